Source: an optimization exercise on an open RTL-to-GDS flow (aim: small area). Production flows keep margins and buffers that such runs may drop. Only simulation tests tie the RTL to the original design; equivalence was not proved. The runs stand in the order in which they began. Some may have run side by side, so a run need not build on the results above it, and the first need not be the original design. Not every run is shown, and edits may drop behaviour that the tests do not exercise. Power is estimated from default activity; no workload was simulated.

==> design.v <==
`timescale 1ns / 1ps
module StartCastle(clk_vga, CurrentX, CurrentY, mapData, wall);
	input clk_vga;
	input [9:0]CurrentX;
	input [8:0]CurrentY;
	input [7:0]wall;
	output [7:0]mapData;
	reg [7:0]mColor;
	always @(posedge clk_vga) begin
		if(CurrentY < 40) begin
			mColor[7:0] <= wall;
		end
		else if(CurrentX < 40) begin
			mColor[7:0] <= wall;
		end
		else if(~(CurrentX < 600)) begin
			mColor[7:0] <= wall;
		end
		else if((~(CurrentY < 440) && (CurrentX < 260)) || (~(CurrentY < 440) && ~(CurrentX < 380))) begin
			mColor[7:0] <= wall;
		end else
			mColor[7:0] <= 8'b10110110;	
	end
	assign mapData = mColor;
endmodule
`timescale 1ns / 1ps
module HallwayTop(clk_vga, CurrentX, CurrentY, mapData, wall);
	input clk_vga;
	input [9:0]CurrentX;
	input [8:0]CurrentY;
	input [7:0]wall;
	output [7:0]mapData;
	reg [7:0]mColor;
	always @(posedge clk_vga) begin
		if(~(CurrentY < 440)) begin
			mColor[7:0] <= wall;
		end
		else if(CurrentX > 600)begin
			mColor[7:0] <= wall;
		end
		else if(((CurrentY < 40) && (CurrentX < 260)) || ((CurrentY < 40) && ~(CurrentX < 380))) begin
			mColor[7:0] <= wall;
		end else
			mColor[7:0] <= 8'b10110110;
	end
	assign mapData = mColor;
endmodule
`timescale 1ns / 1ps
module HallwayLeft(clk_vga, CurrentX, CurrentY, mapData, wall);
	input clk_vga;
	input [9:0]CurrentX;
	input [8:0]CurrentY;
	input [7:0]wall;
	output [7:0]mapData;
	reg [7:0]mColor;
	always @(posedge clk_vga) begin
		if(((CurrentY < 40) && (CurrentX < 260)) || ((CurrentY < 40) && ~(CurrentX < 380))) begin
			mColor[7:0] <= wall;
		end
		else if(CurrentX < 40)
			mColor[7:0] <= wall;
		else if(~(CurrentY < 440)) begin
			mColor[7:0] <= wall;
		end else
			mColor[7:0] <= 8'b10110110;	
		end
	assign mapData = mColor;
endmodule
module Castle(clk_vga, CurrentX, CurrentY, mapData, wall);
	input clk_vga;
	input [9:0]CurrentX;
	input [8:0]CurrentY;
	input [7:0]wall;
	output [7:0]mapData;
	reg [7:0]mColor;
	always @(posedge clk_vga) begin
		if(CurrentX >= 0 && CurrentX <= 31)
			mColor[7:0] <= wall;
		else if(CurrentX >= 608)
			mColor[7:0] <= wall;
		else if(CurrentY >=441 && ( (CurrentX <= 256) || (CurrentX >= 384) ) )
			mColor[7:0] <= wall;
		else if(CurrentY <= 39 && ( (CurrentX <= 159) || (CurrentX >= 480) ) )
			mColor[7:0] <= wall;
		else if( (CurrentX >= 160 && CurrentX <= 175) && (
			(CurrentY <= 199) ) )
			mColor[7:0] <= wall;
		else if( (CurrentX >= 176 && CurrentX <= 191) && (
			(CurrentY >= 40 && CurrentY <= 199) ) )
			mColor[7:0] <= wall;
		else if( (CurrentX >= 192 && CurrentX <= 207) && (
			(CurrentY <= 359) ) )
			mColor[7:0] <= wall;
		else if( (CurrentX >= 208 && CurrentX <= 223) && (
			(CurrentY >= 40 && CurrentY <= 359) ) )
			mColor[7:0] <= wall;
		else if( (CurrentX >= 224 && CurrentX <= 239) && (
			(CurrentY <= 359) ) )
			mColor[7:0] <= wall;
		else if( (CurrentX >= 240 && CurrentX <= 255) && (
			(CurrentY >= 40 && CurrentY <= 359) ) )
			mColor[7:0] <= wall;
		else if( (CurrentX >= 256 && CurrentX <= 271) && (
			(CurrentY <= 359) ) )
			mColor[7:0] <= wall;
		else if( (CurrentX >= 272 && CurrentX <= 287) && (
			(CurrentY >= 120 && CurrentY <= 359) ) )
			mColor[7:0] <= wall;
		else if( (CurrentX >= 288 && CurrentX <= 351) && (
			(CurrentY >= 120 && CurrentY <= 279) ) )
			mColor[7:0] <= wall;
		else if( (CurrentX >= 352 && CurrentX <= 367) && (
			(CurrentY >= 120 && CurrentY <= 359) ) )
			mColor[7:0] <= wall;
		else if( (CurrentX >= 368 && CurrentX <= 383) && (
			(CurrentY <= 359) ) )
			mColor[7:0] <= wall;
		else if( (CurrentX >= 384 && CurrentX <= 399) && (
			(CurrentY >= 40 && CurrentY <= 359) ) )
			mColor[7:0] <= wall;
		else if( (CurrentX >= 400 && CurrentX <= 415) && (
			(CurrentY <= 359) ) )
			mColor[7:0] <= wall;
		else if( (CurrentX >= 416 && CurrentX <= 431) && (
			(CurrentY >= 40 && CurrentY <= 359) ) )
			mColor[7:0] <= wall;
		else if( (CurrentX >= 432 && CurrentX <= 447) && (
			(CurrentY <= 359) ) )
			mColor[7:0] <= wall;
		else if( (CurrentX >= 448 && CurrentX <= 463) && (
			(CurrentY >= 40 && CurrentY <= 199) ) )
			mColor[7:0] <= wall;
		else if( (CurrentX >= 464 && CurrentX <= 479) && (
			(CurrentY <= 199) ) )
			mColor[7:0] <= wall;
		else
			mColor[7:0] <= 8'b10110110;
	end
	assign mapData = mColor;
endmodule
 module CenterMaze(clk_vga, CurrentX, CurrentY, mapData, wall);
	input clk_vga;
	input [9:0]CurrentX;
	input [8:0]CurrentY;
	input [7:0]wall;
	output [7:0]mapData;
	reg [7:0]mColor;
	always @(posedge clk_vga) begin
		if((CurrentX >= 0 && CurrentX <=63) && ( 
			(CurrentY <= 39) ||
			(CurrentY >= 120 && CurrentY <= 199) || 
			(CurrentY >= 280 && CurrentY <= 359) ||
			(CurrentY >= 441) ) )
			mColor[7:0] <= wall;
		else if( (CurrentX >= 64 && CurrentX <= 95) && ( 
			(CurrentY >= 120 && CurrentY <= 199) || 
			(CurrentY >= 441) ) )
			mColor[7:0] <= wall;
		else if( (CurrentX >= 96 && CurrentX <= 127) && ( 
			(CurrentY <= 199) || 
			(CurrentY >= 441) ) ) 
			mColor[7:0] <= wall;
		else if( (CurrentX >= 128 && CurrentX <= 159) && ( 
			(CurrentY >= 120 && CurrentY <= 199) ) )
			mColor[7:0] <= wall;
		else if( (CurrentX >= 160 && CurrentX <= 191) && (
			(CurrentY <= 39) ||
			(CurrentY >= 120) ) )
			mColor[7:0] <= wall;
		else if( (CurrentX >= 192 && CurrentX <= 223) && (
			(CurrentY <= 39) ) )
			mColor[7:0] <= wall;
		else if( (CurrentX >= 224 && CurrentX <= 255) ) 
			mColor[7:0] <= wall;
		else if( (CurrentX >= 256 && CurrentX <= 287) && (
			(CurrentY <= 359) ) )
			mColor[7:0] <= wall;
		else if( (CurrentX >= 352 && CurrentX <= 383) && (
			(CurrentY <= 359) ) )
			mColor[7:0] <= wall;
		else if( (CurrentX >= 384 && CurrentX <= 415) ) 
			mColor[7:0] <= wall;
		else if( (CurrentX >= 416 && CurrentX <= 447) && (
			(CurrentY <= 39) ) )
			mColor[7:0] <= wall;
		else if( (CurrentX >= 448 && CurrentX <= 479) && (
			(CurrentY <= 39) ||
			(CurrentY >= 120) ) )
			mColor[7:0] <= wall;
		else if( (CurrentX >= 480 && CurrentX <= 511) && (
			(CurrentY >= 120 && CurrentY <= 199) ) )
			mColor[7:0] <= wall;
		else if( (CurrentX >= 512 && CurrentX <= 543) && (
			(CurrentY <= 199) || 
			(CurrentY >= 441) ) ) 
			mColor[7:0] <= wall;
		else if( (CurrentX >= 544 && CurrentX <= 575) && ( 
			(CurrentY >= 120 && CurrentY <= 199) || 
			(CurrentY >= 441) ) )
			mColor[7:0] <= wall;
		else if((CurrentX >= 576 && CurrentX <= 640) && ( 
			(CurrentY <= 39) ||
			(CurrentY >= 120 && CurrentY <= 199) || 
			(CurrentY >= 280 && CurrentY <= 359) ||
			(CurrentY >= 441) ) )
			mColor[7:0] <= wall;
		else
			mColor[7:0] <= 8'b10110110;
	end
	assign mapData = mColor;
endmodule
module ECenter(clk_vga, CurrentX, CurrentY, mapData, wall);
	input clk_vga;
	input [9:0]CurrentX;
	input [8:0]CurrentY;
	input [7:0]wall;
	output [7:0]mapData;
	reg [7:0]mColor;
	always @(posedge clk_vga) begin
		if((CurrentX >= 0 && CurrentX <=63) && ( 
			(CurrentY <= 39) || 
			(CurrentY >= 120 && CurrentY <=199) ||
			(CurrentY >= 280 && CurrentY <= 359) ||
			(CurrentY >= 441) ) )
			mColor[7:0] <= wall;
		else if( (CurrentX >= 64 && CurrentX <= 95) && ( 
			(CurrentY <= 39) ||
			(CurrentY >= 280 && CurrentY <= 359) ||
			(CurrentY >= 441) ) )
			mColor[7:0] <= wall;
		else if( (CurrentX >= 96 && CurrentX <= 127) && ( 
			(CurrentY <= 359) || 
			(CurrentY >= 441) ) ) 
			mColor[7:0] <= wall;
		else if( (CurrentX >= 128 && CurrentX <= 159) && ( 
			(CurrentY >= 441) ) ) 
			mColor[7:0] <= wall;
		else if( (CurrentX >= 160 && CurrentX <= 191) && (
			(CurrentY <= 359) || 
			(CurrentY >= 441) ) ) 
			mColor[7:0] <= wall;
		else if( (CurrentX >= 192 && CurrentX <= 223) && (
			(CurrentY >= 280 && CurrentY <= 360) || 
			(CurrentY >= 441) ) )
			mColor[7:0] <= wall;
		else if( (CurrentX >= 224 && CurrentX <= 255) && (
			(CurrentY <= 199) || 
			(CurrentY >= 280 && CurrentY <= 359))) 
			mColor[7:0] <= wall;
		else if( (CurrentX >= 256 && CurrentX <= 287) && (
			(CurrentY >= 120 && CurrentY <= 199) ||
			(CurrentY >= 280 && CurrentY <= 359) ) )
			mColor[7:0] <= wall;
		else if( (CurrentX >= 288 && CurrentX <= 351) && (
			(CurrentY <= 39) ||
			(CurrentY >= 120 && CurrentY <= 199) ||
			(CurrentY >= 280 && CurrentY <= 359) ) )
			mColor[7:0] <= wall;
		else if( (CurrentX >= 352 && CurrentX <= 383) && (
			(CurrentY >= 120 && CurrentY <= 199) ||
			(CurrentY >= 280 && CurrentY <= 359) ) )
			mColor[7:0] <= wall;
		else if( (CurrentX >= 384 && CurrentX <= 415) && (
			(CurrentY <= 199) || 
			(CurrentY >= 280 && CurrentY <= 359))) 
			mColor[7:0] <= wall;
		else if( (CurrentX >= 416 && CurrentX <= 447) && (
			(CurrentY >= 280 && CurrentY <= 360) || 
			(CurrentY >= 441) ) )
			mColor[7:0] <= wall;
		else if( (CurrentX >= 448 && CurrentX <= 479) && (
			(CurrentY <= 359) || 
			(CurrentY >= 441) ) ) 
			mColor[7:0] <= wall;
		else if( (CurrentX >= 480 && CurrentX <= 511) && (
			(CurrentY >= 441) ) ) 
			mColor[7:0] <= wall;
		else if( (CurrentX >= 512 && CurrentX <= 543) && (
			(CurrentY <= 359) || 
			(CurrentY >= 441) ) ) 
			mColor[7:0] <= wall;
		else if( (CurrentX >= 544 && CurrentX <= 575) && ( 
			(CurrentY <= 39) ||
			(CurrentY >= 280 && CurrentY <= 359) ||
			(CurrentY >= 441) ) )
			mColor[7:0] <= wall;
		else if((CurrentX >= 576 && CurrentX <= 640) && ( 
			(CurrentY <= 39) || 
			(CurrentY >= 120 && CurrentY <=199) ||
			(CurrentY >= 280 && CurrentY <= 359) ||
			(CurrentY >= 441) ) )
			mColor[7:0] <= wall;
		else
			mColor[7:0] <= 8'b10110110;
	end
	assign mapData = mColor;
endmodule
module NCenterMaze(clk_vga, CurrentX, CurrentY, mapData, wall);
	input clk_vga;
	input [9:0] CurrentX;
	input [8:0] CurrentY;
	input [7:0] wall;
	output [7:0] mapData;
	reg [7:0] mColor;
	always @(posedge clk_vga) begin
		if((CurrentX >= 0 && CurrentX <=63) && (
			(CurrentY <= 39) ||
			(CurrentY >= 120 && CurrentY <= 359) || 
			(CurrentY >= 441) ) )
			mColor[7:0] <= wall;
		else if( (CurrentX >= 64 && CurrentX <= 95) && ( 
			(CurrentY <= 39) || 
			(CurrentY >= 280 && CurrentY <= 359) ) )
			mColor[7:0] <= wall;
		else if( (CurrentX >= 96 && CurrentX <= 127) && ( 
			(CurrentY <= 39) || 
			(CurrentY >= 280) ) )
			mColor[7:0] <= wall;
		else if( (CurrentX >= 128 && CurrentX <= 159) && ( 
			(CurrentY <= 359) ) )
			mColor[7:0] <= wall;
		else if( (CurrentX >= 160 && CurrentX <= 224) && (
			(CurrentY <= 39) ||
			(CurrentY >= 280 && CurrentY <= 359) ||
			(CurrentY >= 441) ) )
			mColor[7:0] <= wall;
		else if( (CurrentX >= 224 && CurrentX <= 255) && (
			(CurrentY <= 199) || 
			(CurrentY >= 280 && CurrentY <= 359) ||
			(CurrentY >= 441) ) )
			mColor[7:0] <= wall;
		else if( (CurrentX >= 256 && CurrentX <= 287) && (
			(CurrentY >= 120 && CurrentY <= 199) ||
			(CurrentY >= 280) ) )
			mColor[7:0] <= wall;
		else if( (CurrentX >= 352 && CurrentX <= 383) && (
			(CurrentY >= 120 && CurrentY <= 199) ||
			(CurrentY >= 280) ) )
			mColor[7:0] <= wall;
		else if( (CurrentX >= 384 && CurrentX <= 415) && (
			(CurrentY <= 199) || 
			(CurrentY >= 280 && CurrentY <= 359) ||
			(CurrentY >= 441) ) )
			mColor[7:0] <= wall;
		else if( (CurrentX >= 416 && CurrentX <= 479) && (
			(CurrentY <= 39) ||
			(CurrentY >= 280 && CurrentY <= 359) ||
			(CurrentY >= 441) ) )
			mColor[7:0] <= wall;
		else if( (CurrentX >= 480 && CurrentX <= 511) && (
			(CurrentY <= 359) ) )
			mColor[7:0] <= wall;
		else if( (CurrentX >= 512 && CurrentX <= 543) && (
			(CurrentY <= 39) || 
			(CurrentY >= 280) ) )
			mColor[7:0] <= wall;
		else if( (CurrentX >= 544 && CurrentX <= 575) && ( 
			(CurrentY <= 39) || 
			(CurrentY >= 280 && CurrentY <= 359) ) )
			mColor[7:0] <= wall;
		else if((CurrentX >= 576 && CurrentX <= 640) && ( 
			(CurrentY <= 39) ||
			(CurrentY >= 120 && CurrentY <= 359) || 
			(CurrentY >= 441) ) )
			mColor[7:0] <= wall;
		else
			mColor[7:0] <= 8'b10110110;
	end
	assign mapData = mColor;
endmodule
module SCenterMaze(clk_vga, CurrentX, CurrentY, mapData, wall);
	input clk_vga;
	input [9:0]CurrentX;
	input [8:0]CurrentY;
	input [7:0]wall;
	output [7:0]mapData;
	reg [7:0]mColor;
	always @(posedge clk_vga) begin
		if((CurrentX >= 0 && CurrentX <=63) && ( 
			(CurrentY <= 39) ||
			(CurrentY >= 120 && CurrentY <= 359) || 
			(CurrentY >= 441) ) )
			mColor[7:0] <= wall;
		else if( (CurrentX >= 64 && CurrentX <= 95) && ( 
			(CurrentY <= 39) ||
			(CurrentY >= 280 && CurrentY <= 359) || 
			(CurrentY >= 441) ) )
			mColor[7:0] <= wall;
		else if( (CurrentX >= 96 && CurrentX <= 127) && ( 
			(CurrentY <= 199) || 
			(CurrentY >= 281) ) ) 
			mColor[7:0] <= wall;
		else if( (CurrentX >= 128 && CurrentX <= 159) && ( 
			(CurrentY >= 120 && CurrentY <= 199) || 
			(CurrentY >= 441) ) )
			mColor[7:0] <= wall;
		else if( (CurrentX >= 160 && CurrentX <= 191) && (
			(CurrentY <= 39) ||
			(CurrentY >= 120 && CurrentY <= 199) ||
			(CurrentY >= 441) ) )
			mColor[7:0] <= wall;
		else if( (CurrentX >= 192 && CurrentX <= 223) && (
			(CurrentY >= 120 && CurrentY <= 199) || 
			(CurrentY >= 441) ) )
			mColor[7:0] <= wall;
		else if( (CurrentX >= 224 && CurrentX <= 255) && (
			(CurrentY <= 199) || 
			(CurrentY >= 441) ) ) 
			mColor[7:0] <= wall;
		else if( (CurrentX >= 256 && CurrentX <= 383) && (
			(CurrentY >= 441) ) )
			mColor[7:0] <= wall;
		else if( (CurrentX >= 384 && CurrentX <= 415) && (
			(CurrentY <= 199) || 
			(CurrentY >= 441) ) ) 
			mColor[7:0] <= wall;
		else if( (CurrentX >= 416 && CurrentX <= 447) && (
			(CurrentY >= 120 && CurrentY <= 199) || 
			(CurrentY >= 441) ) )
			mColor[7:0] <= wall;
		else if( (CurrentX >= 448 && CurrentX <= 479) && (
			(CurrentY <= 39) ||
			(CurrentY >= 120 && CurrentY <= 199) ||
			(CurrentY >= 441) ) )
			mColor[7:0] <= wall;
		else if( (CurrentX >= 480 && CurrentX <= 511) && (
			(CurrentY >= 120 && CurrentY <= 199) || 
			(CurrentY >= 441) ) )
			mColor[7:0] <= wall;
		else if( (CurrentX >= 512 && CurrentX <= 543) && (
			(CurrentY <= 199) || 
			(CurrentY >= 281) ) ) 
			mColor[7:0] <= wall;
		else if( (CurrentX >= 544 && CurrentX <= 575) && ( 
			(CurrentY <= 39) ||
			(CurrentY >= 280 && CurrentY <= 359) || 
			(CurrentY >= 441) ) )
			mColor[7:0] <= wall;
		else if((CurrentX >= 576 && CurrentX <= 640) && ( 
			(CurrentY <= 39) ||
			(CurrentY >= 120 && CurrentY <= 359) || 
			(CurrentY >= 441) ) )
			mColor[7:0] <= wall;
		else
			mColor[7:0] <= 8'b10110110;
	end
	assign mapData = mColor;
endmodule
module SWMaze(clk_vga, CurrentX, CurrentY, mapData, wall);
	input clk_vga;
	input [9:0]CurrentX;
	input [8:0]CurrentY;
	input [7:0]wall;
	output [7:0]mapData;
	reg [7:0]mColor;
	always @(posedge clk_vga) begin
		if((CurrentY < 40) && (CurrentX >= 0))
			mColor[7:0] <= wall;
		else if((CurrentX >= 0 && CurrentX <=63) && ( 
			(CurrentY >= 120 && CurrentY <= 359) || 
			(CurrentY >= 441) ) )
			mColor[7:0] <= wall;
		else if( (CurrentX >= 64 && CurrentX <= 95) && ( 
			(CurrentY >= 120 && CurrentY <= 199) || 
			(CurrentY >= 441) ) )
			mColor[7:0] <= wall;
		else if( (CurrentX >= 96 && CurrentX <= 127) && ( 
			(CurrentY >= 120 && CurrentY <= 199) || 
			(CurrentY >= 280) ) ) 
			mColor[7:0] <= wall;
		else if( (CurrentX >= 128 && CurrentX <= 159) && ( 
			(CurrentY >= 120 && CurrentY <= 199) || 
			(CurrentY >= 280 && CurrentY <= 359) ) )
			mColor[7:0] <= wall;
		else if( (CurrentX >= 160 && CurrentX <= 191) && (
			(CurrentY >= 280 && CurrentY <= 359) ||
			(CurrentY >= 400) ) )
			mColor[7:0] <= wall;
		else if( (CurrentX >= 192 && CurrentX <= 223) && (
			(CurrentY >= 120 && CurrentY <= 199) || 
			(CurrentY >= 280 && CurrentY <= 359) ) )
			mColor[7:0] <= wall;
		else if( (CurrentX >= 224 && CurrentX <= 255) && (
			(CurrentY >= 120 && CurrentY <= 199) || 
			(CurrentY >= 280) ) ) 
			mColor[7:0] <= wall;
		else if( (CurrentX >= 256 && CurrentX <= 287) && (
			(CurrentY >= 120 && CurrentY <= 199) ) )
			mColor[7:0] <= wall;
		else if( (CurrentX >= 288 && CurrentX <= 351) && (
			(CurrentY >= 120) ) )
			mColor[7:0] <= wall;
		else if( (CurrentX >= 352 && CurrentX <= 383) && (
			(CurrentY >= 120 && CurrentY <= 199) ) )
			mColor[7:0] <= wall;
		else if( (CurrentX >= 384 && CurrentX <= 415) && (
			(CurrentY >= 120 && CurrentY <= 199) || 
			(CurrentY >= 280) ) ) 
			mColor[7:0] <= wall;
		else if( (CurrentX >= 416 && CurrentX <= 447) && (
			(CurrentY >= 120 && CurrentY <= 199) || 
			(CurrentY >= 280 && CurrentY <= 359) ) )
			mColor[7:0] <= wall;
		else if( (CurrentX >= 448 && CurrentX <= 479) && (
			(CurrentY >= 280 && CurrentY <= 359) ||
			(CurrentY >= 400) ) )
			mColor[7:0] <= wall;
		else if( (CurrentX >= 480 && CurrentX <= 511) && (
			(CurrentY >= 120 && CurrentY <= 199) || 
			(CurrentY >= 280 && CurrentY <= 359) ) )
			mColor[7:0] <= wall;
		else if( (CurrentX >= 512 && CurrentX <= 543) && (
			(CurrentY >= 120 && CurrentY <= 199) || 
			(CurrentY >= 280) ) ) 
			mColor[7:0] <= wall;
		else if( (CurrentX >= 544 && CurrentX <= 575) && ( 
			(CurrentY >= 120 && CurrentY <= 199) || 
			(CurrentY >= 441) ) )
			mColor[7:0] <= wall;
		else if((CurrentX >= 576 && CurrentX <= 640) && ( 
			(CurrentY >= 120 && CurrentY <= 359) || 
			(CurrentY >= 441) ) )
			mColor[7:0] <= wall;
		else
			mColor[7:0] <= 8'b10110110;
	end
	assign mapData = mColor;
endmodule
`timescale 1ns / 1ps
module map_generator(clk_vga, reset, CurrentX, CurrentY, playerColor, mapData,
							mapX, mapY
    );
	input [9:0]CurrentX;
	input [8:0]CurrentY;
	input [7:0]playerColor;
	input [3:0]mapX;
	input [3:0]mapY;
	input clk_vga;
	input reset;
	output [7:0]mapData;
	reg [7:0]mColor;
	wire [7:0] startCastle;
	wire [7:0] hallwayTop;
	wire [7:0] hallwayRight = 8'b00000000;
	wire [7:0] blackKeyRoom = 8'b00000000;
	wire [7:0] hallwayLeft;
	wire [7:0] centerMaze;
	wire [7:0] eCenterMaze;
	wire [7:0] nCenterMaze;
	wire [7:0] sCenterMaze;
	wire [7:0] swMaze;
	wire [7:0] castle;
	StartCastle StartCastle(
		.clk_vga(clk_vga),
		.CurrentX(CurrentX),
		.CurrentY(CurrentY),
		.mapData(startCastle),
		.wall(playerColor)
	);
	HallwayTop HallwayTop(
		.clk_vga(clk_vga),
		.CurrentX(CurrentX),
		.CurrentY(CurrentY),
		.mapData(hallwayTop),
		.wall(playerColor)
	);
	HallwayLeft HallwayLeft(
		.clk_vga(clk_vga),
		.CurrentX(CurrentX),
		.CurrentY(CurrentY),
		.mapData(hallwayLeft),
		.wall(playerColor)
	);
	Castle Castle(
		.clk_vga(clk_vga),
		.CurrentX(CurrentX),
		.CurrentY(CurrentY),
		.mapData(castle),
		.wall(playerColor)
	);
	CenterMaze CenterMaze(
		.clk_vga(clk_vga),
		.CurrentX(CurrentX),
		.CurrentY(CurrentY),
		.mapData(centerMaze),
		.wall(playerColor)
	);
	ECenter ECenterMaze(
		.clk_vga(clk_vga),
		.CurrentX(CurrentX),
		.CurrentY(CurrentY),
		.mapData(eCenterMaze),
		.wall(playerColor)
	);
	NCenterMaze NCenterMaze(
		.clk_vga(clk_vga),
		.CurrentX(CurrentX),
		.CurrentY(CurrentY),
		.mapData(nCenterMaze),
		.wall(playerColor)
	);
	SCenterMaze SCenterMaze(
		.clk_vga(clk_vga),
		.CurrentX(CurrentX),
		.CurrentY(CurrentY),
		.mapData(sCenterMaze),
		.wall(playerColor)
	);
	SWMaze SWMaze(
		.clk_vga(clk_vga),
		.CurrentX(CurrentX),
		.CurrentY(CurrentY),
		.mapData(swMaze),
		.wall(playerColor)
	);
	always @(posedge clk_vga) begin
			if(mapX == 3 && mapY == 5)
				mColor[7:0] <= startCastle[7:0]; 
			else if(mapX == 3 && mapY == 6)
				mColor[7:0] <= hallwayTop[7:0]; 
			else if(mapX == 4 && mapY == 6)
				mColor[7:0] <= hallwayRight[7:0];
			else if(mapX == 4 && mapY == 7)
				mColor[7:0] <= blackKeyRoom[7:0];
			else if(mapX == 2 && mapY == 6)
				mColor[7:0] <= hallwayLeft;
			else if(mapX == 1 && mapY == 6) 
				mColor[7:0] <= sCenterMaze;
			else if(mapX == 2 && mapY == 4)
				mColor[7:0] <= swMaze;
			else if(mapX == 2 && mapY == 5)
				mColor[7:0] <= eCenterMaze;
			else if(mapX == 1 && mapY == 5)
				mColor[7:0] <= centerMaze;
			else if(mapX == 1 && mapY == 4)
				mColor[7:0] <= nCenterMaze;
			else if(mapX == 1 && mapY == 3)
				mColor[7:0] <= castle;
			else if(mapX == 1 && mapY == 2)
				mColor[7:0] <= startCastle;
			else begin
				mColor[7:0] <= 8'b00000000;
			end
		end
	assign mapData[7:0] = mColor[7:0];
endmodule
`timescale 1ns / 1ps
module vga_driver(clk, vs_vga, hs_vga, RED, GREEN, BLUE, CURX, CURY, COLOR, RESET);
	input clk;
	output vs_vga;
	output hs_vga;
	output [2:0] RED;
	output [2:0] GREEN;
	output [1:0] BLUE;
	reg VS;
	reg HS;
	input RESET;
	input [7:0] COLOR;
	output [9:0] CURX;
	output [8:0] CURY;
	parameter HDisplayArea = 640;   
	parameter HLimit = 800;         
	parameter HFrontPorch = 16; 	  
	parameter HBackPorch = 48;		  
	parameter HSyncWidth = 96;		  
	parameter VDisplayArea = 480;   
	parameter VLimit = 525; 		  
	parameter VFrontPorch = 10;	  
	parameter VBackPorch = 33;		  
	parameter VSyncWidth = 2;		  
	reg [9:0] CurHPos;  
	reg [9:0] CurVPos;  
	reg HBlank_reg, VBlank_reg, Blank;
	reg [9:0] CurrentX;     
	reg [8:0] CurrentY;     
	always @(posedge clk) begin
		if(CurHPos < HLimit-1) begin
			CurHPos <= CurHPos + 1;
		end
		else begin
			CurHPos <= 0;
			if(CurVPos < VLimit-1)
				CurVPos <= CurVPos + 1;
			else
				CurVPos <= 0;
		end
		if(RESET) begin
			CurHPos <= 0;
			CurVPos <= 0;
		end
	end
	always @(posedge clk)
		if((CurHPos < HSyncWidth) && ~RESET)
			HS <= 1;
		else
			HS <= 0;
	always @(posedge clk)
		if((CurVPos < VSyncWidth) && ~RESET)
			VS <= 1;
		else
			VS <= 0;
	always @(posedge clk) 
		if((CurHPos >= HSyncWidth + HFrontPorch) && (CurHPos < HSyncWidth + HFrontPorch + HDisplayArea) || RESET)
			HBlank_reg <= 0;
		else
			HBlank_reg <= 1;
	always @(posedge clk)
		if((CurVPos >= VSyncWidth + VFrontPorch) && (CurVPos < VSyncWidth + VFrontPorch + VDisplayArea) || RESET)
			VBlank_reg <= 0;
		else
			VBlank_reg <= 1;
	always @(posedge clk)
		if((HBlank_reg || VBlank_reg) && ~RESET)
			Blank <= 1;
		else
			Blank <= 0;
	always @(posedge clk)
		if(HBlank_reg && ~RESET)
			CurrentX <= 0;
		else
			CurrentX <= CurHPos - HSyncWidth - HFrontPorch;
	always @(posedge clk) 
		if(VBlank_reg && ~RESET)
			CurrentY <= 0;
		else
			CurrentY <= CurVPos - VSyncWidth - VFrontPorch;
	assign CURX = CurrentX;
	assign CURY = CurrentY;
	assign hs_vga = HS;
	assign vs_vga = VS;
	assign RED = (Blank) ? 3'b000 : COLOR[7:5];
	assign GREEN = (Blank) ? 3'b000 : COLOR[4:2];
	assign BLUE = (Blank) ? 2'b00 : COLOR[1:0];
endmodule
`timescale 1ns / 1ps
module main(clk, vs_vga, hs_vga, RED, GREEN, BLUE, SWITCH, BUTTON);
	input [3:0] SWITCH;
	input [3:0] BUTTON;
	input clk;
	output [2:0] RED;
	output [2:0] GREEN;
	output [1:0] BLUE;
	output vs_vga;
	output hs_vga;
	parameter TICK_BITS = 9;
	wire [9:0] CurrentX;
	wire [8:0] CurrentY;
	wire [7:0] mapData;
	wire reset = SWITCH[3];
	reg [TICK_BITS-1:0] counter;
	reg turn;
	wire tick = (counter == {TICK_BITS{1'b1}}) && ~turn;
	reg [9:0] playerPosX;
	reg [8:0] playerPosY;
	reg [7:0] playerColor;
	reg [3:0] mapX;
	reg [3:0] mapY;
	reg [1:0] dragState;
	reg [9:0] grundleX;
	reg [8:0] grundleY;
	localparam [3:0] grundleMapX = 3;
	localparam [3:0] grundleMapY = 5;
	reg itemGet;
	reg [9:0] swordX;
	reg [8:0] swordY;
	parameter swordMapX = 3;
	parameter swordMapY = 5;
	reg [7:0] color;
	reg collision;
	vga_driver vga(.clk(clk),
	               .vs_vga(vs_vga),
						.hs_vga(hs_vga),
						.RED(RED),
						.GREEN(GREEN),
						.BLUE(BLUE),
						.CURX(CurrentX), 
						.CURY(CurrentY), 
						.COLOR(color),
						.RESET(SWITCH[3])
	);
	map_generator map(.clk_vga(clk),
						.CurrentX(CurrentX),
						.CurrentY(CurrentY),
						.reset(SWITCH[3]),
						.mapData(mapData),
						.playerColor(playerColor),
						.mapX(mapX),
						.mapY(mapY)
	);
	always @(posedge clk)begin
		if(reset) begin
			counter <= 0;
			turn <= 0;
		end
		else if(counter < {TICK_BITS{1'b1}})
			counter <= counter +1;
		else begin
			counter <= 0;
			turn <= ~turn;
		end
	end
	always @(posedge clk) begin
		if(reset) begin
			playerPosX <= 320;
			playerPosY <= 380;
			mapX <= 3;
			mapY <= 5;
			playerColor <= 8'b11111100;
		end
		else if(tick) begin
		if(~(dragState == 1))begin
			if(BUTTON[0] && (playerPosX < 624)) begin
				if(collision)begin
					playerPosX <= playerPosX - 7;
				end
				else begin
					playerPosX <= playerPosX + 1;
				end
			end
			if (BUTTON[1] && (playerPosY < 470)) begin
				if(collision) begin
					playerPosY <= playerPosY - 7;
					end
				else begin
					playerPosY <= playerPosY + 1;
				end
			end
			if(BUTTON[2] && ~(playerPosY <= 10)) begin
				if(collision) begin
					playerPosY <= playerPosY + 7;
					end
				else begin
					playerPosY <= playerPosY - 1;
				end
			end
			if(BUTTON[3] && ~(playerPosX <= 16)) begin
				if(collision) begin
					playerPosX <= playerPosX + 7;
					end
				else begin
					playerPosX <= playerPosX - 1;
				end
			end
		end
		if(~(playerPosX < 624) && ~(mapX == 8)) begin
			if(mapX == 1 && mapY == 6) begin
				mapX <= 1;
				mapY <= 4;
			end
			else if(mapX == 2 && mapY == 5) begin
				mapX <= 1;
				mapY <= 5;
			end
			else if(mapX == 2 && mapY == 4) begin
				mapX <= 1;
				mapY <= 6;
			end
			else begin
				mapX <= mapX + 1;
			end
			playerPosX <= 20;
		end
		else if(~(playerPosY < 470) && ~(mapY == 8)) begin
			playerPosY <= 14;
			mapY <= mapY + 1;
		end
		else if(playerPosY <= 10 && ~(mapY == 0)) begin
			playerPosY <= 466;
			mapY <= mapY - 1;
		end
		else if(playerPosX <= 16 && ~(mapX == 0)) begin
			if(mapX == 1 && mapY == 6) begin
				mapX <= 2;
				mapY <= 4;
			end
			else if(mapX == 1 && mapY == 5) begin
				mapX <= 2;
				mapY <= 5;
			end
			else if(mapX == 1 && mapY == 4) begin
				mapX <= 1;
				mapY <= 6;
			end
			else begin
				mapX <= mapX - 1;
			end
			playerPosX <= 619;
		end
		if(mapX == 3 && mapY <= 5) begin
			if(itemGet == 1 && dragState == 2)begin
				playerColor[3:0] <= playerPosX[3:0];
				playerColor[7:4] <= playerPosY[7:4];
			end
			else
				playerColor[7:0] <= 8'b11111100;		
		end
		else if(mapX == 1) begin
			if(mapY == 2)
				playerColor[7:0] <= 8'b10000111;
			else if(mapY == 3)
				playerColor[7:0] <= 8'b00000000;
			else
				playerColor[7:0] <= 8'b00100111;
		end
		else if(mapX == 2	&& mapY < 6)
			playerColor[7:0] <= 8'b00100111;
		else if(mapX == 2 && mapY == 6)
			playerColor[7:0] <= 8'b01111000;
		else if(mapX == 3 && mapY == 6)
			playerColor[7:0] <= 8'b00011100;
		else
			playerColor[7:0] <= 8'b11111111;
		end
	end
	always @(posedge clk) begin
		if(reset) begin
			dragState <= 0;
			grundleX <= 160;
			grundleY <= 240;
		end
		else if(tick) begin
		if(mapX == grundleMapX && mapY == grundleMapY && dragState == 0) begin
			if(playerPosX > grundleX)
				grundleX <= grundleX + 1;
			if(playerPosY > grundleY)
				grundleY <= grundleY + 1;
			if(playerPosX < grundleX)
				grundleX <= grundleX - 1;
			if(playerPosY < grundleY)
				grundleY <= grundleY - 1;	
			if(playerPosX == grundleX && playerPosY == grundleY)
				if(itemGet == 1)
					dragState <= 2;
				else
					dragState <= 1;
			else 
				dragState <= 0;
		end
		end
	end
	always @(posedge clk)begin
		if(reset) begin
			itemGet <= 0;
			swordX <= 560;
			swordY <= 240;
		end
		else if(tick) begin
		if(mapX == swordMapX && mapY == swordMapY) begin
			if((playerPosX > swordX -28 && playerPosX < swordX -24) &&  (playerPosY > swordY -4 && playerPosY < swordY +8))begin
				itemGet <= 1;
			end
		end
		if(itemGet == 1) begin
			swordX <= playerPosX +32;
			swordY <= playerPosY;
		end
		end
	end
	always @(posedge clk) begin
			if((mapX == grundleMapX && mapY == grundleMapY && dragState == 0) 
				&& (
						(((CurrentX >= grundleX -12) && (CurrentX < grundleX -8)) && (
								((CurrentY >= grundleY) && (CurrentY <= grundleY+8)) || 
								((CurrentY >= grundleY + 32) && (CurrentY <= grundleY + 52)) ||
								((CurrentY >= grundleY + 60) && (CurrentY <= grundleY + 68))
							))
						||	(((CurrentX >= grundleX -8) && (CurrentX < grundleX -4)) && (
								((CurrentY >= grundleY) && (CurrentY <= grundleY+8)) ||
								((CurrentY >= grundleY +28) && (CurrentY <= grundleY +52)) ||
								((CurrentY >= grundleY +64) && (CurrentY <= grundleY +68))
							))
						|| (((CurrentX >= grundleX -4) && (CurrentX < grundleX)) && (
								((CurrentY >= grundleY) && (CurrentY <= grundleY+8)) ||
								((CurrentY >= grundleY +24) && (CurrentY <= grundleY +36)) ||
								((CurrentY >= grundleY +48) && (CurrentY <= grundleY +56)) ||
								((CurrentY >= grundleY +64) && (CurrentY <= grundleY +72))
							))
						|| (((CurrentX >= grundleX) && (CurrentX < grundleX +4)) && (
								((CurrentY >= grundleY) && (CurrentY <= grundleY+8)) ||
								((CurrentY >= grundleY +20) && (CurrentY <= grundleY +32)) ||
								((CurrentY >= grundleY +48) && (CurrentY <= grundleY +56)) ||
								((CurrentY >= grundleY +68) && (CurrentY <= grundleY +72))
							))
						|| (((CurrentX >= grundleX +4) && (CurrentX < grundleX +8)) && (
								((CurrentY >= grundleY -4) && (CurrentY <= grundleY)) ||
								((CurrentY >= grundleY +4) && (CurrentY <= grundleY +12)) ||
								((CurrentY >= grundleY +20) && (CurrentY <= grundleY +32)) ||
								((CurrentY >= grundleY +48) && (CurrentY <= grundleY +64)) ||
								((CurrentY >= grundleY +68) && (CurrentY <= grundleY +72))
							))
						|| (((CurrentX >= grundleX +8) && (CurrentX < grundleX +12)) && (
								((CurrentY >= grundleY -8) && (CurrentY <= grundleY)) ||
								((CurrentY >= grundleY +4) && (CurrentY <= grundleY +32)) ||
								((CurrentY >= grundleY +44) && (CurrentY <= grundleY +56)) ||
								((CurrentY >= grundleY +60) && (CurrentY <= grundleY +64)) ||
								((CurrentY >= grundleY +68) && (CurrentY <= grundleY +72))
							))
						|| (((CurrentX >= grundleX +12) && (CurrentX < grundleX +16)) && (
								((CurrentY >= grundleY -8) && (CurrentY <= grundleY +12)) ||
								((CurrentY >= grundleY +20) && (CurrentY <= grundleY +52)) ||
								((CurrentY >= grundleY +60) && (CurrentY <= grundleY +72))
							))
						|| (((CurrentX >= grundleX +16) && (CurrentX < grundleX +20)) && (
								((CurrentY >= grundleY -4) && (CurrentY <= grundleY +4)) ||
								((CurrentY >= grundleY +24) && (CurrentY <= grundleY +52))
							))
						)
			) begin
						color[7:0] <= 8'b00011100;
			end
			else if((mapX == grundleMapX && mapY == grundleMapY && dragState == 1) 
				&& (
						(((CurrentX >= grundleX -12) && (CurrentX < grundleX -8)) && (
								((CurrentY >= grundleY -16) && (CurrentY <= grundleY -12)) || 
								((CurrentY >= grundleY +20) && (CurrentY <= grundleY +24)) ||
								((CurrentY >= grundleY +60) && (CurrentY <= grundleY +72))
							))
						||	(((CurrentX >= grundleX -8) && (CurrentX < grundleX -4)) && (
								((CurrentY >= grundleY -12) && (CurrentY <= grundleY -8)) ||
								((CurrentY >= grundleY +16) && (CurrentY <= grundleY +20)) ||
								((CurrentY >= grundleY +32) && (CurrentY <= grundleY +48)) ||
								((CurrentY >= grundleY +60) && (CurrentY <= grundleY +64)) ||
								((CurrentY >= grundleY +68) && (CurrentY <= grundleY +72))
							))
						|| (((CurrentX >= grundleX -4) && (CurrentX < grundleX)) && (
								((CurrentY >= grundleY -8) && (CurrentY <= grundleY -4)) ||
								((CurrentY >= grundleY +12) && (CurrentY <= grundleY +16)) ||
								((CurrentY >= grundleY +28) && (CurrentY <= grundleY +52)) ||
								((CurrentY >= grundleY +60) && (CurrentY <= grundleY +64)) ||
								((CurrentY >= grundleY +68) && (CurrentY <= grundleY +72))
							))
						|| (((CurrentX >= grundleX) && (CurrentX < grundleX +4)) && (
								((CurrentY >= grundleY -4) && (CurrentY <= grundleY)) ||
								((CurrentY >= grundleY +8) && (CurrentY <= grundleY +12)) ||
								((CurrentY >= grundleY +24) && (CurrentY <= grundleY +56)) ||
								((CurrentY >= grundleY +60) && (CurrentY <= grundleY +64))
							))
						|| (((CurrentX >= grundleX +4) && (CurrentX < grundleX +8)) && (
								((CurrentY >= grundleY -4) && (CurrentY <= grundleY +12)) ||
								((CurrentY >= grundleY +20) && (CurrentY <= grundleY +64))
							))
						|| (((CurrentX >= grundleX +8) && (CurrentX < grundleX +12)) && (
								((CurrentY >= grundleY -8) && (CurrentY <= grundleY)) ||
								((CurrentY >= grundleY +4) && (CurrentY <= grundleY +56))
							))
						|| (((CurrentX >= grundleX +12) && (CurrentX < grundleX +16)) && (
								((CurrentY >= grundleY -8) && (CurrentY <= grundleY +12)) ||
								((CurrentY >= grundleY +20) && (CurrentY <= grundleY +52))
							))
						|| (((CurrentX >= grundleX +16) && (CurrentX < grundleX +20)) && (
								((CurrentY >= grundleY -4) && (CurrentY <= grundleY +4)) ||
								((CurrentY >= grundleY +28) && (CurrentY <= grundleY +48))
						))
					)
			) begin
						color[7:0] <= 8'b00011100;
			end
			else if((mapX == grundleMapX && mapY == grundleMapY && dragState == 2) 
				&& (
						(((CurrentX >= grundleX -12) && (CurrentX < grundleX -8)) && (
								((CurrentY >= grundleY +16) && (CurrentY <= grundleY +36))
							))
						||	(((CurrentX >= grundleX -8) && (CurrentX < grundleX -4)) && (
								((CurrentY >= grundleY +12) && (CurrentY <= grundleY +20)) ||
								((CurrentY >= grundleY +24) && (CurrentY <= grundleY +44)) ||
								((CurrentY >= grundleY +48) && (CurrentY <= grundleY +60))
							))
						|| (((CurrentX >= grundleX -4) && (CurrentX < grundleX)) && (
								((CurrentY >= grundleY +12) && (CurrentY <= grundleY +16)) ||
								((CurrentY >= grundleY +24) && (CurrentY <= grundleY +52)) ||
								((CurrentY >= grundleY +56) && (CurrentY <= grundleY +60))
							))
						|| (((CurrentX >= grundleX) && (CurrentX < grundleX +4)) && (
								((CurrentY >= grundleY +8) && (CurrentY <= grundleY +16)) ||
								((CurrentY >= grundleY +24) && (CurrentY <= grundleY +44)) ||
								((CurrentY >= grundleY +56) && (CurrentY <= grundleY +60))
							))
						|| (((CurrentX >= grundleX +4) && (CurrentX < grundleX +8)) && (
								((CurrentY >= grundleY -8) && (CurrentY <= grundleY +20)) ||
								((CurrentY >= grundleY +24) && (CurrentY <= grundleY +44)) ||
								((CurrentY >= grundleY +48) && (CurrentY <= grundleY +52)) ||
								((CurrentY >= grundleY +56) && (CurrentY <= grundleY +60))
							))
						|| (((CurrentX >= grundleX +8) && (CurrentX < grundleX +12)) && (
								((CurrentY >= grundleY -8) && (CurrentY <= grundleY +8)) ||
								((CurrentY >= grundleY +12) && (CurrentY <= grundleY +20)) ||
								((CurrentY >= grundleY +24) && (CurrentY <= grundleY +40)) ||
								((CurrentY >= grundleY +48) && (CurrentY <= grundleY +52)) ||
								((CurrentY >= grundleY +56) && (CurrentY <= grundleY +60)) 
							))
						|| (((CurrentX >= grundleX +12) && (CurrentX < grundleX +16)) && (
								((CurrentY >= grundleY +4) && (CurrentY <= grundleY +20)) ||
								((CurrentY >= grundleY +28) && (CurrentY <= grundleY +40)) ||
								((CurrentY >= grundleY +48) && (CurrentY <= grundleY +60)) 
							))
						|| (((CurrentX >= grundleX +16) && (CurrentX < grundleX +20)) && (
								((CurrentY >= grundleY +8) && (CurrentY <= grundleY +16))
						))
					)
			) begin
				color[7:0] <= 8'b00011100;
			end
			else if((dragState == 2) && (
					(((CurrentX >= swordX) && (CurrentX < swordX +4)) && (
								((CurrentY >= swordY) && (CurrentY <= swordY +12))
					))
				|| (((CurrentX >= swordX +4) && (CurrentX < swordX +8)) && (
								((CurrentY >= swordY +8) && (CurrentY <= swordY +20)) ||
								((CurrentY >= swordY +32) && (CurrentY <= swordY +36))
					))
				|| (((CurrentX >= swordX +8) && (CurrentX < swordX +12)) && (
								((CurrentY >= swordY +12) && (CurrentY <= swordY +24)) ||
								((CurrentY >= swordY +32) && (CurrentY <= swordY +36))
					))
				|| (((CurrentX >= swordX +12) && (CurrentX < swordX +16)) && (
								((CurrentY >= swordY +12) && (CurrentY <= swordY +36))
					))
				|| (((CurrentX >= swordX +16) && (CurrentX < swordX +20)) && (
								((CurrentY >= swordY +12) && (CurrentY <= swordY +36))
					))
				|| (((CurrentX >= swordX +20) && (CurrentX < swordX +24)) && (
								((CurrentY >= swordY +12) && (CurrentY <= swordY +24)) ||
								((CurrentY >= swordY +32) && (CurrentY <= swordY +36))
					))
				|| (((CurrentX >= swordX +24) && (CurrentX < swordX +28)) && (
								((CurrentY >= swordY +8) && (CurrentY <= swordY +20)) ||
								((CurrentY >= swordY +32) && (CurrentY <= swordY +36))
					))
				|| (((CurrentX >= swordX +28) && (CurrentX < swordX +32)) && (
								((CurrentY >= swordY) && (CurrentY <= swordY +12))
					))
				) 
			) begin
				color[3:0] <= playerPosX[3:0];
				color[7:4] <= playerPosY[7:4];
			end
			else if((((mapX == swordMapX && mapY == swordMapY) || (itemGet == 1)) && ~(dragState == 2)) && (
					(((CurrentY >= swordY -8) && (CurrentY < swordY -4)) && (
								((CurrentX >= swordX -20) && (CurrentX <= swordX -16))
					))
				|| (((CurrentY >= swordY -4) && (CurrentY < swordY)) && (
								((CurrentX >= swordX -24) && (CurrentX <= swordX -20))
					))
				|| (((CurrentY >= swordY) && (CurrentY < swordY +4)) && (
								((CurrentX >= swordX -28) && (CurrentX <= swordX))
					))
				|| (((CurrentY >= swordY +4) && (CurrentY < swordY +8)) && (
								((CurrentX >= swordX -24) && (CurrentX <= swordX -20))
					))
				|| (((CurrentY >= swordY +8) && (CurrentY < swordY +12)) && (
								((CurrentX >= swordX -20) && (CurrentX <= swordX -16))
					))
				)	
			)
				color[7:0] <= 8'b11111100;
			else if((CurrentY < playerPosY+9) && (CurrentX < playerPosX+9) && ~(CurrentY < playerPosY-9) && ~(CurrentX < playerPosX-9))begin
					color[7:0] <= playerColor[7:0];
					if(mapData[7:0] == playerColor[7:0] && ~(mapX == 1 && mapY == 3 && CurrentX > 256 && CurrentX < 384)) begin
						collision <= 1;
					end
					else begin
						collision <= 0;
					end
			end
			else
				color[7:0] <= mapData;
			if(reset)
				collision <= 0;
		end
endmodule
==> run.sh <==
#!/bin/bash
# synth_recipe.tcl (not shown) runs the flow's synth.tcl, then flattens the netlist and writes it again
# the make line also repeats each setting of config.mk as NAME=value (left out here)
make -C /OpenROAD-flow-scripts/flow DESIGN_CONFIG=/design/flow/config.mk WORK_HOME=/design/flow/orfs CLKGATE_MAP_FILE= SYNTH_SCRIPT=/design/flow/synth_recipe.tcl finish
==> config.mk <==
export PLATFORM = sky130hd
export DESIGN_NAME = main
export DESIGN_NICKNAME = main
export VERILOG_FILES = /design/flow/design.v
export SDC_FILE = /design/flow/constraint.sdc
export NUM_CORES = 4
export LEC_CHECK = 0
export CAP_MARGIN = 20
export CORE_MARGIN = 2
export CORE_UTILIZATION = 40
export SLEW_MARGIN = 20
==> constraint.sdc <==
create_clock -name core_clock -period 20.0 [get_ports {clk}]
set_input_delay 4.0000 -clock core_clock [delete_from_list [all_inputs] [get_ports {clk}]]
set_output_delay 4.0000 -clock core_clock [all_outputs]
set_load 0.01 [all_outputs]
==> results of run 1 <==
## worst paths after layout
path / end / slack (ns) / cells after the start
worst min register to register: swordX[1] / 0.46 / 2
worst max register to register: color[7] / 14.04 / 16
worst min-delay path: swordX[1] / 0.46 / 2
worst max-delay path: playerPosX[4] / 13.92 / 7
## cell type report
class	count	area, um2	area share
clock buffer	33	728	0.0254
clock inverter	17	200	0.00699
inverter	181	679	0.0237
multi-input combinational	2912	21100	0.736
sequential	219	4400	0.153
tap	864	1080	0.0377
timing repair buffer	57	463	0.0162
## stage by stage
stage,setup slack [ns],area [um2]
final,13.92,28600
after global routing,13.92,28600
after CTS,14.07,28600
after detailed placement,13.48,27700
after global placement,13.43,27700
after floorplan,14.61,26700
## worst max-delay path, delay by kind of cell
kind,cells,cell delay [ns]
and+or+nand+nor,4,1.24
AOI/OAI and AO/OA,2,0.68
buffers and inverters,1,0.62
## power breakdown
| part | switching [mW] | total, mW | internal, mW | leakage, nW |
|---|---|---|---|---|
| Clock | 0.214 | 0.515 | 0.301 | 0.447 |
| Combinational | 0.119 | 0.189 | 0.0705 | 9.58 |
| Sequential | 0.00923 | 0.456 | 0.447 | 1.78 |
## logic make-up after synthesis
kind of cell / after synthesis
AND/OR/NAND/NOR: 1080
AO/OA/AOI/OAI: 1020
adder cells (fa/ha/maj): 504
buffers and inverters: 329
XOR/XNOR: 282
flip-flops: 219
multiplexers: 26
## Yosys cell counts, drive strengths merged, types with 37 or more instances
library cell / count / area [um2]
a211oi: 42 / 328
a21o: 58 / 435
a21oi: 290 / 1460
a31oi: 44 / 275
clkbuf: 126 / 473
dfxtp: 219 / 4380
ha: 502 / 6280
inv: 177 / 664
nand2: 239 / 897
nand2b: 69 / 432
nand3: 112 / 561
nand4: 50 / 313
nor2: 305 / 1140
nor2b: 87 / 552
nor3: 61 / 305
o21a: 57 / 428
o21ai: 203 / 1020
o22ai: 38 / 244
or2: 39 / 244
xnor2: 245 / 2150
xor2: 37 / 324
## per-layer routing
metal,up-vias,GRT usage,wire (um)
met1,11900,0.335,40400
met2,813,0.392,37700
met3,139,0.0219,4860
met4,2,0.0708,2450
li1,12500,-,-
met5,-,0,16
==> summary.txt, run 1 <==
- Die area: 0.0689 mm2
- Vias in the first global route: between 20,000 and 25,000
- Initial DRC count: roughly 2,000
- Cts hold-fix bufs: 0
- Simple-Gate Fraction of Synth Area: 0.199
- Final WL: 85,400 um
- FF-to-FF Start: grundleY[4]
- Tcrit/Tclk final: 0.304
- Setup bufs post-CTS: 0
- DP HPWL: slightly above 60,000 um
- Post-Synth Adder-Cell Area: 0.237
- GRT Util Overall: 0.240
- Mapped Area: 0.0267 mm2
- RSZ-0062 raised after global routing: false
- First-pass DRT Iterations: 5
- CTS buffer count: 27
- Final global-route overflow total: 0
- Syn_nets: 3,973
- CP required: 20.47 ns
- CP peak stage delay: 0.75 ns
- Post-route insts no fill: 4,283
- Most frequent cells in the layout: ha_1, nor2_1, a21oi_1, xnor2_1, nand2_1
- Die width: 262 um
- Io pins: 19
- TritonCTS clock tree: built
- Skew final: 0.0117 ns
- Startpoint types: input port
- Setup violators final: 0
- Final hold violations: 0
- Flops & latches, synth: 219
- Mapped Cells: 3,460
- Post-CTS sizing: 0
- Post-synthesis mux area share: 0.00993
- Maximum VDD drop: 0.0720 mV
- Crit end category: flop
- Layout area overhead: 7.19%
- Setup_tns: 0 ns
- Die H: 262 um
- Via density: between 5 and 6
- Antenna cells: 0
- Placed Cells: roughly 4,200
- Clk Latency, worst-skew pair: 0.57 ns
- Status: complete, no violations
- PortBufs: 15
- Cell breakdown of the critical path: clkdlybuf4s50_1 > nor2b_1 > nor2_1 > a221o_1 > nand3_1 > nand2_1 > a221oi_1
- Post-synthesis sequential area ratio: 0.164
- Tmin final: just over 6 ns
- Global-route wire length before repair: 136,000 um
- Clock sink total: 219
- Clk slew on worst S/H paths: 0.06 ns
- Drt wl/cell: 19.9 um
- Largest net degree at the start of global routing: 79
- Initial antenna violation count: 1
- Filler instances: ~6,700
- Post-synth ARST share: 0
- CTS max path bufs: 3
- Synth warnings: 12
- MaxCap Viol Count: 0
- Distinct cells, synth: 92
- Crit path DAT: ~6.5 ns
- Ys flop type: dfxtp_1
- Core Area: approximately 0.066 mm2
- Avg Cell Area, Syn: 7.72 um2
- CTS Root Cell: clkbuf_16
- Compound-Gate Fraction of Synth Area: 0.252
- Placer Congestion: 0.938
- Setup crit start: BUTTON[3]
- Hold crit path type: reg -> reg
- Routed Antenna Nets: 0
- Most common cell after layout, fill and taps aside: ha_1
- # rows: between 90 and 100
- PD cells: 40.5 mW/mm2
- Final Core Density: 0.434
- Total power: 1.16 mW
- Slew @ Worst Pin: 0.994 ns
- Largest family of logic cells by synthesized area: compound AO/OA/AOI/OAI gates
- Post-Synth XOR/XNOR Area: 0.0924
- Share of layout cells above drive strength 1: 0.0529
- Remaining DRCs: 0
- Worst path slowest cell: nor2b_1
- Pins Over Slew Limit: 0
- Slew margin rel.: 0.321
- H-tree lvl count: 1
- Initial Utilization: 0.405
- Max frequency: 165 MHz
- Top fanout value on the critical path: 10
- Min Hold Slack: 0.463 ns
- Crit Path Class: in -> reg
- # nets final: just under 4,000
- Detailed-route via count: 25,400
- Post-synth EDFFs: 0
- Leak pwr: between 10 and 15 nW
- Worst hold start: swordX[1]
==> run 2, diff against run 1 <==
==> design.v (replaced) <==
`timescale 1ns / 1ps
module main(clk, vs_vga, hs_vga, RED, GREEN, BLUE, SWITCH, BUTTON);
	input [3:0] SWITCH;
	input [3:0] BUTTON;
	input clk;
	output [2:0] RED;
	output [2:0] GREEN;
	output [1:0] BLUE;
	output vs_vga;
	output hs_vga;
	wire reset = SWITCH[3];
	reg [9:0] xc;
	reg [9:0] yc;
	reg hs, vs, rst_d;
	wire xc_wrap = (xc == 10'd799);
	wire xc_687 = (xc == 10'd687);
	wire [9:0] xc_inc = inc10(xc);
	wire [9:0] yc_inc = (yc == 10'd524) ? 10'd0 : inc10(yc);
	wire [9:0] yc_next = xc_687 ? yc_inc : yc;
	always @(posedge clk) begin
		rst_d <= reset;
		if (reset) begin
			xc <= 10'd687;
			yc <= 10'd512;
		end else begin
			xc <= xc_wrap ? 10'd0 : xc_inc;
			yc <= yc_next;
		end
		hs <= ~reset && GE(xc, 687) && LE(xc, 782);
		vs <= ~reset && (yc_next == 10'd513 || yc_next == 10'd514);
	end
	assign hs_vga = hs;
	assign vs_vga = vs;
	wire x_in = GE(xc, 1) && LE(xc, 640);
	wire y_lt480 = LT(yc, 480);
	wire y_in = y_lt480 || (xc == 10'd688 && yc == 10'd480);
	wire [9:0] CurrentX = x_in ? xc : 10'd0;
	wire [8:0] CurrentY = y_in ? yc[8:0] : 9'd0;
	wire blank_next = ~rst_d && (GE(xc, 640) || ~y_lt480);
	reg [9:0] counter;
	wire tick = (counter == 10'd511);
	always @(posedge clk)
		if (reset) counter <= 10'd0;
		else counter <= inc10(counter);
	reg [9:0] playerPosX;
	reg [8:0] playerPosY;
	reg [2:0] pcClass;       
	reg [3:0] mapX;
	reg [3:0] mapY;
	reg [1:0] dragState;
	reg [9:0] grundleX;
	reg [8:0] grundleY;
	reg itemGet;
	reg [9:0] swordX;
	reg [8:0] swordY;
	reg collision;
	function [7:0] pc_decode; input [2:0] c; input [9:0] sx; input [8:0] sy;
		case (c)
			3'd0: pc_decode = 8'b11111100;
			3'd1: pc_decode = 8'b10000111;
			3'd2: pc_decode = 8'b00000000;
			3'd3: pc_decode = 8'b00100111;
			3'd4: pc_decode = 8'b01111000;
			3'd5: pc_decode = 8'b00011100;
			3'd6: pc_decode = 8'b11111111;
			default: pc_decode = {sy[7:4], sx[3:0]};
		endcase
	endfunction
	wire [7:0] playerColor = pc_decode(pcClass, swordX, swordY);
	wire [9:0] pX_n;
	wire [8:0] pY_n;
	wire [3:0] mX_n;
	wire [3:0] mY_n;
	wire [2:0] pc_n;
	wire [9:0] gX_n;
	wire [8:0] gY_n;
	wire [1:0] dS_n;
	wire iG_n;
	wire [9:0] sX_n;
	wire [8:0] sY_n;
	step step_i(.BUTTON(BUTTON), .collision(collision),
		.playerPosX(playerPosX), .playerPosY(playerPosY), .mapX(mapX), .mapY(mapY),
		.dragState(dragState), .grundleX(grundleX), .grundleY(grundleY), .itemGet(itemGet),
		.swordX(swordX), .swordY(swordY),
		.pX_n(pX_n), .pY_n(pY_n), .mX_n(mX_n), .mY_n(mY_n), .pc_n(pc_n),
		.gX_n(gX_n), .gY_n(gY_n), .dS_n(dS_n), .iG_n(iG_n), .sX_n(sX_n), .sY_n(sY_n));
	wire [3:0] mapX_d = reset ? 4'd3 : (tick ? mX_n : mapX);
	wire [3:0] mapY_d = reset ? 4'd5 : (tick ? mY_n : mapY);
	always @(posedge clk) begin
		mapX <= mapX_d;
		mapY <= mapY_d;
		if (reset) begin
			playerPosX <= 10'd320;
			playerPosY <= 9'd380;
			pcClass <= 3'd0;
			dragState <= 2'd0;
			grundleX <= 10'd160;
			grundleY <= 9'd240;
			itemGet <= 1'b0;
			swordX <= 10'd560;
			swordY <= 9'd240;
		end else if (tick) begin
			playerPosX <= pX_n;
			playerPosY <= pY_n;
			pcClass <= pc_n;
			dragState <= dS_n;
			grundleX <= gX_n;
			grundleY <= gY_n;
			itemGet <= iG_n;
			swordX <= sX_n;
			swordY <= sY_n;
		end
	end
	wire [7:0] roomColor;
	rooms rooms_i(.mapX(mapX_d), .mapY(mapY_d), .CurrentX(CurrentX), .CurrentY(CurrentY),
		.playerColor(playerColor), .color(roomColor));
	reg [7:0] mapStage;
	reg [7:0] mapData;
	always @(posedge clk) begin
		mapStage <= roomColor;
		mapData <= mapStage;
	end
	wire [7:0] color_n;
	wire collision_n;
	render render_i(.CurrentX(CurrentX), .CurrentY(CurrentY), .mapX(mapX), .mapY(mapY),
		.dragState(dragState), .grundleX(grundleX), .grundleY(grundleY), .itemGet(itemGet),
		.swordX(swordX), .swordY(swordY), .playerPosX(playerPosX), .playerPosY(playerPosY),
		.playerColor(playerColor), .mapData(mapData), .collision_in(collision),
		.color(color_n), .collision(collision_n));
	reg [7:0] color;
	always @(posedge clk) begin
		color <= blank_next ? 8'd0 : color_n;
		collision <= ~reset & collision_n;
	end
	assign RED = color[7:5];
	assign GREEN = color[4:2];
	assign BLUE = color[1:0];
	function [11:0] add12; input [11:0] a; input [11:0] b; input cin;
		integer i; reg c;
		begin
			c = cin;
			for (i = 0; i < 12; i = i + 1) begin
				add12[i] = a[i] ^ b[i] ^ c;
				c = (a[i] & b[i]) | (c & (a[i] ^ b[i]));
			end
		end
	endfunction
	function [9:0] add10; input [9:0] a; input [9:0] b;
		reg [11:0] t; begin t = add12({2'b0, a}, {2'b0, b}, 1'b0); add10 = t[9:0]; end
	endfunction
	function [8:0] add9; input [8:0] a; input [8:0] b;
		reg [11:0] t; begin t = add12({3'b0, a}, {3'b0, b}, 1'b0); add9 = t[8:0]; end
	endfunction
	function [3:0] add4; input [3:0] a; input [3:0] b;
		reg [11:0] t; begin t = add12({8'b0, a}, {8'b0, b}, 1'b0); add4 = t[3:0]; end
	endfunction
	function [9:0] inc10; input [9:0] a;
		reg [11:0] t; begin t = add12({2'b0, a}, 12'd0, 1'b1); inc10 = t[9:0]; end
	endfunction
	function [10:0] sub11; input [10:0] a; input [10:0] b;
		reg [11:0] t; begin t = add12({1'b0, a}, ~{1'b0, b}, 1'b1); sub11 = t[10:0]; end
	endfunction
	function [9:0] sub10; input [9:0] a; input [9:0] b;
		reg [11:0] t; begin t = add12({2'b0, a}, ~{2'b0, b}, 1'b1); sub10 = t[9:0]; end
	endfunction
	function LT; input [11:0] a; input [11:0] b;
		integer i; reg c;
		begin
			c = 1'b1;
			for (i = 0; i < 12; i = i + 1)
				c = (a[i] & ~b[i]) | (c & ~(a[i] ^ b[i]));
			LT = ~c;
		end
	endfunction
	function GE; input [11:0] a; input [11:0] b; GE = ~LT(a, b); endfunction
	function GT; input [11:0] a; input [11:0] b; GT = LT(b, a); endfunction
	function LE; input [11:0] a; input [11:0] b; LE = ~LT(b, a); endfunction
endmodule
module step(BUTTON, collision, playerPosX, playerPosY, mapX, mapY, dragState,
		grundleX, grundleY, itemGet, swordX, swordY,
		pX_n, pY_n, mX_n, mY_n, pc_n, gX_n, gY_n, dS_n, iG_n, sX_n, sY_n);
	input [3:0] BUTTON;
	input collision;
	input [9:0] playerPosX;
	input [8:0] playerPosY;
	input [3:0] mapX, mapY;
	input [1:0] dragState;
	input [9:0] grundleX;
	input [8:0] grundleY;
	input itemGet;
	input [9:0] swordX;
	input [8:0] swordY;
	output reg [9:0] pX_n;
	output reg [8:0] pY_n;
	output reg [3:0] mX_n, mY_n;
	output reg [2:0] pc_n;
	output [9:0] gX_n;
	output [8:0] gY_n;
	output [1:0] dS_n;
	output iG_n;
	output [9:0] sX_n;
	output [8:0] sY_n;
	wire startRoom = (mapX == 4'd3) && (mapY == 4'd5);
	wire xr = ~LT(playerPosX, 624);       
	wire xl = LE(playerPosX, 16);         
	wire yd = ~LT(playerPosY, 470);
	wire yu = LE(playerPosY, 10);
	wire mvL = BUTTON[3] & ~xl;
	wire mvR = BUTTON[0] & ~xr;
	wire mvU = BUTTON[2] & ~yu;
	wire mvD = BUTTON[1] & ~yd;
	wire canMove = (dragState != 2'd1);
	wire xmove = canMove & (mvL | mvR);
	wire xneg = mvL ^ collision;          
	wire ymove = canMove & (mvU | mvD);
	wire yneg = mvU ^ collision;
	wire [9:0] xdelta = xmove ? (xneg ? (collision ? 10'h3F9 : 10'h3FF) : (collision ? 10'd7 : 10'd1)) : 10'd0;
	wire [8:0] ydelta = ymove ? (yneg ? (collision ? 9'h1F9 : 9'h1FF) : (collision ? 9'd7 : 9'd1)) : 9'd0;
	wire [9:0] pX_mv = add10(playerPosX, xdelta);
	wire [8:0] pY_mv = add9(playerPosY, ydelta);
	wire trR = xr & (mapX != 4'd8);
	wire trD = yd & (mapY != 4'd8);
	wire trU = yu & (mapY != 4'd0);
	wire trL = xl & (mapX != 4'd0);
	always @(*) begin
		pX_n = pX_mv;
		pY_n = pY_mv;
		mX_n = mapX;
		mY_n = mapY;
		if (trR) begin
			if (mapX == 4'd1 && mapY == 4'd6) begin
				mX_n = 4'd1; mY_n = 4'd4;
			end else if (mapX == 4'd2 && mapY == 4'd5) begin
				mX_n = 4'd1; mY_n = 4'd5;
			end else if (mapX == 4'd2 && mapY == 4'd4) begin
				mX_n = 4'd1; mY_n = 4'd6;
			end else
				mX_n = add4(mapX, 4'd1);
			pX_n = 10'd20;
		end else if (trD) begin
			pY_n = 9'd14;
			mY_n = add4(mapY, 4'd1);
		end else if (trU) begin
			pY_n = 9'd466;
			mY_n = add4(mapY, 4'hF);
		end else if (trL) begin
			if (mapX == 4'd1 && mapY == 4'd6) begin
				mX_n = 4'd2; mY_n = 4'd4;
			end else if (mapX == 4'd1 && mapY == 4'd5) begin
				mX_n = 4'd2; mY_n = 4'd5;
			end else if (mapX == 4'd1 && mapY == 4'd4) begin
				mX_n = 4'd1; mY_n = 4'd6;
			end else
				mX_n = add4(mapX, 4'hF);
			pX_n = 10'd619;
		end
		if (mapX == 4'd3 && LE(mapY, 5))
			pc_n = (itemGet && dragState == 2'd2) ? 3'd7 : 3'd0;
		else if (mapX == 4'd1)
			pc_n = (mapY == 4'd2) ? 3'd1 : (mapY == 4'd3) ? 3'd2 : 3'd3;
		else if (mapX == 4'd2 && LT(mapY, 6))
			pc_n = 3'd3;
		else if (mapX == 4'd2 && mapY == 4'd6)
			pc_n = 3'd4;
		else if (mapX == 4'd3 && mapY == 4'd6)
			pc_n = 3'd5;
		else
			pc_n = 3'd6;
	end
	wire chase = startRoom && (dragState == 2'd0);
	wire [10:0] dgx = sub11({1'b0, playerPosX}, {1'b0, grundleX});
	wire [9:0] dgy = sub10({1'b0, playerPosY}, {1'b0, grundleY});
	wire gx_eq = (dgx == 11'd0);
	wire gy_eq = (dgy == 10'd0);
	assign gX_n = (chase & ~gx_eq) ? add10(grundleX, dgx[10] ? 10'h3FF : 10'd1) : grundleX;
	assign gY_n = (chase & ~gy_eq) ? add9(grundleY, dgy[9] ? 9'h1FF : 9'd1) : grundleY;
	assign dS_n = (chase & gx_eq & gy_eq) ? (itemGet ? 2'd2 : 2'd1) : dragState;
	wire pick = startRoom && GE(playerPosX, 533) && LE(playerPosX, 535) &&
	            GE(playerPosY, 237) && LE(playerPosY, 247);
	assign iG_n = itemGet | pick;
	assign sX_n = itemGet ? add10(playerPosX, 10'd32) : swordX;
	assign sY_n = itemGet ? playerPosY : swordY;
	function [11:0] add12; input [11:0] a; input [11:0] b; input cin;
		integer i; reg c;
		begin
			c = cin;
			for (i = 0; i < 12; i = i + 1) begin
				add12[i] = a[i] ^ b[i] ^ c;
				c = (a[i] & b[i]) | (c & (a[i] ^ b[i]));
			end
		end
	endfunction
	function [9:0] add10; input [9:0] a; input [9:0] b;
		reg [11:0] t; begin t = add12({2'b0, a}, {2'b0, b}, 1'b0); add10 = t[9:0]; end
	endfunction
	function [8:0] add9; input [8:0] a; input [8:0] b;
		reg [11:0] t; begin t = add12({3'b0, a}, {3'b0, b}, 1'b0); add9 = t[8:0]; end
	endfunction
	function [3:0] add4; input [3:0] a; input [3:0] b;
		reg [11:0] t; begin t = add12({8'b0, a}, {8'b0, b}, 1'b0); add4 = t[3:0]; end
	endfunction
	function [9:0] inc10; input [9:0] a;
		reg [11:0] t; begin t = add12({2'b0, a}, 12'd0, 1'b1); inc10 = t[9:0]; end
	endfunction
	function [10:0] sub11; input [10:0] a; input [10:0] b;
		reg [11:0] t; begin t = add12({1'b0, a}, ~{1'b0, b}, 1'b1); sub11 = t[10:0]; end
	endfunction
	function [9:0] sub10; input [9:0] a; input [9:0] b;
		reg [11:0] t; begin t = add12({2'b0, a}, ~{2'b0, b}, 1'b1); sub10 = t[9:0]; end
	endfunction
	function LT; input [11:0] a; input [11:0] b;
		integer i; reg c;
		begin
			c = 1'b1;
			for (i = 0; i < 12; i = i + 1)
				c = (a[i] & ~b[i]) | (c & ~(a[i] ^ b[i]));
			LT = ~c;
		end
	endfunction
	function GE; input [11:0] a; input [11:0] b; GE = ~LT(a, b); endfunction
	function GT; input [11:0] a; input [11:0] b; GT = LT(b, a); endfunction
	function LE; input [11:0] a; input [11:0] b; LE = ~LT(b, a); endfunction
endmodule
module rooms(mapX, mapY, CurrentX, CurrentY, playerColor, color);
	input [3:0] mapX, mapY;
	input [9:0] CurrentX;
	input [8:0] CurrentY;
	input [7:0] playerColor;
	output [7:0] color;
	localparam [7:0] GREY = 8'b10110110;
	function wall_start; input [9:0] X; input [8:0] Y;
		wall_start = (LT(Y, 40)) || (LT(X, 40)) || ~(LT(X, 600)) || (~(LT(Y, 440)) && ((LT(X, 260)) || ~(LT(X, 380))));
	endfunction
	function wall_htop; input [9:0] X; input [8:0] Y;
		wall_htop = ~(LT(Y, 440)) || (GT(X, 600)) || ((LT(Y, 40)) && ((LT(X, 260)) || ~(LT(X, 380))));
	endfunction
	function wall_hleft; input [9:0] X; input [8:0] Y;
		wall_hleft = ((LT(Y, 40)) && ((LT(X, 260)) || ~(LT(X, 380)))) || (LT(X, 40)) || ~(LT(Y, 440));
	endfunction
	function wall_castle; input [9:0] X; input [8:0] Y;
		wall_castle = (LE(X, 31)) || (GE(X, 608)) ||
			(GE(Y, 441) && (LE(X, 256) || GE(X, 384))) ||
			(LE(Y, 39) && (LE(X, 159) || GE(X, 480))) ||
			(GE(X, 160) && LE(X, 175) && LE(Y, 199)) ||
			(GE(X, 176) && LE(X, 191) && GE(Y, 40) && LE(Y, 199)) ||
			(GE(X, 192) && LE(X, 207) && LE(Y, 359)) ||
			(GE(X, 208) && LE(X, 223) && GE(Y, 40) && LE(Y, 359)) ||
			(GE(X, 224) && LE(X, 239) && LE(Y, 359)) ||
			(GE(X, 240) && LE(X, 255) && GE(Y, 40) && LE(Y, 359)) ||
			(GE(X, 256) && LE(X, 271) && LE(Y, 359)) ||
			(GE(X, 272) && LE(X, 287) && GE(Y, 120) && LE(Y, 359)) ||
			(GE(X, 288) && LE(X, 351) && GE(Y, 120) && LE(Y, 279)) ||
			(GE(X, 352) && LE(X, 367) && GE(Y, 120) && LE(Y, 359)) ||
			(GE(X, 368) && LE(X, 383) && LE(Y, 359)) ||
			(GE(X, 384) && LE(X, 399) && GE(Y, 40) && LE(Y, 359)) ||
			(GE(X, 400) && LE(X, 415) && LE(Y, 359)) ||
			(GE(X, 416) && LE(X, 431) && GE(Y, 40) && LE(Y, 359)) ||
			(GE(X, 432) && LE(X, 447) && LE(Y, 359)) ||
			(GE(X, 448) && LE(X, 463) && GE(Y, 40) && LE(Y, 199)) ||
			(GE(X, 464) && LE(X, 479) && LE(Y, 199));
	endfunction
	function wall_center; input [9:0] X; input [8:0] Y;
		wall_center =
			(LE(X, 63) && (LE(Y, 39) || (GE(Y, 120) && LE(Y, 199)) || (GE(Y, 280) && LE(Y, 359)) || GE(Y, 441))) ||
			(GE(X, 64) && LE(X, 95) && ((GE(Y, 120) && LE(Y, 199)) || GE(Y, 441))) ||
			(GE(X, 96) && LE(X, 127) && (LE(Y, 199) || GE(Y, 441))) ||
			(GE(X, 128) && LE(X, 159) && (GE(Y, 120) && LE(Y, 199))) ||
			(GE(X, 160) && LE(X, 191) && (LE(Y, 39) || GE(Y, 120))) ||
			(GE(X, 192) && LE(X, 223) && (LE(Y, 39))) ||
			(GE(X, 224) && LE(X, 255)) ||
			(GE(X, 256) && LE(X, 287) && (LE(Y, 359))) ||
			(GE(X, 352) && LE(X, 383) && (LE(Y, 359))) ||
			(GE(X, 384) && LE(X, 415)) ||
			(GE(X, 416) && LE(X, 447) && (LE(Y, 39))) ||
			(GE(X, 448) && LE(X, 479) && (LE(Y, 39) || GE(Y, 120))) ||
			(GE(X, 480) && LE(X, 511) && (GE(Y, 120) && LE(Y, 199))) ||
			(GE(X, 512) && LE(X, 543) && (LE(Y, 199) || GE(Y, 441))) ||
			(GE(X, 544) && LE(X, 575) && ((GE(Y, 120) && LE(Y, 199)) || GE(Y, 441))) ||
			(GE(X, 576) && LE(X, 640) && (LE(Y, 39) || (GE(Y, 120) && LE(Y, 199)) || (GE(Y, 280) && LE(Y, 359)) || GE(Y, 441)));
	endfunction
	function wall_ecenter; input [9:0] X; input [8:0] Y;
		wall_ecenter =
			(LE(X, 63) && (LE(Y, 39) || (GE(Y, 120) && LE(Y, 199)) || (GE(Y, 280) && LE(Y, 359)) || GE(Y, 441))) ||
			(GE(X, 64) && LE(X, 95) && (LE(Y, 39) || (GE(Y, 280) && LE(Y, 359)) || GE(Y, 441))) ||
			(GE(X, 96) && LE(X, 127) && (LE(Y, 359) || GE(Y, 441))) ||
			(GE(X, 128) && LE(X, 159) && (GE(Y, 441))) ||
			(GE(X, 160) && LE(X, 191) && (LE(Y, 359) || GE(Y, 441))) ||
			(GE(X, 192) && LE(X, 223) && ((GE(Y, 280) && LE(Y, 360)) || GE(Y, 441))) ||
			(GE(X, 224) && LE(X, 255) && (LE(Y, 199) || (GE(Y, 280) && LE(Y, 359)))) ||
			(GE(X, 256) && LE(X, 287) && ((GE(Y, 120) && LE(Y, 199)) || (GE(Y, 280) && LE(Y, 359)))) ||
			(GE(X, 288) && LE(X, 351) && (LE(Y, 39) || (GE(Y, 120) && LE(Y, 199)) || (GE(Y, 280) && LE(Y, 359)))) ||
			(GE(X, 352) && LE(X, 383) && ((GE(Y, 120) && LE(Y, 199)) || (GE(Y, 280) && LE(Y, 359)))) ||
			(GE(X, 384) && LE(X, 415) && (LE(Y, 199) || (GE(Y, 280) && LE(Y, 359)))) ||
			(GE(X, 416) && LE(X, 447) && ((GE(Y, 280) && LE(Y, 360)) || GE(Y, 441))) ||
			(GE(X, 448) && LE(X, 479) && (LE(Y, 359) || GE(Y, 441))) ||
			(GE(X, 480) && LE(X, 511) && (GE(Y, 441))) ||
			(GE(X, 512) && LE(X, 543) && (LE(Y, 359) || GE(Y, 441))) ||
			(GE(X, 544) && LE(X, 575) && (LE(Y, 39) || (GE(Y, 280) && LE(Y, 359)) || GE(Y, 441))) ||
			(GE(X, 576) && LE(X, 640) && (LE(Y, 39) || (GE(Y, 120) && LE(Y, 199)) || (GE(Y, 280) && LE(Y, 359)) || GE(Y, 441)));
	endfunction
	function wall_ncenter; input [9:0] X; input [8:0] Y;
		wall_ncenter =
			(LE(X, 63) && (LE(Y, 39) || (GE(Y, 120) && LE(Y, 359)) || GE(Y, 441))) ||
			(GE(X, 64) && LE(X, 95) && (LE(Y, 39) || (GE(Y, 280) && LE(Y, 359)))) ||
			(GE(X, 96) && LE(X, 127) && (LE(Y, 39) || GE(Y, 280))) ||
			(GE(X, 128) && LE(X, 159) && (LE(Y, 359))) ||
			(GE(X, 160) && LE(X, 224) && (LE(Y, 39) || (GE(Y, 280) && LE(Y, 359)) || GE(Y, 441))) ||
			(GE(X, 224) && LE(X, 255) && (LE(Y, 199) || (GE(Y, 280) && LE(Y, 359)) || GE(Y, 441))) ||
			(GE(X, 256) && LE(X, 287) && ((GE(Y, 120) && LE(Y, 199)) || GE(Y, 280))) ||
			(GE(X, 352) && LE(X, 383) && ((GE(Y, 120) && LE(Y, 199)) || GE(Y, 280))) ||
			(GE(X, 384) && LE(X, 415) && (LE(Y, 199) || (GE(Y, 280) && LE(Y, 359)) || GE(Y, 441))) ||
			(GE(X, 416) && LE(X, 479) && (LE(Y, 39) || (GE(Y, 280) && LE(Y, 359)) || GE(Y, 441))) ||
			(GE(X, 480) && LE(X, 511) && (LE(Y, 359))) ||
			(GE(X, 512) && LE(X, 543) && (LE(Y, 39) || GE(Y, 280))) ||
			(GE(X, 544) && LE(X, 575) && (LE(Y, 39) || (GE(Y, 280) && LE(Y, 359)))) ||
			(GE(X, 576) && LE(X, 640) && (LE(Y, 39) || (GE(Y, 120) && LE(Y, 359)) || GE(Y, 441)));
	endfunction
	function wall_scenter; input [9:0] X; input [8:0] Y;
		wall_scenter =
			(LE(X, 63) && (LE(Y, 39) || (GE(Y, 120) && LE(Y, 359)) || GE(Y, 441))) ||
			(GE(X, 64) && LE(X, 95) && (LE(Y, 39) || (GE(Y, 280) && LE(Y, 359)) || GE(Y, 441))) ||
			(GE(X, 96) && LE(X, 127) && (LE(Y, 199) || GE(Y, 281))) ||
			(GE(X, 128) && LE(X, 159) && ((GE(Y, 120) && LE(Y, 199)) || GE(Y, 441))) ||
			(GE(X, 160) && LE(X, 191) && (LE(Y, 39) || (GE(Y, 120) && LE(Y, 199)) || GE(Y, 441))) ||
			(GE(X, 192) && LE(X, 223) && ((GE(Y, 120) && LE(Y, 199)) || GE(Y, 441))) ||
			(GE(X, 224) && LE(X, 255) && (LE(Y, 199) || GE(Y, 441))) ||
			(GE(X, 256) && LE(X, 383) && (GE(Y, 441))) ||
			(GE(X, 384) && LE(X, 415) && (LE(Y, 199) || GE(Y, 441))) ||
			(GE(X, 416) && LE(X, 447) && ((GE(Y, 120) && LE(Y, 199)) || GE(Y, 441))) ||
			(GE(X, 448) && LE(X, 479) && (LE(Y, 39) || (GE(Y, 120) && LE(Y, 199)) || GE(Y, 441))) ||
			(GE(X, 480) && LE(X, 511) && ((GE(Y, 120) && LE(Y, 199)) || GE(Y, 441))) ||
			(GE(X, 512) && LE(X, 543) && (LE(Y, 199) || GE(Y, 281))) ||
			(GE(X, 544) && LE(X, 575) && (LE(Y, 39) || (GE(Y, 280) && LE(Y, 359)) || GE(Y, 441))) ||
			(GE(X, 576) && LE(X, 640) && (LE(Y, 39) || (GE(Y, 120) && LE(Y, 359)) || GE(Y, 441)));
	endfunction
	function wall_swmaze; input [9:0] X; input [8:0] Y;
		wall_swmaze = (LT(Y, 40)) ||
			(LE(X, 63) && ((GE(Y, 120) && LE(Y, 359)) || GE(Y, 441))) ||
			(GE(X, 64) && LE(X, 95) && ((GE(Y, 120) && LE(Y, 199)) || GE(Y, 441))) ||
			(GE(X, 96) && LE(X, 127) && ((GE(Y, 120) && LE(Y, 199)) || GE(Y, 280))) ||
			(GE(X, 128) && LE(X, 159) && ((GE(Y, 120) && LE(Y, 199)) || (GE(Y, 280) && LE(Y, 359)))) ||
			(GE(X, 160) && LE(X, 191) && ((GE(Y, 280) && LE(Y, 359)) || GE(Y, 400))) ||
			(GE(X, 192) && LE(X, 223) && ((GE(Y, 120) && LE(Y, 199)) || (GE(Y, 280) && LE(Y, 359)))) ||
			(GE(X, 224) && LE(X, 255) && ((GE(Y, 120) && LE(Y, 199)) || GE(Y, 280))) ||
			(GE(X, 256) && LE(X, 287) && (GE(Y, 120) && LE(Y, 199))) ||
			(GE(X, 288) && LE(X, 351) && (GE(Y, 120))) ||
			(GE(X, 352) && LE(X, 383) && (GE(Y, 120) && LE(Y, 199))) ||
			(GE(X, 384) && LE(X, 415) && ((GE(Y, 120) && LE(Y, 199)) || GE(Y, 280))) ||
			(GE(X, 416) && LE(X, 447) && ((GE(Y, 120) && LE(Y, 199)) || (GE(Y, 280) && LE(Y, 359)))) ||
			(GE(X, 448) && LE(X, 479) && ((GE(Y, 280) && LE(Y, 359)) || GE(Y, 400))) ||
			(GE(X, 480) && LE(X, 511) && ((GE(Y, 120) && LE(Y, 199)) || (GE(Y, 280) && LE(Y, 359)))) ||
			(GE(X, 512) && LE(X, 543) && ((GE(Y, 120) && LE(Y, 199)) || GE(Y, 280))) ||
			(GE(X, 544) && LE(X, 575) && ((GE(Y, 120) && LE(Y, 199)) || GE(Y, 441))) ||
			(GE(X, 576) && LE(X, 640) && ((GE(Y, 120) && LE(Y, 359)) || GE(Y, 441)));
	endfunction
	reg room_ok, room_wall;
	always @(*) begin
		room_ok = 1'b1;
		case ({mapX, mapY})
			8'h35, 8'h12: room_wall = wall_start(CurrentX, CurrentY);
			8'h36: room_wall = wall_htop(CurrentX, CurrentY);
			8'h26: room_wall = wall_hleft(CurrentX, CurrentY);
			8'h16: room_wall = wall_scenter(CurrentX, CurrentY);
			8'h24: room_wall = wall_swmaze(CurrentX, CurrentY);
			8'h25: room_wall = wall_ecenter(CurrentX, CurrentY);
			8'h15: room_wall = wall_center(CurrentX, CurrentY);
			8'h14: room_wall = wall_ncenter(CurrentX, CurrentY);
			8'h13: room_wall = wall_castle(CurrentX, CurrentY);
			default: begin room_wall = 1'b0; room_ok = 1'b0; end
		endcase
	end
	assign color = room_ok ? (room_wall ? playerColor : GREY) : 8'd0;
	function [11:0] add12; input [11:0] a; input [11:0] b; input cin;
		integer i; reg c;
		begin
			c = cin;
			for (i = 0; i < 12; i = i + 1) begin
				add12[i] = a[i] ^ b[i] ^ c;
				c = (a[i] & b[i]) | (c & (a[i] ^ b[i]));
			end
		end
	endfunction
	function [9:0] add10; input [9:0] a; input [9:0] b;
		reg [11:0] t; begin t = add12({2'b0, a}, {2'b0, b}, 1'b0); add10 = t[9:0]; end
	endfunction
	function [8:0] add9; input [8:0] a; input [8:0] b;
		reg [11:0] t; begin t = add12({3'b0, a}, {3'b0, b}, 1'b0); add9 = t[8:0]; end
	endfunction
	function [3:0] add4; input [3:0] a; input [3:0] b;
		reg [11:0] t; begin t = add12({8'b0, a}, {8'b0, b}, 1'b0); add4 = t[3:0]; end
	endfunction
	function [9:0] inc10; input [9:0] a;
		reg [11:0] t; begin t = add12({2'b0, a}, 12'd0, 1'b1); inc10 = t[9:0]; end
	endfunction
	function [10:0] sub11; input [10:0] a; input [10:0] b;
		reg [11:0] t; begin t = add12({1'b0, a}, ~{1'b0, b}, 1'b1); sub11 = t[10:0]; end
	endfunction
	function [9:0] sub10; input [9:0] a; input [9:0] b;
		reg [11:0] t; begin t = add12({2'b0, a}, ~{2'b0, b}, 1'b1); sub10 = t[9:0]; end
	endfunction
	function LT; input [11:0] a; input [11:0] b;
		integer i; reg c;
		begin
			c = 1'b1;
			for (i = 0; i < 12; i = i + 1)
				c = (a[i] & ~b[i]) | (c & ~(a[i] ^ b[i]));
			LT = ~c;
		end
	endfunction
	function GE; input [11:0] a; input [11:0] b; GE = ~LT(a, b); endfunction
	function GT; input [11:0] a; input [11:0] b; GT = LT(b, a); endfunction
	function LE; input [11:0] a; input [11:0] b; LE = ~LT(b, a); endfunction
endmodule
module render(CurrentX, CurrentY, mapX, mapY, dragState, grundleX, grundleY, itemGet,
		swordX, swordY, playerPosX, playerPosY, playerColor, mapData, collision_in,
		color, collision);
	input [9:0] CurrentX;
	input [8:0] CurrentY;
	input [3:0] mapX, mapY;
	input [1:0] dragState;
	input [9:0] grundleX;
	input [8:0] grundleY;
	input itemGet;
	input [9:0] swordX;
	input [8:0] swordY;
	input [9:0] playerPosX;
	input [8:0] playerPosY;
	input [7:0] playerColor;
	input [7:0] mapData;
	input collision_in;
	output reg [7:0] color;
	output reg collision;
function [23:0] g_main; input [4:0] i; begin case (i)
  5'd0: g_main = 24'h19f030;
  5'd1: g_main = 24'h11f830;
  5'd2: g_main = 24'h331c30;
  5'd3: g_main = 24'h230e30;
  5'd4: g_main = 24'h2f0e60;
  5'd5: g_main = 24'h2b8fe0;
  5'd6: g_main = 24'h39fe00;
  5'd7: g_main = 24'h01fc00;
  5'd8: g_main = 24'h380200;
  5'd9: g_main = 24'h28f100;
  5'd10: g_main = 24'h29f880;
  5'd11: g_main = 24'h0bfc40;
  5'd12: g_main = 24'h0ffe00;
  5'd13: g_main = 24'h03ffe0;
  5'd14: g_main = 24'h01fe00;
  5'd15: g_main = 24'h00f800;
  5'd16: g_main = 24'h001f00;
  5'd17: g_main = 24'h077d80;
  5'd18: g_main = 24'h05fc80;
  5'd19: g_main = 24'h047cc0;
  5'd20: g_main = 24'h057c00;
  5'd21: g_main = 24'h053d80;
  5'd22: g_main = 24'h0739e0;
  5'd23: g_main = 24'h0000c0;
  default: g_main = 24'h0; endcase end endfunction
function [23:0] g_neg; input [4:0] i; begin case (i)
  5'd4: g_neg = 24'h000008;
  5'd5: g_neg = 24'h00000c;
  5'd6: g_neg = 24'h00007c;
  5'd7: g_neg = 24'h000018;
  5'd8: g_neg = 24'h000001;
  5'd9: g_neg = 24'h000002;
  5'd10: g_neg = 24'h000004;
  5'd11: g_neg = 24'h000008;
  5'd12: g_neg = 24'h000078;
  5'd13: g_neg = 24'h00000c;
  5'd14: g_neg = 24'h00007c;
  5'd15: g_neg = 24'h000018;
  5'd20: g_neg = 24'h0001fc;
  5'd21: g_neg = 24'h00003c;
  default: g_neg = 24'h0; endcase end endfunction
function [1:0] g_thr; input [4:0] i; begin case (i)
  5'd4: g_thr = 2'd0;
  5'd5: g_thr = 2'd1;
  5'd6: g_thr = 2'd1;
  5'd7: g_thr = 2'd0;
  5'd8: g_thr = 2'd3;
  5'd9: g_thr = 2'd2;
  5'd10: g_thr = 2'd1;
  5'd11: g_thr = 2'd0;
  5'd12: g_thr = 2'd0;
  5'd13: g_thr = 2'd1;
  5'd14: g_thr = 2'd1;
  5'd15: g_thr = 2'd0;
  5'd20: g_thr = 2'd1;
  5'd21: g_thr = 2'd1;
  default: g_thr = 2'd0; endcase end endfunction
function [15:0] c_mask; input [2:0] i; begin case (i)
  3'd0: c_mask = 16'h001c;
  3'd1: c_mask = 16'h0470;
  3'd2: c_mask = 16'h04e0;
  3'd3: c_mask = 16'h07e0;
  3'd4: c_mask = 16'h07e0;
  3'd5: c_mask = 16'h04e0;
  3'd6: c_mask = 16'h0470;
  3'd7: c_mask = 16'h001c;
  default: c_mask = 16'h0; endcase end endfunction
	wire startRoom = (mapX == 4'd3) && (mapY == 4'd5);
	wire [11:0] gdx = add12(add12({2'b0, CurrentX}, 12'd12, 1'b0), ~{2'b0, grundleX}, 1'b1);
	wire [11:0] gdy = add12(add12({3'b0, CurrentY}, 12'd16, 1'b0), ~{3'b0, grundleY}, 1'b1);
	wire [4:0] gidx = {dragState, gdx[4:2]};
	wire [31:0] gm = {8'd0, g_main(gidx)};
	wire [31:0] gn = {8'd0, g_neg(gidx)};
	wire [1:0] gt = g_thr(gidx);
	wire [4:0] gq = gdy[6:2];
	wire [4:0] gq1 = gq - 5'd1;
	wire gr0 = (gdy[1:0] == 2'd0);
	wire gm_on = gm[gq] | (gr0 & (gq != 5'd0) & gm[gq1]);
	wire gn_on = gn[gq] | (gr0 & (gq != 5'd0) & gn[gq1]);
	wire gy_ok = (gt == 2'd0) ? GE(grundleY, 4) :
	             (gt == 2'd1) ? GE(grundleY, 8) :
	             (gt == 2'd2) ? GE(grundleY, 12) : GE(grundleY, 16);
	wire gx_ok = (gdx[4:2] == 3'd0) ? GE(grundleX, 12) :
	             (gdx[4:2] == 3'd1) ? GE(grundleX, 8) :
	             (gdx[4:2] == 3'd2) ? GE(grundleX, 4) : 1'b1;
	wire grundle_on = startRoom && (dragState != 2'd3) &&
	                  (gdx[11:5] == 7'd0) && (gdy[11:7] == 5'd0) && gx_ok &&
	                  (gm_on | (gy_ok & gn_on));
	wire [11:0] sdx = add12(add12({2'b0, CurrentX}, 12'd28, 1'b0), ~{2'b0, swordX}, 1'b1);
	wire [11:0] sdy = add12(add12({3'b0, CurrentY}, 12'd8, 1'b0), ~{3'b0, swordY}, 1'b1);
	wire s_win = (sdx[11:6] == 6'd0) && (sdy[11:6] == 6'd0);
	wire [15:0] cm = c_mask(sdx[4:2] + 3'd1);
	wire [3:0] cq = sdy[5:2];
	wire [3:0] cq1 = cq - 4'd1;
	wire c_on = s_win && GE(sdx[5:2], 7) && LE(sdx[5:2], 14) &&
	            (cm[cq] | ((sdy[1:0] == 2'd0) & (cq != 4'd0) & cm[cq1]));
	wire challice_on = (dragState == 2'd2) && c_on;
	wire [5:0] sx6 = sdx[5:0];
	wire sw_r0 = GE(swordY, 8) && GE(swordX, 20) && GE(sx6, 8) && LE(sx6, 12);
	wire sw_r1 = GE(swordY, 4) && GE(swordX, 24) && GE(sx6, 4) && LE(sx6, 8);
	wire sw_r2 = GE(swordX, 28) && LE(sx6, 28);
	wire sw_r3 = GE(swordX, 24) && GE(sx6, 4) && LE(sx6, 8);
	wire sw_r4 = GE(swordX, 20) && GE(sx6, 8) && LE(sx6, 12);
	wire [2:0] sk = sdy[4:2];
	wire sw_on = s_win && (sdy[5] == 1'b0) &&
	             ((sk == 3'd0 && sw_r0) || (sk == 3'd1 && sw_r1) || (sk == 3'd2 && sw_r2) ||
	              (sk == 3'd3 && sw_r3) || (sk == 3'd4 && sw_r4));
	wire sword_on = (startRoom || itemGet) && (dragState != 2'd2) && sw_on;
	wire [11:0] pxd = add12(add12({2'b0, CurrentX}, 12'd9, 1'b0), ~{2'b0, playerPosX}, 1'b1);
	wire [11:0] pyd = add12(add12({3'b0, CurrentY}, 12'd9, 1'b0), ~{3'b0, playerPosY}, 1'b1);
	wire player_on = GE(playerPosX, 9) && GE(playerPosY, 9) &&
	                 LT(pxd, 18) && LT(pyd, 18);
	wire noCollideZone = (mapX == 4'd1) && (mapY == 4'd3) && GT(CurrentX, 256) && LT(CurrentX, 384);
	always @(*) begin
		collision = collision_in;
		if (grundle_on)
			color = 8'b00011100;
		else if (challice_on)
			color = {playerPosY[7:4], playerPosX[3:0]};
		else if (sword_on)
			color = 8'b11111100;
		else if (player_on) begin
			color = playerColor;
			collision = (mapData == playerColor) && ~noCollideZone;
		end else
			color = mapData;
	end
	function [11:0] add12; input [11:0] a; input [11:0] b; input cin;
		integer i; reg c;
		begin
			c = cin;
			for (i = 0; i < 12; i = i + 1) begin
				add12[i] = a[i] ^ b[i] ^ c;
				c = (a[i] & b[i]) | (c & (a[i] ^ b[i]));
			end
		end
	endfunction
	function [9:0] add10; input [9:0] a; input [9:0] b;
		reg [11:0] t; begin t = add12({2'b0, a}, {2'b0, b}, 1'b0); add10 = t[9:0]; end
	endfunction
	function [8:0] add9; input [8:0] a; input [8:0] b;
		reg [11:0] t; begin t = add12({3'b0, a}, {3'b0, b}, 1'b0); add9 = t[8:0]; end
	endfunction
	function [3:0] add4; input [3:0] a; input [3:0] b;
		reg [11:0] t; begin t = add12({8'b0, a}, {8'b0, b}, 1'b0); add4 = t[3:0]; end
	endfunction
	function [9:0] inc10; input [9:0] a;
		reg [11:0] t; begin t = add12({2'b0, a}, 12'd0, 1'b1); inc10 = t[9:0]; end
	endfunction
	function [10:0] sub11; input [10:0] a; input [10:0] b;
		reg [11:0] t; begin t = add12({1'b0, a}, ~{1'b0, b}, 1'b1); sub11 = t[10:0]; end
	endfunction
	function [9:0] sub10; input [9:0] a; input [9:0] b;
		reg [11:0] t; begin t = add12({2'b0, a}, ~{2'b0, b}, 1'b1); sub10 = t[9:0]; end
	endfunction
	function LT; input [11:0] a; input [11:0] b;
		integer i; reg c;
		begin
			c = 1'b1;
			for (i = 0; i < 12; i = i + 1)
				c = (a[i] & ~b[i]) | (c & ~(a[i] ^ b[i]));
			LT = ~c;
		end
	endfunction
	function GE; input [11:0] a; input [11:0] b; GE = ~LT(a, b); endfunction
	function GT; input [11:0] a; input [11:0] b; GT = LT(b, a); endfunction
	function LE; input [11:0] a; input [11:0] b; LE = ~LT(b, a); endfunction
endmodule
==> summary.txt, run 2 <==
- Pins Over Slew Limit: 0 (unchanged)
- Setup_tns: 0 ns (unchanged)
- Hold depth: 0 (-2)
- Final global-route overflow total: 0 (unchanged)
- Final hold violations: 0 (unchanged)
- Global-route wire length before repair: 61,600 um (-55%)
- Tcrit/Tclk final: 0.417 (+0.113)
- Clk Latency, worst-skew pair: 0.45 ns (-0.12 ns)
- Max frequency: 120 MHz (-27%)
- Leak pwr: 6.06 nW (-49%)
- Cell Area, Placed: 0.0136 mm2 (-51%)
- CTS buffer count: 17 (-37%)
- Post-route insts no fill: 2,015 (-53%)
- PD cells: 51.0 mW/mm2 (+26%)
- Syn_nets: 1,825 (-54%)
- CP required: 20.33 ns (-0.14 ns)
- Distinct cells, synth: 95 (+3.3%)
- Synth warnings: 4 (-8)
- Tmin final: 8.34 ns (+2.27 ns)
- Skew final: 0.0217 ns (+0.00999 ns)
- Slew margin rel.: 0.307 (-0.0135)
- H-tree lvl count: 4 (+3)
- Post-CTS sizing: 0 (unchanged)
- Finished Cell Area: 0.0142 mm2 (-50%)
- Reg2reg path depth: 26 (+10)
- Initial DRC count: 1,022 (-50%)
- Initial antenna violation count: 0 (-1)
- First-pass DRT Iterations: 5 (unchanged)
- Routed Antenna Nets: 0 (unchanged)
- FF-to-FF Start: xc[0]
- Worst hold start: mapStage[6]
- Die width: 185 um (-30%)
- Clock Power Share: 0.459 (+0.015)
- Post-synth ARST share: 0 (unchanged)
- Placer Congestion: 0.943 (+0.51%)
- Post-synthesis sequential area ratio: 0.198 (+0.0336)
- Cell family with most CP delay: adder cells
- Setup bufs post-CTS: 0 (unchanged)
- Clock sink total: 129 (-41%)
- Vias in the first global route: 11,400 (-53%)
- Hold endpoint: mapData[6]
- Flops & latches, synth: 129 (-41%)
- Maximum VDD drop: 0.0623 mV (-13%)
- CP peak stage delay: 0.81 ns (+0.06 ns)
- Startpoint types: flop
- Initial Utilization: 0.404 (-0.00135)
- Crit Path Class: reg -> reg
- Status: complete, no violations
- Clk slew on worst S/H paths: 0.08 ns (+0.02 ns)
- Switching part of the total: 0.313 (+0.0188)
- Synth area leaders: dfxtp_1, fa_1, ha_1
- Cts hold-fix bufs: 0 (unchanged)
- Worst path slowest cell: nor4_2
- Die H: 185 um (-30%)
- Drt wl/cell: 18.9 um (-5.3%)
- Cell taking the most area after synthesis: dfxtp_1
- Die area: 0.0341 mm2 (-50%)
- Mapped Area: 0.0131 mm2 (-51%)
- Pre-CTS WS: 11.82 ns (-1.66 ns)
- Io pins: 19 (unchanged)
- Via density: 5.73 (-3.2%)
- Synth top cells by count: nand2_1, inv_1, nor2_1
- RSZ-0062 raised after global routing: false
- DP HPWL: 29,100 um (-53%)
- Ys flop type: dfxtp_1
- Count leader, synth: nand2_1
- Largest net degree at the start of global routing: 76 (-3.8%)
- Total power: 0.724 mW (-38%)
- P_int: 0.497 mW (-39%)
- # rows: 66 (-30%)
- Remaining DRCs: 0 (unchanged)
- Share of the synthesized area in the top cell type: 0.198 (-0.0374)
- Avg Cell Area, Syn: 8.20 um2 (+6.2%)
- CTS max path bufs: 2 (-1)
- Post-route setup slack: 11.66 ns (-2.27 ns)
- Crit end category: flop
- Share of layout cells above drive strength 1: 0.0585 (+0.00555)
- Post-synth EDFFs: 0 (unchanged)
- Flop pwr share: 0.393 (about the same)
- Antenna cells: 0 (unchanged)
- R2R Setup Slk: 11.66 ns (-2.38 ns)
- Crit path DAT: 8.67 ns (+2.13 ns)
- Setup violators final: 0 (unchanged)
- Logic gate share of total power: 0.148 (-0.015)
- PortBufs: 15 (unchanged)
- Most common cell after layout, fill and taps aside: nand2_1
- CTS Root Cell: clkbuf_16
- R2R Path End: color[0]
- Sw Pwr: 0.227 mW (-34%)
- Core Area: 0.0324 mm2 (-51%)
- Crit path buf inv count: 4 (+3)
- MaxCap Viol Count: 0 (unchanged)
- TritonCTS clock tree: built
- GRT Util Overall: 0.231 (-0.00911)
- Most frequent cells in the layout: nand2_1, inv_1, nor2_1, dfxtp_1, ha_1
- Final WL: 38,000 um (-55%)
- Mapped Cells: 1,593 (-54%)
- Placed Cells: 1,983 (-53%)
- # nets final: 1,792 (-54%)
- Hold crit path type: reg -> reg
- Layout area overhead: 8.51%
- CP dominant cell by count: fa_1
- Detailed-route via count: 11,600 (-54%)
- Top fanout value on the critical path: 7 (-3)
- Slew @ Worst Pin: 1.04 ns (+0.0420 ns)
[run 2: changes by cell type after synthesis, moves of 50 or more]
cell | previous run | this run
a21oi_1 | 288 | 107
xnor2_1 | 245 | 16
nand2_1 | 239 | 174
nand3_1 | 112 | 34
nand2b_1 | 69 | 19
nor2b_1 | 86 | 25
ha_1 | 502 | 128
nor2_1 | 305 | 134
dfxtp_1 | 219 | 129
o21ai_0 | 180 | 79
o21a_1 | 57 | 4
clkbuf_1 | 126 | 67
fa_1 | 2 | 95
[run 2: worst register-to-register path: stages (launching register included)]
cell and delay, ns:
dfxtp_1 0.34, inv_1 0.08, ha_1 0.16, nor3b_1 0.34, a31oi_1 0.29, a31oi_1 0.54
and2_1 0.35, inv_1 0.12, ha_1 0.32, fa_1 0.42, fa_1 0.37, inv_1 0.07
fa_1 0.16, inv_1 0.05, fa_1 0.39, fa_1 0.40, fa_1 0.39, fa_1 0.40
fa_1 0.39, fa_1 0.43, or4_1 0.44, nor3_1 0.15, nand4_1 0.22, nor4_2 0.81
mux2_2 0.42, nand3b_1 0.09, a21oi_1 0.08
[run 2: layout make-up]
cell class / instances / area [um2]
Tap cell: 442 / 553
Multi-Input combinational cell: 1224 / 9580
Clock inverter: 15 / 193
Sequential cell: 129 / 2580
Clock buffer: 17 / 425
Timing Repair Buffer: 28 / 243
Inverter: 160 / 601
Fill cell: 3266 / 18200
[run 2: cells by family (layout without fill, tap and decap cells)]
group,count (synthesis),count (layout),share of synthesized area
AO/OA/AOI/OAI,391,391,0.200
adder cells (fa/ha/maj),224,224,0.269
buffers and inverters,240,220,0.0705
flip-flops,129,129,0.198
multiplexers,36,36,0.0373
AND/OR/NAND/NOR,544,544,0.206
XOR/XNOR,29,29,0.0194
[run 2: metal layers]
layer  share of wire  wire length, um  global-route usage  up-vias
li1                -                -                   -     5540
met1            0.46            17300               0.316     5601
met2            0.46            17600               0.377      349
met3           0.055             2110              0.0287       66
met4           0.026              979              0.0768        0
met5               0                0                   0        -
[run 2: worst max path at each step]
stage | startpoint | endpoint | slack [ns] | depth (start not counted)
after floorplan | playerPosX[0] | grundleX[9] | 12.48 | 27
after global placement | xc[0] | color[0] | 11.82 | 26
after detailed placement | xc[0] | color[0] | 11.82 | 26
after CTS | xc[0] | color[0] | 11.76 | 26
after global routing | xc[0] | color[0] | 11.36 | 26
final | xc[0] | color[0] | 11.66 | 26
[run 2: metrics by stage]
step                 util  hold WS (ns)
floorplan               -         0.310
global placement    0.419         0.310
detailed placement  0.419         0.315
CTS                 0.438         0.328
global route        0.438         0.332
finish              0.438         0.328
[run 2: power groups by stage]
stage          logic (mW)  clock network (mW)  registers [mW]
5_1_grt             0.119               0.349           0.286
3_3_place_gp        0.105                   0           0.289
3_5_place_dp        0.106                   0           0.290
4_1_cts             0.107               0.337           0.284
2_1_floorplan      0.0737                   0           0.288
6_report            0.107               0.332           0.284
==> run 3, diff against run 2 <==
--- a/design.v
+++ b/design.v
@@ -330,143 +330,4 @@
 	localparam [7:0] GREY = 8'b10110110;
-	function wall_start; input [9:0] X; input [8:0] Y;
-		wall_start = (LT(Y, 40)) || (LT(X, 40)) || ~(LT(X, 600)) || (~(LT(Y, 440)) && ((LT(X, 260)) || ~(LT(X, 380))));
-	endfunction
-	function wall_htop; input [9:0] X; input [8:0] Y;
-		wall_htop = ~(LT(Y, 440)) || (GT(X, 600)) || ((LT(Y, 40)) && ((LT(X, 260)) || ~(LT(X, 380))));
-	endfunction
-	function wall_hleft; input [9:0] X; input [8:0] Y;
-		wall_hleft = ((LT(Y, 40)) && ((LT(X, 260)) || ~(LT(X, 380)))) || (LT(X, 40)) || ~(LT(Y, 440));
-	endfunction
-	function wall_castle; input [9:0] X; input [8:0] Y;
-		wall_castle = (LE(X, 31)) || (GE(X, 608)) ||
-			(GE(Y, 441) && (LE(X, 256) || GE(X, 384))) ||
-			(LE(Y, 39) && (LE(X, 159) || GE(X, 480))) ||
-			(GE(X, 160) && LE(X, 175) && LE(Y, 199)) ||
-			(GE(X, 176) && LE(X, 191) && GE(Y, 40) && LE(Y, 199)) ||
-			(GE(X, 192) && LE(X, 207) && LE(Y, 359)) ||
-			(GE(X, 208) && LE(X, 223) && GE(Y, 40) && LE(Y, 359)) ||
-			(GE(X, 224) && LE(X, 239) && LE(Y, 359)) ||
-			(GE(X, 240) && LE(X, 255) && GE(Y, 40) && LE(Y, 359)) ||
-			(GE(X, 256) && LE(X, 271) && LE(Y, 359)) ||
-			(GE(X, 272) && LE(X, 287) && GE(Y, 120) && LE(Y, 359)) ||
-			(GE(X, 288) && LE(X, 351) && GE(Y, 120) && LE(Y, 279)) ||
-			(GE(X, 352) && LE(X, 367) && GE(Y, 120) && LE(Y, 359)) ||
-			(GE(X, 368) && LE(X, 383) && LE(Y, 359)) ||
-			(GE(X, 384) && LE(X, 399) && GE(Y, 40) && LE(Y, 359)) ||
-			(GE(X, 400) && LE(X, 415) && LE(Y, 359)) ||
-			(GE(X, 416) && LE(X, 431) && GE(Y, 40) && LE(Y, 359)) ||
-			(GE(X, 432) && LE(X, 447) && LE(Y, 359)) ||
-			(GE(X, 448) && LE(X, 463) && GE(Y, 40) && LE(Y, 199)) ||
-			(GE(X, 464) && LE(X, 479) && LE(Y, 199));
-	endfunction
-	function wall_center; input [9:0] X; input [8:0] Y;
-		wall_center =
-			(LE(X, 63) && (LE(Y, 39) || (GE(Y, 120) && LE(Y, 199)) || (GE(Y, 280) && LE(Y, 359)) || GE(Y, 441))) ||
-			(GE(X, 64) && LE(X, 95) && ((GE(Y, 120) && LE(Y, 199)) || GE(Y, 441))) ||
-			(GE(X, 96) && LE(X, 127) && (LE(Y, 199) || GE(Y, 441))) ||
-			(GE(X, 128) && LE(X, 159) && (GE(Y, 120) && LE(Y, 199))) ||
-			(GE(X, 160) && LE(X, 191) && (LE(Y, 39) || GE(Y, 120))) ||
-			(GE(X, 192) && LE(X, 223) && (LE(Y, 39))) ||
-			(GE(X, 224) && LE(X, 255)) ||
-			(GE(X, 256) && LE(X, 287) && (LE(Y, 359))) ||
-			(GE(X, 352) && LE(X, 383) && (LE(Y, 359))) ||
-			(GE(X, 384) && LE(X, 415)) ||
-			(GE(X, 416) && LE(X, 447) && (LE(Y, 39))) ||
-			(GE(X, 448) && LE(X, 479) && (LE(Y, 39) || GE(Y, 120))) ||
-			(GE(X, 480) && LE(X, 511) && (GE(Y, 120) && LE(Y, 199))) ||
-			(GE(X, 512) && LE(X, 543) && (LE(Y, 199) || GE(Y, 441))) ||
-			(GE(X, 544) && LE(X, 575) && ((GE(Y, 120) && LE(Y, 199)) || GE(Y, 441))) ||
-			(GE(X, 576) && LE(X, 640) && (LE(Y, 39) || (GE(Y, 120) && LE(Y, 199)) || (GE(Y, 280) && LE(Y, 359)) || GE(Y, 441)));
-	endfunction
-	function wall_ecenter; input [9:0] X; input [8:0] Y;
-		wall_ecenter =
-			(LE(X, 63) && (LE(Y, 39) || (GE(Y, 120) && LE(Y, 199)) || (GE(Y, 280) && LE(Y, 359)) || GE(Y, 441))) ||
-			(GE(X, 64) && LE(X, 95) && (LE(Y, 39) || (GE(Y, 280) && LE(Y, 359)) || GE(Y, 441))) ||
-			(GE(X, 96) && LE(X, 127) && (LE(Y, 359) || GE(Y, 441))) ||
-			(GE(X, 128) && LE(X, 159) && (GE(Y, 441))) ||
-			(GE(X, 160) && LE(X, 191) && (LE(Y, 359) || GE(Y, 441))) ||
-			(GE(X, 192) && LE(X, 223) && ((GE(Y, 280) && LE(Y, 360)) || GE(Y, 441))) ||
-			(GE(X, 224) && LE(X, 255) && (LE(Y, 199) || (GE(Y, 280) && LE(Y, 359)))) ||
-			(GE(X, 256) && LE(X, 287) && ((GE(Y, 120) && LE(Y, 199)) || (GE(Y, 280) && LE(Y, 359)))) ||
-			(GE(X, 288) && LE(X, 351) && (LE(Y, 39) || (GE(Y, 120) && LE(Y, 199)) || (GE(Y, 280) && LE(Y, 359)))) ||
-			(GE(X, 352) && LE(X, 383) && ((GE(Y, 120) && LE(Y, 199)) || (GE(Y, 280) && LE(Y, 359)))) ||
-			(GE(X, 384) && LE(X, 415) && (LE(Y, 199) || (GE(Y, 280) && LE(Y, 359)))) ||
-			(GE(X, 416) && LE(X, 447) && ((GE(Y, 280) && LE(Y, 360)) || GE(Y, 441))) ||
-			(GE(X, 448) && LE(X, 479) && (LE(Y, 359) || GE(Y, 441))) ||
-			(GE(X, 480) && LE(X, 511) && (GE(Y, 441))) ||
-			(GE(X, 512) && LE(X, 543) && (LE(Y, 359) || GE(Y, 441))) ||
-			(GE(X, 544) && LE(X, 575) && (LE(Y, 39) || (GE(Y, 280) && LE(Y, 359)) || GE(Y, 441))) ||
-			(GE(X, 576) && LE(X, 640) && (LE(Y, 39) || (GE(Y, 120) && LE(Y, 199)) || (GE(Y, 280) && LE(Y, 359)) || GE(Y, 441)));
-	endfunction
-	function wall_ncenter; input [9:0] X; input [8:0] Y;
-		wall_ncenter =
-			(LE(X, 63) && (LE(Y, 39) || (GE(Y, 120) && LE(Y, 359)) || GE(Y, 441))) ||
-			(GE(X, 64) && LE(X, 95) && (LE(Y, 39) || (GE(Y, 280) && LE(Y, 359)))) ||
-			(GE(X, 96) && LE(X, 127) && (LE(Y, 39) || GE(Y, 280))) ||
-			(GE(X, 128) && LE(X, 159) && (LE(Y, 359))) ||
-			(GE(X, 160) && LE(X, 224) && (LE(Y, 39) || (GE(Y, 280) && LE(Y, 359)) || GE(Y, 441))) ||
-			(GE(X, 224) && LE(X, 255) && (LE(Y, 199) || (GE(Y, 280) && LE(Y, 359)) || GE(Y, 441))) ||
-			(GE(X, 256) && LE(X, 287) && ((GE(Y, 120) && LE(Y, 199)) || GE(Y, 280))) ||
-			(GE(X, 352) && LE(X, 383) && ((GE(Y, 120) && LE(Y, 199)) || GE(Y, 280))) ||
-			(GE(X, 384) && LE(X, 415) && (LE(Y, 199) || (GE(Y, 280) && LE(Y, 359)) || GE(Y, 441))) ||
-			(GE(X, 416) && LE(X, 479) && (LE(Y, 39) || (GE(Y, 280) && LE(Y, 359)) || GE(Y, 441))) ||
-			(GE(X, 480) && LE(X, 511) && (LE(Y, 359))) ||
-			(GE(X, 512) && LE(X, 543) && (LE(Y, 39) || GE(Y, 280))) ||
-			(GE(X, 544) && LE(X, 575) && (LE(Y, 39) || (GE(Y, 280) && LE(Y, 359)))) ||
-			(GE(X, 576) && LE(X, 640) && (LE(Y, 39) || (GE(Y, 120) && LE(Y, 359)) || GE(Y, 441)));
-	endfunction
-	function wall_scenter; input [9:0] X; input [8:0] Y;
-		wall_scenter =
-			(LE(X, 63) && (LE(Y, 39) || (GE(Y, 120) && LE(Y, 359)) || GE(Y, 441))) ||
-			(GE(X, 64) && LE(X, 95) && (LE(Y, 39) || (GE(Y, 280) && LE(Y, 359)) || GE(Y, 441))) ||
-			(GE(X, 96) && LE(X, 127) && (LE(Y, 199) || GE(Y, 281))) ||
-			(GE(X, 128) && LE(X, 159) && ((GE(Y, 120) && LE(Y, 199)) || GE(Y, 441))) ||
-			(GE(X, 160) && LE(X, 191) && (LE(Y, 39) || (GE(Y, 120) && LE(Y, 199)) || GE(Y, 441))) ||
-			(GE(X, 192) && LE(X, 223) && ((GE(Y, 120) && LE(Y, 199)) || GE(Y, 441))) ||
-			(GE(X, 224) && LE(X, 255) && (LE(Y, 199) || GE(Y, 441))) ||
-			(GE(X, 256) && LE(X, 383) && (GE(Y, 441))) ||
-			(GE(X, 384) && LE(X, 415) && (LE(Y, 199) || GE(Y, 441))) ||
-			(GE(X, 416) && LE(X, 447) && ((GE(Y, 120) && LE(Y, 199)) || GE(Y, 441))) ||
-			(GE(X, 448) && LE(X, 479) && (LE(Y, 39) || (GE(Y, 120) && LE(Y, 199)) || GE(Y, 441))) ||
-			(GE(X, 480) && LE(X, 511) && ((GE(Y, 120) && LE(Y, 199)) || GE(Y, 441))) ||
-			(GE(X, 512) && LE(X, 543) && (LE(Y, 199) || GE(Y, 281))) ||
-			(GE(X, 544) && LE(X, 575) && (LE(Y, 39) || (GE(Y, 280) && LE(Y, 359)) || GE(Y, 441))) ||
-			(GE(X, 576) && LE(X, 640) && (LE(Y, 39) || (GE(Y, 120) && LE(Y, 359)) || GE(Y, 441)));
-	endfunction
-	function wall_swmaze; input [9:0] X; input [8:0] Y;
-		wall_swmaze = (LT(Y, 40)) ||
-			(LE(X, 63) && ((GE(Y, 120) && LE(Y, 359)) || GE(Y, 441))) ||
-			(GE(X, 64) && LE(X, 95) && ((GE(Y, 120) && LE(Y, 199)) || GE(Y, 441))) ||
-			(GE(X, 96) && LE(X, 127) && ((GE(Y, 120) && LE(Y, 199)) || GE(Y, 280))) ||
-			(GE(X, 128) && LE(X, 159) && ((GE(Y, 120) && LE(Y, 199)) || (GE(Y, 280) && LE(Y, 359)))) ||
-			(GE(X, 160) && LE(X, 191) && ((GE(Y, 280) && LE(Y, 359)) || GE(Y, 400))) ||
-			(GE(X, 192) && LE(X, 223) && ((GE(Y, 120) && LE(Y, 199)) || (GE(Y, 280) && LE(Y, 359)))) ||
-			(GE(X, 224) && LE(X, 255) && ((GE(Y, 120) && LE(Y, 199)) || GE(Y, 280))) ||
-			(GE(X, 256) && LE(X, 287) && (GE(Y, 120) && LE(Y, 199))) ||
-			(GE(X, 288) && LE(X, 351) && (GE(Y, 120))) ||
-			(GE(X, 352) && LE(X, 383) && (GE(Y, 120) && LE(Y, 199))) ||
-			(GE(X, 384) && LE(X, 415) && ((GE(Y, 120) && LE(Y, 199)) || GE(Y, 280))) ||
-			(GE(X, 416) && LE(X, 447) && ((GE(Y, 120) && LE(Y, 199)) || (GE(Y, 280) && LE(Y, 359)))) ||
-			(GE(X, 448) && LE(X, 479) && ((GE(Y, 280) && LE(Y, 359)) || GE(Y, 400))) ||
-			(GE(X, 480) && LE(X, 511) && ((GE(Y, 120) && LE(Y, 199)) || (GE(Y, 280) && LE(Y, 359)))) ||
-			(GE(X, 512) && LE(X, 543) && ((GE(Y, 120) && LE(Y, 199)) || GE(Y, 280))) ||
-			(GE(X, 544) && LE(X, 575) && ((GE(Y, 120) && LE(Y, 199)) || GE(Y, 441))) ||
-			(GE(X, 576) && LE(X, 640) && ((GE(Y, 120) && LE(Y, 359)) || GE(Y, 441)));
-	endfunction
-	reg room_ok, room_wall;
-	always @(*) begin
-		room_ok = 1'b1;
-		case ({mapX, mapY})
-			8'h35, 8'h12: room_wall = wall_start(CurrentX, CurrentY);
-			8'h36: room_wall = wall_htop(CurrentX, CurrentY);
-			8'h26: room_wall = wall_hleft(CurrentX, CurrentY);
-			8'h16: room_wall = wall_scenter(CurrentX, CurrentY);
-			8'h24: room_wall = wall_swmaze(CurrentX, CurrentY);
-			8'h25: room_wall = wall_ecenter(CurrentX, CurrentY);
-			8'h15: room_wall = wall_center(CurrentX, CurrentY);
-			8'h14: room_wall = wall_ncenter(CurrentX, CurrentY);
-			8'h13: room_wall = wall_castle(CurrentX, CurrentY);
-			default: begin room_wall = 1'b0; room_ok = 1'b0; end
-		endcase
-	end
+	wire room_ok, room_wall;
+	rooms_core core(.mapX(mapX), .mapY(mapY), .CurrentX(CurrentX), .CurrentY(CurrentY), .ok(room_ok), .wall(room_wall));
 	assign color = room_ok ? (room_wall ? playerColor : GREY) : 8'd0;
@@ -532,115 +393,18 @@
 	output reg collision;
-function [23:0] g_main; input [4:0] i; begin case (i)
-  5'd0: g_main = 24'h19f030;
-  5'd1: g_main = 24'h11f830;
-  5'd2: g_main = 24'h331c30;
-  5'd3: g_main = 24'h230e30;
-  5'd4: g_main = 24'h2f0e60;
-  5'd5: g_main = 24'h2b8fe0;
-  5'd6: g_main = 24'h39fe00;
-  5'd7: g_main = 24'h01fc00;
-  5'd8: g_main = 24'h380200;
-  5'd9: g_main = 24'h28f100;
-  5'd10: g_main = 24'h29f880;
-  5'd11: g_main = 24'h0bfc40;
-  5'd12: g_main = 24'h0ffe00;
-  5'd13: g_main = 24'h03ffe0;
-  5'd14: g_main = 24'h01fe00;
-  5'd15: g_main = 24'h00f800;
-  5'd16: g_main = 24'h001f00;
-  5'd17: g_main = 24'h077d80;
-  5'd18: g_main = 24'h05fc80;
-  5'd19: g_main = 24'h047cc0;
-  5'd20: g_main = 24'h057c00;
-  5'd21: g_main = 24'h053d80;
-  5'd22: g_main = 24'h0739e0;
-  5'd23: g_main = 24'h0000c0;
-  default: g_main = 24'h0; endcase end endfunction
-function [23:0] g_neg; input [4:0] i; begin case (i)
-  5'd4: g_neg = 24'h000008;
-  5'd5: g_neg = 24'h00000c;
-  5'd6: g_neg = 24'h00007c;
-  5'd7: g_neg = 24'h000018;
-  5'd8: g_neg = 24'h000001;
-  5'd9: g_neg = 24'h000002;
-  5'd10: g_neg = 24'h000004;
-  5'd11: g_neg = 24'h000008;
-  5'd12: g_neg = 24'h000078;
-  5'd13: g_neg = 24'h00000c;
-  5'd14: g_neg = 24'h00007c;
-  5'd15: g_neg = 24'h000018;
-  5'd20: g_neg = 24'h0001fc;
-  5'd21: g_neg = 24'h00003c;
-  default: g_neg = 24'h0; endcase end endfunction
-function [1:0] g_thr; input [4:0] i; begin case (i)
-  5'd4: g_thr = 2'd0;
-  5'd5: g_thr = 2'd1;
-  5'd6: g_thr = 2'd1;
-  5'd7: g_thr = 2'd0;
-  5'd8: g_thr = 2'd3;
-  5'd9: g_thr = 2'd2;
-  5'd10: g_thr = 2'd1;
-  5'd11: g_thr = 2'd0;
-  5'd12: g_thr = 2'd0;
-  5'd13: g_thr = 2'd1;
-  5'd14: g_thr = 2'd1;
-  5'd15: g_thr = 2'd0;
-  5'd20: g_thr = 2'd1;
-  5'd21: g_thr = 2'd1;
-  default: g_thr = 2'd0; endcase end endfunction
-function [15:0] c_mask; input [2:0] i; begin case (i)
-  3'd0: c_mask = 16'h001c;
-  3'd1: c_mask = 16'h0470;
-  3'd2: c_mask = 16'h04e0;
-  3'd3: c_mask = 16'h07e0;
-  3'd4: c_mask = 16'h07e0;
-  3'd5: c_mask = 16'h04e0;
-  3'd6: c_mask = 16'h0470;
-  3'd7: c_mask = 16'h001c;
-  default: c_mask = 16'h0; endcase end endfunction
 	wire startRoom = (mapX == 4'd3) && (mapY == 4'd5);
-	wire [11:0] gdx = add12(add12({2'b0, CurrentX}, 12'd12, 1'b0), ~{2'b0, grundleX}, 1'b1);
-	wire [11:0] gdy = add12(add12({3'b0, CurrentY}, 12'd16, 1'b0), ~{3'b0, grundleY}, 1'b1);
-	wire [4:0] gidx = {dragState, gdx[4:2]};
-	wire [31:0] gm = {8'd0, g_main(gidx)};
-	wire [31:0] gn = {8'd0, g_neg(gidx)};
-	wire [1:0] gt = g_thr(gidx);
-	wire [4:0] gq = gdy[6:2];
-	wire [4:0] gq1 = gq - 5'd1;
-	wire gr0 = (gdy[1:0] == 2'd0);
-	wire gm_on = gm[gq] | (gr0 & (gq != 5'd0) & gm[gq1]);
-	wire gn_on = gn[gq] | (gr0 & (gq != 5'd0) & gn[gq1]);
-	wire gy_ok = (gt == 2'd0) ? GE(grundleY, 4) :
-	             (gt == 2'd1) ? GE(grundleY, 8) :
-	             (gt == 2'd2) ? GE(grundleY, 12) : GE(grundleY, 16);
-	wire gx_ok = (gdx[4:2] == 3'd0) ? GE(grundleX, 12) :
-	             (gdx[4:2] == 3'd1) ? GE(grundleX, 8) :
-	             (gdx[4:2] == 3'd2) ? GE(grundleX, 4) : 1'b1;
-	wire grundle_on = startRoom && (dragState != 2'd3) &&
-	                  (gdx[11:5] == 7'd0) && (gdy[11:7] == 5'd0) && gx_ok &&
-	                  (gm_on | (gy_ok & gn_on));
-	wire [11:0] sdx = add12(add12({2'b0, CurrentX}, 12'd28, 1'b0), ~{2'b0, swordX}, 1'b1);
-	wire [11:0] sdy = add12(add12({3'b0, CurrentY}, 12'd8, 1'b0), ~{3'b0, swordY}, 1'b1);
-	wire s_win = (sdx[11:6] == 6'd0) && (sdy[11:6] == 6'd0);
-	wire [15:0] cm = c_mask(sdx[4:2] + 3'd1);
-	wire [3:0] cq = sdy[5:2];
-	wire [3:0] cq1 = cq - 4'd1;
-	wire c_on = s_win && GE(sdx[5:2], 7) && LE(sdx[5:2], 14) &&
-	            (cm[cq] | ((sdy[1:0] == 2'd0) & (cq != 4'd0) & cm[cq1]));
-	wire challice_on = (dragState == 2'd2) && c_on;
-	wire [5:0] sx6 = sdx[5:0];
-	wire sw_r0 = GE(swordY, 8) && GE(swordX, 20) && GE(sx6, 8) && LE(sx6, 12);
-	wire sw_r1 = GE(swordY, 4) && GE(swordX, 24) && GE(sx6, 4) && LE(sx6, 8);
-	wire sw_r2 = GE(swordX, 28) && LE(sx6, 28);
-	wire sw_r3 = GE(swordX, 24) && GE(sx6, 4) && LE(sx6, 8);
-	wire sw_r4 = GE(swordX, 20) && GE(sx6, 8) && LE(sx6, 12);
-	wire [2:0] sk = sdy[4:2];
-	wire sw_on = s_win && (sdy[5] == 1'b0) &&
-	             ((sk == 3'd0 && sw_r0) || (sk == 3'd1 && sw_r1) || (sk == 3'd2 && sw_r2) ||
-	              (sk == 3'd3 && sw_r3) || (sk == 3'd4 && sw_r4));
-	wire sword_on = (startRoom || itemGet) && (dragState != 2'd2) && sw_on;
-	wire [11:0] pxd = add12(add12({2'b0, CurrentX}, 12'd9, 1'b0), ~{2'b0, playerPosX}, 1'b1);
-	wire [11:0] pyd = add12(add12({3'b0, CurrentY}, 12'd9, 1'b0), ~{3'b0, playerPosY}, 1'b1);
-	wire player_on = GE(playerPosX, 9) && GE(playerPosY, 9) &&
-	                 LT(pxd, 18) && LT(pyd, 18);
+	wire [10:0] ge = sub11({1'b0, CurrentX}, {1'b0, grundleX});
+	wire [9:0] gf = sub10({1'b0, CurrentY}, {1'b0, grundleY});
+	wire grundle_on;
+	grundle_core gcore(.dragState(dragState), .startRoom(startRoom), .ge(ge), .gf(gf),
+		.grundleX(grundleX), .grundleY(grundleY), .on(grundle_on));
+	wire [10:0] se = sub11({1'b0, CurrentX}, {1'b0, swordX});
+	wire [9:0] sf = sub10({1'b0, CurrentY}, {1'b0, swordY});
+	wire challice_on, sword_on;
+	sword_core score(.dragState(dragState), .itemGet(itemGet), .startRoom(startRoom), .se(se), .sf(sf),
+		.swordX(swordX), .swordY(swordY), .challice_on(challice_on), .sword_on(sword_on));
+	wire [10:0] pe = sub11({1'b0, CurrentX}, {1'b0, playerPosX});
+	wire [9:0] pf = sub10({1'b0, CurrentY}, {1'b0, playerPosY});
+	wire p_xin = (pe[10:4] == 7'd0) ? LE(pe[3:0], 8) : ((pe[10:4] == 7'h7F) && GE(pe[3:0], 7));
+	wire p_yin = (pf[9:4] == 6'd0) ? LE(pf[3:0], 8) : ((pf[9:4] == 6'h3F) && GE(pf[3:0], 7));
+	wire player_on = GE(playerPosX, 9) && GE(playerPosY, 9) && p_xin && p_yin;
 	wire noCollideZone = (mapX == 4'd1) && (mapY == 4'd3) && GT(CurrentX, 256) && LT(CurrentX, 384);
@@ -701 +465,1262 @@
 endmodule
+module rooms_core(mapX, mapY, CurrentX, CurrentY, ok, wall);
+  input [3:0] mapX;
+  wire [3:0] mapX;
+  input [3:0] mapY;
+  wire [3:0] mapY;
+  input [9:0] CurrentX;
+  wire [9:0] CurrentX;
+  input [8:0] CurrentY;
+  wire [8:0] CurrentY;
+  output ok;
+  wire ok;
+  output wall;
+  wire wall;
+  wire _000_;
+  wire _001_;
+  wire _002_;
+  wire _003_;
+  wire _004_;
+  wire _005_;
+  wire _006_;
+  wire _007_;
+  wire _008_;
+  wire _009_;
+  wire _010_;
+  wire _011_;
+  wire _012_;
+  wire _013_;
+  wire _014_;
+  wire _015_;
+  wire _016_;
+  wire _017_;
+  wire _018_;
+  wire _019_;
+  wire _020_;
+  wire _021_;
+  wire _022_;
+  wire _023_;
+  wire _024_;
+  wire _025_;
+  wire _026_;
+  wire _027_;
+  wire _028_;
+  wire _029_;
+  wire _030_;
+  wire _031_;
+  wire _032_;
+  wire _033_;
+  wire _034_;
+  wire _035_;
+  wire _036_;
+  wire _037_;
+  wire _038_;
+  wire _039_;
+  wire _040_;
+  wire _041_;
+  wire _042_;
+  wire _043_;
+  wire _044_;
+  wire _045_;
+  wire _046_;
+  wire _047_;
+  wire _048_;
+  wire _049_;
+  wire _050_;
+  wire _051_;
+  wire _052_;
+  wire _053_;
+  wire _054_;
+  wire _055_;
+  wire _056_;
+  wire _057_;
+  wire _058_;
+  wire _059_;
+  wire _060_;
+  wire _061_;
+  wire _062_;
+  wire _063_;
+  wire _064_;
+  wire _065_;
+  wire _066_;
+  wire _067_;
+  wire _068_;
+  wire _069_;
+  wire _070_;
+  wire _071_;
+  wire _072_;
+  wire _073_;
+  wire _074_;
+  wire _075_;
+  wire _076_;
+  wire _077_;
+  wire _078_;
+  wire _079_;
+  wire _080_;
+  wire _081_;
+  wire _082_;
+  wire _083_;
+  wire _084_;
+  wire _085_;
+  wire _086_;
+  wire _087_;
+  wire _088_;
+  wire _089_;
+  wire _090_;
+  wire _091_;
+  wire _092_;
+  wire _093_;
+  wire _094_;
+  wire _095_;
+  wire _096_;
+  wire _097_;
+  wire _098_;
+  wire _099_;
+  wire _100_;
+  wire _101_;
+  wire _102_;
+  wire _103_;
+  wire _104_;
+  wire _105_;
+  wire _106_;
+  wire _107_;
+  wire _108_;
+  wire _109_;
+  wire _110_;
+  wire _111_;
+  wire _112_;
+  wire _113_;
+  wire _114_;
+  wire _115_;
+  wire _116_;
+  wire _117_;
+  wire _118_;
+  wire _119_;
+  wire _120_;
+  wire _121_;
+  wire _122_;
+  wire _123_;
+  wire _124_;
+  wire _125_;
+  wire _126_;
+  wire _127_;
+  wire _128_;
+  wire _129_;
+  wire _130_;
+  wire _131_;
+  wire _132_;
+  wire _133_;
+  wire _134_;
+  wire _135_;
+  wire _136_;
+  wire _137_;
+  wire _138_;
+  wire _139_;
+  wire _140_;
+  wire _141_;
+  wire _142_;
+  wire _143_;
+  wire _144_;
+  wire _145_;
+  wire _146_;
+  wire _147_;
+  wire _148_;
+  wire _149_;
+  wire _150_;
+  wire _151_;
+  wire _152_;
+  wire _153_;
+  wire _154_;
+  wire _155_;
+  wire _156_;
+  wire _157_;
+  wire _158_;
+  wire _159_;
+  wire _160_;
+  wire _161_;
+  wire _162_;
+  wire _163_;
+  wire _164_;
+  wire _165_;
+  wire _166_;
+  wire _167_;
+  wire _168_;
+  wire _169_;
+  wire _170_;
+  wire _171_;
+  wire _172_;
+  wire _173_;
+  wire _174_;
+  wire _175_;
+  wire _176_;
+  wire _177_;
+  wire _178_;
+  wire _179_;
+  wire _180_;
+  wire _181_;
+  wire _182_;
+  wire _183_;
+  wire _184_;
+  wire _185_;
+  wire _186_;
+  wire _187_;
+  wire _188_;
+  wire _189_;
+  wire _190_;
+  wire _191_;
+  wire _192_;
+  wire _193_;
+  wire _194_;
+  wire _195_;
+  wire _196_;
+  wire _197_;
+  wire _198_;
+  wire _199_;
+  wire _200_;
+  wire _201_;
+  wire _202_;
+  wire _203_;
+  wire _204_;
+  wire _205_;
+  wire _206_;
+  wire _207_;
+  wire _208_;
+  wire _209_;
+  wire _210_;
+  wire _211_;
+  wire _212_;
+  wire _213_;
+  wire _214_;
+  wire _215_;
+  wire _216_;
+  wire _217_;
+  wire _218_;
+  wire _219_;
+  wire _220_;
+  wire _221_;
+  wire _222_;
+  wire _223_;
+  wire _224_;
+  wire _225_;
+  wire _226_;
+  wire _227_;
+  wire _228_;
+  wire _229_;
+  wire _230_;
+  assign _161_ = 4'h1 >> { CurrentX[6], CurrentX[8] };
+  assign _162_ = 4'h8 >> { CurrentX[6], CurrentX[8] };
+  assign _163_ = 4'h1 >> { _162_, _161_ };
+  assign _164_ = 4'h4 >> { CurrentX[7], CurrentX[9] };
+  assign _165_ = 4'h1 >> { CurrentX[5], CurrentX[8] };
+  assign _166_ = 4'h8 >> { CurrentX[5], CurrentX[8] };
+  assign _167_ = 4'h1 >> { _166_, _165_ };
+  assign _168_ = 4'h8 >> { _167_, _164_ };
+  assign _169_ = 4'h8 >> { _168_, _163_ };
+  assign _170_ = 4'h1 >> { CurrentY[7], CurrentY[8] };
+  assign _171_ = 4'h8 >> { CurrentY[3], CurrentY[4] };
+  assign _172_ = 4'h8 >> { _171_, CurrentY[5] };
+  assign _173_ = 4'h8 >> { _172_, CurrentY[6] };
+  assign _174_ = 4'h2 >> { _173_, _170_ };
+  assign _175_ = 4'h8 >> { CurrentY[7], CurrentY[8] };
+  assign _176_ = 4'h1 >> { _172_, CurrentY[6] };
+  assign _177_ = 4'h2 >> { _176_, _175_ };
+  assign _178_ = 4'h1 >> { CurrentY[0], CurrentY[1] };
+  assign _179_ = 4'h4 >> { _178_, CurrentY[2] };
+  assign _180_ = 4'h4 >> { _179_, CurrentY[6] };
+  assign _181_ = 4'h2 >> { _180_, _177_ };
+  assign _182_ = 4'h1 >> { _181_, _174_ };
+  assign _183_ = 4'h2 >> { _182_, _169_ };
+  assign _184_ = 4'h1 >> { CurrentX[5], CurrentX[6] };
+  assign _185_ = 4'h8 >> { CurrentX[5], CurrentX[6] };
+  assign _186_ = 4'h1 >> { _185_, _184_ };
+  assign _187_ = 4'h1 >> { _165_, CurrentX[9] };
+  assign _188_ = 4'h8 >> { _165_, CurrentX[9] };
+  assign _189_ = 4'h1 >> { _188_, _187_ };
+  assign _190_ = 4'h1 >> { _189_, CurrentX[7] };
+  assign _191_ = 4'h1 >> { CurrentY[3], CurrentY[4] };
+  assign _192_ = 4'h2 >> { _191_, CurrentY[5] };
+  assign _193_ = 4'h8 >> { _192_, CurrentY[6] };
+  assign _194_ = 4'h1 >> { _193_, CurrentY[7] };
+  assign _195_ = 4'h2 >> { _194_, CurrentY[8] };
+  assign _196_ = 4'h1 >> CurrentY[6:5];
+  assign _197_ = 4'h4 >> { _196_, _171_ };
+  assign _198_ = 4'h2 >> { _197_, CurrentY[8] };
+  assign _199_ = 4'h1 >> { _198_, _195_ };
+  assign _200_ = 4'h2 >> { _199_, _190_ };
+  assign _201_ = 4'h4 >> { _191_, CurrentY[5] };
+  assign _202_ = 4'h8 >> { CurrentY[6], CurrentY[7] };
+  assign _203_ = 4'h4 >> { _202_, _201_ };
+  assign _204_ = 4'h1 >> { _203_, CurrentY[8] };
+  assign _205_ = 4'h8 >> { _198_, _194_ };
+  assign _206_ = 4'h1 >> { _205_, _204_ };
+  assign _207_ = 4'h2 >> { CurrentX[7], CurrentX[8] };
+  assign _208_ = 4'h4 >> { _207_, CurrentX[9] };
+  assign _209_ = 4'h4 >> { _208_, _174_ };
+  assign _210_ = 4'h1 >> { _209_, _168_ };
+  assign _211_ = 4'h1 >> { _210_, _206_ };
+  assign _212_ = 4'h2 >> { _167_, _164_ };
+  assign _213_ = 4'h8 >> { _212_, _199_ };
+  assign _214_ = 4'h1 >> { _213_, _211_ };
+  assign _215_ = 4'h4 >> { _214_, _200_ };
+  assign _216_ = 4'h1 >> { _215_, _186_ };
+  assign _217_ = 4'h1 >> { _192_, CurrentY[6] };
+  assign _218_ = 4'h8 >> { _217_, _170_ };
+  assign _219_ = 4'h1 >> { _218_, _205_ };
+  assign _220_ = 4'h1 >> { CurrentX[7], CurrentX[8] };
+  assign _221_ = 4'h1 >> { _220_, _164_ };
+  assign _222_ = 4'h1 >> { _221_, _219_ };
+  assign _223_ = 4'h8 >> { _186_, _164_ };
+  assign _224_ = 4'h8 >> { _223_, _181_ };
+  assign _225_ = 4'h1 >> { _224_, _222_ };
+  assign _226_ = 4'h4 >> { _225_, _216_ };
+  assign _227_ = 4'h1 >> { _226_, mapY[1] };
+  assign _228_ = 4'h1 >> { _227_, _183_ };
+  assign _229_ = 4'h1 >> { _228_, mapX[1] };
+  assign _230_ = 4'h1 >> { CurrentX[6], CurrentX[9] };
+  assign _000_ = 4'h8 >> { CurrentX[6], CurrentX[9] };
+  assign _001_ = 4'h1 >> { _000_, _230_ };
+  assign _002_ = 4'h2 >> { _001_, _220_ };
+  assign _003_ = 4'h1 >> CurrentX[1:0];
+  assign _004_ = 4'h1 >> { CurrentX[3], CurrentX[4] };
+  assign _005_ = 4'h4 >> { _184_, CurrentX[2] };
+  assign _006_ = 4'h8 >> { _005_, _004_ };
+  assign _007_ = 4'h8 >> { _006_, _003_ };
+  assign _008_ = 4'h4 >> { _221_, CurrentX[8] };
+  assign _009_ = 4'h8 >> { _008_, _007_ };
+  assign _010_ = 4'h1 >> { _009_, _002_ };
+  assign _011_ = 4'h4 >> { _010_, mapX[1] };
+  assign _012_ = 4'h1 >> { _186_, CurrentX[8] };
+  assign _013_ = 4'h8 >> { _012_, _190_ };
+  assign _014_ = 4'h4 >> { _204_, _174_ };
+  assign _015_ = 4'h1 >> { _014_, _181_ };
+  assign _016_ = 4'h2 >> { _015_, _220_ };
+  assign _017_ = 4'h1 >> { _016_, _169_ };
+  assign _018_ = 4'h4 >> { _017_, _013_ };
+  assign _019_ = 4'h2 >> { _014_, _199_ };
+  assign _020_ = 4'h1 >> { _019_, _018_ };
+  assign _021_ = 4'h8 >> { _208_, _186_ };
+  assign _022_ = 4'h4 >> { _195_, _181_ };
+  assign _023_ = 4'h1 >> { _022_, _010_ };
+  assign _024_ = 4'h1 >> { _023_, _021_ };
+  assign _025_ = 4'h1 >> { _024_, _174_ };
+  assign _026_ = 4'h4 >> { _196_, CurrentY[4] };
+  assign _027_ = 4'h8 >> { _175_, _167_ };
+  assign _028_ = 4'h4 >> { _027_, _026_ };
+  assign _029_ = 4'h1 >> { _028_, _205_ };
+  assign _030_ = 4'h2 >> { _029_, _164_ };
+  assign _031_ = 4'h4 >> { _014_, CurrentX[9] };
+  assign _032_ = 4'h4 >> { _031_, _168_ };
+  assign _033_ = 4'h1 >> { _032_, _218_ };
+  assign _034_ = 4'h4 >> { _033_, _030_ };
+  assign _035_ = 4'h4 >> { _034_, _025_ };
+  assign _036_ = 4'h4 >> { _035_, _020_ };
+  assign _037_ = 4'h1 >> { _036_, _011_ };
+  assign _038_ = 4'h4 >> { _179_, CurrentY[7] };
+  assign _039_ = 4'h8 >> { _038_, _196_ };
+  assign _040_ = 4'h1 >> { _039_, _199_ };
+  assign _041_ = 4'h1 >> { _040_, _204_ };
+  assign _042_ = 4'h4 >> { _181_, CurrentX[9] };
+  assign _043_ = 4'h1 >> { _042_, _013_ };
+  assign _044_ = 4'h1 >> { _043_, _041_ };
+  assign _045_ = 4'h8 >> { _220_, _186_ };
+  assign _046_ = 4'h4 >> { _219_, _181_ };
+  assign _047_ = 4'h2 >> { _046_, _045_ };
+  assign _048_ = 4'h8 >> { _218_, _167_ };
+  assign _049_ = 4'h1 >> { _048_, _014_ };
+  assign _050_ = 4'h2 >> { _049_, _164_ };
+  assign _051_ = 4'h1 >> { _050_, mapX[1] };
+  assign _052_ = 4'h4 >> { _051_, _047_ };
+  assign _053_ = 4'h4 >> { _052_, _044_ };
+  assign _054_ = 4'h2 >> { _053_, mapY[1] };
+  assign _055_ = 4'h1 >> { _054_, _037_ };
+  assign _056_ = 4'h4 >> { _055_, _229_ };
+  assign _057_ = 4'h4 >> { mapY[2], mapY[0] };
+  assign _058_ = 4'h8 >> { _230_, _220_ };
+  assign _059_ = 4'h2 >> { _004_, CurrentX[5] };
+  assign _060_ = 4'h2 >> { _059_, _058_ };
+  assign _061_ = 4'h2 >> { _060_, mapY[1] };
+  assign _062_ = 4'h4 >> { _061_, mapX[0] };
+  assign _063_ = 4'h8 >> mapX[1:0];
+  assign _064_ = 4'h1 >> { _045_, _164_ };
+  assign _065_ = 4'h4 >> { _064_, _190_ };
+  assign _066_ = 4'h8 >> { CurrentX[3], CurrentX[4] };
+  assign _067_ = 4'h8 >> { _066_, _000_ };
+  assign _068_ = 4'h4 >> { _003_, CurrentX[2] };
+  assign _069_ = 4'h2 >> { _068_, _067_ };
+  assign _070_ = 4'h1 >> { _069_, _065_ };
+  assign _071_ = 4'h2 >> { _070_, _061_ };
+  assign _072_ = 4'h2 >> { _071_, _063_ };
+  assign _073_ = 4'h1 >> { _072_, _062_ };
+  assign _074_ = 4'h8 >> { _185_, CurrentX[4] };
+  assign _075_ = 4'h8 >> CurrentX[3:2];
+  assign _076_ = 4'h8 >> { _075_, _074_ };
+  assign _077_ = 4'h2 >> { _006_, _208_ };
+  assign _078_ = 4'h4 >> { _077_, _076_ };
+  assign _079_ = 4'h2 >> { _078_, _218_ };
+  assign _080_ = 4'h1 >> { _079_, _177_ };
+  assign _081_ = 4'h4 >> { _080_, _073_ };
+  assign _082_ = 4'h2 >> { _081_, _057_ };
+  assign _083_ = 4'h4 >> { _082_, _056_ };
+  assign _084_ = 4'h4 >> { _208_, _195_ };
+  assign _085_ = 4'h1 >> { _084_, _031_ };
+  assign _086_ = 4'h1 >> { _085_, _186_ };
+  assign _087_ = 4'h8 >> { _223_, _217_ };
+  assign _088_ = 4'h1 >> { _087_, _013_ };
+  assign _089_ = 4'h2 >> { _088_, _174_ };
+  assign _090_ = 4'h2 >> { _174_, _168_ };
+  assign _091_ = 4'h1 >> { _090_, mapX[1] };
+  assign _092_ = 4'h4 >> { _091_, _089_ };
+  assign _093_ = 4'h4 >> { _092_, _086_ };
+  assign _094_ = 4'h8 >> { _093_, _017_ };
+  assign _095_ = 4'h4 >> { _168_, _163_ };
+  assign _096_ = 4'h1 >> { _095_, _013_ };
+  assign _097_ = 4'h1 >> { _096_, _022_ };
+  assign _098_ = 4'h8 >> { _021_, _218_ };
+  assign _099_ = 4'h1 >> { _098_, mapX[0] };
+  assign _100_ = 4'h4 >> { _099_, _211_ };
+  assign _101_ = 4'h4 >> { _100_, _097_ };
+  assign _102_ = 4'h8 >> { _198_, _186_ };
+  assign _103_ = 4'h4 >> { _038_, CurrentY[4] };
+  assign _104_ = 4'h1 >> { _103_, _194_ };
+  assign _105_ = 4'h2 >> { _104_, _102_ };
+  assign _106_ = 4'h1 >> { _105_, _181_ };
+  assign _107_ = 4'h2 >> { _106_, _212_ };
+  assign _108_ = 4'h1 >> { _107_, _047_ };
+  assign _109_ = 4'h8 >> { _108_, _101_ };
+  assign _110_ = 4'h1 >> { _109_, _094_ };
+  assign _111_ = 4'h8 >> { _015_, _219_ };
+  assign _112_ = 4'h1 >> { _111_, _010_ };
+  assign _113_ = 4'h1 >> { _112_, _110_ };
+  assign _114_ = 4'h2 >> { _113_, mapY[0] };
+  assign _115_ = 4'h2 >> { _114_, mapY[2] };
+  assign _116_ = 4'h8 >> { _204_, _186_ };
+  assign _117_ = 4'h1 >> { _116_, _163_ };
+  assign _118_ = 4'h2 >> { _117_, CurrentX[7] };
+  assign _119_ = 4'h2 >> { _118_, _079_ };
+  assign _120_ = 4'h2 >> { mapY[2], mapY[0] };
+  assign _121_ = 4'h2 >> { _007_, _208_ };
+  assign _122_ = 4'h2 >> { _121_, _181_ };
+  assign _123_ = 4'h2 >> { _122_, _120_ };
+  assign _124_ = 4'h2 >> { _078_, _177_ };
+  assign _125_ = 4'h8 >> { _058_, _004_ };
+  assign _126_ = 4'h1 >> { _125_, _067_ };
+  assign _127_ = 4'h4 >> { _126_, _218_ };
+  assign _128_ = 4'h4 >> { _127_, _124_ };
+  assign _129_ = 4'h1 >> { _128_, _123_ };
+  assign _130_ = 4'h2 >> { _063_, mapY[2] };
+  assign _131_ = 4'h1 >> { _130_, _065_ };
+  assign _132_ = 4'h4 >> { _131_, _129_ };
+  assign _133_ = 4'h4 >> { _132_, _119_ };
+  assign _134_ = 4'h1 >> { _133_, _115_ };
+  assign _135_ = 4'h1 >> { CurrentX[4], CurrentX[8] };
+  assign _136_ = 4'h8 >> { CurrentX[4], CurrentX[8] };
+  assign _137_ = 4'h1 >> { _136_, _135_ };
+  assign _138_ = 4'h8 >> { _137_, _218_ };
+  assign _139_ = 4'h2 >> { _138_, _118_ };
+  assign _140_ = 4'h2 >> { _102_, _209_ };
+  assign _141_ = 4'h4 >> { _184_, CurrentX[4] };
+  assign _142_ = 4'h1 >> { _141_, _074_ };
+  assign _143_ = 4'h2 >> { _142_, _207_ };
+  assign _144_ = 4'h1 >> { _143_, _140_ };
+  assign _145_ = 4'h4 >> { _144_, _139_ };
+  assign _146_ = 4'h4 >> { _120_, _195_ };
+  assign _147_ = 4'h4 >> { _146_, _145_ };
+  assign _148_ = 4'h1 >> { _147_, _134_ };
+  assign _149_ = 4'h4 >> { _148_, _083_ };
+  assign _150_ = 4'h1 >> { mapX[1], mapY[2] };
+  assign _151_ = 4'h2 >> { _057_, mapY[1] };
+  assign _152_ = 4'h4 >> { _151_, _150_ };
+  assign _153_ = 4'h8 >> { mapY[2], mapY[0] };
+  assign _154_ = 4'h1 >> { _153_, mapY[1] };
+  assign _155_ = 4'h4 >> { _154_, _130_ };
+  assign _156_ = 4'h1 >> mapX[1:0];
+  assign _157_ = 4'h1 >> { mapX[3], mapY[3] };
+  assign _158_ = 4'h4 >> { _157_, mapX[2] };
+  assign _159_ = 4'h4 >> { _158_, _156_ };
+  assign _160_ = 4'h4 >> { _159_, _155_ };
+  assign ok = 4'h4 >> { _160_, _152_ };
+  assign wall = 4'h4 >> { ok, _149_ };
+endmodule
+module grundle_core(dragState, startRoom, ge, gf, grundleX, grundleY, on);
+  input [1:0] dragState;
+  wire [1:0] dragState;
+  input startRoom;
+  wire startRoom;
+  input [10:0] ge;
+  wire [10:0] ge;
+  input [9:0] gf;
+  wire [9:0] gf;
+  input [9:0] grundleX;
+  wire [9:0] grundleX;
+  input [8:0] grundleY;
+  wire [8:0] grundleY;
+  output on;
+  wire on;
+  wire _000_;
+  wire _001_;
+  wire _002_;
+  wire _003_;
+  wire _004_;
+  wire _005_;
+  wire _006_;
+  wire _007_;
+  wire _008_;
+  wire _009_;
+  wire _010_;
+  wire _011_;
+  wire _012_;
+  wire _013_;
+  wire _014_;
+  wire _015_;
+  wire _016_;
+  wire _017_;
+  wire _018_;
+  wire _019_;
+  wire _020_;
+  wire _021_;
+  wire _022_;
+  wire _023_;
+  wire _024_;
+  wire _025_;
+  wire _026_;
+  wire _027_;
+  wire _028_;
+  wire _029_;
+  wire _030_;
+  wire _031_;
+  wire _032_;
+  wire _033_;
+  wire _034_;
+  wire _035_;
+  wire _036_;
+  wire _037_;
+  wire _038_;
+  wire _039_;
+  wire _040_;
+  wire _041_;
+  wire _042_;
+  wire _043_;
+  wire _044_;
+  wire _045_;
+  wire _046_;
+  wire _047_;
+  wire _048_;
+  wire _049_;
+  wire _050_;
+  wire _051_;
+  wire _052_;
+  wire _053_;
+  wire _054_;
+  wire _055_;
+  wire _056_;
+  wire _057_;
+  wire _058_;
+  wire _059_;
+  wire _060_;
+  wire _061_;
+  wire _062_;
+  wire _063_;
+  wire _064_;
+  wire _065_;
+  wire _066_;
+  wire _067_;
+  wire _068_;
+  wire _069_;
+  wire _070_;
+  wire _071_;
+  wire _072_;
+  wire _073_;
+  wire _074_;
+  wire _075_;
+  wire _076_;
+  wire _077_;
+  wire _078_;
+  wire _079_;
+  wire _080_;
+  wire _081_;
+  wire _082_;
+  wire _083_;
+  wire _084_;
+  wire _085_;
+  wire _086_;
+  wire _087_;
+  wire _088_;
+  wire _089_;
+  wire _090_;
+  wire _091_;
+  wire _092_;
+  wire _093_;
+  wire _094_;
+  wire _095_;
+  wire _096_;
+  wire _097_;
+  wire _098_;
+  wire _099_;
+  wire _100_;
+  wire _101_;
+  wire _102_;
+  wire _103_;
+  wire _104_;
+  wire _105_;
+  wire _106_;
+  wire _107_;
+  wire _108_;
+  wire _109_;
+  wire _110_;
+  wire _111_;
+  wire _112_;
+  wire _113_;
+  wire _114_;
+  wire _115_;
+  wire _116_;
+  wire _117_;
+  wire _118_;
+  wire _119_;
+  wire _120_;
+  wire _121_;
+  wire _122_;
+  wire _123_;
+  wire _124_;
+  wire _125_;
+  wire _126_;
+  wire _127_;
+  wire _128_;
+  wire _129_;
+  wire _130_;
+  wire _131_;
+  wire _132_;
+  wire _133_;
+  wire _134_;
+  wire _135_;
+  wire _136_;
+  wire _137_;
+  wire _138_;
+  wire _139_;
+  wire _140_;
+  wire _141_;
+  wire _142_;
+  wire _143_;
+  wire _144_;
+  wire _145_;
+  wire _146_;
+  wire _147_;
+  wire _148_;
+  wire _149_;
+  wire _150_;
+  wire _151_;
+  wire _152_;
+  wire _153_;
+  wire _154_;
+  wire _155_;
+  wire _156_;
+  wire _157_;
+  wire _158_;
+  wire _159_;
+  wire _160_;
+  wire _161_;
+  wire _162_;
+  wire _163_;
+  wire _164_;
+  wire _165_;
+  wire _166_;
+  wire _167_;
+  wire _168_;
+  wire _169_;
+  wire _170_;
+  wire _171_;
+  wire _172_;
+  wire _173_;
+  wire _174_;
+  wire _175_;
+  wire _176_;
+  wire _177_;
+  wire _178_;
+  wire _179_;
+  wire _180_;
+  wire _181_;
+  wire _182_;
+  wire _183_;
+  wire _184_;
+  wire _185_;
+  wire _186_;
+  wire _187_;
+  wire _188_;
+  wire _189_;
+  wire _190_;
+  wire _191_;
+  wire _192_;
+  wire _193_;
+  wire _194_;
+  wire _195_;
+  wire _196_;
+  wire _197_;
+  wire _198_;
+  wire _199_;
+  wire _200_;
+  wire _201_;
+  wire _202_;
+  wire _203_;
+  wire _204_;
+  wire _205_;
+  wire _206_;
+  wire _207_;
+  wire _208_;
+  wire _209_;
+  wire _210_;
+  wire _211_;
+  wire _212_;
+  wire _213_;
+  wire _214_;
+  wire _215_;
+  wire _216_;
+  wire _217_;
+  wire _218_;
+  wire _219_;
+  wire _220_;
+  wire _221_;
+  wire _222_;
+  wire _223_;
+  wire _224_;
+  wire _225_;
+  wire _226_;
+  wire _227_;
+  wire _228_;
+  wire _229_;
+  wire _230_;
+  wire _231_;
+  wire _232_;
+  wire _233_;
+  wire _234_;
+  wire _235_;
+  wire _236_;
+  wire _237_;
+  wire _238_;
+  wire _239_;
+  wire _240_;
+  wire _241_;
+  wire _242_;
+  wire _243_;
+  wire _244_;
+  wire _245_;
+  wire _246_;
+  wire _247_;
+  wire _248_;
+  wire _249_;
+  wire _250_;
+  wire _251_;
+  wire _252_;
+  wire _253_;
+  wire _254_;
+  wire _255_;
+  wire _256_;
+  wire _257_;
+  wire _258_;
+  wire _259_;
+  wire _260_;
+  wire _261_;
+  wire _262_;
+  wire _263_;
+  wire _264_;
+  wire _265_;
+  wire _266_;
+  wire _267_;
+  wire _268_;
+  wire _269_;
+  wire _270_;
+  wire _271_;
+  assign _211_ = 4'h8 >> { ge[2], ge[3] };
+  assign _212_ = 4'h1 >> { dragState[1], ge[4] };
+  assign _213_ = 4'h4 >> { _212_, _211_ };
+  assign _214_ = 4'h4 >> { _213_, dragState[0] };
+  assign _215_ = 4'h8 >> { _214_, ge[2] };
+  assign _216_ = 4'h1 >> dragState;
+  assign _217_ = 4'h4 >> { ge[3], ge[4] };
+  assign _218_ = 4'h2 >> { _217_, _216_ };
+  assign _219_ = 4'h1 >> { dragState[1], ge[2] };
+  assign _220_ = 4'h4 >> { _219_, ge[4] };
+  assign _221_ = 4'h4 >> { _220_, _218_ };
+  assign _222_ = 4'h1 >> { _221_, _215_ };
+  assign _223_ = 4'h2 >> { _222_, gf[2] };
+  assign _224_ = 4'h4 >> { gf[3], dragState[1] };
+  assign _225_ = 4'h2 >> { _224_, gf[5] };
+  assign _226_ = 4'h4 >> { gf[2], ge[4] };
+  assign _227_ = 4'h8 >> { ge[3], ge[4] };
+  assign _228_ = 4'h4 >> { _227_, ge[2] };
+  assign _229_ = 4'h2 >> { gf[2], ge[4] };
+  assign _230_ = 4'h1 >> { _229_, _228_ };
+  assign _231_ = 4'h4 >> { _230_, _226_ };
+  assign _232_ = 4'h1 >> { ge[2], ge[3] };
+  assign _233_ = 4'h4 >> { _232_, _216_ };
+  assign _234_ = 4'h8 >> { _216_, ge[4] };
+  assign _235_ = 4'h4 >> { gf[4], gf[5] };
+  assign _236_ = 4'h4 >> { _235_, _234_ };
+  assign _237_ = 4'h4 >> { _236_, _233_ };
+  assign _238_ = 4'h4 >> { _237_, _231_ };
+  assign _239_ = 4'h1 >> { _238_, _225_ };
+  assign _240_ = 4'h8 >> { _217_, gf[2] };
+  assign _241_ = 4'h1 >> { dragState[1], ge[3] };
+  assign _242_ = 4'h2 >> { ge[3], ge[4] };
+  assign _243_ = 4'h2 >> { _242_, dragState[1] };
+  assign _244_ = 4'h1 >> { _243_, _241_ };
+  assign _245_ = 4'h1 >> { _244_, _240_ };
+  assign _246_ = 4'h2 >> { _245_, gf[3] };
+  assign _247_ = 4'h1 >> { _246_, _239_ };
+  assign _248_ = 4'h1 >> { _247_, _223_ };
+  assign _249_ = 4'h2 >> { dragState[1], gf[2] };
+  assign _250_ = 4'h4 >> { _249_, _227_ };
+  assign _251_ = 4'h2 >> { _232_, ge[4] };
+  assign _252_ = 4'h2 >> { _251_, gf[2] };
+  assign _253_ = 4'h1 >> { _252_, _211_ };
+  assign _254_ = 4'h1 >> { _251_, _241_ };
+  assign _255_ = 4'h2 >> { _254_, _253_ };
+  assign _256_ = 4'h8 >> { _242_, ge[2] };
+  assign _257_ = 4'h2 >> { gf[2], ge[3] };
+  assign _258_ = 4'h4 >> { _257_, ge[2] };
+  assign _259_ = 4'h1 >> { _258_, _256_ };
+  assign _260_ = 4'h1 >> { _259_, dragState[1] };
+  assign _261_ = 4'h2 >> { _260_, _255_ };
+  assign _262_ = 4'h1 >> { _261_, ge[3] };
+  assign _263_ = 4'h1 >> { _262_, _250_ };
+  assign _264_ = 4'h1 >> { _263_, gf[3] };
+  assign _265_ = 4'h1 >> { _264_, _248_ };
+  assign _266_ = 4'h1 >> gf[3:2];
+  assign _267_ = 4'h8 >> { gf[4], gf[5] };
+  assign _268_ = 4'h4 >> { _267_, _266_ };
+  assign _269_ = 4'h8 >> { dragState[1], ge[2] };
+  assign _270_ = 4'h1 >> { _219_, ge[4] };
+  assign _271_ = 4'h4 >> { _270_, _269_ };
+  assign _000_ = 4'h2 >> { _271_, ge[3] };
+  assign _001_ = 4'h1 >> { _232_, ge[4] };
+  assign _002_ = 4'h8 >> { _232_, ge[4] };
+  assign _003_ = 4'h1 >> { _002_, dragState[0] };
+  assign _004_ = 4'h4 >> { _003_, _001_ };
+  assign _005_ = 4'h2 >> { _004_, _000_ };
+  assign _006_ = 4'h1 >> { _232_, _211_ };
+  assign _007_ = 4'h2 >> { _006_, dragState[1] };
+  assign _008_ = 4'h8 >> { dragState[1], ge[3] };
+  assign _009_ = 4'h1 >> { _008_, _007_ };
+  assign _010_ = 4'h1 >> { _009_, _257_ };
+  assign _011_ = 4'h1 >> { _010_, _005_ };
+  assign _012_ = 4'h8 >> { _266_, _235_ };
+  assign _013_ = 4'h4 >> { _012_, _011_ };
+  assign _014_ = 4'h1 >> { _013_, _268_ };
+  assign _015_ = 4'h4 >> { _014_, _265_ };
+  assign _016_ = 4'h4 >> { _271_, _223_ };
+  assign _017_ = 4'h1 >> { _240_, _218_ };
+  assign _018_ = 4'h1 >> { gf[4], gf[5] };
+  assign _019_ = 4'h4 >> { _018_, _002_ };
+  assign _020_ = 4'h4 >> { _019_, _017_ };
+  assign _021_ = 4'h4 >> { _020_, _016_ };
+  assign _022_ = 4'h4 >> { _021_, gf[2] };
+  assign _023_ = 4'h4 >> { _251_, gf[2] };
+  assign _024_ = 4'h2 >> { _023_, _253_ };
+  assign _025_ = 4'h2 >> { _257_, ge[2] };
+  assign _026_ = 4'h4 >> { _025_, _024_ };
+  assign _027_ = 4'h8 >> { gf[3], ge[4] };
+  assign _028_ = 4'h1 >> { _027_, gf[4] };
+  assign _029_ = 4'h4 >> { _028_, _226_ };
+  assign _030_ = 4'h1 >> { _029_, _026_ };
+  assign _031_ = 4'h8 >> gf[3:2];
+  assign _032_ = 4'h1 >> { _251_, gf[5] };
+  assign _033_ = 4'h1 >> { _032_, _031_ };
+  assign _034_ = 4'h4 >> { _033_, _030_ };
+  assign _035_ = 4'h8 >> { _241_, grundleY[2] };
+  assign _036_ = 4'h1 >> { _035_, grundleY[3] };
+  assign _037_ = 4'h4 >> { _228_, grundleY[2] };
+  assign _038_ = 4'h1 >> { _037_, _256_ };
+  assign _039_ = 4'h4 >> { _038_, _036_ };
+  assign _040_ = 4'h1 >> grundleY[5:4];
+  assign _041_ = 4'h1 >> grundleY[7:6];
+  assign _042_ = 4'h4 >> { _041_, grundleY[8] };
+  assign _043_ = 4'h8 >> { _042_, _040_ };
+  assign _044_ = 4'h4 >> { _043_, _039_ };
+  assign _045_ = 4'h1 >> { _007_, _004_ };
+  assign _046_ = 4'h4 >> { _045_, _044_ };
+  assign _047_ = 4'h2 >> { _031_, gf[5] };
+  assign _048_ = 4'h8 >> { _047_, _251_ };
+  assign _049_ = 4'h2 >> { _048_, _030_ };
+  assign _050_ = 4'h2 >> { _049_, _046_ };
+  assign _051_ = 4'h4 >> { _050_, _034_ };
+  assign _052_ = 4'h1 >> { _051_, _022_ };
+  assign _053_ = 4'h4 >> { _052_, _015_ };
+  assign _054_ = 4'h1 >> { _031_, dragState[1] };
+  assign _055_ = 4'h8 >> { _054_, _019_ };
+  assign _056_ = 4'h2 >> { _055_, _014_ };
+  assign _057_ = 4'h8 >> { _021_, _266_ };
+  assign _058_ = 4'h1 >> { _211_, dragState[0] };
+  assign _059_ = 4'h2 >> { _058_, ge[4] };
+  assign _060_ = 4'h1 >> { _027_, dragState[0] };
+  assign _061_ = 4'h4 >> { _266_, ge[3] };
+  assign _062_ = 4'h1 >> { _061_, _060_ };
+  assign _063_ = 4'h4 >> { _062_, _059_ };
+  assign _064_ = 4'h1 >> { gf[3], ge[2] };
+  assign _065_ = 4'h2 >> { _064_, _242_ };
+  assign _066_ = 4'h1 >> { _031_, _217_ };
+  assign _067_ = 4'h4 >> { gf[2], ge[2] };
+  assign _068_ = 4'h8 >> { _067_, _066_ };
+  assign _069_ = 4'h1 >> { _068_, _065_ };
+  assign _070_ = 4'h1 >> { _069_, _216_ };
+  assign _071_ = 4'h1 >> { _070_, _224_ };
+  assign _072_ = 4'h4 >> { gf[5], gf[6] };
+  assign _073_ = 4'h8 >> { _234_, _211_ };
+  assign _074_ = 4'h2 >> { _213_, gf[4] };
+  assign _075_ = 4'h4 >> { _074_, _073_ };
+  assign _076_ = 4'h1 >> { _075_, _031_ };
+  assign _077_ = 4'h2 >> { _076_, _072_ };
+  assign _078_ = 4'h4 >> { _077_, _071_ };
+  assign _079_ = 4'h1 >> { gf[0], gf[1] };
+  assign _080_ = 4'h4 >> { _079_, _078_ };
+  assign _081_ = 4'h4 >> { _080_, _063_ };
+  assign _082_ = 4'h4 >> { _081_, _057_ };
+  assign _083_ = 4'h4 >> { _082_, _056_ };
+  assign _084_ = 4'h4 >> { _083_, _053_ };
+  assign _085_ = 4'h2 >> { _229_, ge[2] };
+  assign _086_ = 4'h8 >> { _085_, ge[4] };
+  assign _087_ = 4'h2 >> { _086_, _267_ };
+  assign _088_ = 4'h8 >> { _087_, _046_ };
+  assign _089_ = 4'h8 >> { _088_, _255_ };
+  assign _090_ = 4'h1 >> { _089_, _019_ };
+  assign _091_ = 4'h2 >> { _024_, _216_ };
+  assign _092_ = 4'h8 >> { _256_, dragState[0] };
+  assign _093_ = 4'h8 >> { dragState[0], gf[2] };
+  assign _094_ = 4'h8 >> { _093_, _227_ };
+  assign _095_ = 4'h1 >> { _094_, _092_ };
+  assign _096_ = 4'h4 >> { _095_, _091_ };
+  assign _097_ = 4'h1 >> { _096_, gf[3] };
+  assign _098_ = 4'h4 >> { _097_, _090_ };
+  assign _099_ = 4'h2 >> { _255_, gf[3] };
+  assign _100_ = 4'h8 >> { _099_, _088_ };
+  assign _101_ = 4'h2 >> { _100_, gf[6] };
+  assign _102_ = 4'h4 >> { _101_, _098_ };
+  assign _103_ = 4'h4 >> { _102_, _084_ };
+  assign _104_ = 4'h1 >> { _085_, _223_ };
+  assign _105_ = 4'h1 >> { _104_, ge[3] };
+  assign _106_ = 4'h4 >> { _240_, dragState[0] };
+  assign _107_ = 4'h1 >> { _106_, _094_ };
+  assign _108_ = 4'h4 >> { _107_, _105_ };
+  assign _109_ = 4'h1 >> { _108_, dragState[1] };
+  assign _110_ = 4'h4 >> { dragState[1], gf[2] };
+  assign _111_ = 4'h4 >> { _110_, _242_ };
+  assign _112_ = 4'h1 >> { _111_, _109_ };
+  assign _113_ = 4'h2 >> { _112_, _267_ };
+  assign _114_ = 4'h1 >> { _222_, gf[2] };
+  assign _115_ = 4'h2 >> { _260_, gf[4] };
+  assign _116_ = 4'h2 >> { _115_, _011_ };
+  assign _117_ = 4'h4 >> { _116_, _114_ };
+  assign _118_ = 4'h4 >> { _257_, ge[4] };
+  assign _119_ = 4'h1 >> { _118_, _242_ };
+  assign _120_ = 4'h8 >> { _007_, gf[4] };
+  assign _121_ = 4'h4 >> { _120_, _119_ };
+  assign _122_ = 4'h2 >> { _230_, dragState[0] };
+  assign _123_ = 4'h1 >> { _122_, gf[5] };
+  assign _124_ = 4'h4 >> { _123_, _121_ };
+  assign _125_ = 4'h4 >> { _124_, _117_ };
+  assign _126_ = 4'h2 >> { _125_, gf[3] };
+  assign _127_ = 4'h4 >> { _126_, _113_ };
+  assign _128_ = 4'h8 >> { _227_, ge[2] };
+  assign _129_ = 4'h2 >> { _128_, dragState[1] };
+  assign _130_ = 4'h8 >> { _129_, _000_ };
+  assign _131_ = 4'h1 >> { _216_, _211_ };
+  assign _132_ = 4'h4 >> { _131_, _001_ };
+  assign _133_ = 4'h1 >> { _132_, gf[2] };
+  assign _134_ = 4'h2 >> { _133_, _075_ };
+  assign _135_ = 4'h4 >> { _134_, _130_ };
+  assign _136_ = 4'h2 >> { gf[2], ge[2] };
+  assign _137_ = 4'h4 >> { _136_, _241_ };
+  assign _138_ = 4'h1 >> { _008_, gf[4] };
+  assign _139_ = 4'h4 >> { _138_, _137_ };
+  assign _140_ = 4'h2 >> { _139_, gf[5] };
+  assign _141_ = 4'h4 >> { _140_, _135_ };
+  assign _142_ = 4'h2 >> { _119_, dragState[1] };
+  assign _143_ = 4'h1 >> { _258_, _250_ };
+  assign _144_ = 4'h4 >> { _143_, _142_ };
+  assign _145_ = 4'h2 >> { _144_, _237_ };
+  assign _146_ = 4'h1 >> { _145_, gf[3] };
+  assign _147_ = 4'h4 >> { _146_, _141_ };
+  assign _148_ = 4'h4 >> { _147_, _021_ };
+  assign _149_ = 4'h1 >> { _148_, _127_ };
+  assign _150_ = 4'h8 >> { _052_, _015_ };
+  assign _151_ = 4'h2 >> { _150_, _080_ };
+  assign _152_ = 4'h2 >> { _249_, ge[2] };
+  assign _153_ = 4'h2 >> { _152_, gf[3] };
+  assign _154_ = 4'h4 >> { _067_, dragState[1] };
+  assign _155_ = 4'h2 >> { _110_, gf[4] };
+  assign _156_ = 4'h1 >> { _155_, _154_ };
+  assign _157_ = 4'h8 >> { _156_, _032_ };
+  assign _158_ = 4'h4 >> { _157_, _153_ };
+  assign _159_ = 4'h8 >> { _158_, _222_ };
+  assign _160_ = 4'h8 >> { _159_, _046_ };
+  assign _161_ = 4'h1 >> { _160_, gf[6] };
+  assign _162_ = 4'h4 >> { _161_, _151_ };
+  assign _163_ = 4'h4 >> { _162_, _149_ };
+  assign _164_ = 4'h1 >> { _163_, _103_ };
+  assign _165_ = 4'h4 >> { _072_, gf[4] };
+  assign _166_ = 4'h4 >> { _165_, _073_ };
+  assign _167_ = 4'h4 >> { _166_, _092_ };
+  assign _168_ = 4'h4 >> { _066_, _242_ };
+  assign _169_ = 4'h2 >> { _168_, _129_ };
+  assign _170_ = 4'h8 >> { _240_, gf[3] };
+  assign _171_ = 4'h2 >> { _170_, _214_ };
+  assign _172_ = 4'h1 >> { _171_, _169_ };
+  assign _173_ = 4'h8 >> { _172_, _167_ };
+  assign _174_ = 4'h1 >> { _173_, _164_ };
+  assign _175_ = 4'h1 >> { _211_, grundleX[3] };
+  assign _176_ = 4'h2 >> { _175_, grundleX[2] };
+  assign _177_ = 4'h1 >> grundleX[6:5];
+  assign _178_ = 4'h1 >> grundleX[8:7];
+  assign _179_ = 4'h8 >> { _178_, _177_ };
+  assign _180_ = 4'h8 >> { ge[3], grundleX[3] };
+  assign _181_ = 4'h1 >> { grundleX[4], grundleX[9] };
+  assign _182_ = 4'h4 >> { _181_, _180_ };
+  assign _183_ = 4'h8 >> { _182_, _179_ };
+  assign _184_ = 4'h4 >> { _183_, _176_ };
+  assign _185_ = 4'h8 >> { ge[9], ge[10] };
+  assign _186_ = 4'h8 >> ge[6:5];
+  assign _187_ = 4'h8 >> ge[8:7];
+  assign _188_ = 4'h8 >> { _187_, _186_ };
+  assign _189_ = 4'h8 >> { _188_, _185_ };
+  assign _190_ = 4'h8 >> { _189_, _251_ };
+  assign _191_ = 4'h4 >> { _190_, _184_ };
+  assign _192_ = 4'h1 >> { ge[9], ge[10] };
+  assign _193_ = 4'h1 >> ge[6:5];
+  assign _194_ = 4'h1 >> ge[8:7];
+  assign _195_ = 4'h8 >> { _194_, _193_ };
+  assign _196_ = 4'h8 >> { _195_, _192_ };
+  assign _197_ = 4'h4 >> { _196_, _251_ };
+  assign _198_ = 4'h1 >> { _197_, _191_ };
+  assign _199_ = 4'h8 >> { gf[4], gf[6] };
+  assign _200_ = 4'h1 >> gf[8:7];
+  assign _201_ = 4'h4 >> { _200_, gf[9] };
+  assign _202_ = 4'h4 >> { _201_, _199_ };
+  assign _203_ = 4'h8 >> gf[8:7];
+  assign _204_ = 4'h8 >> { _203_, gf[9] };
+  assign _205_ = 4'h8 >> { _204_, _199_ };
+  assign _206_ = 4'h1 >> { _205_, _202_ };
+  assign _207_ = 4'h8 >> dragState;
+  assign _208_ = 4'h2 >> { _207_, startRoom };
+  assign _209_ = 4'h4 >> { _208_, _206_ };
+  assign _210_ = 4'h4 >> { _209_, _198_ };
+  assign on = 4'h4 >> { _210_, _174_ };
+endmodule
+module sword_core(dragState, itemGet, startRoom, se, sf, swordX, swordY, challice_on, sword_on);
+  input [1:0] dragState;
+  wire [1:0] dragState;
+  input itemGet;
+  wire itemGet;
+  input startRoom;
+  wire startRoom;
+  input [10:0] se;
+  wire [10:0] se;
+  input [9:0] sf;
+  wire [9:0] sf;
+  input [9:0] swordX;
+  wire [9:0] swordX;
+  input [8:0] swordY;
+  wire [8:0] swordY;
+  output challice_on;
+  wire challice_on;
+  output sword_on;
+  wire sword_on;
+  wire _000_;
+  wire _001_;
+  wire _002_;
+  wire _003_;
+  wire _004_;
+  wire _005_;
+  wire _006_;
+  wire _007_;
+  wire _008_;
+  wire _009_;
+  wire _010_;
+  wire _011_;
+  wire _012_;
+  wire _013_;
+  wire _014_;
+  wire _015_;
+  wire _016_;
+  wire _017_;
+  wire _018_;
+  wire _019_;
+  wire _020_;
+  wire _021_;
+  wire _022_;
+  wire _023_;
+  wire _024_;
+  wire _025_;
+  wire _026_;
+  wire _027_;
+  wire _028_;
+  wire _029_;
+  wire _030_;
+  wire _031_;
+  wire _032_;
+  wire _033_;
+  wire _034_;
+  wire _035_;
+  wire _036_;
+  wire _037_;
+  wire _038_;
+  wire _039_;
+  wire _040_;
+  wire _041_;
+  wire _042_;
+  wire _043_;
+  wire _044_;
+  wire _045_;
+  wire _046_;
+  wire _047_;
+  wire _048_;
+  wire _049_;
+  wire _050_;
+  wire _051_;
+  wire _052_;
+  wire _053_;
+  wire _054_;
+  wire _055_;
+  wire _056_;
+  wire _057_;
+  wire _058_;
+  wire _059_;
+  wire _060_;
+  wire _061_;
+  wire _062_;
+  wire _063_;
+  wire _064_;
+  wire _065_;
+  wire _066_;
+  wire _067_;
+  wire _068_;
+  wire _069_;
+  wire _070_;
+  wire _071_;
+  wire _072_;
+  wire _073_;
+  wire _074_;
+  wire _075_;
+  wire _076_;
+  wire _077_;
+  wire _078_;
+  wire _079_;
+  wire _080_;
+  wire _081_;
+  wire _082_;
+  wire _083_;
+  wire _084_;
+  wire _085_;
+  wire _086_;
+  wire _087_;
+  wire _088_;
+  wire _089_;
+  wire _090_;
+  wire _091_;
+  wire _092_;
+  wire _093_;
+  wire _094_;
+  wire _095_;
+  wire _096_;
+  wire _097_;
+  wire _098_;
+  wire _099_;
+  assign _043_ = 4'h1 >> { swordX[5], swordX[9] };
+  assign _044_ = 4'h1 >> swordX[7:6];
+  assign _045_ = 4'h4 >> { _044_, swordX[8] };
+  assign _046_ = 4'h8 >> { _045_, _043_ };
+  assign _047_ = 4'h4 >> { _046_, swordX[2] };
+  assign _048_ = 4'h1 >> { se[0], se[1] };
+  assign _049_ = 4'h1 >> { _048_, se[5] };
+  assign _050_ = 4'h1 >> { sf[3], sf[4] };
+  assign _051_ = 4'h4 >> { _050_, _049_ };
+  assign _052_ = 4'h4 >> { _051_, _047_ };
+  assign _053_ = 4'h4 >> se[4:3];
+  assign _054_ = 4'h2 >> se[4:3];
+  assign _055_ = 4'h1 >> { _054_, _053_ };
+  assign _056_ = 4'h1 >> { se[4], se[2] };
+  assign _057_ = 4'h8 >> { se[4], se[2] };
+  assign _058_ = 4'h1 >> { _057_, _056_ };
+  assign _059_ = 4'h4 >> { _058_, _055_ };
+  assign _060_ = 4'h1 >> swordY[6:5];
+  assign _061_ = 4'h4 >> { _060_, swordY[7] };
+  assign _062_ = 4'h2 >> { swordY[8], sf[4] };
+  assign _063_ = 4'h1 >> swordY[4:3];
+  assign _064_ = 4'h8 >> { _063_, _062_ };
+  assign _065_ = 4'h8 >> { _064_, _061_ };
+  assign _066_ = 4'h2 >> { _048_, se[4] };
+  assign _067_ = 4'h2 >> { _066_, sf[3] };
+  assign _068_ = 4'h4 >> { _067_, _065_ };
+  assign _069_ = 4'h8 >> { _068_, _059_ };
+  assign _070_ = 4'h1 >> { _069_, _052_ };
+  assign _071_ = 4'h1 >> { _070_, sf[2] };
+  assign _072_ = 4'h2 >> { _048_, se[2] };
+  assign _073_ = 4'h8 >> { sf[3], sf[4] };
+  assign _074_ = 4'h1 >> { _073_, _050_ };
+  assign _075_ = 4'h8 >> { _054_, sf[2] };
+  assign _076_ = 4'h4 >> { _075_, _074_ };
+  assign _077_ = 4'h4 >> { _076_, _072_ };
+  assign _078_ = 4'h1 >> { _077_, _071_ };
+  assign _079_ = 4'h4 >> { _065_, swordY[2] };
+  assign _080_ = 4'h2 >> { sf[4], sf[5] };
+  assign _081_ = 4'h1 >> { startRoom, itemGet };
+  assign _082_ = 4'h2 >> { dragState[0], dragState[1] };
+  assign _083_ = 4'h1 >> { _082_, _081_ };
+  assign _084_ = 4'h4 >> { _083_, _080_ };
+  assign _085_ = 4'h4 >> { _084_, _079_ };
+  assign _086_ = 4'h4 >> { sf[4], sf[5] };
+  assign _087_ = 4'h2 >> { _086_, se[5] };
+  assign _088_ = 4'h8 >> { _056_, _055_ };
+  assign _089_ = 4'h1 >> { _088_, _087_ };
+  assign _090_ = 4'h8 >> { sf[3], sf[5] };
+  assign _091_ = 4'h8 >> sf[7:6];
+  assign _092_ = 4'h8 >> { sf[8], sf[9] };
+  assign _093_ = 4'h8 >> { _092_, _091_ };
+  assign _094_ = 4'h8 >> { _093_, _090_ };
+  assign _095_ = 4'h1 >> sf[7:6];
+  assign _096_ = 4'h1 >> { sf[8], sf[9] };
+  assign _097_ = 4'h8 >> { _096_, _095_ };
+  assign _098_ = 4'h4 >> { _097_, _090_ };
+  assign _099_ = 4'h1 >> { _098_, _094_ };
+  assign _000_ = 4'h1 >> { _099_, _089_ };
+  assign _001_ = 4'h8 >> { _000_, _085_ };
+  assign _002_ = 4'h1 >> { se[9], se[10] };
+  assign _003_ = 4'h1 >> { se[5], se[6] };
+  assign _004_ = 4'h1 >> { se[7], se[8] };
+  assign _005_ = 4'h8 >> { _004_, _003_ };
+  assign _006_ = 4'h8 >> { _005_, _002_ };
+  assign _007_ = 4'h8 >> { se[9], se[10] };
+  assign _008_ = 4'h8 >> { se[8], se[6] };
+  assign _009_ = 4'h8 >> { _008_, se[7] };
+  assign _010_ = 4'h8 >> { _009_, _007_ };
+  assign _011_ = 4'h4 >> { _010_, _088_ };
+  assign _012_ = 4'h1 >> { _011_, _006_ };
+  assign _013_ = 4'h2 >> { sf[2], sf[3] };
+  assign _014_ = 4'h8 >> { _013_, swordX[2] };
+  assign _015_ = 4'h1 >> { _014_, swordX[3] };
+  assign _016_ = 4'h2 >> { _015_, swordX[4] };
+  assign _017_ = 4'h2 >> { _016_, _046_ };
+  assign _018_ = 4'h1 >> { _017_, _012_ };
+  assign _019_ = 4'h8 >> { _018_, _001_ };
+  assign sword_on = 4'h4 >> { _019_, _078_ };
+  assign _020_ = 4'h2 >> { _058_, _055_ };
+  assign _021_ = 4'h2 >> { _020_, _074_ };
+  assign _022_ = 4'h1 >> { sf[0], sf[1] };
+  assign _023_ = 4'h2 >> { _022_, sf[2] };
+  assign _024_ = 4'h8 >> { _023_, sf[3] };
+  assign _025_ = 4'h4 >> { _020_, sf[4] };
+  assign _026_ = 4'h4 >> { _025_, _024_ };
+  assign _027_ = 4'h1 >> { _026_, _021_ };
+  assign _028_ = 4'h4 >> { _013_, _055_ };
+  assign _029_ = 4'h4 >> { sf[2], sf[3] };
+  assign _030_ = 4'h8 >> { _029_, _058_ };
+  assign _031_ = 4'h1 >> { _030_, _028_ };
+  assign _032_ = 4'h4 >> { _031_, sf[5] };
+  assign _033_ = 4'h4 >> { _032_, _027_ };
+  assign _034_ = 4'h2 >> { _031_, _022_ };
+  assign _035_ = 4'h1 >> { _034_, _059_ };
+  assign _036_ = 4'h2 >> { _035_, _086_ };
+  assign _037_ = 4'h2 >> { _023_, _080_ };
+  assign _038_ = 4'h8 >> { _037_, _027_ };
+  assign _039_ = 4'h1 >> { _038_, _036_ };
+  assign _040_ = 4'h4 >> { _039_, _033_ };
+  assign _041_ = 4'h8 >> { _006_, _082_ };
+  assign _042_ = 4'h4 >> { _041_, _099_ };
+  assign challice_on = 4'h4 >> { _042_, _040_ };
+endmodule
==> summary.txt, run 3 <==
- # nets final: 1,552 (-13%)
- Post-synth EDFFs: 0 (unchanged)
- Placed Cells: 1,748 (-12%)
- Layout area overhead: 8.74%
- Leak pwr: 5.13 nW (-15%)
- Initial DRC count: 922 (-9.8%)
- R2R Setup Slk: 11.79 ns (+0.14 ns)
- MaxCap Viol Count: 0 (unchanged)
- Post-synth ARST share: 0 (unchanged)
- PD cells: 53.2 mW/mm2 (+4.3%)
- Crit path depth: 26 (unchanged)
- Clock sink total: 129 (unchanged)
- Count leader, synth: nand2_1
- Post-Synth XOR/XNOR Area: 0.0211 (+0.00166)
- Detailed-route via count: 10,600 (-8.6%)
- Tmin final: 8.21 ns (-0.135 ns)
- TritonCTS clock tree: built
- Largest family of logic cells by synthesized area: adder cells
- Setup crit start: playerPosX[0]
- Setup bufs post-CTS: 0 (unchanged)
- Final WL: 35,000 um (-8.1%)
- Worst hold start: mapStage[6]
- Mapped Cells: 1,420 (-11%)
- Post-CTS sizing: 0 (unchanged)
- M1 GR Usage: 0.324 (+0.00752)
- GR Util met3: 0.0385 (+0.00984)
- Hold crit path type: reg -> reg
- Cell taking the most area after synthesis: dfxtp_1
- Synth warnings: 3 (-1)
- Die H: 174 um (-5.6%)
- DP HPWL: 26,000 um (-11%)
- Compound-Gate Fraction of Synth Area: 0.223 (+0.0226)
- Most frequent cells in the layout: nand2_1, inv_1, dfxtp_1, nor2_1, a21oi_1
- Drt wl/cell: 19.6 um (+4.0%)
- Distinct cells, synth: 96 (+1.1%)
- Via density: 5.94 (+3.5%)
- RSZ-0062 raised after global routing: false
- Worst path slowest cell: dfxtp_1
- Skew final: 0.0133 ns (-0.00842 ns)
- Crit Path Class: reg -> reg
- Status: complete, no violations
- Max frequency: 122 MHz (+1.6%)
- Share of layout cells above drive strength 1: 0.0566 (-0.00190)
- Maximum VDD drop: 0.0483 mV (-22%)
- Final global-route overflow total: 0 (unchanged)
- Synth area leaders: dfxtp_1, fa_1, ha_1
- Setup_tns: 0 ns (unchanged)
- Slew @ Worst Pin: 1.17 ns (+0.134 ns)
- Largest net degree at the start of global routing: 49 (-36%)
- CTS buffer count: 17 (unchanged)
- # rows: 62 (-6.1%)
- Initial Utilization: 0.406 (+0.00234)
- Ys flop type: dfxtp_1
- Reg2reg path depth: 26 (unchanged)
- Vias in the first global route: 10,100 (-11%)
- Io pins: 19 (unchanged)
- Avg Cell Area, Syn: 8.18 um2 (-0.22%)
- Tcrit/Tclk final: 0.410 (-0.00676)
- Antenna cells: 0 (unchanged)
- Crit path buf inv count: 4 (unchanged)
- CTS max path bufs: 2 (unchanged)
- Crit end category: flop
- Post-Synth Adder-Cell Area: 0.234 (-0.0344)
- Startpoint types: flop
- Cell Area, Placed: 0.0120 mm2 (-11%)
- GR Util met2: 0.376 (-0.00130)
- Synth top cells by count: nand2_1, inv_1, dfxtp_1
- Slew margin rel.: 0.219 (-0.0885)
- Post-synthesis mux area share: 0.0157 (-0.0216)
- Top fanout value on the critical path: 9 (+2)
- Final Core Density: 0.441 (+0.00347)
- PortBufs: 15 (unchanged)
- Initial antenna violation count: 0 (unchanged)
- Cell family with most CP delay: adder cells
- Min Hold Slack: 0.326 ns (-0.00225 ns)
- Routed Antenna Nets: 0 (unchanged)
- Mapped Area: 0.0116 mm2 (-11%)
- Syn_nets: 1,589 (-13%)
- Post-route insts no fill: 1,780 (-12%)
- CP peak stage delay: 0.68 ns (-0.13 ns)
- Critical Path End: grundleX[9]
- CP required: 20.33 ns (about the same)
- CTS Root Cell: clkbuf_16
- Global-route wire length before repair: 56,600 um (-8.2%)
- H-tree lvl count: 4 (unchanged)
- Setup violators final: 0 (unchanged)
- GRT Util Overall: 0.234 (+0.00282)
- Simple-Gate Fraction of Synth Area: 0.214 (+0.00809)
- Remaining DRCs: 0 (unchanged)
- Core Area: 0.0286 mm2 (-12%)
- Share of the synthesized area in the top cell type: 0.222 (+0.0246)
- Cts hold-fix bufs: 0 (unchanged)
- Clk Latency, worst-skew pair: 0.44 ns (about the same)
- CP dominant cell by count: fa_1
- Most common cell after layout, fill and taps aside: nand2_1
- Final hold violations: 0 (unchanged)
- Pins Over Slew Limit: 0 (unchanged)
- Flops & latches, synth: 129 (unchanged)
- Die area: 0.0304 mm2 (-11%)
- Most Used Layer, Global Route: met2
- Post-synthesis sequential area ratio: 0.222 (+0.0246)
- Crit path DAT: 8.53 ns (-0.14 ns)
- Placer Congestion: 0.959 (+1.6%)
- Clk slew on worst S/H paths: 0.07 ns (about the same)
- First-pass DRT Iterations: 7 (+2)
- Die width: 174 um (-5.6%)
- Finished Cell Area: 0.0126 mm2 (-11%)
- FF-to-FF Start: playerPosX[0]
- R2R Path End: grundleX[9]
[run 3: how the worst min path moves through the flow]
stage	end	slack, ns	depth (start not counted)
after floorplan	mapData[0]	0.31	0
after detailed placement	mapData[4]	0.32	0
final	mapData[6]	0.33	0
after global placement	mapData[3]	0.31	0
after CTS	mapData[6]	0.33	0
after global routing	mapData[5]	0.33	0
[run 3: kinds of logic after synthesis]
group	count (synthesis)
xor+xnor	28
flops	129
mux	18
fa+ha+maj	161
compound gates	382
buf+inv	212
simple gates	490
[run 3: cell type report]
cell class / count / area (um2)
clock inverters: 15 / 199
clock buffers: 17 / 425
inverters: 132 / 495
fillers: 2879 / 16000
multi-input cells: 1079 / 8240
repair buffers: 24 / 213
well taps: 384 / 480
flip-flops and latches: 129 / 2580
[run 3: power breakdown]
group | switching (mW) | total (mW) | internal [mW]
Sequential | 0.0112 | 0.274 | 0.263
Clock | 0.141 | 0.341 | 0.200
Combinational | 0.0354 | 0.0573 | 0.0219
Total | 0.188 | 0.673 | 0.485
[run 3: per-stage QoR]
step / setup slack, ns / total power, mW
floorplan: 12.41 / 0.317
global placement: 11.87 / 0.335
detailed placement: 11.80 / 0.336
CTS: 11.79 / 0.677
global route: 11.47 / 0.697
finish: 11.79 / 0.673
[run 3: routing by layer]
metal / part of all wire / up-vias / wire, um
met5: 0 / - / 0
met4: 0.024 / 0 / 848
li1: - / 4965 / -
met3: 0.058 / 64 / 2040
met2: 0.46 / 399 / 16200
met1: 0.45 / 5139 / 15800
==> run 4, diff against run 3 <==
--- a/design.v
+++ b/design.v
@@ -40,6 +40,7 @@
 	reg [9:0] counter;
-	wire tick = (counter == 10'd511);
+	wire tick = (counter == 10'd132);
+	wire cnt_fb = counter[9] ^ counter[6] ^ (counter[8:0] == 9'd0);
 	always @(posedge clk)
 		if (reset) counter <= 10'd0;
-		else counter <= inc10(counter);
+		else counter <= {counter[8:0], cnt_fb};
 	reg [9:0] playerPosX;
@@ -80,4 +81,4 @@
 	wire [8:0] sY_n;
-	step step_i(.BUTTON(BUTTON), .collision(collision),
-		.playerPosX(playerPosX), .playerPosY(playerPosY), .mapX(mapX), .mapY(mapY),
+	step step_i(.tick(tick), .BUTTON(BUTTON), .collision(collision),
+		.playerPosX(playerPosX), .playerPosY(playerPosY), .mapX(mapX), .mapY(mapY), .pcClass(pcClass),
 		.dragState(dragState), .grundleX(grundleX), .grundleY(grundleY), .itemGet(itemGet),
@@ -86,4 +87,4 @@
 		.gX_n(gX_n), .gY_n(gY_n), .dS_n(dS_n), .iG_n(iG_n), .sX_n(sX_n), .sY_n(sY_n));
-	wire [3:0] mapX_d = reset ? 4'd3 : (tick ? mX_n : mapX);
-	wire [3:0] mapY_d = reset ? 4'd5 : (tick ? mY_n : mapY);
+	wire [3:0] mapX_d = reset ? 4'd3 : mX_n;
+	wire [3:0] mapY_d = reset ? 4'd5 : mY_n;
 	always @(posedge clk) begin
@@ -101,3 +102,3 @@
 			swordY <= 9'd240;
-		end else if (tick) begin
+		end else begin
 			playerPosX <= pX_n;
@@ -178,5 +179,6 @@
 endmodule
-module step(BUTTON, collision, playerPosX, playerPosY, mapX, mapY, dragState,
+module step(tick, BUTTON, collision, playerPosX, playerPosY, mapX, mapY, pcClass, dragState,
 		grundleX, grundleY, itemGet, swordX, swordY,
 		pX_n, pY_n, mX_n, mY_n, pc_n, gX_n, gY_n, dS_n, iG_n, sX_n, sY_n);
+	input tick;
 	input [3:0] BUTTON;
@@ -186,2 +188,3 @@
 	input [3:0] mapX, mapY;
+	input [2:0] pcClass;
 	input [1:0] dragState;
@@ -192,6 +195,6 @@
 	input [8:0] swordY;
-	output reg [9:0] pX_n;
-	output reg [8:0] pY_n;
+	output [9:0] pX_n;
+	output [8:0] pY_n;
 	output reg [3:0] mX_n, mY_n;
-	output reg [2:0] pc_n;
+	output [2:0] pc_n;
 	output [9:0] gX_n;
@@ -211,3 +214,3 @@
 	wire mvD = BUTTON[1] & ~yd;
-	wire canMove = (dragState != 2'd1);
+	wire canMove = tick & (dragState != 2'd1);
 	wire xmove = canMove & (mvL | mvR);
@@ -216,13 +219,13 @@
 	wire yneg = mvU ^ collision;
-	wire [9:0] xdelta = xmove ? (xneg ? (collision ? 10'h3F9 : 10'h3FF) : (collision ? 10'd7 : 10'd1)) : 10'd0;
-	wire [8:0] ydelta = ymove ? (yneg ? (collision ? 9'h1F9 : 9'h1FF) : (collision ? 9'd7 : 9'd1)) : 9'd0;
+	wire [9:0] xdelta = {{7{xmove & xneg}}, xmove & (xneg ^ collision), xmove & (xneg ^ collision), xmove};
+	wire [8:0] ydelta = {{6{ymove & yneg}}, ymove & (yneg ^ collision), ymove & (yneg ^ collision), ymove};
 	wire [9:0] pX_mv = add10(playerPosX, xdelta);
 	wire [8:0] pY_mv = add9(playerPosY, ydelta);
-	wire trR = xr & (mapX != 4'd8);
-	wire trD = yd & (mapY != 4'd8);
-	wire trU = yu & (mapY != 4'd0);
-	wire trL = xl & (mapX != 4'd0);
+	wire trR = tick & xr & (mapX != 4'd8);
+	wire trD = tick & ~trR & yd & (mapY != 4'd8);
+	wire trU = tick & ~trR & ~trD & yu & (mapY != 4'd0);
+	wire trL = tick & ~trR & ~trD & ~trU & xl & (mapX != 4'd0);
+	assign pX_n = trR ? 10'd20 : trL ? 10'd619 : pX_mv;
+	assign pY_n = trD ? 9'd14 : trU ? 9'd466 : pY_mv;
 	always @(*) begin
-		pX_n = pX_mv;
-		pY_n = pY_mv;
 		mX_n = mapX;
@@ -238,8 +241,5 @@
 				mX_n = add4(mapX, 4'd1);
-			pX_n = 10'd20;
 		end else if (trD) begin
-			pY_n = 9'd14;
 			mY_n = add4(mapY, 4'd1);
 		end else if (trU) begin
-			pY_n = 9'd466;
 			mY_n = add4(mapY, 4'hF);
@@ -254,18 +254,21 @@
 				mX_n = add4(mapX, 4'hF);
-			pX_n = 10'd619;
 		end
+	end
+	reg [2:0] pc_s;
+	always @(*) begin
 		if (mapX == 4'd3 && LE(mapY, 5))
-			pc_n = (itemGet && dragState == 2'd2) ? 3'd7 : 3'd0;
+			pc_s = (itemGet && dragState == 2'd2) ? 3'd7 : 3'd0;
 		else if (mapX == 4'd1)
-			pc_n = (mapY == 4'd2) ? 3'd1 : (mapY == 4'd3) ? 3'd2 : 3'd3;
+			pc_s = (mapY == 4'd2) ? 3'd1 : (mapY == 4'd3) ? 3'd2 : 3'd3;
 		else if (mapX == 4'd2 && LT(mapY, 6))
-			pc_n = 3'd3;
+			pc_s = 3'd3;
 		else if (mapX == 4'd2 && mapY == 4'd6)
-			pc_n = 3'd4;
+			pc_s = 3'd4;
 		else if (mapX == 4'd3 && mapY == 4'd6)
-			pc_n = 3'd5;
+			pc_s = 3'd5;
 		else
-			pc_n = 3'd6;
+			pc_s = 3'd6;
 	end
-	wire chase = startRoom && (dragState == 2'd0);
+	assign pc_n = tick ? pc_s : pcClass;
+	wire chase = tick && startRoom && (dragState == 2'd0);
 	wire [10:0] dgx = sub11({1'b0, playerPosX}, {1'b0, grundleX});
@@ -274,4 +277,10 @@
 	wire gy_eq = (dgy == 10'd0);
-	assign gX_n = (chase & ~gx_eq) ? add10(grundleX, dgx[10] ? 10'h3FF : 10'd1) : grundleX;
-	assign gY_n = (chase & ~gy_eq) ? add9(grundleY, dgy[9] ? 9'h1FF : 9'd1) : grundleY;
+	wire gx_dec = chase & ~gx_eq & dgx[10];
+	wire gx_inc = chase & ~gx_eq & ~dgx[10];
+	wire gy_dec = chase & ~gy_eq & dgy[9];
+	wire gy_inc = chase & ~gy_eq & ~dgy[9];
+	wire [11:0] gX_s = add12({2'b0, grundleX}, {12{gx_dec}}, gx_inc);
+	wire [11:0] gY_s = add12({3'b0, grundleY}, {12{gy_dec}}, gy_inc);
+	assign gX_n = gX_s[9:0];
+	assign gY_n = gY_s[8:0];
 	assign dS_n = (chase & gx_eq & gy_eq) ? (itemGet ? 2'd2 : 2'd1) : dragState;
@@ -279,5 +288,6 @@
 	            GE(playerPosY, 237) && LE(playerPosY, 247);
-	assign iG_n = itemGet | pick;
-	assign sX_n = itemGet ? add10(playerPosX, 10'd32) : swordX;
-	assign sY_n = itemGet ? playerPosY : swordY;
+	assign iG_n = itemGet | (tick & pick);
+	wire carry = tick & itemGet;
+	assign sX_n = carry ? add10(playerPosX, 10'd32) : swordX;
+	assign sY_n = carry ? playerPosY : swordY;
 	function [11:0] add12; input [11:0] a; input [11:0] b; input cin;
==> summary.txt, run 4 <==
- Slew @ Worst Pin: 1.01 ns (-0.157 ns)
- Antenna cells: 0 (unchanged)
- Post-synth EDFFs: 0 (unchanged)
- Synth warnings: 3 (unchanged)
- Routed met1 length: 14,400 um (-9.2%)
- Max frequency: 107 MHz (-13%)
- CP required: 20.28 ns (-0.05 ns)
- Syn_nets: 1,504 (-5.3%)
- Flops & latches, synth: 129 (unchanged)
- Die H: 172 um (-1.4%)
- Ys flop type: dfxtp_1
- Mapped Cells: 1,341 (-5.6%)
- Post-CTS sizing: 0 (unchanged)
- # rows: 61 (-1.6%)
- Initial antenna violation count: 0 (unchanged)
- Met3 wire length: 1970 um (-3.5%)
- RSZ-0062 raised after global routing: false
- Global-route wire length before repair: 52,200 um (-7.7%)
- Slew margin rel.: 0.324 (+0.105)
- Final Core Density: 0.444 (+0.00264)
- PD cells: 51.0 mW/mm2 (-4.2%)
- Filler instances: 2,808 (-2.5%)
- Cell taking the most area after synthesis: dfxtp_1
- Placer Congestion: 0.963 (+0.51%)
- R2R Setup Slk: 10.62 ns (-1.18 ns)
- Min Hold Slack: 0.328 ns (+0.00225 ns)
- CP dominant cell by count: fa_1
- Routed Antenna Nets: 0 (unchanged)
- Clock sink total: 129 (unchanged)
- Top sig layer: met4
- Via density: 5.82 (-1.9%)
- Largest net degree at the start of global routing: 57 (+16%)
- TritonCTS clock tree: built
- Skew final: 0.0129 ns (-0.000385 ns)
- CTS buffer count: 17 (unchanged)
- Hold crit path type: reg -> reg
- Crit Path Class: reg -> reg
- Startpoint types: flop
- First-pass DRT Iterations: 5 (-2)
- MaxCap Viol Count: 0 (unchanged)
- Post-synth ARST share: 0 (unchanged)
- Maximum VDD drop: 0.0522 mV (+8.1%)
- Pins Over Slew Limit: 0 (unchanged)
- Distinct cells, synth: 94 (-2.1%)
- Leak pwr: 4.98 nW (-2.9%)
- Final hold violations: 0 (unchanged)
- DP HPWL: 25,000 um (-4.1%)
- Reg area: 0.00258 mm2 (unchanged)
- Metal2 WL: 15,100 um (-6.9%)
- Final global-route overflow total: 0 (unchanged)
- CTS Root Cell: clkbuf_16
- Drt wl/cell: 18.9 um (-3.9%)
- Io pins: 19 (unchanged)
- Die area: 0.0296 mm2 (-2.7%)
- Avg Cell Area, Syn: 8.43 um2 (+3.0%)
- Cts hold-fix bufs: 0 (unchanged)
- Post-synthesis sequential area ratio: 0.229 (+0.00632)
- Detailed-route via count: 9,968 (-5.7%)
- Worst path slowest cell: nor3_1
- Total power: 0.629 mW (-6.5%)
- # nets final: 1,484 (-4.4%)
- Most frequent cells in the layout: nand2_1, dfxtp_1, inv_1, fa_1, a21oi_1
- Tmin final: 9.38 ns (+1.18 ns)
- Multi-input logic area: 0.00803 mm2 (-2.5%)
- Synth area leaders: dfxtp_1, fa_1, ha_1
- Setup bufs post-CTS: 0 (unchanged)
- Initial Utilization: 0.407 (+0.000749)
- Tcrit/Tclk final: 0.469 (+0.0588)
- Layout area overhead: 9.19%
- Final WL: 32,300 um (-7.6%)
- Synth top cells by count: dfxtp_1, nand2_1, inv_1
- Clk Latency, worst-skew pair: 0.43 ns (about the same)
- GRT Util Overall: 0.227 (-0.00622)
- CTS max path bufs: 2 (unchanged)
- H-tree lvl count: 4 (unchanged)
- Die width: 172 um (-1.4%)
- Crit end category: flop
- Remaining DRCs: 0 (unchanged)
- Initial DRC count: 854 (-7.4%)
- Top fanout value on the critical path: 10 (+1)
- Share of layout cells above drive strength 1: 0.0720 (+0.0154)
- Clk slew on worst S/H paths: 0.07 ns (about the same)
- Status: complete, no violations
- PortBufs: 15 (unchanged)
- CP peak stage delay: 0.52 ns (-0.16 ns)
- Setup violators final: 0 (unchanged)
- Mapped Area: 0.0113 mm2 (-2.8%)
- Crit path DAT: 9.66 ns (+1.13 ns)
- Core Area: 0.0278 mm2 (-2.9%)
- Setup_tns: 0 ns (unchanged)
- Vias in the first global route: 9,667 (-4.2%)
- Share of the synthesized area in the top cell type: 0.229 (+0.00632)
[run 4: changes by cell type after synthesis, moves of 12 or more]
cell,previous run,this run
a21o_1,4,16
nor2_1,114,88
a31oi_1,17,30
o211ai_1,30,14
inv_1,132,120
nand2_1,146,129
clkbuf_1,69,55
a21oi_1,108,89
[run 4: metrics by stage]
stage | worst slack [ns] | cells | instance area [um2]
after floorplan | 11.46 | 1341 | 11300
final | 10.62 | 1712 | 12300
after CTS | 10.61 | 1712 | 12300
after detailed placement | 10.75 | 1680 | 11700
after global placement | 10.81 | 1680 | 11700
after global routing | 10.23 | 1712 | 12300
[run 4: area by class of cell]
class,instances,share of cell area
flip-flops and latches,129,0.209
repair buffers,23,0.0168
clock buffers,17,0.0345
clock inverters,15,0.0131
multi-input cells,1029,0.651
well taps,378,0.0383
inverters,121,0.0368
[run 4: final timing paths]
kind	start	endpoint	cells after the start
setup / recovery	playerPosX[0]	grundleX[9]	28
hold / removal	mapStage[5]	mapData[5]	0
setup reg to reg	playerPosX[0]	grundleX[9]	28
hold reg to reg	mapStage[5]	mapData[5]	0
[run 4: kinds of logic (layout without fill, tap and decap cells)]
group / after synthesis / after routing / synth area share
AO/OA/AOI/OAI: 354 / 354 / 0.216
buffers and inverters: 183 / 176 / 0.0613
adder cells (fa/ha/maj): 154 / 154 / 0.235
XOR/XNOR: 29 / 29 / 0.0225
flip-flops: 129 / 129 / 0.229
multiplexers: 14 / 14 / 0.0131
AND/OR/NAND/NOR: 478 / 478 / 0.224
[run 4: layer usage]
metal	track usage	up-vias
met3	0.0421	54
li1	-	4733
met2	0.371	330
met1	0.306	4851
met5	0	-
met4	0.0716	0
[run 4: worst max-delay path, delay by kind of cell (launching register included)]
family | cells | cell delay, ns
compound gates | 1 | 0.07
buf+inv | 3 | 0.45
flops | 1 | 0.48
fa+ha+maj | 18 | 7.00
simple gates | 4 | 0.86
xor+xnor | 2 | 0.35
[run 4: where the power goes]
part	internal [mW]	leakage, nW	switching [mW]
Sequential	0.263	1.05	0.00882
Clock	0.167	0.281	0.145
Combinational	0.0188	3.65	0.0267
Total	0.448	4.98	0.181
==> run 5, diff against run 4 <==
--- a/design.v
+++ b/design.v
@@ -51,7 +51,7 @@
 	reg [1:0] dragState;
-	reg [9:0] grundleX;
-	reg [8:0] grundleY;
+	reg [9:0] ngX;           
+	reg [8:0] ngY;
 	reg itemGet;
-	reg [9:0] swordX;
-	reg [8:0] swordY;
+	reg [9:0] nsX;           
+	reg [8:0] nsY;
 	reg collision;
@@ -69,3 +69,3 @@
 	endfunction
-	wire [7:0] playerColor = pc_decode(pcClass, swordX, swordY);
+	wire [7:0] playerColor = pc_decode(pcClass, ~nsX, ~nsY);
 	wire [9:0] pX_n;
@@ -83,4 +83,4 @@
 		.playerPosX(playerPosX), .playerPosY(playerPosY), .mapX(mapX), .mapY(mapY), .pcClass(pcClass),
-		.dragState(dragState), .grundleX(grundleX), .grundleY(grundleY), .itemGet(itemGet),
-		.swordX(swordX), .swordY(swordY),
+		.dragState(dragState), .ngX(ngX), .ngY(ngY), .itemGet(itemGet),
+		.nsX(nsX), .nsY(nsY),
 		.pX_n(pX_n), .pY_n(pY_n), .mX_n(mX_n), .mY_n(mY_n), .pc_n(pc_n),
@@ -97,7 +97,7 @@
 			dragState <= 2'd0;
-			grundleX <= 10'd160;
-			grundleY <= 9'd240;
+			ngX <= ~10'd160;
+			ngY <= ~9'd240;
 			itemGet <= 1'b0;
-			swordX <= 10'd560;
-			swordY <= 9'd240;
+			nsX <= ~10'd560;
+			nsY <= ~9'd240;
 		end else begin
@@ -107,7 +107,7 @@
 			dragState <= dS_n;
-			grundleX <= gX_n;
-			grundleY <= gY_n;
+			ngX <= gX_n;
+			ngY <= gY_n;
 			itemGet <= iG_n;
-			swordX <= sX_n;
-			swordY <= sY_n;
+			nsX <= sX_n;
+			nsY <= sY_n;
 		end
@@ -126,4 +126,4 @@
 	render render_i(.CurrentX(CurrentX), .CurrentY(CurrentY), .mapX(mapX), .mapY(mapY),
-		.dragState(dragState), .grundleX(grundleX), .grundleY(grundleY), .itemGet(itemGet),
-		.swordX(swordX), .swordY(swordY), .playerPosX(playerPosX), .playerPosY(playerPosY),
+		.dragState(dragState), .ngX(ngX), .ngY(ngY), .itemGet(itemGet),
+		.nsX(nsX), .nsY(nsY), .playerPosX(playerPosX), .playerPosY(playerPosY),
 		.playerColor(playerColor), .mapData(mapData), .collision_in(collision),
@@ -180,3 +180,3 @@
 module step(tick, BUTTON, collision, playerPosX, playerPosY, mapX, mapY, pcClass, dragState,
-		grundleX, grundleY, itemGet, swordX, swordY,
+		ngX, ngY, itemGet, nsX, nsY,
 		pX_n, pY_n, mX_n, mY_n, pc_n, gX_n, gY_n, dS_n, iG_n, sX_n, sY_n);
@@ -190,7 +190,7 @@
 	input [1:0] dragState;
-	input [9:0] grundleX;
-	input [8:0] grundleY;
+	input [9:0] ngX;          
+	input [8:0] ngY;
 	input itemGet;
-	input [9:0] swordX;
-	input [8:0] swordY;
+	input [9:0] nsX;          
+	input [8:0] nsY;
 	output [9:0] pX_n;
@@ -273,4 +273,6 @@
 	wire chase = tick && startRoom && (dragState == 2'd0);
-	wire [10:0] dgx = sub11({1'b0, playerPosX}, {1'b0, grundleX});
-	wire [9:0] dgy = sub10({1'b0, playerPosY}, {1'b0, grundleY});
+	wire [11:0] dgx12 = add12({2'b0, playerPosX}, {2'b11, ngX}, 1'b1);
+	wire [10:0] dgx = dgx12[10:0];
+	wire [11:0] dgy12 = add12({3'b0, playerPosY}, {3'b111, ngY}, 1'b1);
+	wire [9:0] dgy = dgy12[9:0];
 	wire gx_eq = (dgx == 11'd0);
@@ -281,4 +283,4 @@
 	wire gy_inc = chase & ~gy_eq & ~dgy[9];
-	wire [11:0] gX_s = add12({2'b0, grundleX}, {12{gx_dec}}, gx_inc);
-	wire [11:0] gY_s = add12({3'b0, grundleY}, {12{gy_dec}}, gy_inc);
+	wire [11:0] gX_s = add12({2'b0, ngX}, {12{gx_inc}}, gx_dec);
+	wire [11:0] gY_s = add12({3'b0, ngY}, {12{gy_inc}}, gy_dec);
 	assign gX_n = gX_s[9:0];
@@ -290,4 +292,4 @@
 	wire carry = tick & itemGet;
-	assign sX_n = carry ? add10(playerPosX, 10'd32) : swordX;
-	assign sY_n = carry ? playerPosY : swordY;
+	assign sX_n = carry ? ~add10(playerPosX, 10'd32) : nsX;
+	assign sY_n = carry ? ~playerPosY : nsY;
 	function [11:0] add12; input [11:0] a; input [11:0] b; input cin;
@@ -384,4 +386,4 @@
 endmodule
-module render(CurrentX, CurrentY, mapX, mapY, dragState, grundleX, grundleY, itemGet,
-		swordX, swordY, playerPosX, playerPosY, playerColor, mapData, collision_in,
+module render(CurrentX, CurrentY, mapX, mapY, dragState, ngX, ngY, itemGet,
+		nsX, nsY, playerPosX, playerPosY, playerColor, mapData, collision_in,
 		color, collision);
@@ -391,7 +393,7 @@
 	input [1:0] dragState;
-	input [9:0] grundleX;
-	input [8:0] grundleY;
+	input [9:0] ngX;          
+	input [8:0] ngY;
 	input itemGet;
-	input [9:0] swordX;
-	input [8:0] swordY;
+	input [9:0] nsX;          
+	input [8:0] nsY;
 	input [9:0] playerPosX;
@@ -404,12 +406,16 @@
 	wire startRoom = (mapX == 4'd3) && (mapY == 4'd5);
-	wire [10:0] ge = sub11({1'b0, CurrentX}, {1'b0, grundleX});
-	wire [9:0] gf = sub10({1'b0, CurrentY}, {1'b0, grundleY});
+	wire [11:0] ge12 = add12({2'b0, CurrentX}, {2'b11, ngX}, 1'b1);
+	wire [10:0] ge = ge12[10:0];
+	wire [11:0] gf12 = add12({3'b0, CurrentY}, {3'b111, ngY}, 1'b1);
+	wire [9:0] gf = gf12[9:0];
 	wire grundle_on;
 	grundle_core gcore(.dragState(dragState), .startRoom(startRoom), .ge(ge), .gf(gf),
-		.grundleX(grundleX), .grundleY(grundleY), .on(grundle_on));
-	wire [10:0] se = sub11({1'b0, CurrentX}, {1'b0, swordX});
-	wire [9:0] sf = sub10({1'b0, CurrentY}, {1'b0, swordY});
+		.ngX(ngX), .ngY(ngY), .on(grundle_on));
+	wire [11:0] se12 = add12({2'b0, CurrentX}, {2'b11, nsX}, 1'b1);
+	wire [10:0] se = se12[10:0];
+	wire [11:0] sf12 = add12({3'b0, CurrentY}, {3'b111, nsY}, 1'b1);
+	wire [9:0] sf = sf12[9:0];
 	wire challice_on, sword_on;
 	sword_core score(.dragState(dragState), .itemGet(itemGet), .startRoom(startRoom), .se(se), .sf(sf),
-		.swordX(swordX), .swordY(swordY), .challice_on(challice_on), .sword_on(sword_on));
+		.nsX(nsX), .nsY(nsY), .challice_on(challice_on), .sword_on(sword_on));
 	wire [10:0] pe = sub11({1'b0, CurrentX}, {1'b0, playerPosX});
@@ -953,3 +959,3 @@
 endmodule
-module grundle_core(dragState, startRoom, ge, gf, grundleX, grundleY, on);
+module grundle_core(dragState, startRoom, ge, gf, ngX, ngY, on);
   input [1:0] dragState;
@@ -962,6 +968,6 @@
   wire [9:0] gf;
-  input [9:0] grundleX;
-  wire [9:0] grundleX;
-  input [8:0] grundleY;
-  wire [8:0] grundleY;
+  input [9:0] ngX;
+  wire [9:0] ngX;
+  input [8:0] ngY;
+  wire [8:0] ngY;
   output on;
@@ -1240,277 +1246,287 @@
   wire _271_;
-  assign _211_ = 4'h8 >> { ge[2], ge[3] };
-  assign _212_ = 4'h1 >> { dragState[1], ge[4] };
-  assign _213_ = 4'h4 >> { _212_, _211_ };
-  assign _214_ = 4'h4 >> { _213_, dragState[0] };
-  assign _215_ = 4'h8 >> { _214_, ge[2] };
-  assign _216_ = 4'h1 >> dragState;
-  assign _217_ = 4'h4 >> { ge[3], ge[4] };
-  assign _218_ = 4'h2 >> { _217_, _216_ };
-  assign _219_ = 4'h1 >> { dragState[1], ge[2] };
-  assign _220_ = 4'h4 >> { _219_, ge[4] };
-  assign _221_ = 4'h4 >> { _220_, _218_ };
-  assign _222_ = 4'h1 >> { _221_, _215_ };
-  assign _223_ = 4'h2 >> { _222_, gf[2] };
-  assign _224_ = 4'h4 >> { gf[3], dragState[1] };
-  assign _225_ = 4'h2 >> { _224_, gf[5] };
-  assign _226_ = 4'h4 >> { gf[2], ge[4] };
-  assign _227_ = 4'h8 >> { ge[3], ge[4] };
-  assign _228_ = 4'h4 >> { _227_, ge[2] };
-  assign _229_ = 4'h2 >> { gf[2], ge[4] };
-  assign _230_ = 4'h1 >> { _229_, _228_ };
-  assign _231_ = 4'h4 >> { _230_, _226_ };
-  assign _232_ = 4'h1 >> { ge[2], ge[3] };
-  assign _233_ = 4'h4 >> { _232_, _216_ };
-  assign _234_ = 4'h8 >> { _216_, ge[4] };
-  assign _235_ = 4'h4 >> { gf[4], gf[5] };
-  assign _236_ = 4'h4 >> { _235_, _234_ };
-  assign _237_ = 4'h4 >> { _236_, _233_ };
-  assign _238_ = 4'h4 >> { _237_, _231_ };
-  assign _239_ = 4'h1 >> { _238_, _225_ };
-  assign _240_ = 4'h8 >> { _217_, gf[2] };
-  assign _241_ = 4'h1 >> { dragState[1], ge[3] };
-  assign _242_ = 4'h2 >> { ge[3], ge[4] };
-  assign _243_ = 4'h2 >> { _242_, dragState[1] };
-  assign _244_ = 4'h1 >> { _243_, _241_ };
+  wire _272_;
+  wire _273_;
+  wire _274_;
+  wire _275_;
+  wire _276_;
+  assign _216_ = 4'h1 >> { dragState[1], ge[3] };
+  assign _217_ = 4'h4 >> { _216_, ngY[2] };
+  assign _218_ = 4'h2 >> { _217_, ngY[3] };
+  assign _219_ = 4'h1 >> { ge[2], ge[3] };
+  assign _220_ = 4'h8 >> { ge[2], ge[3] };
+  assign _221_ = 4'h1 >> { _220_, _219_ };
+  assign _222_ = 4'h1 >> { ngY[2], ge[2] };
+  assign _223_ = 4'h2 >> { _222_, ge[4] };
+  assign _224_ = 4'h8 >> { _223_, _221_ };
+  assign _225_ = 4'h1 >> { _224_, _218_ };
+  assign _226_ = 4'h8 >> ngY[5:4];
+  assign _227_ = 4'h8 >> ngY[7:6];
+  assign _228_ = 4'h8 >> { _227_, ngY[8] };
+  assign _229_ = 4'h8 >> { _228_, _226_ };
+  assign _230_ = 4'h4 >> { _229_, _225_ };
+  assign _231_ = 4'h8 >> gf[3:2];
+  assign _232_ = 4'h1 >> { _231_, ge[2] };
+  assign _233_ = 4'h2 >> { _232_, ge[3] };
+  assign _234_ = 4'h1 >> { dragState[0], ge[4] };
+  assign _235_ = 4'h4 >> { _234_, _233_ };
+  assign _236_ = 4'h4 >> { ge[2], ge[3] };
+  assign _237_ = 4'h1 >> { _236_, dragState[1] };
+  assign _238_ = 4'h8 >> { dragState[0], ge[4] };
+  assign _239_ = 4'h1 >> { _238_, dragState[1] };
+  assign _240_ = 4'h1 >> { _239_, _237_ };
+  assign _241_ = 4'h8 >> { ge[2], ge[4] };
+  assign _242_ = 4'h1 >> dragState;
+  assign _243_ = 4'h8 >> { _242_, ge[3] };
+  assign _244_ = 4'h8 >> { _243_, _241_ };
   assign _245_ = 4'h1 >> { _244_, _240_ };
-  assign _246_ = 4'h2 >> { _245_, gf[3] };
-  assign _247_ = 4'h1 >> { _246_, _239_ };
-  assign _248_ = 4'h1 >> { _247_, _223_ };
-  assign _249_ = 4'h2 >> { dragState[1], gf[2] };
-  assign _250_ = 4'h4 >> { _249_, _227_ };
-  assign _251_ = 4'h2 >> { _232_, ge[4] };
-  assign _252_ = 4'h2 >> { _251_, gf[2] };
-  assign _253_ = 4'h1 >> { _252_, _211_ };
-  assign _254_ = 4'h1 >> { _251_, _241_ };
-  assign _255_ = 4'h2 >> { _254_, _253_ };
-  assign _256_ = 4'h8 >> { _242_, ge[2] };
-  assign _257_ = 4'h2 >> { gf[2], ge[3] };
-  assign _258_ = 4'h4 >> { _257_, ge[2] };
-  assign _259_ = 4'h1 >> { _258_, _256_ };
-  assign _260_ = 4'h1 >> { _259_, dragState[1] };
-  assign _261_ = 4'h2 >> { _260_, _255_ };
-  assign _262_ = 4'h1 >> { _261_, ge[3] };
-  assign _263_ = 4'h1 >> { _262_, _250_ };
-  assign _264_ = 4'h1 >> { _263_, gf[3] };
-  assign _265_ = 4'h1 >> { _264_, _248_ };
-  assign _266_ = 4'h1 >> gf[3:2];
-  assign _267_ = 4'h8 >> { gf[4], gf[5] };
-  assign _268_ = 4'h4 >> { _267_, _266_ };
-  assign _269_ = 4'h8 >> { dragState[1], ge[2] };
-  assign _270_ = 4'h1 >> { _219_, ge[4] };
-  assign _271_ = 4'h4 >> { _270_, _269_ };
-  assign _000_ = 4'h2 >> { _271_, ge[3] };
-  assign _001_ = 4'h1 >> { _232_, ge[4] };
-  assign _002_ = 4'h8 >> { _232_, ge[4] };
-  assign _003_ = 4'h1 >> { _002_, dragState[0] };
-  assign _004_ = 4'h4 >> { _003_, _001_ };
-  assign _005_ = 4'h2 >> { _004_, _000_ };
-  assign _006_ = 4'h1 >> { _232_, _211_ };
-  assign _007_ = 4'h2 >> { _006_, dragState[1] };
-  assign _008_ = 4'h8 >> { dragState[1], ge[3] };
-  assign _009_ = 4'h1 >> { _008_, _007_ };
-  assign _010_ = 4'h1 >> { _009_, _257_ };
-  assign _011_ = 4'h1 >> { _010_, _005_ };
-  assign _012_ = 4'h8 >> { _266_, _235_ };
-  assign _013_ = 4'h4 >> { _012_, _011_ };
-  assign _014_ = 4'h1 >> { _013_, _268_ };
-  assign _015_ = 4'h4 >> { _014_, _265_ };
-  assign _016_ = 4'h4 >> { _271_, _223_ };
-  assign _017_ = 4'h1 >> { _240_, _218_ };
-  assign _018_ = 4'h1 >> { gf[4], gf[5] };
-  assign _019_ = 4'h4 >> { _018_, _002_ };
-  assign _020_ = 4'h4 >> { _019_, _017_ };
-  assign _021_ = 4'h4 >> { _020_, _016_ };
-  assign _022_ = 4'h4 >> { _021_, gf[2] };
-  assign _023_ = 4'h4 >> { _251_, gf[2] };
-  assign _024_ = 4'h2 >> { _023_, _253_ };
-  assign _025_ = 4'h2 >> { _257_, ge[2] };
-  assign _026_ = 4'h4 >> { _025_, _024_ };
-  assign _027_ = 4'h8 >> { gf[3], ge[4] };
-  assign _028_ = 4'h1 >> { _027_, gf[4] };
-  assign _029_ = 4'h4 >> { _028_, _226_ };
-  assign _030_ = 4'h1 >> { _029_, _026_ };
-  assign _031_ = 4'h8 >> gf[3:2];
-  assign _032_ = 4'h1 >> { _251_, gf[5] };
-  assign _033_ = 4'h1 >> { _032_, _031_ };
-  assign _034_ = 4'h4 >> { _033_, _030_ };
-  assign _035_ = 4'h8 >> { _241_, grundleY[2] };
-  assign _036_ = 4'h1 >> { _035_, grundleY[3] };
-  assign _037_ = 4'h4 >> { _228_, grundleY[2] };
-  assign _038_ = 4'h1 >> { _037_, _256_ };
-  assign _039_ = 4'h4 >> { _038_, _036_ };
-  assign _040_ = 4'h1 >> grundleY[5:4];
-  assign _041_ = 4'h1 >> grundleY[7:6];
-  assign _042_ = 4'h4 >> { _041_, grundleY[8] };
-  assign _043_ = 4'h8 >> { _042_, _040_ };
-  assign _044_ = 4'h4 >> { _043_, _039_ };
-  assign _045_ = 4'h1 >> { _007_, _004_ };
-  assign _046_ = 4'h4 >> { _045_, _044_ };
-  assign _047_ = 4'h2 >> { _031_, gf[5] };
-  assign _048_ = 4'h8 >> { _047_, _251_ };
-  assign _049_ = 4'h2 >> { _048_, _030_ };
-  assign _050_ = 4'h2 >> { _049_, _046_ };
-  assign _051_ = 4'h4 >> { _050_, _034_ };
-  assign _052_ = 4'h1 >> { _051_, _022_ };
-  assign _053_ = 4'h4 >> { _052_, _015_ };
-  assign _054_ = 4'h1 >> { _031_, dragState[1] };
-  assign _055_ = 4'h8 >> { _054_, _019_ };
-  assign _056_ = 4'h2 >> { _055_, _014_ };
-  assign _057_ = 4'h8 >> { _021_, _266_ };
-  assign _058_ = 4'h1 >> { _211_, dragState[0] };
-  assign _059_ = 4'h2 >> { _058_, ge[4] };
-  assign _060_ = 4'h1 >> { _027_, dragState[0] };
-  assign _061_ = 4'h4 >> { _266_, ge[3] };
-  assign _062_ = 4'h1 >> { _061_, _060_ };
-  assign _063_ = 4'h4 >> { _062_, _059_ };
-  assign _064_ = 4'h1 >> { gf[3], ge[2] };
-  assign _065_ = 4'h2 >> { _064_, _242_ };
-  assign _066_ = 4'h1 >> { _031_, _217_ };
-  assign _067_ = 4'h4 >> { gf[2], ge[2] };
-  assign _068_ = 4'h8 >> { _067_, _066_ };
-  assign _069_ = 4'h1 >> { _068_, _065_ };
-  assign _070_ = 4'h1 >> { _069_, _216_ };
-  assign _071_ = 4'h1 >> { _070_, _224_ };
-  assign _072_ = 4'h4 >> { gf[5], gf[6] };
-  assign _073_ = 4'h8 >> { _234_, _211_ };
-  assign _074_ = 4'h2 >> { _213_, gf[4] };
-  assign _075_ = 4'h4 >> { _074_, _073_ };
-  assign _076_ = 4'h1 >> { _075_, _031_ };
-  assign _077_ = 4'h2 >> { _076_, _072_ };
-  assign _078_ = 4'h4 >> { _077_, _071_ };
-  assign _079_ = 4'h1 >> { gf[0], gf[1] };
-  assign _080_ = 4'h4 >> { _079_, _078_ };
-  assign _081_ = 4'h4 >> { _080_, _063_ };
-  assign _082_ = 4'h4 >> { _081_, _057_ };
-  assign _083_ = 4'h4 >> { _082_, _056_ };
-  assign _084_ = 4'h4 >> { _083_, _053_ };
-  assign _085_ = 4'h2 >> { _229_, ge[2] };
-  assign _086_ = 4'h8 >> { _085_, ge[4] };
-  assign _087_ = 4'h2 >> { _086_, _267_ };
-  assign _088_ = 4'h8 >> { _087_, _046_ };
-  assign _089_ = 4'h8 >> { _088_, _255_ };
-  assign _090_ = 4'h1 >> { _089_, _019_ };
-  assign _091_ = 4'h2 >> { _024_, _216_ };
-  assign _092_ = 4'h8 >> { _256_, dragState[0] };
-  assign _093_ = 4'h8 >> { dragState[0], gf[2] };
-  assign _094_ = 4'h8 >> { _093_, _227_ };
-  assign _095_ = 4'h1 >> { _094_, _092_ };
-  assign _096_ = 4'h4 >> { _095_, _091_ };
-  assign _097_ = 4'h1 >> { _096_, gf[3] };
-  assign _098_ = 4'h4 >> { _097_, _090_ };
-  assign _099_ = 4'h2 >> { _255_, gf[3] };
-  assign _100_ = 4'h8 >> { _099_, _088_ };
-  assign _101_ = 4'h2 >> { _100_, gf[6] };
-  assign _102_ = 4'h4 >> { _101_, _098_ };
-  assign _103_ = 4'h4 >> { _102_, _084_ };
-  assign _104_ = 4'h1 >> { _085_, _223_ };
-  assign _105_ = 4'h1 >> { _104_, ge[3] };
-  assign _106_ = 4'h4 >> { _240_, dragState[0] };
-  assign _107_ = 4'h1 >> { _106_, _094_ };
-  assign _108_ = 4'h4 >> { _107_, _105_ };
-  assign _109_ = 4'h1 >> { _108_, dragState[1] };
-  assign _110_ = 4'h4 >> { dragState[1], gf[2] };
-  assign _111_ = 4'h4 >> { _110_, _242_ };
-  assign _112_ = 4'h1 >> { _111_, _109_ };
-  assign _113_ = 4'h2 >> { _112_, _267_ };
-  assign _114_ = 4'h1 >> { _222_, gf[2] };
-  assign _115_ = 4'h2 >> { _260_, gf[4] };
-  assign _116_ = 4'h2 >> { _115_, _011_ };
-  assign _117_ = 4'h4 >> { _116_, _114_ };
-  assign _118_ = 4'h4 >> { _257_, ge[4] };
-  assign _119_ = 4'h1 >> { _118_, _242_ };
-  assign _120_ = 4'h8 >> { _007_, gf[4] };
+  assign _246_ = 4'h4 >> { _245_, _235_ };
+  assign _247_ = 4'h1 >> { gf[2], gf[4] };
+  assign _248_ = 4'h2 >> { _247_, gf[3] };
+  assign _249_ = 4'h8 >> { _248_, _246_ };
+  assign _250_ = 4'h2 >> { ge[3], ge[4] };
+  assign _251_ = 4'h1 >> { _250_, _219_ };
+  assign _252_ = 4'h1 >> { _251_, _237_ };
+  assign _253_ = 4'h1 >> { _252_, _249_ };
+  assign _254_ = 4'h8 >> { gf[2], gf[4] };
+  assign _255_ = 4'h1 >> { _254_, _253_ };
+  assign _256_ = 4'h1 >> { gf[2], ge[2] };
+  assign _257_ = 4'h8 >> { gf[2], ge[2] };
+  assign _258_ = 4'h1 >> { _257_, _256_ };
+  assign _259_ = 4'h4 >> { _258_, _243_ };
+  assign _260_ = 4'h2 >> { _259_, ge[4] };
+  assign _261_ = 4'h4 >> { _216_, gf[2] };
+  assign _262_ = 4'h4 >> { _261_, _238_ };
+  assign _263_ = 4'h1 >> { _262_, _260_ };
+  assign _264_ = 4'h4 >> { dragState[0], ge[3] };
+  assign _265_ = 4'h4 >> { _264_, gf[3] };
+  assign _266_ = 4'h4 >> { _265_, _263_ };
+  assign _267_ = 4'h4 >> { _266_, _255_ };
+  assign _268_ = 4'h1 >> { dragState[1], ge[2] };
+  assign _269_ = 4'h4 >> { _268_, ge[4] };
+  assign _270_ = 4'h4 >> { dragState[0], ge[2] };
+  assign _271_ = 4'h1 >> { _270_, dragState[1] };
+  assign _272_ = 4'h1 >> { _241_, gf[2] };
+  assign _273_ = 4'h4 >> { _272_, _271_ };
+  assign _274_ = 4'h1 >> { _273_, _269_ };
+  assign _275_ = 4'h2 >> { _274_, ge[3] };
+  assign _276_ = 4'h1 >> { _275_, _220_ };
+  assign _000_ = 4'h2 >> { _276_, _249_ };
+  assign _001_ = 4'h2 >> { dragState[1], ge[4] };
+  assign _002_ = 4'h4 >> { _001_, gf[3] };
+  assign _003_ = 4'h1 >> { _002_, _221_ };
+  assign _004_ = 4'h2 >> { _219_, ge[4] };
+  assign _005_ = 4'h1 >> { _004_, gf[5] };
+  assign _006_ = 4'h4 >> { _005_, _003_ };
+  assign _007_ = 4'h1 >> { _006_, _000_ };
+  assign _008_ = 4'h4 >> { _007_, _267_ };
+  assign _009_ = 4'h8 >> { gf[4], gf[6] };
+  assign _010_ = 4'h8 >> { _009_, gf[5] };
+  assign _011_ = 4'h1 >> gf[3:2];
+  assign _012_ = 4'h2 >> { _011_, _010_ };
+  assign _013_ = 4'h2 >> { dragState[1], gf[4] };
+  assign _014_ = 4'h1 >> { _013_, gf[6] };
+  assign _015_ = 4'h1 >> { _014_, _012_ };
+  assign _016_ = 4'h1 >> { gf[0], gf[1] };
+  assign _017_ = 4'h8 >> { _011_, dragState[1] };
+  assign _018_ = 4'h1 >> { _017_, _016_ };
+  assign _019_ = 4'h1 >> { _018_, _015_ };
+  assign _020_ = 4'h4 >> { _019_, _008_ };
+  assign _021_ = 4'h1 >> { _249_, _221_ };
+  assign _022_ = 4'h4 >> { gf[3], ge[4] };
+  assign _023_ = 4'h2 >> { _022_, _221_ };
+  assign _024_ = 4'h4 >> { _023_, _002_ };
+  assign _025_ = 4'h2 >> { _024_, _010_ };
+  assign _026_ = 4'h8 >> { _025_, _263_ };
+  assign _027_ = 4'h4 >> { _026_, _021_ };
+  assign _028_ = 4'h8 >> { dragState[1], ge[2] };
+  assign _029_ = 4'h1 >> { _028_, _268_ };
+  assign _030_ = 4'h1 >> { dragState[0], ge[3] };
+  assign _031_ = 4'h1 >> { _030_, ge[4] };
+  assign _032_ = 4'h4 >> { _031_, _029_ };
+  assign _033_ = 4'h4 >> { _030_, _001_ };
+  assign _034_ = 4'h8 >> { _033_, _029_ };
+  assign _035_ = 4'h1 >> { _034_, _032_ };
+  assign _036_ = 4'h4 >> { gf[3], ge[2] };
+  assign _037_ = 4'h1 >> { _036_, _004_ };
+  assign _038_ = 4'h2 >> { gf[3], ge[2] };
+  assign _039_ = 4'h2 >> { dragState[1], gf[2] };
+  assign _040_ = 4'h4 >> { _039_, _038_ };
+  assign _041_ = 4'h1 >> { gf[4], gf[5] };
+  assign _042_ = 4'h4 >> { _041_, gf[6] };
+  assign _043_ = 4'h4 >> { _042_, _040_ };
+  assign _044_ = 4'h8 >> { _043_, _037_ };
+  assign _045_ = 4'h8 >> { _044_, _035_ };
+  assign _046_ = 4'h1 >> { _045_, _027_ };
+  assign _047_ = 4'h4 >> { _046_, _020_ };
+  assign _048_ = 4'h1 >> { _047_, _230_ };
+  assign _049_ = 4'h8 >> { _236_, gf[3] };
+  assign _050_ = 4'h2 >> { _241_, ge[3] };
+  assign _051_ = 4'h2 >> { _050_, gf[2] };
+  assign _052_ = 4'h1 >> { dragState[1], ge[4] };
+  assign _053_ = 4'h1 >> { _052_, _264_ };
+  assign _054_ = 4'h1 >> { _236_, gf[3] };
+  assign _055_ = 4'h8 >> { _054_, _053_ };
+  assign _056_ = 4'h4 >> { _055_, _051_ };
+  assign _057_ = 4'h1 >> { _056_, _049_ };
+  assign _058_ = 4'h1 >> { _057_, _242_ };
+  assign _059_ = 4'h2 >> { _058_, gf[4] };
+  assign _060_ = 4'h8 >> { _022_, ge[3] };
+  assign _061_ = 4'h2 >> { _060_, dragState[1] };
+  assign _062_ = 4'h2 >> { _250_, gf[3] };
+  assign _063_ = 4'h8 >> { _062_, _061_ };
+  assign _064_ = 4'h8 >> { _038_, dragState[1] };
+  assign _065_ = 4'h2 >> { _064_, gf[5] };
+  assign _066_ = 4'h4 >> { _065_, _063_ };
+  assign _067_ = 4'h1 >> { _066_, _059_ };
+  assign _068_ = 4'h2 >> { _269_, _255_ };
+  assign _069_ = 4'h4 >> { gf[3], dragState[1] };
+  assign _070_ = 4'h4 >> { gf[2], ge[4] };
+  assign _071_ = 4'h1 >> { _070_, _069_ };
+  assign _072_ = 4'h1 >> { _071_, gf[4] };
+  assign _073_ = 4'h2 >> { _072_, gf[5] };
+  assign _074_ = 4'h4 >> { _073_, _068_ };
+  assign _075_ = 4'h1 >> { _074_, _067_ };
+  assign _076_ = 4'h4 >> { _069_, _042_ };
+  assign _077_ = 4'h4 >> { gf[3], gf[5] };
+  assign _078_ = 4'h8 >> { _241_, _216_ };
+  assign _079_ = 4'h2 >> { _078_, _041_ };
+  assign _080_ = 4'h8 >> { gf[4], gf[5] };
+  assign _081_ = 4'h4 >> { _080_, _239_ };
+  assign _082_ = 4'h1 >> { _081_, _079_ };
+  assign _083_ = 4'h2 >> { _269_, _243_ };
+  assign _084_ = 4'h1 >> { _041_, _268_ };
+  assign _085_ = 4'h8 >> { _084_, _251_ };
+  assign _086_ = 4'h1 >> { _085_, _083_ };
+  assign _087_ = 4'h4 >> { _086_, _082_ };
+  assign _088_ = 4'h1 >> { _087_, _077_ };
+  assign _089_ = 4'h2 >> { _035_, _022_ };
+  assign _090_ = 4'h1 >> { _089_, _088_ };
+  assign _091_ = 4'h1 >> { _090_, _076_ };
+  assign _092_ = 4'h2 >> { _091_, gf[2] };
+  assign _093_ = 4'h2 >> { _004_, dragState[0] };
+  assign _094_ = 4'h1 >> { _093_, _219_ };
+  assign _095_ = 4'h1 >> { _094_, _264_ };
+  assign _096_ = 4'h4 >> { _095_, gf[3] };
+  assign _097_ = 4'h1 >> { _052_, dragState[0] };
+  assign _098_ = 4'h1 >> { _097_, gf[4] };
+  assign _099_ = 4'h4 >> { _098_, _093_ };
+  assign _100_ = 4'h1 >> { _099_, _244_ };
+  assign _101_ = 4'h4 >> { _239_, gf[3] };
+  assign _102_ = 4'h2 >> { _101_, _100_ };
+  assign _103_ = 4'h1 >> { _102_, _096_ };
+  assign _104_ = 4'h2 >> { _103_, gf[6] };
+  assign _105_ = 4'h8 >> { _219_, ge[4] };
+  assign _106_ = 4'h2 >> { _105_, _242_ };
+  assign _107_ = 4'h1 >> { _219_, ge[4] };
+  assign _108_ = 4'h2 >> { _107_, _106_ };
+  assign _109_ = 4'h4 >> { _042_, _231_ };
+  assign _110_ = 4'h4 >> { _109_, _108_ };
+  assign _111_ = 4'h2 >> { _041_, gf[6] };
+  assign _112_ = 4'h2 >> { _111_, _016_ };
+  assign _113_ = 4'h4 >> { _112_, _110_ };
+  assign _114_ = 4'h4 >> { _113_, _104_ };
+  assign _115_ = 4'h4 >> { _114_, _092_ };
+  assign _116_ = 4'h4 >> { _115_, _075_ };
+  assign _117_ = 4'h8 >> { dragState[1], ge[4] };
+  assign _118_ = 4'h1 >> { _117_, _052_ };
+  assign _119_ = 4'h1 >> { _118_, ge[2] };
+  assign _120_ = 4'h4 >> { _050_, _029_ };
   assign _121_ = 4'h4 >> { _120_, _119_ };
-  assign _122_ = 4'h2 >> { _230_, dragState[0] };
-  assign _123_ = 4'h1 >> { _122_, gf[5] };
-  assign _124_ = 4'h4 >> { _123_, _121_ };
-  assign _125_ = 4'h4 >> { _124_, _117_ };
-  assign _126_ = 4'h2 >> { _125_, gf[3] };
-  assign _127_ = 4'h4 >> { _126_, _113_ };
-  assign _128_ = 4'h8 >> { _227_, ge[2] };
-  assign _129_ = 4'h2 >> { _128_, dragState[1] };
-  assign _130_ = 4'h8 >> { _129_, _000_ };
-  assign _131_ = 4'h1 >> { _216_, _211_ };
-  assign _132_ = 4'h4 >> { _131_, _001_ };
-  assign _133_ = 4'h1 >> { _132_, gf[2] };
-  assign _134_ = 4'h2 >> { _133_, _075_ };
-  assign _135_ = 4'h4 >> { _134_, _130_ };
-  assign _136_ = 4'h2 >> { gf[2], ge[2] };
-  assign _137_ = 4'h4 >> { _136_, _241_ };
-  assign _138_ = 4'h1 >> { _008_, gf[4] };
+  assign _122_ = 4'h2 >> { _268_, _250_ };
+  assign _123_ = 4'h4 >> { _238_, gf[2] };
+  assign _124_ = 4'h1 >> { _123_, _122_ };
+  assign _125_ = 4'h4 >> { _124_, _121_ };
+  assign _126_ = 4'h8 >> { gf[2], ge[3] };
+  assign _127_ = 4'h4 >> { _126_, dragState[0] };
+  assign _128_ = 4'h2 >> { _127_, _077_ };
+  assign _129_ = 4'h4 >> { _128_, _125_ };
+  assign _130_ = 4'h2 >> { _270_, gf[2] };
+  assign _131_ = 4'h4 >> { _130_, _053_ };
+  assign _132_ = 4'h1 >> { _131_, gf[3] };
+  assign _133_ = 4'h4 >> { _132_, _275_ };
+  assign _134_ = 4'h1 >> { _133_, _129_ };
+  assign _135_ = 4'h8 >> { _028_, _250_ };
+  assign _136_ = 4'h1 >> { _135_, _134_ };
+  assign _137_ = 4'h4 >> { _097_, _216_ };
+  assign _138_ = 4'h2 >> { _105_, _231_ };
   assign _139_ = 4'h4 >> { _138_, _137_ };
-  assign _140_ = 4'h2 >> { _139_, gf[5] };
-  assign _141_ = 4'h4 >> { _140_, _135_ };
-  assign _142_ = 4'h2 >> { _119_, dragState[1] };
-  assign _143_ = 4'h1 >> { _258_, _250_ };
-  assign _144_ = 4'h4 >> { _143_, _142_ };
-  assign _145_ = 4'h2 >> { _144_, _237_ };
-  assign _146_ = 4'h1 >> { _145_, gf[3] };
-  assign _147_ = 4'h4 >> { _146_, _141_ };
-  assign _148_ = 4'h4 >> { _147_, _021_ };
-  assign _149_ = 4'h1 >> { _148_, _127_ };
-  assign _150_ = 4'h8 >> { _052_, _015_ };
-  assign _151_ = 4'h2 >> { _150_, _080_ };
-  assign _152_ = 4'h2 >> { _249_, ge[2] };
-  assign _153_ = 4'h2 >> { _152_, gf[3] };
-  assign _154_ = 4'h4 >> { _067_, dragState[1] };
-  assign _155_ = 4'h2 >> { _110_, gf[4] };
-  assign _156_ = 4'h1 >> { _155_, _154_ };
-  assign _157_ = 4'h8 >> { _156_, _032_ };
-  assign _158_ = 4'h4 >> { _157_, _153_ };
-  assign _159_ = 4'h8 >> { _158_, _222_ };
-  assign _160_ = 4'h8 >> { _159_, _046_ };
-  assign _161_ = 4'h1 >> { _160_, gf[6] };
-  assign _162_ = 4'h4 >> { _161_, _151_ };
-  assign _163_ = 4'h4 >> { _162_, _149_ };
-  assign _164_ = 4'h1 >> { _163_, _103_ };
-  assign _165_ = 4'h4 >> { _072_, gf[4] };
-  assign _166_ = 4'h4 >> { _165_, _073_ };
-  assign _167_ = 4'h4 >> { _166_, _092_ };
-  assign _168_ = 4'h4 >> { _066_, _242_ };
-  assign _169_ = 4'h2 >> { _168_, _129_ };
-  assign _170_ = 4'h8 >> { _240_, gf[3] };
-  assign _171_ = 4'h2 >> { _170_, _214_ };
-  assign _172_ = 4'h1 >> { _171_, _169_ };
-  assign _173_ = 4'h8 >> { _172_, _167_ };
-  assign _174_ = 4'h1 >> { _173_, _164_ };
-  assign _175_ = 4'h1 >> { _211_, grundleX[3] };
-  assign _176_ = 4'h2 >> { _175_, grundleX[2] };
-  assign _177_ = 4'h1 >> grundleX[6:5];
-  assign _178_ = 4'h1 >> grundleX[8:7];
-  assign _179_ = 4'h8 >> { _178_, _177_ };
-  assign _180_ = 4'h8 >> { ge[3], grundleX[3] };
-  assign _181_ = 4'h1 >> { grundleX[4], grundleX[9] };
-  assign _182_ = 4'h4 >> { _181_, _180_ };
-  assign _183_ = 4'h8 >> { _182_, _179_ };
-  assign _184_ = 4'h4 >> { _183_, _176_ };
-  assign _185_ = 4'h8 >> { ge[9], ge[10] };
-  assign _186_ = 4'h8 >> ge[6:5];
-  assign _187_ = 4'h8 >> ge[8:7];
+  assign _140_ = 4'h4 >> { _139_, _095_ };
+  assign _141_ = 4'h1 >> { _250_, _231_ };
+  assign _142_ = 4'h4 >> { _141_, _237_ };
+  assign _143_ = 4'h2 >> { _142_, gf[5] };
+  assign _144_ = 4'h4 >> { _143_, _140_ };
+  assign _145_ = 4'h1 >> { _144_, _136_ };
+  assign _146_ = 4'h2 >> { _145_, gf[4] };
+  assign _147_ = 4'h1 >> { _051_, _011_ };
+  assign _148_ = 4'h4 >> { _147_, _035_ };
+  assign _149_ = 4'h4 >> { _107_, _051_ };
+  assign _150_ = 4'h4 >> { _106_, gf[3] };
+  assign _151_ = 4'h4 >> { _150_, _149_ };
+  assign _152_ = 4'h2 >> { _268_, _231_ };
+  assign _153_ = 4'h4 >> { _152_, _236_ };
+  assign _154_ = 4'h4 >> { _153_, _239_ };
+  assign _155_ = 4'h2 >> { _154_, _041_ };
+  assign _156_ = 4'h4 >> { _155_, _151_ };
+  assign _157_ = 4'h4 >> { _156_, _148_ };
+  assign _158_ = 4'h1 >> { _142_, _220_ };
+  assign _159_ = 4'h2 >> { _158_, _061_ };
+  assign _160_ = 4'h2 >> { _216_, ge[2] };
+  assign _161_ = 4'h8 >> { _160_, _011_ };
+  assign _162_ = 4'h2 >> { gf[4], gf[5] };
+  assign _163_ = 4'h4 >> { _162_, _161_ };
+  assign _164_ = 4'h4 >> { _163_, _246_ };
+  assign _165_ = 4'h4 >> { _164_, _159_ };
+  assign _166_ = 4'h1 >> { _165_, gf[6] };
+  assign _167_ = 4'h4 >> { _166_, _157_ };
+  assign _168_ = 4'h4 >> { _167_, _146_ };
+  assign _169_ = 4'h2 >> { _100_, gf[2] };
+  assign _170_ = 4'h2 >> { _119_, gf[2] };
+  assign _171_ = 4'h8 >> { _170_, _035_ };
+  assign _172_ = 4'h1 >> { _171_, _087_ };
+  assign _173_ = 4'h1 >> { _172_, _169_ };
+  assign _174_ = 4'h1 >> { _080_, gf[6] };
+  assign _175_ = 4'h1 >> { _174_, gf[3] };
+  assign _176_ = 4'h4 >> { _175_, _111_ };
+  assign _177_ = 4'h4 >> { _176_, _173_ };
+  assign _178_ = 4'h1 >> { _177_, _168_ };
+  assign _179_ = 4'h4 >> { _178_, _116_ };
+  assign _180_ = 4'h4 >> { _179_, _048_ };
+  assign _181_ = 4'h4 >> { _220_, ngX[2] };
+  assign _182_ = 4'h2 >> { _181_, ngX[3] };
+  assign _183_ = 4'h2 >> { ge[3], ngX[2] };
+  assign _184_ = 4'h1 >> { _183_, _182_ };
+  assign _185_ = 4'h8 >> { ngX[7], ngX[8] };
+  assign _186_ = 4'h8 >> { ngX[5], ngX[6] };
+  assign _187_ = 4'h8 >> { ngX[9], ngX[4] };
   assign _188_ = 4'h8 >> { _187_, _186_ };
   assign _189_ = 4'h8 >> { _188_, _185_ };
-  assign _190_ = 4'h8 >> { _189_, _251_ };
-  assign _191_ = 4'h4 >> { _190_, _184_ };
-  assign _192_ = 4'h1 >> { ge[9], ge[10] };
-  assign _193_ = 4'h1 >> ge[6:5];
-  assign _194_ = 4'h1 >> ge[8:7];
-  assign _195_ = 4'h8 >> { _194_, _193_ };
-  assign _196_ = 4'h8 >> { _195_, _192_ };
-  assign _197_ = 4'h4 >> { _196_, _251_ };
-  assign _198_ = 4'h1 >> { _197_, _191_ };
-  assign _199_ = 4'h8 >> { gf[4], gf[6] };
-  assign _200_ = 4'h1 >> gf[8:7];
-  assign _201_ = 4'h4 >> { _200_, gf[9] };
-  assign _202_ = 4'h4 >> { _201_, _199_ };
-  assign _203_ = 4'h8 >> gf[8:7];
-  assign _204_ = 4'h8 >> { _203_, gf[9] };
-  assign _205_ = 4'h8 >> { _204_, _199_ };
-  assign _206_ = 4'h1 >> { _205_, _202_ };
-  assign _207_ = 4'h8 >> dragState;
-  assign _208_ = 4'h2 >> { _207_, startRoom };
-  assign _209_ = 4'h4 >> { _208_, _206_ };
-  assign _210_ = 4'h4 >> { _209_, _198_ };
-  assign on = 4'h4 >> { _210_, _174_ };
+  assign _190_ = 4'h4 >> { _189_, _184_ };
+  assign _191_ = 4'h8 >> { ge[9], ge[10] };
+  assign _192_ = 4'h8 >> ge[6:5];
+  assign _193_ = 4'h8 >> ge[8:7];
+  assign _194_ = 4'h8 >> { _193_, _192_ };
+  assign _195_ = 4'h8 >> { _194_, _191_ };
+  assign _196_ = 4'h8 >> { _195_, _004_ };
+  assign _197_ = 4'h4 >> { _196_, _190_ };
+  assign _198_ = 4'h1 >> { ge[9], ge[10] };
+  assign _199_ = 4'h1 >> ge[6:5];
+  assign _200_ = 4'h1 >> ge[8:7];
+  assign _201_ = 4'h8 >> { _200_, _199_ };
+  assign _202_ = 4'h8 >> { _201_, _198_ };
+  assign _203_ = 4'h4 >> { _202_, _004_ };
+  assign _204_ = 4'h1 >> { _203_, _197_ };
+  assign _205_ = 4'h8 >> gf[8:7];
+  assign _206_ = 4'h8 >> { _205_, gf[9] };
+  assign _207_ = 4'h8 >> { _206_, _009_ };
+  assign _208_ = 4'h1 >> gf[8:7];
+  assign _209_ = 4'h4 >> { _208_, gf[9] };
+  assign _210_ = 4'h4 >> { _209_, _009_ };
+  assign _211_ = 4'h1 >> { _210_, _207_ };
+  assign _212_ = 4'h8 >> dragState;
+  assign _213_ = 4'h2 >> { _212_, startRoom };
+  assign _214_ = 4'h4 >> { _213_, _211_ };
+  assign _215_ = 4'h4 >> { _214_, _204_ };
+  assign on = 4'h4 >> { _215_, _180_ };
 endmodule
-module sword_core(dragState, itemGet, startRoom, se, sf, swordX, swordY, challice_on, sword_on);
+module sword_core(dragState, itemGet, startRoom, se, sf, nsX, nsY, challice_on, sword_on);
   input [1:0] dragState;
@@ -1525,6 +1541,6 @@
   wire [9:0] sf;
-  input [9:0] swordX;
-  wire [9:0] swordX;
-  input [8:0] swordY;
-  wire [8:0] swordY;
+  input [9:0] nsX;
+  wire [9:0] nsX;
+  input [8:0] nsY;
+  wire [8:0] nsY;
   output challice_on;
@@ -1630,107 +1646,101 @@
   wire _096_;
-  wire _097_;
-  wire _098_;
-  wire _099_;
-  assign _043_ = 4'h1 >> { swordX[5], swordX[9] };
-  assign _044_ = 4'h1 >> swordX[7:6];
-  assign _045_ = 4'h4 >> { _044_, swordX[8] };
-  assign _046_ = 4'h8 >> { _045_, _043_ };
-  assign _047_ = 4'h4 >> { _046_, swordX[2] };
-  assign _048_ = 4'h1 >> { se[0], se[1] };
-  assign _049_ = 4'h1 >> { _048_, se[5] };
-  assign _050_ = 4'h1 >> { sf[3], sf[4] };
-  assign _051_ = 4'h4 >> { _050_, _049_ };
-  assign _052_ = 4'h4 >> { _051_, _047_ };
-  assign _053_ = 4'h4 >> se[4:3];
-  assign _054_ = 4'h2 >> se[4:3];
-  assign _055_ = 4'h1 >> { _054_, _053_ };
-  assign _056_ = 4'h1 >> { se[4], se[2] };
-  assign _057_ = 4'h8 >> { se[4], se[2] };
-  assign _058_ = 4'h1 >> { _057_, _056_ };
-  assign _059_ = 4'h4 >> { _058_, _055_ };
-  assign _060_ = 4'h1 >> swordY[6:5];
-  assign _061_ = 4'h4 >> { _060_, swordY[7] };
-  assign _062_ = 4'h2 >> { swordY[8], sf[4] };
-  assign _063_ = 4'h1 >> swordY[4:3];
-  assign _064_ = 4'h8 >> { _063_, _062_ };
-  assign _065_ = 4'h8 >> { _064_, _061_ };
-  assign _066_ = 4'h2 >> { _048_, se[4] };
-  assign _067_ = 4'h2 >> { _066_, sf[3] };
-  assign _068_ = 4'h4 >> { _067_, _065_ };
-  assign _069_ = 4'h8 >> { _068_, _059_ };
-  assign _070_ = 4'h1 >> { _069_, _052_ };
-  assign _071_ = 4'h1 >> { _070_, sf[2] };
-  assign _072_ = 4'h2 >> { _048_, se[2] };
-  assign _073_ = 4'h8 >> { sf[3], sf[4] };
-  assign _074_ = 4'h1 >> { _073_, _050_ };
-  assign _075_ = 4'h8 >> { _054_, sf[2] };
+  assign _040_ = 4'h2 >> se[4:3];
+  assign _041_ = 4'h4 >> se[4:3];
+  assign _042_ = 4'h1 >> { _041_, _040_ };
+  assign _043_ = 4'h1 >> { _042_, sf[2] };
+  assign _044_ = 4'h8 >> { _043_, sf[3] };
+  assign _045_ = 4'h8 >> nsY[4:3];
+  assign _046_ = 4'h8 >> { _045_, nsY[8] };
+  assign _047_ = 4'h8 >> { nsY[7], sf[4] };
+  assign _048_ = 4'h8 >> { nsY[5], nsY[6] };
+  assign _049_ = 4'h8 >> { _048_, _047_ };
+  assign _050_ = 4'h8 >> { _049_, _046_ };
+  assign _051_ = 4'h1 >> { se[2], se[3] };
+  assign _052_ = 4'h8 >> { se[2], se[3] };
+  assign _053_ = 4'h1 >> { _052_, _051_ };
+  assign _054_ = 4'h1 >> { se[0], se[1] };
+  assign _055_ = 4'h1 >> { _054_, se[2] };
+  assign _056_ = 4'h1 >> { _055_, _053_ };
+  assign _057_ = 4'h4 >> { _056_, _050_ };
+  assign _058_ = 4'h8 >> { _057_, _044_ };
+  assign _059_ = 4'h8 >> { _050_, nsY[2] };
+  assign _060_ = 4'h1 >> sf[4:3];
+  assign _061_ = 4'h8 >> sf[4:3];
+  assign _062_ = 4'h1 >> { _061_, _060_ };
+  assign _063_ = 4'h2 >> { _054_, se[2] };
+  assign _064_ = 4'h8 >> { _040_, sf[2] };
+  assign _065_ = 4'h4 >> { _064_, _063_ };
+  assign _066_ = 4'h4 >> { _065_, _062_ };
+  assign _067_ = 4'h4 >> { _066_, _059_ };
+  assign _068_ = 4'h8 >> { nsX[7], nsX[8] };
+  assign _069_ = 4'h8 >> { nsX[5], nsX[6] };
+  assign _070_ = 4'h8 >> { _069_, nsX[9] };
+  assign _071_ = 4'h8 >> { _070_, _068_ };
+  assign _072_ = 4'h8 >> { _071_, nsX[2] };
+  assign _073_ = 4'h4 >> { _051_, se[4] };
+  assign _074_ = 4'h4 >> { _073_, _054_ };
+  assign _075_ = 4'h4 >> { _060_, sf[2] };
   assign _076_ = 4'h4 >> { _075_, _074_ };
   assign _077_ = 4'h4 >> { _076_, _072_ };
-  assign _078_ = 4'h1 >> { _077_, _071_ };
-  assign _079_ = 4'h4 >> { _065_, swordY[2] };
-  assign _080_ = 4'h2 >> { sf[4], sf[5] };
-  assign _081_ = 4'h1 >> { startRoom, itemGet };
-  assign _082_ = 4'h2 >> { dragState[0], dragState[1] };
-  assign _083_ = 4'h1 >> { _082_, _081_ };
-  assign _084_ = 4'h4 >> { _083_, _080_ };
-  assign _085_ = 4'h4 >> { _084_, _079_ };
-  assign _086_ = 4'h4 >> { sf[4], sf[5] };
-  assign _087_ = 4'h2 >> { _086_, se[5] };
-  assign _088_ = 4'h8 >> { _056_, _055_ };
-  assign _089_ = 4'h1 >> { _088_, _087_ };
-  assign _090_ = 4'h8 >> { sf[3], sf[5] };
-  assign _091_ = 4'h8 >> sf[7:6];
-  assign _092_ = 4'h8 >> { sf[8], sf[9] };
-  assign _093_ = 4'h8 >> { _092_, _091_ };
-  assign _094_ = 4'h8 >> { _093_, _090_ };
-  assign _095_ = 4'h1 >> sf[7:6];
-  assign _096_ = 4'h1 >> { sf[8], sf[9] };
-  assign _097_ = 4'h8 >> { _096_, _095_ };
-  assign _098_ = 4'h4 >> { _097_, _090_ };
-  assign _099_ = 4'h1 >> { _098_, _094_ };
-  assign _000_ = 4'h1 >> { _099_, _089_ };
-  assign _001_ = 4'h8 >> { _000_, _085_ };
-  assign _002_ = 4'h1 >> { se[9], se[10] };
-  assign _003_ = 4'h1 >> { se[5], se[6] };
-  assign _004_ = 4'h1 >> { se[7], se[8] };
+  assign _078_ = 4'h1 >> { _077_, _067_ };
+  assign _079_ = 4'h4 >> { _078_, _058_ };
+  assign _080_ = 4'h2 >> { sf[2], sf[3] };
+  assign _081_ = 4'h4 >> { _080_, nsX[2] };
+  assign _082_ = 4'h2 >> { _081_, nsX[3] };
+  assign _083_ = 4'h1 >> { _082_, nsX[4] };
+  assign _084_ = 4'h2 >> { _083_, _071_ };
+  assign _085_ = 4'h1 >> { se[9], se[10] };
+  assign _086_ = 4'h1 >> { se[5], se[6] };
+  assign _087_ = 4'h1 >> { se[7], se[8] };
+  assign _088_ = 4'h8 >> { _087_, _086_ };
+  assign _089_ = 4'h8 >> { _088_, _085_ };
+  assign _090_ = 4'h2 >> { _089_, _073_ };
+  assign _091_ = 4'h1 >> { startRoom, itemGet };
+  assign _092_ = 4'h2 >> { dragState[0], dragState[1] };
+  assign _093_ = 4'h1 >> { _092_, _091_ };
+  assign _094_ = 4'h4 >> { _093_, _090_ };
+  assign _095_ = 4'h8 >> { sf[4], sf[5] };
+  assign _096_ = 4'h8 >> sf[7:6];
+  assign _000_ = 4'h8 >> { sf[8], sf[9] };
+  assign _001_ = 4'h8 >> { _000_, _096_ };
+  assign _002_ = 4'h8 >> { _001_, _095_ };
+  assign _003_ = 4'h1 >> sf[7:6];
+  assign _004_ = 4'h1 >> { sf[8], sf[9] };
   assign _005_ = 4'h8 >> { _004_, _003_ };
-  assign _006_ = 4'h8 >> { _005_, _002_ };
-  assign _007_ = 4'h8 >> { se[9], se[10] };
-  assign _008_ = 4'h8 >> { se[8], se[6] };
-  assign _009_ = 4'h8 >> { _008_, se[7] };
-  assign _010_ = 4'h8 >> { _009_, _007_ };
-  assign _011_ = 4'h4 >> { _010_, _088_ };
-  assign _012_ = 4'h1 >> { _011_, _006_ };
-  assign _013_ = 4'h2 >> { sf[2], sf[3] };
-  assign _014_ = 4'h8 >> { _013_, swordX[2] };
-  assign _015_ = 4'h1 >> { _014_, swordX[3] };
-  assign _016_ = 4'h2 >> { _015_, swordX[4] };
-  assign _017_ = 4'h2 >> { _016_, _046_ };
-  assign _018_ = 4'h1 >> { _017_, _012_ };
-  assign _019_ = 4'h8 >> { _018_, _001_ };
-  assign sword_on = 4'h4 >> { _019_, _078_ };
-  assign _020_ = 4'h2 >> { _058_, _055_ };
-  assign _021_ = 4'h2 >> { _020_, _074_ };
-  assign _022_ = 4'h1 >> { sf[0], sf[1] };
-  assign _023_ = 4'h2 >> { _022_, sf[2] };
-  assign _024_ = 4'h8 >> { _023_, sf[3] };
-  assign _025_ = 4'h4 >> { _020_, sf[4] };
-  assign _026_ = 4'h4 >> { _025_, _024_ };
-  assign _027_ = 4'h1 >> { _026_, _021_ };
-  assign _028_ = 4'h4 >> { _013_, _055_ };
-  assign _029_ = 4'h4 >> { sf[2], sf[3] };
-  assign _030_ = 4'h8 >> { _029_, _058_ };
-  assign _031_ = 4'h1 >> { _030_, _028_ };
-  assign _032_ = 4'h4 >> { _031_, sf[5] };
-  assign _033_ = 4'h4 >> { _032_, _027_ };
-  assign _034_ = 4'h2 >> { _031_, _022_ };
-  assign _035_ = 4'h1 >> { _034_, _059_ };
-  assign _036_ = 4'h2 >> { _035_, _086_ };
-  assign _037_ = 4'h2 >> { _023_, _080_ };
-  assign _038_ = 4'h8 >> { _037_, _027_ };
-  assign _039_ = 4'h1 >> { _038_, _036_ };
-  assign _040_ = 4'h4 >> { _039_, _033_ };
-  assign _041_ = 4'h8 >> { _006_, _082_ };
-  assign _042_ = 4'h4 >> { _041_, _099_ };
-  assign challice_on = 4'h4 >> { _042_, _040_ };
+  assign _006_ = 4'h1 >> { sf[4], sf[5] };
+  assign _007_ = 4'h8 >> { _006_, _005_ };
+  assign _008_ = 4'h1 >> { _007_, _002_ };
+  assign _009_ = 4'h8 >> { se[9], se[10] };
+  assign _010_ = 4'h8 >> { se[5], se[6] };
+  assign _011_ = 4'h8 >> { se[7], se[8] };
+  assign _012_ = 4'h8 >> { _011_, _010_ };
+  assign _013_ = 4'h8 >> { _012_, _009_ };
+  assign _014_ = 4'h1 >> { _013_, _073_ };
+  assign _015_ = 4'h1 >> { _014_, _008_ };
+  assign _016_ = 4'h8 >> { _015_, _094_ };
+  assign _017_ = 4'h4 >> { _016_, _084_ };
+  assign sword_on = 4'h4 >> { _017_, _079_ };
+  assign _018_ = 4'h8 >> { _053_, sf[3] };
+  assign _019_ = 4'h1 >> { _018_, _042_ };
+  assign _020_ = 4'h1 >> { sf[0], sf[1] };
+  assign _021_ = 4'h2 >> { _020_, sf[2] };
+  assign _022_ = 4'h2 >> { _053_, sf[3] };
+  assign _023_ = 4'h8 >> { _022_, _021_ };
+  assign _024_ = 4'h1 >> { _023_, sf[4] };
+  assign _025_ = 4'h1 >> { _024_, _019_ };
+  assign _026_ = 4'h1 >> { _025_, sf[5] };
+  assign _027_ = 4'h8 >> { _020_, _043_ };
+  assign _028_ = 4'h2 >> { _053_, _042_ };
+  assign _029_ = 4'h1 >> { _028_, sf[3] };
+  assign _030_ = 4'h4 >> { _029_, _021_ };
+  assign _031_ = 4'h1 >> { _030_, _027_ };
+  assign _032_ = 4'h4 >> { _031_, _026_ };
+  assign _033_ = 4'h4 >> { _029_, sf[5] };
+  assign _034_ = 4'h1 >> { _033_, _044_ };
+  assign _035_ = 4'h1 >> { _034_, sf[4] };
+  assign _036_ = 4'h2 >> { _095_, _092_ };
+  assign _037_ = 4'h8 >> { _036_, _005_ };
+  assign _038_ = 4'h8 >> { _037_, _089_ };
+  assign _039_ = 4'h4 >> { _038_, _035_ };
+  assign challice_on = 4'h4 >> { _039_, _032_ };
 endmodule
--- a/config.mk
+++ b/config.mk
@@ -10,2 +10,5 @@
 export CORE_UTILIZATION = 40
+export CTS_BUF_LIST = sky130_fd_sc_hd__clkbuf_4 sky130_fd_sc_hd__clkbuf_8
+export CTS_CLUSTER_DIAMETER = 100
+export CTS_CLUSTER_SIZE = 30
 export SLEW_MARGIN = 20
==> summary.txt, run 5 <==
- Status: complete, no violations
- Mapped Cells: 1,364 (+1.7%)
- Initial DRC count: 1,049 (+23%)
- Setup bufs post-CTS: 0 (unchanged)
- First-pass DRT Iterations: 6 (+1)
- Clk Latency, worst-skew pair: 0.47 ns (+0.04 ns)
- PortBufs: 15 (unchanged)
- Avg Cell Area, Syn: 8.30 um2 (-1.5%)
- Sw Pwr: 0.162 mW (-10%)
- # rows: 61 (unchanged)
- Crit path DAT: 9.27 ns (-0.39 ns)
- Pins Over Slew Limit: 0 (unchanged)
- Crit Path Class: reg -> reg
- Synth warnings: 3 (unchanged)
- Skew final: 0.0188 ns (+0.00589 ns)
- TritonCTS clock tree: built
- Cell taking the most area after synthesis: dfxtp_1
- DP HPWL: 25,600 um (+2.5%)
- Logic gate share of total power: 0.097 (+0.025)
- CTS Root Cell: clkbuf_8
- Setup crit start: playerPosX[0]
- Tcrit/Tclk final: 0.446 (-0.0229)
- RSZ-0062 raised after global routing: false
- Slew @ Worst Pin: 1.07 ns (+0.0615 ns)
- Core Area: 0.0279 mm2 (+0.28%)
- Reg2reg path depth: 29 (+3.6%)
- Post-synth EDFFs: 0 (unchanged)
- Initial antenna violation count: 0 (unchanged)
- Die width: 172 um (about the same)
- CP dominant cell by count: fa_1
- Routed Antenna Nets: 0 (unchanged)
- Die area: 0.0297 mm2 (+0.18%)
- Layout area overhead: 7.21%
- CTS max path bufs: 2 (unchanged)
- Post-synthesis sequential area ratio: 0.228 (-0.000429)
- Setup_tns: 0 ns (unchanged)
- Final WL: 33,700 um (+4.4%)
- Share of layout cells above drive strength 1: 0.0625 (-0.00942)
- Placer Congestion: 0.933 (-3.2%)
- Switching part of the total: 0.283 (-0.00470)
- Distinct cells, synth: 93 (-1.1%)
- Final global-route overflow total: 0 (unchanged)
- Startpoint types: flop
- Clock sink total: 129 (unchanged)
- Syn_nets: 1,532 (+1.9%)
- Count leader, synth: nand2_1
- Final Core Density: 0.436 (-0.00845)
- PD cells: 47.3 mW/mm2 (-7.2%)
- Critical Path End: ngX[9]
- MaxCap Viol Count: 0 (unchanged)
- Most common cell after layout, fill and taps aside: nand2_1
- Total power: 0.575 mW (-8.7%)
- CTS buffer count: 17 (unchanged)
- Clk slew on worst S/H paths: 0.09 ns (+0.02 ns)
- Leak pwr: 5.11 nW (+2.5%)
- Flops & latches, synth: 129 (unchanged)
- Detailed-route via count: 10,200 (+2.1%)
- Crit end category: flop
- Largest net degree at the start of global routing: 67 (+18%)
- Tmin final: 8.92 ns (-0.459 ns)
- Via density: 5.86 (+0.63%)
- Antenna cells: 0 (unchanged)
- Most frequent cells in the layout: nand2_1, inv_1, dfxtp_1, nor2_1, fa_1
- Mapped Area: 0.0113 mm2 (+0.19%)
- Final hold violations: 0 (unchanged)
- Flop pwr share: 0.476 (+0.045)
- P_int: 0.412 mW (-8.1%)
- # nets final: 1,514 (+2.0%)
- Clock Power Share: 0.427 (-0.069)
- Setup violators final: 0 (unchanged)
- Synth top cells by count: nand2_1, inv_1, dfxtp_1
- FF-to-FF Start: playerPosX[0]
- Post-CTS sizing: 0 (unchanged)
- R2R Setup Slk: 11.08 ns (+0.46 ns)
- Ys flop type: dfxtp_1
- Slew margin rel.: 0.266 (-0.0577)
- Remaining DRCs: 0 (unchanged)
- Die H: 172 um (about the same)
- Global-route wire length before repair: 54,000 um (+3.4%)
- Synth area leaders: dfxtp_1, fa_1, ha_1
- Cts hold-fix bufs: 0 (unchanged)
- Top fanout value on the critical path: 10 (unchanged)
- CP required: 20.34 ns (+0.06 ns)
- CP peak stage delay: 0.43 ns (-0.09 ns)
- Max frequency: 112 MHz (+5.1%)
- Io pins: 19 (unchanged)
- Worst path slowest cell: fa_1
- Initial Utilization: 0.406 (about the same)
- Post-synth ARST share: 0 (unchanged)
- Share of the synthesized area in the top cell type: 0.228 (-0.000429)
- R2R Path End: ngX[9]
- H-tree lvl count: 4 (unchanged)
- Drt wl/cell: 19.4 um (+2.9%)
- Hold crit path type: reg -> reg
- Vias in the first global route: 9,886 (+2.3%)
- Hold depth: 0 (unchanged)
- Maximum VDD drop: 0.0332 mV (-36%)
- GRT Util Overall: 0.237 (+0.00959)
==> run 5: cell types whose count changed after synthesis, moves of 10 or more <==
cell | before | now
inv_1 | 120 | 138
nor2_1 | 88 | 101
a31oi_1 | 30 | 17
a22oi_1 | 10 | 20
and2_1 | 19 | 9
a21o_1 | 16 | 3
nand2_1 | 129 | 139
==> run 5: metrics by stage <==
stage          worst slack (ns)  hold WS, ns  std cells  cell area [um2]
3_3_place_gp              11.19        0.310       1705            11700
6_report                  11.08        0.330       1737            12100
2_1_floorplan             11.58        0.310       1364            11300
5_1_grt                   10.79        0.334       1737            12100
3_5_place_dp              11.06        0.314       1705            11700
4_1_cts                   11.08        0.333       1737            12100
==> run 5: routing by layer <==
layer | up-vias | wire length (um) | GRT usage | share of wire
li1 | 4779 | - | - | -
met1 | 4907 | 14600 | 0.309 | 0.43
met2 | 405 | 15900 | 0.391 | 0.47
met3 | 86 | 2200 | 0.0494 | 0.065
met4 | 0 | 1040 | 0.0818 | 0.031
met5 | - | 0 | 0 | 0
==> run 5: power by group through the flow <==
stage	logic (mW)	clock network [mW]	registers, mW
global placement	0.0556	0	0.279
global route	0.0628	0.260	0.275
finish	0.0556	0.246	0.273
detailed placement	0.0554	0	0.279
floorplan	0.0431	0	0.273
CTS	0.0557	0.251	0.273
==> run 5: cell type report <==
class / count / area, um2
sequential: 129 / 2580
tap: 378 / 473
inverter: 142 / 533
multi-input combinational: 1034 / 7930
clock buffer: 19 / 255
timing repair buffer: 22 / 198
fill: 2795 / 15700
clock inverter: 13 / 161
==> run 5: how the worst min path moves through the flow <==
| stage | startpoint | endpoint | slack, ns |
|---|---|---|---|
| global placement | mapStage[2] | mapData[2] | 0.31 |
| detailed placement | mapStage[3] | mapData[3] | 0.31 |
| CTS | mapStage[3] | mapData[3] | 0.33 |
| global route | mapStage[3] | mapData[3] | 0.33 |
| finish | mapStage[0] | mapData[0] | 0.33 |
| floorplan | mapStage[0] | mapData[0] | 0.31 |
==> run 5: worst max-delay path, delay by kind of cell (launching register included) <==
kind	cells	cell delay, ns
adder cells (fa/ha/maj)	18	6.91
AO/OA/AOI/OAI	1	0.18
buffers and inverters	3	0.50
XOR/XNOR	2	0.31
AND/OR/NAND/NOR	5	0.50
flip-flops	1	0.41
==> run 5: cell families (layout without fill, tap and decap cells) <==
family / Yosys count / in the layout / synth area share
AND/OR/NAND/NOR: 493 / 493 / 0.223
AO/OA/AOI/OAI: 341 / 341 / 0.204
buffers and inverters: 201 / 196 / 0.0711
adder cells (fa/ha/maj): 160 / 160 / 0.241
flip-flops: 129 / 129 / 0.228
XOR/XNOR: 32 / 32 / 0.0248
multiplexers: 8 / 8 / 0.00740
==> run 6, diff against run 5 <==
--- a/config.mk
+++ b/config.mk
@@ -7,2 +7,3 @@
 export LEC_CHECK = 0
+export ABC_AREA = 1
 export CAP_MARGIN = 20
==> summary.txt, run 6 <==
- Status: complete, no violations
- Reg2reg path depth: 27 (-6.9%)
- Skew final: 0.0238 ns (+0.00495 ns)
- Clk slew on worst S/H paths: 0.09 ns (about the same)
- CP required: 20.35 ns (about the same)
- Cell Area, Placed: 0.0114 mm2 (-2.7%)
- Avg Cell Area, Syn: 7.31 um2 (-12%)
- Final WL: 32,400 um (-3.9%)
- Final Core Density: 0.437 (+0.00101)
- Initial DRC count: 922 (-12%)
- Tcrit/Tclk final: 0.459 (+0.0125)
- Clock sink total: 129 (unchanged)
- Top fanout value on the critical path: 9 (-1)
- Slew @ Worst Pin: 0.847 ns (-0.226 ns)
- Die width: 170 um (-1.6%)
- Io pins: 19 (unchanged)
- FF-to-FF Start: playerPosX[1]
- Most common cell after layout, fill and taps aside: inv_1
- RSZ-0062 raised after global routing: false
- Pins Over Slew Limit: 0 (unchanged)
- Mapped Cells: 1,500 (+10%)
- Remaining DRCs: 0 (unchanged)
- Most frequent cells in the layout: inv_1, nand2_1, nor2_1, dfxtp_1, a21oi_1
- H-tree lvl count: 4 (unchanged)
- Share of the synthesized area in the top cell type: 0.236 (+0.00753)
- Hold crit path type: reg -> reg
- Max frequency: 109 MHz (-2.7%)
- Cts hold-fix bufs: 0 (unchanged)
- Detailed-route via count: 9,989 (-1.8%)
- Syn_nets: 1,668 (+8.9%)
- Initial antenna violation count: 0 (unchanged)
- Cell taking the most area after synthesis: dfxtp_1
- First-pass DRT Iterations: 5 (-1)
- Filler instances: 2,730 (-2.3%)
- Post-synth EDFFs: 0 (unchanged)
- R2R Setup Slk: 10.83 ns (-0.25 ns)
- CTS buffer count: 17 (unchanged)
- Post-CTS sizing: 0 (unchanged)
- Vias in the first global route: 9,674 (-2.1%)
- Distinct cells, synth: 55 (-41%)
- Tmin final: 9.17 ns (+0.250 ns)
- Setup bufs post-CTS: 0 (unchanged)
- GRT Util Overall: 0.235 (-0.00213)
- Crit path DAT: 9.53 ns (+0.26 ns)
- Critical Path End: ngX[9]
- Leak pwr: 5.57 nW (+9.2%)
- Via density: 5.36 (-8.4%)
- Global-route wire length before repair: 52,400 um (-3.0%)
- Placer Congestion: 0.960 (+2.9%)
- Pre-CTS WS: 10.81 ns (-0.255 ns)
- Synth warnings: 3 (unchanged)
- CTS Root Cell: clkbuf_8
- Crit end category: flop
- Ys flop type: dfxtp_1
- Setup violators final: 0 (unchanged)
- CTS max path bufs: 2 (unchanged)
- # nets final: 1,676 (+11%)
- Worst hold start: mapStage[2]
- DP HPWL: 25,600 um (+0.28%)
- Die H: 170 um (-1.6%)
- Antenna cells: 0 (unchanged)
- Setup crit start: playerPosX[1]
- Post-synth ARST share: 0 (unchanged)
- Finished Cell Area: 0.0118 mm2 (-3.0%)
- PD cells: 51.9 mW/mm2 (+9.7%)
- Startpoint types: flop
- PortBufs: 15 (unchanged)
- Share of layout cells above drive strength 1: 0.0565 (-0.00600)
- Final global-route overflow total: 0 (unchanged)
- Drt wl/cell: 17.4 um (-10%)
- Crit Path Class: reg -> reg
- Die area: 0.0287 mm2 (-3.1%)
- Routed Antenna Nets: 0 (unchanged)
- Clk Latency, worst-skew pair: 0.47 ns (about the same)
- Setup_tns: 0 ns (unchanged)
- # rows: 60 (-1.6%)
- R2R Path End: ngX[9]
- Post-route setup slack: 10.83 ns (-0.250 ns)
- Post-synthesis sequential area ratio: 0.236 (+0.00753)
- Initial Utilization: 0.407 (about the same)
- Core Area: 0.0270 mm2 (-3.3%)
- Flops & latches, synth: 129 (unchanged)
- Maximum VDD drop: 0.0331 mV (-0.28%)
- Layout area overhead: 7.39%
- Final hold violations: 0 (unchanged)
- MaxCap Viol Count: 0 (unchanged)
- Count leader, synth: inv_1
- Synth top cells by count: inv_1, nand2_1, nor2_1
- Mapped Area: 0.0110 mm2 (-3.2%)
- Synth area leaders: dfxtp_1, fa_1, inv_1
- Largest net degree at the start of global routing: 63 (-6.0%)
- TritonCTS clock tree: built
- Slew margin rel.: 0.432 (+0.166)
[run 6: changes by cell type in the layout (fill, tap and decap cells not counted), moves of 11 or more]
| cell | change |
|---|---|
| o21ai_0 | +30 |
| and3_1 | -11 |
| nor2_1 | +54 |
| nand2_1 | +113 |
| xnor2_1 | -12 |
| nor2b_1 | -34 |
| inv_1 | +132 |
| nand2_2 | +11 |
| nand3_1 | +48 |
| nand2b_1 | -14 |
[run 6: metal layers]
layer,track usage,routed length (um)
met1,0.335,15100
met2,0.371,14500
met3,0.0278,1990
met4,0.0769,854
met5,0,0
[run 6: worst min path at each step]
stage,end,slack (ns),cells after the start
after floorplan,mapData[0],0.31,0
after global placement,mapData[6],0.31,0
after detailed placement,mapData[2],0.31,0
after CTS,mapData[2],0.33,0
after global routing,mapData[7],0.34,0
final,mapData[2],0.34,0
[run 6: cells by family (layout without fill, tap and decap cells)]
logic type,count (synthesis),in the layout,synth area share
AO/OA/AOI/OAI,280,280,0.151
XOR/XNOR,16,16,0.0128
adder cells (fa/ha/maj),159,159,0.248
buffers and inverters,306,327,0.109
flip-flops,129,129,0.236
AND/OR/NAND/NOR,610,610,0.244
[run 6: per-stage QoR]
| step | std cells | power (mW) | hold slack, ns |
|---|---|---|---|
| floorplan | 1500 | 0.356 | 0.310 |
| global placement | 1830 | 0.389 | 0.311 |
| detailed placement | 1830 | 0.389 | 0.313 |
| CTS | 1862 | 0.615 | 0.334 |
| global route | 1862 | 0.643 | 0.341 |
| finish | 1862 | 0.611 | 0.336 |
[run 6: critical path: stages (launching register included)]
cell      delay (ns)
dfxtp_1         0.58
ha_1            0.30
inv_1           0.07
o21bai_1        0.07
fa_1            0.38
fa_1            0.39
fa_1            0.39
fa_1            0.39
fa_1            0.40
fa_1            0.39
fa_1            0.39
fa_1            0.43
nor3_1          0.21
nand3_1         0.21
nand3_1         0.19
inv_1           0.25
fa_1            0.50
fa_1            0.39
fa_1            0.39
fa_1            0.39
fa_1            0.39
fa_1            0.39
fa_1            0.39
fa_1            0.39
fa_1            0.39
xor2_1          0.18
a21oi_1         0.13
o21ai_0         0.10
[run 6: power breakdown]
part           total, mW  switching [mW]  internal [mW]
logic              0.116          0.0775         0.0388
clock network      0.225           0.134         0.0916
registers          0.270         0.00708          0.262
[run 6: area by class of cell]
| class | instances | area, um2 | area share |
|---|---|---|---|
| clock buffer | 17 | 234 | 0.0199 |
| clock inverter | 15 | 135 | 0.0115 |
| inverter | 277 | 1040 | 0.0883 |
| multi-input combinational | 1065 | 7180 | 0.610 |
| sequential | 129 | 2580 | 0.219 |
| tap | 341 | 427 | 0.0363 |
| timing repair buffer | 18 | 168 | 0.0142 |
==> run 7, diff against run 6 <==
--- a/config.mk
+++ b/config.mk
@@ -12,4 +12,4 @@
 export CTS_BUF_LIST = sky130_fd_sc_hd__clkbuf_4 sky130_fd_sc_hd__clkbuf_8
-export CTS_CLUSTER_DIAMETER = 100
-export CTS_CLUSTER_SIZE = 30
+export CTS_CLUSTER_DIAMETER = 60
+export CTS_CLUSTER_SIZE = 12
 export SLEW_MARGIN = 20
==> summary.txt, run 7 <==
- Status: complete, no violations
- R2R Setup Slk: 10.83 ns (about the same)
- GRT Util Overall: 0.235 (unchanged)
- Top fanout value on the critical path: 9 (unchanged)
- Finished Cell Area: 0.0118 mm2 (unchanged)
- Pins Over Slew Limit: 0 (unchanged)
- Cell taking the most area after synthesis: dfxtp_1
- Leak pwr: 5.57 nW (unchanged)
- Syn_nets: 1,668 (unchanged)
- RSZ-0062 raised after global routing: false
- Via density: 5.36 (unchanged)
- Share of layout cells above drive strength 1: 0.0565 (unchanged)
- Cell Area, Placed: 0.0114 mm2 (unchanged)
- Crit Path Class: reg -> reg
- Post-synthesis sequential area ratio: 0.236 (unchanged)
- Startpoint types: flop
- Ys flop type: dfxtp_1
- Post-CTS sizing: 0 (unchanged)
- Layout area overhead: 7.39% (unchanged)
- Max frequency: 109 MHz (unchanged)
- Io pins: 19 (unchanged)
- Most frequent cells in the layout: inv_1, nand2_1, nor2_1, dfxtp_1, a21oi_1
- First-pass DRT Iterations: 5 (unchanged)
- Post-synth ARST share: 0 (unchanged)
- Count leader, synth: inv_1
- Final global-route overflow total: 0 (unchanged)
- DP HPWL: 25,600 um (unchanged)
- Die area: 0.0287 mm2 (unchanged)
- Final WL: 32,400 um (unchanged)
- Post-synth EDFFs: 0 (unchanged)
- Hold crit path type: reg -> reg
- Setup crit start: playerPosX[1]
- Distinct cells, synth: 55 (unchanged)
- Flops & latches, synth: 129 (unchanged)
- H-tree lvl count: 4 (unchanged)
- Initial antenna violation count: 0 (unchanged)
- CP required: 20.35 ns (about the same)
- Synth warnings: 3 (unchanged)
- Reg2reg path depth: 27 (unchanged)
- Cts hold-fix bufs: 0 (unchanged)
- Antenna cells: 0 (unchanged)
- Setup_tns: 0 ns (unchanged)
- Die width: 170 um (unchanged)
- Post-route insts no fill: 1,862 (unchanged)
- Tcrit/Tclk final: 0.459 (unchanged)
- Setup bufs post-CTS: 0 (unchanged)
- Remaining DRCs: 0 (unchanged)
- Crit path DAT: 9.53 ns (about the same)
- Initial DRC count: 922 (unchanged)
- Share of the synthesized area in the top cell type: 0.236 (unchanged)
- Post-route setup slack: 10.83 ns (unchanged)
- Initial Utilization: 0.407 (unchanged)
- Clk Latency, worst-skew pair: 0.47 ns (about the same)
- Largest net degree at the start of global routing: 63 (unchanged)
- Slew @ Worst Pin: 0.847 ns (unchanged)
- Mapped Area: 0.0110 mm2 (unchanged)
- Setup violators final: 0 (unchanged)
- Global-route wire length before repair: 52,400 um (unchanged)
- Synth top cells by count: inv_1, nand2_1, nor2_1
- Pre-CTS WS: 10.81 ns (unchanged)
- R2R Path End: ngX[9]
- Die H: 170 um (unchanged)
- Final hold violations: 0 (unchanged)
- Drt wl/cell: 17.4 um (unchanged)
- CTS buffer count: 17 (unchanged)
- MaxCap Viol Count: 0 (unchanged)
- PortBufs: 15 (unchanged)
- Total power: 0.611 mW (unchanged)
- Routed Antenna Nets: 0 (unchanged)
- Crit end category: flop
- Synth area leaders: dfxtp_1, fa_1, inv_1
- Most common cell after layout, fill and taps aside: inv_1
- Detailed-route via count: 9,989 (unchanged)
- # nets final: 1,676 (unchanged)
- Slew margin rel.: 0.432 (unchanged)
- Placer Congestion: 0.960 (unchanged)
- Core Area: 0.0270 mm2 (unchanged)
- CTS max path bufs: 2 (unchanged)
- Vias in the first global route: 9,674 (unchanged)
- Tmin final: 9.17 ns (unchanged)
- Placed Cells: 1,830 (unchanged)
- FF-to-FF Start: playerPosX[1]
- Clk slew on worst S/H paths: 0.09 ns (about the same)
- CTS Root Cell: clkbuf_8
- Critical Path End: ngX[9]
- PD cells: 51.9 mW/mm2 (unchanged)
- Mapped Cells: 1,500 (unchanged)
- Clock sink total: 129 (unchanged)
- Maximum VDD drop: 0.0331 mV (unchanged)
- Avg Cell Area, Syn: 7.31 um2 (unchanged)
- # rows: 60 (unchanged)
- Skew final: 0.0238 ns (unchanged)
- TritonCTS clock tree: built
==> run 7: cell counts in the layout (fill, tap and decap cells not counted) <==
Identical to the previous run, type by type.
==> run 7: kinds of logic (layout without fill, tap and decap cells) <==
| logic type | Yosys count | count (layout) | share of synthesized area |
|---|---|---|---|
| buffers and inverters | 306 | 327 | 0.109 |
| AND/OR/NAND/NOR | 610 | 610 | 0.244 |
| adder cells (fa/ha/maj) | 159 | 159 | 0.248 |
| flip-flops | 129 | 129 | 0.236 |
| AO/OA/AOI/OAI | 280 | 280 | 0.151 |
| XOR/XNOR | 16 | 16 | 0.0128 |
==> run 7: per-stage QoR <==
step / hold WS, ns / utilization
6_report: 0.336 / 0.437
5_1_grt: 0.341 / 0.437
4_1_cts: 0.334 / 0.437
3_5_place_dp: 0.313 / 0.423
3_3_place_gp: 0.311 / 0.423
2_1_floorplan: 0.310 / -
==> run 7: worst max-delay path, stage by stage (launching register included) <==
cell	delay, ns
dfxtp_1	0.58
ha_1	0.30
inv_1	0.07
o21bai_1	0.07
fa_1	0.38
fa_1	0.39
fa_1	0.39
fa_1	0.39
fa_1	0.40
fa_1	0.39
fa_1	0.39
fa_1	0.43
nor3_1	0.21
nand3_1	0.21
nand3_1	0.19
inv_1	0.25
fa_1	0.50
fa_1	0.39
fa_1	0.39
fa_1	0.39
fa_1	0.39
fa_1	0.39
fa_1	0.39
fa_1	0.39
fa_1	0.39
xor2_1	0.18
a21oi_1	0.13
o21ai_0	0.10
==> run 7: worst min path at each step <==
| stage | start | to | cells past startpoint |
|---|---|---|---|
| 6_report | mapStage[2] | mapData[2] | 0 |
| 5_1_grt | mapStage[7] | mapData[7] | 0 |
| 4_1_cts | mapStage[2] | mapData[2] | 0 |
| 3_5_place_dp | mapStage[2] | mapData[2] | 0 |
| 3_3_place_gp | mapStage[6] | mapData[6] | 0 |
| 2_1_floorplan | mapStage[0] | mapData[0] | 0 |
==> run 7: power by group <==
part / switching (mW) / total (mW) / internal, mW / leakage (nW)
Combinational: 0.0775 / 0.116 / 0.0388 / 4.34
Clock: 0.134 / 0.225 / 0.0916 / 0.186
Sequential: 0.00708 / 0.270 / 0.262 / 1.05
==> run 7: cell type report <==
cell class	instances	area, um2
fill	2730	15200
multi-input combinational	1065	7180
sequential	129	2580
inverter	277	1040
tap	341	427
clock buffer	17	234
timing repair buffer	18	168
clock inverter	15	135
==> run 7: metal layers <==
layer	share of wire	GRT usage	routed length, um	up-vias
li1	-	-	-	4890
met1	0.47	0.335	15100	4656
met2	0.45	0.371	14500	381
met3	0.061	0.0278	1990	62
met4	0.026	0.0769	854	0
met5	0	0	0	-
==> run 8, diff against run 7 <==
==> flow/run.sh (new file) <==
#!/bin/bash
# Layout flow: the standard synthesis, then the combinational logic
# between the standard synthesis's cells that are kept as they are (its
# registers with their names, its adder cells and tie cells) is optimised
# again with ABC (&deepsyn), then the standard layout from floorplan on.
# Each tool writes its full output to a log file in this folder.
set -e
LIB=$FLOW_HOME/platforms/$FLOW_PLATFORM/lib/sky130_fd_sc_hd__tt_025C_1v80.lib
YOSYS=$(command -v yosys || echo $FLOW_HOME/../tools/install/yosys/bin/yosys)
R=orfs/results/$FLOW_PLATFORM/main/base

bash standard.sh synth > run_synth.log 2>&1

cp $R/1_2_yosys.v reopt_in.v
python3 flow/cells2expr.py reopt_in.v reopt_conv.v $LIB > reopt_conv.log 2>&1
DONT_USE=$(grep -o 'cell *( *"\?sky130_fd_sc_hd__\(lpflow\|probe\)[a-z0-9_]*' $LIB | sed 's/.*(\s*"\?//' | sort -u | sed 's/^/-dont_use /' | tr '\n' ' ')
$YOSYS -l reopt_yosys.log -p "read_liberty -lib $LIB; read_verilog reopt_conv.v; hierarchy -top $FLOW_TOP; techmap; opt -fast; abc -script flow/deep.script -liberty $LIB $DONT_USE; opt_clean -purge; splitnets; opt_clean -purge; hilomap -singleton -hicell sky130_fd_sc_hd__conb_1 HI -locell sky130_fd_sc_hd__conb_1 LO; insbuf -buf sky130_fd_sc_hd__buf_4 A X; check -assert -mapped; tee -o reopt_stat.txt stat -liberty $LIB; write_verilog -noattr -nohex -nodec reopt_out.v" > /dev/null
cp reopt_out.v $R/1_2_yosys.v

bash standard.sh finish > run_finish.log 2>&1
==> flow/cells2expr.py (new file) <==
#!/usr/bin/env python3
# Replace the combinational standard-cell instances of a mapped netlist with
# continuous assignments of the cell's logic function (from the liberty file).
# Flip-flops, adder cells and tie cells are kept as instances.
# usage: cells2expr.py IN.v OUT.v LIB
import re, sys
LIB = sys.argv[3]
def parse_lib():
    txt = open(LIB).read()
    cells = {}
    for m in re.finditer(r'cell\s*\(\s*"?(sky130_fd_sc_hd__\w+)"?\s*\)\s*\{', txt):
        name = m.group(1)
        start = m.end(); depth = 1; i = start
        while depth:
            c = txt[i]
            if c == '{': depth += 1
            elif c == '}': depth -= 1
            i += 1
        body = txt[start:i]
        outs = {}
        for pm in re.finditer(r'pin\s*\(\s*"?(\w+)"?\s*\)\s*\{', body):
            pn = pm.group(1)
            j = pm.end(); d = 1; k = j
            while d:
                c = body[k]
                if c == '{': d += 1
                elif c == '}': d -= 1
                k += 1
            pb = body[j:k]
            fm = re.search(r'function\s*:\s*"([^"]*)"', pb)
            dm = re.search(r'direction\s*:\s*"?(\w+)"?', pb)
            if fm and dm and dm.group(1) == 'output':
                outs[pn] = fm.group(1)
        cells[name] = outs
    return cells
def lib2v(f):
    # liberty: ! not, & or space and, | or + or, ^ xor, parentheses
    f = f.strip()
    f = re.sub(r'\)\s*\(', ') & (', f)
    f = re.sub(r'(\w|\))\s+(?=[\w(!])', r'\1 & ', f)
    f = f.replace('!', '~').replace('+', '|')
    return f
cells = parse_lib()
src = open(sys.argv[1]).read()
inst_re = re.compile(r'\n(\s*)(sky130_fd_sc_hd__\w+)\s+(\S+)\s*\((.*?)\);', re.S)
res = []; pos = 0; kept = 0; conv = 0
for m in inst_re.finditer(src):
    cell = m.group(2)
    outs = cells[cell]
    if not outs or 'dfxtp' in cell or '__df' in cell or '__fa_' in cell or '__ha_' in cell or 'conb' in cell:
        kept += 1
        continue
    res.append(src[pos:m.start()])
    pins = dict((k, v.strip()) for k, v in re.findall(r'\.(\w+)\(([^()]*)\)', m.group(4)))
    for op, fn in outs.items():
        if op not in pins:
            continue
        e = lib2v(fn)
        e = re.sub(r'\b([A-Za-z_]\w*)\b', lambda mm: '(' + pins[mm.group(1)] + ' )' if mm.group(1) in pins else mm.group(1), e)
        res.append("\n  assign " + pins[op] + " = " + e + ";")
    conv += 1
    pos = m.end()
res.append(src[pos:])
open(sys.argv[2], 'w').write(''.join(res))
print("kept", kept, "converted", conv)
==> flow/deep.script (new file) <==
&get -n
&st
&deepsyn -T 240
&nf
&put
mfs2
&get -n
&st
&dch
&nf
&put
==> standard.sh (new file) <==
#!/bin/bash
# synth_recipe.tcl (not shown) runs the flow's synth.tcl, then flattens the netlist and writes it again
# the make line also repeats each setting of config.mk as NAME=value (left out here)
make -C /OpenROAD-flow-scripts/flow DESIGN_CONFIG=/design/flow/config.mk WORK_HOME=/design/flow/orfs CLKGATE_MAP_FILE= SYNTH_SCRIPT=/design/flow/synth_recipe.tcl "${@:-finish}"
--- a/config.mk
+++ b/config.mk
@@ -12,4 +12,4 @@
 export CTS_BUF_LIST = sky130_fd_sc_hd__clkbuf_4 sky130_fd_sc_hd__clkbuf_8
-export CTS_CLUSTER_DIAMETER = 60
-export CTS_CLUSTER_SIZE = 12
+export CTS_CLUSTER_DIAMETER = 100
+export CTS_CLUSTER_SIZE = 30
 export SLEW_MARGIN = 20
removed: run.sh
==> summary.txt, run 8 <==
- Slew @ Worst Pin: 0.945 ns (+0.0975 ns)
- # rows: 58 (-3.3%)
- Via density: 5.89 (+9.8%)
- Startpoint types: flop
- Finished Cell Area: 0.0113 mm2 (-3.9%)
- Vias in the first global route: 8,786 (-9.2%)
- Leak pwr: 4.22 nW (-24%)
- Final hold violations: 0 (unchanged)
- Max frequency: 107 MHz (-2.0%)
- MaxCap Viol Count: 0 (unchanged)
- Remaining DRCs: 0 (unchanged)
- Die width: 164 um (-3.0%)
- Setup bufs post-CTS: 0 (unchanged)
- Core Area: 0.0253 mm2 (-6.3%)
- Setup violators final: 0 (unchanged)
- Initial antenna violation count: 0 (unchanged)
- Sw Pwr: 0.160 mW (-27%)
- CTS Root Cell: clkbuf_8
- TritonCTS clock tree: built
- Pins Over Slew Limit: 0 (unchanged)
- Most frequent cells in the layout: clkinv_1, dfxtp_1, nor2_1, nand2_1, fa_1
- CTS max path bufs: 2 (unchanged)
- Post-route setup slack: 10.64 ns (-0.188 ns)
- Pre-CTS WS: 10.54 ns (-0.270 ns)
- DP HPWL: 24,100 um (-5.9%)
- Initial DRC count: 904 (-2.0%)
- P_int: 0.403 mW (+2.5%)
- Io pins: 19 (unchanged)
- Cts hold-fix bufs: 0 (unchanged)
- Final WL: 30,900 um (-4.6%)
- Die area: 0.0271 mm2 (-5.9%)
- Global-route wire length before repair: 49,400 um (-5.8%)
- Most common cell after layout, fill and taps aside: clkinv_1
- Post-CTS sizing: 0 (unchanged)
- CTS buffer count: 17 (unchanged)
- Initial Utilization: 0.408 (+0.00126)
- Top fanout value on the critical path: 9 (unchanged)
- Share of layout cells above drive strength 1: 0.0304 (-0.0262)
- Largest net degree at the start of global routing: 36 (-43%)
- Skew final: 0.0212 ns (-0.00257 ns)
- Crit path DAT: 9.71 ns (+0.18 ns)
- Cell Area, Placed: 0.0109 mm2 (-4.4%)
- Mapped Area: 0.0103 mm2 (-6.0%)
- Setup_tns: 0 ns (unchanged)
- Clock sink total: 129 (unchanged)
- Synth warnings: 3 (unchanged)
- Drt wl/cell: 19.6 um (+12%)
- RSZ-0062 raised after global routing: false
- Clk Latency, worst-skew pair: 0.46 ns (about the same)
- Tcrit/Tclk final: 0.468 (+0.00942)
- Layout area overhead: 9.79%
- H-tree lvl count: 4 (unchanged)
- Mapped Cells: 1,199 (-20%)
- First-pass DRT Iterations: 5 (unchanged)
- Logic gate share of total power: 0.094 (-0.096)
- Crit end category: flop
- Avg Cell Area, Syn: 8.59 um2 (+18%)
- Tmin final: 9.36 ns (+0.188 ns)
- Worst hold start: mapStage[4]
- Final global-route overflow total: 0 (unchanged)
- PortBufs: 15 (unchanged)
- Setup crit start: playerPosX[1]
- Status: complete, no violations
- CP required: 20.35 ns (about the same)
- Detailed-route via count: 9,315 (-6.7%)
- Maximum VDD drop: 0.0309 mV (-6.6%)
- Hold crit path type: reg -> reg
- Slew margin rel.: 0.368 (-0.0638)
- Flop pwr share: 0.485 (+0.044)
- GRT Util Overall: 0.237 (+0.00174)
- Clk slew on worst S/H paths: 0.10 ns (about the same)
- Syn_nets: 1,367 (-18%)
- Die H: 164 um (-3.0%)
- Antenna cells: 0 (unchanged)
- Routed Antenna Nets: 0 (unchanged)
- Switching part of the total: 0.284 (-0.0733)
- Placer Congestion: 0.945 (-1.6%)
- Clock Power Share: 0.422 (+0.054)
- FF-to-FF Start: playerPosX[1]
- # nets final: 1,406 (-16%)
- Crit Path Class: reg -> reg
- PD cells: 49.7 mW/mm2 (-4.2%)
run 8: layout make-up:
cell class / count / area (um2)
Multi-Input combinational cell: 932 / 7200
Timing Repair Buffer: 20 / 183
Sequential cell: 129 / 2580
Inverter: 138 / 518
Clock buffer: 19 / 262
Tap cell: 330 / 413
Clock inverter: 13 / 151
Fill cell: 2503 / 13900
run 8: power groups by stage:
stage | clock network [mW] | logic, mW | registers (mW)
detailed placement | 0 | 0.0520 | 0.278
CTS | 0.241 | 0.0526 | 0.272
floorplan | 0 | 0.0326 | 0.276
global placement | 0 | 0.0521 | 0.278
finish | 0.237 | 0.0528 | 0.273
global route | 0.252 | 0.0586 | 0.274
run 8: critical path, stage by stage (launching register included):
cell	delay [ns]
dfxtp_1	0.52
ha_1	0.30
a21o_1	0.17
fa_1	0.37
fa_1	0.39
fa_1	0.39
fa_1	0.38
fa_1	0.38
fa_1	0.38
fa_1	0.39
fa_1	0.44
nor4_1	0.31
nand3_1	0.16
nand3_1	0.17
clkinv_1	0.43
fa_1	0.58
fa_1	0.39
fa_1	0.40
fa_1	0.39
fa_1	0.39
fa_1	0.39
fa_1	0.39
fa_1	0.39
fa_1	0.38
xor2_1	0.16
a21oi_1	0.12
o21ai_0	0.09
run 8: path summary, 6_finish.rpt:
kind                endpoint  slack, ns  depth (start not counted)
hold reg to reg   mapData[4]       0.33                          0
setup / recovery      ngX[9]      10.64                         26
setup reg to reg      ngX[9]      10.64                         26
hold / removal    mapData[4]       0.33                          0
run 8: layer usage:
layer,wire [um],vias up,track usage,part of all wire
met1,14800,4490,0.358,0.48
met2,13400,386,0.353,0.43
li1,-,4397,-,-
met5,0,-,0,0
met4,604,0,0.0664,0.020
met3,2040,42,0.0306,0.066
run 8: stage by stage:
stage	std cells	utilization	hold slack (ns)	total power, mW
3_5_place_dp	1549	0.431	0.312	0.330
3_3_place_gp	1549	0.431	0.311	0.330
2_1_floorplan	1199	-	0.310	0.309
5_1_grt	1581	0.448	0.334	0.584
4_1_cts	1581	0.448	0.328	0.566
6_report	1581	0.448	0.328	0.563
==> run 9, diff against run 8 <==
--- a/flow/run.sh
+++ b/flow/run.sh
@@ -4,3 +4,4 @@
 # registers with their names, its adder cells and tie cells) is optimised
-# again with ABC (&deepsyn), then the standard layout from floorplan on.
+# again with ABC (&deepsyn), then the standard layout from floorplan on,
+# with a clock tree built without dummy loads.
 # Each tool writes its full output to a log file in this folder.
@@ -19,2 +20,4 @@
 
+# Clock tree: the standard flow's settings from config.mk, without dummy loads.
+export CTS_ARGS="-sink_clustering_enable -repair_clock_nets -sink_clustering_size 30 -sink_clustering_max_diameter 100 -buf_list {sky130_fd_sc_hd__clkbuf_4 sky130_fd_sc_hd__clkbuf_8} -dont_use_dummy_load"
 bash standard.sh finish > run_finish.log 2>&1
==> flow/deep.script (replaced) <==
&get -n
&st
&deepsyn -T 600
&nf
&put
mfs2
&get -n
&st
&dch
&nf
&put
==> summary.txt, run 9 <==
- CTS Root Cell: clkbuf_8
- CTS max path bufs: 2 (unchanged)
- M1 GR Usage: 0.330 (-0.0277)
- Most common cell after layout, fill and taps aside: clkinv_1
- MaxCap Viol Count: 0 (unchanged)
- Avg Cell Area, Syn: 8.53 um2 (-0.69%)
- Setup violators final: 0 (unchanged)
- Final hold violations: 0 (unchanged)
- Io pins: 19 (unchanged)
- Antenna cells: 0 (unchanged)
- Mapped Cells: 1,193 (-0.50%)
- Detailed-route via count: 9,284 (-0.33%)
- Maximum VDD drop: 0.0349 mV (+13%)
- Largest net degree at the start of global routing: 48 (+33%)
- GR Util met2: 0.397 (+0.0442)
- Max frequency: 107 MHz (+0.51%)
- Crit end category: flop
- CTS buffer count: 17 (unchanged)
- Leak pwr: 4.14 nW (-2.0%)
- Startpoint types: flop
- TritonCTS clock tree: built
- Pre-CTS WS: 10.60 ns (+0.0619 ns)
- Routed Antenna Nets: 0 (unchanged)
- Status: complete, no violations
- Placed Cells: 1,547 (-0.13%)
- Cts hold-fix bufs: 0 (unchanged)
- Crit Path Class: reg -> reg
- GR Util met3: 0.0358 (+0.00517)
- Skew final: 0.0237 ns (+0.00256 ns)
- Mapped Area: 0.0102 mm2 (-1.2%)
- Vias in the first global route: 8,939 (+1.7%)
- Final Core Density: 0.440 (-0.00803)
- Top fanout value on the critical path: 9 (unchanged)
- Worst path slowest cell: fa_1
- Pins Over Slew Limit: 0 (unchanged)
- Die area: 0.0267 mm2 (-1.2%)
- Share of layout cells above drive strength 1: 0.0227 (-0.00769)
- CP peak stage delay: 0.57 ns (about the same)
- PD cells: 44.3 mW/mm2 (-11%)
- Syn_nets: 1,361 (-0.44%)
- Tmin final: 9.32 ns (-0.0474 ns)
- CP required: 20.35 ns (about the same)
- Final WL: 31,500 um (+1.8%)
- Setup bufs post-CTS: 0 (unchanged)
- Slew margin rel.: 0.301 (-0.0668)
- Clock sink total: 129 (unchanged)
- Drt wl/cell: 20.1 um (+2.9%)
- Die H: 164 um (-0.58%)
- Initial antenna violation count: 0 (unchanged)
- Clk Latency, worst-skew pair: 0.46 ns (about the same)
- Crit path buf inv count: 1 (unchanged)
- Setup_tns: 0 ns (unchanged)
- Most frequent cells in the layout: clkinv_1, dfxtp_1, nand2_1, fa_1, nor2_1
- Hold crit path type: reg -> reg
- Global-route wire length before repair: 50,000 um (+1.2%)
- # nets final: 1,404 (-0.14%)
- Core Area: 0.0251 mm2 (-0.57%)
- Post-CTS sizing: 0 (unchanged)
- Crit path DAT: 9.67 ns (-0.04 ns)
- Most Used Layer, Global Route: met2
- # rows: 58 (unchanged)
- PortBufs: 15 (unchanged)
- RSZ-0062 raised after global routing: false
- Tcrit/Tclk final: 0.466 (-0.00237)
- Synth warnings: 3 (unchanged)
- Clk slew on worst S/H paths: 0.08 ns (-0.02 ns)
- H-tree lvl count: 4 (unchanged)
- Initial Utilization: 0.405 (-0.00253)
- DP HPWL: 24,400 um (+1.3%)
- First-pass DRT Iterations: 6 (+1)
- Placer Congestion: 0.946 (+0.14%)
- Initial DRC count: 1,072 (+19%)
- CP dominant cell by count: fa_1
- Final global-route overflow total: 0 (unchanged)
- Min Hold Slack: 0.310 ns (-0.0177 ns)
- GRT Util Overall: 0.243 (+0.00613)
- Cell family with most CP delay: adder cells
- Post-route insts no fill: 1,564 (-1.1%)
- Post-route setup slack: 10.68 ns (+0.0474 ns)
- Slew @ Worst Pin: 1.04 ns (+0.0956 ns)
- Remaining DRCs: 0 (unchanged)
- Layout area overhead: 8.49%
- Via density: 5.94 (+0.75%)
- Die width: 164 um (-0.58%)
-- run 9: layout make-up --
class                      count  area (um2)
tap                          330         413
timing repair buffer          24         213
inverter                     133         499
sequential                   129        2580
multi-input combinational    931        7100
clock buffer                  17         234
fill                        2578       14100
-- run 9: through the flow --
stage	power, mW	area, um2
2_1_floorplan	0.305	10200
3_3_place_gp	0.325	10800
3_5_place_dp	0.326	10800
4_1_cts	0.494	11000
5_1_grt	0.511	11000
6_report	0.489	11000
-- run 9: worst paths after layout --
check / from / endpoint / slack [ns] / cells past startpoint
max reg2reg: playerPosX[1] / ngX[9] / 10.68 / 26
max: playerPosX[1] / ngX[9] / 10.68 / 26
min: mapStage[0] / mapData[0] / 0.31 / 0
min reg2reg: mapStage[0] / mapData[0] / 0.31 / 0
-- run 9: power by group --
group	internal, mW	leakage (nW)	switching (mW)
Combinational	0.0189	2.97	0.0291
Sequential	0.263	1.05	0.00879
Clock	0.0748	0.122	0.0943
-- run 9: per-layer routing --
metal  share of wire  vias up  routed length [um]
met3           0.060       57                1900
met4           0.028        0                 891
li1                -     4337                   -
met1            0.45     4525               14100
met2            0.46      365               14600
met5               0        -                   0
==> run 10, diff against run 9 <==
==> flow/deep.script (replaced) <==
&get -n
&st
&deepsyn -T 240
&nf
&put
mfs2
&get -n
&st
&dch
&nf
&put
==> summary.txt, run 10 <==
- Status: complete, no violations
- Pins Over Slew Limit: 0 (unchanged)
- PD cells: 44.2 mW/mm2 (about the same)
- Most frequent cells in the layout: clkinv_1, dfxtp_1, nor2_1, nand2_1, fa_1
- Setup_tns: 0 ns (unchanged)
- Worst hold start: mapStage[4]
- Vias in the first global route: 8,758 (-2.0%)
- Leak pwr: 4.14 nW (+0.11%)
- Post-CTS sizing: 0 (unchanged)
- Most common cell after layout, fill and taps aside: clkinv_1
- Maximum VDD drop: 0.0302 mV (-14%)
- Skew final: 0.0345 ns (+0.0107 ns)
- # rows: 58 (unchanged)
- MaxCap Viol Count: 0 (unchanged)
- Slew margin rel.: 0.323 (+0.0218)
- Initial DRC count: 904 (-16%)
- Via density: 5.94 (+0.12%)
- Detailed-route via count: 9,307 (+0.25%)
- Post-route insts no fill: 1,566 (+0.13%)
- TritonCTS clock tree: built
- Layout area overhead: 8.05%
- Final hold violations: 0 (unchanged)
- CTS max path bufs: 2 (unchanged)
- Setup violators final: 0 (unchanged)
- Hold crit path type: reg -> reg
- Syn_nets: 1,367 (+0.44%)
- Routed Antenna Nets: 0 (unchanged)
- Startpoint types: flop
- Tcrit/Tclk final: 0.471 (+0.00554)
- Setup crit start: playerPosX[1]
- Share of layout cells above drive strength 1: 0.0186 (-0.00408)
- GRT Util Overall: 0.236 (-0.00667)
- Final global-route overflow total: 0 (unchanged)
- GR Util met2: 0.353 (-0.0448)
- # nets final: 1,406 (+0.14%)
- M1 GR Usage: 0.355 (+0.0244)
- Avg Cell Area, Syn: 8.59 um2 (+0.70%)
- R2R Setup Slk: 10.57 ns (-0.11 ns)
- Largest net degree at the start of global routing: 36 (-25%)
- H-tree lvl count: 4 (unchanged)
- FF-to-FF Start: playerPosX[1]
- Most Used Layer, Global Route: met1
- Initial antenna violation count: 0 (unchanged)
- PortBufs: 15 (unchanged)
- Io pins: 19 (unchanged)
- Die H: 164 um (+0.58%)
- Die area: 0.0271 mm2 (+1.2%)
- Clock sink total: 129 (unchanged)
- Mapped Area: 0.0103 mm2 (+1.2%)
- GR Util met3: 0.0347 (-0.00115)
- Drt wl/cell: 19.8 um (-1.6%)
- Final WL: 31,000 um (-1.4%)
- Mapped Cells: 1,199 (+0.50%)
- Tmin final: 9.43 ns (+0.111 ns)
- Initial Utilization: 0.408 (+0.00253)
- First-pass DRT Iterations: 6 (unchanged)
- Placed Cells: 1,549 (+0.13%)
- Crit path DAT: 9.77 ns (+0.10 ns)
- CP required: 20.35 ns (about the same)
- Global-route wire length before repair: 49,200 um (-1.6%)
- Min Hold Slack: 0.318 ns (+0.00772 ns)
- Crit Path Class: reg -> reg
- Core Area: 0.0253 mm2 (+0.58%)
- R2R Path End: ngX[9]
- RSZ-0062 raised after global routing: false
- Die width: 164 um (+0.58%)
- Hold depth: 0 (unchanged)
- Slew @ Worst Pin: 1.00 ns (-0.0354 ns)
- Final Core Density: 0.441 (+0.000940)
- Remaining DRCs: 0 (unchanged)
- Clk Latency, worst-skew pair: 0.46 ns (about the same)
- Top fanout value on the critical path: 9 (unchanged)
- Synth warnings: 3 (unchanged)
- Setup bufs post-CTS: 0 (unchanged)
- Clk slew on worst S/H paths: 0.09 ns (about the same)
- Hold endpoint: mapData[4]
- Crit end category: flop
- Max frequency: 106 MHz (-1.2%)
- CTS buffer count: 17 (unchanged)
- Antenna cells: 0 (unchanged)
- Placer Congestion: 0.945 (-0.14%)
- Total power: 0.493 mW (+0.70%)
- CTS Root Cell: clkbuf_8
- Cts hold-fix bufs: 0 (unchanged)
- Reg2reg path depth: 26 (unchanged)
- DP HPWL: 24,100 um (-1.3%)
run 10: how the worst max path moves through the flow:
stage / to / slack, ns
final: ngX[9] / 10.57
after global routing: ngX[9] / 9.99
after CTS: ngX[9] / 10.53
after detailed placement: ngX[9] / 10.54
after global placement: ngX[9] / 10.69
after floorplan: ngX[9] / 11.20
run 10: final cells by class:
cell class              instances  area (um2)
multi-input cells             932        7200
flip-flops and latches        129        2580
well taps                     330         413
fillers                      2515       14100
repair buffers                 20         183
inverters                     138         518
clock buffers                  17         234
run 10: metrics by stage:
stage	setup WS [ns]	instance area [um2]
2_1_floorplan	11.20	10300
3_3_place_gp	10.69	10900
3_5_place_dp	10.54	10900
4_1_cts	10.53	11100
5_1_grt	9.99	11100
6_report	10.57	11100
run 10: worst max-delay path, cell delays in order, from the launching register on:
cell	delay, ns
dfxtp_1	0.53
ha_1	0.30
a21o_1	0.17
fa_1	0.37
fa_1	0.39
fa_1	0.39
fa_1	0.38
fa_1	0.38
fa_1	0.38
fa_1	0.39
fa_1	0.44
nor4_1	0.32
nand3_1	0.17
nand3_1	0.18
clkinv_1	0.43
fa_1	0.59
fa_1	0.39
fa_1	0.40
fa_1	0.39
fa_1	0.39
fa_1	0.39
fa_1	0.39
fa_1	0.39
fa_1	0.38
xor2_1	0.16
a21oi_1	0.12
o21ai_0	0.09
run 10: power by group:
| part | total [mW] | internal [mW] | switching, mW |
|---|---|---|---|
| registers | 0.273 | 0.263 | 0.00957 |
| clock network | 0.167 | 0.0747 | 0.0921 |
| logic | 0.0529 | 0.0203 | 0.0326 |
| total | 0.493 | 0.358 | 0.134 |
run 10: metal layers:
layer / wire (um) / up-vias
li1: - / 4379
met1: 14600 / 4491
met2: 13500 / 387
met3: 2380 / 50
met4: 637 / 0
met5: 0 / -
==> run 11, diff against run 10 <==
==> flow/deep.script (replaced) <==
&get -n
&st
&deepsyn -T 1000
&nf
&put
mfs2
&get -n
&st
&dch
&nf
&put
==> summary.txt, run 11 <==
- Die H: 164 um (-0.41%)
- Remaining DRCs: 0 (unchanged)
- Global-route wire length before repair: 50,600 um (+2.9%)
- Tmin final: 9.40 ns (-0.0247 ns)
- Initial Utilization: 0.407 (-0.00108)
- Status: complete, no violations
- Placer Congestion: 0.942 (-0.29%)
- CTS Root Cell: clkbuf_8
- CP peak stage delay: 0.61 ns (+0.02 ns)
- Syn_nets: 1,351 (-1.2%)
- Final WL: 31,500 um (+1.4%)
- Initial antenna violation count: 0 (unchanged)
- Startpoint types: flop
- Post-CTS sizing: 0 (unchanged)
- Clk slew on worst S/H paths: 0.08 ns (about the same)
- Tcrit/Tclk final: 0.470 (-0.00123)
- TritonCTS clock tree: built
- Routed Antenna Nets: 0 (unchanged)
- First-pass DRT Iterations: 5 (-1)
- Final hold violations: 0 (unchanged)
- Share of layout cells above drive strength 1: 0.0229 (+0.00427)
- Cts hold-fix bufs: 0 (unchanged)
- Maximum VDD drop: 0.0288 mV (-4.5%)
- # nets final: 1,394 (-0.85%)
- Leak pwr: 4.16 nW (+0.29%)
- Largest net degree at the start of global routing: 52 (+44%)
- H-tree lvl count: 4 (unchanged)
- Initial DRC count: 834 (-7.7%)
- Final Core Density: 0.441 (+0.000604)
- Io pins: 19 (unchanged)
- Vias in the first global route: 9,163 (+4.6%)
- Setup bufs post-CTS: 0 (unchanged)
- DP HPWL: 24,300 um (+0.80%)
- Pins Over Slew Limit: 0 (unchanged)
- Mapped Area: 0.0102 mm2 (-0.84%)
- CTS max path bufs: 2 (unchanged)
- Crit path DAT: 9.73 ns (-0.04 ns)
- Skew final: 0.0395 ns (+0.00502 ns)
- Detailed-route via count: 9,301 (-0.064%)
- Hold crit path type: reg -> reg
- Slew margin rel.: 0.268 (-0.0545)
- Die area: 0.0268 mm2 (-0.82%)
- Setup violators final: 0 (unchanged)
- Via density: 5.99 (+0.71%)
- Avg Cell Area, Syn: 8.63 um2 (+0.50%)
- CTS buffer count: 17 (unchanged)
- RSZ-0062 raised after global routing: false
- Clk Latency, worst-skew pair: 0.46 ns (about the same)
- Top fanout value on the critical path: 9 (unchanged)
- Max frequency: 106 MHz (+0.26%)
- Drt wl/cell: 20.2 um (+2.1%)
- Setup_tns: 0 ns (unchanged)
- CP dominant cell by count: fa_1
- PD cells: 44.5 mW/mm2 (+0.46%)
- Clock sink total: 129 (unchanged)
- Crit end category: flop
- Core Area: 0.0251 mm2 (-0.57%)
- Slew @ Worst Pin: 1.09 ns (+0.0883 ns)
- CP required: 20.33 ns (-0.02 ns)
- Crit path buf inv count: 1 (unchanged)
- Most frequent cells in the layout: clkinv_1, dfxtp_1, nand2_1, fa_1, nor2_1
- Die width: 164 um (-0.41%)
- Post-route insts no fill: 1,554 (-0.77%)
- Cell family with most CP delay: adder cells
- Antenna cells: 0 (unchanged)
- Most common cell after layout, fill and taps aside: clkinv_1
- Crit Path Class: reg -> reg
- # rows: 58 (unchanged)
- Mapped Cells: 1,183 (-1.3%)
- Final global-route overflow total: 0 (unchanged)
- MaxCap Viol Count: 0 (unchanged)
- Layout area overhead: 8.49%
- PortBufs: 15 (unchanged)
- Placed Cells: 1,537 (-0.77%)
- Worst path slowest cell: dfxtp_1
- Synth warnings: 3 (unchanged)
- GRT Util Overall: 0.244 (+0.00816)
## run 11: cell type report
cell class              count  area (um2)
fillers                  2549       14000
multi-input cells         915        7120
flip-flops and latches    129        2580
inverters                 139         522
well taps                 330         413
clock buffers              17         234
repair buffers             24         213
## run 11: path summary, 6_finish.rpt
check | end | from | cells after the start | slack [ns]
worst min register to register | mapData[6] | mapStage[6] | 0 | 0.32
worst max register to register | ngX[9] | playerPosX[1] | 26 | 10.60
worst min-delay path | mapData[6] | mapStage[6] | 0 | 0.32
worst max-delay path | ngX[9] | playerPosX[1] | 26 | 10.60
## run 11: metrics by stage
step                power [mW]  hold slack (ns)  setup slack (ns)  cell area [um2]
detailed placement       0.329            0.313             10.51            10800
CTS                      0.497            0.320             10.49            11100
floorplan                0.309            0.310             11.17            10200
finish                   0.493            0.321             10.60            11100
global placement         0.329            0.310             10.55            10800
global route             0.514            0.316             10.12            11100
## run 11: layer usage
metal,vias up,track usage,share of wire
met5,-,0,0
met4,0,0.0909,0.038
met3,92,0.0369,0.061
met2,397,0.415,0.48
met1,4450,0.315,0.43
li1,4362,-,-
## run 11: report_power, final
group          internal (mW)  leakage [nW]  switching, mW
clock                 0.0746         0.122         0.0937
sequential             0.263          1.05         0.0103
combinational         0.0207          2.99         0.0301
total                  0.359          4.16          0.134

==> static timing again, ports no longer ideal <==
The flow's constraints put no driver on any port. The routed layouts listed below were extracted and timed again, unchanged, in two steps. Step 1 (the two cells are an assumption about what drives the block):
set clk [get_ports {clk}]
set_driving_cell -lib_cell sky130_fd_sc_hd__clkbuf_16 $clk
set_driving_cell -lib_cell sky130_fd_sc_hd__buf_2 [delete_from_list [all_inputs] $clk]
Step 2, shift: input delay + t, output delay - t, t = (earliest + latest rising clock arrival at the registers) / 2. This alone moves slack from input paths to output paths. Slacks: ideal / step 1 / step 2; pairs: ideal / step 1.
| run | t (ns) | setup slack, ns | hold slack, ns | worst data-port slew with drivers (ns) | cell pins on the clock port's net |
|---|---|---|---|---|---|
| run 1 | 0.615 | 13.924 / 13.954 / 13.339 | 0.463 / 0.463 / 0.463 | 0.07 | 1 |
| run 2 | 0.487 | 11.658 / 11.658 / 11.658 | 0.328 / 0.328 / 0.328 | 0.04 | 1 |
| run 3 | 0.485 | 11.793 / 11.793 / 11.784 | 0.326 / 0.326 / 0.326 | 0.05 | 1 |
| run 4 | 0.471 | 10.617 / 10.617 / 10.617 | 0.328 / 0.328 / 0.328 | 0.03 | 1 |
| run 5 | 0.502 | 11.076 / 11.076 / 11.076 | 0.330 / 0.330 / 0.330 | 0.04 | 1 |
| run 6 | 0.506 | 10.826 / 10.826 / 10.826 | 0.336 / 0.336 / 0.336 | 0.03 | 1 |
| run 7 | 0.506 | 10.826 / 10.826 / 10.826 | 0.336 / 0.336 / 0.336 | 0.03 | 1 |
| run 8 | 0.490 | 10.637 / 10.637 / 10.637 | 0.328 / 0.328 / 0.328 | 0.03 | 1 |
| run 9 | 0.490 | 10.685 / 10.685 / 10.685 | 0.310 / 0.310 / 0.310 | 0.03 | 1 |
| run 10 | 0.488 | 10.574 / 10.574 / 10.574 | 0.318 / 0.318 / 0.318 | 0.03 | 1 |
| run 11 | 0.486 | 10.599 / 10.599 / 10.599 | 0.321 / 0.321 / 0.321 | 0.03 | 1 |
After both steps every run listed still meets setup and hold. The setup slack of run 1, which loses most, moves by +0.030 ns with the drivers and by -0.585 ns with both steps.
